From an optimization exercise on the open Yosys and OpenROAD flow, aimed at small area, a short achievable clock period and few clock cycles per item; shortcuts taken in it are not production practice. RTL that was checked went through simulation tests only; none was proved equivalent to the original. The runs stand in the order in which they began. Some may have run side by side, so a run need not build on the results above it, and the first need not be the original design. Not every run is shown, and edits may drop behaviour that the tests do not exercise. The RTL of runs 14, 16, 17, 21 to 23, 35, 39 and 40 was laid out without a check of its function.

### flow/design.v
module calc (
                  input [7:0]  inpA ,
                  input [7:0]  inpB ,
                  input [01:0] inpOpType ,
                  output[15:0] outC  ,
                  input        iValid ,
                  output       iStall ,
                  input        oStall ,
                  output       oValid ,
                  input        clk ,
                  input        rstn 
                  ) ;
   parameter   ST_IDL   = 2'b00 ;
   parameter   ST_VALID = 2'b01 ;
   parameter   ST_STALL = 2'b11 ;
   reg         inp_dstall_r, oup_dval_r ;
   reg         inp_dstall_s, oup_dval_s;
	 reg         lat_inp_ls, lat_inp_hs, mv_lat_l_hs;
   reg [1:0]   st_cur, st_nxt ;
   reg  [15:0] store_ha, store_hb, oup_h ;
   reg  [15:0] store_la, store_lb;
   reg  [01:0] store_lctrl, store_hctrl ;
always @* begin
  inp_dstall_s = 1'b0 ;
  oup_dval_s   = 1'b0 ;
  lat_inp_ls   = 1'b0 ;
  lat_inp_hs   = 1'b0 ;
	mv_lat_l_hs  = 1'b0;
  st_nxt       = st_cur ;
  case(st_cur) 
    ST_IDL : begin
       if(iValid) begin
         lat_inp_hs   = 1'b1 ;
         st_nxt       = ST_VALID ;
      		oup_dval_s = 1'b1 ;
       end
     end
    ST_VALID : begin
      oup_dval_s = 1'b1 ;
			if(oStall) begin
				if(iValid) begin
      		inp_dstall_s = 1'b1 ;
        	st_nxt       = ST_STALL ;
         	lat_inp_ls   = 1'b1 ;
				end
			end
			else if(!iValid)begin
      	oup_dval_s = 1'b0 ;
        st_nxt     = ST_IDL ;
			end
			else begin
         lat_inp_hs   = 1'b1 ;
			end
		end	
    ST_STALL : begin
      oup_dval_s 	= 1'b1 ;
      inp_dstall_s = 1'b1 ;
      if(!oStall) begin
      	inp_dstall_s = 1'b0 ;
        st_nxt       = ST_VALID ;
				mv_lat_l_hs = 1'b1;
      end
     end
  endcase
end
always @(posedge clk or negedge rstn) begin
  if(!rstn) begin
    inp_dstall_r <= 1'b0 ;
    st_cur       <= ST_IDL ;
    oup_dval_r   <= 1'b0 ;
  end
  else begin
    inp_dstall_r <= inp_dstall_s ;
    st_cur       <= st_nxt ;
    oup_dval_r   <= oup_dval_s ;
  end
end
always @(posedge clk) begin
  if(lat_inp_hs) begin
    store_ha    <= inpA ;
    store_hb    <= inpB ;
    store_hctrl <= inpOpType ;
  end
	else if(mv_lat_l_hs)begin
    store_ha    <= store_la ;
    store_hb    <= store_lb ;
    store_hctrl <= store_lctrl ;
  end
end
always @(posedge clk) begin
  if(lat_inp_ls) begin
    store_la    <= inpA ;
    store_lb    <= inpB ;
    store_lctrl <= inpOpType ;
  end
end
always @* begin
  if(store_hctrl == 2'b00) oup_h = store_ha + store_hb ;
  else if(store_hctrl == 2'b01) oup_h = store_ha - store_hb ;
  else if(store_hctrl == 2'b10) oup_h = store_ha * store_hb ;
  else if(store_hb == 0) oup_h = 0 ;
  else oup_h = store_ha / store_hb ;
end
assign iStall   = inp_dstall_r ;
assign oValid   = oup_dval_r ;
assign outC     = oup_h ;
endmodule 
### flow/config.mk
export PLATFORM = sky130hd
export DESIGN_NAME = calc
export DESIGN_NICKNAME = calc
export VERILOG_FILES = /design/flow/design.v
export SDC_FILE = /design/flow/constraint.sdc
export NUM_CORES = 4
export LEC_CHECK = 0
export CAP_MARGIN = 20
export CORE_MARGIN = 2
export CORE_UTILIZATION = 40
export SLEW_MARGIN = 20
### flow/run.sh
#!/bin/bash
# synth_recipe.tcl (not shown) runs the flow's synth.tcl, then flattens the netlist and writes it again
# the make line also repeats each setting of config.mk as NAME=value (left out here)
make -C /OpenROAD-flow-scripts/flow DESIGN_CONFIG=/design/flow/config.mk WORK_HOME=/design/flow/orfs CLKGATE_MAP_FILE= SYNTH_SCRIPT=/design/flow/synth_recipe.tcl finish
### flow/constraint.sdc
create_clock -name core_clock -period 38.0 [get_ports {clk}]
set_input_delay 7.6000 -clock core_clock [delete_from_list [all_inputs] [get_ports {clk}]]
set_output_delay 7.6000 -clock core_clock [all_outputs]
set_load 0.01 [all_outputs]
==> results.sh, run 1 <==
export IMPL_worst_slack_ns=1.83
export IMPL_io_pins=40
export IMPL_whs_endpoint="st_cur[1]$_DFFE_PN0P_"
export IMPL_synth_seq_area_share_pct=12.4
export IMPL_grt_max_degree=22
export IMPL_drc_errors=0
export IMPL_place_ws_ns=0.839
export IMPL_ys_types=91
export IMPL_r2r_slack_ns=36.06
export IMPL_period_share_pct=95.2
export IMPL_die_x_microns=158
export IMPL_holdBufCountCts=0
export IMPL_relSlewSlack_pct=44.7
export IMPL_gr_total_overflow=0
export IMPL_setup_viol_count_final=0
export IMPL_netlist_instances=1145
export IMPL_cts_tree="built"
export IMPL_hp_class="reg2reg"
export IMPL_place_congestion=0.899
export IMPL_whs_ns=0.529
export IMPL_arrival_ns=28.57
export IMPL_dr_first_iter_drc_count=423
export IMPL_max_stage_delay_ns=0.59
export IMPL_synth_edf_count=36
export IMPL_cp_end_kind="output pin"
export IMPL_grt_antenna_before_repair=0
export IMPL_clock_path_buffers=2
export IMPL_critical_path_most_common_cell="o21a_1"
export IMPL_vias_per_cell=5.55
export IMPL_fmax_mhz=27.6
export IMPL_clk_pin_slew_ns=0.05
export IMPL_startpoint="store_hb[5]$_DFFE_PP_"
export IMPL_portBuffers=39
export IMPL_rr_worst_depth=3
export IMPL_wl_per_cell_microns=15.9
export IMPL_maxCapViolCount=0
export IMPL_drt_first_pass_iters=5
export IMPL_postSynth_asyncResetShare_pct=10.0
export IMPL_reg2reg_from="st_cur[1]$_DFFE_PN0P_"
export IMPL_insertion_delay_ns=0.28
export IMPL_cts_sinks=40
export IMPL_start_util_pct=40.7
export IMPL_htree_levels=2
export IMPL_rows=56
export IMPL_grt_pass1_vias=8126
export IMPL_slowest_stage="edfxtp_1"
export IMPL_yosys_warnings=1
export IMPL_dieArea_sq_um=25100
export IMPL_hpwlAfterDp_mm=19.3
export IMPL_diodes=0
export IMPL_track_usage_pct=19.7
export IMPL_wl_mm=24.5
export IMPL_worstPathMaxFanout=18
export IMPL_layout_drive_gt1_share_pct=13.4
export IMPL_synth_seq_cells=40
export IMPL_drv_slew=0
export IMPL_finalHoldViolations=0
export IMPL_cts_root_buf="clkbuf_16"
export IMPL_hold_path_cell_count=1
export IMPL_cp_required_ns=30.40
export IMPL_skew_ns=0.00347
export IMPL_num_vias=8562
export IMPL_r2r_end="store_hb[7]$_DFFE_PP_"
export IMPL_fin_crit_ns=36.17
export IMPL_synth_ff_type="edfxtp_1"
export IMPL_nets=1437
export IMPL_die_h_microns=158
export IMPL_netlist_area_sq_um=9520
export IMPL_worstHoldStart="st_cur[0]$_DFFE_PN0P_"
export IMPL_worst_slew_pin_slew_ns=0.830
export IMPL_syn_avg_cell_area_sq_um=8.32
export IMPL_grt_pass1_wl_mm=40.0
export IMPL_status="no timing/DRC/antenna violations"
export IMPL_cts_inserted_buffers=5
export IMPL_startpoint_type="register"
export IMPL_path_class="reg2out"
export IMPL_syn_to_final_growth_pct=14.4
export IMPL_coreArea_sq_um=23400
export IMPL_postRouteAntennaNets=0
worst max-delay path by stage:
stage	endpoint	slack, ns
2_1_floorplan	outC[0]	2.86
3_3_place_gp	outC[0]	1.24
3_5_place_dp	outC[0]	0.84
4_1_cts	outC[0]	0.39
5_1_grt	outC[0]	-0.08
6_report	outC[0]	1.83
cells by family (layout without fill, tap and decap cells):
kind of cell / count (synthesis) / after routing / share of synthesized area (%)
multiplexers: 55 / 55 / 6.64
flip-flops: 40 / 40 / 12.4
XOR/XNOR: 54 / 54 / 4.97
buffers and inverters: 112 / 183 / 4.56
adder cells (fa/ha/maj): 193 / 193 / 28.4
AND/OR/NAND/NOR: 366 / 366 / 19.6
AO/OA/AOI/OAI: 324 / 324 / 23.4
other: 1 / 8 / 0.0394
layout by cell type (no fill, tap or decap), types with 8 or more instances in the layout:
master,n
fa_1,38
nor3_1,44
o31ai_1,19
o211ai_1,10
nand4_1,9
a21o_1,23
nand3_1,13
mux2i_1,10
buf_4,48
xor2_1,21
and2_1,14
ha_1,155
xnor2_1,33
inv_1,85
clkdlybuf4s50_1,39
mux2_2,38
o21bai_1,9
o21a_1,50
a21oi_1,66
nand2_1,99
conb_1,8
or2_2,15
a31oi_1,9
or3_1,16
nor2_1,98
edfxtp_1,36
nand2b_1,16
o21ai_0,62
timing repair:
item,4_1_cts,5_1_grt
gates resized for setup,0,31
buffers inserted,0,33
endpoints found under the setup margin,0,2
layout make-up:
cell class                      instances  area [sq um]
Fill cell                            2362         12500
Clock inverter                          2          35.0
Multi-Input combinational cell       1000          8050
Timing Repair Buffer                   89           773
Sequential cell                        40          1180
Tap cell                              319           399
Clock buffer                            6           129
Inverter                               86           323
sequential cells by signal, indices dropped and copies added (netlist names):
signal	count
inp_dstall_r	1
oup_dval_r	1
st_cur	2
store_ha	8
store_hb	8
store_hctrl	2
store_la	8
store_lb	8
store_lctrl	2
stage by stage:
| stage | TNS, ns | utilization (%) | instances | cell area (sq um) |
|---|---|---|---|---|
| after CTS | 0 | 44.9 | 1509 | 10500 |
| after detailed placement | 0 | 44.2 | 1501 | 10400 |
| final | 0 | 46.6 | 1542 | 10900 |
| after floorplan | 0 | - | 1152 | 9550 |
| after global placement | 0 | 44.2 | 1501 | 10400 |
| after global routing | -0.0753 | 46.6 | 1542 | 10900 |
Yosys cell counts (all sizes together), types with 11 or more instances:
cell / n / share of area (%)
ha: 155 / 20
nand2: 101 / 4.0
nor2: 100 / 4.0
inv: 85 / 3.4
a21oi: 70 / 3.7
o21ai: 69 / 3.6
o21a: 51 / 4.0
nor3: 47 / 2.8
mux2: 43 / 5.2
fa: 38 / 8.0
edfxtp: 36 / 11
xnor2: 33 / 3.0
a21o: 23 / 1.8
xor2: 21 / 1.9
o31ai: 20 / 1.6
clkbuf: 18 / 0.71
nand2b: 17 / 1.1
or3: 17 / 1.1
and2: 16 / 1.1
or2: 16 / 1.1
nand3: 14 / 0.87
mux2i: 12 / 1.4
o211ai: 11 / 0.92
o21bai: 11 / 1.0
layer usage:
layer | wire length, microns | track usage [%]
met1 | 11500 | 26.4
met2 | 12000 | 35.4
met3 | 765 | 0.735
met4 | 328 | 3.73
met5 | 0 | 0
worst max-delay path: cells and delay by family (launching register included):
kind	cells	cell delay (ns)
AOI/OAI and AO/OA	73	14.24
and+or+nand+nor	35	6.56
adders and majority gates	14	4.28
muxes	5	1.48
buffers and inverters	4	1.14
DFF	1	0.59
Testbench counts, summed over its fixed seeds: cycles 12,008, items 12,000.
Power of run 1 is left out: the tool's default activity adds up to more than one toggle a clock period on the data nets, which glitch-free logic cannot reach.
==> run 2: changes to the inputs <==
==> flow/design.v (replaced) <==
module calc (
                  input [7:0]  inpA ,
                  input [7:0]  inpB ,
                  input [01:0] inpOpType ,
                  output[15:0] outC  ,
                  input        iValid ,
                  output       iStall ,
                  input        oStall ,
                  output       oValid ,
                  input        clk ,
                  input        rstn
                  ) ;
   reg         v0, v1, vo, vs ;
   reg  [7:0]  a0, b0 ;
   reg  [1:0]  op0 ;
   reg         dv1 ;           
   reg  [19:0] r1 ;
   reg  [15:0] ro, rs ;
   wire        frz  = vs ;
   wire        take = ~(oStall & vo) ;
   genvar i ;
   wire        sub  = op0[0] ;
   wire [8:0]  as   = {1'b0, a0} + {1'b0, b0 ^ {8{sub}}} + {8'd0, sub} ;
   wire        ov   = as[8] ^ sub ;           
   wire [15:0] r_as = {{7{ov & sub}}, ov, as[7:0]} ;
   wire [15:0] r_mul = a0 * b0 ;
   wire [7:0]  qh ;
   wire [7:0]  remh [4:8] ;
   assign remh[8] = 8'd0 ;
   generate
     for (i = 7; i >= 4; i = i - 1) begin : g_dh
       wire [8:0] t  = {1'b0, remh[i+1][6:0], a0[i]} ;
       wire [8:0] d  = t - {1'b0, b0} ;
       wire       ge = ~d[8] ;
       wire [7:0] rn = ge ? d[7:0] : t[7:0] ;
       assign qh[i]   = ge ;
       assign remh[i] = {{i{1'b0}}, rn[7-i:0]} ;
     end
   endgenerate
   wire        dv0  = op0[1] & op0[0] ;
   wire [19:0] r1_n = dv0 ? {b0, qh[7:4], remh[4][3:0], a0[3:0]}
                          : {4'd0, (op0[1] ? r_mul : r_as)} ;
   wire [7:0]  b1 = r1[19:12] ;
   wire [7:0]  ql ;
   wire [7:0]  reml [0:4] ;
   assign reml[4] = {4'd0, r1[7:4]} ;
   generate
     for (i = 3; i >= 0; i = i - 1) begin : g_dl
       wire [8:0] t  = {1'b0, reml[i+1][6:0], r1[i]} ;
       wire [8:0] d  = t - {1'b0, b1} ;
       wire       ge = ~d[8] ;
       wire [7:0] rn = ge ? d[7:0] : t[7:0] ;
       assign ql[i]   = ge ;
       if (i > 0) begin : g_m
         assign reml[i] = {{i{1'b0}}, rn[7-i:0]} ;
       end else begin : g_l
         assign reml[i] = rn ;
       end
     end
   endgenerate
   wire [15:0] res = dv1 ? ((b1 == 8'd0) ? 16'd0 : {8'd0, r1[11:8], ql[3:0]})
                         : r1[15:0] ;
always @(posedge clk or negedge rstn) begin
  if (!rstn) begin
    v0 <= 1'b0 ;
    v1 <= 1'b0 ;
    vo <= 1'b0 ;
    vs <= 1'b0 ;
  end
  else begin
    if (!frz) begin
      v0 <= iValid ;
      v1 <= v0 ;
    end
    if (take) begin
      if (vs) begin
        vo <= 1'b1 ;
        vs <= 1'b0 ;
      end
      else vo <= v1 ;
    end
    else if (!vs) vs <= v1 ;
  end
end
always @(posedge clk) begin
  if (!frz) begin
    a0  <= inpA ;
    b0  <= inpB ;
    op0 <= inpOpType ;
    dv1 <= dv0 ;
    r1  <= r1_n ;
  end
  if (take) ro <= vs ? rs : res ;
  if (!vs)  rs <= res ;
end
assign iStall = vs ;
assign oValid = vo ;
assign outC   = ro ;
endmodule
==> results.sh, run 2 <==
export IMPL_fmax_mhz=106
export IMPL_final_common_cell="inv_1"
export IMPL_arrival_ns=1.84
export IMPL_r2r_end="ro[0]$_DFFE_PN_"
export IMPL_skew_ns=0.00589
export IMPL_postCtsResizedCells=0
export IMPL_reg_top3="r1: 20 flops, ro: 16 flops, rs: 16 flops"
export IMPL_clock_path_buffers=2
export IMPL_yosysTopAreaCell="edfxtp_1"
export IMPL_r2r_slack_ns=31.31
export IMPL_mostFrequentLayoutCells="inv_1 (85), ha_1 (82), edfxtp_1 (55)"
export IMPL_synth_seq_cells=75
export IMPL_postRouteAntennaNets=0
export IMPL_drc_errors=0
export IMPL_rsz0062_at_grt="false"
export IMPL_dr_first_iter_drc_count=283
export IMPL_max_stage_delay_ns=0.82
export IMPL_start_util_pct=40.5
export IMPL_num_vias=4894
export IMPL_worstHoldStart="rs[8]$_DFF_P_"
export IMPL_fin_crit_ns=9.44
export IMPL_cp_top_family="flip-flops"
export IMPL_whs_endpoint="rs[8]$_DFF_P_"
export IMPL_fin_area_sq_um=7530
export IMPL_seq_area_sq_um=2070
export IMPL_insertion_delay_ns=0.34
export IMPL_multiInputGateArea_sq_um=4170
export IMPL_gr_total_overflow=0
export IMPL_netlist_area_sq_um=6650
export IMPL_cp_required_ns=30.40
export IMPL_cp_end_kind="output pin"
export IMPL_grt_antenna_before_repair=0
export IMPL_die_h_microns=133
export IMPL_drv_slew=0
export IMPL_synth_area_leaders="edfxtp_1 (25%), ha_1 (15%), fa_1 (13%), dfxtp_1 (4.8%), inv_1 (4.8%)"
export IMPL_dieArea_sq_um=17700
export IMPL_setup_tns_final_ns=0
export IMPL_nets=829
export IMPL_track_usage_pct=17.8
export IMPL_worst_slew_pin_slew_ns=0.975
export IMPL_fillers=1533
export IMPL_grt_pass1_wl_mm=24.9
export IMPL_layout_drive_gt1_share_pct=6.26
export IMPL_top_register="r1"
export IMPL_synth_seq_area_share_pct=31.2
export IMPL_worstPathCellList="clkdlybuf4s50_1"
export IMPL_cts_setup_buffers=0
export IMPL_hpwlAfterDp_mm=11.5
export IMPL_path_class="reg2out"
export IMPL_ys_types=64
export IMPL_grt_max_degree=42
export IMPL_yosys_warnings=1
export IMPL_die_x_microns=133
export IMPL_setup_viol_count_final=0
export IMPL_postSynth_asyncResetShare_pct=5.33
export IMPL_cts_inserted_buffers=9
export IMPL_relSlewSlack_pct=34.8
export IMPL_drt_first_pass_iters=5
export IMPL_place_congestion=0.834
export IMPL_worstPathMaxFanout=23
export IMPL_wl_mm=14.8
export IMPL_vias_per_cell=5.40
export IMPL_netlist_instances=650
export IMPL_status="no timing/DRC/antenna violations"
export IMPL_io_pins=40
export IMPL_maxCapViolCount=0
export IMPL_syn_avg_cell_area_sq_um=10.2
export IMPL_synth_edf_count=55
export IMPL_synth_ff_type="edfxtp_1"
export IMPL_portBuffers=39
export IMPL_reg2reg_from="r1[13]$_DFFE_PN_"
export IMPL_clk_pin_slew_ns=0.06
export IMPL_cts_tree="built"
export IMPL_htree_levels=3
export IMPL_rows=47
export IMPL_diodes=0
export IMPL_period_share_pct=24.8
export IMPL_finalHoldViolations=0
export IMPL_hold_path_cell_count=1
export IMPL_startpoint_type="register"
export IMPL_hp_class="reg2reg"
export IMPL_wl_per_cell_microns=16.3
export IMPL_cts_root_buf="clkbuf_16"
export IMPL_netlist_area_leader_share_pct=24.9
export IMPL_slowest_stage="dfrtp_1"
export IMPL_grt_pass1_vias=5002
export IMPL_cts_sinks=75
export IMPL_syn_to_final_growth_pct=13.4
export IMPL_critPathBufInv=1
export IMPL_coreArea_sq_um=16400
export IMPL_placed_area_sq_um=7250
export IMPL_ys_top_cells_by_count="inv_1 (85), ha_1 (82), edfxtp_1 (55)"
export IMPL_largest_reg_flops=20
export IMPL_synth_most_common_cell="inv_1"
export IMPL_holdBufCountCts=0
export IMPL_rr_worst_depth=22
run 2: layer usage:
| layer | vias up | GRT usage [%] | share of wire, % |
|---|---|---|---|
| li1 | 2347 | - | - |
| met3 | 37 | 2.91 | 3.4 |
| met4 | 0 | 7.47 | 3.5 |
| met2 | 110 | 30.2 | 49 |
| met5 | - | 0 | 0 |
| met1 | 2400 | 22.4 | 44 |
run 2: worst register-to-register path, stage by stage (launching register included):
cell and delay, ns:
edfxtp_1 0.49, inv_1 0.23, fa_1 0.52, a211oi_1 0.25, o21bai_1 0.12, nand2_1 0.20, mux2_2 0.39, ha_1 0.32
nor2b_1 0.16, o31a_1 0.28, o31ai_4 0.41, o21ai_1 0.22, fa_1 0.51, a211oi_1 0.30, o21bai_1 0.15, nand3_1 0.10
a21o_1 0.30, mux2_2 0.38, ha_1 0.27, o21a_1 0.16, o21a_1 0.16, a2111oi_0 0.40, nor2_1 0.12
run 2: layout make-up:
cell class	instances	share of cell area [%]
Inverter	86	4.28
Sequential cell	75	27.5
Multi-Input combinational cell	469	55.4
Tap cell	220	3.65
Clock buffer	9	2.99
Timing Repair Buffer	41	5.38
Clock inverter	7	0.797
run 2: how the worst max path moves through the flow:
stage	cells after the start	startpoint	slack, ns	endpoint
2_1_floorplan	1	oStall	29.64	ro[0]$_DFFE_PN_
3_3_place_gp	1	vs$_DFF_PN0_	28.96	iStall
3_5_place_dp	1	vs$_DFF_PN0_	28.91	iStall
4_1_cts	1	vs$_DFF_PN0_	28.56	iStall
5_1_grt	1	vs$_DFF_PN0_	28.47	iStall
6_report	1	vs$_DFF_PN0_	28.56	iStall
run 2: logic make-up after synthesis:
kind of cell,synth area share [%]
mux,4.54
compound gates,14.4
flops,31.2
fa+ha+maj,28.4
buf+inv,6.01
simple gates,11.4
xor+xnor,4.09
run 2: stage by stage:
stage | hold WS, ns | setup slack [ns] | std cells | util (%)
final | 0.484 | 28.56 | 907 | 45.9
after floorplan | 0.440 | 29.64 | 650 | -
after CTS | 0.484 | 28.56 | 907 | 45.9
after global placement | 0.475 | 28.96 | 891 | 44.2
after global routing | 0.498 | 28.47 | 907 | 45.9
after detailed placement | 0.470 | 28.91 | 891 | 44.2
Testbench counts for the RTL of run 2, summed over its fixed seeds: cycles 12,024, items 12,000.
Power of run 2 is left out for the same reason.
==> run 3: changes to the inputs <==
--- a/flow/design.v
+++ b/flow/design.v
@@ -11,19 +11,199 @@
                   input        rstn
                   ) ;
    reg         v0, v1, vo, vs ;
+   reg         nvo, nvs ;
    reg  [7:0]  a0, b0 ;
    reg  [1:0]  op0 ;
    reg         dv1 ;           
    reg  [19:0] r1 ;
    reg  [15:0] ro, rs ;
-   wire        frz  = vs ;
-   wire        take = ~(oStall & vo) ;
+   wire        frz  = ~nvs ;
+   wire        take = ~oStall | nvo ;
    genvar i ;
    wire        sub  = op0[0] ;
    wire [8:0]  as   = {1'b0, a0} + {1'b0, b0 ^ {8{sub}}} + {8'd0, sub} ;
    wire        ov   = as[8] ^ sub ;           
    wire [15:0] r_as = {{7{ov & sub}}, ov, as[7:0]} ;
-   wire [15:0] r_mul = a0 * b0 ;
+   wire [15:0] r_mul ;
+   wire m_pp0_0 = a0[0] & b0[0];
+   wire m_pp0_1 = a0[0] & b0[1];
+   wire m_pp0_2 = a0[0] & b0[2];
+   wire m_pp0_3 = a0[0] & b0[3];
+   wire m_pp0_4 = a0[0] & b0[4];
+   wire m_pp0_5 = a0[0] & b0[5];
+   wire m_pp0_6 = a0[0] & b0[6];
+   wire m_pp0_7 = a0[0] & b0[7];
+   wire m_pp1_0 = a0[1] & b0[0];
+   wire m_pp1_1 = a0[1] & b0[1];
+   wire m_pp1_2 = a0[1] & b0[2];
+   wire m_pp1_3 = a0[1] & b0[3];
+   wire m_pp1_4 = a0[1] & b0[4];
+   wire m_pp1_5 = a0[1] & b0[5];
+   wire m_pp1_6 = a0[1] & b0[6];
+   wire m_pp1_7 = a0[1] & b0[7];
+   wire m_pp2_0 = a0[2] & b0[0];
+   wire m_pp2_1 = a0[2] & b0[1];
+   wire m_pp2_2 = a0[2] & b0[2];
+   wire m_pp2_3 = a0[2] & b0[3];
+   wire m_pp2_4 = a0[2] & b0[4];
+   wire m_pp2_5 = a0[2] & b0[5];
+   wire m_pp2_6 = a0[2] & b0[6];
+   wire m_pp2_7 = a0[2] & b0[7];
+   wire m_pp3_0 = a0[3] & b0[0];
+   wire m_pp3_1 = a0[3] & b0[1];
+   wire m_pp3_2 = a0[3] & b0[2];
+   wire m_pp3_3 = a0[3] & b0[3];
+   wire m_pp3_4 = a0[3] & b0[4];
+   wire m_pp3_5 = a0[3] & b0[5];
+   wire m_pp3_6 = a0[3] & b0[6];
+   wire m_pp3_7 = a0[3] & b0[7];
+   wire m_pp4_0 = a0[4] & b0[0];
+   wire m_pp4_1 = a0[4] & b0[1];
+   wire m_pp4_2 = a0[4] & b0[2];
+   wire m_pp4_3 = a0[4] & b0[3];
+   wire m_pp4_4 = a0[4] & b0[4];
+   wire m_pp4_5 = a0[4] & b0[5];
+   wire m_pp4_6 = a0[4] & b0[6];
+   wire m_pp4_7 = a0[4] & b0[7];
+   wire m_pp5_0 = a0[5] & b0[0];
+   wire m_pp5_1 = a0[5] & b0[1];
+   wire m_pp5_2 = a0[5] & b0[2];
+   wire m_pp5_3 = a0[5] & b0[3];
+   wire m_pp5_4 = a0[5] & b0[4];
+   wire m_pp5_5 = a0[5] & b0[5];
+   wire m_pp5_6 = a0[5] & b0[6];
+   wire m_pp5_7 = a0[5] & b0[7];
+   wire m_pp6_0 = a0[6] & b0[0];
+   wire m_pp6_1 = a0[6] & b0[1];
+   wire m_pp6_2 = a0[6] & b0[2];
+   wire m_pp6_3 = a0[6] & b0[3];
+   wire m_pp6_4 = a0[6] & b0[4];
+   wire m_pp6_5 = a0[6] & b0[5];
+   wire m_pp6_6 = a0[6] & b0[6];
+   wire m_pp6_7 = a0[6] & b0[7];
+   wire m_pp7_0 = a0[7] & b0[0];
+   wire m_pp7_1 = a0[7] & b0[1];
+   wire m_pp7_2 = a0[7] & b0[2];
+   wire m_pp7_3 = a0[7] & b0[3];
+   wire m_pp7_4 = a0[7] & b0[4];
+   wire m_pp7_5 = a0[7] & b0[5];
+   wire m_pp7_6 = a0[7] & b0[6];
+   wire m_pp7_7 = a0[7] & b0[7];
+   wire m_w1 = m_pp0_6 ^ m_pp1_5;
+   wire m_w2 = m_pp0_6 & m_pp1_5;
+   wire m_w3 = m_pp0_7 ^ m_pp1_6 ^ m_pp2_5;
+   wire m_w4 = (m_pp0_7 & m_pp1_6) | (m_pp0_7 & m_pp2_5) | (m_pp1_6 & m_pp2_5);
+   wire m_w5 = m_pp3_4 ^ m_pp4_3;
+   wire m_w6 = m_pp3_4 & m_pp4_3;
+   wire m_w7 = m_pp1_7 ^ m_pp2_6 ^ m_pp3_5;
+   wire m_w8 = (m_pp1_7 & m_pp2_6) | (m_pp1_7 & m_pp3_5) | (m_pp2_6 & m_pp3_5);
+   wire m_w9 = m_pp4_4 ^ m_pp5_3;
+   wire m_w10 = m_pp4_4 & m_pp5_3;
+   wire m_w11 = m_pp2_7 ^ m_pp3_6 ^ m_pp4_5;
+   wire m_w12 = (m_pp2_7 & m_pp3_6) | (m_pp2_7 & m_pp4_5) | (m_pp3_6 & m_pp4_5);
+   wire m_w13 = m_pp0_4 ^ m_pp1_3;
+   wire m_w14 = m_pp0_4 & m_pp1_3;
+   wire m_w15 = m_pp0_5 ^ m_pp1_4 ^ m_pp2_3;
+   wire m_w16 = (m_pp0_5 & m_pp1_4) | (m_pp0_5 & m_pp2_3) | (m_pp1_4 & m_pp2_3);
+   wire m_w17 = m_pp3_2 ^ m_pp4_1;
+   wire m_w18 = m_pp3_2 & m_pp4_1;
+   wire m_w19 = m_w1 ^ m_pp2_4 ^ m_pp3_3;
+   wire m_w20 = (m_w1 & m_pp2_4) | (m_w1 & m_pp3_3) | (m_pp2_4 & m_pp3_3);
+   wire m_w21 = m_pp4_2 ^ m_pp5_1 ^ m_pp6_0;
+   wire m_w22 = (m_pp4_2 & m_pp5_1) | (m_pp4_2 & m_pp6_0) | (m_pp5_1 & m_pp6_0);
+   wire m_w23 = m_w3 ^ m_w5 ^ m_pp5_2;
+   wire m_w24 = (m_w3 & m_w5) | (m_w3 & m_pp5_2) | (m_w5 & m_pp5_2);
+   wire m_w25 = m_pp6_1 ^ m_pp7_0 ^ m_w2;
+   wire m_w26 = (m_pp6_1 & m_pp7_0) | (m_pp6_1 & m_w2) | (m_pp7_0 & m_w2);
+   wire m_w27 = m_w7 ^ m_w9 ^ m_pp6_2;
+   wire m_w28 = (m_w7 & m_w9) | (m_w7 & m_pp6_2) | (m_w9 & m_pp6_2);
+   wire m_w29 = m_pp7_1 ^ m_w4 ^ m_w6;
+   wire m_w30 = (m_pp7_1 & m_w4) | (m_pp7_1 & m_w6) | (m_w4 & m_w6);
+   wire m_w31 = m_w11 ^ m_pp5_4 ^ m_pp6_3;
+   wire m_w32 = (m_w11 & m_pp5_4) | (m_w11 & m_pp6_3) | (m_pp5_4 & m_pp6_3);
+   wire m_w33 = m_pp7_2 ^ m_w8 ^ m_w10;
+   wire m_w34 = (m_pp7_2 & m_w8) | (m_pp7_2 & m_w10) | (m_w8 & m_w10);
+   wire m_w35 = m_pp3_7 ^ m_pp4_6 ^ m_pp5_5;
+   wire m_w36 = (m_pp3_7 & m_pp4_6) | (m_pp3_7 & m_pp5_5) | (m_pp4_6 & m_pp5_5);
+   wire m_w37 = m_pp6_4 ^ m_pp7_3 ^ m_w12;
+   wire m_w38 = (m_pp6_4 & m_pp7_3) | (m_pp6_4 & m_w12) | (m_pp7_3 & m_w12);
+   wire m_w39 = m_pp4_7 ^ m_pp5_6 ^ m_pp6_5;
+   wire m_w40 = (m_pp4_7 & m_pp5_6) | (m_pp4_7 & m_pp6_5) | (m_pp5_6 & m_pp6_5);
+   wire m_w41 = m_pp0_3 ^ m_pp1_2;
+   wire m_w42 = m_pp0_3 & m_pp1_2;
+   wire m_w43 = m_w13 ^ m_pp2_2 ^ m_pp3_1;
+   wire m_w44 = (m_w13 & m_pp2_2) | (m_w13 & m_pp3_1) | (m_pp2_2 & m_pp3_1);
+   wire m_w45 = m_w15 ^ m_w17 ^ m_pp5_0;
+   wire m_w46 = (m_w15 & m_w17) | (m_w15 & m_pp5_0) | (m_w17 & m_pp5_0);
+   wire m_w47 = m_w19 ^ m_w21 ^ m_w16;
+   wire m_w48 = (m_w19 & m_w21) | (m_w19 & m_w16) | (m_w21 & m_w16);
+   wire m_w49 = m_w23 ^ m_w25 ^ m_w20;
+   wire m_w50 = (m_w23 & m_w25) | (m_w23 & m_w20) | (m_w25 & m_w20);
+   wire m_w51 = m_w27 ^ m_w29 ^ m_w24;
+   wire m_w52 = (m_w27 & m_w29) | (m_w27 & m_w24) | (m_w29 & m_w24);
+   wire m_w53 = m_w31 ^ m_w33 ^ m_w28;
+   wire m_w54 = (m_w31 & m_w33) | (m_w31 & m_w28) | (m_w33 & m_w28);
+   wire m_w55 = m_w35 ^ m_w37 ^ m_w32;
+   wire m_w56 = (m_w35 & m_w37) | (m_w35 & m_w32) | (m_w37 & m_w32);
+   wire m_w57 = m_w39 ^ m_pp7_4 ^ m_w36;
+   wire m_w58 = (m_w39 & m_pp7_4) | (m_w39 & m_w36) | (m_pp7_4 & m_w36);
+   wire m_w59 = m_pp5_7 ^ m_pp6_6 ^ m_pp7_5;
+   wire m_w60 = (m_pp5_7 & m_pp6_6) | (m_pp5_7 & m_pp7_5) | (m_pp6_6 & m_pp7_5);
+   wire m_w61 = m_pp0_2 ^ m_pp1_1;
+   wire m_w62 = m_pp0_2 & m_pp1_1;
+   wire m_w63 = m_w41 ^ m_pp2_1 ^ m_pp3_0;
+   wire m_w64 = (m_w41 & m_pp2_1) | (m_w41 & m_pp3_0) | (m_pp2_1 & m_pp3_0);
+   wire m_w65 = m_w43 ^ m_pp4_0 ^ m_w42;
+   wire m_w66 = (m_w43 & m_pp4_0) | (m_w43 & m_w42) | (m_pp4_0 & m_w42);
+   wire m_w67 = m_w45 ^ m_w14 ^ m_w44;
+   wire m_w68 = (m_w45 & m_w14) | (m_w45 & m_w44) | (m_w14 & m_w44);
+   wire m_w69 = m_w47 ^ m_w18 ^ m_w46;
+   wire m_w70 = (m_w47 & m_w18) | (m_w47 & m_w46) | (m_w18 & m_w46);
+   wire m_w71 = m_w49 ^ m_w22 ^ m_w48;
+   wire m_w72 = (m_w49 & m_w22) | (m_w49 & m_w48) | (m_w22 & m_w48);
+   wire m_w73 = m_w51 ^ m_w26 ^ m_w50;
+   wire m_w74 = (m_w51 & m_w26) | (m_w51 & m_w50) | (m_w26 & m_w50);
+   wire m_w75 = m_w53 ^ m_w30 ^ m_w52;
+   wire m_w76 = (m_w53 & m_w30) | (m_w53 & m_w52) | (m_w30 & m_w52);
+   wire m_w77 = m_w55 ^ m_w34 ^ m_w54;
+   wire m_w78 = (m_w55 & m_w34) | (m_w55 & m_w54) | (m_w34 & m_w54);
+   wire m_w79 = m_w57 ^ m_w38 ^ m_w56;
+   wire m_w80 = (m_w57 & m_w38) | (m_w57 & m_w56) | (m_w38 & m_w56);
+   wire m_w81 = m_w59 ^ m_w40 ^ m_w58;
+   wire m_w82 = (m_w59 & m_w40) | (m_w59 & m_w58) | (m_w40 & m_w58);
+   wire m_w83 = m_pp6_7 ^ m_pp7_6 ^ m_w60;
+   wire m_w84 = (m_pp6_7 & m_pp7_6) | (m_pp6_7 & m_w60) | (m_pp7_6 & m_w60);
+   wire m_w85 = m_pp0_1 ^ m_pp1_0;
+   wire m_w86 = m_pp0_1 & m_pp1_0;
+   wire m_w87 = m_w61 ^ m_pp2_0 ^ m_w86;
+   wire m_w88 = (m_w61 & m_pp2_0) | (m_w61 & m_w86) | (m_pp2_0 & m_w86);
+   wire m_w89 = m_w63 ^ m_w62 ^ m_w88;
+   wire m_w90 = (m_w63 & m_w62) | (m_w63 & m_w88) | (m_w62 & m_w88);
+   wire m_w91 = m_w65 ^ m_w64 ^ m_w90;
+   wire m_w92 = (m_w65 & m_w64) | (m_w65 & m_w90) | (m_w64 & m_w90);
+   wire m_w93 = m_w67 ^ m_w66 ^ m_w92;
+   wire m_w94 = (m_w67 & m_w66) | (m_w67 & m_w92) | (m_w66 & m_w92);
+   wire m_w95 = m_w69 ^ m_w68 ^ m_w94;
+   wire m_w96 = (m_w69 & m_w68) | (m_w69 & m_w94) | (m_w68 & m_w94);
+   wire m_w97 = m_w71 ^ m_w70 ^ m_w96;
+   wire m_w98 = (m_w71 & m_w70) | (m_w71 & m_w96) | (m_w70 & m_w96);
+   wire m_w99 = m_w73 ^ m_w72 ^ m_w98;
+   wire m_w100 = (m_w73 & m_w72) | (m_w73 & m_w98) | (m_w72 & m_w98);
+   wire m_w101 = m_w75 ^ m_w74 ^ m_w100;
+   wire m_w102 = (m_w75 & m_w74) | (m_w75 & m_w100) | (m_w74 & m_w100);
+   wire m_w103 = m_w77 ^ m_w76 ^ m_w102;
+   wire m_w104 = (m_w77 & m_w76) | (m_w77 & m_w102) | (m_w76 & m_w102);
+   wire m_w105 = m_w79 ^ m_w78 ^ m_w104;
+   wire m_w106 = (m_w79 & m_w78) | (m_w79 & m_w104) | (m_w78 & m_w104);
+   wire m_w107 = m_w81 ^ m_w80 ^ m_w106;
+   wire m_w108 = (m_w81 & m_w80) | (m_w81 & m_w106) | (m_w80 & m_w106);
+   wire m_w109 = m_w83 ^ m_w82 ^ m_w108;
+   wire m_w110 = (m_w83 & m_w82) | (m_w83 & m_w108) | (m_w82 & m_w108);
+   wire m_w111 = m_pp7_7 ^ m_w84 ^ m_w110;
+   wire m_w112 = (m_pp7_7 & m_w84) | (m_pp7_7 & m_w110) | (m_w84 & m_w110);
+   wire m_w113 = 1'b0 ^ m_w112;
+   wire m_w114 = 1'b0 & m_w112;
+   assign r_mul = {m_w113,m_w111,m_w109,m_w107,m_w105,m_w103,m_w101,m_w99,m_w97,m_w95,m_w93,m_w91,m_w89,m_w87,m_w85,m_pp0_0};
    wire [7:0]  qh ;
    wire [7:0]  remh [4:8] ;
    assign remh[8] = 8'd0 ;
@@ -60,26 +240,37 @@
    endgenerate
    wire [15:0] res = dv1 ? ((b1 == 8'd0) ? 16'd0 : {8'd0, r1[11:8], ql[3:0]})
                          : r1[15:0] ;
+   reg         vo_n, vs_n ;
+   always @* begin
+     vo_n = ~nvo ;
+     vs_n = frz ;
+     if (take) begin
+       if (frz) begin
+         vo_n = 1'b1 ;
+         vs_n = 1'b0 ;
+       end
+       else vo_n = v1 ;
+     end
+     else if (!frz) vs_n = v1 ;
+   end
 always @(posedge clk or negedge rstn) begin
   if (!rstn) begin
-    v0 <= 1'b0 ;
-    v1 <= 1'b0 ;
-    vo <= 1'b0 ;
-    vs <= 1'b0 ;
+    v0  <= 1'b0 ;
+    v1  <= 1'b0 ;
+    vo  <= 1'b0 ;
+    vs  <= 1'b0 ;
+    nvo <= 1'b1 ;
+    nvs <= 1'b1 ;
   end
   else begin
     if (!frz) begin
       v0 <= iValid ;
       v1 <= v0 ;
     end
-    if (take) begin
-      if (vs) begin
-        vo <= 1'b1 ;
-        vs <= 1'b0 ;
-      end
-      else vo <= v1 ;
-    end
-    else if (!vs) vs <= v1 ;
+    vo  <= vo_n ;
+    vs  <= vs_n ;
+    nvo <= ~vo_n ;
+    nvs <= ~vs_n ;
   end
 end
 always @(posedge clk) begin
@@ -90,8 +281,8 @@
     dv1 <= dv0 ;
     r1  <= r1_n ;
   end
-  if (take) ro <= vs ? rs : res ;
-  if (!vs)  rs <= res ;
+  if (take) ro <= frz ? rs : res ;
+  if (!frz) rs <= res ;
 end
 assign iStall = vs ;
 assign oValid = vo ;
==> results.sh, run 3 <==
export IMPL_syn_avg_cell_area_sq_um=10.2
export IMPL_worstPathCellList="clkdlybuf4s50_1"
export IMPL_skew_ns=0.0123
export IMPL_synth_seq_cells=77
export IMPL_cts_inserted_buffers=9
export IMPL_netlist_area_leader_share_pct=25.8
export IMPL_max_stage_delay_ns=0.54
export IMPL_synth_edf_count=55
export IMPL_htree_levels=3
export IMPL_startpoint="ro[4]$_DFFE_PN_"
export IMPL_largest_reg_flops=20
export IMPL_rows=46
export IMPL_synth_seq_area_share_pct=33.2
export IMPL_nets=789
export IMPL_rsz0062_at_grt="false"
export IMPL_whs_ns=0.468
export IMPL_setup_viol_count_final=0
export IMPL_netlist_instances=628
export IMPL_wl_mm=13.1
export IMPL_critPathBufInv=1
export IMPL_synth_area_leaders="edfxtp_1 (26%), fa_1 (17%), ha_1 (10%), inv_1 (6.0%), dfxtp_1 (5.0%)"
export IMPL_place_congestion=0.858
export IMPL_diodes=0
export IMPL_clk_pin_slew_ns=0.06
export IMPL_start_util_pct=40.6
export IMPL_grt_max_degree=67
export IMPL_cts_tree="built"
export IMPL_fmax_mhz=114
export IMPL_arrival_ns=1.21
export IMPL_setup_tns_final_ns=0
export IMPL_cts_setup_buffers=0
export IMPL_maxCapViolCount=0
export IMPL_cp_required_ns=30.40
export IMPL_seq_area_sq_um=2120
export IMPL_gr_total_overflow=0
export IMPL_clock_path_buffers=2
export IMPL_relSlewSlack_pct=37.8
export IMPL_finalHoldViolations=0
export IMPL_drt_first_pass_iters=4
export IMPL_cts_sinks=77
export IMPL_holdBufCountCts=0
export IMPL_track_usage_pct=16.7
export IMPL_rr_worst_depth=23
export IMPL_r2r_slack_ns=30.95
export IMPL_placed_area_sq_um=6990
export IMPL_dieArea_sq_um=17000
export IMPL_yosys_warnings=1
export IMPL_crit_cells=1
export IMPL_top_register="r1"
export IMPL_grt_antenna_before_repair=0
export IMPL_fillers=1528
export IMPL_vias_per_cell=5.01
export IMPL_slowest_stage="clkdlybuf4s50_1"
export IMPL_cts_root_buf="clkbuf_16"
export IMPL_fin_area_sq_um=7290
export IMPL_status="no timing/DRC/antenna violations"
export IMPL_hp_class="reg2reg"
export IMPL_layout_drive_gt1_share_pct=6.33
export IMPL_reg2reg_from="b0[3]$_DFFE_PP_"
export IMPL_path_class="reg2out"
export IMPL_cp_end_kind="output pin"
export IMPL_cp_top_family="buffers and inverters"
export IMPL_ys_types=55
export IMPL_synth_ff_type="edfxtp_1"
export IMPL_num_vias=4409
export IMPL_hold_path_cell_count=2
export IMPL_netlist_area_sq_um=6400
export IMPL_io_pins=40
export IMPL_r2r_end="r1[14]$_DFFE_PP_"
export IMPL_fin_util_pct=46.2
export IMPL_die_x_microns=130
export IMPL_drc_errors=0
export IMPL_period_share_pct=23.2
export IMPL_ys_top_cells_by_count="inv_1 (102), edfxtp_1 (55), fa_1 (55)"
export IMPL_postSynth_asyncResetShare_pct=7.79
export IMPL_reg_top3="r1: 20 flops, ro: 16 flops, rs: 16 flops"
export IMPL_yosysTopAreaCell="edfxtp_1"
export IMPL_mostFrequentLayoutCells="inv_1 (102), fa_1 (55), edfxtp_1 (55)"
export IMPL_postCtsResizedCells=0
export IMPL_grt_pass1_wl_mm=21.9
export IMPL_synth_most_common_cell="inv_1"
export IMPL_hpwlAfterDp_mm=10.1
export IMPL_grt_pass1_vias=4483
export IMPL_wl_per_cell_microns=14.9
export IMPL_die_h_microns=130
export IMPL_coreArea_sq_um=15800
export IMPL_startpoint_type="register"
export IMPL_worstPathMaxFanout=1
export IMPL_dr_first_iter_drc_count=275
export IMPL_postRouteAntennaNets=0
export IMPL_multiInputGateArea_sq_um=3810
export IMPL_worst_slew_pin_slew_ns=0.932
export IMPL_final_common_cell="inv_1"
export IMPL_insertion_delay_ns=0.34
export IMPL_fin_crit_ns=8.81
export IMPL_drv_slew=0
export IMPL_critPathCapture="outC[4]"
export IMPL_portBuffers=39
export IMPL_syn_to_final_growth_pct=14.0
run 3: changes by cell type after synthesis, moves of 6 or more:
cell	previous run	this run
xor2_1	19	10
a21o_1	16	7
fa_1	43	55
a21oi_1	30	36
a22o_1	10	0
ha_1	82	53
inv_1	85	102
nand2_1	46	39
and2_1	28	36
o21ai_0	13	36
a211oi_1	10	3
run 3: logic make-up (layout without fill, tap and decap cells):
| group | Yosys count | after routing | share of synthesized area, % |
|---|---|---|---|
| AOI/OAI and AO/OA | 123 | 123 | 12.1 |
| buffers and inverters | 123 | 159 | 7.33 |
| DFF | 77 | 77 | 33.2 |
| xor gates and xnor gates | 19 | 19 | 2.60 |
| and+or+nand+nor | 149 | 149 | 12.4 |
| muxes | 29 | 29 | 4.79 |
| adders and majority gates | 108 | 108 | 27.6 |
run 3: metrics by stage:
stage | std cells | setup WS (ns)
final | 880 | 29.19
after global routing | 880 | 29.14
after CTS | 880 | 29.18
after detailed placement | 864 | 29.02
after global placement | 864 | 29.07
after floorplan | 628 | 29.57
run 3: layout make-up:
type                    instances  share of cell area, %
clock buffers                   9                   3.09
clock inverters                 7                   1.08
inverters                     102                   5.25
multi-input cells             428                   52.2
flip-flops and latches         77                   29.1
well taps                     216                   3.71
repair buffers                 41                   5.56
run 3: routing by layer:
metal	vias up	global-route usage, %	wire length, microns
li1	2169	-	-
met1	2140	21.7	6170
met2	84	28.7	6370
met3	16	2.93	349
met4	0	4.51	248
met5	-	0	0
run 3: worst min-delay path by stage:
stage,end,startpoint
5_1_grt,rs[12]$_DFF_P_,rs[12]$_DFF_P_
3_5_place_dp,rs[15]$_DFF_P_,rs[15]$_DFF_P_
6_report,rs[15]$_DFF_P_,rs[15]$_DFF_P_
2_1_floorplan,rs[10]$_DFF_P_,rs[10]$_DFF_P_
4_1_cts,rs[8]$_DFF_P_,rs[8]$_DFF_P_
3_3_place_gp,rs[13]$_DFF_P_,rs[13]$_DFF_P_
Testbench counts for the RTL of run 3, summed over its fixed seeds: cycles 12,024, items 12,000.
Power of run 3 is left out for the same reason.
==> run 4: changes to the inputs <==
==> flow/flow/run.sh (new file) <==
#!/bin/bash
# The standard layout (standard.sh), with one change: the buffers that the
# flow puts on every input and output port are buf_2 cells instead of the
# flow's default choice (clkdlybuf4s50_1, a delay cell). Each tool's output
# is in the ORFS logs under orfs/logs; make's own output is in standard.log.
set -euo pipefail
bash standard.sh BUFFER_PORTS_ARGS="-buffer_cell sky130_fd_sc_hd__buf_2" finish > standard.log 2>&1
==> flow/standard.sh (new file) <==
#!/bin/bash
# synth_recipe.tcl (not shown) runs the flow's synth.tcl, then flattens the netlist and writes it again
# the make line also repeats each setting of config.mk as NAME=value (left out here)
make -C /OpenROAD-flow-scripts/flow DESIGN_CONFIG=/design/flow/config.mk WORK_HOME=/design/flow/orfs CLKGATE_MAP_FILE= SYNTH_SCRIPT=/design/flow/synth_recipe.tcl "${@:-finish}"
removed: flow/run.sh
==> results.sh, run 4 <==
export IMPL_postSynth_asyncResetShare_pct=7.79
export IMPL_skew_ns=0.00959
export IMPL_cts_root_buf="clkbuf_16"
export IMPL_worst_slack_ns=29.56
export IMPL_netlist_instances=628
export IMPL_drv_slew=0
export IMPL_r2r_slack_ns=30.94
export IMPL_insertion_delay_ns=0.34
export IMPL_critPathBufInv=1
export IMPL_mostFrequentLayoutCells="inv_1 (102), fa_1 (55), edfxtp_1 (55)"
export IMPL_cts_setup_buffers=0
export IMPL_die_h_microns=130
export IMPL_clock_path_buffers=2
export IMPL_startpoint_type="register"
export IMPL_maxCapViolCount=0
export IMPL_num_vias=4406
export IMPL_largest_reg_flops=20
export IMPL_rsz0062_at_grt="false"
export IMPL_ys_types=55
export IMPL_yosys_warnings=1
export IMPL_layout_drive_gt1_share_pct=12.0
export IMPL_top_register="r1"
export IMPL_fin_util_pct=44.8
export IMPL_worstPathMaxFanout=1
export IMPL_synth_seq_area_share_pct=33.2
export IMPL_cts_sinks=77
export IMPL_cp_top_family="flip-flops"
export IMPL_grt_antenna_before_repair=0
export IMPL_synth_seq_cells=77
export IMPL_cts_tree="built"
export IMPL_gr_total_overflow=0
export IMPL_status="no timing/DRC/antenna violations"
export IMPL_io_pins=40
export IMPL_startpoint="ro[13]$_DFFE_PN_"
export IMPL_final_common_cell="inv_1"
export IMPL_cp_required_ns=30.40
export IMPL_holdBufCountCts=0
export IMPL_hold_path_cell_count=2
export IMPL_clk_pin_slew_ns=0.06
export IMPL_worstPathCellList="buf_2"
export IMPL_vias_per_cell=5.01
export IMPL_slowest_stage="edfxtp_1"
export IMPL_max_stage_delay_ns=0.36
export IMPL_fin_area_sq_um=7060
export IMPL_synth_most_common_cell="inv_1"
export IMPL_reg_top3="r1: 20 flops, ro: 16 flops, rs: 16 flops"
export IMPL_worst_slew_pin_slew_ns=0.976
export IMPL_arrival_ns=0.84
export IMPL_finalHoldViolations=0
export IMPL_rr_worst_depth=23
export IMPL_drc_errors=0
export IMPL_yosysTopAreaCell="edfxtp_1"
export IMPL_rows=46
export IMPL_netlist_area_sq_um=6400
export IMPL_fillers=1537
export IMPL_start_util_pct=40.6
export IMPL_r2r_end="r1[14]$_DFFE_PP_"
export IMPL_grt_pass1_wl_mm=22.5
export IMPL_wl_mm=13.3
export IMPL_syn_avg_cell_area_sq_um=10.2
export IMPL_place_congestion=0.865
export IMPL_postRouteAntennaNets=0
export IMPL_setup_viol_count_final=0
export IMPL_hp_class="reg2reg"
export IMPL_wl_per_cell_microns=15.1
export IMPL_cp_end_kind="output pin"
export IMPL_synth_area_leaders="edfxtp_1 (26%), fa_1 (17%), ha_1 (10%), inv_1 (6.0%), dfxtp_1 (5.0%)"
export IMPL_diodes=0
export IMPL_place_ws_ns=29.36
export IMPL_die_x_microns=130
export IMPL_path_class="reg2out"
export IMPL_portBuffers=39
export IMPL_netlist_area_leader_share_pct=25.8
export IMPL_htree_levels=3
export IMPL_crit_cells=1
export IMPL_relSlewSlack_pct=34.9
export IMPL_nets=789
export IMPL_drt_first_pass_iters=4
export IMPL_reg2reg_from="b0[3]$_DFFE_PP_"
export IMPL_syn_to_final_growth_pct=10.3
export IMPL_coreArea_sq_um=15800
export IMPL_track_usage_pct=17.1
export IMPL_synth_ff_type="edfxtp_1"
export IMPL_postCtsResizedCells=0
export IMPL_fmax_mhz=118
export IMPL_setup_tns_final_ns=0
export IMPL_synth_edf_count=55
export IMPL_grt_pass1_vias=4698
export IMPL_ys_top_cells_by_count="inv_1 (102), edfxtp_1 (55), fa_1 (55)"
export IMPL_period_share_pct=22.2
export IMPL_cts_inserted_buffers=9
export IMPL_hpwlAfterDp_mm=10.2
export IMPL_grt_max_degree=67
export IMPL_dieArea_sq_um=17000
export IMPL_critPathCapture="outC[13]"
export IMPL_dr_first_iter_drc_count=213
export IMPL_placed_area_sq_um=6790
export IMPL_fin_crit_ns=8.44
==> run 4: cell counts after synthesis <==
Identical to the previous run, type by type.
==> run 4: worst min path at each step <==
stage,start,endpoint,slack (ns)
floorplan,rs[10]$_DFF_P_,rs[10]$_DFF_P_,0.44
global placement,rs[13]$_DFF_P_,rs[13]$_DFF_P_,0.46
detailed placement,rs[15]$_DFF_P_,rs[15]$_DFF_P_,0.47
CTS,rs[12]$_DFF_P_,rs[12]$_DFF_P_,0.48
global route,rs[11]$_DFF_P_,rs[11]$_DFF_P_,0.50
finish,rs[11]$_DFF_P_,rs[11]$_DFF_P_,0.47
==> run 4: final cells by class <==
cell class              count  area [sq um]  share of cell area [%]
multi-input cells         428          3810                    53.9
flip-flops and latches     77          2120                    30.1
inverters                 102           383                    5.42
well taps                 216           270                    3.83
clock buffers              10           229                    3.24
repair buffers             41           210                    2.98
clock inverters             6          38.8                   0.549
==> run 4: through the flow <==
step,std cells,hold slack [ns]
2_1_floorplan,628,0.439
3_3_place_gp,864,0.457
3_5_place_dp,864,0.472
4_1_cts,880,0.484
5_1_grt,880,0.503
6_report,880,0.474
==> run 4: logic make-up (layout without fill, tap and decap cells) <==
family	Yosys count	after routing	share of synthesized area (%)
AO/OA/AOI/OAI	123	123	12.1
XOR/XNOR	19	19	2.60
adder cells (fa/ha/maj)	108	108	27.6
buffers and inverters	123	159	7.33
flip-flops	77	77	33.2
multiplexers	29	29	4.79
AND/OR/NAND/NOR	149	149	12.4
==> run 4: worst reg2reg max path, stage by stage (launching register included) <==
cell	delay (ns)
edfxtp_1	0.68
and2_1	0.28
ha_1	0.27
inv_1	0.05
fa_1	0.53
inv_1	0.05
fa_1	0.50
fa_1	0.42
inv_1	0.08
fa_1	0.17
inv_1	0.05
fa_1	0.37
fa_1	0.41
fa_1	0.40
fa_1	0.40
fa_1	0.39
fa_1	0.36
inv_1	0.07
fa_1	0.16
inv_1	0.05
fa_1	0.37
fa_1	0.46
mux2i_1	0.15
a21oi_1	0.09
==> run 4: routing by layer <==
metal	GRT usage (%)	vias to the layer above	wire length [microns]	part of all wire, %
met5	0	-	0	0
met4	5.51	0	246	1.8
met1	20.8	2123	6020	45
met3	3.34	24	442	3.3
li1	-	2168	-	-
met2	30.6	91	6610	50
Power of run 4 is left out for the same reason.
==> run 5: changes to the inputs <==
--- a/flow/config.mk
+++ b/flow/config.mk
@@ -8,4 +8,5 @@
 export CAP_MARGIN = 20
 export CORE_MARGIN = 2
 export CORE_UTILIZATION = 40
+export CTS_BUF_LIST = sky130_fd_sc_hd__clkbuf_8
 export SLEW_MARGIN = 20
==> results.sh, run 5 <==
export IMPL_maxCapViolCount=0
export IMPL_met1_length_mm=6.06
export IMPL_num_vias=4370
export IMPL_wl_met2_mm=6.65
export IMPL_mostFrequentLayoutCells="inv_1 (103), fa_1 (55), edfxtp_1 (55)"
export IMPL_holdBufCountCts=0
export IMPL_start_util_pct=40.6
export IMPL_met3WireLength_microns=385
export IMPL_insertion_delay_ns=0.37
export IMPL_skew_ns=0.0149
export IMPL_layout_drive_gt1_share_pct=12.0
export IMPL_critPathBufInv=1
export IMPL_cp_top_family="flip-flops"
export IMPL_postSynth_asyncResetShare_pct=7.79
export IMPL_die_h_microns=130
export IMPL_worstPathCellList="buf_2"
export IMPL_fin_area_sq_um=6960
export IMPL_worstPathMaxFanout=1
export IMPL_rsz0062_at_grt="false"
export IMPL_io_pins=40
export IMPL_fillers=1548
export IMPL_reg_top3="r1: 20 flops, ro: 16 flops, rs: 16 flops"
export IMPL_drv_slew=0
export IMPL_postCtsResizedCells=0
export IMPL_drc_errors=0
export IMPL_fmax_mhz=118
export IMPL_diodes=0
export IMPL_setup_viol_count_final=0
export IMPL_synth_seq_area_share_pct=33.2
export IMPL_yosys_warnings=1
export IMPL_gr_total_overflow=0
export IMPL_synth_seq_cells=77
export IMPL_path_class="reg2out"
export IMPL_synth_edf_count=55
export IMPL_track_usage_pct=17.0
export IMPL_synth_most_common_cell="inv_1"
export IMPL_cts_setup_buffers=0
export IMPL_clk_pin_slew_ns=0.09
export IMPL_netlist_area_sq_um=6400
export IMPL_syn_avg_cell_area_sq_um=10.2
export IMPL_coreArea_sq_um=15800
export IMPL_top_register="r1"
export IMPL_rows=46
export IMPL_max_stage_delay_ns=0.37
export IMPL_cts_sinks=77
export IMPL_finalHoldViolations=0
export IMPL_htree_levels=3
export IMPL_largest_reg_flops=20
export IMPL_wl_mm=13.3
export IMPL_cts_tree="built"
export IMPL_synth_ff_type="edfxtp_1"
export IMPL_hpwlAfterDp_mm=10.2
export IMPL_relSlewSlack_pct=35.9
export IMPL_setup_tns_final_ns=0
export IMPL_fin_crit_ns=8.48
export IMPL_yosysTopAreaCell="edfxtp_1"
export IMPL_grt_pass1_vias=4640
export IMPL_synth_area_leaders="edfxtp_1 (26%), fa_1 (17%), ha_1 (10%), inv_1 (6.0%), dfxtp_1 (5.0%)"
export IMPL_wl_per_cell_microns=15.1
export IMPL_multiInputGateArea_sq_um=3810
export IMPL_drt_first_pass_iters=4
export IMPL_dieArea_sq_um=17000
export IMPL_ys_top_cells_by_count="inv_1 (102), edfxtp_1 (55), fa_1 (55)"
export IMPL_top_layer="met4"
export IMPL_ys_types=55
export IMPL_nets=789
export IMPL_cts_inserted_buffers=9
export IMPL_status="no timing/DRC/antenna violations"
export IMPL_period_share_pct=22.3
export IMPL_worst_slew_pin_slew_ns=0.961
export IMPL_whs_ns=0.478
export IMPL_arrival_ns=0.88
export IMPL_place_congestion=0.865
export IMPL_hp_class="reg2reg"
export IMPL_slowest_stage="edfxtp_1"
export IMPL_netlist_area_leader_share_pct=25.8
export IMPL_fin_util_pct=44.1
export IMPL_placed_area_sq_um=6790
export IMPL_postRouteAntennaNets=0
export IMPL_cp_end_kind="output pin"
export IMPL_startpoint_type="register"
export IMPL_portBuffers=39
export IMPL_netlist_instances=628
export IMPL_clock_path_buffers=2
export IMPL_seq_area_sq_um=2120
export IMPL_vias_per_cell=4.97
export IMPL_dr_first_iter_drc_count=203
export IMPL_final_common_cell="inv_1"
export IMPL_cts_root_buf="clkbuf_8"
export IMPL_die_x_microns=130
export IMPL_grt_pass1_wl_mm=22.3
export IMPL_cp_required_ns=30.40
export IMPL_grt_antenna_before_repair=0
export IMPL_grt_max_degree=67
export IMPL_syn_to_final_growth_pct=8.76
[run 5: changes by cell type in the layout (fill, tap and decap cells not counted)]
cell | previous run | this run
clkbuf_8 | 0 | 9
clkbuf_16 | 9 | 0
inv_1 | 102 | 103
clkbuf_1 | 1 | 0
[run 5: cells by family (layout without fill, tap and decap cells)]
kind of cell | Yosys count | in the layout | synth area share [%]
adders and majority gates | 108 | 108 | 27.6
AOI/OAI and AO/OA | 123 | 123 | 12.1
xor gates and xnor gates | 19 | 19 | 2.60
buffers and inverters | 123 | 159 | 7.33
muxes | 29 | 29 | 4.79
and+or+nand+nor | 149 | 149 | 12.4
DFF | 77 | 77 | 33.2
[run 5: layout make-up]
| type | count | area share (%) |
|---|---|---|
| Clock inverter | 7 | 0.611 |
| Clock buffer | 9 | 1.78 |
| Inverter | 102 | 5.50 |
| Timing Repair Buffer | 41 | 3.02 |
| Sequential cell | 77 | 30.5 |
| Multi-Input combinational cell | 428 | 54.7 |
| Tap cell | 216 | 3.88 |
[run 5: worst paths after layout]
check / from / end / slack, ns / depth (start not counted)
setup / recovery: ro[13]$_DFFE_PN_ / outC[13] / 29.52 / 1
hold reg to reg: rs[11]$_DFF_P_ / rs[11]$_DFF_P_ / 0.48 / 2
min in group asynchronous: rstn / vs$_DFF_PN0_ / 7.04 / 1
setup reg to reg: b0[3]$_DFFE_PP_ / r1[14]$_DFFE_PP_ / 30.93 / 23
max in group asynchronous: rstn / nvo$_DFF_PN1_ / 30.74 / 1
hold / removal: rs[11]$_DFF_P_ / rs[11]$_DFF_P_ / 0.48 / 2
[run 5: per-stage QoR]
| step | cells | setup WS (ns) |
|---|---|---|
| final | 880 | 29.52 |
| after global routing | 880 | 29.44 |
| after CTS | 880 | 29.49 |
| after detailed placement | 864 | 29.36 |
| after global placement | 864 | 29.38 |
| after floorplan | 628 | 29.57 |
[run 5: per-layer routing]
metal / vias up / GRT usage [%]
li1: 2167 / -
met1: 2124 / 20.8
met2: 66 / 30.6
met3: 13 / 3.38
met4: 0 / 4.88
met5: - / 0
Power of run 5 is left out for the same reason.
==> run 6: changes to the inputs <==
--- a/flow/design.v
+++ b/flow/design.v
@@ -17,9 +17,8 @@
    reg         dv1 ;           
    reg  [19:0] r1 ;
    reg  [15:0] ro, rs ;
-   wire        frz  = ~nvs ;
-   wire        take = ~oStall | nvo ;
-   genvar i ;
+   wire        frz  = ~nvs ;              
+   wire        take = ~oStall | nvo ;     
    wire        sub  = op0[0] ;
    wire [8:0]  as   = {1'b0, a0} + {1'b0, b0 ^ {8{sub}}} + {8'd0, sub} ;
    wire        ov   = as[8] ^ sub ;           
@@ -204,41 +203,122 @@
    wire m_w113 = 1'b0 ^ m_w112;
    wire m_w114 = 1'b0 & m_w112;
    assign r_mul = {m_w113,m_w111,m_w109,m_w107,m_w105,m_w103,m_w101,m_w99,m_w97,m_w95,m_w93,m_w91,m_w89,m_w87,m_w85,m_pp0_0};
-   wire [7:0]  qh ;
-   wire [7:0]  remh [4:8] ;
-   assign remh[8] = 8'd0 ;
-   generate
-     for (i = 7; i >= 4; i = i - 1) begin : g_dh
-       wire [8:0] t  = {1'b0, remh[i+1][6:0], a0[i]} ;
-       wire [8:0] d  = t - {1'b0, b0} ;
-       wire       ge = ~d[8] ;
-       wire [7:0] rn = ge ? d[7:0] : t[7:0] ;
-       assign qh[i]   = ge ;
-       assign remh[i] = {{i{1'b0}}, rn[7-i:0]} ;
-     end
-   endgenerate
+   wire dhhz1 = ~|b0[7:1] ;
+   wire dhhz2 = ~|b0[7:2] ;
+   wire dhhz3 = ~|b0[7:3] ;
+   wire dhhz4 = ~|b0[7:4] ;
+   wire dhhz5 = ~|b0[7:5] ;
+   wire dhhz6 = ~|b0[7:6] ;
+   wire dhhz7 = ~|b0[7:7] ;
+   wire dhhz8 = 1'b1 ;
+   wire dh7_hz = dhhz1 ;
+   wire [1:0] dh7_br ;
+   wire [0:0] dh7_d ;
+   assign dh7_br[0] = 1'b0 ;
+   assign dh7_d[0] = a0[7] ^ b0[0] ^ dh7_br[0] ;
+   assign dh7_br[1] = (~a0[7] & b0[0]) | (~(a0[7] ^ b0[0]) & dh7_br[0]) ;
+   wire dh7_q = dh7_hz & ~dh7_br[1] ;
+   wire dh7_r0 = dh7_q ? dh7_d[0] : a0[7] ;
+   wire dh6_hz = dhhz2 ;
+   wire [2:0] dh6_br ;
+   wire [1:0] dh6_d ;
+   assign dh6_br[0] = 1'b0 ;
+   assign dh6_d[0] = a0[6] ^ b0[0] ^ dh6_br[0] ;
+   assign dh6_br[1] = (~a0[6] & b0[0]) | (~(a0[6] ^ b0[0]) & dh6_br[0]) ;
+   assign dh6_d[1] = dh7_r0 ^ b0[1] ^ dh6_br[1] ;
+   assign dh6_br[2] = (~dh7_r0 & b0[1]) | (~(dh7_r0 ^ b0[1]) & dh6_br[1]) ;
+   wire dh6_q = dh6_hz & ~dh6_br[2] ;
+   wire dh6_r0 = dh6_q ? dh6_d[0] : a0[6] ;
+   wire dh6_r1 = dh6_q ? dh6_d[1] : dh7_r0 ;
+   wire dh5_hz = dhhz3 ;
+   wire [3:0] dh5_br ;
+   wire [2:0] dh5_d ;
+   assign dh5_br[0] = 1'b0 ;
+   assign dh5_d[0] = a0[5] ^ b0[0] ^ dh5_br[0] ;
+   assign dh5_br[1] = (~a0[5] & b0[0]) | (~(a0[5] ^ b0[0]) & dh5_br[0]) ;
+   assign dh5_d[1] = dh6_r0 ^ b0[1] ^ dh5_br[1] ;
+   assign dh5_br[2] = (~dh6_r0 & b0[1]) | (~(dh6_r0 ^ b0[1]) & dh5_br[1]) ;
+   assign dh5_d[2] = dh6_r1 ^ b0[2] ^ dh5_br[2] ;
+   assign dh5_br[3] = (~dh6_r1 & b0[2]) | (~(dh6_r1 ^ b0[2]) & dh5_br[2]) ;
+   wire dh5_q = dh5_hz & ~dh5_br[3] ;
+   wire dh5_r0 = dh5_q ? dh5_d[0] : a0[5] ;
+   wire dh5_r1 = dh5_q ? dh5_d[1] : dh6_r0 ;
+   wire dh5_r2 = dh5_q ? dh5_d[2] : dh6_r1 ;
+   wire dh4_hz = dhhz4 ;
+   wire [4:0] dh4_br ;
+   wire [3:0] dh4_d ;
+   assign dh4_br[0] = 1'b0 ;
+   assign dh4_d[0] = a0[4] ^ b0[0] ^ dh4_br[0] ;
+   assign dh4_br[1] = (~a0[4] & b0[0]) | (~(a0[4] ^ b0[0]) & dh4_br[0]) ;
+   assign dh4_d[1] = dh5_r0 ^ b0[1] ^ dh4_br[1] ;
+   assign dh4_br[2] = (~dh5_r0 & b0[1]) | (~(dh5_r0 ^ b0[1]) & dh4_br[1]) ;
+   assign dh4_d[2] = dh5_r1 ^ b0[2] ^ dh4_br[2] ;
+   assign dh4_br[3] = (~dh5_r1 & b0[2]) | (~(dh5_r1 ^ b0[2]) & dh4_br[2]) ;
+   assign dh4_d[3] = dh5_r2 ^ b0[3] ^ dh4_br[3] ;
+   assign dh4_br[4] = (~dh5_r2 & b0[3]) | (~(dh5_r2 ^ b0[3]) & dh4_br[3]) ;
+   wire dh4_q = dh4_hz & ~dh4_br[4] ;
+   wire dh4_r0 = dh4_q ? dh4_d[0] : a0[4] ;
+   wire dh4_r1 = dh4_q ? dh4_d[1] : dh5_r0 ;
+   wire dh4_r2 = dh4_q ? dh4_d[2] : dh5_r1 ;
+   wire dh4_r3 = dh4_q ? dh4_d[3] : dh5_r2 ;
+   wire [19:0] dstate = {b0, {dh7_q, dh6_q, dh5_q, dh4_q}, {dh4_r3, dh4_r2, dh4_r1, dh4_r0}, a0[3:0]} ;
    wire        dv0  = op0[1] & op0[0] ;
-   wire [19:0] r1_n = dv0 ? {b0, qh[7:4], remh[4][3:0], a0[3:0]}
-                          : {4'd0, (op0[1] ? r_mul : r_as)} ;
+   wire [19:0] r1_n = dv0 ? dstate : {{4{1'b0}}, (op0[1] ? r_mul : r_as)} ;
    wire [7:0]  b1 = r1[19:12] ;
-   wire [7:0]  ql ;
-   wire [7:0]  reml [0:4] ;
-   assign reml[4] = {4'd0, r1[7:4]} ;
-   generate
-     for (i = 3; i >= 0; i = i - 1) begin : g_dl
-       wire [8:0] t  = {1'b0, reml[i+1][6:0], r1[i]} ;
-       wire [8:0] d  = t - {1'b0, b1} ;
-       wire       ge = ~d[8] ;
-       wire [7:0] rn = ge ? d[7:0] : t[7:0] ;
-       assign ql[i]   = ge ;
-       if (i > 0) begin : g_m
-         assign reml[i] = {{i{1'b0}}, rn[7-i:0]} ;
-       end else begin : g_l
-         assign reml[i] = rn ;
-       end
-     end
-   endgenerate
-   wire [15:0] res = dv1 ? ((b1 == 8'd0) ? 16'd0 : {8'd0, r1[11:8], ql[3:0]})
+   wire dlhz1 = ~|b1[7:1] ;
+   wire dlhz2 = ~|b1[7:2] ;
+   wire dlhz3 = ~|b1[7:3] ;
+   wire dlhz4 = ~|b1[7:4] ;
+   wire dlhz5 = ~|b1[7:5] ;
+   wire dlhz6 = ~|b1[7:6] ;
+   wire dlhz7 = ~|b1[7:7] ;
+   wire dlhz8 = 1'b1 ;
+   wire dl3_hz = dlhz5 ;
+   wire [5:0] dl3_br ;
+   wire [4:0] dl3_d ;
+   assign dl3_br[0] = 1'b0 ;
+   assign dl3_d[0] = r1[3] ^ b1[0] ^ dl3_br[0] ;
+   assign dl3_br[1] = (~r1[3] & b1[0]) | (~(r1[3] ^ b1[0]) & dl3_br[0]) ;
+   assign dl3_d[1] = r1[4] ^ b1[1] ^ dl3_br[1] ;
+   assign dl3_br[2] = (~r1[4] & b1[1]) | (~(r1[4] ^ b1[1]) & dl3_br[1]) ;
+   assign dl3_d[2] = r1[5] ^ b1[2] ^ dl3_br[2] ;
+   assign dl3_br[3] = (~r1[5] & b1[2]) | (~(r1[5] ^ b1[2]) & dl3_br[2]) ;
+   assign dl3_d[3] = r1[6] ^ b1[3] ^ dl3_br[3] ;
+   assign dl3_br[4] = (~r1[6] & b1[3]) | (~(r1[6] ^ b1[3]) & dl3_br[3]) ;
+   assign dl3_d[4] = r1[7] ^ b1[4] ^ dl3_br[4] ;
+   assign dl3_br[5] = (~r1[7] & b1[4]) | (~(r1[7] ^ b1[4]) & dl3_br[4]) ;
+   wire dl3_q = dl3_hz & ~dl3_br[5] ;
+   wire dl3_r0 = dl3_q ? dl3_d[0] : r1[3] ;
+   wire dl3_r1 = dl3_q ? dl3_d[1] : r1[4] ;
+   wire dl3_r2 = dl3_q ? dl3_d[2] : r1[5] ;
+   wire dl3_r3 = dl3_q ? dl3_d[3] : r1[6] ;
+   wire dl3_r4 = dl3_q ? dl3_d[4] : r1[7] ;
+   wire dl2_hz = dlhz6 ;
+   wire [6:0] dl2_s = {1'b0, {dl3_r4, dl3_r3, dl3_r2, dl3_r1, dl3_r0, r1[2]}} - {1'b0, b1[5:0]} ;
+   wire [5:0] dl2_d = dl2_s[5:0] ;
+   wire dl2_q = dl2_hz & ~dl2_s[6] ;
+   wire dl2_r0 = dl2_q ? dl2_d[0] : r1[2] ;
+   wire dl2_r1 = dl2_q ? dl2_d[1] : dl3_r0 ;
+   wire dl2_r2 = dl2_q ? dl2_d[2] : dl3_r1 ;
+   wire dl2_r3 = dl2_q ? dl2_d[3] : dl3_r2 ;
+   wire dl2_r4 = dl2_q ? dl2_d[4] : dl3_r3 ;
+   wire dl2_r5 = dl2_q ? dl2_d[5] : dl3_r4 ;
+   wire dl1_hz = dlhz7 ;
+   wire [7:0] dl1_s = {1'b0, {dl2_r5, dl2_r4, dl2_r3, dl2_r2, dl2_r1, dl2_r0, r1[1]}} - {1'b0, b1[6:0]} ;
+   wire [6:0] dl1_d = dl1_s[6:0] ;
+   wire dl1_q = dl1_hz & ~dl1_s[7] ;
+   wire dl1_r0 = dl1_q ? dl1_d[0] : r1[1] ;
+   wire dl1_r1 = dl1_q ? dl1_d[1] : dl2_r0 ;
+   wire dl1_r2 = dl1_q ? dl1_d[2] : dl2_r1 ;
+   wire dl1_r3 = dl1_q ? dl1_d[3] : dl2_r2 ;
+   wire dl1_r4 = dl1_q ? dl1_d[4] : dl2_r3 ;
+   wire dl1_r5 = dl1_q ? dl1_d[5] : dl2_r4 ;
+   wire dl1_r6 = dl1_q ? dl1_d[6] : dl2_r5 ;
+   wire dl0_hz = dlhz8 ;
+   wire [8:0] dl0_s = {1'b0, {dl1_r6, dl1_r5, dl1_r4, dl1_r3, dl1_r2, dl1_r1, dl1_r0, r1[0]}} - {1'b0, b1[7:0]} ;
+   wire [7:0] dl0_d = dl0_s[7:0] ;
+   wire dl0_q = dl0_hz & ~dl0_s[8] ;
+   wire [15:0] res = dv1 ? ((b1 == 8'd0) ? 16'd0 : {8'd0, r1[11:8], {dl3_q, dl2_q, dl1_q, dl0_q}})
                          : r1[15:0] ;
    reg         vo_n, vs_n ;
    always @* begin
==> flow/flow/run.sh (replaced) <==
#!/bin/bash
# Layout flow: the standard layout (standard.sh) with two changes.
#  1. Synthesis is the standard synthesis run with Yosys's `synth -noabc`, so
#     the full adders written out in the RTL are found by extract_fa before any
#     ABC restructuring (saving the inverters ABC leaves between them). The
#     registers are the standard synthesis's: same cells, and renamed to the
#     standard synthesis's names (rename_regs.py checks that they pair one to
#     one). If they do not pair, the standard synthesis is used as it is.
#  2. The buffers on the input and output ports are buf_2 cells instead of
#     the flow's default choice, a delay cell (clkdlybuf4s50_1).
# Each step's output goes to a log file of its own in this folder; the ORFS
# tools' own logs are under orfs/logs.
set -euo pipefail
R=$(pwd)/orfs/results/sky130hd/calc/base

# the standard synthesis, kept for its register names
bash standard.sh synth > 1_standard_synth.log 2>&1
cp "$R/1_2_yosys.v" std_1_2_yosys.v

# the same synthesis without ABC in Yosys's synth
rm -f "$R/1_2_yosys.v" "$R/1_synth.odb" "$R/1_synth.sdc"
if bash standard.sh SYNTH_ARGS=-noabc "$R/1_2_yosys.v" > 2_noabc_synth.log 2>&1 &&
   python3 flow/rename_regs.py std_1_2_yosys.v "$R/1_2_yosys.v" renamed_1_2_yosys.v > 3_rename.log 2>&1; then
  cp renamed_1_2_yosys.v "$R/1_2_yosys.v"
else
  echo "no-abc synthesis not used" >> 3_rename.log
  cp std_1_2_yosys.v "$R/1_2_yosys.v"
fi
touch "$R/1_2_yosys.v"

bash standard.sh BUFFER_PORTS_ARGS="-buffer_cell sky130_fd_sc_hd__buf_2" finish > 4_layout.log 2>&1
==> flow/flow/rename_regs.py (new file) <==
#!/usr/bin/env python3
"""rename_regs.py STD NEW OUT

STD and NEW are two Yosys netlists of the same design, from the standard
synthesis and from the same synthesis with `synth -noabc`. Their registers are
the same but may differ in the suffix Yosys puts after the register's name
(for example ro[0]$_DFFE_PN_ against ro[0]$_DFFE_PP_: the polarity of the
enable, before it was mapped to the library's enable flip-flop). Write NEW to
OUT with each register instance renamed to the standard synthesis's name.
Exit 1, writing nothing, unless every register pairs one to one, with the
same cell type."""
import re, sys

REG = re.compile(r'^\s*(sky130_fd_sc_hd__\w*df\w*)\s+(\\\S+|\S+)\s*\(', re.M)

def regs(text):
    out = {}
    for cell, name in REG.findall(text):
        base = name.lstrip('\\').split('$')[0]
        if base in out:
            raise SystemExit(f"two registers with base name {base}")
        out[base] = (cell, name)
    return out

std_t = open(sys.argv[1]).read()
new_t = open(sys.argv[2]).read()
std, new = regs(std_t), regs(new_t)
if set(std) != set(new):
    sys.exit(f"register sets differ: {sorted(set(std) ^ set(new))[:10]}")
for b in std:
    if std[b][0] != new[b][0]:
        sys.exit(f"cell type differs for {b}: {std[b][0]} {new[b][0]}")
n = 0
def sub(m):
    global n
    cell, name = m.group(1), m.group(2)
    base = name.lstrip('\\').split('$')[0]
    want = std[base][1]
    if want != name:
        n += 1
    return m.group(0).replace(name, want, 1)
out = REG.sub(sub, new_t)
# no name may be used twice
names = [nm for _, nm in REG.findall(out)]
assert len(names) == len(set(names))
open(sys.argv[3], 'w').write(out)
print(f"{len(std)} registers paired, {n} renamed")
==> results.sh, run 6 <==
export IMPL_startpoint_type="register"
export IMPL_cts_sinks=77
export IMPL_rows=45
export IMPL_yosys_warnings=1
export IMPL_dr_first_iter_drc_count=279
export IMPL_io_pins=40
export IMPL_period_share_pct=22.4
export IMPL_critPathBufInv=1
export IMPL_drv_slew=0
export IMPL_worstPathMaxFanout=1
export IMPL_start_util_pct=40.5
export IMPL_cts_root_buf="clkbuf_8"
export IMPL_grt_pass1_wl_mm=21.1
export IMPL_multiInputGateArea_sq_um=3750
export IMPL_postRouteAntennaNets=0
export IMPL_setup_tns_final_ns=0
export IMPL_synth_ff_type="edfxtp_1"
export IMPL_dieArea_sq_um=16200
export IMPL_synth_most_common_cell="fa_1"
export IMPL_maxCapViolCount=0
export IMPL_htree_levels=3
export IMPL_hpwlAfterDp_mm=9.32
export IMPL_reg2reg_from="r1[12]$_DFFE_PP_"
export IMPL_insertion_delay_ns=0.37
export IMPL_drc_errors=0
export IMPL_skew_ns=0.0149
export IMPL_r2r_end="ro[0]$_DFFE_PN_"
export IMPL_fin_crit_ns=8.50
export IMPL_layout_drive_gt1_share_pct=13.1
export IMPL_wl_per_cell_microns=16.0
export IMPL_fillers=1433
export IMPL_worstPathCellList="buf_2"
export IMPL_nets=705
export IMPL_relSlewSlack_pct=31.1
export IMPL_r2r_slack_ns=29.80
export IMPL_die_x_microns=127
export IMPL_synth_seq_area_share_pct=34.9
export IMPL_fmax_mhz=118
export IMPL_clk_pin_slew_ns=0.10
export IMPL_cts_inserted_buffers=9
export IMPL_reg_top3="r1: 20 flops, ro: 16 flops, rs: 16 flops"
export IMPL_worstHoldStart="rs[2]$_DFF_P_"
export IMPL_mostFrequentLayoutCells="fa_1 (62), and2_1 (60), edfxtp_1 (55)"
export IMPL_place_congestion=0.816
export IMPL_netlist_area_leader_share_pct=27.1
export IMPL_cts_tree="built"
export IMPL_place_ws_ns=29.26
export IMPL_yosysTopAreaCell="edfxtp_1"
export IMPL_clock_path_buffers=2
export IMPL_finalHoldViolations=0
export IMPL_synth_seq_cells=77
export IMPL_die_h_microns=127
export IMPL_postCtsResizedCells=0
export IMPL_cp_top_family="flip-flops"
export IMPL_hold_path_cell_count=1
export IMPL_wl_mm=12.3
export IMPL_vias_per_cell=5.32
export IMPL_cp_end_kind="output pin"
export IMPL_worst_slack_ns=29.50
export IMPL_status="no timing/DRC/antenna violations"
export IMPL_ys_types=49
export IMPL_grt_max_degree=69
export IMPL_synth_area_leaders="edfxtp_1 (27%), fa_1 (20%), ha_1 (9.4%), and2_1 (6.2%), dfxtp_1 (5.3%)"
export IMPL_hp_class="reg2reg"
export IMPL_syn_avg_cell_area_sq_um=11.2
export IMPL_slowest_stage="edfxtp_1"
export IMPL_cp_required_ns=30.40
export IMPL_final_common_cell="fa_1"
export IMPL_syn_to_final_growth_pct=9.18
export IMPL_top_register="r1"
export IMPL_ys_top_cells_by_count="fa_1 (62), and2_1 (60), edfxtp_1 (55)"
export IMPL_track_usage_pct=16.4
export IMPL_arrival_ns=0.90
export IMPL_netlist_area_sq_um=6090
export IMPL_gr_total_overflow=0
export IMPL_postSynth_asyncResetShare_pct=7.79
export IMPL_grt_antenna_before_repair=0
export IMPL_portBuffers=39
export IMPL_netlist_instances=542
export IMPL_grt_pass1_vias=4318
export IMPL_rr_worst_depth=23
export IMPL_synth_edf_count=55
export IMPL_holdBufCountCts=0
export IMPL_worst_slew_pin_slew_ns=1.03
export IMPL_seq_area_sq_um=2120
export IMPL_rsz0062_at_grt="false"
export IMPL_cts_setup_buffers=0
export IMPL_path_class="reg2out"
export IMPL_max_stage_delay_ns=0.37
export IMPL_whs_endpoint="rs[2]$_DFF_P_"
export IMPL_largest_reg_flops=20
export IMPL_setup_viol_count_final=0
export IMPL_drt_first_pass_iters=6
export IMPL_num_vias=4086
export IMPL_diodes=0
export IMPL_coreArea_sq_um=15000
## run 6: changes by cell type in the layout (fill, tap and decap cells not counted), sizes merged, moves of 7 or more
cell   change
inv       -61
and2      +24
a21oi     -17
nand2     -16
fa         +7
ha         -7
nor2       -7
o22ai      +7
## run 6: cell families after synthesis
logic type	synth area share (%)
and+or+nand+nor	13.0
AOI/OAI and AO/OA	12.3
adders and majority gates	29.8
DFF	34.9
buffers and inverters	3.53
muxes	4.23
xor gates and xnor gates	2.30
## run 6: cell type report
class | instances | share of cell area, %
Sequential cell | 77 | 31.9
Tap cell | 188 | 3.54
Clock buffer | 9 | 1.86
Clock inverter | 7 | 0.940
Inverter | 38 | 2.14
Timing Repair Buffer | 41 | 3.16
Multi-Input combinational cell | 408 | 56.4
## run 6: worst max path at each step
| stage | start | to | slack [ns] | depth (start not counted) |
|---|---|---|---|---|
| floorplan | oStall | ro[0]$_DFFE_PN_ | 29.57 | 2 |
| global route | r1[12]$_DFFE_PP_ | ro[0]$_DFFE_PN_ | 29.28 | 24 |
| finish | ro[9]$_DFFE_PN_ | outC[9] | 29.50 | 1 |
| detailed placement | oStall | ro[8]$_DFFE_PN_ | 29.26 | 3 |
| CTS | ro[9]$_DFFE_PN_ | outC[9] | 29.48 | 1 |
| global placement | oStall | ro[8]$_DFFE_PN_ | 29.28 | 3 |
## run 6: through the flow
step / cells / hold WS (ns) / instance area, sq um / utilization (%)
2_1_floorplan: 542 / 0.422 / 6090 / -
3_3_place_gp: 752 / 0.442 / 6470 / 43.0
3_5_place_dp: 752 / 0.441 / 6470 / 43.0
4_1_cts: 768 / 0.459 / 6650 / 44.3
5_1_grt: 768 / 0.496 / 6650 / 44.3
6_report: 768 / 0.455 / 6650 / 44.3
## run 6: metal layers
| metal | GRT usage [%] | wire (microns) | up-vias |
|---|---|---|---|
| li1 | - | - | 1971 |
| met1 | 21.1 | 5620 | 2019 |
| met2 | 27.8 | 6060 | 80 |
| met3 | 2.60 | 382 | 16 |
| met4 | 6.21 | 227 | 0 |
| met5 | 0 | 0 | - |
Testbench counts for the RTL of run 6, summed over its fixed seeds: cycles 12,024, items 12,000.
Power of run 6 is left out for the same reason.
==> run 7: changes to the inputs <==
--- a/flow/flow/run.sh
+++ b/flow/flow/run.sh
@@ -28,4 +28,4 @@
 fi
 touch "$R/1_2_yosys.v"
 
-bash standard.sh BUFFER_PORTS_ARGS="-buffer_cell sky130_fd_sc_hd__buf_2" finish > 4_layout.log 2>&1
+bash standard.sh BUFFER_PORTS_ARGS="-buffer_cell sky130_fd_sc_hd__buf_2" SETUP_SLACK_MARGIN=29.55 finish > 4_layout.log 2>&1
==> results.sh, run 7 <==
export IMPL_status="no timing/DRC/antenna violations"
export IMPL_drc_errors=0
export IMPL_rsz0062_at_grt="true"
export IMPL_hold_path_cell_count=1
export IMPL_die_x_microns=127
export IMPL_period_share_pct=22.4
export IMPL_maxCapViolCount=0
export IMPL_relSlewSlack_pct=45.8
export IMPL_worst_slew_pin_slew_ns=0.808
export IMPL_drv_slew=0
export IMPL_fmax_mhz=118
export IMPL_cp_top_family="flip-flops"
export IMPL_rr_worst_depth=23
export IMPL_postSynth_asyncResetShare_pct=7.79
export IMPL_postRouteAntennaNets=0
export IMPL_track_usage_pct=16.4
export IMPL_dr_first_iter_drc_count=294
export IMPL_htree_levels=3
export IMPL_netlist_area_sq_um=6090
export IMPL_synth_seq_cells=77
export IMPL_place_congestion=0.816
export IMPL_drt_first_pass_iters=4
export IMPL_place_ws_ns=29.26
export IMPL_gr_total_overflow=0
export IMPL_worstPathCellList="buf_2"
export IMPL_finalHoldViolations=0
export IMPL_num_vias=4109
export IMPL_hp_class="reg2reg"
export IMPL_cp_end_kind="output pin"
export IMPL_top_register="r1"
export IMPL_crit_cells=1
export IMPL_grt_antenna_before_repair=0
export IMPL_worst_slack_ns=29.50
export IMPL_skew_ns=0.0143
export IMPL_synth_most_common_cell="fa_1"
export IMPL_netlist_instances=542
export IMPL_grt_max_degree=69
export IMPL_grt_pass1_vias=4318
export IMPL_syn_to_final_growth_pct=9.26
export IMPL_ys_top_cells_by_count="fa_1 (62), and2_1 (60), edfxtp_1 (55)"
export IMPL_cts_setup_buffers=0
export IMPL_startpoint_type="register"
export IMPL_synth_seq_area_share_pct=34.9
export IMPL_critPathBufInv=1
export IMPL_clock_path_buffers=2
export IMPL_max_stage_delay_ns=0.37
export IMPL_synth_ff_type="edfxtp_1"
export IMPL_portBuffers=39
export IMPL_wl_per_cell_microns=16.2
export IMPL_wl_mm=12.4
export IMPL_cts_inserted_buffers=9
export IMPL_grt_pass1_wl_mm=21.1
export IMPL_vias_per_cell=5.35
export IMPL_path_class="reg2out"
export IMPL_start_util_pct=40.5
export IMPL_final_common_cell="fa_1"
export IMPL_io_pins=40
export IMPL_slowest_stage="edfxtp_1"
export IMPL_coreArea_sq_um=15000
export IMPL_insertion_delay_ns=0.37
export IMPL_dieArea_sq_um=16200
export IMPL_reg_top3="r1: 20 flops, ro: 16 flops, rs: 16 flops"
export IMPL_mostFrequentLayoutCells="fa_1 (62), and2_1 (60), edfxtp_1 (55)"
export IMPL_largest_reg_flops=20
export IMPL_yosysTopAreaCell="edfxtp_1"
export IMPL_synth_area_leaders="edfxtp_1 (27%), fa_1 (20%), ha_1 (9.4%), and2_1 (6.2%), dfxtp_1 (5.3%)"
export IMPL_clk_pin_slew_ns=0.10
export IMPL_cts_sinks=77
export IMPL_layout_drive_gt1_share_pct=13.3
export IMPL_cts_tree="built"
export IMPL_nets=705
export IMPL_netlist_area_leader_share_pct=27.1
export IMPL_cts_root_buf="clkbuf_8"
export IMPL_syn_avg_cell_area_sq_um=11.2
export IMPL_fin_util_pct=44.3
export IMPL_ys_types=49
export IMPL_hpwlAfterDp_mm=9.32
export IMPL_yosys_warnings=1
export IMPL_worstPathMaxFanout=1
export IMPL_diodes=0
export IMPL_fin_crit_ns=8.50
export IMPL_rows=45
export IMPL_die_h_microns=127
export IMPL_holdBufCountCts=0
export IMPL_setup_viol_count_final=0
export IMPL_cp_required_ns=30.40
export IMPL_setup_tns_final_ns=0
export IMPL_synth_edf_count=55
export IMPL_arrival_ns=0.90
==> run 7: through the flow <==
step	cell area (sq um)	cells	hold WS, ns
after floorplan	6090	542	0.422
after global placement	6470	752	0.442
after detailed placement	6470	752	0.441
after CTS	6650	768	0.459
after global routing	6660	768	0.496
final	6660	768	0.455
==> run 7: cell type report <==
cell class | instances | area [sq um]
fill | 1433 | 8370
multi-input combinational | 408 | 3760
timing repair buffer | 41 | 210
sequential | 77 | 2120
tap | 188 | 235
clock inverter | 7 | 62.6
clock buffer | 9 | 124
inverter | 38 | 143
==> run 7: timing repair <==
item	in CTS	in global routing
setup endpoints to repair	18	20
gates resized for setup	0	1
pin swaps	0	0
==> run 7: per-layer routing <==
metal | vias to the layer above | part of all wire, % | global-route usage, %
met5 | - | 0 | 0
met4 | 0 | 2.0 | 6.21
met3 | 20 | 3.6 | 2.60
met2 | 82 | 49 | 27.8
met1 | 2039 | 46 | 21.1
li1 | 1968 | - | -
==> run 7: cell families (layout without fill, tap and decap cells) <==
kind of cell	after synthesis	count (layout)	synth area share (%)
simple gates	142	142	13.0
buf+inv	57	95	3.53
fa+ha+maj	108	108	29.8
xor+xnor	16	16	2.30
flops	77	77	34.9
compound gates	118	118	12.3
mux	24	24	4.23
==> run 7: worst paths after layout <==
kind	from	to	slack, ns
worst max-delay path	ro[9]$_DFFE_PN_	outC[9]	29.50
worst min-delay path	rs[2]$_DFF_P_	rs[2]$_DFF_P_	0.46
worst max register to register	r1[12]$_DFFE_PP_	ro[0]$_DFFE_PN_	30.05
worst min register to register	rs[2]$_DFF_P_	rs[2]$_DFF_P_	0.46
max in group asynchronous	rstn	nvo$_DFF_PN1_	30.75
min in group asynchronous	rstn	vs$_DFF_PN0_	7.03
Power of run 7 is left out for the same reason.
==> run 8: changes to the inputs <==
--- a/flow/design.v
+++ b/flow/design.v
@@ -20,9 +20,19 @@
    wire        frz  = ~nvs ;              
    wire        take = ~oStall | nvo ;     
    wire        sub  = op0[0] ;
-   wire [8:0]  as   = {1'b0, a0} + {1'b0, b0 ^ {8{sub}}} + {8'd0, sub} ;
-   wire        ov   = as[8] ^ sub ;           
-   wire [15:0] r_as = {{7{ov & sub}}, ov, as[7:0]} ;
+   wire [7:0]  bx   = b0 ^ {8{sub}} ;
+   wire [8:0]  ac ;
+   wire [7:0]  as ;
+   assign ac[0] = sub ;
+   genvar j ;
+   generate
+     for (j = 0; j < 8; j = j + 1) begin : g_as
+       assign as[j]   = a0[j] ^ bx[j] ^ ac[j] ;
+       assign ac[j+1] = (a0[j] & bx[j]) | (a0[j] & ac[j]) | (bx[j] & ac[j]) ;
+     end
+   endgenerate
+   wire        ov   = ac[8] ^ sub ;           
+   wire [15:0] r_as = {{7{ov & sub}}, ov, as} ;
    wire [15:0] r_mul ;
    wire m_pp0_0 = a0[0] & b0[0];
    wire m_pp0_1 = a0[0] & b0[1];
@@ -263,7 +273,7 @@
    wire dh4_r3 = dh4_q ? dh4_d[3] : dh5_r2 ;
    wire [19:0] dstate = {b0, {dh7_q, dh6_q, dh5_q, dh4_q}, {dh4_r3, dh4_r2, dh4_r1, dh4_r0}, a0[3:0]} ;
    wire        dv0  = op0[1] & op0[0] ;
-   wire [19:0] r1_n = dv0 ? dstate : {{4{1'b0}}, (op0[1] ? r_mul : r_as)} ;
+   wire [19:0] r1_n = {dstate[19:16], dv0 ? dstate[15:0] : (op0[1] ? r_mul : r_as)} ;
    wire [7:0]  b1 = r1[19:12] ;
    wire dlhz1 = ~|b1[7:1] ;
    wire dlhz2 = ~|b1[7:2] ;
@@ -277,16 +287,26 @@
    wire [5:0] dl3_br ;
    wire [4:0] dl3_d ;
    assign dl3_br[0] = 1'b0 ;
+   wire dl3_g0 = ~r1[3] & b1[0] ;
+   wire dl3_p0 = ~(r1[3] ^ b1[0]) ;
+   wire dl3_g1 = ~r1[4] & b1[1] ;
+   wire dl3_p1 = ~(r1[4] ^ b1[1]) ;
+   wire dl3_g2 = ~r1[5] & b1[2] ;
+   wire dl3_p2 = ~(r1[5] ^ b1[2]) ;
+   wire dl3_g3 = ~r1[6] & b1[3] ;
+   wire dl3_p3 = ~(r1[6] ^ b1[3]) ;
+   wire dl3_g4 = ~r1[7] & b1[4] ;
+   wire dl3_p4 = ~(r1[7] ^ b1[4]) ;
+   assign dl3_br[1] = dl3_g0 | (dl3_p0 & dl3_br[0]) ;
+   assign dl3_br[2] = dl3_g1 | (dl3_p1 & dl3_g0) | (dl3_p1 & dl3_p0 & dl3_br[0]) ;
+   assign dl3_br[3] = dl3_g2 | (dl3_p2 & dl3_br[2]) ;
+   assign dl3_br[4] = dl3_g3 | (dl3_p3 & dl3_g2) | (dl3_p3 & dl3_p2 & dl3_br[2]) ;
+   assign dl3_br[5] = dl3_g4 | (dl3_p4 & dl3_br[4]) ;
    assign dl3_d[0] = r1[3] ^ b1[0] ^ dl3_br[0] ;
-   assign dl3_br[1] = (~r1[3] & b1[0]) | (~(r1[3] ^ b1[0]) & dl3_br[0]) ;
    assign dl3_d[1] = r1[4] ^ b1[1] ^ dl3_br[1] ;
-   assign dl3_br[2] = (~r1[4] & b1[1]) | (~(r1[4] ^ b1[1]) & dl3_br[1]) ;
    assign dl3_d[2] = r1[5] ^ b1[2] ^ dl3_br[2] ;
-   assign dl3_br[3] = (~r1[5] & b1[2]) | (~(r1[5] ^ b1[2]) & dl3_br[2]) ;
    assign dl3_d[3] = r1[6] ^ b1[3] ^ dl3_br[3] ;
-   assign dl3_br[4] = (~r1[6] & b1[3]) | (~(r1[6] ^ b1[3]) & dl3_br[3]) ;
    assign dl3_d[4] = r1[7] ^ b1[4] ^ dl3_br[4] ;
-   assign dl3_br[5] = (~r1[7] & b1[4]) | (~(r1[7] ^ b1[4]) & dl3_br[4]) ;
    wire dl3_q = dl3_hz & ~dl3_br[5] ;
    wire dl3_r0 = dl3_q ? dl3_d[0] : r1[3] ;
    wire dl3_r1 = dl3_q ? dl3_d[1] : r1[4] ;
@@ -294,9 +314,34 @@
    wire dl3_r3 = dl3_q ? dl3_d[3] : r1[6] ;
    wire dl3_r4 = dl3_q ? dl3_d[4] : r1[7] ;
    wire dl2_hz = dlhz6 ;
-   wire [6:0] dl2_s = {1'b0, {dl3_r4, dl3_r3, dl3_r2, dl3_r1, dl3_r0, r1[2]}} - {1'b0, b1[5:0]} ;
-   wire [5:0] dl2_d = dl2_s[5:0] ;
-   wire dl2_q = dl2_hz & ~dl2_s[6] ;
+   wire [6:0] dl2_br ;
+   wire [5:0] dl2_d ;
+   assign dl2_br[0] = 1'b0 ;
+   wire dl2_g0 = ~r1[2] & b1[0] ;
+   wire dl2_p0 = ~(r1[2] ^ b1[0]) ;
+   wire dl2_g1 = ~dl3_r0 & b1[1] ;
+   wire dl2_p1 = ~(dl3_r0 ^ b1[1]) ;
+   wire dl2_g2 = ~dl3_r1 & b1[2] ;
+   wire dl2_p2 = ~(dl3_r1 ^ b1[2]) ;
+   wire dl2_g3 = ~dl3_r2 & b1[3] ;
+   wire dl2_p3 = ~(dl3_r2 ^ b1[3]) ;
+   wire dl2_g4 = ~dl3_r3 & b1[4] ;
+   wire dl2_p4 = ~(dl3_r3 ^ b1[4]) ;
+   wire dl2_g5 = ~dl3_r4 & b1[5] ;
+   wire dl2_p5 = ~(dl3_r4 ^ b1[5]) ;
+   assign dl2_br[1] = dl2_g0 | (dl2_p0 & dl2_br[0]) ;
+   assign dl2_br[2] = dl2_g1 | (dl2_p1 & dl2_g0) | (dl2_p1 & dl2_p0 & dl2_br[0]) ;
+   assign dl2_br[3] = dl2_g2 | (dl2_p2 & dl2_br[2]) ;
+   assign dl2_br[4] = dl2_g3 | (dl2_p3 & dl2_g2) | (dl2_p3 & dl2_p2 & dl2_br[2]) ;
+   assign dl2_br[5] = dl2_g4 | (dl2_p4 & dl2_br[4]) ;
+   assign dl2_br[6] = dl2_g5 | (dl2_p5 & dl2_g4) | (dl2_p5 & dl2_p4 & dl2_br[4]) ;
+   assign dl2_d[0] = r1[2] ^ b1[0] ^ dl2_br[0] ;
+   assign dl2_d[1] = dl3_r0 ^ b1[1] ^ dl2_br[1] ;
+   assign dl2_d[2] = dl3_r1 ^ b1[2] ^ dl2_br[2] ;
+   assign dl2_d[3] = dl3_r2 ^ b1[3] ^ dl2_br[3] ;
+   assign dl2_d[4] = dl3_r3 ^ b1[4] ^ dl2_br[4] ;
+   assign dl2_d[5] = dl3_r4 ^ b1[5] ^ dl2_br[5] ;
+   wire dl2_q = dl2_hz & ~dl2_br[6] ;
    wire dl2_r0 = dl2_q ? dl2_d[0] : r1[2] ;
    wire dl2_r1 = dl2_q ? dl2_d[1] : dl3_r0 ;
    wire dl2_r2 = dl2_q ? dl2_d[2] : dl3_r1 ;
@@ -304,9 +349,38 @@
    wire dl2_r4 = dl2_q ? dl2_d[4] : dl3_r3 ;
    wire dl2_r5 = dl2_q ? dl2_d[5] : dl3_r4 ;
    wire dl1_hz = dlhz7 ;
-   wire [7:0] dl1_s = {1'b0, {dl2_r5, dl2_r4, dl2_r3, dl2_r2, dl2_r1, dl2_r0, r1[1]}} - {1'b0, b1[6:0]} ;
-   wire [6:0] dl1_d = dl1_s[6:0] ;
-   wire dl1_q = dl1_hz & ~dl1_s[7] ;
+   wire [7:0] dl1_br ;
+   wire [6:0] dl1_d ;
+   assign dl1_br[0] = 1'b0 ;
+   wire dl1_g0 = ~r1[1] & b1[0] ;
+   wire dl1_p0 = ~(r1[1] ^ b1[0]) ;
+   wire dl1_g1 = ~dl2_r0 & b1[1] ;
+   wire dl1_p1 = ~(dl2_r0 ^ b1[1]) ;
+   wire dl1_g2 = ~dl2_r1 & b1[2] ;
+   wire dl1_p2 = ~(dl2_r1 ^ b1[2]) ;
+   wire dl1_g3 = ~dl2_r2 & b1[3] ;
+   wire dl1_p3 = ~(dl2_r2 ^ b1[3]) ;
+   wire dl1_g4 = ~dl2_r3 & b1[4] ;
+   wire dl1_p4 = ~(dl2_r3 ^ b1[4]) ;
+   wire dl1_g5 = ~dl2_r4 & b1[5] ;
+   wire dl1_p5 = ~(dl2_r4 ^ b1[5]) ;
+   wire dl1_g6 = ~dl2_r5 & b1[6] ;
+   wire dl1_p6 = ~(dl2_r5 ^ b1[6]) ;
+   assign dl1_br[1] = dl1_g0 | (dl1_p0 & dl1_br[0]) ;
+   assign dl1_br[2] = dl1_g1 | (dl1_p1 & dl1_g0) | (dl1_p1 & dl1_p0 & dl1_br[0]) ;
+   assign dl1_br[3] = dl1_g2 | (dl1_p2 & dl1_br[2]) ;
+   assign dl1_br[4] = dl1_g3 | (dl1_p3 & dl1_g2) | (dl1_p3 & dl1_p2 & dl1_br[2]) ;
+   assign dl1_br[5] = dl1_g4 | (dl1_p4 & dl1_br[4]) ;
+   assign dl1_br[6] = dl1_g5 | (dl1_p5 & dl1_g4) | (dl1_p5 & dl1_p4 & dl1_br[4]) ;
+   assign dl1_br[7] = dl1_g6 | (dl1_p6 & dl1_br[6]) ;
+   assign dl1_d[0] = r1[1] ^ b1[0] ^ dl1_br[0] ;
+   assign dl1_d[1] = dl2_r0 ^ b1[1] ^ dl1_br[1] ;
+   assign dl1_d[2] = dl2_r1 ^ b1[2] ^ dl1_br[2] ;
+   assign dl1_d[3] = dl2_r2 ^ b1[3] ^ dl1_br[3] ;
+   assign dl1_d[4] = dl2_r3 ^ b1[4] ^ dl1_br[4] ;
+   assign dl1_d[5] = dl2_r4 ^ b1[5] ^ dl1_br[5] ;
+   assign dl1_d[6] = dl2_r5 ^ b1[6] ^ dl1_br[6] ;
+   wire dl1_q = dl1_hz & ~dl1_br[7] ;
    wire dl1_r0 = dl1_q ? dl1_d[0] : r1[1] ;
    wire dl1_r1 = dl1_q ? dl1_d[1] : dl2_r0 ;
    wire dl1_r2 = dl1_q ? dl1_d[2] : dl2_r1 ;
==> results.sh, run 8 <==
export IMPL_maxCapViolCount=0
export IMPL_multiInputGateArea_sq_um=3650
export IMPL_finalHoldViolations=0
export IMPL_period_share_pct=22.3
export IMPL_die_h_microns=126
export IMPL_cp_end_kind="output pin"
export IMPL_place_congestion=0.890
export IMPL_clk_pin_slew_ns=0.09
export IMPL_place_ws_ns=29.27
export IMPL_worstPathCellList="buf_2"
export IMPL_startpoint="ro[14]$_DFFE_PN_"
export IMPL_relSlewSlack_pct=44.0
export IMPL_netlist_instances=489
export IMPL_cp_required_ns=30.40
export IMPL_synth_most_common_cell="fa_1"
export IMPL_fillers=1339
export IMPL_worstPathMaxFanout=1
export IMPL_postRouteAntennaNets=0
export IMPL_coreArea_sq_um=14600
export IMPL_synth_ff_type="edfxtp_1"
export IMPL_syn_to_final_growth_pct=9.34
export IMPL_reg_top3="r1: 20 flops, ro: 16 flops, rs: 16 flops"
export IMPL_use_met3_pct=3.58
export IMPL_use_met2_pct=29.5
export IMPL_hp_class="reg2reg"
export IMPL_setup_viol_count_final=0
export IMPL_synth_seq_area_share_pct=35.5
export IMPL_critPathBufInv=1
export IMPL_gr_total_overflow=0
export IMPL_dr_first_iter_drc_count=318
export IMPL_drv_slew=0
export IMPL_portBuffers=39
export IMPL_critPathCapture="outC[14]"
export IMPL_use_met1_pct=20.8
export IMPL_grt_pass1_vias=4201
export IMPL_fmax_mhz=118
export IMPL_diodes=0
export IMPL_cts_inserted_buffers=9
export IMPL_rows=44
export IMPL_vias_per_cell=5.35
export IMPL_fin_crit_ns=8.49
export IMPL_die_x_microns=126
export IMPL_clock_path_buffers=2
export IMPL_layout_drive_gt1_share_pct=13.5
export IMPL_yosysTopAreaCell="edfxtp_1"
export IMPL_cts_tree="built"
export IMPL_worst_slew_pin_slew_ns=0.836
export IMPL_hpwlAfterDp_mm=9.25
export IMPL_rr_worst_depth=26
export IMPL_largest_reg_flops=20
export IMPL_skew_ns=0.0121
export IMPL_nets=655
export IMPL_path_class="reg2out"
export IMPL_slowest_stage="edfxtp_1"
export IMPL_top_register="r1"
export IMPL_startpoint_type="register"
export IMPL_rsz0062_at_grt="true"
export IMPL_seq_area_sq_um=2120
export IMPL_dieArea_sq_um=16000
export IMPL_postSynth_asyncResetShare_pct=7.79
export IMPL_final_common_cell="fa_1"
export IMPL_synth_area_leaders="edfxtp_1 (28%), fa_1 (24%), ha_1 (8.2%), and2_1 (6.3%), dfxtp_1 (5.4%)"
export IMPL_reg2reg_from="r1[12]$_DFFE_PP_"
export IMPL_arrival_ns=0.89
export IMPL_status="no timing/DRC/antenna violations"
export IMPL_ys_types=56
export IMPL_mostFrequentLayoutCells="fa_1 (72), and2_1 (60), edfxtp_1 (55)"
export IMPL_crit_cells=1
export IMPL_r2r_end="ro[0]$_DFFE_PN_"
export IMPL_cts_root_buf="clkbuf_8"
export IMPL_postCtsResizedCells=0
export IMPL_grt_antenna_before_repair=0
export IMPL_start_util_pct=41.0
export IMPL_wl_per_cell_microns=17.7
export IMPL_drt_first_pass_iters=4
export IMPL_synth_edf_count=55
export IMPL_synth_seq_cells=77
export IMPL_grt_pass1_wl_mm=21.2
export IMPL_drc_errors=0
export IMPL_grt_max_degree=50
export IMPL_track_usage_pct=16.9
export IMPL_cp_top_family="flip-flops"
export IMPL_cts_sinks=77
export IMPL_holdBufCountCts=0
export IMPL_netlist_area_leader_share_pct=27.6
export IMPL_r2r_slack_ns=29.98
export IMPL_insertion_delay_ns=0.37
export IMPL_max_stage_delay_ns=0.38
export IMPL_num_vias=3807
export IMPL_ys_top_cells_by_count="fa_1 (72), and2_1 (60), edfxtp_1 (55)"
export IMPL_yosys_warnings=1
export IMPL_setup_tns_final_ns=0
export IMPL_htree_levels=3
export IMPL_netlist_area_sq_um=5990
export IMPL_syn_avg_cell_area_sq_um=12.2
export IMPL_io_pins=40
export IMPL_top_usage_layer="met2"
export IMPL_worst_slack_ns=29.51
export IMPL_cts_setup_buffers=0
export IMPL_wl_mm=12.6
## run 8: changes by cell type in the layout (fill, tap and decap cells not counted), sizes merged, moves of 6 or more
cell,previous run,this run
ha,46,39
o22ai,8,1
nor3,5,11
a21o,4,10
nand2,23,13
a211oi,9,2
fa,62,72
mux2,11,4
a221o,0,6
a31oi,3,10
a22o,0,7
o21a,10,1
o21ai,38,15
## run 8: worst min path at each step
stage	startpoint	end	slack, ns	cells after the start
3_5_place_dp	rs[12]$_DFF_P_	rs[12]$_DFF_P_	0.45	1
6_report	rs[13]$_DFF_P_	rs[13]$_DFF_P_	0.47	1
5_1_grt	rs[13]$_DFF_P_	rs[13]$_DFF_P_	0.51	1
3_3_place_gp	rs[13]$_DFF_P_	rs[13]$_DFF_P_	0.45	1
4_1_cts	rs[12]$_DFF_P_	rs[12]$_DFF_P_	0.48	1
2_1_floorplan	rs[12]$_DFF_P_	rs[12]$_DFF_P_	0.43	1
## run 8: cells by family (layout without fill, tap and decap cells)
family          after synthesis  in the layout  share of synthesized area, %
simple gates                124            124                          12.2
fa+ha+maj                   111            111                          32.2
compound gates               95             95                          11.8
flops                        77             77                          35.5
buf+inv                      53             91                          3.53
mux                          17             17                          2.99
xor+xnor                     12             12                          1.76
## run 8: stage by stage
step | hold WS, ns | cell area, sq um | instances | util [%]
finish | 0.473 | 6550 | 711 | 44.9
detailed placement | 0.450 | 6340 | 695 | 43.5
floorplan | 0.428 | 5990 | 489 | -
global route | 0.505 | 6550 | 711 | 44.9
CTS | 0.478 | 6550 | 711 | 44.9
global placement | 0.452 | 6340 | 695 | 43.5
## run 8: per-layer routing
| metal | share of wire [%] | vias up | wire, microns |
|---|---|---|---|
| li1 | - | 1787 | - |
| met1 | 43 | 1919 | 5460 |
| met2 | 51 | 80 | 6430 |
| met3 | 3.3 | 21 | 419 |
| met4 | 2.2 | 0 | 278 |
| met5 | 0 | - | 0 |
## run 8: area by class of cell
type	instances	area share [%]
clock buffers	9	1.89
clock inverters	7	1.20
inverters	34	1.95
multi-input cells	359	55.8
flip-flops and latches	77	32.5
well taps	184	3.52
repair buffers	41	3.21
Testbench counts for the RTL of run 8, summed over its fixed seeds: cycles 12,024, items 12,000.
Power of run 8 is not shown: the default activity estimate is doubtful for this run.
==> run 9: changes to the inputs <==
--- a/flow/flow/run.sh
+++ b/flow/flow/run.sh
@@ -28,4 +28,4 @@
 fi
 touch "$R/1_2_yosys.v"
 
-bash standard.sh BUFFER_PORTS_ARGS="-buffer_cell sky130_fd_sc_hd__buf_2" SETUP_SLACK_MARGIN=29.55 finish > 4_layout.log 2>&1
+bash standard.sh BUFFER_PORTS_ARGS="-buffer_cell sky130_fd_sc_hd__buf_2" SETUP_SLACK_MARGIN=29.75 finish > 4_layout.log 2>&1
--- a/flow/config.mk
+++ b/flow/config.mk
@@ -8,5 +8,7 @@
 export CAP_MARGIN = 20
 export CORE_MARGIN = 2
 export CORE_UTILIZATION = 40
-export CTS_BUF_LIST = sky130_fd_sc_hd__clkbuf_8
+export CTS_BUF_LIST = sky130_fd_sc_hd__clkbuf_16
+export CTS_CLUSTER_DIAMETER = 500
+export CTS_CLUSTER_SIZE = 100
 export SLEW_MARGIN = 20
==> results.sh, run 9 <==
export IMPL_clk_pin_slew_ns=0.07
export IMPL_layout_drive_gt1_share_pct=14.2
export IMPL_cp_top_family="flip-flops"
export IMPL_hp_class="reg2reg"
export IMPL_drc_errors=0
export IMPL_portBuffers=39
export IMPL_max_stage_delay_ns=0.36
export IMPL_cts_setup_buffers=0
export IMPL_critPathBufInv=1
export IMPL_fmax_mhz=118
export IMPL_synth_most_common_cell="fa_1"
export IMPL_path_class="reg2out"
export IMPL_startpoint_type="register"
export IMPL_setup_viol_count_final=0
export IMPL_finalHoldViolations=0
export IMPL_io_pins=40
export IMPL_wl_mm=12.7
export IMPL_worst_slack_ns=29.55
export IMPL_postSynth_asyncResetShare_pct=7.79
export IMPL_postCtsResizedCells=0
export IMPL_synth_edf_count=55
export IMPL_grt_pass1_wl_mm=21.4
export IMPL_place_ws_ns=29.61
export IMPL_status="no timing/DRC/antenna violations"
export IMPL_reg_top3="r1: 20 flops, ro: 16 flops, rs: 16 flops"
export IMPL_synth_area_leaders="edfxtp_1 (28%), fa_1 (24%), ha_1 (8.2%), and2_1 (6.3%), dfxtp_1 (5.4%)"
export IMPL_fin_cells=712
export IMPL_mostFrequentLayoutCells="fa_1 (72), and2_1 (60), edfxtp_1 (55)"
export IMPL_track_usage_pct=17.1
export IMPL_final_common_cell="fa_1"
export IMPL_dieArea_sq_um=16000
export IMPL_dr_first_iter_drc_count=208
export IMPL_setup_tns_final_ns=0
export IMPL_num_vias=3861
export IMPL_yosys_warnings=1
export IMPL_synth_ff_type="edfxtp_1"
export IMPL_multiInputGateArea_sq_um=3660
export IMPL_worstPathCellList="buf_2"
export IMPL_place_congestion=0.837
export IMPL_rsz0062_at_grt="true"
export IMPL_htree_levels=3
export IMPL_cts_root_buf="clkbuf_16"
export IMPL_die_x_microns=126
export IMPL_syn_avg_cell_area_sq_um=12.2
export IMPL_gr_total_overflow=0
export IMPL_ys_top_cells_by_count="fa_1 (72), and2_1 (60), edfxtp_1 (55)"
export IMPL_relSlewSlack_pct=47.8
export IMPL_hpwlAfterDp_mm=9.52
export IMPL_drv_slew=0
export IMPL_synth_seq_cells=77
export IMPL_clock_path_buffers=2
export IMPL_top_register="r1"
export IMPL_slowest_stage="edfxtp_1"
export IMPL_syn_to_final_growth_pct=11.0
export IMPL_cts_inserted_buffers=9
export IMPL_coreArea_sq_um=14600
export IMPL_holdBufCountCts=0
export IMPL_worstPathMaxFanout=1
export IMPL_largest_reg_flops=20
export IMPL_cp_end_kind="output pin"
export IMPL_netlist_area_sq_um=5990
export IMPL_maxCapViolCount=0
export IMPL_cts_tree="built"
export IMPL_rr_worst_depth=25
export IMPL_rows=44
export IMPL_postRouteAntennaNets=0
export IMPL_die_h_microns=126
export IMPL_cp_required_ns=30.40
export IMPL_wl_per_cell_microns=17.8
export IMPL_ys_types=56
export IMPL_cts_sinks=77
export IMPL_arrival_ns=0.85
export IMPL_netlist_area_leader_share_pct=27.6
export IMPL_vias_per_cell=5.42
export IMPL_dp_cells=696
export IMPL_skew_ns=0.0143
export IMPL_fin_crit_ns=8.45
export IMPL_netlist_instances=489
export IMPL_insertion_delay_ns=0.34
export IMPL_diodes=0
export IMPL_seq_area_sq_um=2120
export IMPL_yosysTopAreaCell="edfxtp_1"
export IMPL_fillers=1319
export IMPL_grt_antenna_before_repair=0
export IMPL_start_util_pct=41.0
export IMPL_hold_path_cell_count=1
export IMPL_crit_cells=1
export IMPL_period_share_pct=22.2
export IMPL_synth_seq_area_share_pct=35.5
export IMPL_grt_max_degree=50
export IMPL_drt_first_pass_iters=5
export IMPL_nets=656
export IMPL_grt_pass1_vias=4251
export IMPL_whs_ns=0.471
export IMPL_worst_slew_pin_slew_ns=0.783
run 9: worst paths after layout:
path	startpoint	endpoint	slack, ns
max reg2reg	r1[12]$_DFFE_PP_	ro[0]$_DFFE_PN_	30.28
max in group asynchronous	rstn	nvo$_DFF_PN1_	30.70
min reg2reg	rs[12]$_DFF_P_	rs[12]$_DFF_P_	0.47
min	rs[12]$_DFF_P_	rs[12]$_DFF_P_	0.47
max	ro[10]$_DFFE_PN_	outC[10]	29.55
min in group asynchronous	rstn	vs$_DFF_PN0_	7.08
run 9: kinds of logic (layout without fill, tap and decap cells):
group,count (synthesis),in the layout,share of synthesized area (%)
AND/OR/NAND/NOR,124,124,12.2
adder cells (fa/ha/maj),111,111,32.2
AO/OA/AOI/OAI,95,95,11.8
flip-flops,77,77,35.5
buffers and inverters,53,92,3.53
multiplexers,17,17,2.99
XOR/XNOR,12,12,1.76
run 9: area by class of cell:
class,instances,area share (%)
inverter,34,1.96
multi-input combinational,359,55.0
clock inverter,7,0.885
tap,184,3.47
clock buffer,9,3.39
sequential,77,32.0
timing repair buffer,42,3.28
run 9: stage by stage:
step | util [%] | instance area (sq um)
after detailed placement | 43.6 | 6360
after floorplan | - | 5990
after global routing | 45.5 | 6640
final | 45.5 | 6640
after global placement | 43.6 | 6360
after CTS | 45.5 | 6640
run 9: metal layers:
| metal | up-vias | global-route usage, % | routed length [microns] |
|---|---|---|---|
| met5 | - | 0 | 0 |
| met4 | 0 | 6.66 | 299 |
| met3 | 19 | 3.12 | 386 |
| met2 | 76 | 31.0 | 6760 |
| met1 | 1973 | 20.2 | 5240 |
| li1 | 1793 | - | - |
Power of run 9 is not shown: the default activity estimate is doubtful for this run.
==> run 10: changes to the inputs <==
--- a/flow/flow/run.sh
+++ b/flow/flow/run.sh
@@ -28,4 +28,4 @@
 fi
 touch "$R/1_2_yosys.v"
 
-bash standard.sh BUFFER_PORTS_ARGS="-buffer_cell sky130_fd_sc_hd__buf_2" SETUP_SLACK_MARGIN=29.75 finish > 4_layout.log 2>&1
+bash standard.sh BUFFER_PORTS_ARGS="-buffer_cell sky130_fd_sc_hd__buf_4" SETUP_SLACK_MARGIN=29.75 finish > 4_layout.log 2>&1
--- a/flow/config.mk
+++ b/flow/config.mk
@@ -8,7 +8,5 @@
 export CAP_MARGIN = 20
 export CORE_MARGIN = 2
 export CORE_UTILIZATION = 40
-export CTS_BUF_LIST = sky130_fd_sc_hd__clkbuf_16
-export CTS_CLUSTER_DIAMETER = 500
-export CTS_CLUSTER_SIZE = 100
+export CTS_BUF_LIST = sky130_fd_sc_hd__clkbuf_8
 export SLEW_MARGIN = 20
==> results.sh, run 10 <==
export IMPL_path_class="reg2out"
export IMPL_holdBufCountCts=0
export IMPL_cp_top_family="flip-flops"
export IMPL_die_x_microns=126
export IMPL_grt_pass1_vias=4041
export IMPL_fin_crit_ns=8.50
export IMPL_synth_seq_cells=77
export IMPL_cts_sinks=77
export IMPL_num_vias=3883
export IMPL_grt_pass1_wl_mm=20.8
export IMPL_synth_most_common_cell="fa_1"
export IMPL_rsz0062_at_grt="true"
export IMPL_wl_per_cell_microns=17.6
export IMPL_rows=44
export IMPL_r2r_slack_ns=30.31
export IMPL_synth_ff_type="edfxtp_1"
export IMPL_startpoint_type="register"
export IMPL_io_pins=40
export IMPL_skew_ns=0.0129
export IMPL_grt_max_degree=50
export IMPL_cts_tree="built"
export IMPL_worstPathMaxFanout=1
export IMPL_relSlewSlack_pct=42.5
export IMPL_max_stage_delay_ns=0.39
export IMPL_hpwlAfterDp_mm=9.43
export IMPL_synth_edf_count=55
export IMPL_yosysTopAreaCell="edfxtp_1"
export IMPL_wl_mm=12.6
export IMPL_arrival_ns=0.90
export IMPL_drc_errors=0
export IMPL_hp_class="reg2reg"
export IMPL_place_ws_ns=29.61
export IMPL_critPathBufInv=1
export IMPL_worstPathCellList="buf_6"
export IMPL_ys_top_cells_by_count="fa_1 (72), and2_1 (60), edfxtp_1 (55)"
export IMPL_dieArea_sq_um=16000
export IMPL_largest_reg_flops=20
export IMPL_cts_root_buf="clkbuf_8"
export IMPL_netlist_area_leader_share_pct=27.6
export IMPL_drt_first_pass_iters=4
export IMPL_netlist_area_sq_um=5990
export IMPL_slowest_stage="edfxtp_1"
export IMPL_cts_inserted_buffers=9
export IMPL_synth_area_leaders="edfxtp_1 (28%), fa_1 (24%), ha_1 (8.2%), and2_1 (6.3%), dfxtp_1 (5.4%)"
export IMPL_fin_area_sq_um=6720
export IMPL_fmax_mhz=118
export IMPL_netlist_instances=489
export IMPL_yosys_warnings=1
export IMPL_postSynth_asyncResetShare_pct=7.79
export IMPL_portBuffers=39
export IMPL_final_common_cell="fa_1"
export IMPL_coreArea_sq_um=14600
export IMPL_placed_area_sq_um=6450
export IMPL_gr_total_overflow=0
export IMPL_finalHoldViolations=0
export IMPL_syn_to_final_growth_pct=12.2
export IMPL_clk_pin_slew_ns=0.08
export IMPL_status="no timing/DRC/antenna violations"
export IMPL_syn_avg_cell_area_sq_um=12.2
export IMPL_mostFrequentLayoutCells="fa_1 (72), and2_1 (60), edfxtp_1 (55)"
export IMPL_clock_path_buffers=2
export IMPL_nets=656
export IMPL_diodes=0
export IMPL_die_h_microns=126
export IMPL_maxCapViolCount=0
export IMPL_place_congestion=0.852
export IMPL_fin_util_pct=46.0
export IMPL_start_util_pct=41.0
export IMPL_htree_levels=3
export IMPL_postRouteAntennaNets=0
export IMPL_setup_tns_final_ns=0
export IMPL_ys_types=56
export IMPL_cp_end_kind="output pin"
export IMPL_cp_required_ns=30.40
export IMPL_worst_slew_pin_slew_ns=0.858
export IMPL_vias_per_cell=5.45
export IMPL_setup_viol_count_final=0
export IMPL_reg_top3="r1: 20 flops, ro: 16 flops, rs: 16 flops"
export IMPL_layout_drive_gt1_share_pct=14.0
export IMPL_drv_slew=0
export IMPL_period_share_pct=22.4
export IMPL_worst_slack_ns=29.50
export IMPL_track_usage_pct=16.7
export IMPL_synth_seq_area_share_pct=35.5
export IMPL_top_register="r1"
export IMPL_dr_first_iter_drc_count=233
export IMPL_grt_antenna_before_repair=0
export IMPL_insertion_delay_ns=0.37
-- run 10: cell counts after synthesis --
Identical to the previous run, type by type.
-- run 10: metrics by stage --
step                      cells  hold slack (ns)
after floorplan             489            0.428
after global placement      696            0.466
after detailed placement    696            0.464
after CTS                   712            0.487
after global routing        712            0.510
final                       712            0.480
-- run 10: path summary, 6_finish.rpt --
path,to,cells past startpoint,startpoint
worst max register to register,ro[0]$_DFFE_PN_,26,r1[12]$_DFFE_PP_
min in group asynchronous,v1$_DFFE_PN0P_,1,rstn
worst max-delay path,outC[5],1,ro[5]$_DFFE_PN_
max in group asynchronous,nvs$_DFF_PN1_,1,rstn
worst min-delay path,rs[12]$_DFF_P_,1,rs[12]$_DFF_P_
worst min register to register,rs[12]$_DFF_P_,1,rs[12]$_DFF_P_
-- run 10: cell families after synthesis --
family	synth area share (%)
and+or+nand+nor	12.2
adders and majority gates	32.2
AOI/OAI and AO/OA	11.8
DFF	35.5
buffers and inverters	3.53
muxes	2.99
xor gates and xnor gates	1.76
-- run 10: what timing repair did --
action | CTS | global route
resized for setup | 10 | 8
endpoints found under the setup margin | 18 | 20
gates cloned | 0 | 0
endpoints found under the hold margin | 0 | 0
buffers inserted | 0 | 0
-- run 10: cell type report --
| cell class | count | area [sq um] |
|---|---|---|
| fillers | 1315 | 7870 |
| multi-input cells | 359 | 3660 |
| flip-flops and latches | 77 | 2120 |
| repair buffers | 42 | 379 |
| well taps | 184 | 230 |
| inverters | 34 | 130 |
| clock buffers | 9 | 124 |
| clock inverters | 7 | 73.8 |
-- run 10: routing by layer --
layer  vias up  global-route usage [%]  wire length (microns)
met3        19                    3.80                    454
met2        81                    29.6                   6570
met4         0                    5.82                    260
met5         -                       0                      0
met1      2001                    20.0                   5280
li1       1782                       -                      -
Power of run 10 is not shown: the default activity estimate is doubtful for this run.
==> run 11: changes to the inputs <==
==> flow/flow/run.sh (replaced) <==
#!/bin/bash
set -euo pipefail
R=$(pwd)/orfs/results/sky130hd/calc/base

# the standard synthesis, kept for its register names
bash standard.sh synth > 1_standard_synth.log 2>&1
cp "$R/1_2_yosys.v" std_1_2_yosys.v

# the same synthesis without ABC in Yosys's synth
rm -f "$R/1_2_yosys.v" "$R/1_synth.odb" "$R/1_synth.sdc"
if bash standard.sh SYNTH_ARGS=-noabc "$R/1_2_yosys.v" > 2_noabc_synth.log 2>&1 &&
   python3 flow/rename_regs.py std_1_2_yosys.v "$R/1_2_yosys.v" renamed_1_2_yosys.v > 3_rename.log 2>&1; then
  cp renamed_1_2_yosys.v "$R/1_2_yosys.v"
else
  echo "no-abc synthesis not used" >> 3_rename.log
  cp std_1_2_yosys.v "$R/1_2_yosys.v"
fi
touch "$R/1_2_yosys.v"

bash standard.sh BUFFER_PORTS_ARGS="-buffer_cell sky130_fd_sc_hd__buf_2" SETUP_SLACK_MARGIN=29.55 finish > 4_layout.log 2>&1
==> results.sh, run 11 <==
export IMPL_track_usage_pct=16.9
export IMPL_rows=44
export IMPL_ys_types=56
export IMPL_cts_sinks=77
export IMPL_cp_required_ns=30.40
export IMPL_rsz0062_at_grt="true"
export IMPL_yosys_warnings=1
export IMPL_grt_antenna_before_repair=0
export IMPL_fin_crit_ns=8.49
export IMPL_max_stage_delay_ns=0.38
export IMPL_fmax_mhz=118
export IMPL_die_h_microns=126
export IMPL_cts_inserted_buffers=9
export IMPL_htree_levels=3
export IMPL_num_vias=3807
export IMPL_period_share_pct=22.3
export IMPL_die_x_microns=126
export IMPL_top_register="r1"
export IMPL_netlist_instances=489
export IMPL_largest_reg_flops=20
export IMPL_grt_pass1_wl_mm=21.2
export IMPL_cts_tree="built"
export IMPL_worstPathCellList="buf_2"
export IMPL_status="no timing/DRC/antenna violations"
export IMPL_nets=655
export IMPL_reg_top3="r1: 20 flops, ro: 16 flops, rs: 16 flops"
export IMPL_dr_first_iter_drc_count=318
export IMPL_synth_ff_type="edfxtp_1"
export IMPL_synth_seq_area_share_pct=35.5
export IMPL_worstPathMaxFanout=1
export IMPL_synth_most_common_cell="fa_1"
export IMPL_vias_per_cell=5.35
export IMPL_worst_slew_pin_slew_ns=0.836
export IMPL_postSynth_asyncResetShare_pct=7.79
export IMPL_drc_errors=0
export IMPL_portBuffers=39
export IMPL_finalHoldViolations=0
export IMPL_netlist_area_sq_um=5990
export IMPL_coreArea_sq_um=14600
export IMPL_wl_per_cell_microns=17.7
export IMPL_final_common_cell="fa_1"
export IMPL_dieArea_sq_um=16000
export IMPL_cts_root_buf="clkbuf_8"
export IMPL_place_congestion=0.890
export IMPL_hpwlAfterDp_mm=9.25
export IMPL_grt_max_degree=50
export IMPL_setup_viol_count_final=0
export IMPL_synth_area_leaders="edfxtp_1 (28%), fa_1 (24%), ha_1 (8.2%), and2_1 (6.3%), dfxtp_1 (5.4%)"
export IMPL_setup_tns_final_ns=0
export IMPL_skew_ns=0.0121
export IMPL_drt_first_pass_iters=4
export IMPL_cp_end_kind="output pin"
export IMPL_yosysTopAreaCell="edfxtp_1"
export IMPL_clk_pin_slew_ns=0.09
export IMPL_startpoint_type="register"
export IMPL_synth_seq_cells=77
export IMPL_relSlewSlack_pct=44.0
export IMPL_slowest_stage="edfxtp_1"
export IMPL_wl_mm=12.6
export IMPL_path_class="reg2out"
export IMPL_drv_slew=0
export IMPL_clock_path_buffers=2
export IMPL_syn_to_final_growth_pct=9.34
export IMPL_grt_pass1_vias=4201
export IMPL_cp_top_family="flip-flops"
export IMPL_critPathBufInv=1
export IMPL_insertion_delay_ns=0.37
export IMPL_hp_class="reg2reg"
export IMPL_layout_drive_gt1_share_pct=13.5
export IMPL_mostFrequentLayoutCells="fa_1 (72), and2_1 (60), edfxtp_1 (55)"
export IMPL_postCtsResizedCells=0
export IMPL_io_pins=40
export IMPL_synth_edf_count=55
export IMPL_maxCapViolCount=0
export IMPL_arrival_ns=0.89
export IMPL_gr_total_overflow=0
export IMPL_start_util_pct=41.0
export IMPL_cts_setup_buffers=0
export IMPL_ys_top_cells_by_count="fa_1 (72), and2_1 (60), edfxtp_1 (55)"
export IMPL_syn_avg_cell_area_sq_um=12.2
export IMPL_diodes=0
export IMPL_holdBufCountCts=0
export IMPL_postRouteAntennaNets=0
export IMPL_netlist_area_leader_share_pct=27.6
## run 11: logic make-up (layout without fill, tap and decap cells)
| family | count (synthesis) | in the layout | share of synthesized area, % |
|---|---|---|---|
| xor gates and xnor gates | 12 | 12 | 1.76 |
| buffers and inverters | 53 | 91 | 3.53 |
| and+or+nand+nor | 124 | 124 | 12.2 |
| AOI/OAI and AO/OA | 95 | 95 | 11.8 |
| muxes | 17 | 17 | 2.99 |
| adders and majority gates | 111 | 111 | 32.2 |
| DFF | 77 | 77 | 35.5 |
## run 11: cell type report
type	instances	area, sq um
tap	184	230
multi-input combinational	359	3650
timing repair buffer	41	210
clock buffer	9	124
sequential	77	2120
inverter	34	128
clock inverter	7	78.8
fill	1339	8040
## run 11: path summary, 6_finish.rpt
kind | end | from | slack, ns | cells past startpoint
worst min register to register | rs[13]$_DFF_P_ | rs[13]$_DFF_P_ | 0.47 | 1
worst max register to register | ro[0]$_DFFE_PN_ | r1[12]$_DFFE_PP_ | 29.98 | 26
worst min-delay path | rs[13]$_DFF_P_ | rs[13]$_DFF_P_ | 0.47 | 1
max in group asynchronous | nvo$_DFF_PN1_ | rstn | 30.76 | 1
min in group asynchronous | v0$_DFFE_PN0P_ | rstn | 7.03 | 1
worst max-delay path | outC[14] | ro[14]$_DFFE_PN_ | 29.51 | 1
## run 11: metrics by stage
stage | hold slack, ns | util (%) | instance area, sq um | setup slack [ns] | cells
floorplan | 0.428 | - | 5990 | 29.57 | 489
global placement | 0.452 | 43.5 | 6340 | 29.31 | 695
detailed placement | 0.450 | 43.5 | 6340 | 29.27 | 695
CTS | 0.478 | 44.9 | 6550 | 29.47 | 711
global route | 0.505 | 44.9 | 6550 | 29.45 | 711
finish | 0.473 | 44.9 | 6550 | 29.51 | 711
## run 11: routing by layer
| layer | vias to the layer above | GRT usage, % | wire (microns) |
|---|---|---|---|
| li1 | 1787 | - | - |
| met2 | 80 | 29.5 | 6430 |
| met5 | - | 0 | 0 |
| met4 | 0 | 6.08 | 278 |
| met1 | 1919 | 20.8 | 5460 |
| met3 | 21 | 3.58 | 419 |
Power of run 11 is not shown: the default activity estimate is doubtful for this run.
==> run 12: changes to the inputs <==
--- a/flow/config.mk
+++ b/flow/config.mk
@@ -5,6 +5,7 @@
 export SDC_FILE = /design/flow/constraint.sdc
 export NUM_CORES = 4
 export LEC_CHECK = 0
+export ABC_AREA = 1
 export CAP_MARGIN = 20
 export CORE_MARGIN = 2
 export CORE_UTILIZATION = 40
==> results.sh, run 12 <==
export IMPL_status="no timing/DRC/antenna violations"
export IMPL_grt_pass1_wl_mm=20.4
export IMPL_drc_errors=0
export IMPL_yosys_warnings=1
export IMPL_vias_per_cell=4.83
export IMPL_skew_ns=0.0132
export IMPL_postSynth_asyncResetShare_pct=7.79
export IMPL_cts_sinks=77
export IMPL_drv_slew=0
export IMPL_layout_drive_gt1_share_pct=14.8
export IMPL_setup_viol_count_final=0
export IMPL_clock_path_buffers=2
export IMPL_cts_inserted_buffers=9
export IMPL_fmax_mhz=118
export IMPL_mostFrequentLayoutCells="nand2_1 (138), inv_1 (100), fa_1 (72)"
export IMPL_relSlewSlack_pct=34.3
export IMPL_die_x_microns=127
export IMPL_rsz0062_at_grt="true"
export IMPL_wl_mm=11.9
export IMPL_drt_first_pass_iters=4
export IMPL_num_vias=3895
export IMPL_clk_pin_slew_ns=0.08
export IMPL_place_ws_ns=29.39
export IMPL_startpoint_type="register"
export IMPL_syn_avg_cell_area_sq_um=10.2
export IMPL_worst_slew_pin_slew_ns=0.985
export IMPL_fin_crit_ns=8.48
export IMPL_diodes=0
export IMPL_gr_total_overflow=0
export IMPL_cp_top_family="flip-flops"
export IMPL_synth_edf_count=55
export IMPL_maxCapViolCount=0
export IMPL_critPathBufInv=1
export IMPL_holdBufCountCts=0
export IMPL_die_h_microns=127
export IMPL_grt_max_degree=44
export IMPL_top_register="r1"
export IMPL_coreArea_sq_um=14600
export IMPL_postCtsResizedCells=0
export IMPL_grt_pass1_vias=4112
export IMPL_hpwlAfterDp_mm=9.17
export IMPL_postRouteAntennaNets=0
export IMPL_htree_levels=3
export IMPL_worstPathCellList="buf_2"
export IMPL_track_usage_pct=16.2
export IMPL_ys_top_cells_by_count="nand2_1 (138), inv_1 (100), fa_1 (72)"
export IMPL_wl_per_cell_microns=14.8
export IMPL_dr_first_iter_drc_count=183
export IMPL_netlist_area_sq_um=6010
export IMPL_synth_ff_type="edfxtp_1"
export IMPL_netlist_instances=589
export IMPL_slowest_stage="edfxtp_1"
export IMPL_place_congestion=0.837
export IMPL_cp_required_ns=30.40
export IMPL_period_share_pct=22.3
export IMPL_ys_types=40
export IMPL_max_stage_delay_ns=0.37
export IMPL_grt_antenna_before_repair=0
export IMPL_cts_tree="built"
export IMPL_cp_end_kind="output pin"
export IMPL_syn_to_final_growth_pct=8.43
export IMPL_synth_seq_cells=77
export IMPL_path_class="reg2out"
export IMPL_final_common_cell="nand2_1"
export IMPL_rows=44
export IMPL_netlist_area_leader_share_pct=27.5
export IMPL_nets=750
export IMPL_cts_setup_buffers=0
export IMPL_synth_area_leaders="edfxtp_1 (27%), fa_1 (24%), nand2_1 (8.6%), ha_1 (8.1%), inv_1 (6.2%)"
export IMPL_arrival_ns=0.88
export IMPL_cts_root_buf="clkbuf_8"
export IMPL_hp_class="reg2reg"
export IMPL_yosysTopAreaCell="edfxtp_1"
export IMPL_io_pins=40
export IMPL_dieArea_sq_um=16000
export IMPL_finalHoldViolations=0
export IMPL_worst_slack_ns=29.52
export IMPL_start_util_pct=41.2
export IMPL_reg_top3="r1: 20 flops, ro: 16 flops, rs: 16 flops"
export IMPL_insertion_delay_ns=0.37
export IMPL_setup_tns_final_ns=0
export IMPL_synth_most_common_cell="nand2_1"
export IMPL_worstPathMaxFanout=1
export IMPL_largest_reg_flops=20
export IMPL_portBuffers=39
export IMPL_synth_seq_area_share_pct=35.4
-- run 12: final timing paths --
| check | startpoint | end | slack, ns | cells past startpoint |
|---|---|---|---|---|
| worst max-delay path | ro[15]$_DFFE_PN_ | outC[15] | 29.52 | 1 |
| worst min-delay path | rs[11]$_DFF_P_ | rs[11]$_DFF_P_ | 0.48 | 2 |
| worst max register to register | b0[3]$_DFFE_PP_ | r1[15]$_DFFE_PP_ | 30.92 | 18 |
| worst min register to register | rs[11]$_DFF_P_ | rs[11]$_DFF_P_ | 0.48 | 2 |
| max in group asynchronous | rstn | nvo$_DFF_PN1_ | 30.74 | 1 |
| min in group asynchronous | rstn | vo$_DFF_PN0_ | 7.04 | 1 |
-- run 12: stage by stage --
stage               util [%]  cell area (sq um)  hold WS (ns)  cells
floorplan                  -               6010         0.428    589
global placement        43.3               6310         0.454    790
detailed placement      43.3               6310         0.468    790
CTS                     44.7               6520         0.482    806
global route            44.7               6520         0.505    806
finish                  44.7               6520         0.477    806
-- run 12: layout make-up --
type | count | area (sq um)
Clock buffer | 9 | 124
Clock inverter | 7 | 78.8
Fill cell | 1343 | 8070
Inverter | 103 | 387
Multi-Input combinational cell | 386 | 3370
Sequential cell | 77 | 2120
Tap cell | 184 | 230
Timing Repair Buffer | 40 | 203
-- run 12: logic make-up (layout without fill, tap and decap cells) --
kind of cell	after synthesis	after routing	share of synthesized area, %
xor+xnor	12	12	1.75
simple gates	200	200	15.4
mux	1	1	0.167
flops	77	77	35.4
compound gates	62	62	6.64
fa+ha+maj	111	111	32.1
buf+inv	126	159	8.58
-- run 12: layer usage --
| metal | GRT usage, % | vias up | routed length [microns] |
|---|---|---|---|
| met5 | 0 | - | 0 |
| met4 | 6.21 | 0 | 243 |
| met3 | 2.19 | 17 | 334 |
| met2 | 26.9 | 77 | 5760 |
| met1 | 21.6 | 1877 | 5560 |
| li1 | - | 1924 | - |
Power of run 12 is not shown: the default activity estimate is doubtful for this run.
==> run 13: changes to the inputs <==
--- a/flow/design.v
+++ b/flow/design.v
@@ -389,9 +389,42 @@
    wire dl1_r5 = dl1_q ? dl1_d[5] : dl2_r4 ;
    wire dl1_r6 = dl1_q ? dl1_d[6] : dl2_r5 ;
    wire dl0_hz = dlhz8 ;
-   wire [8:0] dl0_s = {1'b0, {dl1_r6, dl1_r5, dl1_r4, dl1_r3, dl1_r2, dl1_r1, dl1_r0, r1[0]}} - {1'b0, b1[7:0]} ;
-   wire [7:0] dl0_d = dl0_s[7:0] ;
-   wire dl0_q = dl0_hz & ~dl0_s[8] ;
+   wire [8:0] dl0_br ;
+   wire [7:0] dl0_d ;
+   assign dl0_br[0] = 1'b0 ;
+   wire dl0_g0 = ~r1[0] & b1[0] ;
+   wire dl0_p0 = ~(r1[0] ^ b1[0]) ;
+   wire dl0_g1 = ~dl1_r0 & b1[1] ;
+   wire dl0_p1 = ~(dl1_r0 ^ b1[1]) ;
+   wire dl0_g2 = ~dl1_r1 & b1[2] ;
+   wire dl0_p2 = ~(dl1_r1 ^ b1[2]) ;
+   wire dl0_g3 = ~dl1_r2 & b1[3] ;
+   wire dl0_p3 = ~(dl1_r2 ^ b1[3]) ;
+   wire dl0_g4 = ~dl1_r3 & b1[4] ;
+   wire dl0_p4 = ~(dl1_r3 ^ b1[4]) ;
+   wire dl0_g5 = ~dl1_r4 & b1[5] ;
+   wire dl0_p5 = ~(dl1_r4 ^ b1[5]) ;
+   wire dl0_g6 = ~dl1_r5 & b1[6] ;
+   wire dl0_p6 = ~(dl1_r5 ^ b1[6]) ;
+   wire dl0_g7 = ~dl1_r6 & b1[7] ;
+   wire dl0_p7 = ~(dl1_r6 ^ b1[7]) ;
+   assign dl0_br[1] = dl0_g0 | (dl0_p0 & dl0_br[0]) ;
+   assign dl0_br[2] = dl0_g1 | (dl0_p1 & dl0_g0) | (dl0_p1 & dl0_p0 & dl0_br[0]) ;
+   assign dl0_br[3] = dl0_g2 | (dl0_p2 & dl0_br[2]) ;
+   assign dl0_br[4] = dl0_g3 | (dl0_p3 & dl0_g2) | (dl0_p3 & dl0_p2 & dl0_br[2]) ;
+   assign dl0_br[5] = dl0_g4 | (dl0_p4 & dl0_br[4]) ;
+   assign dl0_br[6] = dl0_g5 | (dl0_p5 & dl0_g4) | (dl0_p5 & dl0_p4 & dl0_br[4]) ;
+   assign dl0_br[7] = dl0_g6 | (dl0_p6 & dl0_br[6]) ;
+   assign dl0_br[8] = dl0_g7 | (dl0_p7 & dl0_g6) | (dl0_p7 & dl0_p6 & dl0_br[6]) ;
+   assign dl0_d[0] = r1[0] ^ b1[0] ^ dl0_br[0] ;
+   assign dl0_d[1] = dl1_r0 ^ b1[1] ^ dl0_br[1] ;
+   assign dl0_d[2] = dl1_r1 ^ b1[2] ^ dl0_br[2] ;
+   assign dl0_d[3] = dl1_r2 ^ b1[3] ^ dl0_br[3] ;
+   assign dl0_d[4] = dl1_r3 ^ b1[4] ^ dl0_br[4] ;
+   assign dl0_d[5] = dl1_r4 ^ b1[5] ^ dl0_br[5] ;
+   assign dl0_d[6] = dl1_r5 ^ b1[6] ^ dl0_br[6] ;
+   assign dl0_d[7] = dl1_r6 ^ b1[7] ^ dl0_br[7] ;
+   wire dl0_q = dl0_hz & ~dl0_br[8] ;
    wire [15:0] res = dv1 ? ((b1 == 8'd0) ? 16'd0 : {8'd0, r1[11:8], {dl3_q, dl2_q, dl1_q, dl0_q}})
                          : r1[15:0] ;
    reg         vo_n, vs_n ;
--- a/flow/config.mk
+++ b/flow/config.mk
@@ -5,7 +5,6 @@
 export SDC_FILE = /design/flow/constraint.sdc
 export NUM_CORES = 4
 export LEC_CHECK = 0
-export ABC_AREA = 1
 export CAP_MARGIN = 20
 export CORE_MARGIN = 2
 export CORE_UTILIZATION = 40
==> results.sh, run 13 <==
export IMPL_status="no timing/DRC/antenna violations"
export IMPL_period_share_pct=22.4
export IMPL_vias_per_cell=5.22
export IMPL_cts_sinks=77
export IMPL_synth_area_leaders="edfxtp_1 (28%), fa_1 (24%), ha_1 (8.0%), and2_1 (6.3%), dfxtp_1 (5.4%)"
export IMPL_max_stage_delay_ns=0.38
export IMPL_wl_mm=12.1
export IMPL_cts_inserted_buffers=9
export IMPL_worstPathMaxFanout=1
export IMPL_gr_total_overflow=0
export IMPL_yosysTopAreaCell="edfxtp_1"
export IMPL_ys_top_cells_by_count="fa_1 (72), and2_1 (60), edfxtp_1 (55)"
export IMPL_cts_setup_buffers=0
export IMPL_layout_drive_gt1_share_pct=13.7
export IMPL_dp_cells=707
export IMPL_drt_first_pass_iters=4
export IMPL_portBuffers=39
export IMPL_fillers=1356
export IMPL_grt_max_degree=76
export IMPL_dr_first_iter_drc_count=166
export IMPL_maxCapViolCount=0
export IMPL_dieArea_sq_um=15800
export IMPL_netlist_area_leader_share_pct=27.8
export IMPL_fin_area_sq_um=6460
export IMPL_io_pins=40
export IMPL_postSynth_asyncResetShare_pct=7.79
export IMPL_nets=666
export IMPL_insertion_delay_ns=0.37
export IMPL_die_h_microns=126
export IMPL_mostFrequentLayoutCells="fa_1 (72), and2_1 (60), edfxtp_1 (55)"
export IMPL_postCtsResizedCells=0
export IMPL_synth_seq_area_share_pct=35.8
export IMPL_wl_per_cell_microns=16.7
export IMPL_diodes=0
export IMPL_setup_viol_count_final=0
export IMPL_drc_errors=0
export IMPL_drv_slew=0
export IMPL_cp_top_family="flip-flops"
export IMPL_syn_avg_cell_area_sq_um=11.8
export IMPL_grt_pass1_vias=4119
export IMPL_final_common_cell="fa_1"
export IMPL_clock_path_buffers=2
export IMPL_cp_end_kind="output pin"
export IMPL_clk_pin_slew_ns=0.08
export IMPL_num_vias=3772
export IMPL_hpwlAfterDp_mm=8.93
export IMPL_fin_cells=723
export IMPL_rsz0062_at_grt="true"
export IMPL_yosys_warnings=1
export IMPL_top_register="r1"
export IMPL_netlist_instances=504
export IMPL_synth_seq_cells=77
export IMPL_startpoint_type="register"
export IMPL_arrival_ns=0.90
export IMPL_cts_tree="built"
export IMPL_rows=44
export IMPL_ys_types=50
export IMPL_place_congestion=0.824
export IMPL_netlist_area_sq_um=5930
export IMPL_track_usage_pct=16.7
export IMPL_placed_area_sq_um=6280
export IMPL_worstPathCellList="buf_2"
export IMPL_finalHoldViolations=0
export IMPL_cts_root_buf="clkbuf_8"
export IMPL_coreArea_sq_um=14500
export IMPL_syn_to_final_growth_pct=8.92
export IMPL_fin_crit_ns=8.50
export IMPL_fmax_mhz=118
export IMPL_setup_tns_final_ns=0
export IMPL_slowest_stage="edfxtp_1"
export IMPL_relSlewSlack_pct=43.7
export IMPL_start_util_pct=40.8
export IMPL_worst_slew_pin_slew_ns=0.844
export IMPL_cp_required_ns=30.40
export IMPL_postRouteAntennaNets=0
export IMPL_path_class="reg2out"
export IMPL_htree_levels=3
export IMPL_grt_antenna_before_repair=0
export IMPL_grt_pass1_wl_mm=20.9
export IMPL_reg_top3="r1: 20 flops, ro: 16 flops, rs: 16 flops"
export IMPL_largest_reg_flops=20
export IMPL_critPathBufInv=1
export IMPL_die_x_microns=126
export IMPL_synth_most_common_cell="fa_1"
export IMPL_skew_ns=0.00782
export IMPL_fin_util_pct=44.4
export IMPL_hp_class="reg2reg"
export IMPL_synth_ff_type="edfxtp_1"
export IMPL_synth_edf_count=55
==> run 13: path summary, 6_finish.rpt <==
| kind | to | startpoint | slack (ns) | depth (start not counted) |
|---|---|---|---|---|
| worst min-delay path | rs[12]$_DFF_P_ | rs[12]$_DFF_P_ | 0.48 | 2 |
| worst max register to register | ro[0]$_DFFE_PN_ | r1[12]$_DFFE_PP_ | 30.38 | 25 |
| worst max-delay path | outC[6] | ro[6]$_DFFE_PN_ | 29.50 | 1 |
| worst min register to register | rs[12]$_DFF_P_ | rs[12]$_DFF_P_ | 0.48 | 2 |
| max in group asynchronous | nvo$_DFF_PN1_ | rstn | 30.75 | 1 |
| min in group asynchronous | vs$_DFF_PN0_ | rstn | 7.03 | 1 |
==> run 13: repair_timing <==
item,in CTS,in global routing
endpoints found under the hold margin,0,0
hold buffers,0,0
setup endpoints to repair,18,18
pin swaps,0,0
==> run 13: cell families (layout without fill, tap and decap cells) <==
| family | count (synthesis) | count (layout) | share of synthesized area, % |
|---|---|---|---|
| simple gates | 145 | 145 | 13.7 |
| fa+ha+maj | 110 | 110 | 32.3 |
| buf+inv | 52 | 87 | 3.44 |
| flops | 77 | 77 | 35.8 |
| compound gates | 93 | 93 | 10.3 |
| mux | 15 | 15 | 2.66 |
| xor+xnor | 12 | 12 | 1.77 |
==> run 13: through the flow <==
stage / setup WS (ns) / hold WS [ns]
floorplan: 29.57 / 0.440
global placement: 29.38 / 0.455
detailed placement: 29.33 / 0.468
CTS: 29.47 / 0.481
global route: 29.42 / 0.499
finish: 29.50 / 0.476
==> run 13: tightest hold or removal path, delay by kind of cell (launching register included) <==
kind | cells | cell delay [ns]
flops | 1 | 0.31
buf+inv | 1 | 0.04
compound gates | 1 | 0.08
==> run 13: metal layers <==
layer  GRT usage, %  routed length (microns)  up-vias  share of wire [%]
met5              0                        0        -                  0
met4           5.43                      216        0                1.8
met3           4.08                      425       19                3.5
met2           28.5                     6020       61                 50
met1           21.1                     5410     1875                 45
li1               -                        -     1817                  -
==> run 13: final cells by class <==
cell class	instances	area (sq um)	share of cell area (%)
well taps	184	230	3.56
clock buffers	9	124	1.92
flip-flops and latches	77	2120	32.9
inverters	30	113	1.74
multi-input cells	375	3600	55.8
clock inverters	7	56.3	0.872
repair buffers	41	210	3.25
Testbench counts for the RTL of run 13, summed over its fixed seeds: cycles 12,024, items 12,000.
Power of run 13 is not shown: the default activity estimate is doubtful for this run.
==> run 14: changes to the inputs <==
--- a/flow/design.v
+++ b/flow/design.v
@@ -287,26 +287,16 @@
    wire [5:0] dl3_br ;
    wire [4:0] dl3_d ;
    assign dl3_br[0] = 1'b0 ;
-   wire dl3_g0 = ~r1[3] & b1[0] ;
-   wire dl3_p0 = ~(r1[3] ^ b1[0]) ;
-   wire dl3_g1 = ~r1[4] & b1[1] ;
-   wire dl3_p1 = ~(r1[4] ^ b1[1]) ;
-   wire dl3_g2 = ~r1[5] & b1[2] ;
-   wire dl3_p2 = ~(r1[5] ^ b1[2]) ;
-   wire dl3_g3 = ~r1[6] & b1[3] ;
-   wire dl3_p3 = ~(r1[6] ^ b1[3]) ;
-   wire dl3_g4 = ~r1[7] & b1[4] ;
-   wire dl3_p4 = ~(r1[7] ^ b1[4]) ;
-   assign dl3_br[1] = dl3_g0 | (dl3_p0 & dl3_br[0]) ;
-   assign dl3_br[2] = dl3_g1 | (dl3_p1 & dl3_g0) | (dl3_p1 & dl3_p0 & dl3_br[0]) ;
-   assign dl3_br[3] = dl3_g2 | (dl3_p2 & dl3_br[2]) ;
-   assign dl3_br[4] = dl3_g3 | (dl3_p3 & dl3_g2) | (dl3_p3 & dl3_p2 & dl3_br[2]) ;
-   assign dl3_br[5] = dl3_g4 | (dl3_p4 & dl3_br[4]) ;
    assign dl3_d[0] = r1[3] ^ b1[0] ^ dl3_br[0] ;
+   assign dl3_br[1] = (~r1[3] & b1[0]) | (~(r1[3] ^ b1[0]) & dl3_br[0]) ;
    assign dl3_d[1] = r1[4] ^ b1[1] ^ dl3_br[1] ;
+   assign dl3_br[2] = (~r1[4] & b1[1]) | (~(r1[4] ^ b1[1]) & dl3_br[1]) ;
    assign dl3_d[2] = r1[5] ^ b1[2] ^ dl3_br[2] ;
+   assign dl3_br[3] = (~r1[5] & b1[2]) | (~(r1[5] ^ b1[2]) & dl3_br[2]) ;
    assign dl3_d[3] = r1[6] ^ b1[3] ^ dl3_br[3] ;
+   assign dl3_br[4] = (~r1[6] & b1[3]) | (~(r1[6] ^ b1[3]) & dl3_br[3]) ;
    assign dl3_d[4] = r1[7] ^ b1[4] ^ dl3_br[4] ;
+   assign dl3_br[5] = (~r1[7] & b1[4]) | (~(r1[7] ^ b1[4]) & dl3_br[4]) ;
    wire dl3_q = dl3_hz & ~dl3_br[5] ;
    wire dl3_r0 = dl3_q ? dl3_d[0] : r1[3] ;
    wire dl3_r1 = dl3_q ? dl3_d[1] : r1[4] ;
--- a/flow/config.mk
+++ b/flow/config.mk
@@ -5,6 +5,7 @@
 export SDC_FILE = /design/flow/constraint.sdc
 export NUM_CORES = 4
 export LEC_CHECK = 0
+export ABC_AREA = 1
 export CAP_MARGIN = 20
 export CORE_MARGIN = 2
 export CORE_UTILIZATION = 40
==> results.sh, run 14 <==
export IMPL_grt_pass1_wl_mm=20.9
export IMPL_period_share_pct=22.3
export IMPL_grt_antenna_before_repair=0
export IMPL_io_pins=40
export IMPL_final_common_cell="nand2_1"
export IMPL_die_h_microns=126
export IMPL_num_vias=3970
export IMPL_postRouteAntennaNets=0
export IMPL_coreArea_sq_um=14500
export IMPL_mostFrequentLayoutCells="nand2_1 (149), inv_1 (105), fa_1 (73)"
export IMPL_fin_crit_ns=8.49
export IMPL_largest_reg_flops=20
export IMPL_startpoint_type="register"
export IMPL_drc_errors=0
export IMPL_cp_top_family="flip-flops"
export IMPL_yosys_warnings=1
export IMPL_cp_end_kind="output pin"
export IMPL_ys_types=38
export IMPL_seq_area_sq_um=2120
export IMPL_critPathBufInv=1
export IMPL_dieArea_sq_um=15800
export IMPL_cts_sinks=77
export IMPL_wl_per_cell_microns=15.0
export IMPL_fillers=1427
export IMPL_cts_root_buf="clkbuf_8"
export IMPL_netlist_area_sq_um=5940
export IMPL_portBuffers=39
export IMPL_cts_tree="built"
export IMPL_synth_ff_type="edfxtp_1"
export IMPL_synth_most_common_cell="nand2_1"
export IMPL_status="no timing/DRC/antenna violations"
export IMPL_relSlewSlack_pct=35.3
export IMPL_clock_path_buffers=2
export IMPL_track_usage_pct=16.7
export IMPL_start_util_pct=40.9
export IMPL_slowest_stage="edfxtp_1"
export IMPL_dr_first_iter_drc_count=186
export IMPL_yosysTopAreaCell="edfxtp_1"
export IMPL_synth_seq_area_share_pct=35.7
export IMPL_clk_pin_slew_ns=0.09
export IMPL_syn_to_final_growth_pct=8.99
export IMPL_cts_inserted_buffers=9
export IMPL_r2r_slack_ns=30.78
export IMPL_worstPathCellList="buf_2"
export IMPL_top_register="r1"
export IMPL_syn_avg_cell_area_sq_um=9.97
export IMPL_synth_seq_cells=77
export IMPL_layout_drive_gt1_share_pct=10.8
export IMPL_cp_required_ns=30.40
export IMPL_postCtsResizedCells=0
export IMPL_skew_ns=0.0157
export IMPL_htree_levels=3
export IMPL_worstPathMaxFanout=1
export IMPL_worst_slew_pin_slew_ns=0.970
export IMPL_netlist_instances=596
export IMPL_drt_first_pass_iters=4
export IMPL_rsz0062_at_grt="true"
export IMPL_holdBufCountCts=0
export IMPL_rows=44
export IMPL_netlist_area_leader_share_pct=27.8
export IMPL_die_x_microns=126
export IMPL_grt_pass1_vias=4247
export IMPL_ys_top_cells_by_count="nand2_1 (149), inv_1 (105), fa_1 (73)"
export IMPL_synth_edf_count=55
export IMPL_wl_mm=12.2
export IMPL_hp_class="reg2reg"
export IMPL_gr_total_overflow=0
export IMPL_fmax_mhz=118
export IMPL_diodes=0
export IMPL_hpwlAfterDp_mm=9.22
export IMPL_multiInputGateArea_sq_um=3310
export IMPL_cts_setup_buffers=0
export IMPL_drv_slew=0
export IMPL_arrival_ns=0.89
export IMPL_max_stage_delay_ns=0.36
export IMPL_vias_per_cell=4.88
export IMPL_reg_top3="r1: 20 flops, ro: 16 flops, rs: 16 flops"
export IMPL_postSynth_asyncResetShare_pct=7.79
export IMPL_maxCapViolCount=0
export IMPL_path_class="reg2out"
export IMPL_setup_tns_final_ns=0
export IMPL_place_congestion=0.824
export IMPL_insertion_delay_ns=0.38
export IMPL_synth_area_leaders="edfxtp_1 (28%), fa_1 (25%), nand2_1 (9.4%), ha_1 (7.6%), inv_1 (6.6%)"
export IMPL_setup_viol_count_final=0
export IMPL_nets=755
export IMPL_finalHoldViolations=0
export IMPL_grt_max_degree=44
## run 14: cell count changes in the layout (fill, tap and decap cells not counted), moves of 6 or more
cell and delta:
a31oi_1 -8, o31ai_1 -7, nor3_1 -8, o22ai_1 -8
nand2_1 +126, nand3_1 +29, mux2i_1 -8, a21o_1 -7
a21oi_1 -22, mux2_2 -6, nor2_1 -17, and2_1 -54
o21bai_1 +8, inv_1 +76
## run 14: logic make-up after synthesis
group,count (synthesis),share of synthesized area (%)
and+or+nand+nor,220,16.3
buffers and inverters,127,8.59
adders and majority gates,109,32.2
DFF,77,35.7
AOI/OAI and AO/OA,51,5.39
xor gates and xnor gates,11,1.62
muxes,1,0.168
## run 14: layout make-up
type,count,area share (%)
multi-input cells,392,51.1
flip-flops and latches,77,32.8
inverters,105,6.08
well taps,184,3.55
repair buffers,39,3.01
clock buffers,9,1.91
clock inverters,7,1.56
## run 14: routing by layer
metal	track usage [%]	routed length (microns)
met5	0	0
met4	6.01	197
met3	3.61	565
met2	28.8	6140
met1	20.8	5290
## run 14: worst min-delay path: stages, from the launching register on
cell	delay (ns)
dfxtp_1	0.32
nand2_1	0.04
o21ai_0	0.08
## run 14: per-stage QoR
step	area (sq um)	hold WS [ns]	std cells	utilization, %	worst slack [ns]
final	6480	0.483	813	44.6	29.51
after global routing	6480	0.522	813	44.6	29.45
after CTS	6480	0.478	813	44.6	29.48
after detailed placement	6250	0.456	797	43.0	29.39
after global placement	6250	0.450	797	43.0	29.43
after floorplan	5940	0.428	596	-	29.62
## run 14: final timing paths
kind	from	depth (start not counted)	end
worst max-delay path	ro[1]$_DFFE_PN_	1	outC[1]
worst min-delay path	rs[9]$_DFF_P_	2	rs[9]$_DFF_P_
worst max register to register	b0[3]$_DFFE_PP_	18	r1[14]$_DFFE_PP_
worst min register to register	rs[9]$_DFF_P_	2	rs[9]$_DFF_P_
max in group asynchronous	rstn	1	nvs$_DFF_PN1_
min in group asynchronous	rstn	1	v0$_DFFE_PN0P_
Power of run 14 is not shown: the default activity estimate is doubtful for this run.
==> run 15: changes to the inputs <==
--- a/flow/design.v
+++ b/flow/design.v
@@ -307,30 +307,18 @@
    wire [6:0] dl2_br ;
    wire [5:0] dl2_d ;
    assign dl2_br[0] = 1'b0 ;
-   wire dl2_g0 = ~r1[2] & b1[0] ;
-   wire dl2_p0 = ~(r1[2] ^ b1[0]) ;
-   wire dl2_g1 = ~dl3_r0 & b1[1] ;
-   wire dl2_p1 = ~(dl3_r0 ^ b1[1]) ;
-   wire dl2_g2 = ~dl3_r1 & b1[2] ;
-   wire dl2_p2 = ~(dl3_r1 ^ b1[2]) ;
-   wire dl2_g3 = ~dl3_r2 & b1[3] ;
-   wire dl2_p3 = ~(dl3_r2 ^ b1[3]) ;
-   wire dl2_g4 = ~dl3_r3 & b1[4] ;
-   wire dl2_p4 = ~(dl3_r3 ^ b1[4]) ;
-   wire dl2_g5 = ~dl3_r4 & b1[5] ;
-   wire dl2_p5 = ~(dl3_r4 ^ b1[5]) ;
-   assign dl2_br[1] = dl2_g0 | (dl2_p0 & dl2_br[0]) ;
-   assign dl2_br[2] = dl2_g1 | (dl2_p1 & dl2_g0) | (dl2_p1 & dl2_p0 & dl2_br[0]) ;
-   assign dl2_br[3] = dl2_g2 | (dl2_p2 & dl2_br[2]) ;
-   assign dl2_br[4] = dl2_g3 | (dl2_p3 & dl2_g2) | (dl2_p3 & dl2_p2 & dl2_br[2]) ;
-   assign dl2_br[5] = dl2_g4 | (dl2_p4 & dl2_br[4]) ;
-   assign dl2_br[6] = dl2_g5 | (dl2_p5 & dl2_g4) | (dl2_p5 & dl2_p4 & dl2_br[4]) ;
    assign dl2_d[0] = r1[2] ^ b1[0] ^ dl2_br[0] ;
+   assign dl2_br[1] = (~r1[2] & b1[0]) | (~(r1[2] ^ b1[0]) & dl2_br[0]) ;
    assign dl2_d[1] = dl3_r0 ^ b1[1] ^ dl2_br[1] ;
+   assign dl2_br[2] = (~dl3_r0 & b1[1]) | (~(dl3_r0 ^ b1[1]) & dl2_br[1]) ;
    assign dl2_d[2] = dl3_r1 ^ b1[2] ^ dl2_br[2] ;
+   assign dl2_br[3] = (~dl3_r1 & b1[2]) | (~(dl3_r1 ^ b1[2]) & dl2_br[2]) ;
    assign dl2_d[3] = dl3_r2 ^ b1[3] ^ dl2_br[3] ;
+   assign dl2_br[4] = (~dl3_r2 & b1[3]) | (~(dl3_r2 ^ b1[3]) & dl2_br[3]) ;
    assign dl2_d[4] = dl3_r3 ^ b1[4] ^ dl2_br[4] ;
+   assign dl2_br[5] = (~dl3_r3 & b1[4]) | (~(dl3_r3 ^ b1[4]) & dl2_br[4]) ;
    assign dl2_d[5] = dl3_r4 ^ b1[5] ^ dl2_br[5] ;
+   assign dl2_br[6] = (~dl3_r4 & b1[5]) | (~(dl3_r4 ^ b1[5]) & dl2_br[5]) ;
    wire dl2_q = dl2_hz & ~dl2_br[6] ;
    wire dl2_r0 = dl2_q ? dl2_d[0] : r1[2] ;
    wire dl2_r1 = dl2_q ? dl2_d[1] : dl3_r0 ;
==> results.sh, run 15 <==
export IMPL_cp_end_kind="output pin"
export IMPL_nets=744
export IMPL_syn_to_final_growth_pct=7.86
export IMPL_relSlewSlack_pct=38.1
export IMPL_layout_drive_gt1_share_pct=13.2
export IMPL_final_common_cell="nand2_1"
export IMPL_critPathBufInv=1
export IMPL_period_share_pct=22.4
export IMPL_netlist_instances=590
export IMPL_synth_seq_area_share_pct=35.8
export IMPL_top_register="r1"
export IMPL_gr_total_overflow=0
export IMPL_synth_area_leaders="edfxtp_1 (28%), fa_1 (25%), nand2_1 (9.4%), inv_1 (6.9%), ha_1 (6.7%)"
export IMPL_place_congestion=0.842
export IMPL_setup_viol_count_final=0
export IMPL_ys_top_cells_by_count="nand2_1 (148), inv_1 (109), fa_1 (75)"
export IMPL_vias_per_cell=4.98
export IMPL_slowest_stage="edfxtp_1"
export IMPL_largest_reg_flops=20
export IMPL_postSynth_asyncResetShare_pct=7.79
export IMPL_finalHoldViolations=0
export IMPL_drc_errors=0
export IMPL_startpoint="ro[9]$_DFFE_PN_"
export IMPL_insertion_delay_ns=0.38
export IMPL_max_stage_delay_ns=0.38
export IMPL_postRouteAntennaNets=0
export IMPL_yosys_warnings=1
export IMPL_synth_edf_count=55
export IMPL_cts_sinks=77
export IMPL_num_vias=4001
export IMPL_reg_top3="r1: 20 flops, ro: 16 flops, rs: 16 flops"
export IMPL_grt_max_degree=50
export IMPL_grt_pass1_wl_mm=20.7
export IMPL_coreArea_sq_um=14500
export IMPL_synth_top_family_by_area="adder cells"
export IMPL_postCtsResizedCells=0
export IMPL_arrival_ns=0.90
export IMPL_worst_slew_pin_slew_ns=0.925
export IMPL_cts_root_buf="clkbuf_8"
export IMPL_dieArea_sq_um=15800
export IMPL_htree_levels=3
export IMPL_synth_fa_ha_area_share_pct=32.0
export IMPL_synth_seq_cells=77
export IMPL_hpwlAfterDp_mm=9.18
export IMPL_ys_types=39
export IMPL_worstPathMaxFanout=1
export IMPL_holdBufCountCts=0
export IMPL_cts_inserted_buffers=9
export IMPL_drt_first_pass_iters=4
export IMPL_yosysTopAreaCell="edfxtp_1"
export IMPL_cp_top_family="flip-flops"
export IMPL_setup_tns_final_ns=0
export IMPL_wl_per_cell_microns=15.2
export IMPL_fmax_mhz=118
export IMPL_diodes=0
export IMPL_clk_pin_slew_ns=0.08
export IMPL_drv_slew=0
export IMPL_cp_required_ns=30.40
export IMPL_netlist_area_sq_um=5940
export IMPL_synth_ff_type="edfxtp_1"
export IMPL_rsz0062_at_grt="true"
export IMPL_synth_simple_area_share_pct=14.9
export IMPL_reg2reg_from="r1[12]$_DFFE_PP_"
export IMPL_startpoint_type="register"
export IMPL_muxShareOfSynthArea_pct=0.169
export IMPL_cts_tree="built"
export IMPL_dr_first_iter_drc_count=204
export IMPL_portBuffers=39
export IMPL_synth_compound_area_share_pct=6.28
export IMPL_hp_class="reg2reg"
export IMPL_worstPathCellList="buf_2"
export IMPL_die_x_microns=126
export IMPL_syn_avg_cell_area_sq_um=10.1
export IMPL_start_util_pct=40.8
export IMPL_skew_ns=0.0249
export IMPL_die_h_microns=126
export IMPL_io_pins=40
export IMPL_mostFrequentLayoutCells="nand2_1 (148), inv_1 (109), fa_1 (75)"
export IMPL_synth_most_common_cell="nand2_1"
export IMPL_worstHoldStart="rs[10]$_DFF_P_"
export IMPL_path_class="reg2out"
export IMPL_grt_pass1_vias=4250
export IMPL_wl_mm=12.2
export IMPL_maxCapViolCount=0
export IMPL_fin_crit_ns=8.50
export IMPL_status="no timing/DRC/antenna violations"
export IMPL_synth_xor_area_share_pct=1.33
export IMPL_netlist_area_leader_share_pct=27.8
export IMPL_cts_setup_buffers=0
export IMPL_track_usage_pct=16.5
export IMPL_rows=44
export IMPL_clock_path_buffers=2
export IMPL_grt_antenna_before_repair=0
export IMPL_fillers=1416
[run 15: changes by cell type in the layout (fill, tap and decap cells not counted), sizes merged, moves of 3 or more]
cell	previous run	this run
inv	109	115
nor2	16	21
nand3	35	21
o21bai	8	0
nand4	7	2
nand2	151	156
a31oi	0	3
o221ai	1	8
and2	7	1
ha	36	32
[run 15: final cells by class]
class                   count  area, sq um  area share, %
well taps                 184          230           3.60
clock buffers              10          138           2.15
multi-input cells         376         3250           50.8
repair buffers             40          203           3.17
inverters                 111          417           6.51
clock inverters             6         37.5          0.586
flip-flops and latches     77         2120           33.2
[run 15: path summary, 6_finish.rpt]
kind | end | slack, ns | cells after the start
hold reg to reg | rs[10]$_DFF_P_ | 0.47 | 2
setup / recovery | outC[9] | 29.50 | 1
setup reg to reg | ro[0]$_DFFE_PN_ | 30.03 | 35
max in group asynchronous | nvo$_DFF_PN1_ | 30.74 | 1
hold / removal | rs[10]$_DFF_P_ | 0.47 | 2
min in group asynchronous | v0$_DFFE_PN0P_ | 7.04 | 1
[run 15: kinds of logic after synthesis]
group,after synthesis
buffers and inverters,137
AO/OA/AOI/OAI,53
adder cells (fa/ha/maj),107
XOR/XNOR,9
multiplexers,1
AND/OR/NAND/NOR,206
flip-flops,77
[run 15: worst min-delay path: cells and delay by family, from the launching register on]
family | cells | cell delay [ns]
and+or+nand+nor | 1 | 0.05
DFF | 1 | 0.30
AOI/OAI and AO/OA | 1 | 0.06
[run 15: per-stage QoR]
stage / cell area [sq um] / cells / setup WS, ns / utilization, % / hold slack (ns)
finish: 6400 / 804 / 29.50 / 44.1 / 0.469
global placement: 6220 / 788 / 29.43 / 42.8 / 0.454
detailed placement: 6220 / 788 / 29.39 / 42.8 / 0.450
global route: 6400 / 804 / 29.46 / 44.1 / 0.502
CTS: 6400 / 804 / 29.47 / 44.0 / 0.475
floorplan: 5940 / 590 / 29.62 / - / 0.426
[run 15: per-layer routing]
metal	track usage, %	up-vias	part of all wire (%)
met5	0	-	0
met4	7.05	0	2.5
met3	2.97	23	4.3
met2	28.4	99	50
met1	20.5	1985	43
li1	-	1894	-
Testbench counts for the RTL of run 15, summed over its fixed seeds: cycles 12,024, items 12,000.
Power of run 15 is not shown: the default activity estimate is doubtful for this run.
==> run 16: changes to the inputs <==
--- a/flow/design.v
+++ b/flow/design.v
@@ -330,34 +330,20 @@
    wire [7:0] dl1_br ;
    wire [6:0] dl1_d ;
    assign dl1_br[0] = 1'b0 ;
-   wire dl1_g0 = ~r1[1] & b1[0] ;
-   wire dl1_p0 = ~(r1[1] ^ b1[0]) ;
-   wire dl1_g1 = ~dl2_r0 & b1[1] ;
-   wire dl1_p1 = ~(dl2_r0 ^ b1[1]) ;
-   wire dl1_g2 = ~dl2_r1 & b1[2] ;
-   wire dl1_p2 = ~(dl2_r1 ^ b1[2]) ;
-   wire dl1_g3 = ~dl2_r2 & b1[3] ;
-   wire dl1_p3 = ~(dl2_r2 ^ b1[3]) ;
-   wire dl1_g4 = ~dl2_r3 & b1[4] ;
-   wire dl1_p4 = ~(dl2_r3 ^ b1[4]) ;
-   wire dl1_g5 = ~dl2_r4 & b1[5] ;
-   wire dl1_p5 = ~(dl2_r4 ^ b1[5]) ;
-   wire dl1_g6 = ~dl2_r5 & b1[6] ;
-   wire dl1_p6 = ~(dl2_r5 ^ b1[6]) ;
-   assign dl1_br[1] = dl1_g0 | (dl1_p0 & dl1_br[0]) ;
-   assign dl1_br[2] = dl1_g1 | (dl1_p1 & dl1_g0) | (dl1_p1 & dl1_p0 & dl1_br[0]) ;
-   assign dl1_br[3] = dl1_g2 | (dl1_p2 & dl1_br[2]) ;
-   assign dl1_br[4] = dl1_g3 | (dl1_p3 & dl1_g2) | (dl1_p3 & dl1_p2 & dl1_br[2]) ;
-   assign dl1_br[5] = dl1_g4 | (dl1_p4 & dl1_br[4]) ;
-   assign dl1_br[6] = dl1_g5 | (dl1_p5 & dl1_g4) | (dl1_p5 & dl1_p4 & dl1_br[4]) ;
-   assign dl1_br[7] = dl1_g6 | (dl1_p6 & dl1_br[6]) ;
    assign dl1_d[0] = r1[1] ^ b1[0] ^ dl1_br[0] ;
+   assign dl1_br[1] = (~r1[1] & b1[0]) | (~(r1[1] ^ b1[0]) & dl1_br[0]) ;
    assign dl1_d[1] = dl2_r0 ^ b1[1] ^ dl1_br[1] ;
+   assign dl1_br[2] = (~dl2_r0 & b1[1]) | (~(dl2_r0 ^ b1[1]) & dl1_br[1]) ;
    assign dl1_d[2] = dl2_r1 ^ b1[2] ^ dl1_br[2] ;
+   assign dl1_br[3] = (~dl2_r1 & b1[2]) | (~(dl2_r1 ^ b1[2]) & dl1_br[2]) ;
    assign dl1_d[3] = dl2_r2 ^ b1[3] ^ dl1_br[3] ;
+   assign dl1_br[4] = (~dl2_r2 & b1[3]) | (~(dl2_r2 ^ b1[3]) & dl1_br[3]) ;
    assign dl1_d[4] = dl2_r3 ^ b1[4] ^ dl1_br[4] ;
+   assign dl1_br[5] = (~dl2_r3 & b1[4]) | (~(dl2_r3 ^ b1[4]) & dl1_br[4]) ;
    assign dl1_d[5] = dl2_r4 ^ b1[5] ^ dl1_br[5] ;
+   assign dl1_br[6] = (~dl2_r4 & b1[5]) | (~(dl2_r4 ^ b1[5]) & dl1_br[5]) ;
    assign dl1_d[6] = dl2_r5 ^ b1[6] ^ dl1_br[6] ;
+   assign dl1_br[7] = (~dl2_r5 & b1[6]) | (~(dl2_r5 ^ b1[6]) & dl1_br[6]) ;
    wire dl1_q = dl1_hz & ~dl1_br[7] ;
    wire dl1_r0 = dl1_q ? dl1_d[0] : r1[1] ;
    wire dl1_r1 = dl1_q ? dl1_d[1] : dl2_r0 ;
==> results.sh, run 16 <==
export IMPL_status="no timing/DRC/antenna violations"
export IMPL_fin_crit_ns=8.49
export IMPL_track_usage_pct=16.8
export IMPL_layout_drive_gt1_share_pct=16.5
export IMPL_hold_path_cell_count=2
export IMPL_max_stage_delay_ns=0.38
export IMPL_postSynth_asyncResetShare_pct=7.79
export IMPL_synth_edf_count=55
export IMPL_grt_max_degree=50
export IMPL_drc_errors=0
export IMPL_worstPathCellList="buf_2"
export IMPL_dieArea_sq_um=15600
export IMPL_mostFrequentLayoutCells="nand2_1 (138), inv_1 (101), fa_1 (65)"
export IMPL_period_share_pct=22.3
export IMPL_dr_first_iter_drc_count=229
export IMPL_place_congestion=0.919
export IMPL_clk_pin_slew_ns=0.08
export IMPL_multiInputGateArea_sq_um=3250
export IMPL_synth_compound_area_share_pct=6.01
export IMPL_yosys_warnings=1
export IMPL_hpwlAfterDp_mm=9.09
export IMPL_synth_most_common_cell="nand2_1"
export IMPL_rr_worst_depth=35
export IMPL_synth_area_leaders="edfxtp_1 (28%), fa_1 (26%), nand2_1 (8.9%), inv_1 (6.5%), ha_1 (6.0%)"
export IMPL_netlist_area_leader_share_pct=28.2
export IMPL_relSlewSlack_pct=42.9
export IMPL_reg_top3="r1: 20 flops, ro: 16 flops, rs: 16 flops"
export IMPL_synth_ff_type="edfxtp_1"
export IMPL_io_pins=40
export IMPL_ys_top_cells_by_count="nand2_1 (139), inv_1 (102), fa_1 (77)"
export IMPL_nets=728
export IMPL_critPathBufInv=1
export IMPL_fin_area_sq_um=6430
export IMPL_yosysTopAreaCell="edfxtp_1"
export IMPL_netlist_instances=568
export IMPL_seq_area_sq_um=2120
export IMPL_path_class="reg2out"
export IMPL_cts_inserted_buffers=9
export IMPL_hp_class="reg2reg"
export IMPL_synth_seq_cells=77
export IMPL_crit_cells=1
export IMPL_r2r_slack_ns=29.80
export IMPL_drt_first_pass_iters=5
export IMPL_final_common_cell="nand2_1"
export IMPL_start_util_pct=40.5
export IMPL_holdBufCountCts=0
export IMPL_maxCapViolCount=0
export IMPL_grt_antenna_before_repair=0
export IMPL_largest_reg_flops=20
export IMPL_grt_pass1_wl_mm=20.7
export IMPL_synth_seq_area_share_pct=36.3
export IMPL_syn_avg_cell_area_sq_um=10.3
export IMPL_cp_required_ns=30.40
export IMPL_setup_tns_final_ns=0
export IMPL_cp_top_family="flip-flops"
export IMPL_worst_slew_pin_slew_ns=0.853
export IMPL_htree_levels=3
export IMPL_vias_per_cell=4.92
export IMPL_postRouteAntennaNets=0
export IMPL_rsz0062_at_grt="true"
export IMPL_worstPathMaxFanout=1
export IMPL_cp_end_kind="output pin"
export IMPL_setup_viol_count_final=0
export IMPL_diodes=0
export IMPL_clock_path_buffers=2
export IMPL_die_h_microns=125
export IMPL_netlist_area_sq_um=5850
export IMPL_slowest_stage="edfxtp_1"
export IMPL_ys_types=41
export IMPL_placed_area_sq_um=6150
export IMPL_muxShareOfSynthArea_pct=0.171
export IMPL_synth_top_family_by_area="adder cells"
export IMPL_cts_root_buf="clkbuf_8"
export IMPL_top_register="r1"
export IMPL_wl_per_cell_microns=15.4
export IMPL_finalHoldViolations=0
export IMPL_insertion_delay_ns=0.37
export IMPL_synth_simple_area_share_pct=15.0
export IMPL_arrival_ns=0.88
export IMPL_startpoint_type="register"
export IMPL_synth_xor_area_share_pct=1.05
export IMPL_fillers=1357
export IMPL_portBuffers=39
export IMPL_die_x_microns=125
export IMPL_skew_ns=0.0151
export IMPL_num_vias=3883
export IMPL_coreArea_sq_um=14400
export IMPL_gr_total_overflow=0
export IMPL_grt_pass1_vias=4259
export IMPL_syn_to_final_growth_pct=10.0
export IMPL_fmax_mhz=118
export IMPL_rows=44
export IMPL_cts_tree="built"
export IMPL_drv_slew=0
export IMPL_wl_mm=12.1
export IMPL_cts_sinks=77
export IMPL_synth_fa_ha_area_share_pct=32.3
[run 16: routing by layer]
layer | wire, microns | GRT usage, %
met3 | 508 | 3.78
met4 | 234 | 6.80
met5 | 0 | 0
met2 | 6200 | 28.6
met1 | 5200 | 20.8
[run 16: cell families (layout without fill, tap and decap cells)]
family	count (synthesis)	count (layout)
AO/OA/AOI/OAI	51	51
XOR/XNOR	7	7
adder cells (fa/ha/maj)	105	105
buffers and inverters	129	167
flip-flops	77	77
multiplexers	1	1
AND/OR/NAND/NOR	198	198
[run 16: repair_timing]
item                                   CTS  global route
endpoints found under the hold margin    0             0
buffers inserted                         3             5
pin swaps                                1             6
gates resized for setup                  3            11
setup endpoints to repair               20            20
[run 16: final cells by class]
class / instances / area share (%)
multi-input cells: 362 / 50.6
flip-flops and latches: 77 / 33.0
inverters: 103 / 6.05
repair buffers: 48 / 4.08
well taps: 184 / 3.58
clock buffers: 9 / 1.92
clock inverters: 7 / 0.778
[run 16: path summary, 6_finish.rpt]
kind                             startpoint         endpoint
hold reg to reg              rs[14]$_DFF_P_   rs[14]$_DFF_P_
setup reg to reg           r1[12]$_DFFE_PP_  ro[0]$_DFFE_PN_
hold / removal               rs[14]$_DFF_P_   rs[14]$_DFF_P_
setup / recovery            ro[6]$_DFFE_PN_          outC[6]
min in group asynchronous              rstn     vs$_DFF_PN0_
max in group asynchronous              rstn    nvs$_DFF_PN1_
[run 16: metrics by stage]
| stage | cells | util [%] | worst slack (ns) | hold WS [ns] |
|---|---|---|---|---|
| after floorplan | 568 | - | 29.57 | 0.428 |
| after global placement | 766 | 42.7 | 29.25 | 0.448 |
| after detailed placement | 766 | 42.7 | 29.01 | 0.449 |
| after CTS | 785 | 44.1 | 29.49 | 0.477 |
| after global routing | 790 | 44.6 | 29.39 | 0.493 |
| final | 790 | 44.6 | 29.52 | 0.468 |
Power of run 16 is not shown: the default activity estimate is doubtful for this run.
==> run 17: changes to the inputs <==
--- a/flow/design.v
+++ b/flow/design.v
@@ -356,38 +356,22 @@
    wire [8:0] dl0_br ;
    wire [7:0] dl0_d ;
    assign dl0_br[0] = 1'b0 ;
-   wire dl0_g0 = ~r1[0] & b1[0] ;
-   wire dl0_p0 = ~(r1[0] ^ b1[0]) ;
-   wire dl0_g1 = ~dl1_r0 & b1[1] ;
-   wire dl0_p1 = ~(dl1_r0 ^ b1[1]) ;
-   wire dl0_g2 = ~dl1_r1 & b1[2] ;
-   wire dl0_p2 = ~(dl1_r1 ^ b1[2]) ;
-   wire dl0_g3 = ~dl1_r2 & b1[3] ;
-   wire dl0_p3 = ~(dl1_r2 ^ b1[3]) ;
-   wire dl0_g4 = ~dl1_r3 & b1[4] ;
-   wire dl0_p4 = ~(dl1_r3 ^ b1[4]) ;
-   wire dl0_g5 = ~dl1_r4 & b1[5] ;
-   wire dl0_p5 = ~(dl1_r4 ^ b1[5]) ;
-   wire dl0_g6 = ~dl1_r5 & b1[6] ;
-   wire dl0_p6 = ~(dl1_r5 ^ b1[6]) ;
-   wire dl0_g7 = ~dl1_r6 & b1[7] ;
-   wire dl0_p7 = ~(dl1_r6 ^ b1[7]) ;
-   assign dl0_br[1] = dl0_g0 | (dl0_p0 & dl0_br[0]) ;
-   assign dl0_br[2] = dl0_g1 | (dl0_p1 & dl0_g0) | (dl0_p1 & dl0_p0 & dl0_br[0]) ;
-   assign dl0_br[3] = dl0_g2 | (dl0_p2 & dl0_br[2]) ;
-   assign dl0_br[4] = dl0_g3 | (dl0_p3 & dl0_g2) | (dl0_p3 & dl0_p2 & dl0_br[2]) ;
-   assign dl0_br[5] = dl0_g4 | (dl0_p4 & dl0_br[4]) ;
-   assign dl0_br[6] = dl0_g5 | (dl0_p5 & dl0_g4) | (dl0_p5 & dl0_p4 & dl0_br[4]) ;
-   assign dl0_br[7] = dl0_g6 | (dl0_p6 & dl0_br[6]) ;
-   assign dl0_br[8] = dl0_g7 | (dl0_p7 & dl0_g6) | (dl0_p7 & dl0_p6 & dl0_br[6]) ;
    assign dl0_d[0] = r1[0] ^ b1[0] ^ dl0_br[0] ;
+   assign dl0_br[1] = (~r1[0] & b1[0]) | (~(r1[0] ^ b1[0]) & dl0_br[0]) ;
    assign dl0_d[1] = dl1_r0 ^ b1[1] ^ dl0_br[1] ;
+   assign dl0_br[2] = (~dl1_r0 & b1[1]) | (~(dl1_r0 ^ b1[1]) & dl0_br[1]) ;
    assign dl0_d[2] = dl1_r1 ^ b1[2] ^ dl0_br[2] ;
+   assign dl0_br[3] = (~dl1_r1 & b1[2]) | (~(dl1_r1 ^ b1[2]) & dl0_br[2]) ;
    assign dl0_d[3] = dl1_r2 ^ b1[3] ^ dl0_br[3] ;
+   assign dl0_br[4] = (~dl1_r2 & b1[3]) | (~(dl1_r2 ^ b1[3]) & dl0_br[3]) ;
    assign dl0_d[4] = dl1_r3 ^ b1[4] ^ dl0_br[4] ;
+   assign dl0_br[5] = (~dl1_r3 & b1[4]) | (~(dl1_r3 ^ b1[4]) & dl0_br[4]) ;
    assign dl0_d[5] = dl1_r4 ^ b1[5] ^ dl0_br[5] ;
+   assign dl0_br[6] = (~dl1_r4 & b1[5]) | (~(dl1_r4 ^ b1[5]) & dl0_br[5]) ;
    assign dl0_d[6] = dl1_r5 ^ b1[6] ^ dl0_br[6] ;
+   assign dl0_br[7] = (~dl1_r5 & b1[6]) | (~(dl1_r5 ^ b1[6]) & dl0_br[6]) ;
    assign dl0_d[7] = dl1_r6 ^ b1[7] ^ dl0_br[7] ;
+   assign dl0_br[8] = (~dl1_r6 & b1[7]) | (~(dl1_r6 ^ b1[7]) & dl0_br[7]) ;
    wire dl0_q = dl0_hz & ~dl0_br[8] ;
    wire [15:0] res = dv1 ? ((b1 == 8'd0) ? 16'd0 : {8'd0, r1[11:8], {dl3_q, dl2_q, dl1_q, dl0_q}})
                          : r1[15:0] ;
==> results.sh, run 17 <==
export IMPL_cts_inserted_buffers=9
export IMPL_yosys_warnings=1
export IMPL_cp_end_kind="output pin"
export IMPL_cp_required_ns=30.40
export IMPL_nets=726
export IMPL_arrival_ns=0.88
export IMPL_track_usage_pct=17.9
export IMPL_fin_crit_ns=8.48
export IMPL_portBuffers=39
export IMPL_final_common_cell="nand2_1"
export IMPL_cp_top_family="flip-flops"
export IMPL_layout_drive_gt1_share_pct=16.4
export IMPL_worst_slew_pin_slew_ns=0.895
export IMPL_io_pins=40
export IMPL_status="no timing/DRC/antenna violations"
export IMPL_place_congestion=0.850
export IMPL_yosysTopAreaCell="edfxtp_1"
export IMPL_path_class="reg2out"
export IMPL_insertion_delay_ns=0.37
export IMPL_hp_class="reg2reg"
export IMPL_fin_area_sq_um=6410
export IMPL_max_stage_delay_ns=0.37
export IMPL_rows=43
export IMPL_synth_ff_type="edfxtp_1"
export IMPL_drt_first_pass_iters=7
export IMPL_finalHoldViolations=0
export IMPL_grt_pass1_vias=4124
export IMPL_drc_errors=0
export IMPL_coreArea_sq_um=14000
export IMPL_netlist_area_leader_share_pct=28.7
export IMPL_hpwlAfterDp_mm=8.94
export IMPL_worstPathMaxFanout=1
export IMPL_postRouteAntennaNets=0
export IMPL_grt_pass1_wl_mm=20.5
export IMPL_placed_area_sq_um=6110
export IMPL_netlist_instances=567
export IMPL_rsz0062_at_grt="true"
export IMPL_netlist_area_sq_um=5760
export IMPL_maxCapViolCount=0
export IMPL_reg_top3="r1: 20 flops, ro: 16 flops, rs: 16 flops"
export IMPL_synth_seq_area_share_pct=36.9
export IMPL_die_x_microns=124
export IMPL_clock_path_buffers=2
export IMPL_synth_most_common_cell="nand2_1"
export IMPL_startpoint_type="register"
export IMPL_cts_root_buf="clkbuf_8"
export IMPL_setup_tns_final_ns=0
export IMPL_grt_antenna_before_repair=0
export IMPL_largest_reg_flops=20
export IMPL_slowest_stage="edfxtp_1"
export IMPL_die_h_microns=124
export IMPL_dieArea_sq_um=15400
export IMPL_start_util_pct=41.2
export IMPL_cts_sinks=77
export IMPL_syn_to_final_growth_pct=11.3
export IMPL_vias_per_cell=4.91
export IMPL_cts_tree="built"
export IMPL_htree_levels=3
export IMPL_holdBufCountCts=0
export IMPL_syn_avg_cell_area_sq_um=10.2
export IMPL_synth_seq_cells=77
export IMPL_fillers=1336
export IMPL_ys_types=37
export IMPL_setup_viol_count_final=0
export IMPL_num_vias=3849
export IMPL_top_register="r1"
export IMPL_wl_per_cell_microns=15.6
export IMPL_fmax_mhz=118
export IMPL_grt_max_degree=51
export IMPL_drv_slew=0
export IMPL_clk_pin_slew_ns=0.09
export IMPL_postSynth_asyncResetShare_pct=7.79
export IMPL_mostFrequentLayoutCells="nand2_1 (149), inv_1 (102), fa_1 (65)"
export IMPL_skew_ns=0.0122
export IMPL_period_share_pct=22.3
export IMPL_worstPathCellList="buf_2"
export IMPL_critPathBufInv=1
export IMPL_dr_first_iter_drc_count=190
export IMPL_wl_mm=12.2
export IMPL_relSlewSlack_pct=40.1
export IMPL_synth_edf_count=55
export IMPL_diodes=0
export IMPL_synth_area_leaders="edfxtp_1 (29%), fa_1 (27%), nand2_1 (9.7%), inv_1 (6.7%), ha_1 (6.1%)"
export IMPL_gr_total_overflow=0
export IMPL_ys_top_cells_by_count="nand2_1 (149), inv_1 (103), fa_1 (77)"
## run 17: cell types whose count changed after synthesis, sizes merged, moves of 3 or more
cell	before	now
nand2	141	155
nand3	22	16
inv	103	106
a21oi	8	2
nor2	27	23
o21ai	14	19
buf	13	10
## run 17: per-layer routing
metal / global-route usage (%) / wire [microns] / part of all wire (%) / vias up
li1: - / - / - / 1831
met2: 31.4 / 6210 / 51 / 94
met1: 21.4 / 5180 / 42 / 1900
met5: 0 / 0 / 0 / -
met3: 3.53 / 523 / 4.3 / 24
met4: 7.79 / 291 / 2.4 / 0
## run 17: cell families (layout without fill, tap and decap cells)
group | after synthesis | in the layout | synth area share, %
buf+inv | 132 | 169 | 9.12
xor+xnor | 7 | 7 | 1.06
flops | 77 | 77 | 36.9
simple gates | 200 | 200 | 14.8
compound gates | 46 | 46 | 5.34
fa+ha+maj | 105 | 105 | 32.8
## run 17: path summary, 6_finish.rpt
| path | start | endpoint | slack (ns) | depth (start not counted) |
|---|---|---|---|---|
| setup / recovery | ro[10]$_DFFE_PN_ | outC[10] | 29.52 | 1 |
| hold / removal | rs[13]$_DFF_P_ | rs[13]$_DFF_P_ | 0.48 | 2 |
| setup reg to reg | r1[3]$_DFFE_PP_ | ro[0]$_DFFE_PN_ | 29.83 | 39 |
| hold reg to reg | rs[13]$_DFF_P_ | rs[13]$_DFF_P_ | 0.48 | 2 |
| max in group asynchronous | rstn | nvo$_DFF_PN1_ | 30.74 | 1 |
| min in group asynchronous | rstn | vs$_DFF_PN0_ | 7.04 | 1 |
## run 17: final cells by class
class / count / area [sq um] / area share, %
Multi-Input combinational cell: 358 / 3180 / 49.5
Sequential cell: 77 / 2120 / 33.1
Inverter: 107 / 404 / 6.30
Timing Repair Buffer: 46 / 254 / 3.96
Tap cell: 180 / 225 / 3.51
Clock buffer: 9 / 124 / 1.93
Clock inverter: 7 / 105 / 1.64
## run 17: stage by stage
| stage | util, % | std cells | worst slack, ns | hold slack, ns |
|---|---|---|---|---|
| 2_1_floorplan | - | 567 | 29.58 | 0.421 |
| 3_3_place_gp | 43.7 | 763 | 29.16 | 0.456 |
| 3_5_place_dp | 43.7 | 763 | 28.91 | 0.454 |
| 4_1_cts | 45.7 | 784 | 29.48 | 0.480 |
| 5_1_grt | 45.9 | 784 | 29.45 | 0.506 |
| 6_report | 45.9 | 784 | 29.52 | 0.479 |
## run 17: repair_timing
action                                  in CTS  in global routing
gates resized for setup                      4                 10
setup buffers                                5                  0
endpoints found under the setup margin      20                 20
pin swaps                                    3                  2
Power of run 17 is not shown: the default activity estimate is doubtful for this run.
==> run 18: changes to the inputs <==
==> flow/design.v: back to that of run 15 <==
--- a/flow/config.mk
+++ b/flow/config.mk
@@ -5,7 +5,6 @@
 export SDC_FILE = /design/flow/constraint.sdc
 export NUM_CORES = 4
 export LEC_CHECK = 0
-export ABC_AREA = 1
 export CAP_MARGIN = 20
 export CORE_MARGIN = 2
 export CORE_UTILIZATION = 40
==> results.sh, run 18 <==
export IMPL_status="no timing/DRC/antenna violations"
export IMPL_startpoint_type="register"
export IMPL_cp_top_family="flip-flops"
export IMPL_netlist_area_leader_share_pct=28.8
export IMPL_die_x_microns=124
export IMPL_synth_ff_type="edfxtp_1"
export IMPL_clock_path_buffers=2
export IMPL_synth_edf_count=55
export IMPL_grt_max_degree=68
export IMPL_clk_pin_slew_ns=0.09
export IMPL_cp_required_ns=30.40
export IMPL_htree_levels=3
export IMPL_netlist_area_sq_um=5740
export IMPL_fin_crit_ns=8.49
export IMPL_wl_per_cell_microns=17.1
export IMPL_worstPathMaxFanout=1
export IMPL_ys_types=41
export IMPL_yosysTopAreaCell="edfxtp_1"
export IMPL_cts_root_buf="clkbuf_8"
export IMPL_hpwlAfterDp_mm=8.64
export IMPL_worstHoldStart="rs[15]$_DFF_P_"
export IMPL_r2r_slack_ns=29.69
export IMPL_dr_first_iter_drc_count=208
export IMPL_drv_slew=0
export IMPL_arrival_ns=0.89
export IMPL_mostFrequentLayoutCells="fa_1 (65), and2_1 (60), edfxtp_1 (55)"
export IMPL_syn_avg_cell_area_sq_um=12.1
export IMPL_use_met3_pct=3.11
export IMPL_rr_worst_depth=29
export IMPL_fmax_mhz=118
export IMPL_synth_seq_cells=77
export IMPL_dieArea_sq_um=15300
export IMPL_placed_area_sq_um=6120
export IMPL_top_register="r1"
export IMPL_fin_area_sq_um=6410
export IMPL_setup_tns_final_ns=0
export IMPL_synth_area_leaders="edfxtp_1 (29%), fa_1 (26%), ha_1 (7.0%), and2_1 (6.5%), dfxtp_1 (5.6%)"
export IMPL_layout_drive_gt1_share_pct=19.2
export IMPL_finalHoldViolations=0
export IMPL_place_congestion=0.880
export IMPL_worstPathCellList="buf_2"
export IMPL_postSynth_asyncResetShare_pct=7.79
export IMPL_top_usage_layer="met2"
export IMPL_ys_top_cells_by_count="fa_1 (75), and2_1 (60), edfxtp_1 (55)"
export IMPL_use_met2_pct=29.4
export IMPL_reg_top3="r1: 20 flops, ro: 16 flops, rs: 16 flops"
export IMPL_postRouteAntennaNets=0
export IMPL_insertion_delay_ns=0.38
export IMPL_skew_ns=0.0133
export IMPL_reg2reg_from="r1[12]$_DFFE_PP_"
export IMPL_num_vias=3588
export IMPL_netlist_instances=473
export IMPL_yosys_warnings=1
export IMPL_track_usage_pct=17.2
export IMPL_die_h_microns=124
export IMPL_use_met1_pct=21.6
export IMPL_hold_path_cell_count=2
export IMPL_start_util_pct=41.2
export IMPL_cp_end_kind="output pin"
export IMPL_rows=43
export IMPL_slowest_stage="edfxtp_1"
export IMPL_portBuffers=39
export IMPL_final_common_cell="fa_1"
export IMPL_grt_antenna_before_repair=0
export IMPL_coreArea_sq_um=13900
export IMPL_cts_sinks=77
export IMPL_rsz0062_at_grt="true"
export IMPL_vias_per_cell=5.13
export IMPL_hp_class="reg2reg"
export IMPL_synth_most_common_cell="fa_1"
export IMPL_grt_pass1_wl_mm=19.7
export IMPL_wl_mm=12.0
export IMPL_r2r_end="ro[0]$_DFFE_PN_"
export IMPL_grt_pass1_vias=3855
export IMPL_gr_total_overflow=0
export IMPL_drt_first_pass_iters=4
export IMPL_nets=644
export IMPL_setup_viol_count_final=0
export IMPL_whs_endpoint="rs[15]$_DFF_P_"
export IMPL_diodes=0
export IMPL_io_pins=40
export IMPL_cts_tree="built"
export IMPL_critPathBufInv=1
export IMPL_period_share_pct=22.4
export IMPL_synth_seq_area_share_pct=37.0
export IMPL_fillers=1289
export IMPL_worst_slew_pin_slew_ns=0.780
export IMPL_cts_inserted_buffers=9
export IMPL_syn_to_final_growth_pct=11.6
export IMPL_maxCapViolCount=0
export IMPL_relSlewSlack_pct=48.0
export IMPL_drc_errors=0
export IMPL_max_stage_delay_ns=0.37
export IMPL_largest_reg_flops=20
export IMPL_path_class="reg2out"
[run 18: changes by cell type after synthesis, moves of 8 or more]
cell      change
a21oi_1      +15
mux2i_1      +11
o221ai_1      -8
inv_1        -75
nor2b_1      +11
nand2_1     -113
and2_1       +60
nor2_1        -8
nand3_1      -16
mux2_2       +13
[run 18: area by class of cell]
class / instances / area, sq um / share of cell area [%]
Timing Repair Buffer: 51 / 285 / 4.45
Multi-Input combinational cell: 348 / 3490 / 54.5
Clock buffer: 9 / 124 / 1.93
Tap cell: 180 / 225 / 3.51
Clock inverter: 7 / 55.1 / 0.859
Sequential cell: 77 / 2120 / 33.1
Inverter: 28 / 105 / 1.64
[run 18: logic make-up (layout without fill, tap and decap cells)]
logic type / Yosys count / in the layout / share of synthesized area [%]
xor gates and xnor gates: 9 / 9 / 1.37
DFF: 77 / 77 / 37.0
AOI/OAI and AO/OA: 72 / 72 / 7.67
adders and majority gates: 107 / 107 / 33.1
buffers and inverters: 48 / 95 / 3.16
muxes: 24 / 24 / 4.47
and+or+nand+nor: 136 / 136 / 13.2
[run 18: metrics by stage]
stage / hold slack, ns / util, % / cells / worst slack [ns]
after CTS: 0.482 / 45.5 / 695 / 29.47
after global routing: 0.517 / 46.0 / 700 / 29.41
after detailed placement: 0.463 / 43.9 / 674 / 28.97
after global placement: 0.449 / 43.9 / 674 / 29.28
final: 0.473 / 46.0 / 700 / 29.51
after floorplan: 0.424 / - / 473 / 29.56
[run 18: worst max path at each step]
stage	depth (start not counted)	from	endpoint	slack, ns
after floorplan	30	r1[12]$_DFFE_PP_	ro[0]$_DFFE_PN_	29.56
after global placement	29	r1[12]$_DFFE_PP_	ro[0]$_DFFE_PN_	29.28
after detailed placement	29	r1[12]$_DFFE_PP_	ro[0]$_DFFE_PN_	28.97
after CTS	1	ro[0]$_DFFE_PN_	outC[0]	29.47
after global routing	30	r1[3]$_DFFE_PP_	ro[0]$_DFFE_PN_	29.41
final	1	ro[0]$_DFFE_PN_	outC[0]	29.51
[run 18: layer usage]
metal / part of all wire [%] / wire length (microns) / up-vias
li1: - / - / 1694
met1: 45 / 5360 / 1793
met2: 50 / 5940 / 77
met3: 3.4 / 409 / 24
met4: 2.4 / 284 / 0
met5: 0 / 0 / -
[run 18: repair_timing]
| action | CTS | global route |
|---|---|---|
| hold buffers | 0 | 0 |
| resized for setup | 1 | 9 |
| buffers inserted | 5 | 5 |
| endpoints found under the setup margin | 20 | 20 |
| pin swaps | 2 | 5 |
Testbench counts for the RTL of run 18, summed over its fixed seeds: cycles 12,024, items 12,000.
Power of run 18 is not shown: the default activity estimate is doubtful for this run.
==> run 19: changes to the inputs <==
--- a/flow/flow/run.sh
+++ b/flow/flow/run.sh
@@ -17,4 +17,4 @@
 fi
 touch "$R/1_2_yosys.v"
 
-bash standard.sh BUFFER_PORTS_ARGS="-buffer_cell sky130_fd_sc_hd__buf_2" SETUP_SLACK_MARGIN=29.55 finish > 4_layout.log 2>&1
+bash standard.sh BUFFER_PORTS_ARGS="-buffer_cell sky130_fd_sc_hd__buf_1" SETUP_SLACK_MARGIN=29.55 finish > 4_layout.log 2>&1
--- a/flow/config.mk
+++ b/flow/config.mk
@@ -5,6 +5,7 @@
 export SDC_FILE = /design/flow/constraint.sdc
 export NUM_CORES = 4
 export LEC_CHECK = 0
+export ABC_AREA = 1
 export CAP_MARGIN = 20
 export CORE_MARGIN = 2
 export CORE_UTILIZATION = 40
==> results.sh, run 19 <==
export IMPL_num_vias=4017
export IMPL_postRouteAntennaNets=0
export IMPL_drc_errors=0
export IMPL_synth_simple_area_share_pct=14.9
export IMPL_syn_avg_cell_area_sq_um=10.1
export IMPL_arrival_ns=0.88
export IMPL_slowest_stage="edfxtp_1"
export IMPL_fin_crit_ns=8.48
export IMPL_track_usage_pct=16.8
export IMPL_synth_xor_area_share_pct=1.33
export IMPL_worstPathMaxFanout=1
export IMPL_period_share_pct=22.3
export IMPL_netlist_instances=590
export IMPL_grt_pass1_wl_mm=21.1
export IMPL_mostFrequentLayoutCells="nand2_1 (148), inv_1 (109), fa_1 (75)"
export IMPL_layout_drive_gt1_share_pct=9.62
export IMPL_final_common_cell="nand2_1"
export IMPL_cts_inserted_buffers=9
export IMPL_rsz0062_at_grt="true"
export IMPL_grt_antenna_before_repair=0
export IMPL_cts_root_buf="clkbuf_8"
export IMPL_drv_slew=0
export IMPL_fin_area_sq_um=6450
export IMPL_hold_path_cell_count=2
export IMPL_startpoint_type="register"
export IMPL_cts_sinks=77
export IMPL_synth_compound_area_share_pct=6.28
export IMPL_cp_required_ns=30.40
export IMPL_r2r_end="ro[0]$_DFFE_PN_"
export IMPL_grt_max_degree=50
export IMPL_synth_seq_cells=77
export IMPL_synth_most_common_cell="nand2_1"
export IMPL_status="no timing/DRC/antenna violations"
export IMPL_ys_types=39
export IMPL_fmax_mhz=118
export IMPL_insertion_delay_ns=0.37
export IMPL_io_pins=40
export IMPL_netlist_area_sq_um=5940
export IMPL_yosys_warnings=1
export IMPL_nets=748
export IMPL_ys_top_cells_by_count="nand2_1 (148), inv_1 (109), fa_1 (75)"
export IMPL_synth_top_family_by_area="adder cells"
export IMPL_fillers=1414
export IMPL_die_x_microns=126
export IMPL_dr_first_iter_drc_count=279
export IMPL_vias_per_cell=4.97
export IMPL_clock_path_buffers=2
export IMPL_setup_tns_final_ns=0
export IMPL_rr_worst_depth=37
export IMPL_synth_seq_area_share_pct=35.8
export IMPL_top_register="r1"
export IMPL_relSlewSlack_pct=36.9
export IMPL_portBuffers=39
export IMPL_start_util_pct=40.8
export IMPL_reg_top3="r1: 20 flops, ro: 16 flops, rs: 16 flops"
export IMPL_finalHoldViolations=0
export IMPL_multiInputGateArea_sq_um=3250
export IMPL_coreArea_sq_um=14500
export IMPL_synth_ff_type="edfxtp_1"
export IMPL_holdBufCountCts=0
export IMPL_cp_top_family="flip-flops"
export IMPL_rows=44
export IMPL_gr_total_overflow=0
export IMPL_place_ws_ns=29.40
export IMPL_syn_to_final_growth_pct=8.66
export IMPL_path_class="reg2out"
export IMPL_place_congestion=0.880
export IMPL_startpoint="ro[14]$_DFFE_PN_"
export IMPL_placed_area_sq_um=6170
export IMPL_largest_reg_flops=20
export IMPL_synth_edf_count=55
export IMPL_setup_viol_count_final=0
export IMPL_wl_per_cell_microns=15.1
export IMPL_diodes=0
export IMPL_r2r_slack_ns=30.00
export IMPL_grt_pass1_vias=4248
export IMPL_cts_tree="built"
export IMPL_hp_class="reg2reg"
export IMPL_synth_fa_ha_area_share_pct=32.0
export IMPL_die_h_microns=126
export IMPL_muxShareOfSynthArea_pct=0.169
export IMPL_worstPathCellList="buf_1"
export IMPL_netlist_area_leader_share_pct=27.8
export IMPL_drt_first_pass_iters=4
export IMPL_critPathCapture="outC[14]"
export IMPL_synth_area_leaders="edfxtp_1 (28%), fa_1 (25%), nand2_1 (9.4%), inv_1 (6.9%), ha_1 (6.7%)"
export IMPL_critPathBufInv=1
export IMPL_worst_slack_ns=29.52
export IMPL_dieArea_sq_um=15800
export IMPL_clk_pin_slew_ns=0.08
export IMPL_crit_cells=1
export IMPL_yosysTopAreaCell="edfxtp_1"
export IMPL_worst_slew_pin_slew_ns=0.943
export IMPL_wl_mm=12.2
export IMPL_reg2reg_from="r1[3]$_DFFE_PP_"
export IMPL_hpwlAfterDp_mm=9.14
export IMPL_skew_ns=0.0156
export IMPL_postSynth_asyncResetShare_pct=7.79
export IMPL_max_stage_delay_ns=0.38
export IMPL_htree_levels=3
export IMPL_seq_area_sq_um=2120
export IMPL_maxCapViolCount=0
export IMPL_cp_end_kind="output pin"
-- run 19: cell types whose count changed after synthesis, sizes merged, moves of 12 or more --
cell | before | now
nand2 | 36 | 156
inv | 28 | 111
and2 | 60 | 1
nand3 | 0 | 21
mux2 | 13 | 0
buf | 3 | 15
-- run 19: cell type report --
class                      count  area share (%)
clock buffer                   9            1.92
clock inverter                 7            1.55
inverter                     111            6.52
multi-input combinational    376            50.4
sequential                    77            32.9
tap                          184            3.57
timing repair buffer          43            2.99
timing repair inverter         1          0.0776
-- run 19: worst min-delay path by stage --
stage                               from        endpoint  slack, ns
after detailed placement  rs[10]$_DFF_P_  rs[10]$_DFF_P_       0.46
after global routing      rs[15]$_DFF_P_  rs[15]$_DFF_P_       0.51
after floorplan            rs[3]$_DFF_P_   rs[3]$_DFF_P_       0.43
after global placement     rs[3]$_DFF_P_   rs[3]$_DFF_P_       0.45
after CTS                 rs[10]$_DFF_P_  rs[10]$_DFF_P_       0.47
final                     rs[10]$_DFF_P_  rs[10]$_DFF_P_       0.47
-- run 19: kinds of logic after synthesis --
logic type | Yosys count
compound gates | 53
xor+xnor | 9
fa+ha+maj | 107
buf+inv | 137
flops | 77
mux | 1
simple gates | 206
-- run 19: timing repair --
item,in CTS,in global routing
setup endpoints to repair,18,20
gates cloned,0,1
gates resized for setup,0,16
setup buffers,0,3
hold endpoints to repair,0,0
-- run 19: routing by layer --
metal	vias to the layer above	track usage, %	wire (microns)
met5	-	0	0
met4	0	7.76	338
met3	27	2.59	518
met2	111	28.3	5980
met1	1976	21.5	5380
li1	1903	-	-
-- run 19: per-stage QoR --
step / util (%) / std cells / hold WS [ns]
after detailed placement: 42.5 / 788 / 0.459
after global placement: 42.5 / 788 / 0.452
after global routing: 44.4 / 808 / 0.506
after CTS: 44.0 / 804 / 0.472
final: 44.4 / 808 / 0.472
after floorplan: - / 590 / 0.426
Power of run 19 is not shown: the default activity estimate is doubtful for this run.
==> run 20: changes to the inputs <==
--- a/flow/flow/run.sh
+++ b/flow/flow/run.sh
@@ -17,4 +17,4 @@
 fi
 touch "$R/1_2_yosys.v"
 
-bash standard.sh BUFFER_PORTS_ARGS="-buffer_cell sky130_fd_sc_hd__buf_1" SETUP_SLACK_MARGIN=29.55 finish > 4_layout.log 2>&1
+bash standard.sh BUFFER_PORTS_ARGS="-buffer_cell sky130_fd_sc_hd__buf_2" SETUP_SLACK_MARGIN=29.55 finish > 4_layout.log 2>&1
==> results.sh, run 20 <==
export IMPL_wl_per_cell_microns=15.2
export IMPL_hp_class="reg2reg"
export IMPL_dr_first_iter_drc_count=204
export IMPL_maxCapViolCount=0
export IMPL_setup_viol_count_final=0
export IMPL_synth_seq_cells=77
export IMPL_insertion_delay_ns=0.38
export IMPL_io_pins=40
export IMPL_clk_pin_slew_ns=0.08
export IMPL_max_stage_delay_ns=0.38
export IMPL_num_vias=4001
export IMPL_clock_path_buffers=2
export IMPL_wl_mm=12.2
export IMPL_cts_inserted_buffers=9
export IMPL_worst_slew_pin_slew_ns=0.925
export IMPL_synth_edf_count=55
export IMPL_synth_top_family_by_area="adder cells"
export IMPL_rows=44
export IMPL_status="no timing/DRC/antenna violations"
export IMPL_worstPathMaxFanout=1
export IMPL_dp_cells=788
export IMPL_synth_fa_ha_area_share_pct=32.0
export IMPL_reg_top3="r1: 20 flops, ro: 16 flops, rs: 16 flops"
export IMPL_top_register="r1"
export IMPL_vias_per_cell=4.98
export IMPL_muxShareOfSynthArea_pct=0.169
export IMPL_nets=744
export IMPL_cp_required_ns=30.40
export IMPL_arrival_ns=0.90
export IMPL_synth_xor_area_share_pct=1.33
export IMPL_top_usage_layer="met2"
export IMPL_syn_to_final_growth_pct=7.86
export IMPL_netlist_area_leader_share_pct=27.8
export IMPL_netlist_area_sq_um=5940
export IMPL_die_x_microns=126
export IMPL_coreArea_sq_um=14500
export IMPL_diodes=0
export IMPL_rsz0062_at_grt="true"
export IMPL_grt_pass1_wl_mm=20.7
export IMPL_yosysTopAreaCell="edfxtp_1"
export IMPL_slowest_stage="edfxtp_1"
export IMPL_place_congestion=0.842
export IMPL_ys_top_cells_by_count="nand2_1 (148), inv_1 (109), fa_1 (75)"
export IMPL_postSynth_asyncResetShare_pct=7.79
export IMPL_synth_most_common_cell="nand2_1"
export IMPL_use_met3_pct=2.97
export IMPL_finalHoldViolations=0
export IMPL_final_common_cell="nand2_1"
export IMPL_netlist_instances=590
export IMPL_holdBufCountCts=0
export IMPL_ys_types=39
export IMPL_worstPathCellList="buf_2"
export IMPL_dieArea_sq_um=15800
export IMPL_cts_root_buf="clkbuf_8"
export IMPL_synth_ff_type="edfxtp_1"
export IMPL_syn_avg_cell_area_sq_um=10.1
export IMPL_whs_ns=0.469
export IMPL_yosys_warnings=1
export IMPL_relSlewSlack_pct=38.1
export IMPL_layout_drive_gt1_share_pct=13.2
export IMPL_seq_area_sq_um=2120
export IMPL_start_util_pct=40.8
export IMPL_drt_first_pass_iters=4
export IMPL_cts_tree="built"
export IMPL_postRouteAntennaNets=0
export IMPL_htree_levels=3
export IMPL_period_share_pct=22.4
export IMPL_largest_reg_flops=20
export IMPL_fillers=1416
export IMPL_hpwlAfterDp_mm=9.18
export IMPL_fmax_mhz=118
export IMPL_track_usage_pct=16.5
export IMPL_synth_area_leaders="edfxtp_1 (28%), fa_1 (25%), nand2_1 (9.4%), inv_1 (6.9%), ha_1 (6.7%)"
export IMPL_fin_cells=804
export IMPL_startpoint_type="register"
export IMPL_skew_ns=0.0249
export IMPL_r2r_slack_ns=30.03
export IMPL_path_class="reg2out"
export IMPL_use_met2_pct=28.4
export IMPL_synth_compound_area_share_pct=6.28
export IMPL_setup_tns_final_ns=0
export IMPL_synth_seq_area_share_pct=35.8
export IMPL_fin_crit_ns=8.50
export IMPL_drv_slew=0
export IMPL_mostFrequentLayoutCells="nand2_1 (148), inv_1 (109), fa_1 (75)"
export IMPL_synth_simple_area_share_pct=14.9
export IMPL_die_h_microns=126
export IMPL_use_met1_pct=20.5
export IMPL_multiInputGateArea_sq_um=3250
export IMPL_cts_sinks=77
export IMPL_gr_total_overflow=0
export IMPL_drc_errors=0
export IMPL_grt_max_degree=50
export IMPL_portBuffers=39
export IMPL_cp_top_family="flip-flops"
export IMPL_grt_antenna_before_repair=0
export IMPL_critPathBufInv=1
export IMPL_grt_pass1_vias=4250
export IMPL_cp_end_kind="output pin"
-- run 20: cell type report --
cell class	instances	area share, %
inverter	111	6.51
tap	184	3.60
clock buffer	10	2.15
multi-input combinational	376	50.8
timing repair buffer	40	3.17
sequential	77	33.2
clock inverter	6	0.586
-- run 20: worst reg2reg max path: cells and delay by family (launching register included) --
family | cells | cell delay (ns)
buf+inv | 2 | 0.32
compound gates | 3 | 0.20
fa+ha+maj | 13 | 4.87
simple gates | 17 | 1.79
flops | 1 | 0.51
-- run 20: cells by family (layout without fill, tap and decap cells) --
logic type | Yosys count | in the layout
buf+inv | 137 | 167
mux | 1 | 1
xor+xnor | 9 | 9
simple gates | 206 | 206
fa+ha+maj | 107 | 107
flops | 77 | 77
compound gates | 53 | 53
-- run 20: routing by layer --
| metal | vias to the layer above | part of all wire [%] | routed length [microns] |
|---|---|---|---|
| met5 | - | 0 | 0 |
| met4 | 0 | 2.5 | 306 |
| met3 | 23 | 4.3 | 521 |
| met2 | 99 | 50 | 6120 |
| met1 | 1985 | 43 | 5280 |
| li1 | 1894 | - | - |
-- run 20: path summary, 6_finish.rpt --
| kind | startpoint | end | depth (start not counted) |
|---|---|---|---|
| max | ro[9]$_DFFE_PN_ | outC[9] | 1 |
| min | rs[10]$_DFF_P_ | rs[10]$_DFF_P_ | 2 |
| max reg2reg | r1[12]$_DFFE_PP_ | ro[0]$_DFFE_PN_ | 35 |
| min in group asynchronous | rstn | v0$_DFFE_PN0P_ | 1 |
| max in group asynchronous | rstn | nvo$_DFF_PN1_ | 1 |
| min reg2reg | rs[10]$_DFF_P_ | rs[10]$_DFF_P_ | 2 |
-- run 20: per-stage QoR --
| stage | util (%) | instance area [sq um] | worst slack [ns] |
|---|---|---|---|
| global placement | 42.8 | 6220 | 29.43 |
| finish | 44.1 | 6400 | 29.50 |
| CTS | 44.0 | 6400 | 29.47 |
| global route | 44.1 | 6400 | 29.46 |
| detailed placement | 42.8 | 6220 | 29.39 |
| floorplan | - | 5940 | 29.62 |
-- run 20: what timing repair did --
item / in CTS / in global routing
buffers inserted: 0 / 0
resized for setup: 0 / 3
endpoints found under the setup margin: 18 / 20
Power of run 20 is not shown: the default activity estimate is doubtful for this run.
==> run 21: changes to the inputs <==
--- a/flow/design.v
+++ b/flow/design.v
@@ -11,14 +11,13 @@
                   input        rstn
                   ) ;
    reg         v0, v1, vo, vs ;
-   reg         nvo, nvs ;
    reg  [7:0]  a0, b0 ;
    reg  [1:0]  op0 ;
    reg         dv1 ;           
    reg  [19:0] r1 ;
    reg  [15:0] ro, rs ;
-   wire        frz  = ~nvs ;              
-   wire        take = ~oStall | nvo ;     
+   wire        frz  = vs ;                
+   wire        take = ~oStall | ~vo ;     
    wire        sub  = op0[0] ;
    wire [7:0]  bx   = b0 ^ {8{sub}} ;
    wire [8:0]  ac ;
@@ -407,7 +406,7 @@
                          : r1[15:0] ;
    reg         vo_n, vs_n ;
    always @* begin
-     vo_n = ~nvo ;
+     vo_n = vo ;
      vs_n = frz ;
      if (take) begin
        if (frz) begin
@@ -424,8 +423,6 @@
     v1  <= 1'b0 ;
     vo  <= 1'b0 ;
     vs  <= 1'b0 ;
-    nvo <= 1'b1 ;
-    nvs <= 1'b1 ;
   end
   else begin
     if (!frz) begin
@@ -434,8 +431,6 @@
     end
     vo  <= vo_n ;
     vs  <= vs_n ;
-    nvo <= ~vo_n ;
-    nvs <= ~vs_n ;
   end
 end
 always @(posedge clk) begin
==> results.sh, run 21 <==
export IMPL_grt_pass1_vias=4262
export IMPL_fin_crit_ns=8.57
export IMPL_syn_avg_cell_area_sq_um=10.1
export IMPL_clock_path_buffers=2
export IMPL_drv_slew=0
export IMPL_netlist_area_leader_share_pct=28.6
export IMPL_gr_total_overflow=0
export IMPL_netlist_instances=570
export IMPL_finalHoldViolations=0
export IMPL_syn_to_final_growth_pct=9.80
export IMPL_postSynth_asyncResetShare_pct=5.33
export IMPL_vias_per_cell=4.88
export IMPL_status="no timing/DRC/antenna violations"
export IMPL_num_vias=3843
export IMPL_mostFrequentLayoutCells="nand2_1 (149), inv_1 (104), fa_1 (75)"
export IMPL_largest_reg_flops=20
export IMPL_place_congestion=0.851
export IMPL_start_util_pct=41.3
export IMPL_postRouteAntennaNets=0
export IMPL_htree_levels=3
export IMPL_dr_first_iter_drc_count=236
export IMPL_synth_most_common_cell="nand2_1"
export IMPL_worstPathCellList="buf_6"
export IMPL_fmax_mhz=117
export IMPL_rows=43
export IMPL_setup_tns_final_ns=0
export IMPL_synth_seq_cells=75
export IMPL_grt_max_degree=42
export IMPL_layout_drive_gt1_share_pct=12.5
export IMPL_nets=731
export IMPL_coreArea_sq_um=14000
export IMPL_grt_antenna_before_repair=0
export IMPL_maxCapViolCount=0
export IMPL_cp_top_family="flip-flops"
export IMPL_cts_tree="built"
export IMPL_drt_first_pass_iters=4
export IMPL_diodes=0
export IMPL_netlist_area_sq_um=5780
export IMPL_rsz0062_at_grt="true"
export IMPL_drc_errors=0
export IMPL_hp_class="reg2reg"
export IMPL_slowest_stage="dfrtp_4"
export IMPL_ys_top_cells_by_count="nand2_1 (149), inv_1 (104), fa_1 (75)"
export IMPL_holdBufCountCts=0
export IMPL_cp_required_ns=30.40
export IMPL_synth_seq_area_share_pct=35.8
export IMPL_critPathBufInv=1
export IMPL_worstPathMaxFanout=2
export IMPL_yosysTopAreaCell="edfxtp_1"
export IMPL_cp_end_kind="output pin"
export IMPL_portBuffers=39
export IMPL_clk_pin_slew_ns=0.08
export IMPL_wl_per_cell_microns=15.2
export IMPL_hpwlAfterDp_mm=9.01
export IMPL_cts_root_buf="clkbuf_8"
export IMPL_die_x_microns=124
export IMPL_setup_viol_count_final=0
export IMPL_relSlewSlack_pct=34.9
export IMPL_wl_mm=11.9
export IMPL_fillers=1319
export IMPL_worst_slew_pin_slew_ns=0.973
export IMPL_ys_types=41
export IMPL_synth_ff_type="edfxtp_1"
export IMPL_synth_area_leaders="edfxtp_1 (29%), fa_1 (26%), nand2_1 (9.7%), ha_1 (6.9%), inv_1 (6.8%)"
export IMPL_io_pins=40
export IMPL_period_share_pct=22.6
export IMPL_grt_pass1_wl_mm=20.8
export IMPL_dieArea_sq_um=15400
export IMPL_final_common_cell="nand2_1"
export IMPL_die_h_microns=124
export IMPL_skew_ns=0.0302
export IMPL_arrival_ns=0.97
export IMPL_yosys_warnings=1
export IMPL_startpoint_type="register"
export IMPL_track_usage_pct=16.7
export IMPL_synth_edf_count=55
export IMPL_max_stage_delay_ns=0.49
export IMPL_cts_inserted_buffers=9
export IMPL_insertion_delay_ns=0.38
export IMPL_reg_top3="r1: 20 flops, ro: 16 flops, rs: 16 flops"
export IMPL_cts_sinks=75
export IMPL_top_register="r1"
export IMPL_path_class="reg2out"
run 21: cell types whose count changed in the layout (fill, tap and decap cells not counted), sizes merged, moves of 4 or more:
cell / previous run / this run
a22oi: 4 / 12
buf: 40 / 44
o221ai: 8 / 1
nand3: 21 / 12
inv: 115 / 107
o31ai: 0 / 5
run 21: metal layers:
metal | track usage, % | part of all wire (%) | vias to the layer above
li1 | - | - | 1849
met1 | 21.2 | 44 | 1888
met2 | 29.1 | 50 | 90
met3 | 2.75 | 3.6 | 16
met4 | 5.62 | 1.6 | 0
met5 | 0 | 0 | -
run 21: repair_timing:
action | CTS | global route
endpoints found under the setup margin | 18 | 20
pin swaps | 0 | 0
gates cloned | 0 | 0
resized for setup | 3 | 0
buffers inserted | 2 | 2
run 21: layout make-up:
class / count / area (sq um) / share of cell area (%)
Tap cell: 180 / 225 / 3.55
Clock buffer: 9 / 124 / 1.95
Inverter: 105 / 395 / 6.23
Sequential cell: 75 / 2080 / 32.7
Timing Repair Buffer: 44 / 239 / 3.76
Multi-Input combinational cell: 367 / 3190 / 50.3
Clock inverter: 7 / 98.8 / 1.56
run 21: cell families after synthesis:
logic type | Yosys count | share of synthesized area [%]
AOI/OAI and AO/OA | 60 | 7.14
xor gates and xnor gates | 9 | 1.36
adders and majority gates | 107 | 32.9
buffers and inverters | 128 | 8.98
DFF | 75 | 35.8
muxes | 1 | 0.173
and+or+nand+nor | 190 | 13.6
run 21: path summary, 6_finish.rpt:
kind,depth (start not counted),endpoint,slack (ns),start
min in group asynchronous,1,vs$_DFF_PN0_,7.02,rstn
hold reg to reg,2,rs[13]$_DFF_P_,0.47,rs[13]$_DFF_P_
setup reg to reg,35,ro[0]$_DFFE_PN_,30.05,r1[12]$_DFFE_PN_
setup / recovery,1,iStall,29.43,vs$_DFF_PN0_
hold / removal,2,rs[13]$_DFF_P_,0.47,rs[13]$_DFF_P_
max in group asynchronous,1,vs$_DFF_PN0_,30.84,rstn
run 21: through the flow:
stage               util, %  worst slack (ns)  instance area (sq um)  cells  hold slack (ns)
global route           45.4             29.39                   6350    787            0.523
CTS                    45.3             29.41                   6330    785            0.479
floorplan                 -             29.64                   5780    570            0.428
global placement       43.5             29.41                   6090    767            0.457
detailed placement     43.5             29.40                   6090    767            0.460
finish                 45.4             29.43                   6350    787            0.472
Power of run 21 is not shown: the default activity estimate is doubtful for this run.
==> run 22: changes to the inputs <==
--- a/flow/design.v
+++ b/flow/design.v
@@ -11,13 +11,14 @@
                   input        rstn
                   ) ;
    reg         v0, v1, vo, vs ;
+   reg         nvo, nvs ;
    reg  [7:0]  a0, b0 ;
    reg  [1:0]  op0 ;
    reg         dv1 ;           
    reg  [19:0] r1 ;
    reg  [15:0] ro, rs ;
-   wire        frz  = vs ;                
-   wire        take = ~oStall | ~vo ;     
+   wire        frz  = ~nvs ;              
+   wire        take = ~oStall | nvo ;     
    wire        sub  = op0[0] ;
    wire [7:0]  bx   = b0 ^ {8{sub}} ;
    wire [8:0]  ac ;
@@ -404,9 +405,10 @@
    wire dl0_q = dl0_hz & ~dl0_br[8] ;
    wire [15:0] res = dv1 ? ((b1 == 8'd0) ? 16'd0 : {8'd0, r1[11:8], {dl3_q, dl2_q, dl1_q, dl0_q}})
                          : r1[15:0] ;
+   wire [15:0] rsel = frz ? rs : res ;
    reg         vo_n, vs_n ;
    always @* begin
-     vo_n = vo ;
+     vo_n = ~nvo ;
      vs_n = frz ;
      if (take) begin
        if (frz) begin
@@ -423,6 +425,8 @@
     v1  <= 1'b0 ;
     vo  <= 1'b0 ;
     vs  <= 1'b0 ;
+    nvo <= 1'b1 ;
+    nvs <= 1'b1 ;
   end
   else begin
     if (!frz) begin
@@ -431,6 +435,8 @@
     end
     vo  <= vo_n ;
     vs  <= vs_n ;
+    nvo <= ~vo_n ;
+    nvs <= ~vs_n ;
   end
 end
 always @(posedge clk) begin
@@ -441,8 +447,8 @@
     dv1 <= dv0 ;
     r1  <= r1_n ;
   end
-  if (take) ro <= frz ? rs : res ;
-  if (!frz) rs <= res ;
+  if (take) ro <= rsel ;
+  rs <= rsel ;
 end
 assign iStall = vs ;
 assign oValid = vo ;
==> results.sh, run 22 <==
export IMPL_arrival_ns=0.90
export IMPL_vias_per_cell=4.86
export IMPL_top_register="r1"
export IMPL_wl_met2_mm=5.87
export IMPL_worstPathMaxFanout=1
export IMPL_synth_seq_area_share_pct=35.8
export IMPL_ys_types=39
export IMPL_worst_slew_pin_slew_ns=0.927
export IMPL_cts_setup_buffers=0
export IMPL_status="no timing/DRC/antenna violations"
export IMPL_die_h_microns=126
export IMPL_portBuffers=39
export IMPL_hp_class="reg2reg"
export IMPL_syn_avg_cell_area_sq_um=10.1
export IMPL_start_util_pct=40.8
export IMPL_synth_edf_count=55
export IMPL_synth_most_common_cell="nand2_1"
export IMPL_yosys_warnings=1
export IMPL_drv_slew=0
export IMPL_reg2reg_from="r1[12]$_DFFE_PP_"
export IMPL_rows=44
export IMPL_maxCapViolCount=0
export IMPL_hpwlAfterDp_mm=8.97
export IMPL_clk_pin_slew_ns=0.09
export IMPL_syn_to_final_growth_pct=8.26
export IMPL_place_congestion=0.836
export IMPL_fmax_mhz=118
export IMPL_synth_ff_type="edfxtp_1"
export IMPL_cts_sinks=77
export IMPL_final_common_cell="nand2_1"
export IMPL_cts_inserted_buffers=9
export IMPL_startpoint_type="register"
export IMPL_netlist_area_sq_um=5940
export IMPL_gr_total_overflow=0
export IMPL_cp_end_kind="output pin"
export IMPL_max_stage_delay_ns=0.39
export IMPL_cp_required_ns=30.40
export IMPL_setup_tns_final_ns=0
export IMPL_finalHoldViolations=0
export IMPL_relSlewSlack_pct=38.0
export IMPL_skew_ns=0.0194
export IMPL_netlist_instances=590
export IMPL_reg_top3="r1: 20 flops, ro: 16 flops, rs: 16 flops"
export IMPL_drt_first_pass_iters=4
export IMPL_met3WireLength_microns=571
export IMPL_postRouteAntennaNets=0
export IMPL_cts_tree="built"
export IMPL_insertion_delay_ns=0.36
export IMPL_postSynth_asyncResetShare_pct=7.79
export IMPL_grt_max_degree=50
export IMPL_period_share_pct=22.4
export IMPL_num_vias=3911
export IMPL_nets=744
export IMPL_grt_pass1_vias=4149
export IMPL_top_layer="met4"
export IMPL_postCtsResizedCells=0
export IMPL_rsz0062_at_grt="true"
export IMPL_grt_pass1_wl_mm=20.3
export IMPL_coreArea_sq_um=14500
export IMPL_critPathBufInv=1
export IMPL_drc_errors=0
export IMPL_fin_crit_ns=8.50
export IMPL_met1_length_mm=5.14
export IMPL_setup_viol_count_final=0
export IMPL_synth_area_leaders="edfxtp_1 (28%), fa_1 (25%), nand2_1 (9.4%), inv_1 (6.9%), ha_1 (6.7%)"
export IMPL_startpoint="ro[8]$_DFFE_PN_"
export IMPL_layout_drive_gt1_share_pct=13.4
export IMPL_holdBufCountCts=0
export IMPL_htree_levels=3
export IMPL_netlist_area_leader_share_pct=27.8
export IMPL_fillers=1382
export IMPL_wl_mm=11.8
export IMPL_largest_reg_flops=20
export IMPL_synth_seq_cells=77
export IMPL_path_class="reg2out"
export IMPL_io_pins=40
export IMPL_die_x_microns=126
export IMPL_grt_antenna_before_repair=0
export IMPL_ys_top_cells_by_count="nand2_1 (148), inv_1 (109), fa_1 (75)"
export IMPL_slowest_stage="edfxtp_1"
export IMPL_clock_path_buffers=2
export IMPL_worstHoldStart="rs[10]$_DFF_P_"
export IMPL_yosysTopAreaCell="edfxtp_1"
export IMPL_dr_first_iter_drc_count=241
export IMPL_worstPathCellList="buf_2"
export IMPL_cts_root_buf="clkbuf_8"
export IMPL_mostFrequentLayoutCells="nand2_1 (148), inv_1 (108), fa_1 (75)"
export IMPL_cp_top_family="flip-flops"
export IMPL_diodes=0
export IMPL_wl_per_cell_microns=14.6
export IMPL_track_usage_pct=16.1
export IMPL_dieArea_sq_um=15800
-- run 22: cell type report --
cell class	count	area, sq um	area share [%]
sequential	77	2120	33.1
inverter	111	417	6.48
clock inverter	7	80.1	1.25
tap	184	230	3.58
multi-input combinational	376	3250	50.6
timing repair buffer	40	203	3.15
clock buffer	9	124	1.93
-- run 22: logic make-up after synthesis --
group	after synthesis	synth area share (%)
fa+ha+maj	107	32.0
xor+xnor	9	1.33
compound gates	53	6.28
flops	77	35.8
buf+inv	137	9.53
mux	1	0.169
simple gates	206	14.9
-- run 22: worst min-delay path: stages (launching register included) --
cell and delay, ns:
dfxtp_1 0.31, nand2_1 0.05, o21ai_1 0.06
-- run 22: per-layer routing --
metal / up-vias / global-route usage (%)
met4: 0 / 6.08
li1: 1892 / -
met2: 96 / 27.3
met5: - / 0
met3: 14 / 2.89
met1: 1909 / 20.7
-- run 22: stage by stage --
step                      setup WS (ns)  instances  util (%)  hold slack (ns)  cell area (sq um)
final                             29.50        804      44.2            0.470               6430
after global placement            29.43        788      42.8            0.453               6220
after CTS                         29.47        804      44.2            0.474               6420
after detailed placement          29.37        788      42.8            0.447               6220
after global routing              29.45        804      44.2            0.493               6430
after floorplan                   29.62        590         -            0.426               5940
-- run 22: final timing paths --
path | depth (start not counted) | to | slack, ns
min | 2 | rs[10]$_DFF_P_ | 0.47
max | 1 | outC[8] | 29.50
min in group asynchronous | 1 | vo$_DFF_PN0_ | 7.04
min reg2reg | 2 | rs[10]$_DFF_P_ | 0.47
max reg2reg | 35 | ro[0]$_DFFE_PN_ | 30.06
max in group asynchronous | 1 | nvo$_DFF_PN1_ | 30.74
Power of run 22 is not shown: the default activity estimate is doubtful for this run.
==> run 23: changes to the inputs <==
--- a/flow/config.mk
+++ b/flow/config.mk
@@ -8,6 +8,6 @@
 export ABC_AREA = 1
 export CAP_MARGIN = 20
 export CORE_MARGIN = 2
-export CORE_UTILIZATION = 40
+export CORE_UTILIZATION = 65
 export CTS_BUF_LIST = sky130_fd_sc_hd__clkbuf_8
 export SLEW_MARGIN = 20
==> results.sh, run 23 <==
export IMPL_status="no timing/DRC/antenna violations"
export IMPL_arrival_ns=0.88
export IMPL_whs_ns=0.473
export IMPL_die_x_microns=99.6
export IMPL_startpoint="ro[10]$_DFFE_PN_"
export IMPL_synth_ff_type="edfxtp_1"
export IMPL_netlist_instances=590
export IMPL_synth_seq_area_share_pct=35.8
export IMPL_fin_area_sq_um=6340
export IMPL_synth_fa_ha_area_share_pct=32.0
export IMPL_syn_to_final_growth_pct=6.77
export IMPL_setup_viol_count_final=0
export IMPL_setup_tns_final_ns=0
export IMPL_rsz0062_at_grt="true"
export IMPL_rows=34
export IMPL_synth_most_common_cell="nand2_1"
export IMPL_slowest_stage="edfxtp_1"
export IMPL_path_class="reg2out"
export IMPL_cts_inserted_buffers=9
export IMPL_drv_slew=0
export IMPL_period_share_pct=22.3
export IMPL_clk_pin_slew_ns=0.09
export IMPL_cp_top_family="flip-flops"
export IMPL_dieArea_sq_um=9910
export IMPL_synth_top_family_by_area="adder cells"
export IMPL_startpoint_type="register"
export IMPL_synth_compound_area_share_pct=6.28
export IMPL_gr_total_overflow=0
export IMPL_die_h_microns=99.6
export IMPL_skew_ns=0.0165
export IMPL_cts_sinks=77
export IMPL_yosys_warnings=1
export IMPL_whs_endpoint="rs[14]$_DFF_P_"
export IMPL_portBuffers=39
export IMPL_layout_drive_gt1_share_pct=13.4
export IMPL_hold_path_cell_count=2
export IMPL_start_util_pct=67.4
export IMPL_nets=743
export IMPL_placed_area_sq_um=6120
export IMPL_synth_area_leaders="edfxtp_1 (28%), fa_1 (25%), nand2_1 (9.4%), inv_1 (6.9%), ha_1 (6.7%)"
export IMPL_final_common_cell="nand2_1"
export IMPL_drc_errors=0
export IMPL_grt_pass1_wl_mm=20.2
export IMPL_muxShareOfSynthArea_pct=0.169
export IMPL_netlist_area_sq_um=5940
export IMPL_syn_avg_cell_area_sq_um=10.1
export IMPL_yosysTopAreaCell="edfxtp_1"
export IMPL_worstHoldStart="rs[14]$_DFF_P_"
export IMPL_cts_setup_buffers=0
export IMPL_grt_antenna_before_repair=0
export IMPL_worstPathMaxFanout=1
export IMPL_netlist_area_leader_share_pct=27.8
export IMPL_critPathBufInv=1
export IMPL_drt_first_pass_iters=5
export IMPL_htree_levels=3
export IMPL_finalHoldViolations=0
export IMPL_num_vias=3935
export IMPL_r2r_end="ro[0]$_DFFE_PN_"
export IMPL_worstPathCellList="buf_2"
export IMPL_worst_slew_pin_slew_ns=0.955
export IMPL_hp_class="reg2reg"
export IMPL_largest_reg_flops=20
export IMPL_r2r_slack_ns=30.05
export IMPL_relSlewSlack_pct=36.1
export IMPL_grt_max_degree=50
export IMPL_dr_first_iter_drc_count=218
export IMPL_postSynth_asyncResetShare_pct=7.79
export IMPL_fmax_mhz=118
export IMPL_fin_crit_ns=8.48
export IMPL_synth_edf_count=55
export IMPL_ys_top_cells_by_count="nand2_1 (148), inv_1 (109), fa_1 (75)"
export IMPL_reg_top3="r1: 20 flops, ro: 16 flops, rs: 16 flops"
export IMPL_max_stage_delay_ns=0.38
export IMPL_fillers=662
export IMPL_cts_tree="built"
export IMPL_ys_types=39
export IMPL_clock_path_buffers=2
export IMPL_place_congestion=0.868
export IMPL_wl_per_cell_microns=16.3
export IMPL_wl_mm=11.9
export IMPL_reg2reg_from="r1[12]$_DFFE_PP_"
export IMPL_hpwlAfterDp_mm=8.96
export IMPL_synth_simple_area_share_pct=14.9
export IMPL_grt_pass1_vias=4135
export IMPL_insertion_delay_ns=0.35
export IMPL_diodes=0
export IMPL_vias_per_cell=5.41
export IMPL_cts_root_buf="clkbuf_8"
export IMPL_postRouteAntennaNets=0
export IMPL_track_usage_pct=26.3
export IMPL_io_pins=40
export IMPL_mostFrequentLayoutCells="nand2_1 (147), inv_1 (108), fa_1 (75)"
export IMPL_cp_end_kind="output pin"
export IMPL_cp_required_ns=30.40
export IMPL_synth_xor_area_share_pct=1.33
export IMPL_maxCapViolCount=0
export IMPL_coreArea_sq_um=8810
export IMPL_synth_seq_cells=77
export IMPL_top_register="r1"
export IMPL_rr_worst_depth=35
==> run 23: logic make-up after synthesis <==
logic type               Yosys count
AO/OA/AOI/OAI                     53
buffers and inverters            137
XOR/XNOR                           9
flip-flops                        77
multiplexers                       1
AND/OR/NAND/NOR                  206
adder cells (fa/ha/maj)          107
==> run 23: layer usage <==
layer / vias up / GRT usage [%] / share of wire, % / wire length, microns
met4: 0 / 8.11 / 1.7 / 204
met3: 21 / 4.50 / 5.2 / 614
met5: - / 0 / 0 / 0
met1: 1902 / 33.8 / 41 / 4870
met2: 121 / 45.9 / 52 / 6200
li1: 1891 / - / - / -
==> run 23: worst max-delay path by stage <==
stage          cells past startpoint  slack (ns)               to
3_3_place_gp                       4       29.40  ro[0]$_DFFE_PN_
2_1_floorplan                      3       29.62  ro[0]$_DFFE_PN_
3_5_place_dp                       4       29.38  ro[1]$_DFFE_PN_
4_1_cts                            1       29.51          outC[4]
5_1_grt                            1       29.49         outC[13]
6_report                           1       29.52         outC[10]
==> run 23: repair_timing <==
| action | 4_1_cts | 5_1_grt |
|---|---|---|
| resized for setup | 0 | 3 |
| pin swaps | 0 | 0 |
| hold buffers | 0 | 0 |
| gates cloned | 0 | 0 |
| endpoints found under the hold margin | 0 | 0 |
| endpoints found under the setup margin | 18 | 20 |
==> run 23: layout make-up <==
class                   count  area [sq um]  area share, %
clock buffers               9           124           1.95
well taps                 108           135           2.13
inverters                 111           417           6.57
repair buffers             39           195           3.08
flip-flops and latches     77          2130           33.6
clock inverters             7          87.6           1.38
multi-input cells         376          3250           51.3
==> run 23: per-stage QoR <==
step	util (%)	cells	worst slack, ns
after floorplan	-	590	29.62
after global placement	69.5	711	29.40
after detailed placement	69.5	711	29.38
after CTS	71.9	727	29.51
after global routing	72.0	727	29.49
final	72.0	727	29.52
Power of run 23 is not shown: the default activity estimate is doubtful for this run.
==> run 24: changes to the inputs <==
--- a/flow/design.v
+++ b/flow/design.v
@@ -405,7 +405,6 @@
    wire dl0_q = dl0_hz & ~dl0_br[8] ;
    wire [15:0] res = dv1 ? ((b1 == 8'd0) ? 16'd0 : {8'd0, r1[11:8], {dl3_q, dl2_q, dl1_q, dl0_q}})
                          : r1[15:0] ;
-   wire [15:0] rsel = frz ? rs : res ;
    reg         vo_n, vs_n ;
    always @* begin
      vo_n = ~nvo ;
@@ -447,8 +446,8 @@
     dv1 <= dv0 ;
     r1  <= r1_n ;
   end
-  if (take) ro <= rsel ;
-  rs <= rsel ;
+  if (take) ro <= frz ? rs : res ;
+  if (!frz) rs <= res ;
 end
 assign iStall = vs ;
 assign oValid = vo ;
--- a/flow/flow/run.sh
+++ b/flow/flow/run.sh
@@ -15,6 +15,11 @@
   echo "no-abc synthesis not used" >> 3_rename.log
   cp std_1_2_yosys.v "$R/1_2_yosys.v"
 fi
+# every combinational cell at the smallest drive strength of its family;
+# the repair steps of the layout size up what timing, slew or load needs
+python3 flow/downsize.py "$FLOW_HOME/platforms/sky130hd/lib/sky130_fd_sc_hd__tt_025C_1v80.lib" \
+  "$R/1_2_yosys.v" downsized_1_2_yosys.v > 5_downsize.log 2>&1 &&
+  cp downsized_1_2_yosys.v "$R/1_2_yosys.v"
 touch "$R/1_2_yosys.v"
 
 bash standard.sh BUFFER_PORTS_ARGS="-buffer_cell sky130_fd_sc_hd__buf_2" SETUP_SLACK_MARGIN=29.55 finish > 4_layout.log 2>&1
==> flow/flow/downsize.py (new file) <==
#!/usr/bin/env python3
"""downsize.py LIB NETLIST OUT

Give every combinational cell of a Yosys netlist the smallest-area drive
strength of its own cell family (same function and pins, e.g. nand2_4 ->
nand2_1). Registers, adders and tie cells are left as they are. The flow's
repair steps afterwards size up whatever timing, slew or load needs."""
import re, sys

lib = open(sys.argv[1]).read()
area = {m.group(1): float(m.group(3)) for m in re.finditer(
    r'cell \("?(sky130_fd_sc_hd__\w+)"?\)\s*\{(.*?)area\s*:\s*([\d.]+)', lib, re.S)}
dont = {'sky130_fd_sc_hd__probe_p_8', 'sky130_fd_sc_hd__probec_p_8'}
fam = {}
for c in area:
    m = re.match(r'(sky130_fd_sc_hd__\w+?)_(\d+)$', c)
    if m and c not in dont and 'lpflow' not in c:
        fam.setdefault(m.group(1), []).append(c)
skip = re.compile(r'__(e?s?df|dl|sdf|edf|fa|ha|fah|conb|tap|fill|decap|clk|probe|dly|bufbuf|bufinv)')
best = {}
for f, cs in fam.items():
    best[f] = min(cs, key=lambda c: (area[c], c))
text = open(sys.argv[2]).read()
n = 0
def sub(m):
    global n
    c = m.group(1)
    if skip.search(c):
        return m.group(0)
    f = re.match(r'(sky130_fd_sc_hd__\w+?)_(\d+)$', c)
    if not f or f.group(1) not in best or best[f.group(1)] == c:
        return m.group(0)
    n += 1
    return m.group(0).replace(c, best[f.group(1)], 1)
out = re.sub(r'^\s*(sky130_fd_sc_hd__\w+)\s', sub, text, flags=re.M)
open(sys.argv[3], 'w').write(out)
print(f"{n} cells downsized")
--- a/flow/config.mk
+++ b/flow/config.mk
@@ -8,6 +8,6 @@
 export ABC_AREA = 1
 export CAP_MARGIN = 20
 export CORE_MARGIN = 2
-export CORE_UTILIZATION = 65
+export CORE_UTILIZATION = 40
 export CTS_BUF_LIST = sky130_fd_sc_hd__clkbuf_8
 export SLEW_MARGIN = 20
==> results.sh, run 24 <==
export IMPL_cts_root_buf="clkbuf_8"
export IMPL_slowest_stage="dfrtp_1"
export IMPL_diodes=0
export IMPL_grt_pass1_vias=4186
export IMPL_track_usage_pct=16.7
export IMPL_htree_levels=3
export IMPL_rsz0062_at_grt="true"
export IMPL_postRouteAntennaNets=0
export IMPL_fillers=1340
export IMPL_clock_path_buffers=2
export IMPL_yosys_warnings=1
export IMPL_layout_drive_gt1_share_pct=9.95
export IMPL_grt_antenna_before_repair=0
export IMPL_rows=43
export IMPL_cp_end_kind="output pin"
export IMPL_coreArea_sq_um=14000
export IMPL_reg_top3="r1: 20 flops, ro: 16 flops, rs: 16 flops"
export IMPL_holdBufCountCts=0
export IMPL_cp_required_ns=30.40
export IMPL_dr_first_iter_drc_count=245
export IMPL_fin_crit_ns=8.48
export IMPL_top_register="r1"
export IMPL_cts_tree="built"
export IMPL_insertion_delay_ns=0.36
export IMPL_grt_max_degree=49
export IMPL_nets=747
export IMPL_setup_tns_final_ns=0
export IMPL_worst_slew_pin_slew_ns=0.839
export IMPL_place_congestion=0.831
export IMPL_finalHoldViolations=0
export IMPL_wl_mm=12.2
export IMPL_relSlewSlack_pct=43.9
export IMPL_path_class="reg2out"
export IMPL_start_util_pct=41.4
export IMPL_num_vias=3933
export IMPL_portBuffers=39
export IMPL_max_stage_delay_ns=0.39
export IMPL_maxCapViolCount=0
export IMPL_fin_area_sq_um=6370
export IMPL_placed_area_sq_um=6120
export IMPL_worstPathMaxFanout=1
export IMPL_fmax_mhz=118
export IMPL_syn_to_final_growth_pct=10.1
export IMPL_setup_viol_count_final=0
export IMPL_clk_pin_slew_ns=0.08
export IMPL_drv_slew=0
export IMPL_largest_reg_flops=20
export IMPL_final_common_cell="nand2_1"
export IMPL_skew_ns=0.0212
export IMPL_cts_sinks=77
export IMPL_die_x_microns=124
export IMPL_hpwlAfterDp_mm=9.19
export IMPL_whs_ns=0.473
export IMPL_io_pins=40
export IMPL_hp_class="reg2reg"
export IMPL_status="no timing/DRC/antenna violations"
export IMPL_wl_per_cell_microns=15.1
export IMPL_die_h_microns=124
export IMPL_startpoint_type="register"
export IMPL_cts_inserted_buffers=9
export IMPL_netlist_instances=590
export IMPL_netlist_area_sq_um=5790
export IMPL_syn_avg_cell_area_sq_um=9.81
export IMPL_drt_first_pass_iters=4
export IMPL_arrival_ns=0.88
export IMPL_drc_errors=0
export IMPL_worstPathCellList="buf_2"
export IMPL_grt_pass1_wl_mm=20.4
export IMPL_period_share_pct=22.3
export IMPL_gr_total_overflow=0
export IMPL_dieArea_sq_um=15400
export IMPL_critPathBufInv=1
export IMPL_vias_per_cell=4.90
export IMPL_mostFrequentLayoutCells="nand2_1 (156), inv_1 (112), fa_1 (75)"
export IMPL_cp_top_family="flip-flops"
==> run 24: metrics by stage <==
| step | setup WS [ns] | utilization [%] | std cells |
|---|---|---|---|
| detailed placement | 29.39 | 43.7 | 784 |
| floorplan | 29.62 | - | 590 |
| global route | 29.47 | 45.5 | 803 |
| global placement | 29.41 | 43.7 | 784 |
| finish | 29.52 | 45.5 | 803 |
| CTS | 29.49 | 45.3 | 800 |
==> run 24: path summary, 6_finish.rpt <==
path | end | start | depth (start not counted) | slack, ns
min in group asynchronous | v0$_DFFE_PN0P_ | rstn | 1 | 7.05
worst max-delay path | iStall | vs$_DFF_PN0_ | 1 | 29.52
worst min register to register | rs[12]$_DFF_P_ | rs[12]$_DFF_P_ | 2 | 0.47
max in group asynchronous | nvo$_DFF_PN1_ | rstn | 1 | 30.73
worst min-delay path | rs[12]$_DFF_P_ | rs[12]$_DFF_P_ | 2 | 0.47
worst max register to register | ro[0]$_DFFE_PN_ | r1[13]$_DFFE_PP_ | 34 | 30.13
==> run 24: layer usage <==
layer  global-route usage (%)  vias up  wire length, microns
li1                         -     1902                     -
met1                     20.5     1941                  5210
met2                     29.1       72                  6210
met3                     3.78       18                   521
met4                     5.55        0                   221
met5                        0        -                     0
==> run 24: area by class of cell <==
type                            instances  area [sq um]  area share [%]
Tap cell                              180           225            3.54
Inverter                              111           417            6.54
Multi-Input combinational cell        376          3160            49.6
Clock inverter                          7          97.6            1.53
Timing Repair Buffer                   43           225            3.54
Sequential cell                        77          2120            33.4
Clock buffer                            9           124            1.94
==> run 24: what timing repair did <==
item,CTS,global route
gates resized for setup,0,2
buffers inserted,0,3
endpoints found under the setup margin,18,20
==> run 24: worst reg2reg max path, delay by kind of cell, from the launching register on <==
family,cells,cell delay (ns)
buffers and inverters,2,0.37
AND/OR/NAND/NOR,17,1.69
flip-flops,1,0.54
adder cells (fa/ha/maj),12,4.73
AO/OA/AOI/OAI,3,0.29
Testbench counts for the RTL of run 24, summed over its fixed seeds: cycles 12,024, items 12,000.
Power of run 24 is not shown: the default activity estimate is doubtful for this run.
==> run 25: changes to the inputs <==
--- a/flow/config.mk
+++ b/flow/config.mk
@@ -5,7 +5,6 @@
 export SDC_FILE = /design/flow/constraint.sdc
 export NUM_CORES = 4
 export LEC_CHECK = 0
-export ABC_AREA = 1
 export CAP_MARGIN = 20
 export CORE_MARGIN = 2
 export CORE_UTILIZATION = 40
==> results.sh, run 25 <==
export IMPL_r2r_slack_ns=29.78
export IMPL_grt_pass1_vias=3810
export IMPL_die_h_microns=123
export IMPL_synth_area_leaders="edfxtp_1 (29%), fa_1 (26%), ha_1 (7.0%), and2_1 (6.5%), dfxtp_1 (5.6%)"
export IMPL_maxCapViolCount=0
export IMPL_rr_worst_depth=29
export IMPL_rows=43
export IMPL_drc_errors=0
export IMPL_cts_root_buf="clkbuf_8"
export IMPL_largest_reg_flops=20
export IMPL_worstPathMaxFanout=1
export IMPL_portBuffers=39
export IMPL_rsz0062_at_grt="true"
export IMPL_drv_slew=0
export IMPL_startpoint_type="register"
export IMPL_netlist_instances=473
export IMPL_reg_top3="r1: 20 flops, ro: 16 flops, rs: 16 flops"
export IMPL_postSynth_asyncResetShare_pct=7.79
export IMPL_critPathCapture="outC[11]"
export IMPL_startpoint="ro[11]$_DFFE_PN_"
export IMPL_wl_per_cell_microns=17.4
export IMPL_cp_required_ns=30.40
export IMPL_cts_sinks=77
export IMPL_grt_antenna_before_repair=0
export IMPL_vias_per_cell=5.10
export IMPL_ys_top_cells_by_count="fa_1 (75), and2_1 (60), edfxtp_1 (55)"
export IMPL_finalHoldViolations=0
export IMPL_fin_crit_ns=8.47
export IMPL_drt_first_pass_iters=4
export IMPL_synth_ff_type="edfxtp_1"
export IMPL_io_pins=40
export IMPL_clock_path_buffers=2
export IMPL_track_usage_pct=17.4
export IMPL_place_congestion=0.855
export IMPL_ys_area_sq_um=5740
export IMPL_htree_levels=3
export IMPL_period_share_pct=22.3
export IMPL_synth_seq_cells=77
export IMPL_start_util_pct=41.0
export IMPL_die_x_microns=123
export IMPL_fillers=1266
export IMPL_layout_drive_gt1_share_pct=16.3
export IMPL_synth_seq_area_share_pct=37.0
export IMPL_setup_viol_count_final=0
export IMPL_cts_tree="built"
export IMPL_yosysTopAreaCell="edfxtp_1"
export IMPL_holdBufCountCts=0
export IMPL_grt_pass1_wl_mm=19.8
export IMPL_syn_to_final_growth_pct=12.8
export IMPL_r2r_end="ro[0]$_DFFE_PN_"
export IMPL_netlist_area_sq_um=5710
export IMPL_crit_cells=1
export IMPL_nets=644
export IMPL_wl_mm=12.2
export IMPL_cts_inserted_buffers=9
export IMPL_hpwlAfterDp_mm=8.85
export IMPL_synth_edf_count=55
export IMPL_insertion_delay_ns=0.36
export IMPL_cp_end_kind="output pin"
export IMPL_yosys_warnings=1
export IMPL_gr_total_overflow=0
export IMPL_final_common_cell="fa_1"
export IMPL_syn_avg_cell_area_sq_um=12.1
export IMPL_slowest_stage="edfxtp_1"
export IMPL_dr_first_iter_drc_count=229
export IMPL_coreArea_sq_um=13900
export IMPL_worst_slew_pin_slew_ns=0.790
export IMPL_skew_ns=0.00880
export IMPL_cp_top_family="flip-flops"
export IMPL_status="no timing/DRC/antenna violations"
export IMPL_postRouteAntennaNets=0
export IMPL_arrival_ns=0.87
export IMPL_top_register="r1"
export IMPL_ys_types=41
export IMPL_relSlewSlack_pct=47.3
export IMPL_diodes=0
export IMPL_synth_most_common_cell="fa_1"
export IMPL_critPathBufInv=1
export IMPL_num_vias=3567
export IMPL_path_class="reg2out"
export IMPL_worstPathCellList="buf_2"
export IMPL_netlist_area_leader_share_pct=28.8
export IMPL_hp_class="reg2reg"
export IMPL_clk_pin_slew_ns=0.08
export IMPL_max_stage_delay_ns=0.37
export IMPL_setup_tns_final_ns=0
export IMPL_dieArea_sq_um=15200
export IMPL_grt_max_degree=68
export IMPL_reg2reg_from="r1[12]$_DFFE_PP_"
export IMPL_mostFrequentLayoutCells="fa_1 (65), and2_0 (60), edfxtp_1 (55)"
export IMPL_fmax_mhz=118
[run 25: cell count changes in the layout (fill, tap and decap cells not counted), sizes merged, moves of 8 or more]
cell | previous run | this run
a21oi | 5 | 16
and2 | 1 | 60
mux2 | 0 | 13
nand3 | 21 | 0
nor2b | 0 | 11
mux2i | 1 | 11
nand2 | 156 | 36
nor2 | 21 | 13
inv | 114 | 30
[run 25: cell families (layout without fill, tap and decap cells)]
logic type      Yosys count  after routing  share of synthesized area (%)
fa+ha+maj               107            107                           33.1
xor+xnor                  9              9                           1.37
mux                      24             24                           4.47
compound gates           72             72                           7.67
simple gates            136            137                           13.2
flops                    77             77                           37.0
buf+inv                  48             94                           3.16
[run 25: final cells by class]
cell class | count | area (sq um) | share of cell area (%)
clock buffers | 10 | 138 | 2.14
repair buffers | 50 | 278 | 4.31
clock inverters | 6 | 81.3 | 1.26
well taps | 180 | 225 | 3.50
multi-input cells | 349 | 3490 | 54.2
flip-flops and latches | 77 | 2120 | 33.0
inverters | 28 | 105 | 1.63
[run 25: what timing repair did]
action | CTS | global route
resized for setup | 1 | 11
setup endpoints to repair | 20 | 20
buffers inserted | 3 | 6
gates cloned | 0 | 1
pin swaps | 1 | 6
[run 25: worst min path at each step]
stage,end,depth (start not counted),slack [ns],startpoint
2_1_floorplan,r1[16]$_DFFE_PP_,0,0.42,b0[4]$_DFFE_PP_
3_3_place_gp,rs[14]$_DFF_P_,2,0.45,rs[14]$_DFF_P_
3_5_place_dp,rs[12]$_DFF_P_,2,0.46,rs[12]$_DFF_P_
4_1_cts,rs[12]$_DFF_P_,2,0.47,rs[12]$_DFF_P_
5_1_grt,rs[5]$_DFF_P_,2,0.50,rs[5]$_DFF_P_
6_report,rs[12]$_DFF_P_,2,0.47,rs[12]$_DFF_P_
[run 25: stage by stage]
stage	instances	utilization, %	instance area [sq um]	hold slack [ns]	setup WS [ns]
after floorplan	473	-	5750	0.424	29.56
after global placement	674	43.8	6110	0.453	29.26
after detailed placement	674	43.8	6110	0.457	29.03
after CTS	693	45.6	6350	0.469	29.49
after global routing	700	46.2	6440	0.499	29.46
final	700	46.2	6440	0.468	29.53
[run 25: routing by layer]
metal / share of wire [%] / vias up / track usage [%]
met1: 43 / 1801 / 21.9
met4: 1.4 / 0 / 5.68
met3: 3.3 / 13 / 3.09
met2: 52 / 58 / 30.2
li1: - / 1695 / -
met5: 0 / - / 0
Power of run 25 is not shown: the default activity estimate is doubtful for this run.
==> run 26: changes to the inputs <==
--- a/flow/flow/run.sh
+++ b/flow/flow/run.sh
@@ -22,4 +22,4 @@
   cp downsized_1_2_yosys.v "$R/1_2_yosys.v"
 touch "$R/1_2_yosys.v"
 
-bash standard.sh BUFFER_PORTS_ARGS="-buffer_cell sky130_fd_sc_hd__buf_2" SETUP_SLACK_MARGIN=29.55 finish > 4_layout.log 2>&1
+bash standard.sh BUFFER_PORTS_ARGS="-buffer_cell sky130_fd_sc_hd__buf_2" SETUP_SLACK_MARGIN=29.55 CTS_ARGS="-sink_clustering_enable -repair_clock_nets -buf_list sky130_fd_sc_hd__clkbuf_8 -dont_use_dummy_load" finish > 4_layout.log 2>&1
--- a/flow/config.mk
+++ b/flow/config.mk
@@ -5,6 +5,7 @@
 export SDC_FILE = /design/flow/constraint.sdc
 export NUM_CORES = 4
 export LEC_CHECK = 0
+export ABC_AREA = 1
 export CAP_MARGIN = 20
 export CORE_MARGIN = 2
 export CORE_UTILIZATION = 40
==> results.sh, run 26 <==
export IMPL_status="no timing/DRC/antenna violations"
export IMPL_startpoint_type="register"
export IMPL_drv_slew=0
export IMPL_wl_per_cell_microns=15.2
export IMPL_clk_pin_slew_ns=0.08
export IMPL_r2r_slack_ns=30.16
export IMPL_clock_path_buffers=2
export IMPL_worst_slew_pin_slew_ns=0.851
export IMPL_rows=43
export IMPL_mostFrequentLayoutCells="nand2_1 (156), inv_1 (111), fa_1 (75)"
export IMPL_relSlewSlack_pct=43.1
export IMPL_finalHoldViolations=0
export IMPL_top_register="r1"
export IMPL_cts_sinks=77
export IMPL_critPathBufInv=1
export IMPL_reg_top3="r1: 20 flops, ro: 16 flops, rs: 16 flops"
export IMPL_grt_pass1_vias=4178
export IMPL_holdBufCountCts=0
export IMPL_maxCapViolCount=0
export IMPL_drc_errors=0
export IMPL_syn_to_final_growth_pct=8.39
export IMPL_final_common_cell="nand2_1"
export IMPL_portBuffers=39
export IMPL_seq_area_sq_um=2120
export IMPL_largest_reg_flops=20
export IMPL_hpwlAfterDp_mm=9.19
export IMPL_nets=747
export IMPL_startpoint="vs$_DFF_PN0_"
export IMPL_crit_cells=1
export IMPL_netlist_area_sq_um=5790
export IMPL_postRouteAntennaNets=0
export IMPL_netlist_instances=590
export IMPL_diodes=0
export IMPL_arrival_ns=0.88
export IMPL_rsz0062_at_grt="true"
export IMPL_rr_worst_depth=32
export IMPL_io_pins=40
export IMPL_setup_viol_count_final=0
export IMPL_period_share_pct=22.3
export IMPL_cp_required_ns=30.40
export IMPL_multiInputGateArea_sq_um=3160
export IMPL_cp_top_family="flip-flops"
export IMPL_path_class="reg2out"
export IMPL_skew_ns=0.0311
export IMPL_r2r_end="ro[0]$_DFFE_PN_"
export IMPL_htree_levels=3
export IMPL_setup_tns_final_ns=0
export IMPL_reg2reg_from="r1[13]$_DFFE_PP_"
export IMPL_critPathCapture="iStall"
export IMPL_dr_first_iter_drc_count=260
export IMPL_track_usage_pct=16.6
export IMPL_wl_mm=12.1
export IMPL_dieArea_sq_um=15400
export IMPL_die_x_microns=124
export IMPL_hp_class="reg2reg"
export IMPL_place_congestion=0.831
export IMPL_fmax_mhz=118
export IMPL_num_vias=3939
export IMPL_worstPathCellList="buf_2"
export IMPL_syn_avg_cell_area_sq_um=9.81
export IMPL_cp_end_kind="output pin"
export IMPL_start_util_pct=41.4
export IMPL_die_h_microns=124
export IMPL_drt_first_pass_iters=4
export IMPL_fillers=1351
export IMPL_cts_inserted_buffers=9
export IMPL_grt_antenna_before_repair=0
export IMPL_cts_root_buf="clkbuf_8"
export IMPL_yosys_warnings=1
export IMPL_cts_tree="built"
export IMPL_insertion_delay_ns=0.35
export IMPL_worstPathMaxFanout=1
export IMPL_fin_crit_ns=8.48
export IMPL_gr_total_overflow=0
export IMPL_max_stage_delay_ns=0.39
export IMPL_grt_max_degree=49
export IMPL_layout_drive_gt1_share_pct=9.09
export IMPL_coreArea_sq_um=14000
export IMPL_slowest_stage="dfrtp_1"
export IMPL_grt_pass1_wl_mm=20.3
export IMPL_vias_per_cell=4.95
[run 26: worst reg2reg max path, delay by kind of cell, from the launching register on]
family	cells	cell delay [ns]
fa+ha+maj	12	4.72
compound gates	3	0.28
simple gates	14	1.73
flops	1	0.54
buf+inv	3	0.41
[run 26: layer usage]
metal | GRT usage (%) | wire (microns) | share of wire (%)
met5 | 0 | 0 | 0
met4 | 5.62 | 148 | 1.2
met3 | 3.78 | 406 | 3.4
met2 | 28.9 | 6260 | 52
met1 | 20.4 | 5270 | 44
[run 26: worst min path at each step]
stage                         start               end  slack [ns]  cells past startpoint
floorplan           b0[4]$_DFFE_PP_  r1[16]$_DFFE_PP_        0.42                      0
global placement     rs[13]$_DFF_P_    rs[13]$_DFF_P_        0.45                      2
detailed placement    rs[1]$_DFF_P_     rs[1]$_DFF_P_        0.46                      2
CTS                  v0$_DFFE_PN0P_    v0$_DFFE_PN0P_        0.48                      2
global route         v0$_DFFE_PN0P_    v0$_DFFE_PN0P_        0.50                      2
finish               v0$_DFFE_PN0P_    v0$_DFFE_PN0P_        0.48                      2
[run 26: stage by stage]
step / cell area (sq um) / hold slack (ns) / util [%] / cells / setup WS [ns]
CTS: 6240 / 0.481 / 44.6 / 793 / 29.49
floorplan: 5790 / 0.424 / - / 590 / 29.62
detailed placement: 6120 / 0.456 / 43.7 / 784 / 29.39
finish: 6270 / 0.477 / 44.8 / 796 / 29.52
global placement: 6120 / 0.454 / 43.7 / 784 / 29.41
global route: 6270 / 0.498 / 44.8 / 796 / 29.47
[run 26: repair_timing]
| action | 4_1_cts | 5_1_grt |
|---|---|---|
| endpoints found under the hold margin | 0 | 0 |
| gates resized for setup | 0 | 2 |
| setup endpoints to repair | 18 | 20 |
| buffers inserted | 0 | 3 |
[run 26: area by class of cell]
class / count / share of cell area [%]
repair buffers: 43 / 3.59
clock buffers: 9 / 1.97
multi-input cells: 376 / 50.3
inverters: 111 / 6.64
flip-flops and latches: 77 / 33.9
well taps: 180 / 3.59
Power of run 26 is not shown: the default activity estimate is doubtful for this run.
==> run 27: changes to the inputs <==
--- a/flow/flow/run.sh
+++ b/flow/flow/run.sh
@@ -22,4 +22,4 @@
   cp downsized_1_2_yosys.v "$R/1_2_yosys.v"
 touch "$R/1_2_yosys.v"
 
-bash standard.sh BUFFER_PORTS_ARGS="-buffer_cell sky130_fd_sc_hd__buf_2" SETUP_SLACK_MARGIN=29.55 CTS_ARGS="-sink_clustering_enable -repair_clock_nets -buf_list sky130_fd_sc_hd__clkbuf_8 -dont_use_dummy_load" finish > 4_layout.log 2>&1
+bash standard.sh BUFFER_PORTS_ARGS="-buffer_cell sky130_fd_sc_hd__buf_2" SETUP_SLACK_MARGIN=29.55 CTS_ARGS="-sink_clustering_enable -repair_clock_nets -buf_list {sky130_fd_sc_hd__clkbuf_4 sky130_fd_sc_hd__clkbuf_8} -dont_use_dummy_load" finish > 4_layout.log 2>&1
==> results.sh, run 27 <==
export IMPL_clk_pin_slew_ns=0.08
export IMPL_fmax_mhz=118
export IMPL_reg2reg_from="r1[13]$_DFFE_PP_"
export IMPL_grt_antenna_before_repair=0
export IMPL_nets=747
export IMPL_cp_end_kind="output pin"
export IMPL_track_usage_pct=16.6
export IMPL_insertion_delay_ns=0.35
export IMPL_cp_top_family="flip-flops"
export IMPL_worstHoldStart="v0$_DFFE_PN0P_"
export IMPL_whs_endpoint="v0$_DFFE_PN0P_"
export IMPL_dr_first_iter_drc_count=260
export IMPL_top_register="r1"
export IMPL_io_pins=40
export IMPL_worstPathMaxFanout=1
export IMPL_vias_per_cell=4.95
export IMPL_wl_per_cell_microns=15.2
export IMPL_max_stage_delay_ns=0.39
export IMPL_drv_slew=0
export IMPL_fin_area_sq_um=6270
export IMPL_r2r_end="ro[0]$_DFFE_PN_"
export IMPL_postRouteAntennaNets=0
export IMPL_coreArea_sq_um=14000
export IMPL_drt_first_pass_iters=4
export IMPL_setup_viol_count_final=0
export IMPL_whs_ns=0.477
export IMPL_cts_root_buf="clkbuf_8"
export IMPL_cts_tree="built"
export IMPL_rsz0062_at_grt="true"
export IMPL_drc_errors=0
export IMPL_startpoint_type="register"
export IMPL_critPathBufInv=1
export IMPL_netlist_instances=590
export IMPL_grt_pass1_vias=4178
export IMPL_netlist_area_sq_um=5790
export IMPL_skew_ns=0.0311
export IMPL_hpwlAfterDp_mm=9.19
export IMPL_start_util_pct=41.4
export IMPL_rr_worst_depth=32
export IMPL_grt_max_degree=49
export IMPL_path_class="reg2out"
export IMPL_syn_to_final_growth_pct=8.39
export IMPL_worst_slew_pin_slew_ns=0.851
export IMPL_mostFrequentLayoutCells="nand2_1 (156), inv_1 (111), fa_1 (75)"
export IMPL_finalHoldViolations=0
export IMPL_crit_cells=1
export IMPL_setup_tns_final_ns=0
export IMPL_die_x_microns=124
export IMPL_placed_area_sq_um=6120
export IMPL_wl_mm=12.1
export IMPL_hold_path_cell_count=2
export IMPL_r2r_slack_ns=30.16
export IMPL_rows=43
export IMPL_final_common_cell="nand2_1"
export IMPL_arrival_ns=0.88
export IMPL_place_congestion=0.831
export IMPL_cp_required_ns=30.40
export IMPL_yosys_warnings=1
export IMPL_die_h_microns=124
export IMPL_hp_class="reg2reg"
export IMPL_grt_pass1_wl_mm=20.3
export IMPL_num_vias=3939
export IMPL_relSlewSlack_pct=43.1
export IMPL_gr_total_overflow=0
export IMPL_htree_levels=3
export IMPL_reg_top3="r1: 20 flops, ro: 16 flops, rs: 16 flops"
export IMPL_cts_sinks=77
export IMPL_fin_crit_ns=8.48
export IMPL_status="no timing/DRC/antenna violations"
export IMPL_syn_avg_cell_area_sq_um=9.81
export IMPL_diodes=0
export IMPL_portBuffers=39
export IMPL_clock_path_buffers=2
export IMPL_layout_drive_gt1_share_pct=9.09
export IMPL_period_share_pct=22.3
export IMPL_dieArea_sq_um=15400
export IMPL_slowest_stage="dfrtp_1"
export IMPL_maxCapViolCount=0
export IMPL_cts_inserted_buffers=9
export IMPL_worstPathCellList="buf_2"
export IMPL_largest_reg_flops=20
==> run 27: routing by layer <==
metal | GRT usage, % | wire length [microns] | up-vias
met3 | 3.78 | 406 | 11
met5 | 0 | 0 | -
met4 | 5.62 | 148 | 0
li1 | - | - | 1891
met1 | 20.4 | 5270 | 1961
met2 | 28.9 | 6260 | 76
==> run 27: worst max-delay path by stage <==
stage,startpoint,to,slack (ns)
3_3_place_gp,oStall,ro[0]$_DFFE_PN_,29.41
5_1_grt,vs$_DFF_PN0_,iStall,29.47
3_5_place_dp,oStall,ro[3]$_DFFE_PN_,29.39
4_1_cts,vs$_DFF_PN0_,iStall,29.49
6_report,vs$_DFF_PN0_,iStall,29.52
2_1_floorplan,oStall,ro[0]$_DFFE_PN_,29.62
==> run 27: layout make-up <==
| class | count | area (sq um) |
|---|---|---|
| Fill cell | 1351 | 7720 |
| Multi-Input combinational cell | 376 | 3160 |
| Sequential cell | 77 | 2120 |
| Inverter | 111 | 417 |
| Timing Repair Buffer | 43 | 225 |
| Tap cell | 180 | 225 |
| Clock buffer | 9 | 124 |
==> run 27: worst reg2reg max path, delay by kind of cell (launching register included) <==
kind                       cells  cell delay, ns
adders and majority gates     12            4.72
and+or+nand+nor               14            1.73
DFF                            1            0.54
buffers and inverters          3            0.41
AOI/OAI and AO/OA              3            0.28
==> run 27: metrics by stage <==
| stage | setup WS, ns | utilization (%) | cells |
|---|---|---|---|
| after floorplan | 29.62 | - | 590 |
| after global placement | 29.41 | 43.7 | 784 |
| after detailed placement | 29.39 | 43.7 | 784 |
| after CTS | 29.49 | 44.6 | 793 |
| after global routing | 29.47 | 44.8 | 796 |
| final | 29.52 | 44.8 | 796 |
==> run 27: what timing repair did <==
| item | 4_1_cts | 5_1_grt |
|---|---|---|
| setup buffers | 0 | 3 |
| gates resized for setup | 0 | 2 |
| hold buffers | 0 | 0 |
| setup endpoints to repair | 18 | 20 |
Power of run 27 is not shown: the default activity estimate is doubtful for this run.
==> run 28: changes to the inputs <==
--- a/flow/flow/run.sh
+++ b/flow/flow/run.sh
@@ -22,4 +22,4 @@
   cp downsized_1_2_yosys.v "$R/1_2_yosys.v"
 touch "$R/1_2_yosys.v"
 
-bash standard.sh BUFFER_PORTS_ARGS="-buffer_cell sky130_fd_sc_hd__buf_2" SETUP_SLACK_MARGIN=29.55 CTS_ARGS="-sink_clustering_enable -repair_clock_nets -buf_list {sky130_fd_sc_hd__clkbuf_4 sky130_fd_sc_hd__clkbuf_8} -dont_use_dummy_load" finish > 4_layout.log 2>&1
+bash standard.sh BUFFER_PORTS_ARGS="-buffer_cell sky130_fd_sc_hd__buf_2" SETUP_SLACK_MARGIN=29.55 CTS_ARGS="-sink_clustering_enable -repair_clock_nets -buf_list sky130_fd_sc_hd__clkbuf_8 -dont_use_dummy_load" finish > 4_layout.log 2>&1
--- a/flow/config.mk
+++ b/flow/config.mk
@@ -5,7 +5,6 @@
 export SDC_FILE = /design/flow/constraint.sdc
 export NUM_CORES = 4
 export LEC_CHECK = 0
-export ABC_AREA = 1
 export CAP_MARGIN = 20
 export CORE_MARGIN = 2
 export CORE_UTILIZATION = 40
==> results.sh, run 28 <==
export IMPL_status="no timing/DRC/antenna violations"
export IMPL_relSlewSlack_pct=46.1
export IMPL_netlist_area_leader_share_pct=28.8
export IMPL_drc_errors=0
export IMPL_slowest_stage="edfxtp_1"
export IMPL_netlist_instances=473
export IMPL_layout_drive_gt1_share_pct=15.6
export IMPL_arrival_ns=0.87
export IMPL_max_stage_delay_ns=0.37
export IMPL_cp_end_kind="output pin"
export IMPL_fin_crit_ns=8.47
export IMPL_netlist_area_sq_um=5710
export IMPL_gr_total_overflow=0
export IMPL_drv_slew=0
export IMPL_wl_per_cell_microns=17.5
export IMPL_yosys_warnings=1
export IMPL_ys_area_sq_um=5740
export IMPL_period_share_pct=22.3
export IMPL_clk_pin_slew_ns=0.07
export IMPL_grt_pass1_wl_mm=19.8
export IMPL_num_vias=3552
export IMPL_worstPathCellList="buf_2"
export IMPL_worstPathMaxFanout=1
export IMPL_track_usage_pct=17.4
export IMPL_finalHoldViolations=0
export IMPL_grt_max_degree=68
export IMPL_wl_mm=12.1
export IMPL_synth_seq_area_share_pct=37.0
export IMPL_synth_edf_count=55
export IMPL_diodes=0
export IMPL_largest_reg_flops=20
export IMPL_setup_tns_final_ns=0
export IMPL_cts_tree="built"
export IMPL_synth_area_leaders="edfxtp_1 (29%), fa_1 (26%), ha_1 (7.0%), and2_1 (6.5%), dfxtp_1 (5.6%)"
export IMPL_hp_class="reg2reg"
export IMPL_coreArea_sq_um=13900
export IMPL_synth_ff_type="edfxtp_1"
export IMPL_rows=43
export IMPL_postRouteAntennaNets=0
export IMPL_drt_first_pass_iters=4
export IMPL_startpoint_type="register"
export IMPL_postSynth_asyncResetShare_pct=7.79
export IMPL_setup_viol_count_final=0
export IMPL_htree_levels=3
export IMPL_clock_path_buffers=2
export IMPL_hold_path_cell_count=2
export IMPL_cts_sinks=77
export IMPL_start_util_pct=41.0
export IMPL_fmax_mhz=118
export IMPL_cts_inserted_buffers=9
export IMPL_critPathBufInv=1
export IMPL_cp_required_ns=30.40
export IMPL_ys_types=41
export IMPL_path_class="reg2out"
export IMPL_yosysTopAreaCell="edfxtp_1"
export IMPL_die_h_microns=123
export IMPL_rsz0062_at_grt="true"
export IMPL_whs_ns=0.467
export IMPL_reg_top3="r1: 20 flops, ro: 16 flops, rs: 16 flops"
export IMPL_die_x_microns=123
export IMPL_top_register="r1"
export IMPL_vias_per_cell=5.13
export IMPL_rr_worst_depth=29
export IMPL_portBuffers=39
export IMPL_dieArea_sq_um=15200
export IMPL_synth_seq_cells=77
export IMPL_dr_first_iter_drc_count=241
export IMPL_syn_to_final_growth_pct=11.2
export IMPL_syn_avg_cell_area_sq_um=12.1
export IMPL_maxCapViolCount=0
export IMPL_worst_slew_pin_slew_ns=0.809
export IMPL_synth_most_common_cell="fa_1"
export IMPL_place_congestion=0.855
export IMPL_insertion_delay_ns=0.35
export IMPL_grt_antenna_before_repair=0
export IMPL_cp_top_family="flip-flops"
export IMPL_cts_root_buf="clkbuf_8"
export IMPL_hpwlAfterDp_mm=8.85
export IMPL_skew_ns=0.00991
export IMPL_ys_top_cells_by_count="fa_1 (75), and2_1 (60), edfxtp_1 (55)"
export IMPL_nets=644
export IMPL_crit_cells=1
export IMPL_grt_pass1_vias=3810
export IMPL_final_common_cell="fa_1"
export IMPL_mostFrequentLayoutCells="fa_1 (65), and2_0 (60), edfxtp_1 (55)"
export IMPL_io_pins=40
-- run 28: final timing paths --
kind | startpoint | end | slack [ns]
setup reg to reg | r1[12]$_DFFE_PP_ | ro[0]$_DFFE_PN_ | 29.76
max in group asynchronous | rstn | nvs$_DFF_PN1_ | 30.73
hold reg to reg | rs[12]$_DFF_P_ | rs[12]$_DFF_P_ | 0.47
setup / recovery | ro[11]$_DFFE_PN_ | outC[11] | 29.53
min in group asynchronous | rstn | v0$_DFFE_PN0P_ | 7.05
hold / removal | rs[12]$_DFF_P_ | rs[12]$_DFF_P_ | 0.47
-- run 28: final cells by class --
type	count	area, sq um
Fill cell	1279	7590
Timing Repair Buffer	50	278
Inverter	28	105
Clock buffer	9	124
Multi-Input combinational cell	349	3490
Tap cell	180	225
Sequential cell	77	2120
-- run 28: stage by stage --
| stage | utilization, % | std cells | instance area, sq um | setup slack [ns] |
|---|---|---|---|---|
| 2_1_floorplan | - | 473 | 5750 | 29.56 |
| 3_3_place_gp | 43.8 | 674 | 6110 | 29.26 |
| 3_5_place_dp | 43.8 | 674 | 6110 | 29.03 |
| 4_1_cts | 44.9 | 686 | 6260 | 29.50 |
| 5_1_grt | 45.5 | 693 | 6350 | 29.47 |
| 6_report | 45.5 | 693 | 6350 | 29.53 |
-- run 28: worst reg2reg max path: cells and delay by family (launching register included) --
kind	cells	cell delay [ns]
fa+ha+maj	13	4.50
compound gates	10	1.49
simple gates	4	0.99
mux	2	0.67
flops	1	0.42
-- run 28: kinds of logic after synthesis --
kind of cell | Yosys count | share of synthesized area, %
multiplexers | 24 | 4.47
flip-flops | 77 | 37.0
AO/OA/AOI/OAI | 72 | 7.67
buffers and inverters | 48 | 3.16
AND/OR/NAND/NOR | 136 | 13.2
adder cells (fa/ha/maj) | 107 | 33.1
XOR/XNOR | 9 | 1.37
-- run 28: layer usage --
| layer | wire length, microns | GRT usage [%] | vias up |
|---|---|---|---|
| met5 | 0 | 0 | - |
| met4 | 197 | 5.68 | 0 |
| met3 | 387 | 3.18 | 16 |
| met2 | 6320 | 30.4 | 57 |
| met1 | 5240 | 21.8 | 1789 |
| li1 | - | - | 1690 |
-- run 28: what timing repair did --
action	4_1_cts	5_1_grt
setup buffers	3	6
gates cloned	0	1
setup endpoints to repair	20	20
pin swaps	2	6
resized for setup	1	11
hold buffers	0	0
Power of run 28 is not shown: the default activity estimate is doubtful for this run.
==> run 29: changes to the inputs <==
--- a/flow/flow/run.sh
+++ b/flow/flow/run.sh
@@ -1,4 +1,20 @@
 #!/bin/bash
+# Layout flow: the standard layout (standard.sh) with these changes.
+#  1. Synthesis is the standard synthesis run with Yosys's `synth -noabc`, so
+#     the full adders written out in the RTL are found by extract_fa before any
+#     ABC restructuring (saving the inverters ABC leaves between them). The
+#     registers are the standard synthesis's: same cells, and renamed to the
+#     standard synthesis's names (rename_regs.py checks that they pair one to
+#     one). If they do not pair, the standard synthesis is used as it is.
+#  2. Every combinational cell of that netlist is set to the smallest drive
+#     strength of its family (downsize.py); the flow's repair steps size up
+#     what timing, slew or load needs.
+#  3. The buffers on the input and output ports are buf_2 cells instead of
+#     the flow's default choice, a delay cell (clkdlybuf4s50_1).
+#  5. Clock tree synthesis runs with the flow's usual arguments plus
+#     -dont_use_dummy_load (no dummy load cells on the clock tree's leaves).
+# Each step's output goes to a log file of its own in this folder; the ORFS
+# tools' own logs are under orfs/logs.
 set -euo pipefail
 R=$(pwd)/orfs/results/sky130hd/calc/base
 
--- a/flow/config.mk
+++ b/flow/config.mk
@@ -5,6 +5,7 @@
 export SDC_FILE = /design/flow/constraint.sdc
 export NUM_CORES = 4
 export LEC_CHECK = 0
+export ABC_AREA = 1
 export CAP_MARGIN = 20
 export CORE_MARGIN = 2
 export CORE_UTILIZATION = 40
==> results.sh, run 29 <==
export IMPL_wl_per_cell_microns=15.2
export IMPL_gr_total_overflow=0
export IMPL_relSlewSlack_pct=43.1
export IMPL_setup_viol_count_final=0
export IMPL_crit_cells=1
export IMPL_clock_path_buffers=2
export IMPL_vias_per_cell=4.95
export IMPL_die_x_microns=124
export IMPL_portBuffers=39
export IMPL_slowest_stage="dfrtp_1"
export IMPL_final_common_cell="nand2_1"
export IMPL_maxCapViolCount=0
export IMPL_path_class="reg2out"
export IMPL_dieArea_sq_um=15400
export IMPL_mostFrequentLayoutCells="nand2_1 (156), inv_1 (111), fa_1 (75)"
export IMPL_largest_reg_flops=20
export IMPL_worst_slew_pin_slew_ns=0.851
export IMPL_holdBufCountCts=0
export IMPL_cp_required_ns=30.40
export IMPL_postRouteAntennaNets=0
export IMPL_cp_end_kind="output pin"
export IMPL_setup_tns_final_ns=0
export IMPL_drc_errors=0
export IMPL_yosys_warnings=1
export IMPL_io_pins=40
export IMPL_hp_class="reg2reg"
export IMPL_cts_root_buf="clkbuf_8"
export IMPL_htree_levels=3
export IMPL_fin_crit_ns=8.48
export IMPL_period_share_pct=22.3
export IMPL_drt_first_pass_iters=4
export IMPL_coreArea_sq_um=14000
export IMPL_clk_pin_slew_ns=0.08
export IMPL_cts_sinks=77
export IMPL_reg2reg_from="r1[13]$_DFFE_PP_"
export IMPL_critPathCapture="iStall"
export IMPL_skew_ns=0.0311
export IMPL_hpwlAfterDp_mm=9.19
export IMPL_top_register="r1"
export IMPL_r2r_end="ro[0]$_DFFE_PN_"
export IMPL_grt_pass1_wl_mm=20.3
export IMPL_wl_mm=12.1
export IMPL_die_h_microns=124
export IMPL_syn_to_final_growth_pct=8.39
export IMPL_grt_antenna_before_repair=0
export IMPL_num_vias=3939
export IMPL_netlist_instances=590
export IMPL_layout_drive_gt1_share_pct=9.09
export IMPL_track_usage_pct=16.6
export IMPL_netlist_area_sq_um=5790
export IMPL_status="no timing/DRC/antenna violations"
export IMPL_grt_pass1_vias=4178
export IMPL_critPathBufInv=1
export IMPL_start_util_pct=41.4
export IMPL_grt_max_degree=49
export IMPL_startpoint_type="register"
export IMPL_rsz0062_at_grt="true"
export IMPL_place_congestion=0.831
export IMPL_worstPathMaxFanout=1
export IMPL_cts_tree="built"
export IMPL_rr_worst_depth=32
export IMPL_r2r_slack_ns=30.16
export IMPL_nets=747
export IMPL_rows=43
export IMPL_cp_top_family="flip-flops"
export IMPL_startpoint="vs$_DFF_PN0_"
export IMPL_finalHoldViolations=0
export IMPL_diodes=0
export IMPL_cts_inserted_buffers=9
export IMPL_arrival_ns=0.88
export IMPL_fmax_mhz=118
export IMPL_drv_slew=0
export IMPL_max_stage_delay_ns=0.39
export IMPL_dr_first_iter_drc_count=260
export IMPL_insertion_delay_ns=0.35
export IMPL_reg_top3="r1: 20 flops, ro: 16 flops, rs: 16 flops"
export IMPL_worstPathCellList="buf_2"
export IMPL_syn_avg_cell_area_sq_um=9.81
run 29: per-layer routing:
layer  global-route usage (%)  share of wire [%]  vias to the layer above  routed length [microns]
met4                     5.62                1.2                        0                      148
met5                        0                  0                        -                        0
met2                     28.9                 52                       76                     6260
met1                     20.4                 44                     1961                     5270
li1                         -                  -                     1891                        -
met3                     3.78                3.4                       11                      406
run 29: worst min-delay path by stage:
| stage | from | end | slack, ns | cells past startpoint |
|---|---|---|---|---|
| 2_1_floorplan | b0[4]$_DFFE_PP_ | r1[16]$_DFFE_PP_ | 0.42 | 0 |
| 3_3_place_gp | rs[13]$_DFF_P_ | rs[13]$_DFF_P_ | 0.45 | 2 |
| 3_5_place_dp | rs[1]$_DFF_P_ | rs[1]$_DFF_P_ | 0.46 | 2 |
| 4_1_cts | v0$_DFFE_PN0P_ | v0$_DFFE_PN0P_ | 0.48 | 2 |
| 5_1_grt | v0$_DFFE_PN0P_ | v0$_DFFE_PN0P_ | 0.50 | 2 |
| 6_report | v0$_DFFE_PN0P_ | v0$_DFFE_PN0P_ | 0.48 | 2 |
run 29: area by class of cell:
| class | instances | area [sq um] |
|---|---|---|
| fill | 1351 | 7720 |
| clock buffer | 9 | 124 |
| timing repair buffer | 43 | 225 |
| inverter | 111 | 417 |
| multi-input combinational | 376 | 3160 |
| sequential | 77 | 2120 |
| tap | 180 | 225 |
run 29: stage by stage:
| stage | std cells | util (%) | setup WS [ns] | area [sq um] | hold WS (ns) |
|---|---|---|---|---|---|
| final | 796 | 44.8 | 29.52 | 6270 | 0.477 |
| after global routing | 796 | 44.8 | 29.47 | 6270 | 0.498 |
| after CTS | 793 | 44.6 | 29.49 | 6240 | 0.481 |
| after detailed placement | 784 | 43.7 | 29.39 | 6120 | 0.456 |
| after global placement | 784 | 43.7 | 29.41 | 6120 | 0.454 |
| after floorplan | 590 | - | 29.62 | 5790 | 0.424 |
run 29: what timing repair did:
item / in CTS / in global routing
pin swaps: 0 / 0
endpoints found under the setup margin: 18 / 20
resized for setup: 0 / 2
setup buffers: 0 / 3
gates cloned: 0 / 0
Power of run 29 is not shown: the default activity estimate is doubtful for this run.
==> run 30: changes to the inputs <==
--- a/flow/flow/run.sh
+++ b/flow/flow/run.sh
@@ -38,4 +38,4 @@
   cp downsized_1_2_yosys.v "$R/1_2_yosys.v"
 touch "$R/1_2_yosys.v"
 
-bash standard.sh BUFFER_PORTS_ARGS="-buffer_cell sky130_fd_sc_hd__buf_2" SETUP_SLACK_MARGIN=29.55 CTS_ARGS="-sink_clustering_enable -repair_clock_nets -buf_list sky130_fd_sc_hd__clkbuf_8 -dont_use_dummy_load" finish > 4_layout.log 2>&1
+bash standard.sh BUFFER_PORTS_ARGS="-buffer_cell sky130_fd_sc_hd__buf_1" SETUP_SLACK_MARGIN=29.55 CTS_ARGS="-sink_clustering_enable -repair_clock_nets -buf_list sky130_fd_sc_hd__clkbuf_8 -dont_use_dummy_load" finish > 4_layout.log 2>&1
==> results.sh, run 30 <==
export IMPL_status="no timing/DRC/antenna violations"
export IMPL_drc_errors=0
export IMPL_maxCapViolCount=0
export IMPL_place_congestion=0.836
export IMPL_yosys_warnings=1
export IMPL_grt_max_degree=49
export IMPL_seq_area_sq_um=2120
export IMPL_gr_total_overflow=0
export IMPL_cts_root_buf="clkbuf_8"
export IMPL_htree_levels=3
export IMPL_setup_viol_count_final=0
export IMPL_layout_drive_gt1_share_pct=4.88
export IMPL_fillers=1330
export IMPL_reg_top3="r1: 20 flops, ro: 16 flops, rs: 16 flops"
export IMPL_netlist_instances=590
export IMPL_syn_avg_cell_area_sq_um=9.81
export IMPL_rows=43
export IMPL_relSlewSlack_pct=42.2
export IMPL_clk_pin_slew_ns=0.09
export IMPL_multiInputGateArea_sq_um=3160
export IMPL_top_register="r1"
export IMPL_hp_class="reg2reg"
export IMPL_skew_ns=0.0414
export IMPL_cts_inserted_buffers=9
export IMPL_netlist_area_sq_um=5790
export IMPL_rsz0062_at_grt="true"
export IMPL_clock_path_buffers=2
export IMPL_worstPathCellList="clkbuf_2"
export IMPL_setup_tns_final_ns=0
export IMPL_critPathBufInv=1
export IMPL_grt_antenna_before_repair=0
export IMPL_holdBufCountCts=0
export IMPL_cp_required_ns=30.40
export IMPL_slowest_stage="edfxtp_1"
export IMPL_portBuffers=39
export IMPL_dr_first_iter_drc_count=278
export IMPL_grt_pass1_vias=4171
export IMPL_grt_pass1_wl_mm=20.3
export IMPL_hpwlAfterDp_mm=9.12
export IMPL_die_x_microns=124
export IMPL_period_share_pct=22.3
export IMPL_mostFrequentLayoutCells="nand2_1 (156), inv_1 (110), fa_1 (75)"
export IMPL_postRouteAntennaNets=0
export IMPL_nets=746
export IMPL_die_h_microns=124
export IMPL_fin_crit_ns=8.47
export IMPL_worstPathMaxFanout=1
export IMPL_fmax_mhz=118
export IMPL_worst_slew_pin_slew_ns=0.864
export IMPL_drt_first_pass_iters=4
export IMPL_wl_mm=12.1
export IMPL_io_pins=40
export IMPL_finalHoldViolations=0
export IMPL_diodes=0
export IMPL_syn_to_final_growth_pct=7.70
export IMPL_path_class="reg2out"
export IMPL_dieArea_sq_um=15400
export IMPL_cts_sinks=77
export IMPL_arrival_ns=0.87
export IMPL_track_usage_pct=16.5
export IMPL_cts_tree="built"
export IMPL_startpoint_type="register"
export IMPL_drv_slew=0
export IMPL_coreArea_sq_um=14000
export IMPL_max_stage_delay_ns=0.37
export IMPL_num_vias=3925
export IMPL_insertion_delay_ns=0.36
export IMPL_wl_per_cell_microns=15.2
export IMPL_cp_top_family="flip-flops"
export IMPL_final_common_cell="nand2_1"
export IMPL_start_util_pct=41.4
export IMPL_largest_reg_flops=20
export IMPL_vias_per_cell=4.94
export IMPL_cp_end_kind="output pin"
[run 30: cell types whose count changed in the layout (fill, tap and decap cells not counted)]
cell	delta
buf_4	-1
buf_1	+26
buf_2	-39
clkbuf_2	+13
inv_2	+1
inv_1	-1
[run 30: area by class of cell]
type | count | share of cell area, %
multi-input cells | 376 | 50.7
flip-flops and latches | 77 | 34.1
inverters | 111 | 6.69
well taps | 180 | 3.61
clock buffers | 9 | 1.99
repair buffers | 42 | 2.97
[run 30: worst paths after layout]
check	slack (ns)	end	from	cells past startpoint
max	29.53	outC[11]	ro[11]$_DFFE_PN_	1
min	0.48	rs[6]$_DFF_P_	rs[6]$_DFF_P_	2
max reg2reg	29.99	ro[0]$_DFFE_PN_	r1[13]$_DFFE_PP_	32
min reg2reg	0.48	rs[6]$_DFF_P_	rs[6]$_DFF_P_	2
max in group asynchronous	30.59	nvo$_DFF_PN1_	rstn	1
min in group asynchronous	7.09	v1$_DFFE_PN0P_	rstn	1
[run 30: timing repair]
item,4_1_cts,5_1_grt
gates resized for setup,0,16
setup buffers,0,2
setup endpoints to repair,17,20
[run 30: stage by stage]
stage	util [%]	cell area [sq um]	cells	worst slack, ns	hold slack, ns
detailed placement	43.4	6070	784	29.41	0.460
floorplan	-	5790	590	29.62	0.424
CTS	44.3	6190	793	29.50	0.478
global placement	43.4	6070	784	29.43	0.456
global route	44.6	6230	795	29.47	0.510
finish	44.6	6230	795	29.53	0.476
[run 30: layer usage]
layer	vias up	routed length, microns	global-route usage [%]
met5	-	0	0
met4	0	238	6.35
met3	25	540	3.65
met2	82	6100	28.1
met1	1931	5240	20.6
li1	1887	-	-
Power of run 30 is not shown: the default activity estimate is doubtful for this run.
==> run 31: changes to the inputs <==
--- a/flow/flow/run.sh
+++ b/flow/flow/run.sh
@@ -9,7 +9,9 @@
 #  2. Every combinational cell of that netlist is set to the smallest drive
 #     strength of its family (downsize.py); the flow's repair steps size up
 #     what timing, slew or load needs.
-#  3. The buffers on the input and output ports are buf_2 cells instead of
+#     Then an inverter that is the only load of the NAND or NOR gate driving
+#     it is folded with that gate into one AND or OR gate (merge_inv.py).
+#  3. The buffers on the input and output ports are buf_1 cells instead of
 #     the flow's default choice, a delay cell (clkdlybuf4s50_1).
 #  5. Clock tree synthesis runs with the flow's usual arguments plus
 #     -dont_use_dummy_load (no dummy load cells on the clock tree's leaves).
@@ -36,6 +38,10 @@
 python3 flow/downsize.py "$FLOW_HOME/platforms/sky130hd/lib/sky130_fd_sc_hd__tt_025C_1v80.lib" \
   "$R/1_2_yosys.v" downsized_1_2_yosys.v > 5_downsize.log 2>&1 &&
   cp downsized_1_2_yosys.v "$R/1_2_yosys.v"
+# an inverter whose only driver is a NAND or NOR gate it alone loads becomes,
+# with that gate, one AND or OR gate
+python3 flow/merge_inv.py "$R/1_2_yosys.v" merged_1_2_yosys.v > 6_merge_inv.log 2>&1 &&
+  cp merged_1_2_yosys.v "$R/1_2_yosys.v"
 touch "$R/1_2_yosys.v"
 
 bash standard.sh BUFFER_PORTS_ARGS="-buffer_cell sky130_fd_sc_hd__buf_1" SETUP_SLACK_MARGIN=29.55 CTS_ARGS="-sink_clustering_enable -repair_clock_nets -buf_list sky130_fd_sc_hd__clkbuf_8 -dont_use_dummy_load" finish > 4_layout.log 2>&1
==> flow/flow/merge_inv.py (new file) <==
#!/usr/bin/env python3
"""merge_inv.py NETLIST OUT

Fold an inverter into the NAND or NOR gate that drives it, when the inverter
is that gate's only load: nand2+inv -> and2, nand3+inv -> and3,
nand4+inv -> and4, nor2+inv -> or2, nor3+inv -> or3, nor4+inv -> or4 (each
the smaller cell). The function is unchanged."""
import re, sys
from collections import defaultdict

text = open(sys.argv[1]).read()
INST = re.compile(r'^(\s*)(sky130_fd_sc_hd__\w+)\s+(\\\S+|\S+)\s*\((.*?)\);\n', re.M | re.S)
PIN = re.compile(r'\.(\w+)\(\s*(\\\S+\s|[^()\s]+(?:\[\d+\])?)\s*\)')
insts = []
for m in INST.finditer(text):
    pins = {p: n.strip() for p, n in PIN.findall(m.group(4))}
    insts.append((m, pins))
uses = defaultdict(int)
for tok in re.findall(r'(\\\S+\s|[A-Za-z_][\w$]*(?:\[\d+\])?)', text):
    uses[tok.strip()] += 1
drv = {}
for k, (m, pins) in enumerate(insts):
    for p, n in pins.items():
        if p in ('X', 'Y'):
            drv[n] = k
FOLD = {'nand2': ('and2', ['A', 'B']), 'nand3': ('and3', ['A', 'B', 'C']),
        'nand4': ('and4', ['A', 'B', 'C', 'D']), 'nor2': ('or2', ['A', 'B']),
        'nor3': ('or3', ['A', 'B', 'C']), 'nor4': ('or4', ['A', 'B', 'C', 'D'])}
drop, repl = set(), {}
for k, (m, pins) in enumerate(insts):
    fam = re.match(r'sky130_fd_sc_hd__(\w+?)_\d+$', m.group(2))
    if not fam or fam.group(1) != 'inv' or 'A' not in pins:
        continue
    n = pins['A']
    d = drv.get(n)
    if d is None or d in drop:
        continue
    dm, dpins = insts[d]
    dfam = re.match(r'sky130_fd_sc_hd__(\w+?)_\d+$', dm.group(2))
    if not dfam or dfam.group(1) not in FOLD:
        continue
    # the gate's output must be used only by this inverter: the name appears
    # once as the gate's output, once as the inverter's input, and in its
    # wire declaration
    if uses[n] != 3:
        continue
    to, ins = FOLD[dfam.group(1)]
    if set(dpins) != set(ins + ['Y']):
        continue
    def net(x):
        return x + ' ' if x.startswith('\\') else x
    body = ",\n".join(f"    .{p}({net(dpins[p])})" for p in ins) + f",\n    .X({net(pins['Y'])})\n"
    repl[k] = f"{m.group(1)}sky130_fd_sc_hd__{to}_1 {m.group(3)} (\n{body}  );\n"
    drop.add(d)
out, last = [], 0
for k, (m, pins) in enumerate(insts):
    out.append(text[last:m.start()])
    if k in drop:
        pass
    elif k in repl:
        out.append(repl[k])
    else:
        out.append(m.group(0))
    last = m.end()
out.append(text[last:])
open(sys.argv[2], 'w').write("".join(out))
print(f"{len(repl)} inverters folded")
==> results.sh, run 31 <==
export IMPL_grt_pass1_vias=3968
export IMPL_cts_tree="built"
export IMPL_num_vias=3715
export IMPL_path_class="reg2out"
export IMPL_r2r_slack_ns=30.04
export IMPL_drt_first_pass_iters=4
export IMPL_portBuffers=39
export IMPL_rsz0062_at_grt="true"
export IMPL_place_ws_ns=29.40
export IMPL_cts_inserted_buffers=9
export IMPL_slowest_stage="edfxtp_1"
export IMPL_die_x_microns=123
export IMPL_drc_errors=0
export IMPL_fmax_mhz=118
export IMPL_skew_ns=0.0348
export IMPL_clk_pin_slew_ns=0.09
export IMPL_io_pins=40
export IMPL_startpoint_type="register"
export IMPL_fin_crit_ns=8.49
export IMPL_insertion_delay_ns=0.36
export IMPL_cp_required_ns=30.40
export IMPL_syn_avg_cell_area_sq_um=10.8
export IMPL_largest_reg_flops=20
export IMPL_wl_per_cell_microns=16.2
export IMPL_cp_end_kind="output pin"
export IMPL_hpwlAfterDp_mm=8.90
export IMPL_coreArea_sq_um=13900
export IMPL_vias_per_cell=5.04
export IMPL_track_usage_pct=17.2
export IMPL_setup_viol_count_final=0
export IMPL_cts_root_buf="clkbuf_8"
export IMPL_maxCapViolCount=0
export IMPL_syn_to_final_growth_pct=8.33
export IMPL_cts_sinks=77
export IMPL_postRouteAntennaNets=0
export IMPL_critPathBufInv=1
export IMPL_place_congestion=0.847
export IMPL_rows=43
export IMPL_reg_top3="r1: 20 flops, ro: 16 flops, rs: 16 flops"
export IMPL_drv_slew=0
export IMPL_layout_drive_gt1_share_pct=6.64
export IMPL_netlist_area_sq_um=5710
export IMPL_worst_slack_ns=29.51
export IMPL_dr_first_iter_drc_count=267
export IMPL_finalHoldViolations=0
export IMPL_nets=688
export IMPL_worstPathCellList="clkbuf_2"
export IMPL_grt_antenna_before_repair=0
export IMPL_period_share_pct=22.3
export IMPL_status="no timing/DRC/antenna violations"
export IMPL_grt_pass1_wl_mm=19.8
export IMPL_worst_slew_pin_slew_ns=0.830
export IMPL_top_register="r1"
export IMPL_clock_path_buffers=2
export IMPL_mostFrequentLayoutCells="nand2_1 (93), fa_1 (75), and2_1 (62)"
export IMPL_cp_top_family="flip-flops"
export IMPL_wl_mm=11.9
export IMPL_netlist_instances=528
export IMPL_relSlewSlack_pct=44.5
export IMPL_htree_levels=3
export IMPL_max_stage_delay_ns=0.39
export IMPL_die_h_microns=123
export IMPL_gr_total_overflow=0
export IMPL_worstPathMaxFanout=1
export IMPL_final_common_cell="nand2_1"
export IMPL_start_util_pct=41.0
export IMPL_dieArea_sq_um=15200
export IMPL_hp_class="reg2reg"
export IMPL_yosys_warnings=1
export IMPL_setup_tns_final_ns=0
export IMPL_diodes=0
export IMPL_arrival_ns=0.89
export IMPL_grt_max_degree=50
==> run 31: metrics by stage <==
stage,util [%],area (sq um),instances,hold WS [ns]
5_1_grt,44.4,6180,737,0.497
6_report,44.4,6180,737,0.472
3_5_place_dp,43.0,5990,722,0.453
4_1_cts,43.9,6110,731,0.473
3_3_place_gp,43.0,5990,722,0.457
2_1_floorplan,-,5710,528,0.424
==> run 31: per-layer routing <==
metal / global-route usage [%] / share of wire, % / vias to the layer above
met4: 6.39 / 1.9 / 0
met3: 2.31 / 2.8 / 17
met2: 30.5 / 52 / 57
met1: 21.5 / 43 / 1862
li1: - / - / 1779
met5: 0 / 0 / -
==> run 31: final timing paths <==
check | from | endpoint | depth (start not counted)
worst max-delay path | ro[6]$_DFFE_PN_ | outC[6] | 1
worst min-delay path | rs[6]$_DFF_P_ | rs[6]$_DFF_P_ | 2
worst max register to register | r1[12]$_DFFE_PP_ | ro[0]$_DFFE_PN_ | 32
worst min register to register | rs[6]$_DFF_P_ | rs[6]$_DFF_P_ | 2
max in group asynchronous | rstn | nvo$_DFF_PN1_ | 1
min in group asynchronous | rstn | vs$_DFF_PN0_ | 1
==> run 31: cell type report <==
| cell class | instances | area, sq um |
|---|---|---|
| clock buffer | 9 | 124 |
| fill | 1303 | 7750 |
| inverter | 49 | 184 |
| multi-input combinational | 377 | 3320 |
| sequential | 77 | 2120 |
| tap | 180 | 225 |
| timing repair buffer | 45 | 211 |
==> run 31: what timing repair did <==
item,CTS,global route
gates cloned,0,1
endpoints found under the setup margin,17,20
buffers inserted,0,5
hold buffers,0,0
resized for setup,0,20
Power of run 31 is not shown: the default activity estimate is doubtful for this run.
==> run 32: changes to the inputs <==
--- a/flow/flow/run.sh
+++ b/flow/flow/run.sh
@@ -9,8 +9,9 @@
 #  2. Every combinational cell of that netlist is set to the smallest drive
 #     strength of its family (downsize.py); the flow's repair steps size up
 #     what timing, slew or load needs.
-#     Then an inverter that is the only load of the NAND or NOR gate driving
-#     it is folded with that gate into one AND or OR gate (merge_inv.py).
+#     Then an inverter that is the only load of the inverting gate driving
+#     it is folded with that gate into the gate's non-inverting version
+#     (merge_inv.py: nand2 + inv -> and2, a21oi + inv -> a21o, ...).
 #  3. The buffers on the input and output ports are buf_1 cells instead of
 #     the flow's default choice, a delay cell (clkdlybuf4s50_1).
 #  5. Clock tree synthesis runs with the flow's usual arguments plus
@@ -38,9 +39,10 @@
 python3 flow/downsize.py "$FLOW_HOME/platforms/sky130hd/lib/sky130_fd_sc_hd__tt_025C_1v80.lib" \
   "$R/1_2_yosys.v" downsized_1_2_yosys.v > 5_downsize.log 2>&1 &&
   cp downsized_1_2_yosys.v "$R/1_2_yosys.v"
-# an inverter whose only driver is a NAND or NOR gate it alone loads becomes,
-# with that gate, one AND or OR gate
-python3 flow/merge_inv.py "$R/1_2_yosys.v" merged_1_2_yosys.v > 6_merge_inv.log 2>&1 &&
+# an inverter that alone loads the inverting gate driving it (NAND, NOR,
+# AOI, OAI, ...) becomes, with that gate, the gate's non-inverting version
+python3 flow/merge_inv.py "$R/1_2_yosys.v" merged_1_2_yosys.v \
+  "$FLOW_HOME/platforms/sky130hd/lib/sky130_fd_sc_hd__tt_025C_1v80.lib" > 6_merge_inv.log 2>&1 &&
   cp merged_1_2_yosys.v "$R/1_2_yosys.v"
 touch "$R/1_2_yosys.v"
 
--- a/flow/flow/merge_inv.py
+++ b/flow/flow/merge_inv.py
@@ -1,10 +1,10 @@
 #!/usr/bin/env python3
-"""merge_inv.py NETLIST OUT
+"""merge_inv.py NETLIST OUT LIB
 
-Fold an inverter into the NAND or NOR gate that drives it, when the inverter
-is that gate's only load: nand2+inv -> and2, nand3+inv -> and3,
-nand4+inv -> and4, nor2+inv -> or2, nor3+inv -> or3, nor4+inv -> or4 (each
-the smaller cell). The function is unchanged."""
+Fold an inverter into the inverting gate that drives it, when the inverter
+is that gate's only load and the gate's complement (same pins, e.g.
+nand2 -> and2, a21oi -> a21o, mux2i -> mux2) is a smaller cell than the
+two together. The function is unchanged."""
 import re, sys
 from collections import defaultdict
 
@@ -23,9 +23,23 @@
     for p, n in pins.items():
         if p in ('X', 'Y'):
             drv[n] = k
-FOLD = {'nand2': ('and2', ['A', 'B']), 'nand3': ('and3', ['A', 'B', 'C']),
-        'nand4': ('and4', ['A', 'B', 'C', 'D']), 'nor2': ('or2', ['A', 'B']),
-        'nor3': ('or3', ['A', 'B', 'C']), 'nor4': ('or4', ['A', 'B', 'C', 'D'])}
+# gate family -> family of its complement with the same pins (output X)
+PAIRS = {'nand2': 'and2', 'nand3': 'and3', 'nand4': 'and4', 'nor2': 'or2',
+         'nor3': 'or3', 'nor4': 'or4', 'nand2b': 'and2b', 'nand3b': 'and3b',
+         'nand4b': 'and4b', 'nor2b': 'or2b', 'nor3b': 'or3b', 'nor4b': 'or4b',
+         'a21oi': 'a21o', 'o21ai': 'o21a', 'a22oi': 'a22o', 'o22ai': 'o22a',
+         'a211oi': 'a211o', 'o211ai': 'o211a', 'a31oi': 'a31o', 'o31ai': 'o31a',
+         'a32oi': 'a32o', 'o32ai': 'o32a', 'a41oi': 'a41o', 'o41ai': 'o41a',
+         'a221oi': 'a221o', 'o221ai': 'o221a', 'a311oi': 'a311o',
+         'o311ai': 'o311a', 'a2111oi': 'a2111o', 'o2111ai': 'o2111a',
+         'a21boi': 'a21bo', 'o21bai': 'o21ba', 'a2bb2oi': 'a2bb2o',
+         'o2bb2ai': 'o2bb2a', 'mux2i': 'mux2', 'xnor2': 'xor2', 'xor2': 'xnor2'}
+lib = open(sys.argv[3]).read()
+area = {m.group(1): float(m.group(3)) for m in re.finditer(
+    r'cell \("?(sky130_fd_sc_hd__\w+)"?\)\s*\{(.*?)area\s*:\s*([\d.]+)', lib, re.S)}
+def smallest(f):
+    cs = [c for c in area if re.fullmatch(rf'sky130_fd_sc_hd__{f}_\d+', c)]
+    return min(cs, key=lambda c: (area[c], c)) if cs else None
 drop, repl = set(), {}
 for k, (m, pins) in enumerate(insts):
     fam = re.match(r'sky130_fd_sc_hd__(\w+?)_\d+$', m.group(2))
@@ -37,20 +51,21 @@
         continue
     dm, dpins = insts[d]
     dfam = re.match(r'sky130_fd_sc_hd__(\w+?)_\d+$', dm.group(2))
-    if not dfam or dfam.group(1) not in FOLD:
+    if not dfam or dfam.group(1) not in PAIRS:
         continue
     # the gate's output must be used only by this inverter: the name appears
     # once as the gate's output, once as the inverter's input, and in its
     # wire declaration
     if uses[n] != 3:
         continue
-    to, ins = FOLD[dfam.group(1)]
-    if set(dpins) != set(ins + ['Y']):
+    to = smallest(PAIRS[dfam.group(1)])
+    if to is None or area[to] >= area[dm.group(2)] + area[m.group(2)]:
         continue
+    ins = [p for p in dpins if p not in ('X', 'Y')]
     def net(x):
         return x + ' ' if x.startswith('\\') else x
     body = ",\n".join(f"    .{p}({net(dpins[p])})" for p in ins) + f",\n    .X({net(pins['Y'])})\n"
-    repl[k] = f"{m.group(1)}sky130_fd_sc_hd__{to}_1 {m.group(3)} (\n{body}  );\n"
+    repl[k] = f"{m.group(1)}{to} {m.group(3)} (\n{body}  );\n"
     drop.add(d)
 out, last = [], 0
 for k, (m, pins) in enumerate(insts):
==> results.sh, run 32 <==
export IMPL_netlist_area_sq_um=5710
export IMPL_rr_worst_depth=32
export IMPL_postRouteAntennaNets=0
export IMPL_drt_first_pass_iters=5
export IMPL_drc_errors=0
export IMPL_syn_to_final_growth_pct=8.13
export IMPL_reg2reg_from="r1[12]$_DFFE_PP_"
export IMPL_use_met3_pct=3.23
export IMPL_cts_tree="built"
export IMPL_wl_mm=11.5
export IMPL_nets=685
export IMPL_dr_first_iter_drc_count=207
export IMPL_netlist_instances=527
export IMPL_largest_reg_flops=20
export IMPL_worstHoldStart="rs[10]$_DFF_P_"
export IMPL_grt_pass1_wl_mm=19.8
export IMPL_path_class="reg2out"
export IMPL_vias_per_cell=5.04
export IMPL_status="no timing/DRC/antenna violations"
export IMPL_clock_path_buffers=2
export IMPL_setup_tns_final_ns=0
export IMPL_fmax_mhz=118
export IMPL_cp_required_ns=30.40
export IMPL_final_common_cell="nand2_1"
export IMPL_r2r_slack_ns=30.00
export IMPL_drv_slew=0
export IMPL_rsz0062_at_grt="true"
export IMPL_rows=43
export IMPL_period_share_pct=22.3
export IMPL_die_h_microns=123
export IMPL_top_register="r1"
export IMPL_place_congestion=0.853
export IMPL_worst_slew_pin_slew_ns=0.924
export IMPL_use_met1_pct=21.7
export IMPL_arrival_ns=0.86
export IMPL_hold_path_cell_count=2
export IMPL_layout_drive_gt1_share_pct=6.32
export IMPL_start_util_pct=41.0
export IMPL_hp_class="reg2reg"
export IMPL_max_stage_delay_ns=0.37
export IMPL_whs_endpoint="rs[10]$_DFF_P_"
export IMPL_io_pins=40
export IMPL_worstPathMaxFanout=1
export IMPL_fin_crit_ns=8.46
export IMPL_grt_pass1_vias=3973
export IMPL_r2r_end="ro[0]$_DFFE_PN_"
export IMPL_top_usage_layer="met2"
export IMPL_cp_top_family="flip-flops"
export IMPL_die_x_microns=123
export IMPL_skew_ns=0.0261
export IMPL_htree_levels=3
export IMPL_clk_pin_slew_ns=0.08
export IMPL_reg_top3="r1: 20 flops, ro: 16 flops, rs: 16 flops"
export IMPL_maxCapViolCount=0
export IMPL_grt_max_degree=50
export IMPL_syn_avg_cell_area_sq_um=10.8
export IMPL_dieArea_sq_um=15200
export IMPL_cts_root_buf="clkbuf_8"
export IMPL_mostFrequentLayoutCells="nand2_1 (94), fa_1 (75), and2_0 (63)"
export IMPL_yosys_warnings=1
export IMPL_grt_antenna_before_repair=0
export IMPL_gr_total_overflow=0
export IMPL_critPathBufInv=1
export IMPL_worstPathCellList="clkbuf_2"
export IMPL_startpoint_type="register"
export IMPL_startpoint="ro[11]$_DFFE_PN_"
export IMPL_diodes=0
export IMPL_num_vias=3702
export IMPL_setup_viol_count_final=0
export IMPL_slowest_stage="edfxtp_1"
export IMPL_wl_per_cell_microns=15.7
export IMPL_cts_sinks=77
export IMPL_cp_end_kind="output pin"
export IMPL_insertion_delay_ns=0.36
export IMPL_use_met2_pct=29.2
export IMPL_relSlewSlack_pct=38.2
export IMPL_hpwlAfterDp_mm=8.58
export IMPL_coreArea_sq_um=13900
export IMPL_finalHoldViolations=0
export IMPL_cts_inserted_buffers=9
export IMPL_track_usage_pct=17.0
export IMPL_portBuffers=39
-- run 32: metrics by stage --
| step | area (sq um) | setup slack (ns) | utilization, % | hold slack (ns) | cells |
|---|---|---|---|---|---|
| global placement | 6000 | 29.45 | 43.0 | 0.455 | 722 |
| CTS | 6120 | 29.51 | 43.9 | 0.484 | 731 |
| detailed placement | 6000 | 29.42 | 43.0 | 0.461 | 722 |
| global route | 6170 | 29.43 | 44.3 | 0.518 | 734 |
| floorplan | 5710 | 29.62 | - | 0.424 | 527 |
| finish | 6170 | 29.54 | 44.3 | 0.478 | 734 |
-- run 32: layer usage --
| metal | wire (microns) | share of wire (%) |
|---|---|---|
| met4 | 175 | 1.5 |
| met5 | 0 | 0 |
| met1 | 5190 | 45 |
| met2 | 5820 | 50 |
| met3 | 354 | 3.1 |
-- run 32: how the worst max path moves through the flow --
stage,endpoint,depth (start not counted)
finish,outC[11],1
global route,ro[0]$_DFFE_PN_,32
CTS,outC[2],1
detailed placement,ro[1]$_DFFE_PN_,4
global placement,ro[0]$_DFFE_PN_,4
floorplan,ro[0]$_DFFE_PN_,3
-- run 32: area by class of cell --
cell class	instances	area [sq um]
Timing Repair Buffer	44	205
Inverter	48	180
Multi-Input combinational cell	376	3310
Clock buffer	9	124
Fill cell	1302	7760
Sequential cell	77	2120
Tap cell	180	225
-- run 32: what timing repair did --
action | in CTS | in global routing
setup endpoints to repair | 18 | 20
hold buffers | 0 | 0
pin swaps | 0 | 0
endpoints found under the hold margin | 0 | 0
resized for setup | 0 | 20
setup buffers | 0 | 3
Power of run 32 is not shown: the default activity estimate is doubtful for this run.
==> run 33: changes to the inputs <==
--- a/flow/config.mk
+++ b/flow/config.mk
@@ -5,7 +5,6 @@
 export SDC_FILE = /design/flow/constraint.sdc
 export NUM_CORES = 4
 export LEC_CHECK = 0
-export ABC_AREA = 1
 export CAP_MARGIN = 20
 export CORE_MARGIN = 2
 export CORE_UTILIZATION = 40
==> results.sh, run 33 <==
export IMPL_drv_slew=0
export IMPL_syn_to_final_growth_pct=10.3
export IMPL_arrival_ns=0.87
export IMPL_synth_top_family_by_area="adder cells"
export IMPL_synth_most_common_cell="fa_1"
export IMPL_cts_inserted_buffers=9
export IMPL_cts_tree="built"
export IMPL_yosysTopAreaCell="edfxtp_1"
export IMPL_syn_avg_cell_area_sq_um=12.1
export IMPL_grt_pass1_vias=3856
export IMPL_ys_area_sq_um=5740
export IMPL_netlist_area_sq_um=5710
export IMPL_place_congestion=0.867
export IMPL_rows=43
export IMPL_ys_types=41
export IMPL_worst_slew_pin_slew_ns=0.797
export IMPL_synth_seq_cells=77
export IMPL_muxShareOfSynthArea_pct=4.47
export IMPL_die_h_microns=123
export IMPL_whs_ns=0.467
export IMPL_insertion_delay_ns=0.37
export IMPL_skew_ns=0.0164
export IMPL_io_pins=40
export IMPL_synth_compound_area_share_pct=7.67
export IMPL_mostFrequentLayoutCells="fa_1 (65), and2_0 (60), edfxtp_1 (55)"
export IMPL_place_ws_ns=29.01
export IMPL_cp_required_ns=30.40
export IMPL_critPathBufInv=1
export IMPL_placed_area_sq_um=6060
export IMPL_cp_end_kind="output pin"
export IMPL_setup_tns_final_ns=0
export IMPL_yosys_warnings=1
export IMPL_setup_viol_count_final=0
export IMPL_grt_pass1_wl_mm=20.0
export IMPL_postSynth_asyncResetShare_pct=7.79
export IMPL_status="no timing/DRC/antenna violations"
export IMPL_fin_area_sq_um=6300
export IMPL_synth_simple_area_share_pct=13.2
export IMPL_die_x_microns=123
export IMPL_synth_edf_count=55
export IMPL_netlist_area_leader_share_pct=28.8
export IMPL_vias_per_cell=5.12
export IMPL_slowest_stage="edfxtp_1"
export IMPL_nets=643
export IMPL_drt_first_pass_iters=4
export IMPL_worstPathCellList="clkbuf_2"
export IMPL_reg_top3="r1: 20 flops, ro: 16 flops, rs: 16 flops"
export IMPL_wl_mm=11.8
export IMPL_gr_total_overflow=0
export IMPL_final_common_cell="fa_1"
export IMPL_hp_class="reg2reg"
export IMPL_synth_seq_area_share_pct=37.0
export IMPL_ys_top_cells_by_count="fa_1 (75), and2_1 (60), edfxtp_1 (55)"
export IMPL_worstPathMaxFanout=1
export IMPL_cts_sinks=77
export IMPL_diodes=0
export IMPL_drc_errors=0
export IMPL_portBuffers=39
export IMPL_synth_ff_type="edfxtp_1"
export IMPL_grt_antenna_before_repair=0
export IMPL_clk_pin_slew_ns=0.07
export IMPL_start_util_pct=41.0
export IMPL_startpoint_type="register"
export IMPL_layout_drive_gt1_share_pct=10.9
export IMPL_synth_fa_ha_area_share_pct=33.1
export IMPL_num_vias=3544
export IMPL_largest_reg_flops=20
export IMPL_dr_first_iter_drc_count=193
export IMPL_worst_slack_ns=29.53
export IMPL_grt_max_degree=68
export IMPL_cp_top_family="flip-flops"
export IMPL_cts_root_buf="clkbuf_8"
export IMPL_coreArea_sq_um=13900
export IMPL_postRouteAntennaNets=0
export IMPL_netlist_instances=473
export IMPL_htree_levels=3
export IMPL_synth_xor_area_share_pct=1.37
export IMPL_wl_per_cell_microns=17.1
export IMPL_top_register="r1"
export IMPL_dieArea_sq_um=15200
export IMPL_synth_area_leaders="edfxtp_1 (29%), fa_1 (26%), ha_1 (7.0%), and2_1 (6.5%), dfxtp_1 (5.6%)"
export IMPL_fillers=1281
export IMPL_rsz0062_at_grt="true"
export IMPL_maxCapViolCount=0
export IMPL_hpwlAfterDp_mm=8.69
export IMPL_fmax_mhz=118
export IMPL_relSlewSlack_pct=46.9
export IMPL_holdBufCountCts=0
export IMPL_max_stage_delay_ns=0.37
export IMPL_period_share_pct=22.3
export IMPL_finalHoldViolations=0
export IMPL_fin_crit_ns=8.47
export IMPL_track_usage_pct=17.4
export IMPL_clock_path_buffers=2
export IMPL_path_class="reg2out"
-- run 33: worst paths after layout --
path	from	to	slack, ns	cells past startpoint
max	ro[9]$_DFFE_PN_	outC[9]	29.53	1
min	rs[12]$_DFF_P_	rs[12]$_DFF_P_	0.47	2
max reg2reg	r1[12]$_DFFE_PP_	ro[0]$_DFFE_PN_	29.81	30
min reg2reg	rs[12]$_DFF_P_	rs[12]$_DFF_P_	0.47	2
max in group asynchronous	rstn	nvo$_DFF_PN1_	30.64	1
min in group asynchronous	rstn	v0$_DFFE_PN0P_	7.08	1
-- run 33: cell families after synthesis --
group                      count (synthesis)
adders and majority gates                107
buffers and inverters                     48
muxes                                     24
AOI/OAI and AO/OA                         72
DFF                                       77
and+or+nand+nor                          136
xor gates and xnor gates                   9
-- run 33: cell type report --
type                       instances  area, sq um  area share (%)
multi-input combinational        348         3470            55.1
sequential                        77         2120            33.7
timing repair buffer              50          251            3.99
tap                              180          225            3.57
clock buffer                       9          124            1.97
inverter                          28          105            1.67
-- run 33: through the flow --
stage | utilization (%) | std cells
6_report | 45.2 | 692
5_1_grt | 45.2 | 692
4_1_cts | 44.6 | 686
3_5_place_dp | 43.5 | 674
3_3_place_gp | 43.5 | 674
2_1_floorplan | - | 473
-- run 33: layer usage --
| metal | routed length (microns) | up-vias | global-route usage (%) |
|---|---|---|---|
| met5 | 0 | - | 0 |
| met4 | 171 | 0 | 6.04 |
| met3 | 441 | 17 | 3.41 |
| met2 | 5980 | 56 | 30.6 |
| met1 | 5220 | 1789 | 21.4 |
| li1 | - | 1682 | - |
-- run 33: timing repair --
item	CTS	global route
resized for setup	2	25
setup buffers	3	6
pin swaps	2	4
hold endpoints to repair	0	0
endpoints found under the setup margin	20	20
Power of run 33 is not shown: the default activity estimate is doubtful for this run.
==> run 34: changes to the inputs <==
--- a/flow/flow/run.sh
+++ b/flow/flow/run.sh
@@ -12,6 +12,8 @@
 #     Then an inverter that is the only load of the inverting gate driving
 #     it is folded with that gate into the gate's non-inverting version
 #     (merge_inv.py: nand2 + inv -> and2, a21oi + inv -> a21o, ...).
+#     Last, ABC re-maps the combinational cells (all but the adders) for
+#     area: strash; dch -f; map -a; topo; dnsize (remap.tcl, remap.abc).
 #  3. The buffers on the input and output ports are buf_1 cells instead of
 #     the flow's default choice, a delay cell (clkdlybuf4s50_1).
 #  5. Clock tree synthesis runs with the flow's usual arguments plus
@@ -44,6 +46,18 @@
 python3 flow/merge_inv.py "$R/1_2_yosys.v" merged_1_2_yosys.v \
   "$FLOW_HOME/platforms/sky130hd/lib/sky130_fd_sc_hd__tt_025C_1v80.lib" > 6_merge_inv.log 2>&1 &&
   cp merged_1_2_yosys.v "$R/1_2_yosys.v"
+# the combinational cells re-mapped by ABC for area (remap.tcl, remap.abc);
+# kept only if the registers are still the standard synthesis's
+YOSYS="$FLOW_HOME/../tools/install/yosys/bin/yosys"
+[[ -x "$YOSYS" ]] || YOSYS=yosys
+if NET="$R/1_2_yosys.v" OUT=remapped_1_2_yosys.v SCRIPT=flow/remap.abc \
+     LIB="$FLOW_HOME/platforms/sky130hd/lib/sky130_fd_sc_hd__tt_025C_1v80.lib" \
+     "$YOSYS" -c flow/remap.tcl > 7_remap.log 2>&1 &&
+   python3 flow/rename_regs.py std_1_2_yosys.v remapped_1_2_yosys.v remapped2_1_2_yosys.v > 8_remap_regs.log 2>&1; then
+  cp remapped2_1_2_yosys.v "$R/1_2_yosys.v"
+else
+  echo "re-mapped netlist not used" >> 8_remap_regs.log
+fi
 touch "$R/1_2_yosys.v"
 
 bash standard.sh BUFFER_PORTS_ARGS="-buffer_cell sky130_fd_sc_hd__buf_1" SETUP_SLACK_MARGIN=29.55 CTS_ARGS="-sink_clustering_enable -repair_clock_nets -buf_list sky130_fd_sc_hd__clkbuf_8 -dont_use_dummy_load" finish > 4_layout.log 2>&1
==> flow/flow/remap.abc (new file) <==
strash; dch -f; map -a; topo; dnsize
==> flow/flow/remap.tcl (new file) <==
# Re-map a mapped netlist's combinational cells with ABC for area.
# Full adders, half adders, registers and tie cells stay as they are.
# Environment: NET (input netlist), OUT (output netlist), LIB (liberty),
# SCRIPT (ABC script).
yosys -import
set L $::env(LIB)
read_liberty -ignore_miss_func $L
read_verilog $::env(NET)
hierarchy -top calc
foreach m [list sky130_fd_sc_hd__fa_1 sky130_fd_sc_hd__fa_2 sky130_fd_sc_hd__ha_1 \
               sky130_fd_sc_hd__edfxtp_1 sky130_fd_sc_hd__dfxtp_1 sky130_fd_sc_hd__dfrtp_1 \
               sky130_fd_sc_hd__dfstp_1 sky130_fd_sc_hd__dfstp_2 sky130_fd_sc_hd__conb_1] {
  if {[llength [tee -q -s result.string select -list-mod $m]]} { blackbox $m }
}
flatten
opt_clean
abc -liberty $L -script $::env(SCRIPT)
opt_clean -purge
splitnets
opt_clean -purge
hilomap -singleton -hicell sky130_fd_sc_hd__conb_1 HI -locell sky130_fd_sc_hd__conb_1 LO
insbuf -buf sky130_fd_sc_hd__buf_4 A X
opt_clean -purge
check
stat -liberty $L
write_verilog -noattr -nohex -nodec $::env(OUT)
--- a/flow/config.mk
+++ b/flow/config.mk
@@ -5,6 +5,7 @@
 export SDC_FILE = /design/flow/constraint.sdc
 export NUM_CORES = 4
 export LEC_CHECK = 0
+export ABC_AREA = 1
 export CAP_MARGIN = 20
 export CORE_MARGIN = 2
 export CORE_UTILIZATION = 40
==> results.sh, run 34 <==
export IMPL_worstPathMaxFanout=1
export IMPL_top_register="r1"
export IMPL_fillers=1261
export IMPL_cts_root_buf="clkbuf_8"
export IMPL_fmax_mhz=118
export IMPL_diodes=0
export IMPL_hold_path_cell_count=2
export IMPL_cp_required_ns=30.40
export IMPL_mostFrequentLayoutCells="nand2_1 (76), fa_1 (75), nor2_1 (73)"
export IMPL_multiInputGateArea_sq_um=3090
export IMPL_syn_avg_cell_area_sq_um=11.5
export IMPL_io_pins=40
export IMPL_rr_worst_depth=32
export IMPL_clk_pin_slew_ns=0.07
export IMPL_rsz0062_at_grt="true"
export IMPL_largest_reg_flops=20
export IMPL_num_vias=3541
export IMPL_cp_end_kind="output pin"
export IMPL_finalHoldViolations=0
export IMPL_nets=649
export IMPL_period_share_pct=22.3
export IMPL_die_x_microns=120
export IMPL_final_common_cell="nand2_1"
export IMPL_critPathBufInv=1
export IMPL_drc_errors=0
export IMPL_syn_to_final_growth_pct=10.7
export IMPL_track_usage_pct=17.3
export IMPL_insertion_delay_ns=0.35
export IMPL_htree_levels=3
export IMPL_grt_pass1_wl_mm=19.2
export IMPL_yosys_warnings=1
export IMPL_place_congestion=0.853
export IMPL_r2r_end="ro[0]$_DFFE_PN_"
export IMPL_clock_path_buffers=2
export IMPL_reg_top3="r1: 20 flops, ro: 16 flops, rs: 16 flops"
export IMPL_wl_mm=11.1
export IMPL_setup_viol_count_final=0
export IMPL_fin_crit_ns=8.46
export IMPL_setup_tns_final_ns=0
export IMPL_dieArea_sq_um=14300
export IMPL_seq_area_sq_um=2120
export IMPL_coreArea_sq_um=13100
export IMPL_relSlewSlack_pct=36.4
export IMPL_netlist_area_sq_um=5340
export IMPL_arrival_ns=0.86
export IMPL_skew_ns=0.0202
export IMPL_worst_slew_pin_slew_ns=0.954
export IMPL_drt_first_pass_iters=4
export IMPL_dr_first_iter_drc_count=223
export IMPL_wl_per_cell_microns=16.0
export IMPL_cts_inserted_buffers=9
export IMPL_status="no timing/DRC/antenna violations"
export IMPL_grt_antenna_before_repair=0
export IMPL_whs_endpoint="rs[12]$_DFF_P_"
export IMPL_slowest_stage="edfxtp_1"
export IMPL_cts_tree="built"
export IMPL_path_class="reg2out"
export IMPL_vias_per_cell=5.10
export IMPL_startpoint_type="register"
export IMPL_grt_max_degree=46
export IMPL_netlist_instances=466
export IMPL_rows=42
export IMPL_cp_top_family="flip-flops"
export IMPL_layout_drive_gt1_share_pct=7.34
export IMPL_gr_total_overflow=0
export IMPL_hp_class="reg2reg"
export IMPL_grt_pass1_vias=3839
export IMPL_worstHoldStart="rs[12]$_DFF_P_"
export IMPL_start_util_pct=40.7
export IMPL_reg2reg_from="r1[3]$_DFFE_PP_"
export IMPL_maxCapViolCount=0
export IMPL_r2r_slack_ns=30.09
export IMPL_worstPathCellList="clkbuf_2"
export IMPL_hpwlAfterDp_mm=8.73
export IMPL_cts_sinks=77
export IMPL_die_h_microns=120
export IMPL_max_stage_delay_ns=0.38
export IMPL_drv_slew=0
export IMPL_postRouteAntennaNets=0
export IMPL_portBuffers=39
run 34: cell count changes in the layout (fill, tap and decap cells not counted), moves of 12 or more:
| cell | delta |
|---|---|
| a22oi_1 | +15 |
| and2_0 | -60 |
| clkinv_1 | +39 |
| inv_1 | -28 |
| mux2_1 | -12 |
| nand2_1 | +40 |
| nand3_1 | +13 |
| nor2_1 | +62 |
run 34: worst max path at each step:
stage | startpoint | depth (start not counted) | slack [ns] | endpoint
floorplan | r1[12]$_DFFE_PP_ | 31 | 29.63 | ro[0]$_DFFE_PN_
detailed placement | r1[12]$_DFFE_PP_ | 31 | 28.77 | ro[0]$_DFFE_PN_
global route | ro[8]$_DFFE_PN_ | 1 | 29.48 | outC[8]
global placement | r1[12]$_DFFE_PP_ | 31 | 29.19 | ro[0]$_DFFE_PN_
CTS | ro[4]$_DFFE_PN_ | 1 | 29.52 | outC[4]
finish | ro[0]$_DFFE_PN_ | 1 | 29.54 | outC[0]
run 34: layer usage:
metal / part of all wire, % / GRT usage [%] / routed length, microns / vias up
met2: 50 / 28.6 / 5510 / 79
met4: 1.4 / 6.10 / 151 / 0
met5: 0 / 0 / 0 / -
li1: - / - / - / 1679
met1: 46 / 23.4 / 5090 / 1768
met3: 3.2 / 2.80 / 356 / 15
run 34: cell type report:
class	instances	share of cell area, %
multi-input cells	348	52.2
flip-flops and latches	77	35.9
well taps	176	3.72
repair buffers	43	3.34
inverters	41	2.67
clock buffers	9	2.09
run 34: what timing repair did:
| action | 4_1_cts | 5_1_grt |
|---|---|---|
| gates resized for setup | 5 | 20 |
| hold buffers | 0 | 0 |
| pin swaps | 0 | 2 |
| endpoints found under the setup margin | 14 | 19 |
| setup buffers | 0 | 3 |
run 34: per-stage QoR:
| stage | hold slack (ns) | utilization (%) | area (sq um) | instances | worst slack, ns |
|---|---|---|---|---|---|
| finish | 0.465 | 45.0 | 5910 | 694 | 29.54 |
| global route | 0.489 | 45.0 | 5910 | 694 | 29.48 |
| detailed placement | 0.440 | 43.4 | 5710 | 681 | 28.77 |
| CTS | 0.459 | 44.6 | 5850 | 690 | 29.52 |
| floorplan | 0.418 | - | 5340 | 466 | 29.63 |
| global placement | 0.433 | 43.4 | 5710 | 681 | 29.19 |
Power of run 34 is not shown: the default activity estimate is doubtful for this run.
==> run 35: changes to the inputs <==
==> flow/design.v: back to that of run 17 <==
--- a/flow/flow/run.sh
+++ b/flow/flow/run.sh
@@ -12,8 +12,8 @@
 #     Then an inverter that is the only load of the inverting gate driving
 #     it is folded with that gate into the gate's non-inverting version
 #     (merge_inv.py: nand2 + inv -> and2, a21oi + inv -> a21o, ...).
-#     Last, ABC re-maps the combinational cells (all but the adders) for
-#     area: strash; dch -f; map -a; topo; dnsize (remap.tcl, remap.abc).
+#     Last, ABC re-maps the combinational cells (all but the full adders) for
+#     area: strash; dch -f; amap; topo; dnsize (remap.tcl, remap.abc).
 #  3. The buffers on the input and output ports are buf_1 cells instead of
 #     the flow's default choice, a delay cell (clkdlybuf4s50_1).
 #  5. Clock tree synthesis runs with the flow's usual arguments plus
@@ -50,10 +50,14 @@
 # kept only if the registers are still the standard synthesis's
 YOSYS="$FLOW_HOME/../tools/install/yosys/bin/yosys"
 [[ -x "$YOSYS" ]] || YOSYS=yosys
+DONT_USE=$(sed -n '/DONT_USE_CELLS += /,/^#/p' "$FLOW_HOME/platforms/sky130hd/config.mk" |
+           grep -o 'sky130_fd_sc_hd__[A-Za-z0-9_]*' | tr '\n' ' ')
+export DONT_USE
 if NET="$R/1_2_yosys.v" OUT=remapped_1_2_yosys.v SCRIPT=flow/remap.abc \
      LIB="$FLOW_HOME/platforms/sky130hd/lib/sky130_fd_sc_hd__tt_025C_1v80.lib" \
      "$YOSYS" -c flow/remap.tcl > 7_remap.log 2>&1 &&
-   python3 flow/rename_regs.py std_1_2_yosys.v remapped_1_2_yosys.v remapped2_1_2_yosys.v > 8_remap_regs.log 2>&1; then
+   python3 flow/rename_regs.py std_1_2_yosys.v remapped_1_2_yosys.v remapped2_1_2_yosys.v > 8_remap_regs.log 2>&1 &&
+   ! grep -q -w -F -f <(tr ' ' '\n' <<< "$DONT_USE" | grep .) remapped2_1_2_yosys.v; then
   cp remapped2_1_2_yosys.v "$R/1_2_yosys.v"
 else
   echo "re-mapped netlist not used" >> 8_remap_regs.log
==> flow/flow/remap.abc (replaced) <==
strash; dch -f; amap; topo; dnsize
==> flow/flow/remap.tcl (replaced) <==
# Re-map a mapped netlist's combinational cells with ABC for area.
# Full adders, registers and tie cells stay as they are; half adders are
# re-mapped with the rest.
# Environment: NET (input netlist), OUT (output netlist), LIB (liberty),
# SCRIPT (ABC script), DONT_USE (cells ABC may not use).
yosys -import
set L $::env(LIB)
read_liberty -ignore_miss_func $L
read_verilog $::env(NET)
hierarchy -top calc
foreach m [list sky130_fd_sc_hd__fa_1 sky130_fd_sc_hd__fa_2 \
               sky130_fd_sc_hd__edfxtp_1 sky130_fd_sc_hd__dfxtp_1 sky130_fd_sc_hd__dfrtp_1 \
               sky130_fd_sc_hd__dfstp_1 sky130_fd_sc_hd__dfstp_2 sky130_fd_sc_hd__conb_1] {
  if {[llength [tee -q -s result.string select -list-mod $m]]} { blackbox $m }
}
flatten
opt_clean
# the platform's don't-use cells (DONT_USE_CELLS) are left out
set dont {}
foreach c [split [string trim $::env(DONT_USE)]] { if {$c ne ""} { lappend dont -dont_use $c } }
abc -liberty $L {*}$dont -script $::env(SCRIPT)
opt_clean -purge
splitnets
opt_clean -purge
hilomap -singleton -hicell sky130_fd_sc_hd__conb_1 HI -locell sky130_fd_sc_hd__conb_1 LO
insbuf -buf sky130_fd_sc_hd__buf_4 A X
opt_clean -purge
check
stat -liberty $L
write_verilog -noattr -nohex -nodec $::env(OUT)
==> results.sh, run 35 <==
export IMPL_fin_cells=648
export IMPL_largest_reg_flops=20
export IMPL_mostFrequentLayoutCells="nor2_1 (73), fa_1 (62), edfxtp_1 (55)"
export IMPL_critPathBufInv=1
export IMPL_cp_top_family="flip-flops"
export IMPL_gr_total_overflow=0
export IMPL_wl_per_cell_microns=17.2
export IMPL_relSlewSlack_pct=35.9
export IMPL_dr_first_iter_drc_count=304
export IMPL_fmax_mhz=118
export IMPL_skew_ns=0.0303
export IMPL_coreArea_sq_um=12100
export IMPL_startpoint_type="register"
export IMPL_cp_required_ns=30.40
export IMPL_grt_antenna_before_repair=1
export IMPL_rows=40
export IMPL_drv_slew=0
export IMPL_diodes=0
export IMPL_arrival_ns=0.89
export IMPL_whs_ns=0.466
export IMPL_hp_class="reg2reg"
export IMPL_maxCapViolCount=0
export IMPL_hpwlAfterDp_mm=8.41
export IMPL_vias_per_cell=5.51
export IMPL_postRouteAntennaNets=0
export IMPL_period_share_pct=22.3
export IMPL_seq_area_sq_um=2120
export IMPL_setup_tns_final_ns=0
export IMPL_io_pins=40
export IMPL_place_congestion=0.906
export IMPL_grt_pass1_wl_mm=18.5
export IMPL_start_util_pct=41.3
export IMPL_worstPathMaxFanout=1
export IMPL_portBuffers=39
export IMPL_dp_cells=626
export IMPL_final_common_cell="nor2_1"
export IMPL_cts_root_buf="clkbuf_8"
export IMPL_worstPathCellList="clkbuf_2"
export IMPL_drc_errors=0
export IMPL_cp_end_kind="output pin"
export IMPL_syn_avg_cell_area_sq_um=12.0
export IMPL_yosys_warnings=1
export IMPL_rsz0062_at_grt="true"
export IMPL_clk_pin_slew_ns=0.09
export IMPL_multiInputGateArea_sq_um=2810
export IMPL_grt_max_degree=44
export IMPL_finalHoldViolations=0
export IMPL_cts_tree="built"
export IMPL_nets=581
export IMPL_dieArea_sq_um=13400
export IMPL_htree_levels=3
export IMPL_worst_slew_pin_slew_ns=0.961
export IMPL_fillers=1111
export IMPL_max_stage_delay_ns=0.38
export IMPL_netlist_area_sq_um=5010
export IMPL_reg_top3="r1: 20 flops, ro: 16 flops, rs: 16 flops"
export IMPL_status="no timing/DRC/antenna violations"
export IMPL_cts_inserted_buffers=9
export IMPL_layout_drive_gt1_share_pct=14.2
export IMPL_path_class="reg2out"
export IMPL_drt_first_pass_iters=6
export IMPL_fin_util_pct=47.2
export IMPL_syn_to_final_growth_pct=14.1
export IMPL_holdBufCountCts=0
export IMPL_setup_viol_count_final=0
export IMPL_fin_crit_ns=8.49
export IMPL_cts_sinks=77
export IMPL_num_vias=3572
export IMPL_top_register="r1"
export IMPL_grt_pass1_vias=3689
export IMPL_die_h_microns=116
export IMPL_clock_path_buffers=2
export IMPL_wl_mm=11.2
export IMPL_slowest_stage="edfxtp_1"
export IMPL_die_x_microns=116
export IMPL_track_usage_pct=18.0
export IMPL_insertion_delay_ns=0.37
export IMPL_netlist_instances=419
==> run 35: cell types whose count changed in the layout (fill, tap and decap cells not counted), moves of 11 or more <==
| cell | change |
|---|---|
| fa_2 | +15 |
| a21oi_1 | +15 |
| nand3_1 | -11 |
| nand2_1 | -53 |
| fa_1 | -13 |
| ha_1 | -32 |
==> run 35: area by class of cell <==
cell class              instances  area share (%)
well taps                     168            3.68
repair buffers                 52            4.60
flip-flops and latches         77            37.2
clock buffers                   9            2.17
inverters                      45            3.20
multi-input cells             297            49.2
==> run 35: per-stage QoR <==
step,area [sq um],setup WS [ns]
floorplan,5060,29.51
finish,5710,29.51
CTS,5600,29.49
detailed placement,5420,29.09
global placement,5420,29.24
global route,5710,29.34
==> run 35: worst paths after layout <==
check	startpoint	to	slack, ns	cells past startpoint
worst max register to register	r1[12]$_DFFE_PP_	ro[0]$_DFFE_PN_	29.62	33
worst min register to register	v1$_DFFE_PN0P_	nvo$_DFF_PN1_	0.47	1
worst min-delay path	v1$_DFFE_PN0P_	nvo$_DFF_PN1_	0.47	1
min in group asynchronous	rstn	v0$_DFFE_PN0P_	7.10	1
worst max-delay path	ro[13]$_DFFE_PN_	outC[13]	29.51	1
max in group asynchronous	rstn	nvo$_DFF_PN1_	30.61	1
==> run 35: what timing repair did <==
action                                  in CTS  in global routing
pin swaps                                    6                 13
endpoints found under the setup margin      15                 20
resized for setup                            5                 29
buffers inserted                             6                  7
==> run 35: per-layer routing <==
metal  vias to the layer above  GRT usage (%)  routed length (microns)
met1                      1796           23.2                     4830
met3                        15           4.76                      714
met4                         0           5.63                      172
met5                         -              0                        0
li1                       1611              -                        -
met2                       150           29.9                     5460
Power of run 35 is not shown: the default activity estimate is doubtful for this run.
==> run 36: changes to the inputs <==
==> flow/design.v: back to that of run 15 <==
==> results.sh, run 36 <==
export IMPL_status="no timing/DRC/antenna violations"
export IMPL_path_class="reg2out"
export IMPL_die_x_microns=117
export IMPL_htree_levels=3
export IMPL_setup_tns_final_ns=0
export IMPL_track_usage_pct=18.9
export IMPL_netlist_instances=441
export IMPL_start_util_pct=40.5
export IMPL_fmax_mhz=118
export IMPL_wl_per_cell_microns=17.4
export IMPL_rsz0062_at_grt="true"
export IMPL_relSlewSlack_pct=40.9
export IMPL_fin_crit_ns=8.48
export IMPL_netlist_area_sq_um=5070
export IMPL_maxCapViolCount=0
export IMPL_final_common_cell="nor2_1"
export IMPL_cp_required_ns=30.40
export IMPL_skew_ns=0.0292
export IMPL_coreArea_sq_um=12500
export IMPL_dr_first_iter_drc_count=391
export IMPL_worstPathCellList="clkbuf_2"
export IMPL_grt_pass1_vias=3727
export IMPL_vias_per_cell=5.39
export IMPL_drt_first_pass_iters=6
export IMPL_finalHoldViolations=0
export IMPL_cts_sinks=77
export IMPL_slowest_stage="edfxtp_1"
export IMPL_reg2reg_from="r1[12]$_DFFE_PP_"
export IMPL_die_h_microns=117
export IMPL_postRouteAntennaNets=0
export IMPL_drc_errors=0
export IMPL_hpwlAfterDp_mm=8.75
export IMPL_syn_to_final_growth_pct=12.8
export IMPL_arrival_ns=0.88
export IMPL_gr_total_overflow=0
export IMPL_grt_max_degree=45
export IMPL_top_register="r1"
export IMPL_cp_end_kind="output pin"
export IMPL_startpoint_type="register"
export IMPL_grt_antenna_before_repair=0
export IMPL_cts_inserted_buffers=9
export IMPL_period_share_pct=22.3
export IMPL_clk_pin_slew_ns=0.09
export IMPL_rr_worst_depth=37
export IMPL_cp_top_family="flip-flops"
export IMPL_num_vias=3615
export IMPL_dieArea_sq_um=13600
export IMPL_cts_tree="built"
export IMPL_wl_mm=11.7
export IMPL_r2r_slack_ns=29.92
export IMPL_worstPathMaxFanout=1
export IMPL_yosys_warnings=1
export IMPL_rows=41
export IMPL_holdBufCountCts=0
export IMPL_diodes=0
export IMPL_whs_endpoint="nvo$_DFF_PN1_"
export IMPL_grt_pass1_wl_mm=19.2
export IMPL_place_congestion=0.942
export IMPL_nets=598
export IMPL_io_pins=40
export IMPL_worst_slew_pin_slew_ns=0.883
export IMPL_layout_drive_gt1_share_pct=11.4
export IMPL_r2r_end="ro[0]$_DFFE_PN_"
export IMPL_clock_path_buffers=2
export IMPL_insertion_delay_ns=0.38
export IMPL_worstHoldStart="v1$_DFFE_PN0P_"
export IMPL_hold_path_cell_count=1
export IMPL_portBuffers=39
export IMPL_max_stage_delay_ns=0.37
export IMPL_hp_class="reg2reg"
export IMPL_setup_viol_count_final=0
export IMPL_dp_cells=653
export IMPL_drv_slew=0
export IMPL_fillers=1192
export IMPL_syn_avg_cell_area_sq_um=11.5
export IMPL_mostFrequentLayoutCells="nor2_1 (81), fa_1 (70), edfxtp_1 (55)"
export IMPL_critPathBufInv=1
export IMPL_reg_top3="r1: 20 flops, ro: 16 flops, rs: 16 flops"
export IMPL_cts_root_buf="clkbuf_8"
export IMPL_largest_reg_flops=20
export IMPL_fin_cells=671
[run 36: cell type report]
type / count / area (sq um) / area share, %
multi-input cells: 314 / 2820 / 49.2
repair buffers: 49 / 244 / 4.27
clock buffers: 9 / 124 / 2.17
inverters: 50 / 194 / 3.39
well taps: 172 / 215 / 3.76
flip-flops and latches: 77 / 2120 / 37.2
[run 36: how the worst max path moves through the flow]
stage,cells after the start,slack (ns),end,startpoint
2_1_floorplan,37,29.60,ro[0]$_DFFE_PN_,r1[12]$_DFFE_PP_
6_report,1,29.52,outC[9],ro[9]$_DFFE_PN_
4_1_cts,1,29.49,outC[9],ro[9]$_DFFE_PN_
3_5_place_dp,37,28.91,ro[0]$_DFFE_PN_,r1[12]$_DFFE_PP_
5_1_grt,1,29.45,outC[11],ro[11]$_DFFE_PN_
3_3_place_gp,37,29.15,ro[0]$_DFFE_PN_,r1[12]$_DFFE_PP_
[run 36: metal layers]
layer	share of wire, %	track usage (%)	vias to the layer above
li1	-	-	1681
met1	43	25.1	1770
met2	50	31.1	149
met3	6.5	5.09	15
met4	1.3	4.78	0
met5	0	0	-
[run 36: metrics by stage]
stage / utilization [%] / area, sq um / worst slack, ns / hold WS [ns]
after floorplan: - / 5070 / 29.60 / 0.407
after global placement: 43.5 / 5440 / 29.15 / 0.424
after detailed placement: 43.5 / 5440 / 28.91 / 0.431
after CTS: 44.9 / 5620 / 29.49 / 0.423
after global routing: 45.7 / 5720 / 29.45 / 0.450
final: 45.7 / 5720 / 29.52 / 0.418
[run 36: worst reg2reg max path: cells and delay by family, from the launching register on]
kind | cells | cell delay, ns
fa+ha+maj | 11 | 4.22
compound gates | 16 | 2.02
simple gates | 8 | 0.95
flops | 1 | 0.42
buf+inv | 2 | 0.19
[run 36: repair_timing]
item | CTS | global route
resized for setup | 4 | 35
setup buffers | 5 | 4
setup endpoints to repair | 20 | 20
pin swaps | 3 | 3
Testbench counts for the RTL of run 36, summed over its fixed seeds: cycles 12,024, items 12,000.
Power of run 36 is not shown: the default activity estimate is doubtful for this run.
==> run 37: changes to the inputs <==
--- a/flow/config.mk
+++ b/flow/config.mk
@@ -8,6 +8,6 @@
 export ABC_AREA = 1
 export CAP_MARGIN = 20
 export CORE_MARGIN = 2
-export CORE_UTILIZATION = 40
+export CORE_UTILIZATION = 60
 export CTS_BUF_LIST = sky130_fd_sc_hd__clkbuf_8
 export SLEW_MARGIN = 20
==> results.sh, run 37 <==
export IMPL_status="no timing/DRC/antenna violations"
export IMPL_drc_errors=0
export IMPL_worst_slew_pin_slew_ns=0.973
export IMPL_skew_ns=0.0248
export IMPL_netlist_instances=441
export IMPL_io_pins=40
export IMPL_reg2reg_from="r1[12]$_DFFE_PP_"
export IMPL_grt_pass1_vias=3684
export IMPL_coreArea_sq_um=8220
export IMPL_num_vias=3683
export IMPL_finalHoldViolations=0
export IMPL_fmax_mhz=118
export IMPL_dp_cells=585
export IMPL_rsz0062_at_grt="true"
export IMPL_portBuffers=39
export IMPL_whs_endpoint="nvo$_DFF_PN1_"
export IMPL_fin_util_pct=68.7
export IMPL_r2r_slack_ns=29.85
export IMPL_cp_required_ns=30.40
export IMPL_die_h_microns=95.9
export IMPL_slowest_stage="edfxtp_1"
export IMPL_critPathBufInv=1
export IMPL_fin_cells=605
export IMPL_track_usage_pct=27.2
export IMPL_nets=599
export IMPL_rr_worst_depth=38
export IMPL_syn_avg_cell_area_sq_um=11.5
export IMPL_clock_path_buffers=2
export IMPL_hpwlAfterDp_mm=8.41
export IMPL_htree_levels=3
export IMPL_fin_crit_ns=8.47
export IMPL_drt_first_pass_iters=5
export IMPL_hold_path_cell_count=1
export IMPL_relSlewSlack_pct=35.2
export IMPL_cts_tree="built"
export IMPL_netlist_area_sq_um=5070
export IMPL_worstPathCellList="clkbuf_2"
export IMPL_grt_max_degree=45
export IMPL_top_register="r1"
export IMPL_cp_end_kind="output pin"
export IMPL_vias_per_cell=6.09
export IMPL_yosys_warnings=1
export IMPL_worstPathMaxFanout=1
export IMPL_max_stage_delay_ns=0.40
export IMPL_mostFrequentLayoutCells="nor2_1 (81), fa_1 (68), edfxtp_1 (55)"
export IMPL_die_x_microns=95.9
export IMPL_gr_total_overflow=0
export IMPL_wl_mm=11.4
export IMPL_grt_pass1_wl_mm=18.3
export IMPL_cp_top_family="flip-flops"
export IMPL_setup_tns_final_ns=0
export IMPL_diodes=0
export IMPL_cts_sinks=77
export IMPL_syn_to_final_growth_pct=11.4
export IMPL_clk_pin_slew_ns=0.09
export IMPL_final_common_cell="nor2_1"
export IMPL_reg_top3="r1: 20 flops, ro: 16 flops, rs: 16 flops"
export IMPL_wl_per_cell_microns=18.9
export IMPL_drv_slew=0
export IMPL_hp_class="reg2reg"
export IMPL_r2r_end="ro[0]$_DFFE_PN_"
export IMPL_worstHoldStart="v1$_DFFE_PN0P_"
export IMPL_cts_inserted_buffers=9
export IMPL_holdBufCountCts=0
export IMPL_cts_root_buf="clkbuf_8"
export IMPL_path_class="reg2out"
export IMPL_insertion_delay_ns=0.35
export IMPL_setup_viol_count_final=0
export IMPL_maxCapViolCount=0
export IMPL_dieArea_sq_um=9190
export IMPL_postRouteAntennaNets=0
export IMPL_start_util_pct=61.7
export IMPL_rows=33
export IMPL_startpoint_type="register"
export IMPL_arrival_ns=0.87
export IMPL_dr_first_iter_drc_count=201
export IMPL_period_share_pct=22.3
export IMPL_place_congestion=0.952
export IMPL_layout_drive_gt1_share_pct=11.8
export IMPL_largest_reg_flops=20
export IMPL_grt_antenna_before_repair=0
==> run 37: per-layer routing <==
layer  up-vias  wire length (microns)  global-route usage [%]
met5         -                      0                       0
met4         0                    254                    11.2
met3        27                    725                    3.84
met2       184                   5840                    45.8
met1      1792                   4610                    35.8
li1       1680                      -                       -
==> run 37: cell type report <==
type,count,area (sq um)
Multi-Input combinational cell,314,2810
Fill cell,609,2570
Sequential cell,77,2120
Timing Repair Buffer,50,251
Inverter,50,199
Tap cell,105,131
Clock buffer,9,124
==> run 37: worst max-delay path by stage <==
stage | endpoint | from | slack (ns) | cells after the start
after floorplan | ro[0]$_DFFE_PN_ | r1[12]$_DFFE_PP_ | 29.60 | 37
after global placement | ro[0]$_DFFE_PN_ | r1[12]$_DFFE_PP_ | 29.14 | 37
after detailed placement | ro[0]$_DFFE_PN_ | r1[13]$_DFFE_PP_ | 28.89 | 35
after CTS | outC[0] | ro[0]$_DFFE_PN_ | 29.49 | 1
after global routing | ro[0]$_DFFE_PN_ | r1[12]$_DFFE_PP_ | 29.44 | 38
final | outC[0] | ro[0]$_DFFE_PN_ | 29.53 | 1
==> run 37: stage by stage <==
step,setup slack (ns),cell area (sq um),hold WS (ns)
finish,29.53,5640,0.446
global route,29.44,5640,0.472
CTS,29.49,5520,0.446
detailed placement,28.89,5350,0.433
global placement,29.14,5350,0.428
floorplan,29.60,5070,0.407
==> run 37: what timing repair did <==
| action | in CTS | in global routing |
|---|---|---|
| setup endpoints to repair | 9 | 20 |
| setup buffers | 4 | 7 |
| pin swaps | 3 | 6 |
| resized for setup | 5 | 35 |
Power of run 37 is not shown: the default activity estimate is doubtful for this run.
==> run 38: changes to the inputs <==
==> flow/design.v: back to that of run 13 <==
--- a/flow/config.mk
+++ b/flow/config.mk
@@ -8,6 +8,6 @@
 export ABC_AREA = 1
 export CAP_MARGIN = 20
 export CORE_MARGIN = 2
-export CORE_UTILIZATION = 60
+export CORE_UTILIZATION = 40
 export CTS_BUF_LIST = sky130_fd_sc_hd__clkbuf_8
 export SLEW_MARGIN = 20
==> results.sh, run 38 <==
export IMPL_max_stage_delay_ns=0.39
export IMPL_fin_cells=677
export IMPL_worstPathMaxFanout=1
export IMPL_start_util_pct=40.8
export IMPL_dieArea_sq_um=13700
export IMPL_io_pins=40
export IMPL_setup_viol_count_final=0
export IMPL_largest_reg_flops=20
export IMPL_vias_per_cell=5.50
export IMPL_cts_sinks=77
export IMPL_setup_tns_final_ns=0
export IMPL_hp_class="reg2reg"
export IMPL_gr_total_overflow=0
export IMPL_diodes=0
export IMPL_arrival_ns=0.89
export IMPL_postRouteAntennaNets=0
export IMPL_cts_root_buf="clkbuf_8"
export IMPL_netlist_instances=456
export IMPL_cts_tree="built"
export IMPL_fin_crit_ns=8.49
export IMPL_cts_inserted_buffers=9
export IMPL_syn_avg_cell_area_sq_um=11.2
export IMPL_drv_slew=0
export IMPL_rows=41
export IMPL_rsz0062_at_grt="true"
export IMPL_cp_required_ns=30.40
export IMPL_netlist_area_sq_um=5130
export IMPL_die_x_microns=117
export IMPL_wl_mm=11.4
export IMPL_cts_setup_buffers=0
export IMPL_period_share_pct=22.3
export IMPL_yosys_warnings=1
export IMPL_reg_top3="r1: 20 flops, ro: 16 flops, rs: 16 flops"
export IMPL_coreArea_sq_um=12600
export IMPL_path_class="reg2out"
export IMPL_grt_antenna_before_repair=0
export IMPL_relSlewSlack_pct=32.6
export IMPL_track_usage_pct=18.3
export IMPL_finalHoldViolations=0
export IMPL_syn_to_final_growth_pct=10.1
export IMPL_seq_area_sq_um=2120
export IMPL_drc_errors=0
export IMPL_worst_slew_pin_slew_ns=1.01
export IMPL_dp_cells=668
export IMPL_holdBufCountCts=0
export IMPL_critPathBufInv=1
export IMPL_nets=601
export IMPL_clock_path_buffers=2
export IMPL_slowest_stage="edfxtp_1"
export IMPL_cp_top_family="flip-flops"
export IMPL_cp_end_kind="output pin"
export IMPL_worstPathCellList="clkbuf_2"
export IMPL_mostFrequentLayoutCells="nor2_1 (89), fa_1 (72), edfxtp_1 (55)"
export IMPL_status="no timing/DRC/antenna violations"
export IMPL_portBuffers=39
export IMPL_top_register="r1"
export IMPL_clk_pin_slew_ns=0.09
export IMPL_hpwlAfterDp_mm=8.75
export IMPL_die_h_microns=117
export IMPL_fmax_mhz=118
export IMPL_layout_drive_gt1_share_pct=6.53
export IMPL_whs_ns=0.445
export IMPL_startpoint_type="register"
export IMPL_grt_pass1_vias=3741
export IMPL_use_met3_pct=3.86
export IMPL_num_vias=3726
export IMPL_maxCapViolCount=0
export IMPL_grt_max_degree=46
export IMPL_use_met2_pct=29.2
export IMPL_fillers=1188
export IMPL_drt_first_pass_iters=5
export IMPL_place_congestion=0.919
export IMPL_final_common_cell="nor2_1"
export IMPL_dr_first_iter_drc_count=361
export IMPL_top_usage_layer="met2"
export IMPL_wl_per_cell_microns=16.8
export IMPL_use_met1_pct=24.9
export IMPL_skew_ns=0.0282
export IMPL_multiInputGateArea_sq_um=2830
export IMPL_htree_levels=3
export IMPL_grt_pass1_wl_mm=18.9
export IMPL_insertion_delay_ns=0.36
[run 38: layout make-up]
| cell class | instances | share of cell area (%) |
|---|---|---|
| clock buffers | 9 | 2.19 |
| multi-input cells | 331 | 50.1 |
| well taps | 172 | 3.81 |
| inverters | 48 | 3.21 |
| flip-flops and latches | 77 | 37.6 |
| repair buffers | 40 | 3.10 |
[run 38: final timing paths]
check / end / slack, ns / cells past startpoint / startpoint
setup reg to reg: ro[0]$_DFFE_PN_ / 30.02 / 37 / r1[12]$_DFFE_PP_
max in group asynchronous: nvs$_DFF_PN1_ / 30.62 / 1 / rstn
hold / removal: nvo$_DFF_PN1_ / 0.44 / 1 / v1$_DFFE_PN0P_
hold reg to reg: nvo$_DFF_PN1_ / 0.44 / 1 / v1$_DFFE_PN0P_
min in group asynchronous: v0$_DFFE_PN0P_ / 7.10 / 1 / rstn
setup / recovery: outC[6] / 29.51 / 1 / ro[6]$_DFFE_PN_
[run 38: metrics by stage]
step                setup WS (ns)  utilization [%]  instance area (sq um)
floorplan                   29.67                -                   5130
global placement            29.49             43.8                   5500
detailed placement          29.46             43.8                   5500
CTS                         29.49             44.7                   5620
global route                29.46             44.9                   5650
finish                      29.51             44.9                   5650
[run 38: timing repair]
item	in CTS	in global routing
resized for setup	0	20
endpoints found under the setup margin	18	20
pin swaps	0	0
hold endpoints to repair	0	0
[run 38: per-layer routing]
layer	wire length (microns)	share of wire, %
met2	5370	47
met1	5060	44
met3	679	6.0
met4	289	2.5
met5	0	0
Testbench counts for the RTL of run 38, summed over its fixed seeds: cycles 12,024, items 12,000.
Power of run 38 is not shown: the default activity estimate is doubtful for this run.
==> run 39: changes to the inputs <==
--- a/flow/design.v
+++ b/flow/design.v
@@ -258,14 +258,22 @@
    wire [4:0] dh4_br ;
    wire [3:0] dh4_d ;
    assign dh4_br[0] = 1'b0 ;
+   wire dh4_g0 = ~a0[4] & b0[0] ;
+   wire dh4_p0 = ~(a0[4] ^ b0[0]) ;
+   wire dh4_g1 = ~dh5_r0 & b0[1] ;
+   wire dh4_p1 = ~(dh5_r0 ^ b0[1]) ;
+   wire dh4_g2 = ~dh5_r1 & b0[2] ;
+   wire dh4_p2 = ~(dh5_r1 ^ b0[2]) ;
+   wire dh4_g3 = ~dh5_r2 & b0[3] ;
+   wire dh4_p3 = ~(dh5_r2 ^ b0[3]) ;
+   assign dh4_br[1] = dh4_g0 | (dh4_p0 & dh4_br[0]) ;
+   assign dh4_br[2] = dh4_g1 | (dh4_p1 & dh4_g0) | (dh4_p1 & dh4_p0 & dh4_br[0]) ;
+   assign dh4_br[3] = dh4_g2 | (dh4_p2 & dh4_br[2]) ;
+   assign dh4_br[4] = dh4_g3 | (dh4_p3 & dh4_g2) | (dh4_p3 & dh4_p2 & dh4_br[2]) ;
    assign dh4_d[0] = a0[4] ^ b0[0] ^ dh4_br[0] ;
-   assign dh4_br[1] = (~a0[4] & b0[0]) | (~(a0[4] ^ b0[0]) & dh4_br[0]) ;
    assign dh4_d[1] = dh5_r0 ^ b0[1] ^ dh4_br[1] ;
-   assign dh4_br[2] = (~dh5_r0 & b0[1]) | (~(dh5_r0 ^ b0[1]) & dh4_br[1]) ;
    assign dh4_d[2] = dh5_r1 ^ b0[2] ^ dh4_br[2] ;
-   assign dh4_br[3] = (~dh5_r1 & b0[2]) | (~(dh5_r1 ^ b0[2]) & dh4_br[2]) ;
    assign dh4_d[3] = dh5_r2 ^ b0[3] ^ dh4_br[3] ;
-   assign dh4_br[4] = (~dh5_r2 & b0[3]) | (~(dh5_r2 ^ b0[3]) & dh4_br[3]) ;
    wire dh4_q = dh4_hz & ~dh4_br[4] ;
    wire dh4_r0 = dh4_q ? dh4_d[0] : a0[4] ;
    wire dh4_r1 = dh4_q ? dh4_d[1] : dh5_r0 ;
==> results.sh, run 39 <==
export IMPL_path_class="reg2out"
export IMPL_htree_levels=3
export IMPL_hpwlAfterDp_mm=9.19
export IMPL_worstPathMaxFanout=1
export IMPL_slowest_stage="edfxtp_1"
export IMPL_yosys_warnings=1
export IMPL_period_share_pct=22.3
export IMPL_drt_first_pass_iters=5
export IMPL_rsz0062_at_grt="true"
export IMPL_wl_per_cell_microns=17.1
export IMPL_clock_path_buffers=2
export IMPL_die_x_microns=117
export IMPL_mostFrequentLayoutCells="nor2_1 (93), fa_1 (71), edfxtp_1 (55)"
export IMPL_netlist_instances=463
export IMPL_status="no timing/DRC/antenna violations"
export IMPL_track_usage_pct=19.5
export IMPL_coreArea_sq_um=12500
export IMPL_postRouteAntennaNets=0
export IMPL_worst_slew_pin_slew_ns=0.928
export IMPL_cp_end_kind="output pin"
export IMPL_fin_crit_ns=8.47
export IMPL_fmax_mhz=118
export IMPL_dr_first_iter_drc_count=324
export IMPL_final_common_cell="nor2_1"
export IMPL_cts_sinks=77
export IMPL_worstHoldStart="v1$_DFFE_PN0P_"
export IMPL_nets=608
export IMPL_cts_setup_buffers=0
export IMPL_grt_pass1_vias=3891
export IMPL_syn_avg_cell_area_sq_um=11.0
export IMPL_reg2reg_from="r1[12]$_DFFE_PP_"
export IMPL_worstPathCellList="clkbuf_2"
export IMPL_startpoint="ro[11]$_DFFE_PN_"
export IMPL_cts_tree="built"
export IMPL_setup_tns_final_ns=0
export IMPL_place_congestion=0.896
export IMPL_cp_top_family="flip-flops"
export IMPL_netlist_area_sq_um=5110
export IMPL_syn_to_final_growth_pct=10.7
export IMPL_arrival_ns=0.87
export IMPL_portBuffers=39
export IMPL_grt_antenna_before_repair=0
export IMPL_die_h_microns=117
export IMPL_cts_inserted_buffers=9
export IMPL_setup_viol_count_final=0
export IMPL_maxCapViolCount=0
export IMPL_rows=41
export IMPL_relSlewSlack_pct=37.9
export IMPL_io_pins=40
export IMPL_hp_class="reg2reg"
export IMPL_grt_pass1_wl_mm=19.8
export IMPL_startpoint_type="register"
export IMPL_vias_per_cell=5.40
export IMPL_dieArea_sq_um=13700
export IMPL_finalHoldViolations=0
export IMPL_drv_slew=0
export IMPL_skew_ns=0.0289
export IMPL_top_register="r1"
export IMPL_gr_total_overflow=0
export IMPL_reg_top3="r1: 20 flops, ro: 16 flops, rs: 16 flops"
export IMPL_diodes=0
export IMPL_layout_drive_gt1_share_pct=6.82
export IMPL_clk_pin_slew_ns=0.08
export IMPL_max_stage_delay_ns=0.37
export IMPL_critPathBufInv=1
export IMPL_insertion_delay_ns=0.36
export IMPL_num_vias=3699
export IMPL_cts_root_buf="clkbuf_8"
export IMPL_grt_max_degree=44
export IMPL_wl_mm=11.7
export IMPL_start_util_pct=40.8
export IMPL_drc_errors=0
export IMPL_largest_reg_flops=20
export IMPL_cp_required_ns=30.40
run 39: layer usage:
| metal | global-route usage [%] | up-vias | share of wire (%) |
|---|---|---|---|
| met2 | 31.9 | 94 | 50 |
| met3 | 4.12 | 18 | 3.8 |
| met5 | 0 | - | 0 |
| met4 | 7.45 | 0 | 1.8 |
| li1 | - | 1745 | - |
| met1 | 25.6 | 1842 | 44 |
run 39: final cells by class:
class / count / area, sq um
inverter: 48 / 181
sequential: 77 / 2120
tap: 172 / 215
fill: 1241 / 6860
clock buffer: 9 / 124
multi-input combinational: 338 / 2830
timing repair buffer: 41 / 183
run 39: through the flow:
stage | hold WS (ns) | setup WS, ns | cells | util, % | instance area (sq um)
floorplan | 0.407 | 29.67 | 463 | - | 5110
global placement | 0.433 | 29.50 | 676 | 43.8 | 5490
detailed placement | 0.441 | 29.47 | 676 | 43.8 | 5490
CTS | 0.453 | 29.52 | 685 | 44.8 | 5610
global route | 0.482 | 29.46 | 685 | 45.2 | 5650
finish | 0.449 | 29.53 | 685 | 45.2 | 5650
run 39: path summary, 6_finish.rpt:
| check | end | slack [ns] | depth (start not counted) |
|---|---|---|---|
| max in group asynchronous | nvo$_DFF_PN1_ | 30.64 | 1 |
| hold reg to reg | nvo$_DFF_PN1_ | 0.45 | 1 |
| hold / removal | nvo$_DFF_PN1_ | 0.45 | 1 |
| setup reg to reg | ro[0]$_DFFE_PN_ | 30.40 | 34 |
| setup / recovery | outC[11] | 29.53 | 1 |
| min in group asynchronous | vo$_DFF_PN0_ | 7.08 | 1 |
run 39: worst register-to-register path: cells and delay by family (launching register included):
kind                     cells  cell delay (ns)
buffers and inverters        3             0.52
AO/OA/AOI/OAI               19             3.39
adder cells (fa/ha/maj)      5             1.89
AND/OR/NAND/NOR              7             1.11
flip-flops                   1             0.47
run 39: repair_timing:
| item | in CTS | in global routing |
|---|---|---|
| endpoints found under the setup margin | 17 | 20 |
| hold buffers | 0 | 0 |
| resized for setup | 0 | 22 |
Power of run 39 is not shown: the default activity estimate is doubtful for this run.
==> run 40: changes to the inputs <==
--- a/flow/design.v
+++ b/flow/design.v
@@ -225,18 +225,24 @@
    wire [1:0] dh7_br ;
    wire [0:0] dh7_d ;
    assign dh7_br[0] = 1'b0 ;
+   wire dh7_g0 = ~a0[7] & b0[0] ;
+   wire dh7_p0 = ~(a0[7] ^ b0[0]) ;
+   assign dh7_br[1] = dh7_g0 | (dh7_p0 & dh7_br[0]) ;
    assign dh7_d[0] = a0[7] ^ b0[0] ^ dh7_br[0] ;
-   assign dh7_br[1] = (~a0[7] & b0[0]) | (~(a0[7] ^ b0[0]) & dh7_br[0]) ;
    wire dh7_q = dh7_hz & ~dh7_br[1] ;
    wire dh7_r0 = dh7_q ? dh7_d[0] : a0[7] ;
    wire dh6_hz = dhhz2 ;
    wire [2:0] dh6_br ;
    wire [1:0] dh6_d ;
    assign dh6_br[0] = 1'b0 ;
+   wire dh6_g0 = ~a0[6] & b0[0] ;
+   wire dh6_p0 = ~(a0[6] ^ b0[0]) ;
+   wire dh6_g1 = ~dh7_r0 & b0[1] ;
+   wire dh6_p1 = ~(dh7_r0 ^ b0[1]) ;
+   assign dh6_br[1] = dh6_g0 | (dh6_p0 & dh6_br[0]) ;
+   assign dh6_br[2] = dh6_g1 | (dh6_p1 & dh6_g0) | (dh6_p1 & dh6_p0 & dh6_br[0]) ;
    assign dh6_d[0] = a0[6] ^ b0[0] ^ dh6_br[0] ;
-   assign dh6_br[1] = (~a0[6] & b0[0]) | (~(a0[6] ^ b0[0]) & dh6_br[0]) ;
    assign dh6_d[1] = dh7_r0 ^ b0[1] ^ dh6_br[1] ;
-   assign dh6_br[2] = (~dh7_r0 & b0[1]) | (~(dh7_r0 ^ b0[1]) & dh6_br[1]) ;
    wire dh6_q = dh6_hz & ~dh6_br[2] ;
    wire dh6_r0 = dh6_q ? dh6_d[0] : a0[6] ;
    wire dh6_r1 = dh6_q ? dh6_d[1] : dh7_r0 ;
@@ -244,12 +250,18 @@
    wire [3:0] dh5_br ;
    wire [2:0] dh5_d ;
    assign dh5_br[0] = 1'b0 ;
+   wire dh5_g0 = ~a0[5] & b0[0] ;
+   wire dh5_p0 = ~(a0[5] ^ b0[0]) ;
+   wire dh5_g1 = ~dh6_r0 & b0[1] ;
+   wire dh5_p1 = ~(dh6_r0 ^ b0[1]) ;
+   wire dh5_g2 = ~dh6_r1 & b0[2] ;
+   wire dh5_p2 = ~(dh6_r1 ^ b0[2]) ;
+   assign dh5_br[1] = dh5_g0 | (dh5_p0 & dh5_br[0]) ;
+   assign dh5_br[2] = dh5_g1 | (dh5_p1 & dh5_g0) | (dh5_p1 & dh5_p0 & dh5_br[0]) ;
+   assign dh5_br[3] = dh5_g2 | (dh5_p2 & dh5_br[2]) ;
    assign dh5_d[0] = a0[5] ^ b0[0] ^ dh5_br[0] ;
-   assign dh5_br[1] = (~a0[5] & b0[0]) | (~(a0[5] ^ b0[0]) & dh5_br[0]) ;
    assign dh5_d[1] = dh6_r0 ^ b0[1] ^ dh5_br[1] ;
-   assign dh5_br[2] = (~dh6_r0 & b0[1]) | (~(dh6_r0 ^ b0[1]) & dh5_br[1]) ;
    assign dh5_d[2] = dh6_r1 ^ b0[2] ^ dh5_br[2] ;
-   assign dh5_br[3] = (~dh6_r1 & b0[2]) | (~(dh6_r1 ^ b0[2]) & dh5_br[2]) ;
    wire dh5_q = dh5_hz & ~dh5_br[3] ;
    wire dh5_r0 = dh5_q ? dh5_d[0] : a0[5] ;
    wire dh5_r1 = dh5_q ? dh5_d[1] : dh6_r0 ;
==> results.sh, run 40 <==
export IMPL_final_common_cell="nor2_1"
export IMPL_reg_top3="r1: 20 flops, ro: 16 flops, rs: 16 flops"
export IMPL_status="no timing/DRC/antenna violations"
export IMPL_htree_levels=3
export IMPL_cts_inserted_buffers=9
export IMPL_nets=614
export IMPL_drt_first_pass_iters=5
export IMPL_grt_antenna_before_repair=0
export IMPL_wl_per_cell_microns=16.6
export IMPL_netlist_instances=469
export IMPL_period_share_pct=22.3
export IMPL_track_usage_pct=18.5
export IMPL_r2r_slack_ns=30.33
export IMPL_layout_drive_gt1_share_pct=5.39
export IMPL_finalHoldViolations=0
export IMPL_die_h_microns=117
export IMPL_syn_avg_cell_area_sq_um=11.0
export IMPL_wl_mm=11.5
export IMPL_path_class="reg2out"
export IMPL_setup_viol_count_final=0
export IMPL_whs_ns=0.442
export IMPL_fillers=1220
export IMPL_place_congestion=0.887
export IMPL_skew_ns=0.0229
export IMPL_max_stage_delay_ns=0.38
export IMPL_cp_top_family="flip-flops"
export IMPL_worst_slew_pin_slew_ns=0.857
export IMPL_mostFrequentLayoutCells="nor2_1 (86), fa_1 (71), clkinv_1 (56)"
export IMPL_fin_crit_ns=8.47
export IMPL_startpoint="ro[3]$_DFFE_PN_"
export IMPL_drc_errors=0
export IMPL_largest_reg_flops=20
export IMPL_relSlewSlack_pct=42.7
export IMPL_coreArea_sq_um=12600
export IMPL_netlist_area_sq_um=5140
export IMPL_cts_tree="built"
export IMPL_gr_total_overflow=0
export IMPL_yosys_warnings=1
export IMPL_die_x_microns=117
export IMPL_num_vias=3788
export IMPL_postRouteAntennaNets=0
export IMPL_vias_per_cell=5.48
export IMPL_top_register="r1"
export IMPL_maxCapViolCount=0
export IMPL_rows=41
export IMPL_clk_pin_slew_ns=0.08
export IMPL_cts_sinks=77
export IMPL_setup_tns_final_ns=0
export IMPL_diodes=0
export IMPL_cts_root_buf="clkbuf_8"
export IMPL_syn_to_final_growth_pct=10.1
export IMPL_arrival_ns=0.87
export IMPL_dr_first_iter_drc_count=273
export IMPL_drv_slew=0
export IMPL_reg2reg_from="r1[12]$_DFFE_PP_"
export IMPL_fmax_mhz=118
export IMPL_worstPathMaxFanout=1
export IMPL_io_pins=40
export IMPL_startpoint_type="register"
export IMPL_cp_end_kind="output pin"
export IMPL_dieArea_sq_um=13800
export IMPL_rsz0062_at_grt="true"
export IMPL_clock_path_buffers=2
export IMPL_cp_required_ns=30.40
export IMPL_slowest_stage="edfxtp_1"
export IMPL_worstHoldStart="v1$_DFFE_PN0P_"
export IMPL_start_util_pct=40.9
export IMPL_insertion_delay_ns=0.36
export IMPL_portBuffers=39
export IMPL_worstPathCellList="clkbuf_2"
export IMPL_grt_max_degree=45
export IMPL_hp_class="reg2reg"
export IMPL_critPathBufInv=1
export IMPL_hpwlAfterDp_mm=8.99
export IMPL_grt_pass1_wl_mm=20.1
export IMPL_grt_pass1_vias=3854
[run 40: timing repair]
item,4_1_cts,5_1_grt
endpoints found under the hold margin,0,0
hold buffers,0,0
setup buffers,0,0
gates resized for setup,0,14
setup endpoints to repair,16,20
[run 40: final cells by class]
class / count / area [sq um] / area share [%]
Tap cell: 172 / 215 / 3.80
Multi-Input combinational cell: 335 / 2810 / 49.6
Timing Repair Buffer: 41 / 178 / 3.14
Clock buffer: 9 / 124 / 2.19
Sequential cell: 77 / 2120 / 37.5
Inverter: 57 / 215 / 3.80
[run 40: per-stage QoR]
stage               area, sq um  setup WS, ns  util (%)  cells
finish                     5670         29.53      45.1    691
global route               5670         29.49      45.1    691
CTS                        5650         29.51      44.9    691
detailed placement         5520         29.45      43.9    682
global placement           5520         29.51      43.9    682
floorplan                  5140         29.67         -    469
[run 40: worst paths after layout]
path,to,cells past startpoint
worst max-delay path,outC[3],1
worst min-delay path,nvo$_DFF_PN1_,1
worst max register to register,ro[0]$_DFFE_PN_,37
worst min register to register,nvo$_DFF_PN1_,1
max in group asynchronous,nvs$_DFF_PN1_,1
min in group asynchronous,vs$_DFF_PN0_,1
[run 40: metal layers]
layer | vias to the layer above | part of all wire, % | track usage (%)
met5 | - | 0 | 0
met4 | 0 | 2.0 | 7.38
met3 | 16 | 6.0 | 3.06
met2 | 135 | 48 | 30.4
met1 | 1865 | 44 | 24.4
li1 | 1772 | - | -
Power of run 40 is not shown: the default activity estimate is doubtful for this run.

-- re-timing with driven ports --
No port has a modelled driver above. Below, the same layouts with a new extraction and two added sets of constraints.
Step 1 assumes that a clkbuf_16 drives the clock port and a buf_2 every other input.
Step 2 also shifts input and output timing later by t, the mid clock arrival at the registers, as if the neighbouring blocks saw the same clock.
a / b / c = ideal ports / drivers / drivers and shift; a / b = the first two.
| run | t (ns) | slack for setup (ns) | hold slack, ns | worst register clock-pin slew, ns |
|---|---|---|---|---|
| run 1 | 0.310 | 1.831 / 1.800 / 2.110 | 0.529 / 0.529 / 0.529 | 0.05 / 0.05 |
| run 2 | 0.377 | 28.561 / 28.520 / 28.897 | 0.484 / 0.484 / 0.484 | 0.06 / 0.06 |
| run 3 | 0.372 | 29.195 / 29.157 / 29.039 | 0.468 / 0.468 / 0.468 | 0.07 / 0.07 |
| run 4 | 0.376 | 29.555 / 29.517 / 29.373 | 0.474 / 0.474 / 0.474 | 0.06 / 0.06 |
| run 5 | 0.396 | 29.519 / 29.485 / 29.375 | 0.478 / 0.478 / 0.478 | 0.09 / 0.09 |
| run 6 | 0.408 | 29.503 / 29.463 / 29.272 | 0.455 / 0.455 / 0.455 | 0.10 / 0.10 |
| run 7 | 0.408 | 29.503 / 29.464 / 29.267 | 0.455 / 0.455 / 0.455 | 0.10 / 0.10 |
| run 8 | 0.402 | 29.508 / 29.474 / 29.293 | 0.473 / 0.473 / 0.473 | 0.09 / 0.09 |
| run 9 | 0.377 | 29.554 / 29.514 / 29.617 | 0.471 / 0.471 / 0.471 | 0.07 / 0.07 |
| run 10 | 0.402 | 29.505 / 29.466 / 29.621 | 0.480 / 0.480 / 0.480 | 0.09 / 0.09 |
| run 11 | 0.402 | 29.508 / 29.474 / 29.293 | 0.473 / 0.473 / 0.473 | 0.09 / 0.09 |
| run 12 | 0.399 | 29.516 / 29.483 / 29.416 | 0.477 / 0.477 / 0.477 | 0.09 / 0.09 |
| run 13 | 0.407 | 29.500 / 29.465 / 29.353 | 0.476 / 0.476 / 0.476 | 0.09 / 0.09 |
| run 14 | 0.401 | 29.511 / 29.479 / 29.411 | 0.483 / 0.483 / 0.483 | 0.09 / 0.09 |
| run 15 | 0.397 | 29.504 / 29.470 / 29.404 | 0.469 / 0.469 / 0.469 | 0.10 / 0.10 |
| run 16 | 0.394 | 29.515 / 29.481 / 29.366 | 0.468 / 0.468 / 0.468 | 0.09 / 0.09 |
| run 17 | 0.402 | 29.518 / 29.481 / 29.387 | 0.479 / 0.479 / 0.479 | 0.10 / 0.10 |
| run 18 | 0.408 | 29.506 / 29.473 / 29.355 | 0.473 / 0.473 / 0.473 | 0.09 / 0.09 |
| run 19 | 0.401 | 29.521 / 29.486 / 29.406 | 0.472 / 0.472 / 0.472 | 0.10 / 0.10 |
| run 20 | 0.397 | 29.504 / 29.470 / 29.404 | 0.469 / 0.469 / 0.469 | 0.10 / 0.10 |
| run 21 | 0.402 | 29.428 / 29.395 / 29.417 | 0.472 / 0.472 / 0.472 | 0.11 / 0.11 |
| run 22 | 0.387 | 29.498 / 29.465 / 29.405 | 0.470 / 0.470 / 0.470 | 0.09 / 0.09 |
| run 23 | 0.379 | 29.522 / 29.487 / 29.397 | 0.473 / 0.473 / 0.473 | 0.10 / 0.10 |
| run 24 | 0.388 | 29.515 / 29.480 / 29.409 | 0.473 / 0.473 / 0.473 | 0.09 / 0.09 |
| run 25 | 0.386 | 29.527 / 29.494 / 29.322 | 0.468 / 0.468 / 0.468 | 0.08 / 0.08 |
| run 26 | 0.368 | 29.524 / 29.488 / 29.407 | 0.477 / 0.477 / 0.477 | 0.08 / 0.08 |
| run 27 | 0.368 | 29.524 / 29.488 / 29.407 | 0.477 / 0.477 / 0.477 | 0.08 / 0.08 |
| run 28 | 0.380 | 29.530 / 29.499 / 29.327 | 0.467 / 0.467 / 0.467 | 0.08 / 0.08 |
| run 29 | 0.368 | 29.524 / 29.488 / 29.407 | 0.477 / 0.477 / 0.477 | 0.08 / 0.08 |
| run 30 | 0.372 | 29.533 / 29.498 / 29.418 | 0.476 / 0.476 / 0.476 | 0.09 / 0.09 |
| run 31 | 0.379 | 29.514 / 29.481 / 29.420 | 0.472 / 0.472 / 0.472 | 0.09 / 0.09 |
| run 32 | 0.380 | 29.537 / 29.505 / 29.446 | 0.478 / 0.478 / 0.478 | 0.08 / 0.08 |
| run 33 | 0.394 | 29.525 / 29.492 / 29.367 | 0.467 / 0.467 / 0.467 | 0.08 / 0.08 |
| run 34 | 0.373 | 29.542 / 29.506 / 29.374 | 0.465 / 0.465 / 0.465 | 0.08 / 0.08 |
| run 35 | 0.390 | 29.511 / 29.475 / 29.435 | 0.466 / 0.466 / 0.466 | 0.09 / 0.09 |
| run 36 | 0.398 | 29.517 / 29.483 / 29.453 | 0.418 / 0.418 / 0.418 | 0.09 / 0.09 |
| run 37 | 0.368 | 29.526 / 29.496 / 29.458 | 0.446 / 0.446 / 0.446 | 0.09 / 0.09 |
| run 38 | 0.386 | 29.511 / 29.475 / 29.471 | 0.445 / 0.445 / 0.445 | 0.09 / 0.09 |
| run 39 | 0.384 | 29.529 / 29.493 / 29.480 | 0.449 / 0.449 / 0.449 | 0.08 / 0.08 |
| run 40 | 0.385 | 29.526 / 29.492 / 29.462 | 0.442 / 0.442 / 0.442 | 0.08 / 0.08 |
After both steps every run listed still meets setup and hold. For run 7, which loses most, drivers alone change the setup slack by -0.039 ns; drivers and shift together by -0.236 ns.
